Context: an optimization exercise on an open-source flow, tuned for small area, a short achievable clock period and few clock cycles per item. The choices shown serve that exercise and are no tape-out recipe.
At most, simulation tests tie the RTL to the original design; equivalence was not proved.
The runs stand in the order in which they began. Some may have run side by side, so a run need not build on the results above it, and the first need not be the original design.
Not every run is shown, and edits may drop behaviour that the tests do not exercise.
No functional check of the RTL was part of runs 2, 4, 7 to 11, 16 to 20, 26 to 28, 33 to 36, 38, 39, 41, 42 and 47.
The clock cells of runs 20 to 49 come from the design's own scripts or RTL, not from TritonCTS.
The clock port is modelled as an ideal driver, which makes a skipped or thinned clock tree look cheaper than it is; a real chip needs a root buffer or a tree.
Power and IR drop assume default switching activity.

[design/flow/design.v]
module AEC(clk, rst, ascii_in, ready, valid, result);
input clk;
input rst;
input ready;
input [7:0] ascii_in;
output valid;
output [6:0] result;
reg valid_flag;
reg [7:0] input_Stack [0:15];
reg [6:0] output_result;
reg [7:0] output_Stack [0:15];
reg [7:0] operator_Stack [0:15];
integer i;
integer flag;
integer input_top;
integer output_top;
integer operator_top;
parameter [5:0] ADD = 6'd43;        
parameter [5:0] SUB = 6'd45;        
parameter [5:0] MUL = 6'd42;        
parameter [5:0] LPAREN = 6'd40;     
parameter [5:0] RPAREN = 6'd41;     
parameter [5:0] EQL = 6'd61;        
always @(posedge clk) begin
    if (rst || valid) begin
        flag = 0;
        input_top = -1;
        output_top = -1;
        operator_top = -1;
        valid_flag = 0;
        output_result = 7'd0;
        for (i = 0; i < 16; i = i + 1) begin
            input_Stack[i] = 8'd0;
            output_Stack[i] = 8'd0;
            operator_Stack[i] = 8'd0;
        end
    end else if(flag == 0) begin
        if(ascii_in == EQL) begin
            input_top = input_top + 1;
            input_Stack[input_top] = ascii_in;
            flag = 1;
            i = 0;
        end else begin
            input_top = input_top + 1;
            input_Stack[input_top] = ascii_in;
        end
    end else if(flag == 1) begin
        if(input_Stack[i] != EQL) begin
            if(input_Stack[i]>=48 && input_Stack[i]<=57) begin   
                output_top = output_top + 1;
                output_Stack[output_top] = input_Stack[i]-48;
                i = i + 1;
            end else if(input_Stack[i]>=97 && input_Stack[i]<=102) begin  
                output_top = output_top + 1;
                output_Stack[output_top] = input_Stack[i]-87;
                i = i + 1;
            end else if(input_Stack[i] == LPAREN) begin
                operator_top = operator_top + 1;
                operator_Stack[operator_top] = input_Stack[i];
                i = i + 1;
            end else if(input_Stack[i] == RPAREN) begin
                if(operator_Stack[operator_top] == LPAREN) begin
                    i = i + 1;
                end else begin
                    output_top = output_top + 1;
                    output_Stack[output_top] = operator_Stack[operator_top];
                end
                operator_top = operator_top - 1;
            end else begin
                if( ( operator_top!=-1 && rank(operator_Stack[operator_top]) >= rank(input_Stack[i]) ) && operator_Stack[operator_top]!=LPAREN) begin
                    output_top = output_top + 1;
                    output_Stack[output_top] = operator_Stack[operator_top];
                    operator_top = operator_top - 1;
                end else begin
                    operator_top = operator_top + 1;
                    operator_Stack[operator_top] = input_Stack[i];
                    i = i + 1;
                end
            end
        end else begin
            if(operator_top > -1) begin
                output_top = output_top + 1;
                output_Stack[output_top] = operator_Stack[operator_top];
                operator_top = operator_top - 1;
            end else begin
                flag = 2;
                i = 0;
            end
        end
    end else if(flag == 2) begin
        if(i<=output_top) begin
            if(output_Stack[i] == ADD) begin
                operator_Stack[operator_top-1] = operator_Stack[operator_top-1] + operator_Stack[operator_top];
                operator_top = operator_top - 1;
            end else if(output_Stack[i] == SUB) begin
                operator_Stack[operator_top-1] = operator_Stack[operator_top-1] - operator_Stack[operator_top];
                operator_top = operator_top - 1;
            end else if(output_Stack[i] == MUL)  begin
                operator_Stack[operator_top-1] = operator_Stack[operator_top-1] * operator_Stack[operator_top];
                operator_top = operator_top - 1;
            end else begin
                operator_top = operator_top + 1;
                operator_Stack[operator_top] = output_Stack[i];
            end
            i = i + 1;
        end else begin
            output_top = -1;
            flag = 3;
        end
    end else if(flag == 3) begin
        output_result = operator_Stack[0];
        valid_flag = 1;
    end
end
assign valid = valid_flag;
assign result = output_result;
function rank;
input [7:0] x;
    case(x)
        ADD: rank = 0;
        SUB: rank = 0;
        MUL: rank = 1;
        default: rank = 0;
    endcase
endfunction
endmodule
[design/flow/run.sh]
#!/bin/bash
# synth_recipe.tcl (not shown) runs the flow's synth.tcl, then flattens the netlist and writes it again
# the make line also repeats each setting of config.mk as NAME=value (left out here)
make -C /OpenROAD-flow-scripts/flow DESIGN_CONFIG=/design/flow/config.mk WORK_HOME=/design/flow/orfs CLKGATE_MAP_FILE= SYNTH_SCRIPT=/design/flow/synth_recipe.tcl finish
[design/flow/constraint.sdc]
create_clock -name core_clock -period 10.0 [get_ports {clk}]
set_input_delay 2.0000 -clock core_clock [delete_from_list [all_inputs] [get_ports {clk}]]
set_output_delay 2.0000 -clock core_clock [all_outputs]
set_load 0.01 [all_outputs]
[design/flow/config.mk]
export PLATFORM = sky130hd
export DESIGN_NAME = AEC
export DESIGN_NICKNAME = AEC
export VERILOG_FILES = /design/flow/design.v
export SDC_FILE = /design/flow/constraint.sdc
export NUM_CORES = 4
export LEC_CHECK = 0
export CAP_MARGIN = 20
export CORE_MARGIN = 2
export CORE_UTILIZATION = 40
export SLEW_MARGIN = 20
==> results.json, run 1 <==
{
  "status": "timing/DRC/antenna clean",
  "root_buffer": "clkbuf_16",
  "grt_pass1_vias": 24369,
  "synthMuxAreaShare_pct": 12.6,
  "finalCriticalPeriod_ns": 8.58,
  "syn_area_um2": 29500,
  "p_sw_share_pct": 44.4,
  "power.switching_uw": 3920,
  "worst_slack_ns": 1.42,
  "r2r_end": "operator_Stack[9][7]$_SDFFE_PP0P_",
  "crit_start": "operator_top[0]$_SDFFE_PP1P_",
  "p_seq_share_pct": 28.3,
  "crit_type": "flip-flop to flip-flop",
  "htreeDepth": 2,
  "cts_setup_buffers": 0,
  "clock_latency_ns": 0.64,
  "grt_pass1_wl_um": 146000,
  "syn_inst": 3532,
  "ys_ff_latch": 494,
  "nets": 3522,
  "synth_edf_count": 0,
  "wl_per_cell_um": 21.4,
  "grt-ovfl-total": 0,
  "synth.area.top_cells": "dfxtp_1 (33%), mux2i_1 (12%), nor2_1 (6.8%)",
  "fin_crit_sh_pct": 85.8,
  "viasPerCell": 6.00,
  "yosysSeqAreaShare_pct": 33.5,
  "hold_buffers": 0,
  "yosysTopAreaCell": "dfxtp_1",
  "clkPwrFrac_pct": 23.9,
  "syn2layout_area_growth_pct": 8.87,
  "finClkSkew_ns": 0.0459,
  "reg2reg_depth": 24,
  "port_buffers": 17,
  "ys.flop_type": "dfxtp_1",
  "cts_num_sinks": 494,
  "synth.distinct_cells": 119,
  "setup_viol_count_final": 0,
  "wl_um": 94300,
  "synth-async-reset-ratio_pct": 0,
  "endpoint": "operator_Stack[9][7]$_SDFFE_PP0P_",
  "cp_max_fo": 22,
  "stdcell_area_um2": 32200,
  "critical_path_arrival_ns": 9.04,
  "final_hold_viol_count": 0,
  "drt_iter0_markers": 2816,
  "synth_fp_nets": 3651,
  "fillerInstances": 7313,
  "fmax_ghz": 0.117,
  "required_ns": 10.45,
  "synthAdderAreaFrac_pct": 4.93,
  "seqCellArea_um2": 9890,
  "synthSimpleGateAreaFrac_pct": 21.3,
  "hpwl_um": 61700,
  "initial_core_util_pct": 40.4,
  "power_uw": 8840,
  "cap_violations": 0,
  "rsz0062_at_grt": "no",
  "die_area_um2": 76000,
  "drtPass1Iterations": 10,
  "die_y_um": 276,
  "fin_util_pct": 44.0,
  "place_area_um2": 30200,
  "p_leak_uw": 0.0124,
  "grt_start_max_net_pins": 161,
  "antenna_left": 0,
  "slew_headroom_pct": 25.3,
  "powerDensity_nw_per_um2": 275,
  "antenna_found_initial": 0,
  "rrSetupSlack_ns": 1.42,
  "cts_tree": "done",
  "gp_congestion": 0.922,
  "avgSynthCellArea_um2": 8.36,
  "p_comb_share_pct": 47.8,
  "multi_input_area_um2": 18000,
  "synth_xor_area_share_pct": 1.87,
  "endpoint_kind": "flip-flop",
  "drcViolationCount": 0,
  "num_vias": 26455,
  "synth_top_family_by_area": "simple AND/OR/NAND/NOR gates",
  "yosysWarnings": 4,
  "drive_above_1_share_pct": 8.24,
  "fin_setup_tns_ns": 0,
  "worst_pin_slew_ns": 1.12,
  "rr_startpoint": "operator_top[0]$_SDFFE_PP1P_",
  "post_cts_resized": 0,
  "drv_slew": 0,
  "antennaDiodeCount": 0,
  "synth-compound-area-share_pct": 20.1,
  "dp_slack_ns": 1.53,
  "numCtsBuffers": 55,
  "core_um2": 73100,
  "row_count": 99,
  "clk_pin_slew_ns": 0.06,
  "start_kind": "flip-flop",
  "ir_drop_mv": 0.260,
  "cts_buffer_depth": 3,
  "grtUsageTotal_pct": 24.2,
  "synth_top_area_share_pct": 33.5,
  "p_int_uw": 4910,
  "hold_class": "flip-flop to flip-flop",
  "ios": 19,
  "fp.dieW_um": 276
}
==> cell families (layout without fill, tap and decap cells) <==
logic type | Yosys count | count (layout)
and+or+nand+nor | 1285 | 1285
AOI/OAI and AO/OA | 827 | 827
DFF | 494 | 494
xor gates and xnor gates | 60 | 60
muxes | 367 | 367
buffers and inverters | 391 | 307
adders and majority gates | 108 | 108
==> power by group through the flow <==
stage | logic [uW] | registers (uW) | clock network (uW)
after CTS | 4160 | 2490 | 2150
final | 4220 | 2500 | 2110
after global routing | 4580 | 2540 | 2230
after floorplan | 3160 | 2460 | 0
after detailed placement | 4140 | 2530 | 0
after global placement | 4120 | 2530 | 0
==> synthesized netlist by cell type, drive strengths merged, types with 12 or more instances <==
| cell | instances |
|---|---|
| a221oi | 22 |
| o211ai | 22 |
| a21o | 46 |
| xnor2 | 45 |
| o31ai | 18 |
| or3 | 45 |
| nand2b | 22 |
| and2 | 42 |
| nand3b | 16 |
| nor3 | 85 |
| clkbuf | 145 |
| inv | 117 |
| a222oi | 34 |
| a21oi | 180 |
| mux2i | 351 |
| a31oi | 47 |
| nor2b | 13 |
| buf | 127 |
| a22oi | 85 |
| fa | 14 |
| or4 | 17 |
| and3 | 38 |
| dfxtp | 494 |
| xor2 | 13 |
| a22o | 22 |
| nand3 | 139 |
| o22ai | 22 |
| o21ai | 106 |
| a211oi | 74 |
| ha | 94 |
| o21a | 12 |
| nand4 | 34 |
| or2 | 13 |
| and4 | 15 |
| nor2 | 537 |
| mux2 | 15 |
| nand2 | 221 |
| nor4 | 24 |
==> registers in the layout, summed over array words and instances (netlist names) <==
register        flops
input_Stack       128
operator_Stack    128
output_Stack      128
i                  32
operator_top       32
output_top         32
output_result       7
input_top           4
flag                2
valid_flag          1
==> worst min-delay path by stage <==
| stage | startpoint | end | slack (ns) | depth (start not counted) |
|---|---|---|---|---|
| final | output_Stack[5][4]$_SDFFE_PP0P_ | output_Stack[5][4]$_SDFFE_PP0P_ | 0.46 | 2 |
| after floorplan | output_Stack[15][7]$_SDFFE_PP0P_ | output_Stack[15][7]$_SDFFE_PP0P_ | 0.43 | 1 |
| after global placement | output_Stack[8][4]$_SDFFE_PP0P_ | output_Stack[8][4]$_SDFFE_PP0P_ | 0.45 | 2 |
| after detailed placement | output_Stack[0][4]$_SDFFE_PP0P_ | output_Stack[0][4]$_SDFFE_PP0P_ | 0.45 | 2 |
| after CTS | output_Stack[0][4]$_SDFFE_PP0P_ | output_Stack[0][4]$_SDFFE_PP0P_ | 0.46 | 2 |
| after global routing | output_Stack[0][4]$_SDFFE_PP0P_ | output_Stack[0][4]$_SDFFE_PP0P_ | 0.48 | 2 |
==> critical path: stages, from the launching register on <==
cell,delay [ns]
dfxtp_1,0.69
ha_2,0.68
clkinv_1,0.49
o21ai_2,0.67
nand4_1,0.20
nor4_2,0.65
nor2_1,0.15
ha_1,0.25
inv_1,0.13
fa_1,0.41
inv_1,0.07
ha_1,0.23
fa_1,0.55
inv_1,0.06
fa_1,0.53
inv_1,0.04
ha_1,0.30
a21oi_1,0.17
xnor2_1,0.20
xnor2_1,0.16
xnor3_1,0.46
xnor3_1,0.40
nor3_1,0.06
o221ai_2,0.67
o21ai_0,0.18
==> final cells by class <==
type	instances	area share, %
Sequential cell	494	30.8
Clock inverter	27	0.899
Multi-Input combinational cell	2647	56.0
Tap cell	959	3.73
Inverter	119	1.39
Clock buffer	75	4.99
Timing Repair Buffer	86	2.24
==> layer usage <==
| layer | vias up | wire length (um) | GRT usage, % |
|---|---|---|---|
| li1 | 12573 | - | - |
| met1 | 12662 | 44000 | 35.6 |
| met2 | 1036 | 40200 | 36.2 |
| met3 | 184 | 7020 | 3.15 |
| met4 | 0 | 3060 | 7.95 |
| met5 | - | 0 | 0 |
==> through the flow <==
step           cells  hold WS, ns
6_report        4407        0.465
5_1_grt         4407        0.477
4_1_cts         4406        0.462
3_5_place_dp    4304        0.454
3_3_place_gp    4304        0.446
2_1_floorplan   3532        0.429
==> cells in the final DEF, fill, tap and decap left out, types with 85 or more instances in the layout <==
| cell type | count |
|---|---|
| nor2_1 | 533 |
| dfxtp_1 | 490 |
| mux2i_1 | 351 |
| nand2_1 | 218 |
| a21oi_1 | 175 |
| nand3_1 | 139 |
| inv_1 | 114 |
| o21ai_0 | 97 |
| a22oi_1 | 85 |
| ha_1 | 85 |
Testbench counts, summed over its fixed seeds: cycles 127,247, items 4,000.
==> run 2, diff against run 1 <==
==> design/flow/design.v (replaced) <==
module AEC(clk, rst, ascii_in, ready, valid, result);
input clk;
input rst;
input ready;
input [7:0] ascii_in;
output valid;
output [6:0] result;
reg c_dig, c_lp, c_rp, c_add, c_sub, c_eq;
reg [3:0] c_val;
wire a_grp = ~ascii_in[6] & ~ascii_in[4];           
wire a_num = ~ascii_in[6] &  ascii_in[4] & ~(ascii_in[3] & ascii_in[2]);
wire a_eq  = ~ascii_in[6] &  ascii_in[4] &   ascii_in[3] & ascii_in[2];
wire a_dig = ascii_in[6] | a_num;
wire [3:0] a_val = ascii_in[6] ? ascii_in[3:0] + 4'd9 : ascii_in[3:0];
always @(posedge clk) begin
    if (rst || c_eq) begin
        c_dig <= 1'b0; c_lp <= 1'b0; c_rp <= 1'b0;
        c_add <= 1'b0; c_sub <= 1'b0; c_eq <= 1'b0;
    end else begin
        c_dig <= a_dig;
        c_lp  <= a_grp & (ascii_in[2:0] == 3'b000);
        c_rp  <= a_grp & (ascii_in[2:0] == 3'b001);
        c_add <= a_grp & (ascii_in[2:0] == 3'b011);
        c_sub <= a_grp & (ascii_in[2:0] == 3'b101);
        c_eq  <= a_eq;
    end
    c_val <= a_val;
end
reg [6:0] S, M;
reg       triv;                  
reg [6:0] mark;                  
reg [6:0] DS0, DS1, DS2;         
reg [6:0] DM0, DM1, DM2;
wire [6:0] sum  = S + M;
wire [6:0] ctxS = mark[0] ? 7'd0 : DS0;
wire [6:0] ctxM = mark[0] ? 7'd1 : DM0;
wire [6:0] mul_a = c_rp ? ctxM : M;
wire [6:0] mul_b = c_rp ? sum  : {3'd0, c_val};
wire [6:0] prod = mul_a * mul_b;
wire push = c_lp & ~triv;
wire pop  = c_rp & ~mark[0];
always @(posedge clk) begin
    if (rst || c_eq) begin
        S <= 7'd0;
        M <= 7'd1;
        triv <= 1'b1;
    end else if (c_dig) begin
        M <= prod;
        triv <= 1'b0;
    end else if (c_add | c_sub) begin
        S <= sum;
        M <= c_sub ? 7'h7f : 7'd1;
    end else if (c_lp) begin
        S <= 7'd0;
        M <= 7'd1;
        triv <= 1'b1;
    end else if (c_rp) begin
        S <= ctxS;
        M <= prod;
        triv <= 1'b0;
    end
end
always @(posedge clk) begin
    if (c_lp)
        mark <= {mark[5:0], triv};
    else if (c_rp)
        mark <= {1'b0, mark[6:1]};
end
always @(posedge clk) begin
    if (push) begin
        DS0 <= S;   DM0 <= M;
        DS1 <= DS0; DM1 <= DM0;
        DS2 <= DS1; DM2 <= DM1;
    end else if (pop) begin
        DS0 <= DS1; DM0 <= DM1;
        DS1 <= DS2; DM1 <= DM2;
    end
end
assign valid = c_eq;
assign result = sum;
endmodule
==> run 2 against run 1 <==
Largest cell class is now registers. Synthesized cell count shrank 90%. Cell area fell by 86%. Core utilization grew 2.0 points. Highest routed layer unchanged. Die area shrank 86%. Area after synthesis fell by 86%. Still clean on timing, DRC and antenna. Sequential share of layout area rose by 13 points.
==> results.json, run 2 <==
{
  "start_kind": "flip-flop",
  "p_comb_share_pct": 17.7,
  "die_y_um": 105,
  "min_to": "DM2[6]$_DFFE_PP_",
  "clk_pin_slew_ns": 0.08,
  "cts_buffer_depth": 2,
  "row_count": 36,
  "power.switching_uw": 194,
  "p_sw_share_pct": 27.9,
  "layout_common_cells": "edfxtp_1 (49), mux2_2 (27), dfxtp_1 (25)",
  "synth_edf_count": 49,
  "clkPwrFrac_pct": 33.1,
  "holdPathStages": 0,
  "grt_util_met1_pct": 21.7,
  "required_ns": 10.22,
  "rrSetupSlack_ns": 4.12,
  "numCtsBuffers": 9,
  "final_common_cell": "edfxtp_1",
  "rr_startpoint": "M[0]$_SDFFE_PP1P_",
  "yosysWarnings": 1,
  "core_um2": 9820,
  "finClkSkew_ns": 0.0117,
  "fp.dieW_um": 105,
  "gp_congestion": 0.828,
  "syn_area_um2": 4050,
  "synth-async-reset-ratio_pct": 0,
  "num_vias": 2564,
  "antenna_left": 0,
  "hold_buffers": 0,
  "synthTopCellsByCount": "edfxtp_1 (49), mux2_2 (27), dfxtp_1 (25), nand2_1 (24), ha_1 (23)",
  "htreeDepth": 3,
  "status": "timing/DRC/antenna clean",
  "hold_class": "flip-flop to flip-flop",
  "dp.cells": 479,
  "fillerInstances": 978,
  "finalCriticalPeriod_ns": 5.88,
  "antenna_found_initial": 0,
  "drive_above_1_share_pct": 16.6,
  "die_area_um2": 10900,
  "grt_pass1_wl_um": 13200,
  "yosysTopAreaCell": "edfxtp_1",
  "grtUsageMet2_pct": 22.8,
  "post_cts_resized": 0,
  "drv_slew": 0,
  "clock_latency_ns": 0.35,
  "reg2reg_depth": 20,
  "fin_crit_sh_pct": 58.8,
  "drtPass1Iterations": 4,
  "ys_ff_latch": 74,
  "syn_inst": 340,
  "yosysMostFrequentCell": "edfxtp_1",
  "ys.flop_type": "edfxtp_1",
  "powerDensity_nw_per_um2": 154,
  "initial_core_util_pct": 41.2,
  "syn2layout_area_growth_pct": 11.6,
  "grt-ovfl-total": 0,
  "grt_pass1_vias": 2580,
  "top_usage_layer": "met2",
  "cp_max_fo": 5,
  "hold_ws_ns": 0.450,
  "ios": 19,
  "final_hold_viol_count": 0,
  "r2r_end": "M[6]$_SDFFE_PP0P_",
  "nets": 399,
  "cts_num_sinks": 74,
  "avgSynthCellArea_um2": 11.9,
  "hp-start": "DM1[6]$_DFFE_PP_",
  "wl_um": 7910,
  "drt_iter0_markers": 108,
  "synth.distinct_cells": 57,
  "viasPerCell": 5.18,
  "synth_top_area_share_pct": 36.3,
  "rsz0062_at_grt": "no",
  "finalNonFillerCells": 495,
  "worst_pin_slew_ns": 0.962,
  "synth.area.top_cells": "edfxtp_1 (36%), dfxtp_1 (12%), mux2_2 (7.5%)",
  "endpoint_kind": "flip-flop",
  "yosysSeqAreaShare_pct": 48.7,
  "grtUsageTotal_pct": 15.4,
  "fin_setup_tns_ns": 0,
  "drcViolationCount": 0,
  "fin_util_pct": 46.0,
  "setup_viol_count_final": 0,
  "critical_path_arrival_ns": 6.10,
  "slew_headroom_pct": 35.3,
  "cts_tree": "done",
  "hpwl_um": 5780,
  "antennaDiodeCount": 0,
  "fmax_ghz": 0.170,
  "p_leak_uw": 0.00176,
  "crit_type": "flip-flop to flip-flop",
  "grt_start_max_net_pins": 32,
  "root_buffer": "clkbuf_8",
  "ir_drop_mv": 0.0920,
  "wl_per_cell_um": 16.0,
  "use_met3_pct": 3.24,
  "p_int_uw": 503,
  "synth_fp_nets": 382,
  "power_uw": 697,
  "p_seq_share_pct": 49.3,
  "cts_setup_buffers": 0,
  "port_buffers": 15,
  "cap_violations": 0
}
[run 2: cell count changes in the layout (fill, tap and decap cells not counted), sizes merged, moves of 71 or more]
cell,previous run,this run
nor2,537,22
dfxtp,494,25
inv,118,14
nor3,85,5
o21ai,106,12
a21oi,180,17
nand2,221,24
a22oi,85,8
mux2i,351,4
nand3,139,2
ha,94,23
[run 2: per-layer routing]
layer / wire length [um] / vias to the layer above
met4: 206 / 0
met2: 3370 / 45
met5: 0 / -
met3: 339 / 15
met1: 3990 / 1228
li1: - / 1276
[run 2: critical path, stage by stage, from the launching register on]
cell and delay (ns):
dfxtp_1 0.39, ha_1 0.27, fa_1 0.41, xor2_1 0.43, mux2i_1 0.25, or2_1 0.28
fa_1 0.50, inv_1 0.04, ha_1 0.27, inv_1 0.06, fa_1 0.52, inv_1 0.05
fa_1 0.48, ha_1 0.34, a21oi_1 0.23, xor2_1 0.22, xnor2_1 0.17, xnor3_1 0.35
xor2_1 0.16, xnor2_1 0.22, o22ai_1 0.11
[run 2: per-stage QoR]
step                      setup WS (ns)  instance area (um^2)
after floorplan                    4.74                  4050
after global placement             4.20                  4330
after detailed placement           4.13                  4330
after CTS                          4.09                  4520
after global routing               3.78                  4520
final                              4.12                  4520
[run 2: power groups by stage]
stage	registers, uW	logic [uW]	clock network, uW
finish	343	123	230
global route	345	141	249
CTS	344	125	235
detailed placement	351	124	0
global placement	351	123	0
floorplan	345	90.2	0
[run 2: final cells by class]
type                            count  area [um^2]  share of cell area [%]
Clock inverter                      7         68.8                    1.52
Tap cell                          133          166                    3.68
Inverter                           13         48.8                    1.08
Sequential cell                    74         1970                    43.6
Clock buffer                        9          124                    2.74
Timing Repair Buffer               18          173                    3.82
Multi-Input combinational cell    241         1970                    43.5
[run 2: cell families after synthesis]
kind of cell    count (synthesis)  synth area share [%]
mux                            38                  10.4
flops                          74                  48.7
fa+ha+maj                      31                  11.1
buf+inv                        25                  2.78
xor+xnor                       17                  4.02
compound gates                 73                  12.6
simple gates                   82                  10.4
[run 2: worst max-delay path by stage]
| stage | from | end | cells after the start |
|---|---|---|---|
| finish | M[0]$_SDFFE_PP1P_ | M[6]$_SDFFE_PP0P_ | 20 |
| global route | M[0]$_SDFFE_PP1P_ | M[6]$_SDFFE_PP0P_ | 20 |
| CTS | M[0]$_SDFFE_PP1P_ | M[6]$_SDFFE_PP0P_ | 20 |
| detailed placement | M[0]$_SDFFE_PP1P_ | M[6]$_SDFFE_PP0P_ | 20 |
| global placement | M[0]$_SDFFE_PP1P_ | M[6]$_SDFFE_PP0P_ | 20 |
| floorplan | M[0]$_SDFFE_PP1P_ | M[6]$_SDFFE_PP0P_ | 20 |
==> run 3, diff against run 2 <==
--- a/design/flow/design.v
+++ b/design/flow/design.v
@@ -26,38 +26,50 @@
     end
     c_val <= a_val;
 end
-reg [6:0] S, M;
+reg [6:0] S, M, K;
 reg       triv;                  
 reg [6:0] mark;                  
+reg [1:0] sp;                    
 reg [6:0] DS0, DS1, DS2;         
-reg [6:0] DM0, DM1, DM2;
+reg [6:0] DK1, DK2;              
 wire [6:0] sum  = S + M;
-wire [6:0] ctxS = mark[0] ? 7'd0 : DS0;
-wire [6:0] ctxM = mark[0] ? 7'd1 : DM0;
-wire [6:0] mul_a = c_rp ? ctxM : M;
-wire [6:0] mul_b = c_rp ? sum  : {3'd0, c_val};
-wire [6:0] prod = mul_a * mul_b;
+wire [6:0] prod = M * c_val;
+wire [6:0] ctxS = (sp == 2'd1) ? DS0 : (sp == 2'd2) ? DS1 : DS2;
+wire [6:0] ctxK = (sp == 2'd1) ? 7'd1 : (sp == 2'd2) ? DK1 : DK2;
 wire push = c_lp & ~triv;
 wire pop  = c_rp & ~mark[0];
 always @(posedge clk) begin
     if (rst || c_eq) begin
         S <= 7'd0;
         M <= 7'd1;
+        K <= 7'd1;
         triv <= 1'b1;
-    end else if (c_dig) begin
-        M <= prod;
-        triv <= 1'b0;
-    end else if (c_add | c_sub) begin
-        S <= sum;
-        M <= c_sub ? 7'h7f : 7'd1;
-    end else if (c_lp) begin
-        S <= 7'd0;
-        M <= 7'd1;
-        triv <= 1'b1;
-    end else if (c_rp) begin
-        S <= ctxS;
-        M <= prod;
-        triv <= 1'b0;
+        sp <= 2'd0;
+    end else begin
+        if (c_dig) begin
+            M <= prod;
+            triv <= 1'b0;
+        end
+        if (c_add | c_sub) begin
+            S <= sum;
+            M <= c_sub ? -K : K;
+        end
+        if (push) begin
+            S <= 7'd0;
+            K <= M;
+            triv <= 1'b1;
+            sp <= sp + 2'd1;
+        end
+        if (c_rp) begin
+            S <= 7'd0;
+            M <= sum;
+            triv <= 1'b0;
+        end
+        if (pop) begin
+            S <= ctxS;
+            K <= ctxK;
+            sp <= sp - 2'd1;
+        end
     end
 end
 always @(posedge clk) begin
@@ -68,12 +80,9 @@
 end
 always @(posedge clk) begin
     if (push) begin
-        DS0 <= S;   DM0 <= M;
-        DS1 <= DS0; DM1 <= DM0;
-        DS2 <= DS1; DM2 <= DM1;
-    end else if (pop) begin
-        DS0 <= DS1; DM0 <= DM1;
-        DS1 <= DS2; DM1 <= DM2;
+        if (sp == 2'd0) DS0 <= S;
+        if (sp == 2'd1) begin DS1 <= S; DK1 <= K; end
+        if (sp == 2'd2) begin DS2 <= S; DK2 <= K; end
     end
 end
 assign valid = c_eq;
--- a/design/flow/config.mk
+++ b/design/flow/config.mk
@@ -5,6 +5,7 @@
 export SDC_FILE = /design/flow/constraint.sdc
 export NUM_CORES = 4
 export LEC_CHECK = 0
+export ABC_CLOCK_PERIOD_IN_PS = 1000
 export CAP_MARGIN = 20
 export CORE_MARGIN = 2
 export CORE_UTILIZATION = 40
==> run 3 against run 2 <==
Still clean. Sequential power rose by 2%. Critical path depth fell by 14. Area after synthesis fell by 0.34%. Via count rose by 9.8%. Worst setup slack improved by 1.1 ns. Synthesized cell count rose by 11%. Global-route usage rose by 1.3 points. Final cell count rose by 6.7%. Sequential cell count rose by 2. Cell area rose by 1.0%. Critical path type is now flip-flop to output port.
==> results.json, run 3 <==
{
  "drtPass1Iterations": 5,
  "post_cts_resized": 0,
  "power_uw": 759,
  "htreeDepth": 3,
  "viasPerCell": 5.33,
  "synth_edf_count": 42,
  "yosysSeqAreaShare_pct": 48.1,
  "die_y_um": 104,
  "grt_util_met1_pct": 23.3,
  "rrSetupSlack_ns": 6.78,
  "p_seq_share_pct": 46.0,
  "syn_inst": 379,
  "ios": 19,
  "final_hold_viol_count": 0,
  "nets": 430,
  "seqCellArea_um2": 1940,
  "antenna_left": 0,
  "fillerInstances": 927,
  "fmax_ghz": 0.208,
  "clkPwrFrac_pct": 41.0,
  "dp_slack_ns": 5.57,
  "fp.dieW_um": 104,
  "yosysMostFrequentCell": "edfxtp_1",
  "finClkSkew_ns": 0.00943,
  "grtUsageMet2_pct": 25.7,
  "cpMaxStageDelayCell": "clkdlybuf4s50_1",
  "grt_start_max_net_pins": 18,
  "ir_drop_mv": 0.0679,
  "core_um2": 9770,
  "cp_max_fo": 6,
  "syn_area_um2": 4040,
  "fin_crit_sh_pct": 48.0,
  "endpoint_kind": "output port",
  "grt_pass1_vias": 2738,
  "initial_core_util_pct": 41.3,
  "start_kind": "flip-flop",
  "setup_viol_count_final": 0,
  "antennaDiodeCount": 0,
  "power.switching_uw": 183,
  "p_leak_uw": 0.00178,
  "p_comb_share_pct": 13.0,
  "reg2reg_depth": 11,
  "root_buffer": "clkbuf_8",
  "final_common_cell": "edfxtp_1",
  "die_area_um2": 10900,
  "critical_path_arrival_ns": 2.80,
  "yosysTopAreaCell": "edfxtp_1",
  "synthTopCellsByCount": "edfxtp_1 (42), o21ai_0 (40), dfxtp_1 (34), nand2_1 (31), a21oi_1 (24)",
  "rsz0062_at_grt": "no",
  "grt_pass1_wl_um": 14200,
  "grtUsageTotal_pct": 16.7,
  "path_cells": "ha_1 > fa_1 > a211oi_1 > nor4_1 > nor3_1 > clkdlybuf4s50_1",
  "slowest_delay_ns": 0.60,
  "cts_buffer_depth": 2,
  "finalCriticalPeriod_ns": 4.80,
  "synth.distinct_cells": 47,
  "cts_setup_buffers": 0,
  "synth.area.top_cells": "edfxtp_1 (31%), dfxtp_1 (17%), ha_1 (6.5%)",
  "p_int_uw": 576,
  "powerDensity_nw_per_um2": 166,
  "numCtsBuffers": 9,
  "rr_startpoint": "M[1]$_SDFFE_PP0P_",
  "worst_pin_slew_ns": 0.931,
  "drv_slew": 0,
  "syn2layout_area_growth_pct": 13.1,
  "holdPathStages": 0,
  "worst_slack_ns": 5.20,
  "drcViolationCount": 0,
  "grt-ovfl-total": 0,
  "port_buffers": 15,
  "hold_buffers": 0,
  "antenna_found_initial": 0,
  "hpwl_um": 6170,
  "ys_ff_latch": 76,
  "wl_um": 8610,
  "row_count": 36,
  "fin_setup_tns_ns": 0,
  "slew_headroom_pct": 38.0,
  "required_ns": 8.00,
  "drive_above_1_share_pct": 7.59,
  "top_usage_layer": "met2",
  "crit_type": "flip-flop to output port",
  "clock_latency_ns": 0.35,
  "synth_fp_nets": 419,
  "cts_num_sinks": 76,
  "wl_per_cell_um": 16.3,
  "ys.flop_type": "edfxtp_1",
  "gp_congestion": 0.845,
  "hold_class": "flip-flop to flip-flop",
  "cap_violations": 0,
  "hp-start": "K[0]$_SDFFE_PP1P_",
  "status": "timing/DRC/antenna clean",
  "p_sw_share_pct": 24.1,
  "synth-async-reset-ratio_pct": 0,
  "min_to": "DK1[0]$_DFFE_PP_",
  "avgSynthCellArea_um2": 10.7,
  "yosysWarnings": 1,
  "layout_common_cells": "edfxtp_1 (42), o21ai_0 (40), dfxtp_1 (34)",
  "multi_input_area_um2": 1960,
  "synth_top_area_share_pct": 31.2,
  "r2r_end": "M[4]$_SDFFE_PP0P_",
  "num_vias": 2816,
  "drt_iter0_markers": 155,
  "use_met3_pct": 3.57,
  "cts_tree": "done",
  "clk_pin_slew_ns": 0.08
}
run 3: kinds of logic after synthesis:
group / synth area share, %
buffers and inverters: 3.41
multiplexers: 7.19
XOR/XNOR: 3.29
AO/OA/AOI/OAI: 14.3
AND/OR/NAND/NOR: 13.3
adder cells (fa/ha/maj): 10.5
flip-flops: 48.1
run 3: worst max-delay path by stage:
stage	from	endpoint	slack (ns)	depth (start not counted)
3_3_place_gp	M[1]$_SDFFE_PP0P_	result[5]	5.58	6
3_5_place_dp	M[1]$_SDFFE_PP0P_	result[5]	5.57	6
2_1_floorplan	M[0]$_SDFFE_PP1P_	result[6]	6.32	5
6_report	M[0]$_SDFFE_PP1P_	result[6]	5.20	6
4_1_cts	M[1]$_SDFFE_PP0P_	result[5]	5.17	6
5_1_grt	M[0]$_SDFFE_PP1P_	result[6]	5.05	6
run 3: worst max-delay path, delay by kind of cell, from the launching register on:
kind                       cells  cell delay, ns
and+or+nand+nor                2            0.39
AOI/OAI and AO/OA              1            0.39
DFF                            1            0.38
buffers and inverters          1            0.60
adders and majority gates      2            0.69
run 3: routing by layer:
metal / part of all wire, % / vias up / wire, um
li1: - / 1390 / -
met1: 48 / 1353 / 4130
met4: 1.3 / 0 / 111
met3: 4.5 / 9 / 383
met2: 46 / 64 / 3980
met5: 0 / - / 0
run 3: final cells by class:
class | count | share of cell area (%)
clock buffers | 9 | 2.71
well taps | 133 | 3.65
repair buffers | 15 | 3.29
flip-flops and latches | 76 | 42.6
inverters | 20 | 1.65
clock inverters | 7 | 3.21
multi-input cells | 268 | 42.9
run 3: power groups by stage:
stage / sequential, uW / combinational [uW] / clock, uW
2_1_floorplan: 349 / 69.9 / 0
3_3_place_gp: 356 / 96.1 / 0
3_5_place_dp: 356 / 97.8 / 0
4_1_cts: 349 / 98.9 / 317
5_1_grt: 351 / 111 / 329
6_report: 349 / 98.5 / 312
run 3: through the flow:
step / hold slack (ns) / utilization (%) / cell area [um^2] / cells
floorplan: 0.463 / - / 4040 / 379
global placement: 0.485 / 43.9 / 4290 / 512
detailed placement: 0.506 / 43.9 / 4290 / 512
CTS: 0.518 / 46.7 / 4560 / 528
global route: 0.547 / 46.7 / 4560 / 528
finish: 0.518 / 46.7 / 4560 / 528
Testbench counts for the RTL of run 3, summed over its fixed seeds: cycles 41,688, items 4,000.
==> run 4, diff against run 3 <==
--- a/design/flow/design.v
+++ b/design/flow/design.v
@@ -5,27 +5,15 @@
 input [7:0] ascii_in;
 output valid;
 output [6:0] result;
-reg c_dig, c_lp, c_rp, c_add, c_sub, c_eq;
-reg [3:0] c_val;
 wire a_grp = ~ascii_in[6] & ~ascii_in[4];           
 wire a_num = ~ascii_in[6] &  ascii_in[4] & ~(ascii_in[3] & ascii_in[2]);
-wire a_eq  = ~ascii_in[6] &  ascii_in[4] &   ascii_in[3] & ascii_in[2];
-wire a_dig = ascii_in[6] | a_num;
-wire [3:0] a_val = ascii_in[6] ? ascii_in[3:0] + 4'd9 : ascii_in[3:0];
-always @(posedge clk) begin
-    if (rst || c_eq) begin
-        c_dig <= 1'b0; c_lp <= 1'b0; c_rp <= 1'b0;
-        c_add <= 1'b0; c_sub <= 1'b0; c_eq <= 1'b0;
-    end else begin
-        c_dig <= a_dig;
-        c_lp  <= a_grp & (ascii_in[2:0] == 3'b000);
-        c_rp  <= a_grp & (ascii_in[2:0] == 3'b001);
-        c_add <= a_grp & (ascii_in[2:0] == 3'b011);
-        c_sub <= a_grp & (ascii_in[2:0] == 3'b101);
-        c_eq  <= a_eq;
-    end
-    c_val <= a_val;
-end
+wire c_eq  = ~ascii_in[6] &  ascii_in[4] &   ascii_in[3] & ascii_in[2];
+wire c_dig = ascii_in[6] | a_num;
+wire [3:0] c_val = ascii_in[6] ? ascii_in[3:0] + 4'd9 : ascii_in[3:0];
+wire c_lp  = a_grp & (ascii_in[2:0] == 3'b000);
+wire c_rp  = a_grp & (ascii_in[2:0] == 3'b001);
+wire c_add = a_grp & (ascii_in[2:0] == 3'b011);
+wire c_sub = a_grp & (ascii_in[2:0] == 3'b101);
 reg [6:0] S, M, K;
 reg       triv;                  
 reg [6:0] mark;                  
--- a/design/flow/config.mk
+++ b/design/flow/config.mk
@@ -5,7 +5,6 @@
 export SDC_FILE = /design/flow/constraint.sdc
 export NUM_CORES = 4
 export LEC_CHECK = 0
-export ABC_CLOCK_PERIOD_IN_PS = 1000
 export CAP_MARGIN = 20
 export CORE_MARGIN = 2
 export CORE_UTILIZATION = 40
==> run 4 against run 3 <==
Still clean on timing, DRC and antenna. Sequential cell count shrank 10. Register-to-register slack worse by 0.10 ns. Cell area is 4.7% lower. Count of clock-buffer cells in the layout grew 1. Maximum frequency fell by 20%. Global-route usage is 0.70 points higher. Total power decreased by 0.81%. Synthesized cell count grew 1.8%. Sequential share of layout area shrank 2.5 points. Largest power group unchanged. Highest routed layer unchanged.
==> results.json, run 4 <==
{
  "cts_buffer_depth": 2,
  "worst_pin_slew_ns": 0.933,
  "cts_num_sinks": 66,
  "status": "timing/DRC/antenna clean",
  "critical_path_arrival_ns": 6.26,
  "drive_above_1_share_pct": 7.23,
  "power_uw": 753,
  "gp_congestion": 0.836,
  "port_buffers": 15,
  "crit_type": "input port to flip-flop",
  "finalNonFillerCells": 534,
  "rsz0062_at_grt": "no",
  "endpoint_kind": "flip-flop",
  "setup_viol_count_final": 0,
  "rr_startpoint": "M[1]$_SDFFE_PP0P_",
  "reg2reg_depth": 12,
  "initial_core_util_pct": 40.6,
  "min_to": "sp[1]$_SDFFE_PP0P_",
  "required_ns": 10.28,
  "drtPass1Iterations": 4,
  "antenna_left": 0,
  "synthTopCellsByCount": "edfxtp_1 (42), nand2_1 (42), nor2_1 (34), o21ai_0 (25), dfxtp_1 (24)",
  "synth_fp_nets": 426,
  "ys_ff_latch": 66,
  "fin_util_pct": 45.3,
  "p_leak_uw": 0.00165,
  "syn2layout_area_growth_pct": 11.6,
  "num_vias": 2786,
  "finalCriticalPeriod_ns": 5.98,
  "powerDensity_nw_per_um2": 173,
  "start_kind": "input port",
  "synth_xor_area_share_pct": 3.95,
  "finClkSkew_ns": 0.00880,
  "avgSynthCellArea_um2": 10.1,
  "drcViolationCount": 0,
  "hp-start": "sp[1]$_SDFFE_PP0P_",
  "post_cts_resized": 0,
  "synth_top_area_share_pct": 32.3,
  "holdPathStages": 2,
  "fp.dieW_um": 103,
  "ir_drop_mv": 0.0679,
  "hold_class": "flip-flop to flip-flop",
  "cts_tree": "done",
  "viasPerCell": 5.22,
  "r2r_end": "M[6]$_SDFFE_PP0P_",
  "nets": 436,
  "final_hold_viol_count": 0,
  "ios": 19,
  "core_um2": 9590,
  "dp.cells": 518,
  "fin_setup_tns_ns": 0,
  "synth_top_family_by_area": "simple AND/OR/NAND/NOR gates",
  "layout_common_cells": "edfxtp_1 (42), nand2_1 (42), nor2_1 (34)",
  "antennaDiodeCount": 0,
  "synth.area.top_cells": "edfxtp_1 (32%), dfxtp_1 (12%), ha_1 (6.7%)",
  "cts_setup_buffers": 0,
  "grt-ovfl-total": 0,
  "yosysSeqAreaShare_pct": 44.7,
  "hold_buffers": 0,
  "fmax_ghz": 0.167,
  "fillerInstances": 926,
  "drv_slew": 0,
  "synthMuxAreaShare_pct": 5.30,
  "clock_latency_ns": 0.35,
  "cp_max_fo": 18,
  "grt_pass1_vias": 2727,
  "synth-compound-area-share_pct": 14.5,
  "antenna_found_initial": 0,
  "htreeDepth": 3,
  "grt_pass1_wl_um": 13900,
  "root_buffer": "clkbuf_8",
  "row_count": 36,
  "clk_pin_slew_ns": 0.08,
  "synth_edf_count": 42,
  "wl_um": 8230,
  "synth-async-reset-ratio_pct": 0,
  "numCtsBuffers": 9,
  "yosysTopAreaCell": "edfxtp_1",
  "synthSimpleGateAreaFrac_pct": 16.5,
  "fin_crit_sh_pct": 59.8,
  "cap_violations": 0,
  "synth.distinct_cells": 55,
  "ys.flop_type": "edfxtp_1",
  "die_y_um": 103,
  "synthAdderAreaFrac_pct": 10.8,
  "drt_iter0_markers": 143,
  "wl_per_cell_um": 15.4,
  "yosysWarnings": 1,
  "die_area_um2": 10600,
  "hpwl_um": 6070,
  "syn_area_um2": 3900,
  "syn_inst": 386,
  "rrSetupSlack_ns": 6.68,
  "grt_start_max_net_pins": 23,
  "grtUsageTotal_pct": 17.4,
  "slew_headroom_pct": 37.8
}
## run 4: changes by cell type after synthesis, sizes merged, moves of 5 or more
cell,before,now
nor2,19,35
o21ai,40,28
nand2,31,42
dfxtp,34,24
o211a,7,0
a311oi,1,7
and2,17,11
mux2i,20,15
o211ai,1,6
## run 4: layer usage
layer  GRT usage [%]  share of wire [%]  up-vias
met2            28.2                 48       51
met1            23.4                 47     1304
met5               0                  0        -
li1                -                  -     1418
met3            2.92                3.0       13
met4            6.56                2.0        0
## run 4: how the worst max path moves through the flow
stage	startpoint	endpoint	cells past startpoint
floorplan	ascii_in[2]	M[6]$_SDFFE_PP0P_	16
global placement	ascii_in[6]	M[6]$_SDFFE_PP0P_	15
detailed placement	ascii_in[6]	M[6]$_SDFFE_PP0P_	15
CTS	ascii_in[6]	M[6]$_SDFFE_PP0P_	15
global route	ascii_in[6]	M[6]$_SDFFE_PP0P_	15
finish	ascii_in[6]	M[6]$_SDFFE_PP0P_	15
## run 4: critical path, stage by stage
cell	delay [ns]
clkdlybuf4s50_1	0.93
o31ai_1	0.20
xnor2_1	0.37
nand2_1	0.15
fa_1	0.55
inv_1	0.05
fa_1	0.56
inv_1	0.06
fa_1	0.45
inv_1	0.07
a21o_1	0.12
a21oi_1	0.08
xnor2_1	0.21
xnor3_1	0.33
o21ai_1	0.13
## run 4: cell type report
type                            count  area, um^2  share of cell area, %
Tap cell                          133         166                   3.83
Clock inverter                      6        90.1                   2.07
Sequential cell                    66        1740                   40.0
Inverter                           20        75.1                   1.73
Multi-Input combinational cell    283        1990                   45.8
Clock buffer                       10         128                   2.93
Timing Repair Buffer               16         158                   3.62
## run 4: metrics by stage
stage          hold slack [ns]  setup slack, ns  instance area [um^2]
2_1_floorplan            0.448             4.69                  3900
3_5_place_dp             0.491             3.65                  4130
6_report                 0.500             4.02                  4350
3_3_place_gp             0.492             3.68                  4130
4_1_cts                  0.504             3.97                  4350
5_1_grt                  0.539             3.76                  4350
## run 4: cells by family after synthesis
| logic type | after synthesis |
|---|---|
| buf+inv | 37 |
| fa+ha+maj | 29 |
| compound gates | 90 |
| simple gates | 128 |
| xor+xnor | 16 |
| flops | 66 |
| mux | 20 |
## run 4: power by group
group	leakage (uW)	switching [uW]	internal (uW)	total, uW
Combinational	0.000939	97.0	91.6	189
Sequential	0.000599	20.2	299	319
Clock	0.000107	104	141	245
Total	0.00165	221	532	753
==> run 5, diff against run 4 <==
--- a/design/flow/design.v
+++ b/design/flow/design.v
@@ -5,15 +5,27 @@
 input [7:0] ascii_in;
 output valid;
 output [6:0] result;
+reg c_dig, c_lp, c_rp, c_add, c_sub, c_eq;
+reg [3:0] c_val;
 wire a_grp = ~ascii_in[6] & ~ascii_in[4];           
 wire a_num = ~ascii_in[6] &  ascii_in[4] & ~(ascii_in[3] & ascii_in[2]);
-wire c_eq  = ~ascii_in[6] &  ascii_in[4] &   ascii_in[3] & ascii_in[2];
-wire c_dig = ascii_in[6] | a_num;
-wire [3:0] c_val = ascii_in[6] ? ascii_in[3:0] + 4'd9 : ascii_in[3:0];
-wire c_lp  = a_grp & (ascii_in[2:0] == 3'b000);
-wire c_rp  = a_grp & (ascii_in[2:0] == 3'b001);
-wire c_add = a_grp & (ascii_in[2:0] == 3'b011);
-wire c_sub = a_grp & (ascii_in[2:0] == 3'b101);
+wire a_eq  = ~ascii_in[6] &  ascii_in[4] &   ascii_in[3] & ascii_in[2];
+wire a_dig = ascii_in[6] | a_num;
+wire [3:0] a_val = ascii_in[6] ? ascii_in[3:0] + 4'd9 : ascii_in[3:0];
+always @(posedge clk) begin
+    if (rst || c_eq) begin
+        c_dig <= 1'b0; c_lp <= 1'b0; c_rp <= 1'b0;
+        c_add <= 1'b0; c_sub <= 1'b0; c_eq <= 1'b0;
+    end else begin
+        c_dig <= a_dig;
+        c_lp  <= a_grp & (ascii_in[2:0] == 3'b000);
+        c_rp  <= a_grp & (ascii_in[2:0] == 3'b001);
+        c_add <= a_grp & (ascii_in[2:0] == 3'b011);
+        c_sub <= a_grp & (ascii_in[2:0] == 3'b101);
+        c_eq  <= a_eq;
+    end
+    c_val <= a_val;
+end
 reg [6:0] S, M, K;
 reg       triv;                  
 reg [6:0] mark;                  
==> run 5 against run 4 <==
Hold slack improved by 0.017 ns. Largest power group unchanged. Critical path depth decreased by 9. Critical path type is now flip-flop to output port. Cell area increased by 4.9%. Sequential power increased by 9.4%. Final cell count decreased by 1.1%. Sequential share of layout area increased by 2.5 points. Total power increased by 0.82%. Global-route usage decreased by 0.70 points. First-iteration DRC count increased by 8.4%. Routed wire length increased by 4.5%.
==> results.json, run 5 <==
{
  "final_hold_viol_count": 0,
  "cp_max_fo": 6,
  "post_cts_resized": 0,
  "drt_iter0_markers": 155,
  "core_um2": 9770,
  "clkPwrFrac_pct": 41.0,
  "viasPerCell": 5.33,
  "root_buffer": "clkbuf_8",
  "powerDensity_nw_per_um2": 166,
  "critical_path_arrival_ns": 2.80,
  "worst_slack_ns": 5.20,
  "die_y_um": 104,
  "cts_num_sinks": 76,
  "grt_start_max_net_pins": 18,
  "antennaDiodeCount": 0,
  "p_leak_uw": 0.00178,
  "synth_edf_count": 42,
  "yosysMostFrequentCell": "edfxtp_1",
  "finClkSkew_ns": 0.00943,
  "fin_setup_tns_ns": 0,
  "drv_slew": 0,
  "crit_type": "flip-flop to output port",
  "clk_pin_slew_ns": 0.08,
  "antenna_left": 0,
  "grt_pass1_wl_um": 14200,
  "synth_fp_nets": 419,
  "syn_area_um2": 4040,
  "start_kind": "flip-flop",
  "port_buffers": 15,
  "yosysSeqAreaShare_pct": 48.1,
  "fp.dieW_um": 104,
  "row_count": 36,
  "yosysTopAreaCell": "edfxtp_1",
  "fin_util_pct": 46.7,
  "wl_per_cell_um": 16.3,
  "cts_buffer_depth": 2,
  "die_area_um2": 10900,
  "initial_core_util_pct": 41.3,
  "stdcell_area_um2": 4560,
  "final_common_cell": "edfxtp_1",
  "drive_above_1_share_pct": 7.59,
  "synth_top_area_share_pct": 31.2,
  "synthTopCellsByCount": "edfxtp_1 (42), o21ai_0 (40), dfxtp_1 (34), nand2_1 (31), a21oi_1 (24)",
  "clock_latency_ns": 0.35,
  "drtPass1Iterations": 5,
  "synth-async-reset-ratio_pct": 0,
  "synth.distinct_cells": 47,
  "place_area_um2": 4290,
  "grt-ovfl-total": 0,
  "slew_headroom_pct": 38.0,
  "power.switching_uw": 183,
  "num_vias": 2816,
  "htreeDepth": 3,
  "layout_common_cells": "edfxtp_1 (42), o21ai_0 (40), dfxtp_1 (34)",
  "numCtsBuffers": 9,
  "hold_class": "flip-flop to flip-flop",
  "hold_buffers": 0,
  "finalCriticalPeriod_ns": 4.80,
  "rsz0062_at_grt": "no",
  "fmax_ghz": 0.208,
  "avgSynthCellArea_um2": 10.7,
  "fin_crit_sh_pct": 48.0,
  "setup_viol_count_final": 0,
  "status": "timing/DRC/antenna clean",
  "grtUsageTotal_pct": 16.7,
  "grt_pass1_vias": 2738,
  "p_comb_share_pct": 13.0,
  "nets": 430,
  "p_int_uw": 576,
  "dp_slack_ns": 5.57,
  "ios": 19,
  "endpoint_kind": "output port",
  "required_ns": 8.00,
  "p_seq_share_pct": 46.0,
  "wl_um": 8610,
  "hpwl_um": 6170,
  "crit_start": "M[0]$_SDFFE_PP1P_",
  "gp_congestion": 0.845,
  "cap_violations": 0,
  "antenna_found_initial": 0,
  "hp-start": "K[0]$_SDFFE_PP1P_",
  "cts_setup_buffers": 0,
  "yosysWarnings": 1,
  "worst_pin_slew_ns": 0.931,
  "cts_tree": "done",
  "synth.area.top_cells": "edfxtp_1 (31%), dfxtp_1 (17%), ha_1 (6.5%)",
  "drcViolationCount": 0,
  "p_sw_share_pct": 24.1,
  "ys.flop_type": "edfxtp_1",
  "syn2layout_area_growth_pct": 13.1,
  "ir_drop_mv": 0.0679,
  "rr_startpoint": "M[1]$_SDFFE_PP0P_",
  "syn_inst": 379,
  "ys_ff_latch": 76
}
-- run 5: changes by cell type after synthesis, moves of 7 or more --
| cell | before | now |
|---|---|---|
| nor2_1 | 34 | 19 |
| dfxtp_1 | 24 | 34 |
| o21ai_0 | 25 | 40 |
| nand2_1 | 42 | 31 |
| o211a_1 | 0 | 7 |
-- run 5: cell type report --
class	instances	area (um^2)
fill	927	5210
multi-input combinational	268	1960
sequential	76	1940
tap	133	166
timing repair buffer	15	150
clock inverter	7	146
clock buffer	9	124
inverter	20	75.1
-- run 5: per-stage QoR --
stage               hold WS (ns)  power [uW]  instances
finish                     0.518         759        528
global route               0.547         791        528
CTS                        0.518         765        528
detailed placement         0.506         454        512
global placement           0.485         452        512
floorplan                  0.463         419        379
-- run 5: worst paths after layout --
check	endpoint	slack (ns)	depth (start not counted)
setup / recovery	result[6]	5.20	6
hold / removal	DK1[0]$_DFFE_PP_	0.52	0
setup reg to reg	M[4]$_SDFFE_PP0P_	6.78	11
hold reg to reg	DK1[0]$_DFFE_PP_	0.52	0
-- run 5: worst max-delay path, cell delays in order, from the launching register on --
cell and delay (ns):
dfxtp_1 0.38, ha_1 0.26, fa_1 0.43, a211oi_1 0.39
nor4_1 0.12, nor3_1 0.27, clkdlybuf4s50_1 0.60
-- run 5: cells by family after synthesis --
group | after synthesis | synth area share [%]
buffers and inverters | 35 | 3.41
multiplexers | 28 | 7.19
AND/OR/NAND/NOR | 105 | 13.3
AO/OA/AOI/OAI | 94 | 14.3
XOR/XNOR | 12 | 3.29
adder cells (fa/ha/maj) | 29 | 10.5
flip-flops | 76 | 48.1
-- run 5: power by group through the flow --
stage	Clock (uW)	Sequential, uW	Combinational [uW]
CTS	317	349	98.9
floorplan	0	349	69.9
finish	312	349	98.5
global route	329	351	111
detailed placement	0	356	97.8
global placement	0	356	96.1
-- run 5: routing by layer --
layer	global-route usage (%)	vias to the layer above	part of all wire, %
met5	0	-	0
met4	5.69	0	1.3
met3	3.57	9	4.5
met2	25.7	64	46
met1	23.3	1353	48
li1	-	1390	-
Testbench counts for the RTL of run 5, summed over its fixed seeds: cycles 41,688, items 4,000.
==> run 6, diff against run 5 <==
==> design/flow/flow/run.sh (new file) <==
#!/bin/bash
# Standard ORFS layout with a tighter setup target for repair_timing and
# ports buffered with buf_4 cells. Clock period and SDC are unchanged.
set -euo pipefail
MARGIN=${MARGIN:-6.5}
bash standard.sh SETUP_SLACK_MARGIN=$MARGIN \
  "BUFFER_PORTS_ARGS=-buffer_cell sky130_fd_sc_hd__buf_4" finish > std_flow.log 2>&1
==> design/flow/standard.sh (new file) <==
#!/bin/bash
# synth_recipe.tcl (not shown) runs the flow's synth.tcl, then flattens the netlist and writes it again
# the make line also repeats each setting of config.mk as NAME=value (left out here)
make -C /OpenROAD-flow-scripts/flow DESIGN_CONFIG=/design/flow/config.mk WORK_HOME=/design/flow/orfs CLKGATE_MAP_FILE= SYNTH_SCRIPT=/design/flow/synth_recipe.tcl "${@:-finish}"
removed: design/flow/run.sh
==> run 6 against run 5 <==
Critical path depth did not move. First-iteration DRC count fell by 5.8%. Core utilization rose by 1.8 points. Synthesized cell count did not move. Combinational power rose by about 20%. Routed wire length rose by 3.5%. Count of clock-buffer cells in the layout rose by 1. Via count rose by 2.7%. Critical path type unchanged. Critical endpoint unchanged.
==> results.json, run 6 <==
{
  "wl_per_cell_um": 16.4,
  "clkPwrFrac_pct": 32.8,
  "synth.area.top_cells": "edfxtp_1 (31%), dfxtp_1 (17%), ha_1 (6.5%)",
  "root_buffer": "clkbuf_8",
  "path_cells": "ha_4 > fa_2 > a211oi_4 > o211a_1 > nor3_2 > buf_4",
  "fin_crit_sh_pct": 40.0,
  "grt_pass1_vias": 2758,
  "ios": 19,
  "power.switching_uw": 186,
  "drtPass1Iterations": 4,
  "port_buffers": 15,
  "p_comb_share_pct": 17.0,
  "cts_num_sinks": 76,
  "crit_type": "flip-flop to output port",
  "yosysMostFrequentCell": "edfxtp_1",
  "nets": 445,
  "drcViolationCount": 0,
  "drv_slew": 0,
  "antenna_left": 0,
  "antennaDiodeCount": 0,
  "final_hold_viol_count": 0,
  "grt_pass1_wl_um": 14300,
  "finalCriticalPeriod_ns": 4.00,
  "grt-ovfl-total": 0,
  "synthTopCellsByCount": "edfxtp_1 (42), o21ai_0 (40), dfxtp_1 (34), nand2_1 (31), a21oi_1 (24)",
  "yosysTopAreaCell": "edfxtp_1",
  "drt_iter0_markers": 146,
  "antenna_found_initial": 0,
  "synth_fp_nets": 419,
  "row_count": 36,
  "fin_setup_tns_ns": 0,
  "fp.dieW_um": 104,
  "status": "timing/DRC/antenna clean",
  "grtUsageTotal_pct": 16.8,
  "final_common_cell": "edfxtp_1",
  "clock_latency_ns": 0.35,
  "htreeDepth": 3,
  "die_y_um": 104,
  "drive_above_1_share_pct": 19.8,
  "num_vias": 2891,
  "p_sw_share_pct": 26.8,
  "hp-start": "S[1]$_SDFFE_PP0P_",
  "layout_common_cells": "edfxtp_1 (42), o21ai_0 (39), nand2_1 (31)",
  "crit_start": "M[0]$_SDFFE_PP1P_",
  "ys.flop_type": "edfxtp_1",
  "worst_slack_ns": 6.00,
  "initial_core_util_pct": 41.3,
  "hold_ws_ns": 0.508,
  "p_seq_share_pct": 50.2,
  "p_leak_uw": 0.00187,
  "power_uw": 696,
  "endpoint_kind": "output port",
  "numCtsBuffers": 9,
  "fmax_ghz": 0.250,
  "synth_top_area_share_pct": 31.2,
  "critical_path_arrival_ns": 2.00,
  "yosysWarnings": 1,
  "start_kind": "flip-flop",
  "core_um2": 9770,
  "powerDensity_nw_per_um2": 147,
  "ir_drop_mv": 0.0564,
  "cts_buffer_depth": 2,
  "gp_congestion": 0.804,
  "p_int_uw": 510,
  "cap_violations": 0,
  "avgSynthCellArea_um2": 10.7,
  "slowest_delay_ns": 0.38,
  "syn_area_um2": 4040,
  "finClkSkew_ns": 0.0120,
  "clk_pin_slew_ns": 0.08,
  "syn_inst": 379,
  "hold_buffers": 0,
  "setup_viol_count_final": 0,
  "synth.distinct_cells": 47,
  "rsz0062_at_grt": "yes",
  "synth-async-reset-ratio_pct": 0,
  "hold_class": "flip-flop to flip-flop",
  "worst_pin_slew_ns": 0.916,
  "yosysSeqAreaShare_pct": 48.1,
  "die_area_um2": 10900,
  "rrSetupSlack_ns": 6.89,
  "required_ns": 8.00,
  "rr_startpoint": "M[1]$_SDFFE_PP0P_",
  "slew_headroom_pct": 39.0,
  "hpwl_um": 6160,
  "cp_max_fo": 3,
  "grt_start_max_net_pins": 18,
  "wl_um": 8910,
  "cpMaxStageDelayCell": "fa_2",
  "fin_util_pct": 48.5,
  "synth_edf_count": 42,
  "ys_ff_latch": 76,
  "syn2layout_area_growth_pct": 17.5,
  "viasPerCell": 5.32,
  "cts_tree": "done",
  "dp_slack_ns": 6.16
}
==> run 6: cell counts after synthesis <==
No cell type changed its count.
==> run 6: what timing repair did <==
item | CTS | global route
resized for setup | 25 | 7
hold endpoints to repair | 0 | 0
setup buffers | 13 | 2
endpoints found under the setup margin | 6 | 6
pin swaps | 7 | 7
==> run 6: routing by layer <==
layer	GRT usage, %	part of all wire, %	vias to the layer above	routed length, um
met5	0	0	-	0
met4	6.37	1.5	0	138
met3	3.26	3.4	11	300
met2	27.4	49	46	4350
met1	22.2	46	1416	4120
li1	-	-	1418	-
==> run 6: layout make-up <==
| class | count | area [um^2] |
|---|---|---|
| Clock buffer | 10 | 128 |
| Sequential cell | 76 | 1960 |
| Timing Repair Buffer | 30 | 240 |
| Inverter | 20 | 75.1 |
| Multi-Input combinational cell | 268 | 2110 |
| Clock inverter | 6 | 65.1 |
| Tap cell | 133 | 166 |
| Fill cell | 902 | 5030 |
==> run 6: worst max-delay path: cells and delay by family, from the launching register on <==
family | cells | cell delay [ns]
AOI/OAI and AO/OA | 2 | 0.54
adders and majority gates | 2 | 0.54
buffers and inverters | 1 | 0.15
DFF | 1 | 0.36
and+or+nand+nor | 1 | 0.06
==> run 6: stage by stage <==
step / instance area, um^2 / std cells
detailed placement: 4280 / 512
CTS: 4690 / 541
finish: 4740 / 543
floorplan: 4070 / 379
global route: 4740 / 543
global placement: 4280 / 512
==> run 6: final timing paths <==
| kind | to | cells past startpoint |
|---|---|---|
| max reg2reg | M[4]$_SDFFE_PP0P_ | 12 |
| min | DS0[1]$_DFFE_PP_ | 0 |
| min reg2reg | DS0[1]$_DFFE_PP_ | 0 |
| max | result[6] | 6 |
==> run 6: cell families after synthesis <==
logic type,synth area share [%]
AO/OA/AOI/OAI,14.3
multiplexers,7.19
XOR/XNOR,3.29
adder cells (fa/ha/maj),10.5
buffers and inverters,3.41
AND/OR/NAND/NOR,13.3
flip-flops,48.1
==> run 6: power groups by stage <==
stage	clock (uW)	combinational (uW)	sequential, uW
final	228	118	350
after global routing	247	131	351
after CTS	234	115	349
after detailed placement	0	99.1	356
after global placement	0	96.6	356
after floorplan	0	73.2	349
==> run 7, diff against run 6 <==
==> design/flow/design.v (replaced) <==
module AEC(clk, rst, ascii_in, ready, valid, result);
input clk;
input rst;
input ready;
input [7:0] ascii_in;
output valid;
output [6:0] result;
localparam [3:0] OP_NOP  = 4'b0000;     
localparam [3:0] OP_EQ   = 4'b0010;
localparam [3:0] OP_LP   = 4'b0001;     
localparam [3:0] OP_LPT  = 4'b0011;     
localparam [3:0] OP_RP   = 4'b0100;
localparam [3:0] OP_MUL  = 4'b0110;
localparam [3:0] OP_ADD  = 4'b1000;
localparam [3:0] OP_SUB  = 4'b1001;
reg       c_dig;
reg [3:0] c_v;
wire is_eq  = ~c_dig & (c_v == OP_EQ);
wire is_lp  = ~c_dig & ~c_v[3] & c_v[0];
wire is_lpt = ~c_dig & ~c_v[3] & c_v[1] & c_v[0];
wire is_rp  = ~c_dig & (c_v == OP_RP);
wire is_as  = ~c_dig & c_v[3];
wire is_sub = ~c_dig & c_v[3] & c_v[0];
wire is_open = ~c_dig & ~c_v[3] & ~c_v[2] & (c_v[0] | ~c_v[1]);   
wire a_grp = ~ascii_in[6] & ~ascii_in[4];           
wire a_num = ~ascii_in[6] &  ascii_in[4] & ~(ascii_in[3] & ascii_in[2]);
wire a_eq  = ~ascii_in[6] &  ascii_in[4] &   ascii_in[3] & ascii_in[2];
wire a_dig = ascii_in[6] | a_num;
wire [3:0] a_val = ascii_in[6] ? ascii_in[3:0] + 4'd9 : ascii_in[3:0];
reg  [3:0] a_op;
always @* begin
    case (ascii_in[2:0])
        3'b000:  a_op = is_open ? OP_LPT : OP_LP;
        3'b001:  a_op = OP_RP;
        3'b010:  a_op = OP_MUL;
        3'b011:  a_op = OP_ADD;
        default: a_op = OP_SUB;
    endcase
    if (!a_grp)
        a_op = a_eq ? OP_EQ : OP_NOP;
end
always @(posedge clk) begin
    if (rst || is_eq) begin
        c_dig <= 1'b0;
        c_v   <= OP_NOP;
    end else begin
        c_dig <= a_dig;
        c_v   <= a_dig ? a_val : a_op;
    end
end
reg [6:0] S, M;
reg [6:0] mark;                  
reg [1:0] sp;                    
reg [6:0] DS0, DS1, DS2;         
reg [6:0] DK1, DK2;
reg [6:0] K;
wire [6:0] ctxK = (sp == 2'd1) ? 7'd1 : (sp == 2'd2) ? DK1 : DK2;
wire [6:0] ctxS = (sp == 2'd1) ? DS0 : (sp == 2'd2) ? DS1 : DS2;
wire [6:0] sum  = S + M;
wire [6:0] pp0 = c_v[0] ? M : 7'd0;
wire [6:0] pp1 = c_v[1] ? {M[5:0], 1'b0} : 7'd0;
wire [6:0] pp2 = c_v[2] ? {M[4:0], 2'b0} : 7'd0;
wire [6:0] pp3 = c_v[3] ? {M[3:0], 3'b0} : 7'd0;
wire [6:0] prod = (pp0 + pp1) + (pp2 + pp3);
wire push = is_lp & ~is_lpt;
wire pop  = is_rp & ~mark[0];
always @(posedge clk) begin
    if (rst || is_eq) begin
        S <= 7'd0;
        M <= 7'd1;
        K <= 7'd1;
        sp <= 2'd0;
    end else begin
        if (c_dig)
            M <= prod;
        if (is_as) begin
            S <= sum;
            M <= is_sub ? -K : K;
        end
        if (push) begin
            S <= 7'd0;
            K <= M;
            sp <= sp + 2'd1;
        end
        if (is_rp) begin
            S <= pop ? ctxS : 7'd0;
            M <= sum;
        end
        if (pop) begin
            sp <= sp - 2'd1;
            K <= ctxK;
        end
    end
end
always @(posedge clk) begin
    if (is_lp)
        mark <= {mark[5:0], is_lpt};
    else if (is_rp)
        mark <= {1'b0, mark[6:1]};
end
always @(posedge clk) begin
    if (push) begin
        if (sp == 2'd0) DS0 <= S;
        if (sp == 2'd1) begin DS1 <= S; DK1 <= K; end
        if (sp == 2'd2) begin DS2 <= S; DK2 <= K; end
    end
end
assign valid = is_eq;
assign result = sum;
endmodule
==> run 7 against run 6 <==
Still clean. Non-clock buffer count up 3. Core utilization down 0.39 points. Synthesized cell count up 2.9%. Maximum frequency down 4.5%. Sequential power up 2%. Register-to-register slack worse by 0.04 ns. Largest cell class unchanged. Highest routed layer unchanged.
==> results.json, run 7 <==
{
  "status": "timing/DRC/antenna clean",
  "synth-async-reset-ratio_pct": 0,
  "hp-start": "S[3]$_SDFFE_PP0P_",
  "p_int_uw": 603,
  "yosysMostFrequentCell": "nand2_1",
  "start_kind": "flip-flop",
  "layout_common_cells": "nand2_1 (51), edfxtp_1 (42), buf_4 (30)",
  "nets": 454,
  "num_vias": 2934,
  "drv_slew": 0,
  "min_to": "DS2[3]$_DFFE_PP_",
  "p_comb_share_pct": 25.2,
  "yosysWarnings": 1,
  "slew_headroom_pct": 44.7,
  "htreeDepth": 3,
  "fin_crit_sh_pct": 41.9,
  "holdPathStages": 0,
  "cts_buffer_depth": 2,
  "clock_latency_ns": 0.35,
  "antenna_left": 0,
  "critical_path_arrival_ns": 2.19,
  "syn2layout_area_growth_pct": 18.1,
  "dp.cells": 520,
  "ys_ff_latch": 70,
  "grt_pass1_vias": 2822,
  "row_count": 36,
  "core_um2": 9680,
  "clk_pin_slew_ns": 0.08,
  "ys.flop_type": "edfxtp_1",
  "viasPerCell": 5.32,
  "cp_max_fo": 2,
  "port_buffers": 15,
  "drcViolationCount": 0,
  "drive_above_1_share_pct": 22.4,
  "crit_type": "flip-flop to output port",
  "grt-ovfl-total": 0,
  "grt_start_max_net_pins": 25,
  "ir_drop_mv": 0.0857,
  "cap_violations": 0,
  "synth_edf_count": 42,
  "fin_setup_tns_ns": 0,
  "clkPwrFrac_pct": 32.9,
  "final_common_cell": "nand2_1",
  "cts_tree": "done",
  "p_sw_share_pct": 29.2,
  "reg2reg_depth": 11,
  "setup_viol_count_final": 0,
  "fp.dieW_um": 103,
  "drtPass1Iterations": 4,
  "syn_inst": 390,
  "fillerInstances": 893,
  "initial_core_util_pct": 40.7,
  "finalNonFillerCells": 552,
  "yosysSeqAreaShare_pct": 46.2,
  "antenna_found_initial": 0,
  "root_buffer": "clkbuf_8",
  "hold_ws_ns": 0.494,
  "synth.area.top_cells": "edfxtp_1 (32%), dfxtp_1 (14%), ha_1 (6.3%)",
  "cts_num_sinks": 70,
  "power.switching_uw": 248,
  "finClkSkew_ns": 0.00853,
  "rrSetupSlack_ns": 6.85,
  "required_ns": 8.00,
  "synth_fp_nets": 430,
  "wl_per_cell_um": 15.7,
  "hold_buffers": 0,
  "finalCriticalPeriod_ns": 4.19,
  "drt_iter0_markers": 111,
  "rsz0062_at_grt": "yes",
  "grtUsageTotal_pct": 18.1,
  "endpoint_kind": "output port",
  "ios": 19,
  "grt_pass1_wl_um": 14500,
  "synthTopCellsByCount": "nand2_1 (51), edfxtp_1 (42), dfxtp_1 (28), a21oi_1 (25)",
  "final_hold_viol_count": 0,
  "p_seq_share_pct": 41.9,
  "fmax_ghz": 0.239,
  "die_area_um2": 10700,
  "worst_pin_slew_ns": 0.830,
  "die_y_um": 103,
  "yosysTopAreaCell": "edfxtp_1",
  "numCtsBuffers": 9,
  "hpwl_um": 6080,
  "synth_top_area_share_pct": 32.0,
  "gp_congestion": 0.844,
  "syn_area_um2": 3950,
  "hold_class": "flip-flop to flip-flop",
  "r2r_end": "M[5]$_SDFFE_PP0P_",
  "p_leak_uw": 0.00175,
  "rr_startpoint": "c_v[2]$_SDFF_PP0_",
  "wl_um": 8640,
  "avgSynthCellArea_um2": 10.1,
  "antennaDiodeCount": 0,
  "synth.distinct_cells": 51,
  "powerDensity_nw_per_um2": 183
}
run 7: worst max-delay path: stages, from the launching register on:
cell and delay, ns:
dfxtp_4 0.36, ha_4 0.16, inv_2 0.05, fa_2 0.24, nor2b_4 0.05, o31a_1 0.26
or4_1 0.40, and3_4 0.19, buf_4 0.14
run 7: metrics by stage:
| stage | utilization (%) | power, uW | area [um^2] | setup WS (ns) |
|---|---|---|---|---|
| 2_1_floorplan | - | 474 | 3960 | 6.34 |
| 3_3_place_gp | 43.0 | 528 | 4160 | 6.04 |
| 3_5_place_dp | 43.0 | 531 | 4160 | 6.05 |
| 4_1_cts | 47.4 | 840 | 4590 | 5.79 |
| 5_1_grt | 48.1 | 893 | 4660 | 5.73 |
| 6_report | 48.1 | 851 | 4660 | 5.81 |
run 7: power by group through the flow:
stage	Clock [uW]	Combinational (uW)	Sequential (uW)
floorplan	0	126	348
global placement	0	166	362
detailed placement	0	168	363
CTS	284	200	356
global route	296	236	360
finish	280	214	357
run 7: cell type report:
cell class	instances	area (um^2)	share of cell area (%)
multi-input combinational	276	2050	44.1
sequential	70	1850	39.6
timing repair buffer	33	259	5.56
tap	133	166	3.57
clock buffer	9	124	2.66
clock inverter	7	120	2.58
inverter	24	90.1	1.93
run 7: timing repair:
item / CTS / global route
setup endpoints to repair: 7 / 7
pin swaps: 8 / 9
resized for setup: 22 / 8
cloned: 0 / 0
setup buffers: 13 / 3
run 7: kinds of logic (layout without fill, tap and decap cells):
| group | count (synthesis) | count (layout) | synth area share (%) |
|---|---|---|---|
| adder cells (fa/ha/maj) | 29 | 29 | 10.9 |
| buffers and inverters | 44 | 73 | 4.66 |
| flip-flops | 70 | 70 | 46.2 |
| XOR/XNOR | 17 | 17 | 3.77 |
| AND/OR/NAND/NOR | 118 | 118 | 14.7 |
| AO/OA/AOI/OAI | 93 | 93 | 14.6 |
| multiplexers | 19 | 19 | 5.20 |
run 7: worst max path at each step:
stage	end	from	slack (ns)
2_1_floorplan	result[6]	S[0]$_SDFFE_PP0P_	6.34
3_3_place_gp	result[6]	M[2]$_SDFFE_PP0P_	6.04
3_5_place_dp	result[6]	M[2]$_SDFFE_PP0P_	6.05
4_1_cts	result[6]	S[2]$_SDFFE_PP0P_	5.79
5_1_grt	result[6]	S[0]$_SDFFE_PP0P_	5.73
6_report	result[6]	S[0]$_SDFFE_PP0P_	5.81
run 7: routing by layer:
metal / global-route usage (%) / wire, um / up-vias
met5: 0 / 0 / -
met4: 6.17 / 164 / 0
met3: 3.49 / 351 / 13
met2: 28.9 / 4110 / 77
met1: 24.8 / 4010 / 1407
li1: - / - / 1437
==> run 8, diff against run 7 <==
--- a/design/flow/design.v
+++ b/design/flow/design.v
@@ -49,6 +49,7 @@
     end
 end
 reg [6:0] S, M;
+reg [6:0] R;                     
 reg [6:0] mark;                  
 reg [1:0] sp;                    
 reg [6:0] DS0, DS1, DS2;         
@@ -56,7 +57,6 @@
 reg [6:0] K;
 wire [6:0] ctxK = (sp == 2'd1) ? 7'd1 : (sp == 2'd2) ? DK1 : DK2;
 wire [6:0] ctxS = (sp == 2'd1) ? DS0 : (sp == 2'd2) ? DS1 : DS2;
-wire [6:0] sum  = S + M;
 wire [6:0] pp0 = c_v[0] ? M : 7'd0;
 wire [6:0] pp1 = c_v[1] ? {M[5:0], 1'b0} : 7'd0;
 wire [6:0] pp2 = c_v[2] ? {M[4:0], 2'b0} : 7'd0;
@@ -64,18 +64,39 @@
 wire [6:0] prod = (pp0 + pp1) + (pp2 + pp3);
 wire push = is_lp & ~is_lpt;
 wire pop  = is_rp & ~mark[0];
+wire [6:0] Kpm = is_sub ? -K : K;
+reg  [6:0] X, Y;
+always @* begin
+    X = 7'd0;
+    Y = R;
+    if (c_dig) begin
+        X = S;
+        Y = prod;
+    end else if (is_as) begin
+        X = R;
+        Y = Kpm;
+    end else if (is_lp) begin
+        Y = M;
+    end else if (pop) begin
+        X = ctxS;
+    end
+end
+wire [6:0] Rn = X + Y;
 always @(posedge clk) begin
     if (rst || is_eq) begin
         S <= 7'd0;
         M <= 7'd1;
         K <= 7'd1;
+        R <= 7'd1;
         sp <= 2'd0;
     end else begin
+        if (c_dig | is_as | push | is_rp)
+            R <= Rn;
         if (c_dig)
             M <= prod;
         if (is_as) begin
-            S <= sum;
-            M <= is_sub ? -K : K;
+            S <= R;
+            M <= Kpm;
         end
         if (push) begin
             S <= 7'd0;
@@ -84,7 +105,7 @@
         end
         if (is_rp) begin
             S <= pop ? ctxS : 7'd0;
-            M <= sum;
+            M <= R;
         end
         if (pop) begin
             sp <= sp - 2'd1;
@@ -106,5 +127,5 @@
     end
 end
 assign valid = is_eq;
-assign result = sum;
+assign result = R;
 endmodule
==> design/flow/flow/run.sh (replaced) <==
#!/bin/bash
# Standard ORFS layout with a tighter setup target for repair_timing and
# ports buffered with buf_4 cells. Clock period and SDC are unchanged.
set -euo pipefail
MARGIN=${MARGIN:-7}
bash standard.sh SETUP_SLACK_MARGIN=$MARGIN \
  "BUFFER_PORTS_ARGS=-buffer_cell sky130_fd_sc_hd__buf_4" finish > std_flow.log 2>&1
==> run 8 against run 7 <==
Still clean on timing, DRC and antenna. Core utilization fell by 1.1 points. Register-to-register slack got worse by 0.43 ns. Worst setup slack improved by 0.61 ns. Die area rose by 11%. Synthesized cell count rose by 14%. Clock skew fell by 0.0016 ns. Global-route usage rose by 0.39 points. Area after synthesis rose by 11%. Critical path depth rose by 5. Combinational power fell by 2%. Maximum frequency rose by 17%. Critical path type is now flip-flop to flip-flop.
==> results.json, run 8 <==
{
  "status": "timing/DRC/antenna clean",
  "hold_buffers": 0,
  "r2r_end": "R[6]$_SDFFE_PP0P_",
  "met2_length_um": 4860,
  "num_vias": 3314,
  "fmax_ghz": 0.280,
  "top_layer_used": "met4",
  "antennaDiodeCount": 0,
  "ir_drop_mv": 0.0663,
  "cp_max_fo": 7,
  "drt_iter0_markers": 151,
  "wl_per_cell_um": 16.5,
  "synthTopCellsByCount": "nand2_1 (54), edfxtp_1 (42), o21ai_0 (41), dfxtp_1 (35), a21oi_1 (32)",
  "nets": 508,
  "drive_above_1_share_pct": 22.4,
  "wl_um": 10100,
  "die_y_um": 109,
  "drcViolationCount": 0,
  "ios": 19,
  "cts_buffer_depth": 2,
  "dp.cells": 582,
  "grt_pass1_wl_um": 16600,
  "reg2reg_depth": 13,
  "antenna_left": 0,
  "fin_crit_sh_pct": 35.8,
  "viasPerCell": 5.41,
  "stdcell_area_um2": 5050,
  "rrSetupSlack_ns": 6.42,
  "drv_slew": 0,
  "ys.flop_type": "edfxtp_1",
  "avgSynthCellArea_um2": 9.83,
  "yosysTopAreaCell": "edfxtp_1",
  "cts_tree": "done",
  "holdPathStages": 0,
  "path_cells": "buf_4 > and2_2 > fa_1 > inv_1 > fa_1 > fa_1 > xor2_2 > a21oi_2 > ha_1 > a21oi_2 > xor2_1 > xnor2_1 > a21oi_1",
  "yosysSeqAreaShare_pct": 44.8,
  "synth.distinct_cells": 48,
  "rr_startpoint": "c_v[2]$_SDFF_PP0_",
  "critical-path-top-delay-family": "adder cells",
  "critical_path_arrival_ns": 3.79,
  "power_uw": 839,
  "p_leak_uw": 0.00195,
  "cpMaxStageDelayCell": "fa_1",
  "synth_fp_nets": 486,
  "gp_congestion": 0.800,
  "antenna_found_initial": 0,
  "met1_length_um": 4660,
  "min_to": "DS2[2]$_DFFE_PP_",
  "grt_start_max_net_pins": 33,
  "core_um2": 10700,
  "finClkSkew_ns": 0.00691,
  "place_area_um2": 4650,
  "finalCriticalPeriod_ns": 3.58,
  "hpwl_um": 6990,
  "synth.area.top_cells": "edfxtp_1 (29%), dfxtp_1 (16%), ha_1 (5.7%)",
  "numCtsBuffers": 9,
  "grtUsageTotal_pct": 18.5,
  "ys_ff_latch": 77,
  "start_kind": "flip-flop",
  "htreeDepth": 3,
  "slowest_delay_ns": 0.49,
  "crit_top_cell": "fa_1",
  "fillerInstances": 1033,
  "fp.dieW_um": 109,
  "hp-start": "S[2]$_SDFFE_PP0P_",
  "finalNonFillerCells": 613,
  "clock_latency_ns": 0.35,
  "rsz0062_at_grt": "yes",
  "fin_setup_tns_ns": 0,
  "root_buffer": "clkbuf_8",
  "crit_type": "flip-flop to flip-flop",
  "endpoint_kind": "flip-flop",
  "slew_headroom_pct": 44.7,
  "initial_core_util_pct": 40.8,
  "grt_pass1_vias": 3257,
  "yosysMostFrequentCell": "nand2_1",
  "wl_met3_um": 450,
  "cts_num_sinks": 77,
  "cap_violations": 0,
  "final_hold_viol_count": 0,
  "row_count": 38,
  "syn_area_um2": 4380,
  "die_area_um2": 11800,
  "synth_top_area_share_pct": 28.8,
  "syn2layout_area_growth_pct": 15.3,
  "setup_viol_count_final": 0,
  "final_common_cell": "nand2_1",
  "synth_edf_count": 42,
  "powerDensity_nw_per_um2": 166,
  "clk_pin_slew_ns": 0.08,
  "port_buffers": 15,
  "drtPass1Iterations": 7,
  "grt-ovfl-total": 0,
  "cp_num_buf_inv": 2,
  "syn_inst": 446,
  "yosysWarnings": 1,
  "synth-async-reset-ratio_pct": 0,
  "worst_pin_slew_ns": 0.827,
  "layout_common_cells": "nand2_1 (52), edfxtp_1 (42), o21ai_0 (38)",
  "hold_class": "flip-flop to flip-flop",
  "required_ns": 10.22
}
## run 8: cell count changes after synthesis, moves of 6 or more
| cell | previous run | this run |
|---|---|---|
| o21ai_0 | 19 | 41 |
| mux2i_1 | 7 | 15 |
| dfxtp_1 | 28 | 35 |
| nor2_1 | 22 | 28 |
| o21ai_1 | 10 | 1 |
| nor3_1 | 4 | 14 |
| mux2_2 | 12 | 18 |
| xnor2_1 | 13 | 6 |
| a21oi_1 | 25 | 32 |
| clkbuf_1 | 8 | 17 |
| a31oi_1 | 6 | 0 |
| nand3_1 | 10 | 2 |
## run 8: worst max-delay path by stage
stage / startpoint / endpoint / depth (start not counted)
after floorplan: c_v[0]$_SDFF_PP0_ / R[6]$_SDFFE_PP0P_ / 19
after global placement: c_v[0]$_SDFF_PP0_ / R[6]$_SDFFE_PP0P_ / 15
after detailed placement: c_v[0]$_SDFF_PP0_ / R[6]$_SDFFE_PP0P_ / 15
after CTS: c_v[2]$_SDFF_PP0_ / R[6]$_SDFFE_PP0P_ / 15
after global routing: c_v[2]$_SDFF_PP0_ / R[6]$_SDFFE_PP0P_ / 15
final: c_v[2]$_SDFF_PP0_ / R[6]$_SDFFE_PP0P_ / 13
## run 8: cell families (layout without fill, tap and decap cells)
kind of cell / Yosys count / after routing / share of synthesized area (%)
xor gates and xnor gates: 17 / 17 / 4.03
buffers and inverters: 49 / 76 / 4.31
DFF: 77 / 77 / 44.8
adders and majority gates: 29 / 29 / 9.82
muxes: 33 / 33 / 8.05
AOI/OAI and AO/OA: 113 / 113 / 15.7
and+or+nand+nor: 128 / 128 / 13.3
## run 8: metal layers
layer  track usage, %  up-vias
met5                0        -
met4             7.60        0
met3             2.39       11
met2             30.2       83
met1             24.9     1597
li1                 -     1623
## run 8: layout make-up
cell class / count / area, um^2 / share of cell area (%)
flip-flops and latches: 77 / 1990 / 39.3
inverters: 26 / 97.6 / 1.93
repair buffers: 34 / 270 / 5.35
multi-input cells: 320 / 2330 / 46.2
clock buffers: 9 / 124 / 2.45
well taps: 140 / 175 / 3.47
clock inverters: 7 / 66.3 / 1.31
## run 8: where the power goes
| group | leakage (uW) | switching (uW) | internal (uW) |
|---|---|---|---|
| Sequential | 0.000679 | 31.4 | 365 |
| Clock | 0.000100 | 118 | 114 |
| Combinational | 0.00117 | 117 | 93.2 |
## run 8: through the flow
stage	utilization, %	setup slack [ns]	hold slack, ns
after floorplan	-	6.43	0.459
after global placement	43.3	6.01	0.484
after detailed placement	43.3	5.99	0.500
after CTS	46.6	6.42	0.519
after global routing	47.0	6.27	0.529
final	47.0	6.42	0.522
## run 8: what timing repair did
action,CTS,global route
setup buffers,15,0
cloned,0,0
pin swaps,8,3
resized for setup,26,15
endpoints found under the setup margin,49,37
==> run 9, diff against run 8 <==
--- a/design/flow/design.v
+++ b/design/flow/design.v
@@ -69,10 +69,7 @@
 always @* begin
     X = 7'd0;
     Y = R;
-    if (c_dig) begin
-        X = S;
-        Y = prod;
-    end else if (is_as) begin
+    if (is_as) begin
         X = R;
         Y = Kpm;
     end else if (is_lp) begin
@@ -81,7 +78,7 @@
         X = ctxS;
     end
 end
-wire [6:0] Rn = X + Y;
+wire [6:0] Rn = c_dig ? ((S + pp0) + (pp1 + pp2 + pp3)) : X + Y;
 always @(posedge clk) begin
     if (rst || is_eq) begin
         S <= 7'd0;
==> run 9 against run 8 <==
Core utilization rose by 1.4 points. Cell area rose by 15%. Sequential power barely moved. Highest routed layer unchanged. Hold slack got worse by 0.045 ns. Critical endpoint unchanged.
==> results.json, run 9 <==
{
  "core_um2": 12000,
  "syn_area_um2": 4910,
  "crit_top_cell": "fa_1",
  "hold_buffers": 0,
  "cts_num_sinks": 77,
  "slew_headroom_pct": 37.0,
  "synth-async-reset-ratio_pct": 0,
  "ys_ff_latch": 77,
  "initial_core_util_pct": 40.9,
  "drcViolationCount": 0,
  "antennaDiodeCount": 0,
  "clock_latency_ns": 0.34,
  "yosysSeqAreaShare_pct": 39.9,
  "wl_um": 11600,
  "fin_setup_tns_ns": 0,
  "yosysWarnings": 1,
  "synth_fp_nets": 578,
  "grtUsageTotal_pct": 18.6,
  "synth_edf_count": 42,
  "finalCriticalPeriod_ns": 3.43,
  "cp_max_fo": 2,
  "antenna_left": 0,
  "rsz0062_at_grt": "yes",
  "die_area_um2": 13200,
  "hpwl_um": 8170,
  "clkPwrFrac_pct": 36.2,
  "worst_pin_slew_ns": 0.936,
  "p_leak_uw": 0.00235,
  "path_cells": "and2_4 > inv_2 > fa_1 > inv_1 > fa_1 > inv_2 > fa_1 > inv_1 > ha_1 > a21o_1 > a21oi_2 > xnor2_2 > xnor2_1 > a21oi_1 > and3b_1",
  "yosysTopAreaCell": "edfxtp_1",
  "slowest_delay_ns": 0.50,
  "setup_viol_count_final": 0,
  "powerDensity_nw_per_um2": 179,
  "grt_start_max_net_pins": 26,
  "cpMaxStageDelayCell": "fa_1",
  "clk_pin_slew_ns": 0.06,
  "ir_drop_mv": 0.0690,
  "numCtsBuffers": 9,
  "grt-ovfl-total": 0,
  "cp_num_buf_inv": 4,
  "layout_common_cells": "nand2_1 (64), edfxtp_1 (42), inv_1 (42)",
  "ios": 19,
  "cts_buffer_depth": 2,
  "ys.flop_type": "edfxtp_1",
  "drive_above_1_share_pct": 23.5,
  "drv_slew": 0,
  "synth.distinct_cells": 53,
  "syn2layout_area_growth_pct": 18.4,
  "hold_class": "flip-flop to flip-flop",
  "cap_violations": 0,
  "grt_pass1_vias": 3708,
  "endpoint_kind": "flip-flop",
  "row_count": 40,
  "p_int_uw": 727,
  "status": "timing/DRC/antenna clean",
  "p_comb_share_pct": 25.4,
  "antenna_found_initial": 0,
  "place_area_um2": 5150,
  "avgSynthCellArea_um2": 9.45,
  "synth_top_area_share_pct": 25.7,
  "fp.dieW_um": 115,
  "start_kind": "flip-flop",
  "p_seq_share_pct": 38.4,
  "die_y_um": 115,
  "fmax_ghz": 0.292,
  "finClkSkew_ns": 0.00600,
  "grt_pass1_wl_um": 18900,
  "power.switching_uw": 315,
  "viasPerCell": 5.39,
  "final_common_cell": "nand2_1",
  "stdcell_area_um2": 5820,
  "seqCellArea_um2": 2000,
  "synthTopCellsByCount": "nand2_1 (66), inv_1 (50), o21ai_0 (43), edfxtp_1 (42), nor2_1 (41)",
  "nets": 603,
  "root_buffer": "clkbuf_16",
  "syn_inst": 520,
  "critical-path-top-delay-family": "adder cells",
  "wl_per_cell_um": 16.6,
  "htreeDepth": 3,
  "critical_path_arrival_ns": 3.67,
  "multi_input_area_um2": 2790,
  "final_hold_viol_count": 0,
  "synth.area.top_cells": "edfxtp_1 (26%), dfxtp_1 (14%), fa_1 (8.6%)",
  "drt_iter0_markers": 286,
  "drtPass1Iterations": 4,
  "num_vias": 3755,
  "fillerInstances": 1157,
  "cts_tree": "done",
  "yosysMostFrequentCell": "nand2_1",
  "crit_type": "flip-flop to flip-flop",
  "required_ns": 10.24,
  "p_sw_share_pct": 30.2,
  "gp_congestion": 0.839,
  "fin_crit_sh_pct": 34.3,
  "port_buffers": 15
}
[run 9: cells by family after synthesis]
family | count (synthesis) | share of synthesized area (%)
AO/OA/AOI/OAI | 112 | 14.1
XOR/XNOR | 26 | 4.64
adder cells (fa/ha/maj) | 47 | 15.2
buffers and inverters | 76 | 6.04
flip-flops | 77 | 39.9
multiplexers | 23 | 5.02
AND/OR/NAND/NOR | 159 | 15.1
[run 9: final timing paths]
kind | from | end | slack (ns) | cells past startpoint
setup / recovery | M[4]$_SDFFE_PP0P_ | R[6]$_SDFFE_PP0P_ | 6.57 | 15
hold / removal | S[4]$_SDFFE_PP0P_ | DS2[4]$_DFFE_PP_ | 0.48 | 0
setup reg to reg | M[4]$_SDFFE_PP0P_ | R[6]$_SDFFE_PP0P_ | 6.57 | 15
hold reg to reg | S[4]$_SDFFE_PP0P_ | DS2[4]$_DFFE_PP_ | 0.48 | 0
[run 9: through the flow]
| step | util, % | hold slack (ns) | worst slack, ns | power (uW) | std cells |
|---|---|---|---|---|---|
| final | 48.4 | 0.477 | 6.57 | 1040 | 697 |
| after global routing | 48.4 | 0.490 | 6.42 | 1090 | 697 |
| after CTS | 47.4 | 0.473 | 6.50 | 1030 | 689 |
| after detailed placement | 42.9 | 0.509 | 6.12 | 635 | 659 |
| after global placement | 42.9 | 0.479 | 6.15 | 629 | 659 |
| after floorplan | - | 0.459 | 6.47 | 565 | 520 |
[run 9: repair_timing]
item / in CTS / in global routing
setup buffers: 14 / 8
setup endpoints to repair: 13 / 14
resized for setup: 41 / 22
pin swaps: 16 / 24
[run 9: routing by layer]
metal | routed length, um | GRT usage, %
met1 | 5320 | 25.5
met5 | 0 | 0
met2 | 5380 | 29.3
met4 | 348 | 8.35
met3 | 534 | 2.95
[run 9: worst reg2reg max path, stage by stage (launching register included)]
cell and delay (ns):
dfxtp_4 0.36, and2_4 0.14, inv_2 0.03, fa_1 0.47
inv_1 0.05, fa_1 0.49, inv_2 0.04, fa_1 0.51
inv_1 0.05, ha_1 0.26, a21o_1 0.17, a21oi_2 0.17
xnor2_2 0.09, xnor2_1 0.23, a21oi_1 0.10, and3b_1 0.17
[run 9: layout make-up]
cell class / instances / share of cell area [%]
Clock inverter: 7 / 2.06
Inverter: 50 / 3.23
Clock buffer: 9 / 3.87
Multi-Input combinational cell: 367 / 47.9
Tap cell: 147 / 3.16
Timing Repair Buffer: 40 / 5.42
Sequential cell: 77 / 34.3
[run 9: power by group through the flow]
stage / sequential [uW] / combinational (uW) / clock [uW]
6_report: 400 / 265 / 377
5_1_grt: 405 / 296 / 393
4_1_cts: 403 / 248 / 382
3_5_place_dp: 413 / 222 / 0
3_3_place_gp: 412 / 217 / 0
2_1_floorplan: 392 / 174 / 0
==> run 10, diff against run 9 <==
--- a/design/flow/design.v
+++ b/design/flow/design.v
@@ -69,7 +69,10 @@
 always @* begin
     X = 7'd0;
     Y = R;
-    if (is_as) begin
+    if (c_dig) begin
+        X = S;
+        Y = prod;
+    end else if (is_as) begin
         X = R;
         Y = Kpm;
     end else if (is_lp) begin
@@ -78,7 +81,7 @@
         X = ctxS;
     end
 end
-wire [6:0] Rn = c_dig ? ((S + pp0) + (pp1 + pp2 + pp3)) : X + Y;
+wire [6:0] Rn = X + Y;
 always @(posedge clk) begin
     if (rst || is_eq) begin
         S <= 7'd0;
==> design/flow/flow/run.sh (replaced) <==
#!/bin/bash
# Standard ORFS layout with a tighter setup target for repair_timing and
# ports buffered with buf_4 cells. Clock period and SDC are unchanged.
set -euo pipefail
MARGIN=${MARGIN:-8}
bash standard.sh SETUP_SLACK_MARGIN=$MARGIN \
  "BUFFER_PORTS_ARGS=-buffer_cell sky130_fd_sc_hd__buf_4" finish > std_flow.log 2>&1
==> run 10 against run 9 <==
Still clean on timing, DRC and antenna. Cell area up 4.4%. Total power down 1.5%. Combinational power up 13%. First-iteration DRC count down 36%. Non-clock buffer count up 34. Count of clock-buffer cells in the layout unchanged. Sequential power down 2%.
==> results.json, run 10 <==
{
  "place_area_um2": 4820,
  "initial_core_util_pct": 40.8,
  "grt_start_max_net_pins": 19,
  "cts_tree": "done",
  "final_hold_viol_count": 0,
  "grt_pass1_vias": 3569,
  "fin_setup_tns_ns": 0,
  "cts_num_sinks": 77,
  "crit_top_cell": "fa_1",
  "syn_inst": 446,
  "drive_above_1_share_pct": 42.0,
  "finalCriticalPeriod_ns": 3.61,
  "antenna_found_initial": 0,
  "num_vias": 3577,
  "cts_buffer_depth": 2,
  "final_common_cell": "nand2_1",
  "die_area_um2": 11800,
  "hold_class": "flip-flop to flip-flop",
  "rr_startpoint": "c_v[2]$_SDFF_PP0_",
  "row_count": 38,
  "reg2reg_depth": 13,
  "fillerInstances": 952,
  "yosysWarnings": 1,
  "p_leak_uw": 0.00233,
  "cpMaxStageDelayCell": "fa_1",
  "cp_max_fo": 6,
  "synth.distinct_cells": 48,
  "dp.cells": 582,
  "cap_violations": 0,
  "ios": 19,
  "fp.dieW_um": 109,
  "die_y_um": 109,
  "gp_congestion": 0.832,
  "numCtsBuffers": 9,
  "critical-path-top-delay-family": "adder cells",
  "crit_start": "c_v[2]$_SDFF_PP0_",
  "port_buffers": 15,
  "crit_type": "flip-flop to flip-flop",
  "synth_top_area_share_pct": 28.8,
  "fin_crit_sh_pct": 36.1,
  "top_layer_used": "met4",
  "r2r_end": "R[6]$_SDFFE_PP0P_",
  "synth_fp_nets": 486,
  "syn_area_um2": 4380,
  "dp_slack_ns": 5.96,
  "antennaDiodeCount": 0,
  "grt_pass1_wl_um": 18900,
  "endpoint": "R[6]$_SDFFE_PP0P_",
  "yosysSeqAreaShare_pct": 44.8,
  "hpwl_um": 7050,
  "ys_ff_latch": 77,
  "synth.area.top_cells": "edfxtp_1 (29%), dfxtp_1 (16%), ha_1 (5.7%)",
  "clock_latency_ns": 0.36,
  "critical_path_arrival_ns": 3.84,
  "worst_slack_ns": 6.39,
  "worst_pin_slew_ns": 0.749,
  "cp_num_buf_inv": 2,
  "met1_length_um": 5150,
  "root_buffer": "clkbuf_8",
  "start_kind": "flip-flop",
  "synthTopCellsByCount": "nand2_1 (54), edfxtp_1 (42), o21ai_0 (41), dfxtp_1 (35), a21oi_1 (32)",
  "met2_length_um": 6010,
  "htreeDepth": 3,
  "yosysTopAreaCell": "edfxtp_1",
  "nets": 550,
  "avgSynthCellArea_um2": 9.83,
  "slew_headroom_pct": 49.7,
  "required_ns": 10.22,
  "stdcell_area_um2": 6070,
  "grt-ovfl-total": 0,
  "status": "timing/DRC/antenna clean",
  "setup_viol_count_final": 0,
  "clk_pin_slew_ns": 0.09,
  "drt_iter0_markers": 184,
  "wl_um": 11900,
  "rrSetupSlack_ns": 6.39,
  "synth_edf_count": 42,
  "grtUsageTotal_pct": 21.4,
  "yosysMostFrequentCell": "nand2_1",
  "slowest_delay_ns": 0.55,
  "ys.flop_type": "edfxtp_1",
  "core_um2": 10700,
  "layout_common_cells": "nand2_1 (45), buf_4 (44), edfxtp_1 (42)",
  "synth-async-reset-ratio_pct": 0,
  "endpoint_kind": "flip-flop",
  "path_cells": "buf_6 > and2_4 > fa_1 > inv_2 > fa_1 > fa_1 > xor2_2 > a21oi_2 > ha_1 > a21oi_2 > xor2_1 > xnor2_1 > a21oi_1",
  "fmax_ghz": 0.277,
  "cp_num_cells": 13,
  "ir_drop_mv": 0.0694,
  "viasPerCell": 5.47,
  "finalNonFillerCells": 654,
  "antenna_left": 0,
  "drv_slew": 0,
  "hold_buffers": 0,
  "drcViolationCount": 0,
  "powerDensity_nw_per_um2": 169,
  "fin_util_pct": 56.5,
  "wl_per_cell_um": 18.2,
  "drtPass1Iterations": 5,
  "syn2layout_area_growth_pct": 38.6,
  "wl_met3_um": 360,
  "rsz0062_at_grt": "yes",
  "finClkSkew_ns": 0.0126
}
[run 10: cell count changes after synthesis, sizes merged, moves of 4 or more]
cell | before | now
mux2i | 10 | 15
xnor2 | 18 | 6
inv | 50 | 26
a21oi | 25 | 32
nor2 | 42 | 28
fa | 21 | 9
mux2 | 13 | 18
ha | 26 | 20
buf | 10 | 6
nand2 | 68 | 54
[run 10: worst min path at each step]
stage / start / to / depth (start not counted) / slack (ns)
final: K[0]$_SDFFE_PP1P_ / DK1[0]$_DFFE_PP_ / 0 / 0.53
after global routing: K[6]$_SDFFE_PP0P_ / DK1[6]$_DFFE_PP_ / 0 / 0.55
after CTS: S[6]$_SDFFE_PP0P_ / DS1[6]$_DFFE_PP_ / 0 / 0.52
after detailed placement: S[6]$_SDFFE_PP0P_ / DS1[6]$_DFFE_PP_ / 0 / 0.50
after global placement: S[6]$_SDFFE_PP0P_ / DS1[6]$_DFFE_PP_ / 0 / 0.49
after floorplan: K[0]$_SDFFE_PP1P_ / DK1[0]$_DFFE_PP_ / 0 / 0.46
[run 10: cell type report]
class / instances / area, um^2 / share of cell area [%]
multi-input combinational: 322 / 2690 / 44.3
sequential: 77 / 2010 / 33.2
timing repair buffer: 74 / 793 / 13.1
tap: 140 / 175 / 2.88
clock inverter: 6 / 159 / 2.62
clock buffer: 9 / 124 / 2.04
inverter: 26 / 115 / 1.89
[run 10: power by group]
group | switching (uW) | internal, uW | total (uW) | leakage, uW
Combinational | 155 | 144 | 299 | 0.00151
Sequential | 26.1 | 367 | 393 | 0.000683
Clock | 119 | 216 | 335 | 0.000140
Total | 300 | 727 | 1030 | 0.00233
[run 10: per-layer routing]
metal	track usage, %	vias to the layer above
met2	36.3	101
met3	2.69	28
met4	9.62	0
met5	0	-
li1	-	1718
met1	27.3	1730
[run 10: what timing repair did]
action,in CTS,in global routing
resized for setup,93,48
buffers inserted,42,11
cloned,4,0
endpoints found under the setup margin,78,64
pin swaps,35,28
hold endpoints to repair,0,0
[run 10: kinds of logic (layout without fill, tap and decap cells)]
logic type | count (synthesis) | in the layout | synth area share [%]
fa+ha+maj | 29 | 29 | 9.82
simple gates | 128 | 130 | 13.3
compound gates | 113 | 113 | 15.7
buf+inv | 49 | 115 | 4.31
mux | 33 | 33 | 8.05
xor+xnor | 17 | 17 | 4.03
flops | 77 | 77 | 44.8
[run 10: through the flow]
stage | power, uW | hold WS (ns)
after CTS | 1000 | 0.524
after global placement | 607 | 0.490
after floorplan | 550 | 0.463
final | 1030 | 0.528
after detailed placement | 611 | 0.504
after global routing | 1070 | 0.548
==> run 11, diff against run 10 <==
==> design/flow/flow/run.sh (replaced) <==
#!/bin/bash
# Standard ORFS layout with a tighter setup target for repair_timing and
# ports buffered with buf_4 cells. Clock period and SDC are unchanged.
set -euo pipefail
MARGIN=${MARGIN:-6}
bash standard.sh SETUP_SLACK_MARGIN=$MARGIN \
  "BUFFER_PORTS_ARGS=-buffer_cell sky130_fd_sc_hd__buf_4" finish > std_flow.log 2>&1
==> run 11 against run 10 <==
Synthesized cell count is the same. Core utilization shrank 11 points. Still clean. Sequential share of layout area up 6.8 points.
==> results.json, run 11 <==
{
  "status": "timing/DRC/antenna clean",
  "final_hold_viol_count": 0,
  "cts_buffer_depth": 2,
  "yosysMostFrequentCell": "nand2_1",
  "cts_num_sinks": 77,
  "critical_path_arrival_ns": 4.05,
  "finalNonFillerCells": 605,
  "htreeDepth": 3,
  "cts_tree": "done",
  "slew_headroom_pct": 31.1,
  "required_ns": 10.22,
  "ys_ff_latch": 77,
  "avgSynthCellArea_um2": 9.83,
  "wl_um": 10100,
  "nets": 500,
  "synth.distinct_cells": 48,
  "grt_start_max_net_pins": 33,
  "drt_iter0_markers": 197,
  "drive_above_1_share_pct": 16.1,
  "die_area_um2": 11800,
  "path_cells": "and2_1 > fa_1 > inv_1 > fa_1 > inv_1 > ha_1 > inv_1 > fa_1 > nand2b_1 > nand2_1 > ha_4 > o21ai_2 > o21bai_1 > a21oi_1 > xor2_1 > xnor2_1 > a21oi_1",
  "critical-path-top-delay-family": "adder cells",
  "antennaDiodeCount": 0,
  "fin_setup_tns_ns": 0,
  "yosysWarnings": 1,
  "start_kind": "flip-flop",
  "ir_drop_mv": 0.0634,
  "die_y_um": 109,
  "fmax_ghz": 0.261,
  "port_buffers": 15,
  "cp_max_fo": 4,
  "powerDensity_nw_per_um2": 177,
  "numCtsBuffers": 9,
  "dp.cells": 583,
  "grtUsageTotal_pct": 18.5,
  "syn_inst": 446,
  "antenna_left": 0,
  "final_common_cell": "nand2_1",
  "place_area_um2": 4620,
  "drcViolationCount": 0,
  "cpMaxStageDelayCell": "fa_1",
  "synth-async-reset-ratio_pct": 0,
  "yosysTopAreaCell": "edfxtp_1",
  "synthTopCellsByCount": "nand2_1 (54), edfxtp_1 (42), o21ai_0 (41), dfxtp_1 (35), a21oi_1 (32)",
  "hold_buffers": 0,
  "stdcell_area_um2": 4940,
  "grt_pass1_vias": 3184,
  "wl_per_cell_um": 16.7,
  "layout_common_cells": "nand2_1 (54), edfxtp_1 (42), o21ai_0 (40)",
  "crit_type": "flip-flop to flip-flop",
  "synth_fp_nets": 486,
  "hpwl_um": 7000,
  "endpoint_kind": "flip-flop",
  "setup_viol_count_final": 0,
  "viasPerCell": 5.45,
  "rsz0062_at_grt": "no",
  "clock_latency_ns": 0.36,
  "drv_slew": 0,
  "num_vias": 3295,
  "synth.area.top_cells": "edfxtp_1 (29%), dfxtp_1 (16%), ha_1 (5.7%)",
  "grt_pass1_wl_um": 16600,
  "cap_violations": 0,
  "synth_top_area_share_pct": 28.8,
  "p_leak_uw": 0.00191,
  "gp_congestion": 0.807,
  "syn_area_um2": 4380,
  "ios": 19,
  "ys.flop_type": "edfxtp_1",
  "row_count": 38,
  "core_um2": 10700,
  "slowest_delay_ns": 0.54,
  "power_uw": 876,
  "worst_pin_slew_ns": 1.03,
  "antenna_found_initial": 0,
  "finalCriticalPeriod_ns": 3.83,
  "clk_pin_slew_ns": 0.09,
  "initial_core_util_pct": 40.8,
  "synth_edf_count": 42,
  "syn2layout_area_growth_pct": 12.8,
  "cp_num_buf_inv": 3,
  "fp.dieW_um": 109,
  "root_buffer": "clkbuf_8",
  "hold_class": "flip-flop to flip-flop",
  "drtPass1Iterations": 5,
  "grt-ovfl-total": 0,
  "yosysSeqAreaShare_pct": 44.8,
  "finClkSkew_ns": 0.0104,
  "fin_crit_sh_pct": 38.3
}
-- run 11: cell count changes in the layout (fill, tap and decap cells not counted), sizes merged --
| cell | change |
|---|---|
| or2 | -2 |
| buf | -46 |
| inv | -1 |
| clkinvlp | +1 |
| bufinv | -2 |
| clkbuf | +1 |
| clkinv | +2 |
| bufbuf | -2 |
-- run 11: stage by stage --
step	worst slack (ns)	hold slack (ns)	utilization [%]
final	6.17	0.525	46.0
after global routing	6.01	0.537	46.0
after CTS	6.03	0.515	45.2
after detailed placement	5.85	0.506	43.0
after global placement	5.89	0.489	43.0
after floorplan	6.12	0.459	-
-- run 11: repair_timing --
action                                  CTS  global route
hold endpoints to repair                  0             0
setup buffers                             0             6
gates cloned                              0             0
endpoints found under the setup margin    1             1
resized for setup                         3            11
pin swaps                                 0             1
-- run 11: logic make-up (layout without fill, tap and decap cells) --
logic type | Yosys count | in the layout | share of synthesized area, %
AOI/OAI and AO/OA | 113 | 113 | 15.7
muxes | 33 | 33 | 8.05
xor gates and xnor gates | 17 | 17 | 4.03
adders and majority gates | 29 | 29 | 9.82
buffers and inverters | 49 | 68 | 4.31
DFF | 77 | 77 | 44.8
and+or+nand+nor | 128 | 128 | 13.3
-- run 11: where the power goes --
group,total [uW],internal (uW),switching [uW]
sequential,397,364,33.1
combinational,194,83.1,111
clock,285,166,119
total,876,613,263
-- run 11: path summary, 6_finish.rpt --
path                        to         startpoint  depth (start not counted)  slack [ns]
min reg2reg   DS0[2]$_DFFE_PP_  S[2]$_SDFFE_PP0P_                          0        0.52
max reg2reg  R[6]$_SDFFE_PP0P_  c_v[0]$_SDFF_PP0_                         17        6.17
min           DS0[2]$_DFFE_PP_  S[2]$_SDFFE_PP0P_                          0        0.52
max          R[6]$_SDFFE_PP0P_  c_v[0]$_SDFF_PP0_                         17        6.17
-- run 11: routing by layer --
metal	global-route usage [%]	up-vias	part of all wire, %
li1	-	1609	-
met1	24.9	1601	46
met2	29.9	71	48
met3	3.47	14	4.2
met4	6.87	0	2.0
met5	0	-	0
-- run 11: cell type report --
| class | count | area, um^2 |
|---|---|---|
| clock inverters | 6 | 111 |
| fillers | 1033 | 5800 |
| inverters | 26 | 97.6 |
| repair buffers | 26 | 195 |
| multi-input cells | 320 | 2260 |
| well taps | 140 | 175 |
| clock buffers | 10 | 128 |
| flip-flops and latches | 77 | 1980 |
==> run 12, diff against run 11 <==
--- a/design/flow/design.v
+++ b/design/flow/design.v
@@ -39,8 +39,10 @@
     if (!a_grp)
         a_op = a_eq ? OP_EQ : OP_NOP;
 end
+reg       out_v;
+reg [6:0] out_r;
 always @(posedge clk) begin
-    if (rst || is_eq) begin
+    if (rst || is_eq || out_v) begin
         c_dig <= 1'b0;
         c_v   <= OP_NOP;
     end else begin
@@ -49,7 +51,6 @@
     end
 end
 reg [6:0] S, M;
-reg [6:0] R;                     
 reg [6:0] mark;                  
 reg [1:0] sp;                    
 reg [6:0] DS0, DS1, DS2;         
@@ -57,6 +58,7 @@
 reg [6:0] K;
 wire [6:0] ctxK = (sp == 2'd1) ? 7'd1 : (sp == 2'd2) ? DK1 : DK2;
 wire [6:0] ctxS = (sp == 2'd1) ? DS0 : (sp == 2'd2) ? DS1 : DS2;
+wire [6:0] sum  = S + M;
 wire [6:0] pp0 = c_v[0] ? M : 7'd0;
 wire [6:0] pp1 = c_v[1] ? {M[5:0], 1'b0} : 7'd0;
 wire [6:0] pp2 = c_v[2] ? {M[4:0], 2'b0} : 7'd0;
@@ -64,39 +66,18 @@
 wire [6:0] prod = (pp0 + pp1) + (pp2 + pp3);
 wire push = is_lp & ~is_lpt;
 wire pop  = is_rp & ~mark[0];
-wire [6:0] Kpm = is_sub ? -K : K;
-reg  [6:0] X, Y;
-always @* begin
-    X = 7'd0;
-    Y = R;
-    if (c_dig) begin
-        X = S;
-        Y = prod;
-    end else if (is_as) begin
-        X = R;
-        Y = Kpm;
-    end else if (is_lp) begin
-        Y = M;
-    end else if (pop) begin
-        X = ctxS;
-    end
-end
-wire [6:0] Rn = X + Y;
 always @(posedge clk) begin
     if (rst || is_eq) begin
         S <= 7'd0;
         M <= 7'd1;
         K <= 7'd1;
-        R <= 7'd1;
         sp <= 2'd0;
     end else begin
-        if (c_dig | is_as | push | is_rp)
-            R <= Rn;
         if (c_dig)
             M <= prod;
         if (is_as) begin
-            S <= R;
-            M <= Kpm;
+            S <= sum;
+            M <= is_sub ? -K : K;
         end
         if (push) begin
             S <= 7'd0;
@@ -105,7 +86,7 @@
         end
         if (is_rp) begin
             S <= pop ? ctxS : 7'd0;
-            M <= R;
+            M <= sum;
         end
         if (pop) begin
             sp <= sp - 2'd1;
@@ -126,6 +107,10 @@
         if (sp == 2'd2) begin DS2 <= S; DK2 <= K; end
     end
 end
-assign valid = is_eq;
-assign result = R;
+always @(posedge clk) begin
+    out_v <= is_eq & ~rst;
+    out_r <= sum;
+end
+assign valid = out_v;
+assign result = out_r;
 endmodule
==> design/flow/flow/run.sh (replaced) <==
#!/bin/bash
# Standard ORFS layout with a tighter setup target for repair_timing and
# ports buffered with buf_4 cells. Clock period and SDC are unchanged.
set -euo pipefail
MARGIN=${MARGIN:-7.5}
bash standard.sh SETUP_SLACK_MARGIN=$MARGIN \
  "BUFFER_PORTS_ARGS=-buffer_cell sky130_fd_sc_hd__buf_4" finish > std_flow.log 2>&1
==> run 12 against run 11 <==
Global-route usage fell by 0.27 points. Sequential share of layout area rose by 0.16 points. Total power down 1.3%. Cell area is 1.7% higher. Maximum frequency grew 29%. First-iteration DRC count down 8.6%. Combinational power increased by 24%.
==> results.json, run 12 <==
{
  "fin_crit_sh_pct": 29.7,
  "syn2layout_area_growth_pct": 21.4,
  "grt_start_max_net_pins": 18,
  "synth_edf_count": 42,
  "start_kind": "flip-flop",
  "synth_top_area_share_pct": 30.4,
  "yosysMostFrequentCell": "nand2_1",
  "layout_common_cells": "nand2_1 (47), edfxtp_1 (42), buf_4 (26)",
  "status": "timing/DRC/antenna clean",
  "htreeDepth": 3,
  "synth-async-reset-ratio_pct": 0,
  "clock_latency_ns": 0.37,
  "fmax_ghz": 0.336,
  "die_area_um2": 11200,
  "cts_num_sinks": 78,
  "cp_num_buf_inv": 2,
  "fin_setup_tns_ns": 0,
  "synth_fp_nets": 440,
  "nets": 474,
  "syn_area_um2": 4140,
  "yosysWarnings": 1,
  "clk_pin_slew_ns": 0.09,
  "rr_startpoint": "c_v[2]$_SDFF_PP0_",
  "holdPathStages": 2,
  "top_usage_layer": "met2",
  "grt-ovfl-total": 0,
  "viasPerCell": 5.40,
  "hold_class": "flip-flop to flip-flop",
  "fp.dieW_um": 106,
  "gp_congestion": 0.860,
  "avgSynthCellArea_um2": 10.4,
  "path_cells": "and2_4 > fa_1 > inv_1 > fa_1 > inv_2 > ha_4 > a21o_1 > a21oi_2 > xnor3_1 > a222oi_1 > a21oi_1",
  "cp_max_fo": 4,
  "cpMaxStageDelayCell": "fa_1",
  "numCtsBuffers": 9,
  "grtUsageTotal_pct": 18.3,
  "place_area_um2": 4450,
  "die_y_um": 106,
  "rsz0062_at_grt": "yes",
  "syn_inst": 400,
  "worst_pin_slew_ns": 0.812,
  "core_um2": 10200,
  "cts_tree": "done",
  "drcViolationCount": 0,
  "rrSetupSlack_ns": 7.03,
  "antenna_found_initial": 0,
  "num_vias": 3106,
  "fin_util_pct": 49.4,
  "drt_iter0_markers": 180,
  "ir_drop_mv": 0.0753,
  "hpwl_um": 6660,
  "antennaDiodeCount": 0,
  "r2r_end": "M[6]$_SDFFE_PP0P_",
  "wl_um": 9900,
  "ys.flop_type": "edfxtp_1",
  "use_met3_pct": 4.08,
  "critical_path_arrival_ns": 3.23,
  "yosysTopAreaCell": "edfxtp_1",
  "critical-path-top-delay-family": "adder cells",
  "slew_headroom_pct": 45.9,
  "stdcell_area_um2": 5030,
  "grt_pass1_vias": 3085,
  "required_ns": 10.25,
  "grt_util_met1_pct": 22.8,
  "power_uw": 865,
  "final_hold_viol_count": 0,
  "antenna_left": 0,
  "crit_type": "flip-flop to flip-flop",
  "drv_slew": 0,
  "ys_ff_latch": 78,
  "crit_top_cell": "fa_1",
  "synth.area.top_cells": "edfxtp_1 (30%), dfxtp_1 (17%), ha_1 (6.0%)",
  "powerDensity_nw_per_um2": 172,
  "wl_per_cell_um": 17.2,
  "slowest_delay_ns": 0.53,
  "ios": 19,
  "finClkSkew_ns": 0.0133,
  "grt_pass1_wl_um": 15700,
  "final_common_cell": "nand2_1",
  "cts_buffer_depth": 2,
  "setup_viol_count_final": 0,
  "drtPass1Iterations": 4,
  "min_to": "sp[1]$_SDFFE_PP0P_",
  "initial_core_util_pct": 40.7,
  "grtUsageMet2_pct": 30.3,
  "root_buffer": "clkbuf_8",
  "reg2reg_depth": 11,
  "synthTopCellsByCount": "nand2_1 (48), edfxtp_1 (42), dfxtp_1 (36), inv_1 (28), o21ai_0 (26)",
  "yosysSeqAreaShare_pct": 47.8,
  "row_count": 37,
  "port_buffers": 15,
  "hp-start": "sp[1]$_SDFFE_PP0P_",
  "drive_above_1_share_pct": 27.6,
  "finalCriticalPeriod_ns": 2.97,
  "endpoint_kind": "flip-flop",
  "cap_violations": 0,
  "p_leak_uw": 0.00190,
  "synth.distinct_cells": 55
}
==> run 12: changes by cell type in the layout (fill, tap and decap cells not counted), sizes merged, moves of 8 or more <==
cell	previous run	this run
a31oi	0	9
o21ai	42	27
a21oi	32	24
mux2	18	10
nor2	28	20
buf	26	40
nor3	14	6
nand3	2	10
==> run 12: what timing repair did <==
item / CTS / global route
gates cloned: 0 / 1
hold buffers: 0 / 0
setup endpoints to repair: 16 / 27
resized for setup: 38 / 30
setup buffers: 17 / 7
pin swaps: 14 / 14
==> run 12: worst max path at each step <==
stage	from	end	depth (start not counted)
2_1_floorplan	c_v[0]$_SDFF_PP0_	M[6]$_SDFFE_PP0P_	13
3_3_place_gp	c_v[1]$_SDFF_PP0_	M[6]$_SDFFE_PP0P_	9
3_5_place_dp	c_v[1]$_SDFF_PP0_	M[6]$_SDFFE_PP0P_	9
4_1_cts	c_v[2]$_SDFF_PP0_	M[6]$_SDFFE_PP0P_	11
5_1_grt	c_v[2]$_SDFF_PP0_	M[6]$_SDFFE_PP0P_	11
6_report	c_v[2]$_SDFF_PP0_	M[6]$_SDFFE_PP0P_	11
==> run 12: metal layers <==
| layer | vias to the layer above | wire length (um) |
|---|---|---|
| met4 | 0 | 228 |
| met2 | 61 | 4910 |
| met3 | 17 | 361 |
| li1 | 1513 | - |
| met1 | 1515 | 4410 |
| met5 | - | 0 |
==> run 12: power breakdown <==
group | switching, uW | internal [uW]
clock | 123 | 92.0
combinational | 130 | 110
sequential | 31.9 | 378
==> run 12: metrics by stage <==
| step | hold WS (ns) | instances | setup slack [ns] |
|---|---|---|---|
| after CTS | 0.514 | 567 | 7.01 |
| final | 0.504 | 575 | 7.03 |
| after detailed placement | 0.496 | 534 | 6.62 |
| after global placement | 0.475 | 534 | 6.70 |
| after global routing | 0.530 | 575 | 6.92 |
| after floorplan | 0.462 | 400 | 6.98 |
==> run 12: cells by family (layout without fill, tap and decap cells) <==
family	count (synthesis)	after routing	synth area share, %
xor gates and xnor gates	15	15	3.83
adders and majority gates	29	29	10.4
AOI/OAI and AO/OA	94	95	14.3
DFF	78	78	47.8
muxes	19	19	4.89
and+or+nand+nor	119	119	14.3
buffers and inverters	46	84	4.44
==> run 12: area by class of cell <==
cell class / instances / area, um^2
Inverter: 28 / 118
Clock inverter: 6 / 43.8
Timing Repair Buffer: 40 / 374
Sequential cell: 78 / 2020
Clock buffer: 10 / 128
Fill cell: 957 / 5150
Multi-Input combinational cell: 277 / 2180
Tap cell: 136 / 170
Testbench counts for the RTL of run 12, summed over its fixed seeds: cycles 45,688, items 4,000.
==> run 13, diff against run 12 <==
==> design/flow/flow/run.sh (replaced) <==
#!/bin/bash
# Standard ORFS layout with a tighter setup target for repair_timing and
# ports buffered with buf_4 cells. Clock period and SDC are unchanged.
set -euo pipefail
MARGIN=${MARGIN:-7}
bash standard.sh SETUP_SLACK_MARGIN=$MARGIN \
  "BUFFER_PORTS_ARGS=-buffer_cell sky130_fd_sc_hd__buf_4" finish > std_flow.log 2>&1
==> run 13 against run 12 <==
Hold slack worse by 0.014 ns. Clock skew is 0.0039 ns lower. Critical path depth stayed put. Global-route usage is 0.73 points lower. Die area stayed put. First-iteration DRC count is 6.7% lower. Routed wire length is 8.2% lower. Non-clock buffer count is 15 lower. Combinational power is 15% lower. Sequential share of layout area is 2.4 points higher. Worst setup slack worse by 0.10 ns. Largest cell class unchanged. Sequential power hardly changed. Highest routed layer unchanged.
==> results.json, run 13 <==
{
  "ios": 19,
  "cts_num_sinks": 78,
  "yosysSeqAreaShare_pct": 47.8,
  "antenna_left": 0,
  "p_sw_share_pct": 31.6,
  "yosysTopAreaCell": "edfxtp_1",
  "synth.distinct_cells": 55,
  "required_ns": 10.24,
  "critical_path_arrival_ns": 3.31,
  "yosysWarnings": 1,
  "layout_common_cells": "nand2_1 (48), edfxtp_1 (42), dfxtp_1 (28), inv_1 (28), o21ai_0 (26)",
  "cp_max_fo": 7,
  "drv_slew": 0,
  "avgSynthCellArea_um2": 10.4,
  "syn_area_um2": 4140,
  "reg2reg_depth": 11,
  "r2r_end": "M[6]$_SDFFE_PP0P_",
  "die_area_um2": 11200,
  "finalCriticalPeriod_ns": 3.07,
  "fin_crit_sh_pct": 30.7,
  "cap_violations": 0,
  "rrSetupSlack_ns": 6.93,
  "drtPass1Iterations": 4,
  "ys_ff_latch": 78,
  "syn_inst": 400,
  "power.switching_uw": 270,
  "worst_pin_slew_ns": 0.836,
  "hold_class": "flip-flop to flip-flop",
  "antenna_found_initial": 0,
  "synth_fp_nets": 440,
  "nets": 458,
  "dp.cells": 534,
  "rsz0062_at_grt": "yes",
  "grt_pass1_vias": 3005,
  "synth_top_area_share_pct": 30.4,
  "fillerInstances": 1009,
  "p_int_uw": 583,
  "row_count": 37,
  "numCtsBuffers": 9,
  "num_vias": 2974,
  "p_comb_share_pct": 23.8,
  "ir_drop_mv": 0.0638,
  "viasPerCell": 5.32,
  "die_y_um": 106,
  "initial_core_util_pct": 40.7,
  "final_hold_viol_count": 0,
  "powerDensity_nw_per_um2": 181,
  "htreeDepth": 3,
  "power_uw": 853,
  "wl_um": 9090,
  "synthTopCellsByCount": "nand2_1 (48), edfxtp_1 (42), dfxtp_1 (36), inv_1 (28), o21ai_0 (26)",
  "drt_iter0_markers": 168,
  "grt-ovfl-total": 0,
  "grtUsageTotal_pct": 17.5,
  "syn2layout_area_growth_pct": 13.7,
  "synth-async-reset-ratio_pct": 0,
  "p_leak_uw": 0.00181,
  "setup_viol_count_final": 0,
  "hp-start": "out_v$_DFF_P_",
  "grt_pass1_wl_um": 15300,
  "rr_startpoint": "M[3]$_SDFFE_PP0P_",
  "status": "timing/DRC/antenna clean",
  "p_seq_share_pct": 47.7,
  "final_common_cell": "nand2_1",
  "core_um2": 10200,
  "cts_tree": "done",
  "crit_type": "flip-flop to flip-flop",
  "root_buffer": "clkbuf_8",
  "start_kind": "flip-flop",
  "cts_buffer_depth": 2,
  "antennaDiodeCount": 0,
  "clock_latency_ns": 0.35,
  "min_to": "c_v[1]$_SDFF_PP0_",
  "hold_ws_ns": 0.490,
  "hpwl_um": 6480,
  "fmax_ghz": 0.325,
  "endpoint_kind": "flip-flop",
  "synth_edf_count": 42,
  "holdPathStages": 1,
  "port_buffers": 15,
  "fin_setup_tns_ns": 0,
  "drcViolationCount": 0,
  "wl_per_cell_um": 16.3,
  "finalNonFillerCells": 559,
  "finClkSkew_ns": 0.00940,
  "clk_pin_slew_ns": 0.09,
  "yosysMostFrequentCell": "nand2_1",
  "grt_start_max_net_pins": 18,
  "synth.area.top_cells": "edfxtp_1 (30%), dfxtp_1 (17%), ha_1 (6.0%)",
  "fin_util_pct": 46.3,
  "fp.dieW_um": 106,
  "gp_congestion": 0.850,
  "drive_above_1_share_pct": 17.5,
  "ys.flop_type": "edfxtp_1",
  "clkPwrFrac_pct": 28.5,
  "slew_headroom_pct": 44.3
}
==> run 13: worst max path at each step <==
stage,depth (start not counted),from,end
final,11,M[3]$_SDFFE_PP0P_,M[6]$_SDFFE_PP0P_
after global routing,11,M[3]$_SDFFE_PP0P_,M[6]$_SDFFE_PP0P_
after CTS,11,c_v[0]$_SDFF_PP0_,M[6]$_SDFFE_PP0P_
after detailed placement,4,rst,c_v[2]$_SDFF_PP0_
after global placement,4,rst,c_v[2]$_SDFF_PP0_
after floorplan,13,c_v[0]$_SDFF_PP0_,M[6]$_SDFFE_PP0P_
==> run 13: per-layer routing <==
layer	wire length, um	global-route usage (%)	share of wire, %	vias to the layer above
met2	4310	28.3	47	52
li1	-	-	-	1466
met5	0	0	0	-
met4	227	7.14	2.5	0
met1	4250	23.2	47	1441
met3	306	3.28	3.4	15
==> run 13: logic make-up after synthesis <==
group | synth area share (%)
simple gates | 14.3
compound gates | 14.3
flops | 47.8
buf+inv | 4.44
fa+ha+maj | 10.4
mux | 4.89
xor+xnor | 3.83
==> run 13: layout make-up <==
cell class                 instances  area (um^2)  area share (%)
clock inverter                     7         82.6            1.75
sequential                        78         2000            42.5
tap                              136          170            3.61
inverter                          28          105            2.23
clock buffer                       9          124            2.63
multi-input combinational        276         2030            43.0
timing repair buffer              25          200            4.25
==> run 13: power by group through the flow <==
stage / sequential, uW / clock, uW / combinational [uW]
floorplan: 406 / 0 / 134
global placement: 416 / 0 / 184
CTS: 407 / 249 / 200
detailed placement: 418 / 0 / 187
finish: 407 / 243 / 203
global route: 411 / 262 / 229
==> run 13: critical path: stages (launching register included) <==
cell,delay (ns)
dfxtp_2,0.39
and2_1,0.17
fa_1,0.52
inv_1,0.05
fa_1,0.54
inv_1,0.06
ha_1,0.26
a21o_1,0.19
a21oi_2,0.12
xnor3_1,0.24
a222oi_1,0.29
a21oi_1,0.12
==> run 13: repair_timing <==
item / in CTS / in global routing
buffers inserted: 7 / 2
gates resized for setup: 10 / 6
hold buffers: 0 / 0
endpoints found under the setup margin: 2 / 8
pin swaps: 7 / 7
==> run 13: stage by stage <==
step | cell area, um^2 | setup slack [ns]
after floorplan | 4180 | 6.98
after global placement | 4380 | 6.68
after detailed placement | 4380 | 6.68
after CTS | 4670 | 6.92
after global routing | 4710 | 6.85
final | 4710 | 6.93
==> run 14, diff against run 13 <==
==> design/flow/flow/run.sh (replaced) <==
#!/bin/bash
# Standard ORFS layout, with:
#  - synthesis leaving adders to ABC instead of mapping them onto the
#    library's full/half-adder cells (faster logic; same registers),
#  - ports buffered with buf_4 cells,
#  - a tighter setup target for repair_timing.
# Clock period and SDC are unchanged.
set -euo pipefail
MARGIN=${MARGIN:-7.5}
bash standard.sh SETUP_SLACK_MARGIN=$MARGIN ADDER_MAP_FILE= \
  "BUFFER_PORTS_ARGS=-buffer_cell sky130_fd_sc_hd__buf_4" finish > std_flow.log 2>&1
==> run 14 against run 13 <==
Core utilization up 2.3 points. Count of clock-buffer cells in the layout up 1. Combinational power rose by 13%. Sequential power up 5%. Critical path depth decreased by 10. Largest power group unchanged. Highest routed layer unchanged.
==> results.json, run 14 <==
{
  "status": "timing/DRC/antenna clean",
  "slowest_delay_ns": 0.36,
  "rsz0062_at_grt": "yes",
  "syn2layout_area_growth_pct": 18.0,
  "wl_um": 10400,
  "antenna_found_initial": 0,
  "fin_util_pct": 48.6,
  "numCtsBuffers": 9,
  "row_count": 37,
  "dp_slack_ns": 6.57,
  "syn_inst": 451,
  "die_y_um": 107,
  "setup_viol_count_final": 0,
  "cts_tree": "done",
  "viasPerCell": 5.77,
  "synth.area.top_cells": "edfxtp_1 (30%), dfxtp_1 (17%), o21ai_0 (5.2%)",
  "ys.flop_type": "edfxtp_1",
  "cp_max_fo": 2,
  "cts_buffer_depth": 2,
  "syn_area_um2": 4250,
  "hold_buffers": 0,
  "cap_violations": 0,
  "final_common_cell": "nand2_1",
  "core_um2": 10300,
  "antenna_left": 0,
  "num_vias": 3513,
  "ir_drop_mv": 0.0628,
  "initial_core_util_pct": 41.2,
  "grt_start_max_net_pins": 34,
  "drt_iter0_markers": 295,
  "path_cells": "buf_6",
  "die_area_um2": 11500,
  "cts_num_sinks": 78,
  "crit_start": "out_v$_DFF_P_",
  "ys_ff_latch": 78,
  "yosysSeqAreaShare_pct": 46.6,
  "synth_fp_nets": 462,
  "finClkSkew_ns": 0.0128,
  "crit_type": "flip-flop to output port",
  "root_buffer": "clkbuf_8",
  "fin_setup_tns_ns": 0,
  "synth-async-reset-ratio_pct": 0,
  "nets": 479,
  "grtUsageTotal_pct": 19.0,
  "layout_common_cells": "nand2_1 (48), edfxtp_1 (42), o21ai_0 (34)",
  "synthTopCellsByCount": "nand2_1 (48), o21ai_0 (44), edfxtp_1 (42), dfxtp_1 (36), a21oi_1 (30)",
  "yosysTopAreaCell": "edfxtp_1",
  "hold_class": "flip-flop to flip-flop",
  "yosysMostFrequentCell": "nand2_1",
  "synth.distinct_cells": 54,
  "fillerInstances": 949,
  "powerDensity_nw_per_um2": 177,
  "synth_edf_count": 42,
  "drv_slew": 0,
  "antennaDiodeCount": 0,
  "htreeDepth": 3,
  "finalNonFillerCells": 609,
  "grt_pass1_wl_um": 16900,
  "final_hold_viol_count": 0,
  "hold_ws_ns": 0.513,
  "grt_pass1_vias": 3319,
  "multi_input_area_um2": 2250,
  "hpwl_um": 6650,
  "cp_num_buf_inv": 1,
  "synth_xor_area_share_pct": 9.42,
  "rr_startpoint": "c_v[0]$_SDFF_PP0_",
  "drtPass1Iterations": 7,
  "synthSimpleGateAreaFrac_pct": 15.3,
  "clk_pin_slew_ns": 0.09,
  "drive_above_1_share_pct": 22.8,
  "avgSynthCellArea_um2": 9.42,
  "endpoint_kind": "output port",
  "start_kind": "flip-flop",
  "synthMuxAreaShare_pct": 3.27,
  "ios": 19,
  "fmax_ghz": 0.352,
  "worst_slack_ns": 7.16,
  "seqCellArea_um2": 2020,
  "synth_top_family_by_area": "compound AO/OA/AOI/OAI gates",
  "critical_path_arrival_ns": 0.84,
  "worst_pin_slew_ns": 0.867,
  "hp-start": "DS2[0]$_DFFE_PP_",
  "critical-path-top-delay-family": "flip-flops",
  "dp.cells": 571,
  "slew_headroom_pct": 42.1,
  "wl_per_cell_um": 17.1,
  "synth_top_area_share_pct": 29.7,
  "clock_latency_ns": 0.37,
  "yosysWarnings": 1,
  "fin_crit_sh_pct": 28.4,
  "p_leak_uw": 0.00167,
  "grt-ovfl-total": 0,
  "gp_congestion": 0.827,
  "drcViolationCount": 0,
  "required_ns": 8.00,
  "cpMaxStageDelayCell": "dfxtp_4",
  "port_buffers": 15,
  "synthAdderAreaFrac_pct": 1.47,
  "finalCriticalPeriod_ns": 2.84,
  "fp.dieW_um": 107,
  "synth-compound-area-share_pct": 20.3
}
run 14: cell count changes in the layout (fill, tap and decap cells not counted), moves of 10 or more:
cell	previous run	this run
ha_1	19	0
xnor2_1	6	23
xor2_1	6	18
and2_1	14	4
inv_1	28	3
o21ai_1	1	13
run 14: metal layers:
metal / vias to the layer above / routed length [um] / track usage, %
li1: 1688 / - / -
met1: 1710 / 4870 / 25.6
met2: 95 / 4880 / 30.1
met3: 20 / 478 / 3.59
met4: 0 / 178 / 7.88
met5: - / 0 / 0
run 14: path summary, 6_finish.rpt:
kind,slack [ns],end,depth (start not counted)
max reg2reg,7.62,M[5]$_SDFFE_PP0P_,9
min reg2reg,0.51,S[0]$_SDFFE_PP0P_,2
min,0.51,S[0]$_SDFFE_PP0P_,2
max,7.16,valid,1
run 14: cells by family after synthesis:
kind of cell	count (synthesis)
AOI/OAI and AO/OA	139
and+or+nand+nor	134
DFF	78
xor gates and xnor gates	44
buffers and inverters	37
muxes	13
adders and majority gates	6
run 14: final cells by class:
type / count / area share, %
Sequential cell: 78 / 40.3
Inverter: 3 / 0.225
Multi-Input combinational cell: 336 / 44.9
Clock inverter: 6 / 1.25
Tap cell: 136 / 3.39
Clock buffer: 10 / 2.54
Timing Repair Buffer: 40 / 7.46
run 14: repair_timing:
item,4_1_cts,5_1_grt
resized for setup,35,23
setup endpoints to repair,46,37
setup buffers,8,14
pin swaps,2,9
run 14: report_power, final:
part	leakage, uW	internal (uW)	switching [uW]	total [uW]
clock	0.0000883	114	119	233
combinational	0.000895	107	123	230
sequential	0.000685	379	47.8	426
total	0.00167	600	290	890
run 14: stage by stage:
stage,instance area [um^2],power (uW)
after floorplan,4350,560
after global placement,4450,616
after detailed placement,4450,621
after CTS,4820,874
after global routing,5010,934
final,5010,890
==> run 15, diff against run 14 <==
--- a/design/flow/flow/run.sh
+++ b/design/flow/flow/run.sh
@@ -6,6 +6,6 @@
 #  - a tighter setup target for repair_timing.
 # Clock period and SDC are unchanged.
 set -euo pipefail
-MARGIN=${MARGIN:-7.5}
+MARGIN=${MARGIN:-7}
 bash standard.sh SETUP_SLACK_MARGIN=$MARGIN ADDER_MAP_FILE= \
   "BUFFER_PORTS_ARGS=-buffer_cell sky130_fd_sc_hd__buf_4" finish > std_flow.log 2>&1
==> run 15 against run 14 <==
Combinational power shrank 19%. Via count fell by 4.1%. Core utilization down 3.7 points. Global-route usage down 0.64 points. Maximum frequency down 0.75%. Sequential share of layout area is 2.7 points higher. Critical path type unchanged. Largest cell class unchanged. Highest routed layer unchanged.
==> results.json, run 15 <==
{
  "fin_util_pct": 44.8,
  "syn_area_um2": 4250,
  "core_um2": 10300,
  "fmax_ghz": 0.350,
  "nets": 458,
  "finalCriticalPeriod_ns": 2.86,
  "cp_max_fo": 6,
  "place_area_um2": 4430,
  "worst_pin_slew_ns": 0.832,
  "slowest_delay_ns": 0.38,
  "clk_pin_slew_ns": 0.08,
  "ios": 19,
  "final_hold_viol_count": 0,
  "crit_type": "flip-flop to output port",
  "synthTopCellsByCount": "nand2_1 (48), o21ai_0 (44), edfxtp_1 (42), dfxtp_1 (36), a21oi_1 (30)",
  "fp.dieW_um": 107,
  "drcViolationCount": 0,
  "finClkSkew_ns": 0.0122,
  "slew_headroom_pct": 44.3,
  "drv_slew": 0,
  "required_ns": 8.00,
  "yosysMostFrequentCell": "nand2_1",
  "fin_crit_sh_pct": 28.6,
  "yosysSeqAreaShare_pct": 46.6,
  "drtPass1Iterations": 4,
  "die_y_um": 107,
  "start_kind": "flip-flop",
  "hold_class": "flip-flop to flip-flop",
  "numCtsBuffers": 9,
  "cp_num_buf_inv": 1,
  "stdcell_area_um2": 4630,
  "hpwl_um": 6730,
  "fin_setup_tns_ns": 0,
  "port_buffers": 15,
  "gp_congestion": 0.823,
  "yosysWarnings": 1,
  "yosysTopAreaCell": "edfxtp_1",
  "worst_slack_ns": 7.14,
  "critical-path-top-delay-family": "flip-flops",
  "drt_iter0_markers": 238,
  "antenna_left": 0,
  "clock_latency_ns": 0.35,
  "cts_buffer_depth": 2,
  "root_buffer": "clkbuf_8",
  "rsz0062_at_grt": "yes",
  "setup_viol_count_final": 0,
  "row_count": 37,
  "synth_edf_count": 42,
  "p_leak_uw": 0.00150,
  "powerDensity_nw_per_um2": 181,
  "num_vias": 3370,
  "cts_tree": "done",
  "syn2layout_area_growth_pct": 8.92,
  "grt_pass1_wl_um": 16500,
  "path_cells": "buf_4",
  "antennaDiodeCount": 0,
  "grt_pass1_vias": 3229,
  "cts_num_sinks": 78,
  "avgSynthCellArea_um2": 9.42,
  "fillerInstances": 1025,
  "drive_above_1_share_pct": 12.6,
  "final_common_cell": "nand2_1",
  "grt_start_max_net_pins": 32,
  "dp_slack_ns": 6.50,
  "initial_core_util_pct": 41.2,
  "layout_common_cells": "nand2_1 (48), o21ai_0 (43), edfxtp_1 (42)",
  "htreeDepth": 3,
  "critical_path_arrival_ns": 0.86,
  "ys_ff_latch": 78,
  "antenna_found_initial": 0,
  "synth_fp_nets": 462,
  "die_area_um2": 11500,
  "endpoint_kind": "output port",
  "ys.flop_type": "edfxtp_1",
  "grt-ovfl-total": 0,
  "status": "timing/DRC/antenna clean",
  "synth.distinct_cells": 54,
  "wl_per_cell_um": 16.8,
  "ir_drop_mv": 0.0864,
  "grtUsageTotal_pct": 18.4,
  "wl_um": 9870,
  "cap_violations": 0,
  "cts_setup_buffers": 0,
  "synth.area.top_cells": "edfxtp_1 (30%), dfxtp_1 (17%), o21ai_0 (5.2%)",
  "cpMaxStageDelayCell": "dfxtp_2",
  "synth_top_area_share_pct": 29.7,
  "syn_inst": 451,
  "viasPerCell": 5.73,
  "synth-async-reset-ratio_pct": 0
}
## run 15: repair_timing
item	CTS	global route
hold buffers	0	0
resized for setup	5	3
setup endpoints to repair	16	11
cloned	0	0
## run 15: cells by family (layout without fill, tap and decap cells)
kind of cell	Yosys count	count (layout)	share of synthesized area [%]
compound gates	139	139	20.3
xor+xnor	44	44	9.42
fa+ha+maj	6	6	1.47
buf+inv	37	38	3.59
flops	78	78	46.6
mux	13	13	3.27
simple gates	134	134	15.3
## run 15: where the power goes
part / total [uW] / switching, uW / internal (uW)
sequential: 426 / 51.0 / 375
combinational: 186 / 104 / 81.1
clock: 226 / 112 / 114
## run 15: cell type report
class                           instances  area (um^2)  area share (%)
Sequential cell                        78         1990            42.9
Inverter                                3         11.3           0.243
Multi-Input combinational cell        336         2130            46.1
Tap cell                              136          170            3.68
Timing Repair Buffer                   19          143            3.08
Clock inverter                          5         51.3            1.11
Clock buffer                           11          131            2.84
## run 15: per-layer routing
| metal | part of all wire, % | vias up | routed length (um) | track usage [%] |
|---|---|---|---|---|
| met1 | 48 | 1626 | 4720 | 25.5 |
| met3 | 4.3 | 17 | 422 | 3.16 |
| met4 | 1.6 | 0 | 157 | 6.59 |
| li1 | - | 1646 | - | - |
| met2 | 46 | 81 | 4570 | 28.8 |
| met5 | 0 | - | 0 | 0 |
## run 15: final timing paths
| path | startpoint | to | slack (ns) | depth (start not counted) |
|---|---|---|---|---|
| max | out_v$_DFF_P_ | valid | 7.14 | 1 |
| min | out_v$_DFF_P_ | c_v[0]$_SDFF_PP0_ | 0.49 | 1 |
| max reg2reg | M[3]$_SDFFE_PP0P_ | M[6]$_SDFFE_PP0P_ | 7.20 | 9 |
| min reg2reg | out_v$_DFF_P_ | c_v[0]$_SDFF_PP0_ | 0.49 | 1 |
## run 15: metrics by stage
step / cells / hold slack (ns) / total power [uW]
after floorplan: 451 / 0.450 / 553
after global placement: 572 / 0.465 / 613
after detailed placement: 572 / 0.488 / 619
after CTS: 588 / 0.508 / 843
after global routing: 588 / 0.520 / 885
final: 588 / 0.491 / 838
==> run 16, diff against run 15 <==
--- a/design/flow/design.v
+++ b/design/flow/design.v
@@ -40,7 +40,6 @@
         a_op = a_eq ? OP_EQ : OP_NOP;
 end
 reg       out_v;
-reg [6:0] out_r;
 always @(posedge clk) begin
     if (rst || is_eq || out_v) begin
         c_dig <= 1'b0;
@@ -67,7 +66,7 @@
 wire push = is_lp & ~is_lpt;
 wire pop  = is_rp & ~mark[0];
 always @(posedge clk) begin
-    if (rst || is_eq) begin
+    if (rst || out_v) begin
         S <= 7'd0;
         M <= 7'd1;
         K <= 7'd1;
@@ -75,6 +74,8 @@
     end else begin
         if (c_dig)
             M <= prod;
+        if (is_eq)
+            S <= sum;
         if (is_as) begin
             S <= sum;
             M <= is_sub ? -K : K;
@@ -107,10 +108,8 @@
         if (sp == 2'd2) begin DS2 <= S; DK2 <= K; end
     end
 end
-always @(posedge clk) begin
+always @(posedge clk)
     out_v <= is_eq & ~rst;
-    out_r <= sum;
-end
 assign valid = out_v;
-assign result = out_r;
+assign result = S;
 endmodule
==> run 16 against run 15 <==
Still clean. Critical path depth stayed put. Non-clock buffer count is 2 lower. Routed wire length is 2.9% lower. Area after synthesis is 3.4% lower. Clock skew is 0.00061 ns lower. Die area is 3.3% lower. Clock power hardly changed. Register-to-register slack hardly changed. Global-route usage is 0.056 points lower. Worst setup slack worse by 0.080 ns.
==> results.json, run 16 <==
{
  "ios": 19,
  "status": "timing/DRC/antenna clean",
  "synth.distinct_cells": 62,
  "synth_edf_count": 42,
  "wl_per_cell_um": 17.1,
  "fin_crit_sh_pct": 29.4,
  "fp.dieW_um": 105,
  "gp_congestion": 0.840,
  "antenna_left": 0,
  "grt-ovfl-total": 0,
  "slowest_delay_ns": 0.43,
  "synth_fp_nets": 435,
  "powerDensity_nw_per_um2": 180,
  "rsz0062_at_grt": "no",
  "rr_startpoint": "c_v[2]$_SDFF_PP0_",
  "avgSynthCellArea_um2": 9.68,
  "synth-async-reset-ratio_pct": 0,
  "layout_common_cells": "nand2_1 (51), edfxtp_1 (42), nor2_1 (36)",
  "initial_core_util_pct": 41.6,
  "core_um2": 9860,
  "cp_max_fo": 9,
  "antenna_found_initial": 0,
  "yosysWarnings": 1,
  "port_buffers": 15,
  "nets": 433,
  "numCtsBuffers": 9,
  "start_kind": "flip-flop",
  "slew_headroom_pct": 43.8,
  "syn_inst": 424,
  "drcViolationCount": 0,
  "worst_slack_ns": 7.06,
  "endpoint": "result[0]",
  "rrSetupSlack_ns": 7.19,
  "clock_latency_ns": 0.35,
  "cap_violations": 0,
  "hpwl_um": 6330,
  "finalCriticalPeriod_ns": 2.94,
  "viasPerCell": 5.60,
  "dp_slack_ns": 6.30,
  "row_count": 36,
  "required_ns": 8.00,
  "crit_type": "flip-flop to output port",
  "endpoint_kind": "output port",
  "final_hold_viol_count": 0,
  "drt_iter0_markers": 208,
  "syn_area_um2": 4110,
  "ys_ff_latch": 71,
  "worst_pin_slew_ns": 0.841,
  "die_y_um": 105,
  "cts_buffer_depth": 2,
  "reg2reg_depth": 6,
  "clk_pin_slew_ns": 0.08,
  "grt_start_max_net_pins": 26,
  "syn2layout_area_growth_pct": 8.66,
  "critical-path-top-delay-family": "flip-flops",
  "htreeDepth": 3,
  "yosysTopAreaCell": "edfxtp_1",
  "setup_viol_count_final": 0,
  "root_buffer": "clkbuf_8",
  "p_leak_uw": 0.00155,
  "cts_num_sinks": 71,
  "num_vias": 3136,
  "fin_setup_tns_ns": 0,
  "fmax_ghz": 0.340,
  "ir_drop_mv": 0.0704,
  "cp_num_cells": 1,
  "drive_above_1_share_pct": 17.3,
  "finClkSkew_ns": 0.0116,
  "synth_top_area_share_pct": 30.7,
  "wl_um": 9590,
  "cts_setup_buffers": 0,
  "path_cells": "buf_4",
  "die_area_um2": 11100,
  "synth.area.top_cells": "edfxtp_1 (31%), dfxtp_1 (14%), xnor2_1 (6.0%)",
  "fillerInstances": 928,
  "grt_pass1_wl_um": 16000,
  "hold_class": "flip-flop to flip-flop",
  "cp_num_buf_inv": 1,
  "drv_slew": 0,
  "cpMaxStageDelayCell": "dfxtp_2",
  "cts_tree": "done",
  "synthTopCellsByCount": "nand2_1 (51), edfxtp_1 (42), nor2_1 (38), o21ai_0 (35), dfxtp_1 (29)",
  "yosysMostFrequentCell": "nand2_1",
  "drtPass1Iterations": 6,
  "antennaDiodeCount": 0,
  "r2r_end": "S[1]$_SDFFE_PP0P_",
  "final_common_cell": "nand2_1",
  "grt_pass1_vias": 3023,
  "crit_start": "S[0]$_SDFFE_PP0P_",
  "yosysSeqAreaShare_pct": 44.9,
  "critical_path_arrival_ns": 0.94,
  "grtUsageTotal_pct": 18.3,
  "ys.flop_type": "edfxtp_1"
}
-- run 16: cell count changes after synthesis, sizes merged, moves of 6 or more --
cell	delta
o21ai	-13
xor2	-6
dfxtp	-7
xnor2	+6
a21oi	-10
nor2	+15
-- run 16: timing repair --
action / CTS / global route
gates cloned: 0 / 0
setup endpoints to repair: 22 / 38
hold buffers: 0 / 0
hold endpoints to repair: 0 / 0
gates resized for setup: 8 / 9
-- run 16: routing by layer --
layer,up-vias,part of all wire (%),routed length [um],GRT usage (%)
met4,0,1.2,119,5.90
met2,78,46,4450,28.2
li1,1544,-,-,-
met5,-,0,0,0
met1,1503,47,4480,24.8
met3,11,5.7,542,5.26
-- run 16: cell families (layout without fill, tap and decap cells) --
family / count (synthesis) / after routing / synth area share (%)
AOI/OAI and AO/OA: 116 / 116 / 18.7
muxes: 15 / 15 / 4.21
adders and majority gates: 4 / 4 / 0.975
and+or+nand+nor: 137 / 137 / 16.6
DFF: 71 / 71 / 44.9
buffers and inverters: 37 / 40 / 4.66
xor gates and xnor gates: 44 / 44 / 10.1
-- run 16: cell type report --
type / instances / area, um^2 / area share [%]
clock buffers: 9 / 124 / 2.78
clock inverters: 7 / 63.8 / 1.43
inverters: 7 / 26.3 / 0.589
multi-input cells: 316 / 2090 / 46.9
flip-flops and latches: 71 / 1860 / 41.7
well taps: 133 / 166 / 3.73
repair buffers: 17 / 128 / 2.86
-- run 16: how the worst min path moves through the flow --
| stage | endpoint | startpoint | depth (start not counted) |
|---|---|---|---|
| 2_1_floorplan | DK1[6]$_DFFE_PP_ | K[6]$_SDFFE_PP0P_ | 0 |
| 3_3_place_gp | S[5]$_SDFFE_PP0P_ | DS2[5]$_DFFE_PP_ | 2 |
| 3_5_place_dp | S[5]$_SDFFE_PP0P_ | DS2[5]$_DFFE_PP_ | 2 |
| 4_1_cts | S[5]$_SDFFE_PP0P_ | DS2[5]$_DFFE_PP_ | 2 |
| 5_1_grt | DS1[6]$_DFFE_PP_ | S[6]$_SDFFE_PP0P_ | 0 |
| 6_report | DS1[6]$_DFFE_PP_ | S[6]$_SDFFE_PP0P_ | 0 |
-- run 16: through the flow --
stage               instances  utilization [%]  cell area (um^2)  power, uW  hold slack (ns)
floorplan                 424                -              4110        531            0.463
global placement          544             43.0              4240        574            0.491
detailed placement        544             43.0              4240        578            0.508
CTS                       560             45.0              4440        805            0.526
global route              560             45.2              4460        846            0.530
finish                    560             45.2              4460        804            0.520
-- run 16: power breakdown --
part	internal, uW	leakage [uW]	switching [uW]	total, uW
Combinational	82.3	0.000819	97.5	180
Sequential	342	0.000636	55.4	398
Clock	113	0.0000941	114	227
Total	537	0.00155	266	804
==> run 17, diff against run 16 <==
--- a/design/flow/flow/run.sh
+++ b/design/flow/flow/run.sh
@@ -7,5 +7,5 @@
 # Clock period and SDC are unchanged.
 set -euo pipefail
 MARGIN=${MARGIN:-7}
-bash standard.sh SETUP_SLACK_MARGIN=$MARGIN ADDER_MAP_FILE= \
+bash standard.sh SETUP_SLACK_MARGIN=$MARGIN ADDER_MAP_FILE= ABC_AREA=1 \
   "BUFFER_PORTS_ARGS=-buffer_cell sky130_fd_sc_hd__buf_4" finish > std_flow.log 2>&1
==> run 17 against run 16 <==
Combinational power shrank 6%. Area after synthesis fell by 5.6%. Total power up 2.7%. Critical path type unchanged. Still clean on timing, DRC and antenna.
==> results.json, run 17 <==
{
  "dp_slack_ns": 6.61,
  "finClkSkew_ns": 0.0104,
  "drive_above_1_share_pct": 12.7,
  "row_count": 35,
  "synth.distinct_cells": 44,
  "fin_setup_tns_ns": 0,
  "htreeDepth": 3,
  "drv_slew": 0,
  "endpoint_kind": "output port",
  "synthTopCellsByCount": "nand2_1 (141), inv_1 (55), edfxtp_1 (42), nand3_1 (38), o21ai_0 (36)",
  "synth_top_family_by_area": "simple AND/OR/NAND/NOR gates",
  "syn2layout_area_growth_pct": 13.0,
  "hold_ws_ns": 0.503,
  "fin_util_pct": 47.0,
  "clock_latency_ns": 0.35,
  "grt_pass1_vias": 2987,
  "p_sw_share_pct": 30.7,
  "clk_pin_slew_ns": 0.08,
  "yosysMostFrequentCell": "nand2_1",
  "setup_viol_count_final": 0,
  "p_comb_share_pct": 20.6,
  "seqCellArea_um2": 1850,
  "fmax_ghz": 0.343,
  "ios": 19,
  "num_vias": 3240,
  "ir_drop_mv": 0.0774,
  "multi_input_area_um2": 1750,
  "grt_start_max_net_pins": 21,
  "avgSynthCellArea_um2": 7.89,
  "numCtsBuffers": 9,
  "cp_num_buf_inv": 1,
  "clkPwrFrac_pct": 33.3,
  "synth-compound-area-share_pct": 13.7,
  "antenna_left": 0,
  "final_hold_viol_count": 0,
  "fp.dieW_um": 102,
  "viasPerCell": 5.05,
  "rsz0062_at_grt": "no",
  "slew_headroom_pct": 29.3,
  "hold_class": "flip-flop to flip-flop",
  "synth_top_area_share_pct": 32.5,
  "die_y_um": 102,
  "power.switching_uw": 253,
  "syn_inst": 491,
  "die_area_um2": 10500,
  "cts_buffer_depth": 2,
  "critical_path_arrival_ns": 0.92,
  "rrSetupSlack_ns": 7.31,
  "dp.cells": 624,
  "crit_type": "flip-flop to output port",
  "cts_num_sinks": 71,
  "initial_core_util_pct": 41.6,
  "yosysWarnings": 1,
  "p_seq_share_pct": 46.0,
  "hold_buffers": 0,
  "root_buffer": "clkbuf_8",
  "drt_iter0_markers": 172,
  "cpMaxStageDelayCell": "dfxtp_1",
  "antenna_found_initial": 0,
  "syn_area_um2": 3880,
  "synth.area.top_cells": "edfxtp_1 (33%), dfxtp_1 (15%), nand2_1 (14%)",
  "gp_congestion": 0.812,
  "synth_edf_count": 42,
  "drcViolationCount": 0,
  "powerDensity_nw_per_um2": 188,
  "synthAdderAreaFrac_pct": 0,
  "yosysTopAreaCell": "edfxtp_1",
  "synth_fp_nets": 502,
  "ys_ff_latch": 71,
  "drtPass1Iterations": 5,
  "cp_max_fo": 6,
  "ys.flop_type": "edfxtp_1",
  "cts_tree": "done",
  "worst_pin_slew_ns": 1.06,
  "synth-async-reset-ratio_pct": 0,
  "synthSimpleGateAreaFrac_pct": 26.4,
  "path_cells": "buf_4",
  "fillerInstances": 932,
  "synth_xor_area_share_pct": 4.52,
  "finalCriticalPeriod_ns": 2.92,
  "fin_crit_sh_pct": 29.2,
  "nets": 519,
  "slowest_delay_ns": 0.42,
  "hpwl_um": 6230,
  "layout_common_cells": "nand2_1 (141), inv_1 (54), edfxtp_1 (42)",
  "core_um2": 9330,
  "grt_pass1_wl_um": 14200,
  "yosysSeqAreaShare_pct": 47.5,
  "antennaDiodeCount": 0,
  "grt-ovfl-total": 0,
  "p_int_uw": 572,
  "finalNonFillerCells": 642,
  "required_ns": 8.00,
  "final_common_cell": "nand2_1",
  "wl_per_cell_um": 13.5,
  "synthMuxAreaShare_pct": 0,
  "critical-path-top-delay-family": "flip-flops",
  "worst_slack_ns": 7.08,
  "wl_um": 8650,
  "grtUsageTotal_pct": 17.6,
  "start_kind": "flip-flop",
  "status": "timing/DRC/antenna clean",
  "cap_violations": 0,
  "port_buffers": 15,
  "p_leak_uw": 0.00192
}
-- run 17: path summary, 6_finish.rpt --
check,start,end,depth (start not counted)
min,S[2]$_SDFFE_PP0P_,DS1[2]$_DFFE_PP_,0
max,S[1]$_SDFFE_PP0P_,result[1],1
max reg2reg,c_v[3]$_SDFF_PP0_,M[5]$_SDFFE_PP0P_,12
min reg2reg,S[2]$_SDFFE_PP0P_,DS1[2]$_DFFE_PP_,0
-- run 17: layout make-up --
type,count,share of cell area [%]
Clock buffer,11,3.00
Multi-Input combinational cell,347,39.9
Sequential cell,71,42.2
Inverter,58,5.06
Clock inverter,5,2.46
Tap cell,129,3.68
Timing Repair Buffer,21,3.68
-- run 17: repair_timing --
| item | CTS | global route |
|---|---|---|
| gates resized for setup | 3 | 6 |
| pin swaps | 0 | 0 |
| gates cloned | 0 | 0 |
| buffers inserted | 0 | 2 |
| setup endpoints to repair | 4 | 7 |
-- run 17: power groups by stage --
stage / clock [uW] / sequential [uW] / combinational, uW
final: 275 / 380 / 170
after global routing: 288 / 385 / 195
after CTS: 278 / 379 / 168
after detailed placement: 0 / 386 / 167
after global placement: 0 / 384 / 164
after floorplan: 0 / 369 / 131
-- run 17: cell families after synthesis --
group	after synthesis
AOI/OAI and AO/OA	92
DFF	71
xor gates and xnor gates	20
buffers and inverters	73
and+or+nand+nor	235
-- run 17: metal layers --
metal  GRT usage, %  routed length [um]
met5              0                   0
met3           3.49                 433
met2           28.9                3940
met4           5.95                  95
met1           23.4                4180
-- run 17: through the flow --
step	power, uW	area [um^2]
global route	868	4380
detailed placement	553	4100
global placement	548	4100
finish	826	4380
CTS	826	4340
floorplan	500	3880
==> run 18, diff against run 17 <==
==> design/flow/flow/run.sh (replaced) <==
#!/bin/bash
# Standard ORFS layout, with:
#  - synthesis leaving adders to ABC (area script) instead of mapping them
#    onto the library's full/half-adder cells; same registers,
#  - ports buffered with buf_4 cells,
#  - a tighter setup target for repair_timing.
# Clock period and SDC are unchanged.
set -euo pipefail
bash standard.sh SETUP_SLACK_MARGIN=7 ADDER_MAP_FILE= ABC_AREA=1 CTS_BUF_LIST=sky130_fd_sc_hd__clkbuf_16 CTS_CLUSTER_SIZE=100 CTS_CLUSTER_DIAMETER=500 \
  "BUFFER_PORTS_ARGS=-buffer_cell sky130_fd_sc_hd__buf_4" finish > std_flow.log 2>&1
==> run 18 against run 17 <==
Combinational power hardly changed. Core utilization increased by 1.1 points. Clock power grew 31%. Critical path type unchanged. Critical endpoint is now result[2]. Highest routed layer unchanged.
==> results.json, run 18 <==
{
  "fillerInstances": 917,
  "finalNonFillerCells": 643,
  "die_area_um2": 10500,
  "final_common_cell": "nand2_1",
  "crit_type": "flip-flop to output port",
  "required_ns": 8.00,
  "synth_top_area_share_pct": 32.5,
  "viasPerCell": 5.03,
  "grt_pass1_wl_um": 14400,
  "setup_viol_count_final": 0,
  "nets": 520,
  "endpoint_kind": "output port",
  "start_kind": "flip-flop",
  "worst_pin_slew_ns": 1.05,
  "antenna_left": 0,
  "ys_ff_latch": 71,
  "drt_iter0_markers": 180,
  "rsz0062_at_grt": "yes",
  "root_buffer": "clkbuf_16",
  "numCtsBuffers": 9,
  "ir_drop_mv": 0.115,
  "dp.cells": 624,
  "layout_common_cells": "nand2_1 (141), inv_1 (56), edfxtp_1 (42)",
  "grt-ovfl-total": 0,
  "yosysMostFrequentCell": "nand2_1",
  "synth_fp_nets": 502,
  "fmax_ghz": 0.341,
  "num_vias": 3237,
  "die_y_um": 102,
  "powerDensity_nw_per_um2": 203,
  "synth-async-reset-ratio_pct": 0,
  "synth.distinct_cells": 44,
  "p_leak_uw": 0.00197,
  "critical_path_arrival_ns": 0.94,
  "ios": 19,
  "clk_pin_slew_ns": 0.05,
  "initial_core_util_pct": 41.6,
  "cts_buffer_depth": 2,
  "finClkSkew_ns": 0.00917,
  "slew_headroom_pct": 30.1,
  "cap_violations": 0,
  "fin_setup_tns_ns": 0,
  "hold_ws_ns": 0.500,
  "dp_slack_ns": 6.61,
  "grt_start_max_net_pins": 21,
  "syn_inst": 491,
  "synth_edf_count": 42,
  "synth.area.top_cells": "edfxtp_1 (33%), dfxtp_1 (15%), nand2_1 (14%)",
  "drtPass1Iterations": 5,
  "hpwl_um": 6230,
  "grt_pass1_vias": 3023,
  "drv_slew": 0,
  "clock_latency_ns": 0.33,
  "avgSynthCellArea_um2": 7.89,
  "hold_class": "flip-flop to flip-flop",
  "slowest_delay_ns": 0.44,
  "grtUsageTotal_pct": 17.7,
  "path_cells": "buf_4",
  "final_hold_viol_count": 0,
  "yosysTopAreaCell": "edfxtp_1",
  "cpMaxStageDelayCell": "dfxtp_1",
  "yosysSeqAreaShare_pct": 47.5,
  "cts_tree": "done",
  "worst_slack_ns": 7.06,
  "core_um2": 9330,
  "antenna_found_initial": 0,
  "finalCriticalPeriod_ns": 2.94,
  "htreeDepth": 3,
  "cp_max_fo": 7,
  "ys.flop_type": "edfxtp_1",
  "status": "timing/DRC/antenna clean",
  "port_buffers": 15,
  "cp_num_buf_inv": 1,
  "gp_congestion": 0.812,
  "synthTopCellsByCount": "nand2_1 (141), inv_1 (55), edfxtp_1 (42), nand3_1 (38), o21ai_0 (36)",
  "syn_area_um2": 3880,
  "syn2layout_area_growth_pct": 15.6,
  "fp.dieW_um": 102,
  "critical-path-top-delay-family": "flip-flops",
  "drcViolationCount": 0,
  "drive_above_1_share_pct": 12.3,
  "wl_um": 8700,
  "fin_crit_sh_pct": 29.4,
  "wl_per_cell_um": 13.5,
  "cts_num_sinks": 71,
  "yosysWarnings": 1,
  "row_count": 35,
  "antennaDiodeCount": 0
}
-- run 18: cell types whose count changed in the layout (fill, tap and decap cells not counted), sizes merged --
cell | before | now
buf | 21 | 22
inv | 57 | 59
clkbuf | 11 | 9
-- run 18: metal layers --
metal  up-vias  GRT usage (%)  part of all wire (%)
met3        12           2.80                   4.2
met4         0           5.95                   1.6
met2        73           29.6                    46
met5         -              0                     0
li1       1684              -                     -
met1      1468           23.4                    48
-- run 18: cell families (layout without fill, tap and decap cells) --
family          Yosys count  in the layout  share of synthesized area (%)
compound gates           92             92                           13.7
buf+inv                  73             96                           7.81
flops                    71             71                           47.5
xor+xnor                 20             20                           4.52
simple gates            235            235                           26.4
-- run 18: area by class of cell --
cell class	instances	area, um^2	area share [%]
flip-flops and latches	71	1850	41.2
multi-input cells	347	1740	38.9
clock buffers	9	225	5.03
inverters	58	221	4.94
repair buffers	22	166	3.72
well taps	129	161	3.60
clock inverters	7	115	2.57
-- run 18: path summary, 6_finish.rpt --
kind	start	endpoint	slack, ns	cells past startpoint
min	sp[0]$_SDFFE_PP0P_	sp[0]$_SDFFE_PP0P_	0.50	1
max	S[2]$_SDFFE_PP0P_	result[2]	7.06	1
max reg2reg	c_v[3]$_SDFF_PP0_	M[5]$_SDFFE_PP0P_	7.30	12
min reg2reg	sp[0]$_SDFFE_PP0P_	sp[0]$_SDFFE_PP0P_	0.50	1
-- run 18: power breakdown --
group          total (uW)  switching, uW  internal [uW]  leakage (uW)
Combinational         170            107           63.1       0.00119
Sequential            380           37.8            342      0.000614
Clock                 361            118            243      0.000172
-- run 18: metrics by stage --
stage / power [uW] / instance area [um^2] / util (%)
after floorplan: 500 / 3880 / -
after detailed placement: 553 / 4100 / 44.0
after global placement: 548 / 4100 / 44.0
after CTS: 912 / 4440 / 47.6
after global routing: 955 / 4480 / 48.0
final: 911 / 4480 / 48.0
-- run 18: repair_timing --
item	CTS	global route
setup buffers	0	2
endpoints found under the setup margin	3	7
hold buffers	0	0
resized for setup	1	6
hold endpoints to repair	0	0
-- run 18: worst reg2reg max path, stage by stage, from the launching register on --
cell     delay (ns)
dfxtp_1        0.46
inv_1          0.07
nor2_1         0.56
inv_1          0.28
nor2_1         0.24
inv_1          0.08
o21ai_0        0.28
o21ai_0        0.13
a21oi_1        0.23
nor2_1         0.06
o21ai_1        0.07
nand2_1        0.06
a21oi_1        0.11
==> run 19, diff against run 18 <==
==> design/flow/flow/run.sh (replaced) <==
#!/bin/bash
# Standard ORFS layout, with:
#  - synthesis leaving adders to ABC (area script) instead of mapping them
#    onto the library's full/half-adder cells; same registers,
#  - ports buffered with buf_4 cells,
#  - a tighter setup target for repair_timing.
# Clock period and SDC are unchanged.
set -euo pipefail
bash standard.sh SETUP_SLACK_MARGIN=7.3 ADDER_MAP_FILE= ABC_AREA=1  \
  "BUFFER_PORTS_ARGS=-buffer_cell sky130_fd_sc_hd__buf_4" finish > std_flow.log 2>&1
==> run 19 against run 18 <==
Final cell count increased by 2.6%. Hold slack improved by 0.0051 ns. Critical endpoint unchanged. Critical path type unchanged. Area after synthesis unchanged. Highest routed layer unchanged. Largest power group unchanged. Clock power decreased by 45%.
==> results.json, run 19 <==
{
  "cp_num_cells": 1,
  "worst_pin_slew_ns": 0.995,
  "slowest_delay_ns": 0.35,
  "cts_num_sinks": 71,
  "synth_edf_count": 42,
  "synthTopCellsByCount": "nand2_1 (141), inv_1 (55), edfxtp_1 (42), nand3_1 (38), o21ai_0 (36)",
  "place_area_um2": 4100,
  "initial_core_util_pct": 41.6,
  "drt_iter0_markers": 149,
  "path_cells": "buf_6",
  "gp_congestion": 0.878,
  "grt_start_max_net_pins": 21,
  "critical-path-top-delay-family": "flip-flops",
  "grt-ovfl-total": 0,
  "final_hold_viol_count": 0,
  "dp.cells": 624,
  "syn2layout_area_growth_pct": 15.9,
  "fmax_ghz": 0.356,
  "finalNonFillerCells": 660,
  "syn_inst": 491,
  "start_kind": "flip-flop",
  "finClkSkew_ns": 0.00862,
  "root_buffer": "clkbuf_8",
  "slew_headroom_pct": 33.4,
  "fin_crit_sh_pct": 28.1,
  "ys_ff_latch": 71,
  "stdcell_area_um2": 4490,
  "p_leak_uw": 0.00198,
  "finalCriticalPeriod_ns": 2.81,
  "drv_slew": 0,
  "antenna_found_initial": 0,
  "reg2reg_depth": 12,
  "endpoint_kind": "output port",
  "antennaDiodeCount": 0,
  "grtUsageTotal_pct": 18.9,
  "viasPerCell": 5.06,
  "die_y_um": 102,
  "ios": 19,
  "yosysTopAreaCell": "edfxtp_1",
  "yosysMostFrequentCell": "nand2_1",
  "cp_num_buf_inv": 1,
  "synth-async-reset-ratio_pct": 0,
  "cpMaxStageDelayCell": "dfxtp_4",
  "ir_drop_mv": 0.0691,
  "antenna_left": 0,
  "fp.dieW_um": 102,
  "required_ns": 8.00,
  "clk_pin_slew_ns": 0.07,
  "synth_fp_nets": 502,
  "rr_startpoint": "c_v[3]$_SDFF_PP0_",
  "rrSetupSlack_ns": 7.50,
  "rsz0062_at_grt": "yes",
  "setup_viol_count_final": 0,
  "yosysWarnings": 1,
  "crit_start": "S[2]$_SDFFE_PP0P_",
  "hpwl_um": 6330,
  "cp_max_fo": 2,
  "drtPass1Iterations": 7,
  "drcViolationCount": 0,
  "synth.area.top_cells": "edfxtp_1 (33%), dfxtp_1 (15%), nand2_1 (14%)",
  "status": "timing/DRC/antenna clean",
  "clock_latency_ns": 0.35,
  "grt_pass1_vias": 3208,
  "synth.distinct_cells": 44,
  "die_area_um2": 10500,
  "wl_per_cell_um": 14.1,
  "layout_common_cells": "nand2_1 (141), inv_1 (54), edfxtp_1 (42)",
  "powerDensity_nw_per_um2": 173,
  "critical_path_arrival_ns": 0.81,
  "nets": 537,
  "port_buffers": 15,
  "final_common_cell": "nand2_1",
  "synth_top_area_share_pct": 32.5,
  "drive_above_1_share_pct": 16.4,
  "endpoint": "result[2]",
  "hold_class": "flip-flop to flip-flop",
  "yosysSeqAreaShare_pct": 47.5,
  "fin_setup_tns_ns": 0,
  "ys.flop_type": "edfxtp_1",
  "grt_pass1_wl_um": 15100,
  "numCtsBuffers": 9,
  "syn_area_um2": 3880,
  "fin_util_pct": 48.2,
  "avgSynthCellArea_um2": 7.89,
  "r2r_end": "M[5]$_SDFFE_PP0P_",
  "cts_tree": "done",
  "row_count": 35,
  "crit_type": "flip-flop to output port",
  "fillerInstances": 926,
  "cts_buffer_depth": 2,
  "htreeDepth": 3,
  "num_vias": 3341,
  "cap_violations": 0,
  "core_um2": 9330,
  "wl_um": 9300
}
run 19: per-stage QoR:
step / total power [uW] / setup slack, ns / hold WS, ns
floorplan: 500 / 7.32 / 0.444
global placement: 548 / 6.75 / 0.458
detailed placement: 554 / 6.74 / 0.485
CTS: 770 / 7.18 / 0.494
global route: 826 / 7.16 / 0.529
finish: 776 / 7.19 / 0.505
run 19: how the worst min path moves through the flow:
stage / start / endpoint / slack, ns / cells past startpoint
after floorplan: sp[0]$_SDFFE_PP0P_ / sp[0]$_SDFFE_PP0P_ / 0.44 / 1
after global placement: sp[0]$_SDFFE_PP0P_ / sp[0]$_SDFFE_PP0P_ / 0.46 / 1
after detailed placement: K[4]$_SDFFE_PP0P_ / DK2[4]$_DFFE_PP_ / 0.48 / 0
after CTS: sp[0]$_SDFFE_PP0P_ / sp[0]$_SDFFE_PP0P_ / 0.49 / 1
after global routing: K[4]$_SDFFE_PP0P_ / DK2[4]$_DFFE_PP_ / 0.53 / 0
final: sp[0]$_SDFFE_PP0P_ / sp[0]$_SDFFE_PP0P_ / 0.50 / 1
run 19: per-layer routing:
| layer | GRT usage, % | vias to the layer above | part of all wire (%) |
|---|---|---|---|
| met4 | 7.49 | 0 | 1.8 |
| li1 | - | 1709 | - |
| met3 | 4.86 | 16 | 3.9 |
| met1 | 23.5 | 1552 | 46 |
| met5 | 0 | - | 0 |
| met2 | 31.3 | 64 | 48 |
run 19: area by class of cell:
type / count / area (um^2) / share of cell area (%)
Timing Repair Buffer: 39 / 324 / 7.21
Clock buffer: 11 / 131 / 2.92
Sequential cell: 71 / 1870 / 41.6
Inverter: 58 / 221 / 4.93
Multi-Input combinational cell: 347 / 1760 / 39.2
Tap cell: 129 / 161 / 3.59
Clock inverter: 5 / 26.3 / 0.585
run 19: timing repair:
item	in CTS	in global routing
endpoints found under the hold margin	0	0
endpoints found under the setup margin	13	22
setup buffers	9	10
pin swaps	0	2
gates cloned	0	1
hold buffers	0	0
resized for setup	25	4
run 19: report_power, final:
part	leakage (uW)	switching, uW	internal (uW)
combinational	0.00129	122	82.0
sequential	0.000617	31.2	344
clock	0.0000805	109	88.1
total	0.00198	262	514
run 19: cells by family after synthesis:
family | after synthesis | synth area share, %
xor+xnor | 20 | 4.52
simple gates | 235 | 26.4
flops | 71 | 47.5
compound gates | 92 | 13.7
buf+inv | 73 | 7.81
==> run 20, diff against run 19 <==
==> design/flow/flow/run.sh (replaced) <==
#!/bin/bash
# Standard ORFS layout, with:
#  - synthesis leaving adders to ABC (area script) instead of mapping them
#    onto the library's full/half-adder cells; same registers,
#  - ports buffered with buf_4 cells,
#  - a tighter setup target for repair_timing,
#  - the clock distributed by flow/cts_hook.tcl (one level of equal
#    buffers) instead of TritonCTS's two-level tree.
# Clock period and SDC are unchanged.
set -euo pipefail
bash standard.sh SETUP_SLACK_MARGIN=${MARGIN:-7.3} ADDER_MAP_FILE= ABC_AREA=1 \
  PRE_CTS_TCL=$PWD/flow/cts_hook.tcl \
  "BUFFER_PORTS_ARGS=-buffer_cell sky130_fd_sc_hd__buf_4" finish > std_flow.log 2>&1
==> design/flow/flow/cts_hook.tcl (new file) <==
# Clock distribution in place of TritonCTS's tree, sourced by ORFS's cts.tcl
# as its PRE_CTS_TCL hook. The design has well under a hundred flip-flops,
# for which the H-tree gives two buffer levels; here the clock port drives
# CLKBUF_COUNT buffers of one size directly, each driving one group of
# flip-flops (the sinks sorted by x and cut into groups of equal size), so
# every register sees one buffer of the same kind and a similar load. The
# rest of cts.tcl (placement legalisation, repair_timing) runs as usual.
set cb_count [expr {[info exists ::env(CLKBUF_COUNT)] ? $::env(CLKBUF_COUNT) : 3}]
set cb_cell [expr {[info exists ::env(CLKBUF_CELL)] ? $::env(CLKBUF_CELL) : "sky130_fd_sc_hd__clkbuf_16"}]

set cb_db [ord::get_db]
set cb_block [ord::get_db_block]
set cb_master [$cb_db findMaster $cb_cell]
set cb_port [get_full_name [lindex [get_property [lindex [all_clocks] 0] sources] 0]]
set cb_net [[$cb_block findBTerm $cb_port] getNet]

proc cb_x { it } { return [lindex [[$it getInst] getLocation] 0] }
set cb_sinks [lsort -command {apply {{a b} {expr {[cb_x $a] - [cb_x $b]}}}} [$cb_net getITerms]]
set cb_n [llength $cb_sinks]
puts "clock distribution: $cb_n sinks, $cb_count x $cb_cell"

for {set g 0} {$g < $cb_count} {incr g} {
  set net [odb::dbNet_create $cb_block clknet_g$g]
  $net setSigType CLOCK
  set inst [odb::dbInst_create $cb_block $cb_master clkbuf_g$g]
  set lo [expr {$g * $cb_n / $cb_count}]
  set hi [expr {($g + 1) * $cb_n / $cb_count}]
  set sx 0
  set sy 0
  for {set k $lo} {$k < $hi} {incr k} {
    set it [lindex $cb_sinks $k]
    set loc [[$it getInst] getLocation]
    set sx [expr {$sx + [lindex $loc 0]}]
    set sy [expr {$sy + [lindex $loc 1]}]
    $it disconnect
    $it connect $net
  }
  set cnt [expr {$hi - $lo}]
  $inst setLocation [expr {$sx / $cnt}] [expr {$sy / $cnt}]
  $inst setPlacementStatus PLACED
  [$inst findITerm A] connect $cb_net
  [$inst findITerm X] connect $net
  puts "  clkbuf_g$g drives $cnt sinks"
}

set_propagated_clock [all_clocks]

# cts.tcl calls clock_tree_synthesis next: the clock is already distributed.
rename clock_tree_synthesis orig_clock_tree_synthesis
proc clock_tree_synthesis { args } {
  puts "clock_tree_synthesis skipped: clock distributed by cts_hook.tcl"
}
==> run 20 against run 19 <==
Sequential share of layout area grew 1.3 points. Register-to-register slack gained 0.04 ns. Critical path depth grew 7. Final cell count shrank 3.3%. Worst setup slack gained 0.0010 ns. Combinational power shrank 9%. Maximum frequency is essentially flat. Sequential cell count is the same. Clock power shrank 35%. Cell area shrank 3.0%.
==> results.json, run 20 <==
{
  "synth_top_family_by_area": "simple AND/OR/NAND/NOR gates",
  "ys.flop_type": "edfxtp_1",
  "crit_top_cell": "buf_6",
  "final_hold_viol_count": 0,
  "fillerInstances": 921,
  "syn_area_um2": 3880,
  "critical_path_arrival_ns": 2.87,
  "cp_max_fo": 4,
  "core_um2": 9330,
  "finalNonFillerCells": 638,
  "gp_congestion": 0.878,
  "wl_per_cell_um": 13.8,
  "holdPathStages": 0,
  "yosysTopAreaCell": "edfxtp_1",
  "drv_slew": 0,
  "r2r_end": "M[5]$_SDFFE_PP0P_",
  "ir_drop_mv": 0.0775,
  "initial_core_util_pct": 41.6,
  "drive_above_1_share_pct": 14.5,
  "rrSetupSlack_ns": 7.54,
  "antenna_left": 0,
  "min_to": "DS1[3]$_DFFE_PP_",
  "wl_um": 8810,
  "yosysWarnings": 1,
  "grt_start_max_net_pins": 25,
  "synthMuxAreaShare_pct": 0,
  "clock_latency_ns": 0.16,
  "status": "timing/DRC/antenna clean",
  "layout_common_cells": "nand2_1 (139), inv_1 (53), edfxtp_1 (42)",
  "fin_setup_tns_ns": 0,
  "ios": 19,
  "syn_inst": 491,
  "antenna_found_initial": 0,
  "die_area_um2": 10500,
  "dp.cells": 624,
  "reg2reg_depth": 12,
  "slowest_delay_ns": 0.15,
  "antennaDiodeCount": 0,
  "ys_ff_latch": 71,
  "synth_fp_nets": 502,
  "yosysMostFrequentCell": "nand2_1",
  "grt_pass1_wl_um": 14700,
  "fin_crit_sh_pct": 28.1,
  "grt-ovfl-total": 0,
  "synth.distinct_cells": 44,
  "fp.dieW_um": 102,
  "rsz0062_at_grt": "yes",
  "hpwl_um": 6330,
  "grt_pass1_vias": 3104,
  "cp_num_buf_inv": 5,
  "hp-start": "S[3]$_SDFFE_PP0P_",
  "clk_pin_slew_ns": 0.09,
  "synthTopCellsByCount": "nand2_1 (141), inv_1 (55), edfxtp_1 (42), nand3_1 (38), o21ai_0 (36)",
  "power_uw": 693,
  "yosysSeqAreaShare_pct": 47.5,
  "cpMaxStageDelayCell": "buf_4",
  "synth-compound-area-share_pct": 13.7,
  "synth_top_area_share_pct": 32.5,
  "port_buffers": 15,
  "synth-async-reset-ratio_pct": 0,
  "finClkSkew_ns": 0.00703,
  "row_count": 35,
  "fmax_ghz": 0.356,
  "rr_startpoint": "c_v[3]$_SDFF_PP0_",
  "worst_pin_slew_ns": 0.982,
  "synthAdderAreaFrac_pct": 0,
  "endpoint_kind": "flip-flop",
  "grtUsageTotal_pct": 17.3,
  "drt_iter0_markers": 120,
  "crit_type": "input port to flip-flop",
  "num_vias": 3212,
  "synth.area.top_cells": "edfxtp_1 (33%), dfxtp_1 (15%), nand2_1 (14%)",
  "p_leak_uw": 0.00190,
  "viasPerCell": 5.03,
  "setup_viol_count_final": 0,
  "start_kind": "input port",
  "syn2layout_area_growth_pct": 12.4,
  "crit_start": "rst",
  "critical-path-top-delay-family": "buffers and inverters",
  "hold_ws_ns": 0.472,
  "required_ns": 10.06,
  "finalCriticalPeriod_ns": 2.81,
  "avgSynthCellArea_um2": 7.89,
  "slew_headroom_pct": 34.3,
  "cap_violations": 0,
  "path_cells": "buf_8 > nor2_4 > buf_6 > clkinvlp_4 > buf_4 > buf_6 > a21oi_1 > nand2_1",
  "hold_class": "flip-flop to flip-flop",
  "powerDensity_nw_per_um2": 159,
  "drtPass1Iterations": 4,
  "die_y_um": 102,
  "synth_xor_area_share_pct": 4.52,
  "nets": 522,
  "synth_edf_count": 42,
  "drcViolationCount": 0,
  "synthSimpleGateAreaFrac_pct": 26.4,
  "final_common_cell": "nand2_1"
}
==> run 20: cell counts after synthesis <==
Identical to the previous run, type by type.
==> run 20: timing repair <==
item / in CTS / in global routing
gates cloned: 1 / 0
endpoints found under the setup margin: 16 / 21
hold buffers: 0 / 0
pin swaps: 4 / 2
endpoints found under the hold margin: 0 / 0
gates resized for setup: 22 / 14
setup buffers: 5 / 5
==> run 20: metrics by stage <==
stage               utilization (%)  worst slack, ns  cell area (um^2)
floorplan                         -             7.32              3880
CTS                            45.8             7.28              4280
finish                         46.7             7.19              4360
detailed placement             44.0             6.74              4100
global placement               44.0             6.75              4100
global route                   46.7             7.17              4360
==> run 20: layout make-up <==
type | count | area (um^2) | share of cell area, %
well taps | 129 | 161 | 3.70
plain buffers | 3 | 75.1 | 1.72
flip-flops and latches | 71 | 1870 | 42.8
repair buffers | 30 | 244 | 5.60
multi-input cells | 347 | 1790 | 41.1
inverters | 58 | 221 | 5.08
==> run 20: worst max path at each step <==
stage	end	slack, ns	cells past startpoint
after global placement	c_v[2]$_SDFF_PP0_	6.75	9
after CTS	c_v[2]$_SDFF_PP0_	7.28	9
final	M[0]$_SDFFE_PP1P_	7.19	8
after detailed placement	c_v[2]$_SDFF_PP0_	6.74	9
after global routing	c_v[3]$_SDFF_PP0_	7.17	8
after floorplan	M[6]$_SDFFE_PP0P_	7.32	5
==> run 20: where the power goes <==
part / internal, uW / leakage, uW / total (uW) / switching (uW)
Clock: 55.1 / 0.0000370 / 128 / 72.5
Sequential: 344 / 0.000617 / 379 / 35.0
Combinational: 70.9 / 0.00124 / 186 / 116
Total: 470 / 0.00190 / 693 / 223
==> run 20: kinds of logic (layout without fill, tap and decap cells) <==
kind of cell              after synthesis  in the layout
AOI/OAI and AO/OA                      92             92
xor gates and xnor gates               20             20
buffers and inverters                  73             91
DFF                                    71             71
and+or+nand+nor                       235            235
==> run 20: per-layer routing <==
metal / routed length, um / track usage, % / up-vias / share of wire [%]
met1: 4130 / 22.6 / 1487 / 47
met2: 4270 / 31.7 / 46 / 48
li1: - / - / 1673 / -
met5: 0 / 0 / - / 0
met4: 99 / 3.08 / 0 / 1.1
met3: 304 / 1.16 / 6 / 3.5
==> run 21, diff against run 20 <==
--- a/design/flow/design.v
+++ b/design/flow/design.v
@@ -40,6 +40,7 @@
         a_op = a_eq ? OP_EQ : OP_NOP;
 end
 reg       out_v;
+reg       clr;
 always @(posedge clk) begin
     if (rst || is_eq || out_v) begin
         c_dig <= 1'b0;
@@ -66,7 +67,7 @@
 wire push = is_lp & ~is_lpt;
 wire pop  = is_rp & ~mark[0];
 always @(posedge clk) begin
-    if (rst || out_v) begin
+    if (clr) begin
         S <= 7'd0;
         M <= 7'd1;
         K <= 7'd1;
@@ -108,8 +109,10 @@
         if (sp == 2'd2) begin DS2 <= S; DK2 <= K; end
     end
 end
-always @(posedge clk)
+always @(posedge clk) begin
     out_v <= is_eq & ~rst;
+    clr <= is_eq | rst;
+end
 assign valid = out_v;
 assign result = S;
 endmodule
==> run 21 against run 20 <==
Die area grew 0.18%. Critical path depth shrank 7. Sequential power grew 2%. Clock power is essentially flat. Global-route usage shrank 0.37 points. Routed wire length shrank 1.2%. Clock skew grew 0.0073 ns. Worst setup slack gained 0.13 ns. Total power shrank 2.1%. Core utilization shrank 0.78 points. Largest power group unchanged.
==> results.json, run 21 <==
{
  "status": "timing/DRC/antenna clean",
  "antennaDiodeCount": 0,
  "min_to": "DS1[0]$_DFFE_PP_",
  "fin_crit_sh_pct": 26.8,
  "synth_edf_count": 42,
  "grt-ovfl-total": 0,
  "drive_above_1_share_pct": 12.4,
  "hp-start": "S[0]$_SDFFE_PP0P_",
  "slew_headroom_pct": 54.2,
  "cp_num_buf_inv": 1,
  "yosysSeqAreaShare_pct": 47.9,
  "synth-async-reset-ratio_pct": 0,
  "ys_ff_latch": 72,
  "crit_start": "S[5]$_SDFFE_PP0P_",
  "final_common_cell": "nand2_1",
  "powerDensity_nw_per_um2": 158,
  "fin_util_pct": 45.9,
  "final_hold_viol_count": 0,
  "setup_viol_count_final": 0,
  "drtPass1Iterations": 4,
  "hpwl_um": 6400,
  "viasPerCell": 5.09,
  "cap_violations": 0,
  "drcViolationCount": 0,
  "row_count": 35,
  "nets": 513,
  "die_area_um2": 10500,
  "grt_pass1_vias": 2973,
  "fmax_ghz": 0.374,
  "r2r_end": "DK1[5]$_DFFE_PP_",
  "critical-path-top-delay-family": "flip-flops",
  "port_buffers": 15,
  "synthTopCellsByCount": "nand2_1 (140), inv_1 (58), edfxtp_1 (42), nand3_1 (39), o21ai_0 (37)",
  "syn_area_um2": 3880,
  "antenna_found_initial": 0,
  "reg2reg_depth": 5,
  "yosysMostFrequentCell": "nand2_1",
  "endpoint_kind": "output port",
  "rsz0062_at_grt": "yes",
  "hold_buffers": 0,
  "fin_setup_tns_ns": 0,
  "start_kind": "flip-flop",
  "synth_fp_nets": 505,
  "grt_start_max_net_pins": 25,
  "ios": 19,
  "synth-compound-area-share_pct": 13.9,
  "yosysTopAreaCell": "edfxtp_1",
  "ir_drop_mv": 0.112,
  "drt_iter0_markers": 167,
  "finalCriticalPeriod_ns": 2.68,
  "rr_startpoint": "c_v[0]$_SDFF_PP0_",
  "avgSynthCellArea_um2": 7.86,
  "wl_per_cell_um": 13.8,
  "slowest_delay_ns": 0.37,
  "layout_common_cells": "nand2_1 (139), inv_1 (55), edfxtp_1 (42)",
  "clk_pin_slew_ns": 0.10,
  "yosysWarnings": 1,
  "synth_xor_area_share_pct": 4.51,
  "fillerInstances": 926,
  "worst_slack_ns": 7.32,
  "wl_um": 8700,
  "synth.distinct_cells": 45,
  "worst_pin_slew_ns": 0.685,
  "cpMaxStageDelayCell": "dfxtp_4",
  "gp_congestion": 0.845,
  "grtUsageTotal_pct": 16.9,
  "required_ns": 8.00,
  "synth_top_area_share_pct": 32.5,
  "dp_slack_ns": 7.05,
  "synthMuxAreaShare_pct": 0.258,
  "grt_pass1_wl_um": 14400,
  "syn2layout_area_growth_pct": 10.3,
  "synthAdderAreaFrac_pct": 0,
  "synth.area.top_cells": "edfxtp_1 (32%), dfxtp_1 (15%), nand2_1 (14%)",
  "ys.flop_type": "edfxtp_1",
  "rrSetupSlack_ns": 7.53,
  "fp.dieW_um": 103,
  "holdPathStages": 0,
  "initial_core_util_pct": 41.6,
  "crit_type": "flip-flop to output port",
  "finClkSkew_ns": 0.0143,
  "path_cells": "buf_4",
  "drv_slew": 0,
  "die_y_um": 103,
  "core_um2": 9330,
  "cp_max_fo": 6,
  "antenna_left": 0,
  "syn_inst": 494,
  "critical_path_arrival_ns": 0.68,
  "clock_latency_ns": 0.16,
  "synth_top_family_by_area": "simple AND/OR/NAND/NOR gates",
  "power_uw": 679,
  "num_vias": 3201,
  "synthSimpleGateAreaFrac_pct": 25.5,
  "hold_class": "flip-flop to flip-flop",
  "p_leak_uw": 0.00185
}
## run 21: final cells by class
class                      count  area (um^2)  area share, %
tap                          129          161           3.77
multi-input combinational    345         1780           41.4
inverter                      61          233           5.43
sequential                    72         1890           44.0
buffer                         3         75.1           1.75
timing repair buffer          19          154           3.59
## run 21: worst max-delay path by stage
stage / depth (start not counted) / slack (ns) / end
after CTS: 1 / 7.29 / result[0]
after global routing: 7 / 7.28 / c_v[3]$_SDFF_PP0_
final: 1 / 7.32 / result[5]
after floorplan: 6 / 7.26 / c_v[3]$_SDFF_PP0_
after detailed placement: 7 / 7.05 / c_v[3]$_SDFF_PP0_
after global placement: 7 / 7.06 / c_v[3]$_SDFF_PP0_
## run 21: through the flow
step / instances / area [um^2] / hold slack, ns
after global placement: 624 / 4110 / 0.455
final: 629 / 4290 / 0.472
after global routing: 629 / 4290 / 0.488
after detailed placement: 624 / 4110 / 0.464
after CTS: 627 / 4210 / 0.498
after floorplan: 494 / 3910 / 0.444
## run 21: per-layer routing
layer  share of wire, %  global-route usage [%]
met5                  0                       0
met4               0.61                    1.13
met3                4.4                    1.36
met2                 49                    31.3
met1                 46                    22.7
## run 21: what timing repair did
action,CTS,global route
buffers inserted,0,2
pin swaps,2,5
resized for setup,11,18
endpoints found under the setup margin,17,21
cloned,0,0
## run 21: report_power, final
group          internal, uW  switching, uW  total (uW)
combinational          62.3            105         167
clock                  55.1           71.8         127
sequential              347           37.9         385
## run 21: logic make-up (layout without fill, tap and decap cells)
| family | after synthesis | in the layout |
|---|---|---|
| flip-flops | 72 | 72 |
| AO/OA/AOI/OAI | 93 | 93 |
| XOR/XNOR | 20 | 20 |
| AND/OR/NAND/NOR | 231 | 231 |
| buffers and inverters | 77 | 83 |
| multiplexers | 1 | 1 |
Testbench counts for the RTL of run 21, summed over its fixed seeds: cycles 45,688, items 4,000.
==> run 22, diff against run 21 <==
--- a/design/flow/flow/run.sh
+++ b/design/flow/flow/run.sh
@@ -8,6 +8,6 @@
 #    buffers) instead of TritonCTS's two-level tree.
 # Clock period and SDC are unchanged.
 set -euo pipefail
-bash standard.sh SETUP_SLACK_MARGIN=${MARGIN:-7.3} ADDER_MAP_FILE= ABC_AREA=1 \
+bash standard.sh SETUP_SLACK_MARGIN=${MARGIN:-7.45} ADDER_MAP_FILE= ABC_AREA=1 \
   PRE_CTS_TCL=$PWD/flow/cts_hook.tcl \
   "BUFFER_PORTS_ARGS=-buffer_cell sky130_fd_sc_hd__buf_4" finish > std_flow.log 2>&1
==> run 22 against run 21 <==
Final cell count up 2.4%. Hold slack lost 0.0084 ns. Clock skew rose by 0.00083 ns.
==> results.json, run 22 <==
{
  "crit_type": "input port to flip-flop",
  "avgSynthCellArea_um2": 7.86,
  "cap_violations": 0,
  "port_buffers": 15,
  "yosysSeqAreaShare_pct": 47.9,
  "num_vias": 3264,
  "rrSetupSlack_ns": 7.74,
  "final_hold_viol_count": 0,
  "synth.area.top_cells": "edfxtp_1 (32%), dfxtp_1 (15%), nand2_1 (14%)",
  "antenna_found_initial": 0,
  "rr_startpoint": "c_v[2]$_SDFF_PP0_",
  "initial_core_util_pct": 41.6,
  "critical_path_arrival_ns": 2.75,
  "final_common_cell": "nand2_1",
  "endpoint_kind": "flip-flop",
  "r2r_end": "K[1]$_SDFFE_PP0P_",
  "drt_iter0_markers": 231,
  "synth_top_family_by_area": "simple AND/OR/NAND/NOR gates",
  "slew_headroom_pct": 54.4,
  "synthSimpleGateAreaFrac_pct": 25.5,
  "ir_drop_mv": 0.112,
  "hpwl_um": 6400,
  "synth-async-reset-ratio_pct": 0,
  "finalCriticalPeriod_ns": 2.70,
  "core_um2": 9330,
  "finClkSkew_ns": 0.0152,
  "ios": 19,
  "grt_start_max_net_pins": 25,
  "finalNonFillerCells": 644,
  "start_kind": "input port",
  "hold_ws_ns": 0.464,
  "power_uw": 697,
  "drv_slew": 0,
  "viasPerCell": 5.07,
  "synth_edf_count": 42,
  "synth-compound-area-share_pct": 13.9,
  "synth_top_area_share_pct": 32.5,
  "row_count": 35,
  "syn2layout_area_growth_pct": 14.7,
  "antenna_left": 0,
  "grt-ovfl-total": 0,
  "synth_fp_nets": 505,
  "synthMuxAreaShare_pct": 0.258,
  "p_leak_uw": 0.00194,
  "reg2reg_depth": 10,
  "wl_per_cell_um": 13.8,
  "powerDensity_nw_per_um2": 156,
  "gp_congestion": 0.845,
  "yosysWarnings": 1,
  "hold_class": "flip-flop to flip-flop",
  "worst_pin_slew_ns": 0.682,
  "grt_pass1_wl_um": 14600,
  "wl_um": 8890,
  "endpoint": "c_v[3]$_SDFF_PP0_",
  "status": "timing/DRC/antenna clean",
  "clock_latency_ns": 0.16,
  "synth_xor_area_share_pct": 4.51,
  "layout_common_cells": "nand2_1 (139), inv_1 (54), edfxtp_1 (42)",
  "ys_ff_latch": 72,
  "syn_inst": 494,
  "synthAdderAreaFrac_pct": 0,
  "yosysMostFrequentCell": "nand2_1",
  "die_area_um2": 10500,
  "drcViolationCount": 0,
  "clk_pin_slew_ns": 0.09,
  "synth.distinct_cells": 45,
  "yosysTopAreaCell": "edfxtp_1",
  "rsz0062_at_grt": "yes",
  "die_y_um": 103,
  "stdcell_area_um2": 4450,
  "fp.dieW_um": 103,
  "drive_above_1_share_pct": 15.3,
  "place_area_um2": 4110,
  "drtPass1Iterations": 4,
  "required_ns": 10.06,
  "fmax_ghz": 0.371,
  "dp.cells": 624,
  "setup_viol_count_final": 0,
  "crit_start": "rst",
  "synthTopCellsByCount": "nand2_1 (140), inv_1 (58), edfxtp_1 (42), nand3_1 (39), o21ai_0 (37)",
  "fin_setup_tns_ns": 0,
  "antennaDiodeCount": 0,
  "nets": 528,
  "grt_pass1_vias": 3036,
  "fin_crit_sh_pct": 27.0,
  "grtUsageTotal_pct": 17.2,
  "ys.flop_type": "edfxtp_1",
  "syn_area_um2": 3880,
  "cp_max_fo": 3
}
run 22: kinds of logic after synthesis:
logic type                Yosys count
AOI/OAI and AO/OA                  93
xor gates and xnor gates           20
buffers and inverters              77
DFF                                72
muxes                               1
and+or+nand+nor                   231
run 22: layout make-up:
| class | instances | area (um^2) |
|---|---|---|
| multi-input cells | 345 | 1780 |
| inverters | 61 | 233 |
| repair buffers | 34 | 313 |
| flip-flops and latches | 72 | 1890 |
| plain buffers | 3 | 75.1 |
| fillers | 918 | 4870 |
| well taps | 129 | 161 |
run 22: report_power, final:
group	internal (uW)	switching, uW	leakage [uW]
logic	76.0	112	0.00127
clock network	55.1	72.2	0.0000370
registers	347	34.8	0.000627
run 22: what timing repair did:
item                                    4_1_cts  5_1_grt
resized for setup                            30       13
setup buffers                                 5       12
hold endpoints to repair                      0        0
hold buffers                                  0        0
pin swaps                                     8        0
endpoints found under the setup margin       28       43
run 22: layer usage:
layer	vias to the layer above	wire length, um	track usage (%)
li1	1684	-	-
met1	1516	4010	22.8
met2	60	4460	32.0
met3	4	365	1.36
met4	0	53	1.13
met5	-	0	0
run 22: worst max-delay path, cell delays in order:
cell and delay [ns]:
buf_6 0.09, or2_4 0.23, nor2_4 0.10, inv_2 0.07
nor2_4 0.10, inv_2 0.05, o32ai_1 0.10
run 22: how the worst min path moves through the flow:
stage | start | endpoint | slack [ns] | depth (start not counted)
after global routing | S[2]$_SDFFE_PP0P_ | DS2[2]$_DFFE_PP_ | 0.47 | 0
after global placement | sp[0]$_SDFFE_PP0P_ | sp[0]$_SDFFE_PP0P_ | 0.46 | 1
after detailed placement | sp[0]$_SDFFE_PP0P_ | sp[0]$_SDFFE_PP0P_ | 0.46 | 1
after floorplan | sp[0]$_SDFFE_PP0P_ | sp[0]$_SDFFE_PP0P_ | 0.44 | 1
final | S[2]$_SDFFE_PP0P_ | DS2[2]$_DFFE_PP_ | 0.46 | 0
after CTS | sp[0]$_SDFFE_PP0P_ | sp[0]$_SDFFE_PP0P_ | 0.50 | 1
run 22: per-stage QoR:
step,setup slack [ns],util [%]
6_report,7.30,47.8
5_1_grt,7.28,47.8
4_1_cts,7.31,46.2
3_5_place_dp,7.05,44.1
3_3_place_gp,7.06,44.1
2_1_floorplan,7.26,-
==> run 23, diff against run 22 <==
--- a/design/flow/flow/run.sh
+++ b/design/flow/flow/run.sh
@@ -8,6 +8,6 @@
 #    buffers) instead of TritonCTS's two-level tree.
 # Clock period and SDC are unchanged.
 set -euo pipefail
-bash standard.sh SETUP_SLACK_MARGIN=${MARGIN:-7.45} ADDER_MAP_FILE= ABC_AREA=1 \
+bash standard.sh SETUP_SLACK_MARGIN=${MARGIN:-7.1} ADDER_MAP_FILE= ABC_AREA=1 \
   PRE_CTS_TCL=$PWD/flow/cts_hook.tcl \
   "BUFFER_PORTS_ARGS=-buffer_cell sky130_fd_sc_hd__buf_4" finish > std_flow.log 2>&1
==> run 23 against run 22 <==
Area after synthesis stayed put. Highest routed layer unchanged. Maximum frequency is 4.2% lower. Final cell count is 2.5% lower. Cell area is 5.6% lower. Critical path type is now flip-flop to output port. Synthesized cell count stayed put. Worst setup slack worse by 0.12 ns.
==> results.json, run 23 <==
{
  "layout_common_cells": "nand2_1 (140), inv_1 (57), edfxtp_1 (42)",
  "status": "timing/DRC/antenna clean",
  "cp_num_buf_inv": 1,
  "port_buffers": 15,
  "grtUsageTotal_pct": 17.3,
  "p_leak_uw": 0.00183,
  "syn_inst": 494,
  "cap_violations": 0,
  "critical_path_arrival_ns": 0.81,
  "grt_util_met1_pct": 23.8,
  "cp_max_fo": 8,
  "finalCriticalPeriod_ns": 2.81,
  "synth_top_area_share_pct": 32.5,
  "rsz0062_at_grt": "no",
  "fin_util_pct": 45.1,
  "slew_headroom_pct": 24.4,
  "crit_type": "flip-flop to output port",
  "wl_um": 9090,
  "yosysSeqAreaShare_pct": 47.9,
  "nets": 512,
  "synth-async-reset-ratio_pct": 0,
  "ir_drop_mv": 0.113,
  "synthTopCellsByCount": "nand2_1 (140), inv_1 (58), edfxtp_1 (42), nand3_1 (39), o21ai_0 (37)",
  "synth_edf_count": 42,
  "synth.distinct_cells": 45,
  "antenna_found_initial": 0,
  "grt_start_max_net_pins": 25,
  "wl_per_cell_um": 14.5,
  "path_cells": "buf_4",
  "required_ns": 8.00,
  "endpoint_kind": "output port",
  "core_um2": 9330,
  "final_common_cell": "nand2_1",
  "grtUsageMet2_pct": 31.3,
  "setup_viol_count_final": 0,
  "drtPass1Iterations": 5,
  "fp.dieW_um": 103,
  "num_vias": 3228,
  "drcViolationCount": 0,
  "row_count": 35,
  "cpMaxStageDelayCell": "dfxtp_1",
  "initial_core_util_pct": 41.6,
  "syn2layout_area_growth_pct": 8.22,
  "synth_fp_nets": 505,
  "worst_pin_slew_ns": 1.13,
  "drt_iter0_markers": 214,
  "top_usage_layer": "met2",
  "final_hold_viol_count": 0,
  "yosysMostFrequentCell": "nand2_1",
  "yosysTopAreaCell": "edfxtp_1",
  "fmax_ghz": 0.355,
  "die_y_um": 103,
  "fin_crit_sh_pct": 28.1,
  "start_kind": "flip-flop",
  "grt_pass1_vias": 2938,
  "fin_setup_tns_ns": 0,
  "drive_above_1_share_pct": 9.02,
  "finClkSkew_ns": 0.0172,
  "synth.area.top_cells": "edfxtp_1 (32%), dfxtp_1 (15%), nand2_1 (14%)",
  "critical-path-top-delay-family": "flip-flops",
  "hpwl_um": 6650,
  "slowest_delay_ns": 0.49,
  "fillerInstances": 954,
  "antenna_left": 0,
  "place_area_um2": 4100,
  "antennaDiodeCount": 0,
  "syn_area_um2": 3880,
  "ys_ff_latch": 72,
  "grt_pass1_wl_um": 14500,
  "die_area_um2": 10500,
  "viasPerCell": 5.14,
  "gp_congestion": 0.864,
  "clk_pin_slew_ns": 0.09,
  "drv_slew": 0,
  "clock_latency_ns": 0.16,
  "powerDensity_nw_per_um2": 160,
  "ys.flop_type": "edfxtp_1",
  "ios": 19,
  "hold_class": "flip-flop to flip-flop",
  "grt-ovfl-total": 0,
  "yosysWarnings": 1,
  "avgSynthCellArea_um2": 7.86,
  "use_met3_pct": 1.08,
  "stdcell_area_um2": 4200
}
run 23: cell counts after synthesis:
No cell type changed its count.
run 23: path summary, 6_finish.rpt:
| kind | start | to | slack (ns) | cells after the start |
|---|---|---|---|---|
| setup / recovery | S[0]$_SDFFE_PP0P_ | result[0] | 7.19 | 1 |
| hold / removal | K[4]$_SDFFE_PP0P_ | DK1[4]$_DFFE_PP_ | 0.50 | 0 |
| setup reg to reg | c_v[0]$_SDFF_PP0_ | DS1[3]$_DFFE_PP_ | 7.37 | 5 |
| hold reg to reg | K[4]$_SDFFE_PP0P_ | DK1[4]$_DFFE_PP_ | 0.50 | 0 |
run 23: final cells by class:
type	count	area, um^2	area share (%)
timing repair buffer	18	135	3.22
tap	129	161	3.84
sequential	72	1860	44.3
inverter	61	229	5.45
multi-input combinational	345	1740	41.4
buffer	3	75.1	1.79
run 23: where the power goes:
group          switching (uW)  internal (uW)  leakage [uW]  total, uW
registers                38.8            344      0.000621        383
clock network            71.8           55.1     0.0000370        127
logic                     104           60.0       0.00117        164
run 23: kinds of logic (layout without fill, tap and decap cells):
logic type,after synthesis,after routing,share of synthesized area [%]
mux,1,1,0.258
simple gates,231,231,25.5
flops,72,72,47.9
xor+xnor,20,20,4.51
compound gates,93,93,13.9
buf+inv,77,82,7.89
run 23: timing repair:
action | 4_1_cts | 5_1_grt
resized for setup | 3 | 3
pin swaps | 1 | 2
hold buffers | 0 | 0
endpoints found under the setup margin | 3 | 3
buffers inserted | 1 | 0
run 23: routing by layer:
metal,routed length [um],up-vias
met2,4450,57
met5,0,-
met3,335,4
met1,4250,1518
met4,53,0
li1,-,1649
run 23: stage by stage:
stage | hold WS (ns) | setup slack [ns] | instances | power [uW]
floorplan | 0.444 | 7.13 | 494 | 498
global placement | 0.457 | 6.88 | 624 | 547
detailed placement | 0.470 | 6.80 | 624 | 552
CTS | 0.494 | 7.11 | 628 | 675
global route | 0.527 | 7.13 | 628 | 710
finish | 0.496 | 7.19 | 628 | 674
==> run 24, diff against run 23 <==
--- a/design/flow/flow/run.sh
+++ b/design/flow/flow/run.sh
@@ -8,6 +8,6 @@
 #    buffers) instead of TritonCTS's two-level tree.
 # Clock period and SDC are unchanged.
 set -euo pipefail
-bash standard.sh SETUP_SLACK_MARGIN=${MARGIN:-7.1} ADDER_MAP_FILE= ABC_AREA=1 \
+bash standard.sh SETUP_SLACK_MARGIN=${MARGIN:-7.3} ADDER_MAP_FILE= ABC_AREA=1 CAP_MARGIN=0 SLEW_MARGIN=0 \
   PRE_CTS_TCL=$PWD/flow/cts_hook.tcl \
   "BUFFER_PORTS_ARGS=-buffer_cell sky130_fd_sc_hd__buf_4" finish > std_flow.log 2>&1
==> run 24 against run 23 <==
Global-route usage fell by 0.35 points. Routed wire length fell by 4.3%. Highest routed layer unchanged. Sequential power barely moved.
==> results.json, run 24 <==
{
  "yosysWarnings": 1,
  "worst_pin_slew_ns": 0.685,
  "min_to": "DS1[0]$_DFFE_PP_",
  "fin_util_pct": 45.9,
  "yosysMostFrequentCell": "nand2_1",
  "die_y_um": 103,
  "final_hold_viol_count": 0,
  "antenna_left": 0,
  "clock_latency_ns": 0.16,
  "num_vias": 3201,
  "ys_ff_latch": 72,
  "die_area_um2": 10500,
  "finalCriticalPeriod_ns": 2.68,
  "ys.flop_type": "edfxtp_1",
  "finClkSkew_ns": 0.0143,
  "synth_fp_nets": 505,
  "row_count": 35,
  "crit_type": "flip-flop to output port",
  "viasPerCell": 5.09,
  "drt_iter0_markers": 167,
  "r2r_end": "DK1[5]$_DFFE_PP_",
  "nets": 513,
  "drv_slew": 0,
  "avgSynthCellArea_um2": 7.86,
  "path_cells": "buf_4",
  "hpwl_um": 6400,
  "syn_inst": 494,
  "met2_length_um": 4290,
  "p_leak_uw": 0.00185,
  "rsz0062_at_grt": "yes",
  "required_ns": 8.00,
  "grt_pass1_wl_um": 14400,
  "status": "timing/DRC/antenna clean",
  "grt_pass1_vias": 2973,
  "antenna_found_initial": 0,
  "gp_congestion": 0.845,
  "fp.dieW_um": 103,
  "drive_above_1_share_pct": 12.4,
  "ir_drop_mv": 0.112,
  "synth_top_area_share_pct": 32.5,
  "core_um2": 9330,
  "initial_core_util_pct": 41.6,
  "cap_violations": 0,
  "fmax_ghz": 0.374,
  "clk_pin_slew_ns": 0.10,
  "wl_per_cell_um": 13.8,
  "critical_path_arrival_ns": 0.68,
  "layout_common_cells": "nand2_1 (139), inv_1 (55), edfxtp_1 (42)",
  "cp_max_fo": 6,
  "fin_setup_tns_ns": 0,
  "antennaDiodeCount": 0,
  "slew_headroom_pct": 54.2,
  "port_buffers": 15,
  "reg2reg_depth": 5,
  "hp-start": "S[0]$_SDFFE_PP0P_",
  "endpoint_kind": "output port",
  "hold_ws_ns": 0.472,
  "grt-ovfl-total": 0,
  "cpMaxStageDelayCell": "dfxtp_4",
  "drtPass1Iterations": 4,
  "critical-path-top-delay-family": "flip-flops",
  "slowest_delay_ns": 0.37,
  "synth.area.top_cells": "edfxtp_1 (32%), dfxtp_1 (15%), nand2_1 (14%)",
  "wl_met3_um": 385,
  "synth.distinct_cells": 45,
  "start_kind": "flip-flop",
  "powerDensity_nw_per_um2": 158,
  "hold_class": "flip-flop to flip-flop",
  "synth-async-reset-ratio_pct": 0,
  "rr_startpoint": "c_v[0]$_SDFF_PP0_",
  "top_layer_used": "met4",
  "cp_num_buf_inv": 1,
  "setup_viol_count_final": 0,
  "yosysTopAreaCell": "edfxtp_1",
  "ios": 19,
  "syn_area_um2": 3880,
  "met1_length_um": 3980,
  "grt_start_max_net_pins": 25,
  "final_common_cell": "nand2_1",
  "rrSetupSlack_ns": 7.53,
  "syn2layout_area_growth_pct": 10.3,
  "fin_crit_sh_pct": 26.8,
  "drcViolationCount": 0,
  "holdPathStages": 0,
  "yosysSeqAreaShare_pct": 47.9,
  "grtUsageTotal_pct": 16.9,
  "wl_um": 8700,
  "synthTopCellsByCount": "nand2_1 (140), inv_1 (58), edfxtp_1 (42), nand3_1 (39), o21ai_0 (37)",
  "synth_edf_count": 42
}
run 24: layout make-up:
class / count / area (um^2)
Timing Repair Buffer: 19 / 154
Inverter: 61 / 233
Multi-Input combinational cell: 345 / 1780
Buffer: 3 / 75.1
Tap cell: 129 / 161
Fill cell: 926 / 5040
Sequential cell: 72 / 1890
run 24: report_power, final:
| part | switching, uW | leakage (uW) | internal, uW |
|---|---|---|---|
| Combinational | 105 | 0.00118 | 62.3 |
| Clock | 71.8 | 0.0000370 | 55.1 |
| Sequential | 37.9 | 0.000626 | 347 |
run 24: through the flow:
stage          setup slack (ns)  instance area [um^2]  instances  power, uW
2_1_floorplan              7.26                  3910        494        500
3_3_place_gp               7.06                  4110        624        547
3_5_place_dp               7.05                  4110        624        551
4_1_cts                    7.29                  4210        627        676
5_1_grt                    7.28                  4290        629        718
6_report                   7.32                  4290        629        679
run 24: routing by layer:
layer / up-vias / GRT usage, %
met5: - / 0
met4: 0 / 1.13
met3: 4 / 1.36
met2: 55 / 31.3
met1: 1485 / 22.7
li1: 1657 / -
run 24: cell families (layout without fill, tap and decap cells):
kind of cell           Yosys count  after routing  synth area share (%)
multiplexers                     1              1                 0.258
AND/OR/NAND/NOR                231            231                  25.5
XOR/XNOR                        20             20                  4.51
flip-flops                      72             72                  47.9
AO/OA/AOI/OAI                   93             93                  13.9
buffers and inverters           77             83                  7.89
run 24: repair_timing:
action,in CTS,in global routing
endpoints found under the setup margin,17,21
hold endpoints to repair,0,0
pin swaps,2,5
hold buffers,0,0
gates resized for setup,11,19
buffers inserted,0,2
run 24: how the worst max path moves through the flow:
stage	cells past startpoint	slack, ns	endpoint	startpoint
finish	1	7.32	result[5]	S[5]$_SDFFE_PP0P_
global placement	7	7.06	c_v[3]$_SDFF_PP0_	rst
CTS	1	7.29	result[0]	S[0]$_SDFFE_PP0P_
floorplan	6	7.26	c_v[3]$_SDFF_PP0_	rst
detailed placement	7	7.05	c_v[3]$_SDFF_PP0_	rst
global route	7	7.28	c_v[3]$_SDFF_PP0_	rst
==> run 25, diff against run 24 <==
--- a/design/flow/flow/run.sh
+++ b/design/flow/flow/run.sh
@@ -8,6 +8,6 @@
 #    buffers) instead of TritonCTS's two-level tree.
 # Clock period and SDC are unchanged.
 set -euo pipefail
-bash standard.sh SETUP_SLACK_MARGIN=${MARGIN:-7.3} ADDER_MAP_FILE= ABC_AREA=1 CAP_MARGIN=0 SLEW_MARGIN=0 \
+bash standard.sh SETUP_SLACK_MARGIN=${MARGIN:-7.3} ADDER_MAP_FILE= ABC_AREA=1 RECOVER_POWER=100 \
   PRE_CTS_TCL=$PWD/flow/cts_hook.tcl \
   "BUFFER_PORTS_ARGS=-buffer_cell sky130_fd_sc_hd__buf_4" finish > std_flow.log 2>&1
==> run 25 against run 24 <==
Clock power hardly changed. Cell area is 2.7% lower. Global-route usage unchanged. Worst setup slack lost 0.61 ns. Critical endpoint is now DK1[5]$_DFFE_PP_. Largest power group unchanged.
==> results.json, run 25 <==
{
  "syn_area_um2": 3880,
  "final_hold_viol_count": 0,
  "finalCriticalPeriod_ns": 3.29,
  "fin_crit_sh_pct": 32.9,
  "cap_violations": 0,
  "antenna_left": 0,
  "reg2reg_depth": 5,
  "power_uw": 668,
  "worst_pin_slew_ns": 1.38,
  "wl_per_cell_um": 14.0,
  "stdcell_area_um2": 4170,
  "cp_num_buf_inv": 2,
  "fmax_ghz": 0.304,
  "synth_edf_count": 42,
  "start_kind": "flip-flop",
  "die_area_um2": 10500,
  "hold_buffers": 0,
  "yosysSeqAreaShare_pct": 47.9,
  "rsz0062_at_grt": "yes",
  "antennaDiodeCount": 0,
  "wl_um": 8780,
  "nets": 513,
  "drtPass1Iterations": 4,
  "cpMaxStageDelayCell": "nor3_1",
  "slowest_delay_ns": 1.10,
  "ys_ff_latch": 72,
  "critical-path-top-delay-family": "simple AND/OR/NAND/NOR gates",
  "yosysWarnings": 1,
  "required_ns": 9.81,
  "ir_drop_mv": 0.112,
  "initial_core_util_pct": 41.6,
  "layout_common_cells": "nand2_1 (140), inv_1 (57), edfxtp_1 (42)",
  "fin_util_pct": 44.7,
  "die_y_um": 103,
  "avgSynthCellArea_um2": 7.86,
  "gp_congestion": 0.845,
  "synthTopCellsByCount": "nand2_1 (140), inv_1 (58), edfxtp_1 (42), nand3_1 (39), o21ai_0 (37)",
  "endpoint_kind": "flip-flop",
  "status": "timing/DRC/antenna clean",
  "grt_pass1_wl_um": 14400,
  "slew_headroom_pct": 7.27,
  "synth-async-reset-ratio_pct": 0,
  "drv_slew": 0,
  "cp_num_cells": 5,
  "cp_max_fo": 13,
  "syn_inst": 494,
  "drive_above_1_share_pct": 6.60,
  "synth_top_area_share_pct": 32.5,
  "grtUsageTotal_pct": 16.9,
  "critical_path_arrival_ns": 3.09,
  "powerDensity_nw_per_um2": 160,
  "port_buffers": 15,
  "holdPathStages": 1,
  "synth.distinct_cells": 45,
  "clk_pin_slew_ns": 0.10,
  "setup_viol_count_final": 0,
  "core_um2": 9330,
  "hpwl_um": 6400,
  "finClkSkew_ns": 0.0115,
  "drt_iter0_markers": 219,
  "crit_type": "flip-flop to flip-flop",
  "fin_setup_tns_ns": 0,
  "yosysMostFrequentCell": "nand2_1",
  "place_area_um2": 4110,
  "antenna_found_initial": 0,
  "grt-ovfl-total": 0,
  "grt_start_max_net_pins": 25,
  "row_count": 35,
  "yosysTopAreaCell": "edfxtp_1",
  "drcViolationCount": 0,
  "num_vias": 3196,
  "grt_pass1_vias": 2973,
  "fp.dieW_um": 103,
  "path_cells": "nand2_1 > nor2_1 > inv_1 > nor3_1 > clkbuf_1",
  "syn2layout_area_growth_pct": 7.38,
  "synth_fp_nets": 505,
  "hold_class": "flip-flop to flip-flop",
  "clock_latency_ns": 0.16,
  "p_leak_uw": 0.00179,
  "ios": 19,
  "synth.area.top_cells": "edfxtp_1 (32%), dfxtp_1 (15%), nand2_1 (14%)",
  "viasPerCell": 5.08,
  "final_common_cell": "nand2_1",
  "ys.flop_type": "edfxtp_1"
}
==> run 25: cell counts after synthesis <==
No cell type changed its count.
==> run 25: per-stage QoR <==
stage | hold slack (ns) | instances | worst slack [ns]
final | 0.497 | 629 | 6.71
after global routing | 0.525 | 629 | 6.48
after floorplan | 0.444 | 494 | 7.26
after CTS | 0.498 | 627 | 7.29
after global placement | 0.455 | 624 | 7.06
after detailed placement | 0.464 | 624 | 7.05
==> run 25: final cells by class <==
| type | count | area (um^2) |
|---|---|---|
| Timing Repair Buffer | 19 | 113 |
| Sequential cell | 72 | 1860 |
| Buffer | 3 | 75.1 |
| Fill cell | 960 | 5160 |
| Tap cell | 129 | 161 |
| Multi-Input combinational cell | 345 | 1730 |
| Inverter | 61 | 230 |
==> run 25: final timing paths <==
kind         slack [ns]               start                  to
max                6.71   c_v[0]$_SDFF_PP0_    DK1[5]$_DFFE_PP_
min reg2reg        0.50  sp[0]$_SDFFE_PP0P_  sp[0]$_SDFFE_PP0P_
max reg2reg        6.71   c_v[0]$_SDFF_PP0_    DK1[5]$_DFFE_PP_
min                0.50  sp[0]$_SDFFE_PP0P_  sp[0]$_SDFFE_PP0P_
==> run 25: logic make-up (layout without fill, tap and decap cells) <==
family	count (synthesis)	in the layout	share of synthesized area, %
AOI/OAI and AO/OA	93	93	13.9
xor gates and xnor gates	20	20	4.51
buffers and inverters	77	83	7.89
DFF	72	72	47.9
muxes	1	1	0.258
and+or+nand+nor	231	231	25.5
==> run 25: worst reg2reg max path, stage by stage, from the launching register on <==
cell and delay [ns]:
dfxtp_1 0.63, nand2_1 0.33, nor2_1 0.22, inv_1 0.21, nor3_1 1.10, clkbuf_1 0.45
==> run 25: what timing repair did <==
| action | 4_1_cts | 5_1_grt |
|---|---|---|
| buffers inserted | 0 | 2 |
| setup endpoints to repair | 17 | 21 |
| pin swaps | 2 | 5 |
| gates resized for setup | 11 | 18 |
==> run 25: report_power, final <==
group          total [uW]  internal, uW  leakage, uW  switching (uW)
Combinational         159          55.9      0.00113             104
Sequential            382           344     0.000621            37.5
Clock                 127          55.1    0.0000370            71.8
==> run 25: routing by layer <==
metal  vias to the layer above  track usage (%)  wire length (um)
met5                         -                0                 0
met4                         0             1.13                51
met3                         4             1.36               441
met2                        60             31.3              4330
met1                      1478             22.7              3960
li1                       1654                -                 -
==> run 26, diff against run 25 <==
--- a/design/flow/design.v
+++ b/design/flow/design.v
@@ -51,7 +51,7 @@
     end
 end
 reg [6:0] S, M;
-reg [6:0] mark;                  
+reg [5:0] mark;                  
 reg [1:0] sp;                    
 reg [6:0] DS0, DS1, DS2;         
 reg [6:0] DK1, DK2;
@@ -98,9 +98,9 @@
 end
 always @(posedge clk) begin
     if (is_lp)
-        mark <= {mark[5:0], is_lpt};
+        mark <= {mark[4:0], is_lpt};
     else if (is_rp)
-        mark <= {1'b0, mark[6:1]};
+        mark <= {1'b1, mark[5:1]};
 end
 always @(posedge clk) begin
     if (push) begin
--- a/design/flow/flow/run.sh
+++ b/design/flow/flow/run.sh
@@ -8,6 +8,6 @@
 #    buffers) instead of TritonCTS's two-level tree.
 # Clock period and SDC are unchanged.
 set -euo pipefail
-bash standard.sh SETUP_SLACK_MARGIN=${MARGIN:-7.3} ADDER_MAP_FILE= ABC_AREA=1 RECOVER_POWER=100 \
+bash standard.sh SETUP_SLACK_MARGIN=${MARGIN:-7.3} ADDER_MAP_FILE= ABC_AREA=1 \
   PRE_CTS_TCL=$PWD/flow/cts_hook.tcl \
   "BUFFER_PORTS_ARGS=-buffer_cell sky130_fd_sc_hd__buf_4" finish > std_flow.log 2>&1
==> run 26 against run 25 <==
Still clean on timing, DRC and antenna. Routed wire length rose by 1.2%. Sequential share of layout area fell by 2.0 points. Total power rose by 4.0%. Sequential power barely moved. Maximum frequency rose by 22%. Global-route usage rose by 0.16 points. First-iteration DRC count fell by 21%. Die area rose by 0.96%. Largest cell class unchanged. Hold slack got worse by 0.025 ns. Clock skew fell by 0.0019 ns. Core utilization rose by 0.50 points. Area after synthesis rose by 1.0%.
==> results.json, run 26 <==
{
  "ir_drop_mv": 0.0902,
  "reg2reg_depth": 5,
  "crit_start": "rst",
  "required_ns": 10.09,
  "slowest_delay_ns": 0.25,
  "fin_setup_tns_ns": 0,
  "fin_crit_sh_pct": 26.9,
  "syn_area_um2": 3920,
  "use_met3_pct": 0.746,
  "synth.distinct_cells": 46,
  "grt_pass1_wl_um": 14700,
  "grtUsageMet2_pct": 30.0,
  "num_vias": 3227,
  "status": "timing/DRC/antenna clean",
  "row_count": 36,
  "grt-ovfl-total": 0,
  "top_usage_layer": "met2",
  "worst_pin_slew_ns": 0.630,
  "hpwl_um": 6490,
  "initial_core_util_pct": 40.7,
  "grt_util_met1_pct": 24.1,
  "wl_per_cell_um": 14.0,
  "avgSynthCellArea_um2": 8.04,
  "yosysMostFrequentCell": "nand2_1",
  "critical_path_arrival_ns": 2.79,
  "setup_viol_count_final": 0,
  "ys_ff_latch": 71,
  "finalNonFillerCells": 634,
  "rr_startpoint": "c_v[0]$_SDFF_PP0_",
  "die_y_um": 103,
  "drv_slew": 0,
  "hold_ws_ns": 0.472,
  "stdcell_area_um2": 4360,
  "synth_top_area_share_pct": 31.4,
  "endpoint": "c_v[0]$_SDFF_PP0_",
  "yosysSeqAreaShare_pct": 46.7,
  "final_hold_viol_count": 0,
  "syn2layout_area_growth_pct": 11.1,
  "finalCriticalPeriod_ns": 2.69,
  "finClkSkew_ns": 0.00961,
  "cap_violations": 0,
  "core_um2": 9640,
  "drcViolationCount": 0,
  "hold_class": "flip-flop to flip-flop",
  "antenna_found_initial": 0,
  "clock_latency_ns": 0.16,
  "dp.cells": 626,
  "final_common_cell": "nand2_1",
  "synth_fp_nets": 499,
  "grtUsageTotal_pct": 17.1,
  "die_area_um2": 10600,
  "layout_common_cells": "nand2_1 (119), inv_1 (57), nand3_1 (44)",
  "fp.dieW_um": 103,
  "nets": 514,
  "cpMaxStageDelayCell": "or2_4",
  "fmax_ghz": 0.371,
  "endpoint_kind": "flip-flop",
  "synth_edf_count": 41,
  "cp_max_fo": 3,
  "start_kind": "input port",
  "yosysTopAreaCell": "edfxtp_1",
  "viasPerCell": 5.09,
  "synth.area.top_cells": "edfxtp_1 (31%), dfxtp_1 (15%), nand2_1 (11%)",
  "antenna_left": 0,
  "syn_inst": 488,
  "drt_iter0_markers": 173,
  "synthTopCellsByCount": "nand2_1 (120), inv_1 (59), nand3_1 (44), edfxtp_1 (41), o21ai_0 (36)",
  "rrSetupSlack_ns": 7.58,
  "ys.flop_type": "edfxtp_1",
  "synth-async-reset-ratio_pct": 0,
  "r2r_end": "DS1[6]$_DFFE_PP_",
  "drtPass1Iterations": 5,
  "wl_um": 8880,
  "ios": 19,
  "powerDensity_nw_per_um2": 160,
  "gp_congestion": 0.858,
  "rsz0062_at_grt": "yes",
  "drive_above_1_share_pct": 16.2,
  "slew_headroom_pct": 57.8,
  "antennaDiodeCount": 0,
  "yosysWarnings": 1,
  "clk_pin_slew_ns": 0.09,
  "grt_pass1_vias": 2960,
  "place_area_um2": 4170,
  "holdPathStages": 0,
  "path_cells": "buf_6 > or2_4 > nor2_4 > inv_2 > nor2_4 > inv_2 > o21ai_1",
  "grt_start_max_net_pins": 25,
  "p_leak_uw": 0.00188,
  "port_buffers": 15,
  "crit_type": "input port to flip-flop"
}
## run 26: cell types whose count changed after synthesis, sizes merged, moves of 2 or more
cell / before / now
inv: 60 / 62
nand3: 41 / 47
nand2: 145 / 131
a21oi: 28 / 31
buf: 10 / 6
clkbuf: 6 / 8
## run 26: cell type report
cell class / count / area (um^2)
Buffer: 3 / 75.1
Fill cell: 979 / 5280
Inverter: 62 / 233
Multi-Input combinational cell: 341 / 1830
Sequential cell: 71 / 1860
Tap cell: 133 / 166
Timing Repair Buffer: 24 / 195
## run 26: logic make-up (layout without fill, tap and decap cells)
family / Yosys count / in the layout / share of synthesized area, %
buffers and inverters: 76 / 89 / 7.94
AOI/OAI and AO/OA: 98 / 98 / 15.0
muxes: 1 / 1 / 0.255
DFF: 71 / 71 / 46.7
and+or+nand+nor: 220 / 220 / 25.2
xor gates and xnor gates: 22 / 22 / 4.91
## run 26: metrics by stage
step,power [uW],utilization [%],setup WS (ns)
after global placement,554,43.3,7.06
after detailed placement,559,43.3,7.06
final,695,45.2,7.31
after floorplan,503,-,7.26
after global routing,739,45.2,7.23
after CTS,690,44.4,7.27
## run 26: worst min-delay path by stage
stage	start	endpoint
finish	S[4]$_SDFFE_PP0P_	DS2[4]$_DFFE_PP_
global route	S[4]$_SDFFE_PP0P_	DS2[4]$_DFFE_PP_
CTS	S[2]$_SDFFE_PP0P_	DS1[2]$_DFFE_PP_
detailed placement	sp[0]$_SDFFE_PP0P_	sp[0]$_SDFFE_PP0P_
global placement	sp[0]$_SDFFE_PP0P_	sp[0]$_SDFFE_PP0P_
floorplan	clr$_DFF_P_	sp[1]$_SDFFE_PP0P_
## run 26: where the power goes
group | leakage [uW] | switching, uW | total (uW) | internal, uW
combinational | 0.00122 | 116 | 188 | 71.5
clock | 0.0000370 | 72.8 | 128 | 55.1
sequential | 0.000614 | 36.9 | 379 | 342
## run 26: per-layer routing
layer | vias to the layer above | share of wire (%)
met5 | - | 0
met4 | 0 | 1.7
met3 | 9 | 3.7
met2 | 62 | 48
met1 | 1509 | 46
li1 | 1647 | -
## run 26: timing repair
action | CTS | global route
setup buffers | 0 | 5
endpoints found under the hold margin | 0 | 0
setup endpoints to repair | 19 | 38
pin swaps | 4 | 0
resized for setup | 17 | 11
hold buffers | 0 | 0
## run 26: worst max-delay path: cells and delay by family
kind                   cells  cell delay [ns]
buffers and inverters      3             0.20
AND/OR/NAND/NOR            3             0.46
AO/OA/AOI/OAI              1             0.12
==> run 27, diff against run 26 <==
--- a/design/flow/flow/run.sh
+++ b/design/flow/flow/run.sh
@@ -8,6 +8,6 @@
 #    buffers) instead of TritonCTS's two-level tree.
 # Clock period and SDC are unchanged.
 set -euo pipefail
-bash standard.sh SETUP_SLACK_MARGIN=${MARGIN:-7.3} ADDER_MAP_FILE= ABC_AREA=1 \
+bash standard.sh SETUP_SLACK_MARGIN=${MARGIN:-7.3} ADDER_MAP_FILE= ABC_AREA=1 CORE_UTILIZATION=65 PLACE_DENSITY=0.75 \
   PRE_CTS_TCL=$PWD/flow/cts_hook.tcl \
   "BUFFER_PORTS_ARGS=-buffer_cell sky130_fd_sc_hd__buf_4" finish > std_flow.log 2>&1
==> run 27 against run 26 <==
Critical path depth decreased by 6. Still clean on timing, DRC and antenna. Via count grew 1.2%. Largest power group unchanged. Worst setup slack lost 0.0010 ns. First-iteration DRC count increased by 31%. Largest cell class unchanged. Total power shrank 0.44%. Clock skew rose by 0.00074 ns. Sequential power hardly changed. Global-route usage up 9.5 points.
==> results.json, run 27 <==
{
  "row_count": 28,
  "final_common_cell": "nand2_1",
  "path_cells": "buf_4",
  "stdcell_area_um2": 4280,
  "synth_fp_nets": 499,
  "drcViolationCount": 0,
  "grt-ovfl-total": 0,
  "ir_drop_mv": 0.195,
  "synth.area.top_cells": "edfxtp_1 (31%), dfxtp_1 (15%), nand2_1 (11%)",
  "final_hold_viol_count": 0,
  "cp_num_buf_inv": 1,
  "gp_congestion": 0.872,
  "place_area_um2": 4100,
  "synthTopCellsByCount": "nand2_1 (120), inv_1 (59), nand3_1 (44), edfxtp_1 (41), o21ai_0 (36)",
  "drive_above_1_share_pct": 16.3,
  "syn_area_um2": 3920,
  "synthAdderAreaFrac_pct": 0,
  "finClkSkew_ns": 0.0104,
  "synthSimpleGateAreaFrac_pct": 25.2,
  "synth_xor_area_share_pct": 4.91,
  "die_y_um": 81.7,
  "power_uw": 692,
  "fin_setup_tns_ns": 0,
  "ys.flop_type": "edfxtp_1",
  "start_kind": "flip-flop",
  "core_um2": 5890,
  "layout_common_cells": "nand2_1 (119), inv_1 (57), nand3_1 (44)",
  "yosysWarnings": 1,
  "ys_ff_latch": 71,
  "synth.distinct_cells": 46,
  "syn_inst": 488,
  "antenna_found_initial": 0,
  "slew_headroom_pct": 58.0,
  "slowest_delay_ns": 0.40,
  "antennaDiodeCount": 0,
  "finalCriticalPeriod_ns": 2.70,
  "drtPass1Iterations": 5,
  "critical-path-top-delay-family": "flip-flops",
  "port_buffers": 15,
  "critical_path_arrival_ns": 0.70,
  "cpMaxStageDelayCell": "dfxtp_2",
  "powerDensity_nw_per_um2": 162,
  "grt_start_max_net_pins": 25,
  "synth-compound-area-share_pct": 15.0,
  "crit_type": "flip-flop to output port",
  "initial_core_util_pct": 66.6,
  "hpwl_um": 6210,
  "required_ns": 8.00,
  "rsz0062_at_grt": "yes",
  "grt_pass1_wl_um": 14000,
  "fin_crit_sh_pct": 27.0,
  "ios": 19,
  "die_area_um2": 6670,
  "cp_max_fo": 7,
  "top_usage_layer": "met2",
  "synthMuxAreaShare_pct": 0.255,
  "grt_pass1_vias": 2877,
  "synth_top_area_share_pct": 31.4,
  "synth-async-reset-ratio_pct": 0,
  "wl_per_cell_um": 14.9,
  "yosysSeqAreaShare_pct": 46.7,
  "num_vias": 3266,
  "grtUsageTotal_pct": 26.6,
  "yosysTopAreaCell": "edfxtp_1",
  "hold_class": "flip-flop to flip-flop",
  "grt_util_met1_pct": 35.7,
  "clk_pin_slew_ns": 0.10,
  "viasPerCell": 5.66,
  "endpoint_kind": "output port",
  "avgSynthCellArea_um2": 8.04,
  "worst_pin_slew_ns": 0.629,
  "drv_slew": 0,
  "clock_latency_ns": 0.16,
  "p_leak_uw": 0.00188,
  "fmax_ghz": 0.371,
  "hold_buffers": 0,
  "use_met3_pct": 1.65,
  "nets": 515,
  "antenna_left": 0,
  "setup_viol_count_final": 0,
  "drt_iter0_markers": 227,
  "fp.dieW_um": 81.7,
  "cap_violations": 0,
  "synth_top_family_by_area": "simple AND/OR/NAND/NOR gates",
  "synth_edf_count": 41,
  "syn2layout_area_growth_pct": 9.09,
  "grtUsageMet2_pct": 47.3,
  "wl_um": 8590,
  "status": "timing/DRC/antenna clean",
  "yosysMostFrequentCell": "nand2_1"
}
-- run 27: changes by cell type in the layout (fill, tap and decap cells not counted), sizes merged --
cell	change
buf	+1
-- run 27: cell type report --
type | count | area, um^2
flip-flops and latches | 71 | 1860
multi-input cells | 341 | 1830
fillers | 467 | 1610
inverters | 62 | 233
repair buffers | 25 | 191
well taps | 75 | 93.8
plain buffers | 3 | 75.1
-- run 27: timing repair --
| item | 4_1_cts | 5_1_grt |
|---|---|---|
| gates cloned | 0 | 0 |
| pin swaps | 4 | 0 |
| setup buffers | 1 | 5 |
| setup endpoints to repair | 12 | 23 |
| gates resized for setup | 16 | 9 |
-- run 27: layer usage --
| layer | vias up | part of all wire, % |
|---|---|---|
| met2 | 99 | 50 |
| li1 | 1659 | - |
| met4 | 0 | 1.8 |
| met1 | 1497 | 43 |
| met5 | - | 0 |
| met3 | 11 | 5.4 |
-- run 27: stage by stage --
step | utilization (%) | hold WS [ns] | setup slack [ns] | cells
global placement | 69.6 | 0.468 | 7.07 | 568
CTS | 71.6 | 0.500 | 7.28 | 572
global route | 72.7 | 0.478 | 7.26 | 577
finish | 72.7 | 0.472 | 7.30 | 577
detailed placement | 69.6 | 0.466 | 7.04 | 568
floorplan | - | 0.433 | 7.26 | 488
-- run 27: worst paths after layout --
| kind | to | cells past startpoint | startpoint | slack (ns) |
|---|---|---|---|---|
| max | result[2] | 1 | S[2]$_SDFFE_PP0P_ | 7.30 |
| min | DS0[5]$_DFFE_PP_ | 0 | S[5]$_SDFFE_PP0P_ | 0.47 |
| max reg2reg | DS2[0]$_DFFE_PP_ | 5 | c_v[0]$_SDFF_PP0_ | 7.52 |
| min reg2reg | DS0[5]$_DFFE_PP_ | 0 | S[5]$_SDFFE_PP0P_ | 0.47 |
-- run 27: logic make-up (layout without fill, tap and decap cells) --
group / count (synthesis) / after routing
AND/OR/NAND/NOR: 220 / 220
AO/OA/AOI/OAI: 98 / 98
buffers and inverters: 76 / 90
flip-flops: 71 / 71
XOR/XNOR: 22 / 22
multiplexers: 1 / 1
-- run 27: where the power goes --
part	internal [uW]	switching, uW
registers	342	35.8
logic	71.1	115
clock network	55.1	72.5
==> run 28, diff against run 27 <==
--- a/design/flow/design.v
+++ b/design/flow/design.v
@@ -66,35 +66,25 @@
 wire [6:0] prod = (pp0 + pp1) + (pp2 + pp3);
 wire push = is_lp & ~is_lpt;
 wire pop  = is_rp & ~mark[0];
+wire       s_en = clr | is_as | is_eq | push | is_rp;
+wire [6:0] s_d  = (is_as | is_eq) ? sum : pop ? ctxS : 7'd0;
+wire       m_en = clr | c_dig | is_as | is_rp;
+wire [6:0] m_d  = clr ? 7'd1 : c_dig ? prod : is_as ? (is_sub ? -K : K) : sum;
+wire       k_en = clr | push | pop;
+wire [6:0] k_d  = clr ? 7'd1 : push ? M : ctxK;
 always @(posedge clk) begin
-    if (clr) begin
-        S <= 7'd0;
-        M <= 7'd1;
-        K <= 7'd1;
+    if (s_en)
+        S <= s_d;
+    if (m_en)
+        M <= m_d;
+    if (k_en)
+        K <= k_d;
+    if (clr)
         sp <= 2'd0;
-    end else begin
-        if (c_dig)
-            M <= prod;
-        if (is_eq)
-            S <= sum;
-        if (is_as) begin
-            S <= sum;
-            M <= is_sub ? -K : K;
-        end
-        if (push) begin
-            S <= 7'd0;
-            K <= M;
-            sp <= sp + 2'd1;
-        end
-        if (is_rp) begin
-            S <= pop ? ctxS : 7'd0;
-            M <= sum;
-        end
-        if (pop) begin
-            sp <= sp - 2'd1;
-            K <= ctxK;
-        end
-    end
+    else if (push)
+        sp <= sp + 2'd1;
+    else if (pop)
+        sp <= sp - 2'd1;
 end
 always @(posedge clk) begin
     if (is_lp)
--- a/design/flow/flow/run.sh
+++ b/design/flow/flow/run.sh
@@ -8,6 +8,6 @@
 #    buffers) instead of TritonCTS's two-level tree.
 # Clock period and SDC are unchanged.
 set -euo pipefail
-bash standard.sh SETUP_SLACK_MARGIN=${MARGIN:-7.3} ADDER_MAP_FILE= ABC_AREA=1 CORE_UTILIZATION=65 PLACE_DENSITY=0.75 \
+bash standard.sh SETUP_SLACK_MARGIN=${MARGIN:-7.3} ADDER_MAP_FILE= ABC_AREA=1 \
   PRE_CTS_TCL=$PWD/flow/cts_hook.tcl \
   "BUFFER_PORTS_ARGS=-buffer_cell sky130_fd_sc_hd__buf_4" finish > std_flow.log 2>&1
==> run 28 against run 27 <==
Sequential cell count did not move. Critical endpoint is now result[1]. Worst setup slack got worse by 0.045 ns. First-iteration DRC count fell by 30%. Critical path type unchanged. Sequential share of layout area rose by 2.3 points. Still clean on timing, DRC and antenna. Combinational power rose by 46%. Largest power group unchanged. Synthesized cell count fell by 5.5%.
==> results.json, run 28 <==
{
  "required_ns": 8.00,
  "yosysMostFrequentCell": "nand2_1",
  "yosysSeqAreaShare_pct": 52.0,
  "grt_pass1_vias": 2957,
  "grtUsageTotal_pct": 17.3,
  "clk_pin_slew_ns": 0.10,
  "p_seq_share_pct": 51.1,
  "core_um2": 9640,
  "antenna_found_initial": 0,
  "antenna_left": 0,
  "finalNonFillerCells": 622,
  "crit_type": "flip-flop to output port",
  "critical_path_arrival_ns": 0.74,
  "viasPerCell": 5.13,
  "initial_core_util_pct": 40.7,
  "syn_inst": 461,
  "rsz0062_at_grt": "yes",
  "grt_start_max_net_pins": 25,
  "hpwl_um": 6600,
  "syn_area_um2": 3930,
  "synth.distinct_cells": 40,
  "fin_crit_sh_pct": 27.4,
  "num_vias": 3192,
  "finalCriticalPeriod_ns": 2.74,
  "p_leak_uw": 0.00187,
  "power_uw": 819,
  "p_sw_share_pct": 34.1,
  "cp_max_fo": 2,
  "synthTopCellsByCount": "nand2_1 (145), edfxtp_1 (62), inv_1 (47), nand3_1 (38), nor2_1 (27)",
  "ys_ff_latch": 71,
  "hold_class": "flip-flop to flip-flop",
  "fin_setup_tns_ns": 0,
  "cp_num_buf_inv": 1,
  "p_int_uw": 540,
  "wl_um": 8950,
  "powerDensity_nw_per_um2": 183,
  "synth_fp_nets": 472,
  "die_area_um2": 10600,
  "final_hold_viol_count": 0,
  "ys.flop_type": "edfxtp_1",
  "wl_per_cell_um": 14.4,
  "critical-path-top-delay-family": "flip-flops",
  "drive_above_1_share_pct": 17.4,
  "cap_violations": 0,
  "fp.dieW_um": 103,
  "die_y_um": 103,
  "yosysTopAreaCell": "edfxtp_1",
  "synth-async-reset-ratio_pct": 0,
  "p_comb_share_pct": 33.1,
  "ios": 19,
  "final_common_cell": "nand2_1",
  "power.switching_uw": 280,
  "nets": 502,
  "synth_edf_count": 62,
  "slowest_delay_ns": 0.44,
  "synth.area.top_cells": "edfxtp_1 (47%), nand2_1 (14%), nand3_1 (4.8%)",
  "drcViolationCount": 0,
  "layout_common_cells": "nand2_1 (145), edfxtp_1 (62), inv_1 (45)",
  "grt_pass1_wl_um": 14600,
  "drtPass1Iterations": 5,
  "drt_iter0_markers": 158,
  "avgSynthCellArea_um2": 8.52,
  "drv_slew": 0,
  "worst_pin_slew_ns": 0.685,
  "cpMaxStageDelayCell": "edfxtp_1",
  "ir_drop_mv": 0.0751,
  "row_count": 36,
  "clkPwrFrac_pct": 15.8,
  "yosysWarnings": 1,
  "clock_latency_ns": 0.16,
  "fmax_ghz": 0.365,
  "start_kind": "flip-flop",
  "hold_buffers": 0,
  "dp.cells": 604,
  "endpoint_kind": "output port",
  "setup_viol_count_final": 0,
  "synth_top_area_share_pct": 47.4,
  "gp_congestion": 0.806,
  "path_cells": "buf_6",
  "status": "timing/DRC/antenna clean",
  "fin_util_pct": 46.4,
  "port_buffers": 15,
  "antennaDiodeCount": 0,
  "syn2layout_area_growth_pct": 13.8,
  "grt-ovfl-total": 0,
  "finClkSkew_ns": 0.00902,
  "slew_headroom_pct": 54.2
}
[run 28: cell types whose count changed in the layout (fill, tap and decap cells not counted), sizes merged, moves of 3 or more]
| cell | change |
|---|---|
| inv | -6 |
| a31oi | +9 |
| a21oi | -12 |
| nand3 | -5 |
| nand4 | +3 |
| xnor2 | +3 |
| nor2 | +3 |
| xor2 | -10 |
| edfxtp | +21 |
| o211ai | -7 |
| dfxtp | -21 |
| nand2 | +22 |
| buf | +7 |
| o21ai | -19 |
[run 28: power groups by stage]
stage | registers [uW] | logic [uW] | clock network, uW
detailed placement | 434 | 227 | 0
finish | 419 | 271 | 129
global route | 423 | 307 | 143
CTS | 419 | 257 | 132
global placement | 433 | 222 | 0
floorplan | 412 | 174 | 0
[run 28: through the flow]
| stage | worst slack (ns) | cell area, um^2 | hold WS, ns |
|---|---|---|---|
| finish | 7.26 | 4470 | 0.519 |
| global route | 7.24 | 4470 | 0.554 |
| CTS | 7.25 | 4350 | 0.496 |
| detailed placement | 7.00 | 4190 | 0.468 |
| global placement | 7.09 | 4190 | 0.453 |
| floorplan | 7.30 | 3940 | 0.444 |
[run 28: area by class of cell]
class                           instances  area (um^2)
Fill cell                             951         5170
Sequential cell                        71         2040
Multi-Input combinational cell        326         1700
Timing Repair Buffer                   32          270
Inverter                               57          216
Tap cell                              133          166
Buffer                                  3         75.1
[run 28: repair_timing]
item                       4_1_cts  5_1_grt
setup endpoints to repair       25       34
gates resized for setup         11       13
setup buffers                    7        8
pin swaps                        1        2
[run 28: cell families (layout without fill, tap and decap cells)]
kind of cell / Yosys count / in the layout / share of synthesized area (%)
XOR/XNOR: 15 / 15 / 3.35
buffers and inverters: 64 / 92 / 6.66
flip-flops: 71 / 71 / 52.0
AO/OA/AOI/OAI: 67 / 67 / 10.2
AND/OR/NAND/NOR: 244 / 244 / 27.8
[run 28: worst paths after layout]
| path | endpoint | start | slack, ns | depth (start not counted) |
|---|---|---|---|---|
| worst max-delay path | result[1] | S[1]$_DFFE_PP_ | 7.26 | 1 |
| worst max register to register | DS2[6]$_DFFE_PP_ | c_dig$_SDFF_PP0_ | 7.55 | 8 |
| worst min register to register | DK2[4]$_DFFE_PP_ | K[4]$_SDFFCE_PP0P_ | 0.52 | 0 |
| worst min-delay path | DK2[4]$_DFFE_PP_ | K[4]$_SDFFCE_PP0P_ | 0.52 | 0 |
[run 28: metal layers]
metal | track usage, % | up-vias | wire [um]
met5 | 0 | - | 0
met4 | 3.04 | 0 | 117
met3 | 1.02 | 11 | 361
met2 | 29.7 | 69 | 4300
met1 | 24.4 | 1508 | 4170
li1 | - | 1604 | -
==> run 29, diff against run 28 <==
--- a/design/flow/design.v
+++ b/design/flow/design.v
@@ -51,7 +51,7 @@
     end
 end
 reg [6:0] S, M;
-reg [5:0] mark;                  
+reg [6:0] mark;                  
 reg [1:0] sp;                    
 reg [6:0] DS0, DS1, DS2;         
 reg [6:0] DK1, DK2;
@@ -66,31 +66,41 @@
 wire [6:0] prod = (pp0 + pp1) + (pp2 + pp3);
 wire push = is_lp & ~is_lpt;
 wire pop  = is_rp & ~mark[0];
-wire       s_en = clr | is_as | is_eq | push | is_rp;
-wire [6:0] s_d  = (is_as | is_eq) ? sum : pop ? ctxS : 7'd0;
-wire       m_en = clr | c_dig | is_as | is_rp;
-wire [6:0] m_d  = clr ? 7'd1 : c_dig ? prod : is_as ? (is_sub ? -K : K) : sum;
-wire       k_en = clr | push | pop;
-wire [6:0] k_d  = clr ? 7'd1 : push ? M : ctxK;
 always @(posedge clk) begin
-    if (s_en)
-        S <= s_d;
-    if (m_en)
-        M <= m_d;
-    if (k_en)
-        K <= k_d;
-    if (clr)
+    if (clr) begin
+        S <= 7'd0;
+        M <= 7'd1;
+        K <= 7'd1;
         sp <= 2'd0;
-    else if (push)
-        sp <= sp + 2'd1;
-    else if (pop)
-        sp <= sp - 2'd1;
+    end else begin
+        if (c_dig)
+            M <= prod;
+        if (is_eq)
+            S <= sum;
+        if (is_as) begin
+            S <= sum;
+            M <= is_sub ? -K : K;
+        end
+        if (push) begin
+            S <= 7'd0;
+            K <= M;
+            sp <= sp + 2'd1;
+        end
+        if (is_rp) begin
+            S <= pop ? ctxS : 7'd0;
+            M <= sum;
+        end
+        if (pop) begin
+            sp <= sp - 2'd1;
+            K <= ctxK;
+        end
+    end
 end
 always @(posedge clk) begin
     if (is_lp)
-        mark <= {mark[4:0], is_lpt};
+        mark <= {mark[5:0], is_lpt};
     else if (is_rp)
-        mark <= {1'b1, mark[5:1]};
+        mark <= {1'b0, mark[6:1]};
 end
 always @(posedge clk) begin
     if (push) begin
--- a/design/flow/flow/run.sh
+++ b/design/flow/flow/run.sh
@@ -8,6 +8,6 @@
 #    buffers) instead of TritonCTS's two-level tree.
 # Clock period and SDC are unchanged.
 set -euo pipefail
-bash standard.sh SETUP_SLACK_MARGIN=${MARGIN:-7.3} ADDER_MAP_FILE= ABC_AREA=1 \
+bash standard.sh SETUP_SLACK_MARGIN=${MARGIN:-7.35} ADDER_MAP_FILE= ABC_AREA=1 \
   PRE_CTS_TCL=$PWD/flow/cts_hook.tcl \
   "BUFFER_PORTS_ARGS=-buffer_cell sky130_fd_sc_hd__buf_4" finish > std_flow.log 2>&1
==> run 29 against run 28 <==
Clock skew up 0.0040 ns. Total power down 15%. Core utilization up 0.92 points. Cell area down 1.3%. Still clean. Clock power about the same. Critical path depth up 6. Global-route usage down 0.31 points. Critical endpoint is now c_v[3]$_SDFF_PP0_. Sequential share of layout area down 2.9 points.
==> results.json, run 29 <==
{
  "status": "timing/DRC/antenna clean",
  "wl_per_cell_um": 13.7,
  "grt-ovfl-total": 0,
  "grt_pass1_vias": 2977,
  "syn_inst": 494,
  "nets": 525,
  "synth_top_family_by_area": "simple AND/OR/NAND/NOR gates",
  "cp_max_fo": 3,
  "synth.distinct_cells": 45,
  "die_area_um2": 10500,
  "synth_top_area_share_pct": 32.5,
  "fin_util_pct": 47.3,
  "antenna_left": 0,
  "power.switching_uw": 217,
  "die_y_um": 103,
  "p_comb_share_pct": 26.7,
  "stdcell_area_um2": 4410,
  "synth_xor_area_share_pct": 4.51,
  "clock_latency_ns": 0.16,
  "setup_viol_count_final": 0,
  "yosysWarnings": 1,
  "hold_buffers": 0,
  "power_uw": 693,
  "critical_path_arrival_ns": 2.73,
  "synth.area.top_cells": "edfxtp_1 (32%), dfxtp_1 (15%), nand2_1 (14%)",
  "fin_setup_tns_ns": 0,
  "core_um2": 9330,
  "clkPwrFrac_pct": 18.3,
  "port_buffers": 15,
  "slew_headroom_pct": 54.2,
  "yosysSeqAreaShare_pct": 47.9,
  "synthSimpleGateAreaFrac_pct": 25.5,
  "synth-async-reset-ratio_pct": 0,
  "holdPathStages": 0,
  "ios": 19,
  "place_area_um2": 4110,
  "initial_core_util_pct": 41.6,
  "rr_startpoint": "c_v[3]$_SDFF_PP0_",
  "final_common_cell": "nand2_1",
  "p_seq_share_pct": 55.0,
  "ir_drop_mv": 0.112,
  "fp.dieW_um": 103,
  "start_kind": "input port",
  "hold_class": "flip-flop to flip-flop",
  "synthMuxAreaShare_pct": 0.258,
  "grt_pass1_wl_um": 14500,
  "finalCriticalPeriod_ns": 2.67,
  "syn_area_um2": 3880,
  "synthTopCellsByCount": "nand2_1 (140), inv_1 (58), edfxtp_1 (42), nand3_1 (39), o21ai_0 (37)",
  "wl_um": 8790,
  "gp_congestion": 0.845,
  "synth_fp_nets": 505,
  "final_hold_viol_count": 0,
  "row_count": 35,
  "p_int_uw": 476,
  "crit_type": "input port to flip-flop",
  "ys.flop_type": "edfxtp_1",
  "grtUsageTotal_pct": 16.9,
  "r2r_end": "M[5]$_SDFFE_PP0P_",
  "drive_above_1_share_pct": 14.5,
  "antenna_found_initial": 0,
  "hpwl_um": 6400,
  "hp-start": "S[2]$_SDFFE_PP0P_",
  "synth_edf_count": 42,
  "avgSynthCellArea_um2": 7.86,
  "drt_iter0_markers": 237,
  "num_vias": 3257,
  "p_leak_uw": 0.00192,
  "drv_slew": 0,
  "antennaDiodeCount": 0,
  "grt_start_max_net_pins": 25,
  "powerDensity_nw_per_um2": 157,
  "cap_violations": 0,
  "layout_common_cells": "nand2_1 (139), inv_1 (54), edfxtp_1 (42)",
  "finClkSkew_ns": 0.0130,
  "p_sw_share_pct": 31.3,
  "min_to": "DS2[2]$_DFFE_PP_",
  "syn2layout_area_growth_pct": 13.5,
  "clk_pin_slew_ns": 0.09,
  "synthAdderAreaFrac_pct": 0,
  "drcViolationCount": 0,
  "yosysTopAreaCell": "edfxtp_1",
  "ys_ff_latch": 72,
  "required_ns": 10.07,
  "endpoint_kind": "flip-flop",
  "rrSetupSlack_ns": 7.65,
  "fmax_ghz": 0.375,
  "synth-compound-area-share_pct": 13.9,
  "hold_ws_ns": 0.456,
  "fin_crit_sh_pct": 26.7,
  "yosysMostFrequentCell": "nand2_1",
  "viasPerCell": 5.08,
  "rsz0062_at_grt": "yes",
  "reg2reg_depth": 12,
  "worst_pin_slew_ns": 0.685,
  "drtPass1Iterations": 4
}
-- run 29: logic make-up after synthesis --
logic type,Yosys count
compound gates,93
buf+inv,77
flops,72
xor+xnor,20
simple gates,231
mux,1
-- run 29: final cells by class --
class,instances,area (um^2)
Fill cell,918,4920
Buffer,3,75.1
Sequential cell,72,1890
Timing Repair Buffer,31,279
Tap cell,129,161
Multi-Input combinational cell,345,1770
Inverter,61,233
-- run 29: worst max path at each step --
| stage | to | depth (start not counted) | start |
|---|---|---|---|
| 2_1_floorplan | c_v[3]$_SDFF_PP0_ | 6 | rst |
| 3_3_place_gp | c_v[3]$_SDFF_PP0_ | 7 | rst |
| 3_5_place_dp | c_v[3]$_SDFF_PP0_ | 7 | rst |
| 6_report | c_v[3]$_SDFF_PP0_ | 7 | rst |
| 4_1_cts | result[4] | 1 | S[4]$_SDFFE_PP0P_ |
| 5_1_grt | c_v[3]$_SDFF_PP0_ | 7 | rst |
-- run 29: per-layer routing --
metal / part of all wire, % / GRT usage, %
met1: 45 / 22.7
met2: 49 / 31.3
met3: 4.5 / 1.36
met4: 0.67 / 1.13
met5: 0 / 0
-- run 29: critical path, stage by stage --
cell	delay, ns
buf_6	0.09
or2_4	0.23
nor2_4	0.10
inv_2	0.07
nor2_4	0.10
inv_2	0.05
o32ai_1	0.09
-- run 29: power groups by stage --
stage	Sequential [uW]	Combinational (uW)	Clock, uW
after floorplan	372	128	0
after global placement	389	158	0
after detailed placement	390	162	0
after CTS	384	167	128
after global routing	385	209	139
final	381	185	127
-- run 29: timing repair --
item / 4_1_cts / 5_1_grt
setup buffers: 1 / 13
resized for setup: 19 / 17
endpoints found under the hold margin: 0 / 0
setup endpoints to repair: 26 / 24
pin swaps: 3 / 4
-- run 29: through the flow --
| stage | setup slack [ns] | instances |
|---|---|---|
| 6_report | 7.33 | 641 |
| 5_1_grt | 7.29 | 641 |
| 4_1_cts | 7.31 | 628 |
| 3_5_place_dp | 7.05 | 624 |
| 3_3_place_gp | 7.06 | 624 |
| 2_1_floorplan | 7.26 | 494 |
Testbench counts for the RTL of run 29, summed over its fixed seeds: cycles 45,688, items 4,000.
==> run 30, diff against run 29 <==
--- a/design/flow/flow/run.sh
+++ b/design/flow/flow/run.sh
@@ -8,6 +8,6 @@
 #    buffers) instead of TritonCTS's two-level tree.
 # Clock period and SDC are unchanged.
 set -euo pipefail
-bash standard.sh SETUP_SLACK_MARGIN=${MARGIN:-7.35} ADDER_MAP_FILE= ABC_AREA=1 \
+bash standard.sh SETUP_SLACK_MARGIN=${MARGIN:-7.3} ADDER_MAP_FILE= ABC_AREA=1 \
   PRE_CTS_TCL=$PWD/flow/cts_hook.tcl \
   "BUFFER_PORTS_ARGS=-buffer_cell sky130_fd_sc_hd__buf_4" finish > std_flow.log 2>&1
--- a/design/flow/flow/cts_hook.tcl
+++ b/design/flow/flow/cts_hook.tcl
@@ -5,7 +5,7 @@
 # flip-flops (the sinks sorted by x and cut into groups of equal size), so
 # every register sees one buffer of the same kind and a similar load. The
 # rest of cts.tcl (placement legalisation, repair_timing) runs as usual.
-set cb_count [expr {[info exists ::env(CLKBUF_COUNT)] ? $::env(CLKBUF_COUNT) : 3}]
+set cb_count [expr {[info exists ::env(CLKBUF_COUNT)] ? $::env(CLKBUF_COUNT) : 4}]
 set cb_cell [expr {[info exists ::env(CLKBUF_CELL)] ? $::env(CLKBUF_CELL) : "sky130_fd_sc_hd__clkbuf_16"}]
 
 set cb_db [ord::get_db]
==> run 30 against run 29 <==
Die area is the same. Total power about the same. Sequential power rose by 1%. Via count shrank 1.8%. Sequential cell count is the same. Clock power is 13% higher. Routed wire length fell by 0.72%.
==> results.json, run 30 <==
{
  "status": "timing/DRC/antenna clean",
  "synthTopCellsByCount": "nand2_1 (140), inv_1 (58), edfxtp_1 (42), nand3_1 (39), o21ai_0 (37)",
  "hp-start": "S[5]$_SDFFE_PP0P_",
  "clock_latency_ns": 0.14,
  "p_leak_uw": 0.00185,
  "synth_edf_count": 42,
  "ir_drop_mv": 0.0767,
  "worst_pin_slew_ns": 0.683,
  "ios": 19,
  "initial_core_util_pct": 41.6,
  "cap_violations": 0,
  "synth.area.top_cells": "edfxtp_1 (32%), dfxtp_1 (15%), nand2_1 (14%)",
  "crit_type": "input port to flip-flop",
  "start_kind": "input port",
  "hold_class": "flip-flop to flip-flop",
  "grt_pass1_wl_um": 14500,
  "r2r_end": "DK1[5]$_DFFE_PP_",
  "required_ns": 10.05,
  "hpwl_um": 6400,
  "rrSetupSlack_ns": 7.54,
  "synth_top_area_share_pct": 32.5,
  "cpMaxStageDelayCell": "or2_4",
  "die_area_um2": 10500,
  "nets": 513,
  "row_count": 35,
  "die_y_um": 103,
  "drt_iter0_markers": 177,
  "setup_viol_count_final": 0,
  "critical-path-top-delay-family": "simple AND/OR/NAND/NOR gates",
  "synth-async-reset-ratio_pct": 0,
  "slew_headroom_pct": 54.3,
  "grt_start_max_net_pins": 20,
  "rsz0062_at_grt": "yes",
  "hold_ws_ns": 0.494,
  "drv_slew": 0,
  "antenna_found_initial": 0,
  "yosysSeqAreaShare_pct": 47.9,
  "num_vias": 3197,
  "final_common_cell": "nand2_1",
  "yosysWarnings": 1,
  "powerDensity_nw_per_um2": 161,
  "fmax_ghz": 0.371,
  "cp_max_fo": 3,
  "finClkSkew_ns": 0.00824,
  "final_hold_viol_count": 0,
  "fin_setup_tns_ns": 0,
  "holdPathStages": 0,
  "antenna_left": 0,
  "critical_path_arrival_ns": 2.74,
  "syn_inst": 494,
  "core_um2": 9330,
  "fp.dieW_um": 103,
  "antennaDiodeCount": 0,
  "syn_area_um2": 3880,
  "drive_above_1_share_pct": 12.2,
  "grt-ovfl-total": 0,
  "synth_fp_nets": 505,
  "fillerInstances": 927,
  "min_to": "DS0[5]$_DFFE_PP_",
  "grt_pass1_vias": 3007,
  "grtUsageTotal_pct": 17.0,
  "path_cells": "buf_6 > or2_4 > nor2_4 > inv_2 > nor2_4 > inv_2 > o32ai_1",
  "wl_um": 8720,
  "gp_congestion": 0.845,
  "worst_slack_ns": 7.31,
  "cp_num_cells": 7,
  "cp_num_buf_inv": 3,
  "ys_ff_latch": 72,
  "syn2layout_area_growth_pct": 10.7,
  "endpoint_kind": "flip-flop",
  "yosysTopAreaCell": "edfxtp_1",
  "port_buffers": 15,
  "fin_util_pct": 46.1,
  "reg2reg_depth": 5,
  "fin_crit_sh_pct": 26.9,
  "ys.flop_type": "edfxtp_1",
  "avgSynthCellArea_um2": 7.86,
  "wl_per_cell_um": 13.9,
  "layout_common_cells": "nand2_1 (139), inv_1 (55), edfxtp_1 (42)",
  "rr_startpoint": "c_v[0]$_SDFF_PP0_",
  "viasPerCell": 5.08,
  "drcViolationCount": 0,
  "slowest_delay_ns": 0.23,
  "clk_pin_slew_ns": 0.08,
  "synth.distinct_cells": 45,
  "yosysMostFrequentCell": "nand2_1",
  "drtPass1Iterations": 4,
  "dp_slack_ns": 7.05,
  "finalCriticalPeriod_ns": 2.69
}
[run 30: per-stage QoR]
step                instances  cell area (um^2)  total power (uW)
finish                    629              4300               694
global route              629              4300               735
CTS                       628              4230               693
detailed placement        624              4110               551
global placement          624              4110               547
floorplan                 494              3910               500
[run 30: area by class of cell]
class | instances | area [um^2] | area share (%)
Sequential cell | 72 | 1880 | 43.7
Multi-Input combinational cell | 345 | 1780 | 41.3
Inverter | 61 | 233 | 5.41
Tap cell | 129 | 161 | 3.75
Timing Repair Buffer | 18 | 150 | 3.49
Buffer | 4 | 100 | 2.33
[run 30: worst max path at each step]
stage                     start                 to  slack, ns
after floorplan             rst  c_v[3]$_SDFF_PP0_       7.26
after global placement      rst  c_v[3]$_SDFF_PP0_       7.06
after detailed placement    rst  c_v[3]$_SDFF_PP0_       7.05
after CTS                   rst  c_v[3]$_SDFF_PP0_       7.28
after global routing        rst  c_v[3]$_SDFF_PP0_       7.26
final                       rst  c_v[3]$_SDFF_PP0_       7.31
[run 30: worst register-to-register path: stages (launching register included)]
cell     delay (ns)
dfxtp_1        0.63
nand2_1        0.33
nor2_1         0.22
inv_1          0.25
nor3_4         0.47
buf_4          0.27
[run 30: layer usage]
layer / up-vias / global-route usage, % / share of wire, %
li1: 1653 / - / -
met4: 0 / 1.85 / 1.2
met2: 62 / 31.3 / 50
met5: - / 0 / 0
met3: 9 / 1.36 / 4.3
met1: 1473 / 22.5 / 45
[run 30: where the power goes]
group          internal, uW  switching, uW
Sequential              347           38.5
Combinational          61.4            104
Clock                  72.3           71.0
Total                   480            213
[run 30: repair_timing]
action                                  4_1_cts  5_1_grt
endpoints found under the setup margin       11       25
setup buffers                                 0        1
pin swaps                                     2        5
hold buffers                                  0        0
resized for setup                            11       16
[run 30: logic make-up (layout without fill, tap and decap cells)]
logic type / Yosys count / count (layout) / synth area share [%]
compound gates: 93 / 93 / 13.9
mux: 1 / 1 / 0.258
simple gates: 231 / 231 / 25.5
buf+inv: 77 / 83 / 7.89
xor+xnor: 20 / 20 / 4.51
flops: 72 / 72 / 47.9
==> run 31, diff against run 30 <==
--- a/design/flow/flow/run.sh
+++ b/design/flow/flow/run.sh
@@ -8,6 +8,6 @@
 #    buffers) instead of TritonCTS's two-level tree.
 # Clock period and SDC are unchanged.
 set -euo pipefail
-bash standard.sh SETUP_SLACK_MARGIN=${MARGIN:-7.3} ADDER_MAP_FILE= ABC_AREA=1 \
+bash standard.sh SETUP_SLACK_MARGIN=${MARGIN:-7.25} ADDER_MAP_FILE= ABC_AREA=1 \
   PRE_CTS_TCL=$PWD/flow/cts_hook.tcl \
   "BUFFER_PORTS_ARGS=-buffer_cell sky130_fd_sc_hd__buf_4" finish > std_flow.log 2>&1
--- a/design/flow/flow/cts_hook.tcl
+++ b/design/flow/flow/cts_hook.tcl
@@ -5,7 +5,7 @@
 # flip-flops (the sinks sorted by x and cut into groups of equal size), so
 # every register sees one buffer of the same kind and a similar load. The
 # rest of cts.tcl (placement legalisation, repair_timing) runs as usual.
-set cb_count [expr {[info exists ::env(CLKBUF_COUNT)] ? $::env(CLKBUF_COUNT) : 4}]
+set cb_count [expr {[info exists ::env(CLKBUF_COUNT)] ? $::env(CLKBUF_COUNT) : 3}]
 set cb_cell [expr {[info exists ::env(CLKBUF_CELL)] ? $::env(CLKBUF_CELL) : "sky130_fd_sc_hd__clkbuf_16"}]
 
 set cb_db [ord::get_db]
==> run 31 against run 30 <==
Worst setup slack lost 0.017 ns. Core utilization shrank 0.59 points. Final cell count down 0.16%. Via count up 0.84%. Total power shrank 2.7%. First-iteration DRC count up 8.5%. Synthesized cell count unchanged. Die area unchanged. Clock power shrank 13%. Sequential share of layout area is 0.33 points higher. Critical path type is now flip-flop to output port. Largest cell class unchanged.
==> results.json, run 31 <==
{
  "yosysSeqAreaShare_pct": 47.9,
  "syn_inst": 494,
  "critical-path-top-delay-family": "flip-flops",
  "grt-ovfl-total": 0,
  "fin_util_pct": 45.5,
  "synth.area.top_cells": "edfxtp_1 (32%), dfxtp_1 (15%), nand2_1 (14%)",
  "path_cells": "buf_4",
  "synth_top_area_share_pct": 32.5,
  "slowest_delay_ns": 0.41,
  "grt_start_max_net_pins": 25,
  "fin_setup_tns_ns": 0,
  "crit_type": "flip-flop to output port",
  "rr_startpoint": "c_v[0]$_SDFF_PP0_",
  "antenna_left": 0,
  "fp.dieW_um": 103,
  "syn2layout_area_growth_pct": 9.31,
  "p_int_uw": 462,
  "drcViolationCount": 0,
  "antenna_found_initial": 0,
  "worst_pin_slew_ns": 0.687,
  "row_count": 35,
  "clock_latency_ns": 0.17,
  "die_y_um": 103,
  "final_common_cell": "nand2_1",
  "port_buffers": 15,
  "die_area_um2": 10500,
  "slew_headroom_pct": 54.0,
  "required_ns": 8.00,
  "cpMaxStageDelayCell": "dfxtp_2",
  "clk_pin_slew_ns": 0.10,
  "cap_violations": 0,
  "powerDensity_nw_per_um2": 159,
  "initial_core_util_pct": 41.6,
  "drv_slew": 0,
  "gp_congestion": 0.850,
  "finalNonFillerCells": 628,
  "viasPerCell": 5.13,
  "synth.distinct_cells": 45,
  "wl_met3_um": 417,
  "start_kind": "flip-flop",
  "avgSynthCellArea_um2": 7.86,
  "final_hold_viol_count": 0,
  "yosysWarnings": 1,
  "core_um2": 9330,
  "ios": 19,
  "p_sw_share_pct": 31.6,
  "ys_ff_latch": 72,
  "top_layer_used": "met4",
  "finClkSkew_ns": 0.0207,
  "syn_area_um2": 3880,
  "cp_num_buf_inv": 1,
  "antennaDiodeCount": 0,
  "yosysMostFrequentCell": "nand2_1",
  "yosysTopAreaCell": "edfxtp_1",
  "cp_max_fo": 8,
  "p_seq_share_pct": 57.0,
  "grtUsageTotal_pct": 17.4,
  "hold_class": "flip-flop to flip-flop",
  "endpoint_kind": "output port",
  "layout_common_cells": "nand2_1 (139), inv_1 (56), edfxtp_1 (42)",
  "critical_path_arrival_ns": 0.71,
  "rsz0062_at_grt": "yes",
  "wl_per_cell_um": 14.1,
  "power.switching_uw": 213,
  "fin_crit_sh_pct": 27.1,
  "grt_pass1_wl_um": 14800,
  "dp.cells": 624,
  "crit_start": "S[0]$_SDFFE_PP0P_",
  "num_vias": 3224,
  "synth-async-reset-ratio_pct": 0,
  "drive_above_1_share_pct": 11.6,
  "drt_iter0_markers": 192,
  "hold_buffers": 0,
  "clkPwrFrac_pct": 18.5,
  "hp-start": "K[4]$_SDFFE_PP0P_",
  "setup_viol_count_final": 0,
  "synth_fp_nets": 505,
  "hpwl_um": 6480,
  "ys.flop_type": "edfxtp_1",
  "finalCriticalPeriod_ns": 2.71,
  "power_uw": 675,
  "nets": 512,
  "met1_length_um": 4060,
  "grt_pass1_vias": 3032,
  "ir_drop_mv": 0.118,
  "synthTopCellsByCount": "nand2_1 (140), inv_1 (58), edfxtp_1 (42), nand3_1 (39), o21ai_0 (37)",
  "drtPass1Iterations": 4,
  "p_comb_share_pct": 24.5,
  "met2_length_um": 4250,
  "synth_edf_count": 42,
  "wl_um": 8840,
  "p_leak_uw": 0.00184,
  "fmax_ghz": 0.369,
  "status": "timing/DRC/antenna clean"
}
==> run 31: cell counts after synthesis <==
No cell type changed its count.
==> run 31: worst paths after layout <==
kind                            slack (ns)  cells after the start               end
worst max-delay path                  7.29                      1         result[0]
worst min register to register        0.48                      0  DK2[4]$_DFFE_PP_
worst min-delay path                  0.48                      0  DK2[4]$_DFFE_PP_
worst max register to register        7.56                      5  DK1[5]$_DFFE_PP_
==> run 31: kinds of logic (layout without fill, tap and decap cells) <==
logic type | after synthesis | after routing | share of synthesized area [%]
multiplexers | 1 | 1 | 0.258
AND/OR/NAND/NOR | 231 | 231 | 25.5
buffers and inverters | 77 | 82 | 7.89
XOR/XNOR | 20 | 20 | 4.51
flip-flops | 72 | 72 | 47.9
AO/OA/AOI/OAI | 93 | 93 | 13.9
==> run 31: power by group through the flow <==
stage	Combinational, uW	Sequential (uW)	Clock, uW
5_1_grt	190	390	140
6_report	166	385	125
3_5_place_dp	162	390	0
3_3_place_gp	158	389	0
2_1_floorplan	128	372	0
4_1_cts	163	385	129
==> run 31: cell type report <==
type	instances	area, um^2
buffer	3	75.1
multi-input combinational	345	1770
inverter	61	229
fill	921	5080
timing repair buffer	18	139
sequential	72	1870
tap	129	161
==> run 31: metal layers <==
layer | vias up | global-route usage, %
met2 | 69 | 31.1
met1 | 1494 | 23.7
met3 | 9 | 1.36
li1 | 1652 | -
met5 | - | 0
met4 | 0 | 2.05
==> run 31: repair_timing <==
item                                    CTS  global route
endpoints found under the setup margin    8            14
pin swaps                                 1             3
gates cloned                              0             0
resized for setup                         7            10
buffers inserted                          0             1
==> run 31: through the flow <==
stage / instance area [um^2] / worst slack, ns / hold slack (ns)
6_report: 4250 / 7.29 / 0.480
5_1_grt: 4250 / 7.24 / 0.515
4_1_cts: 4200 / 7.23 / 0.490
3_5_place_dp: 4110 / 7.06 / 0.468
3_3_place_gp: 4110 / 7.06 / 0.456
2_1_floorplan: 3900 / 7.26 / 0.444
==> run 32, diff against run 31 <==
--- a/design/flow/flow/run.sh
+++ b/design/flow/flow/run.sh
@@ -8,6 +8,6 @@
 #    buffers) instead of TritonCTS's two-level tree.
 # Clock period and SDC are unchanged.
 set -euo pipefail
-bash standard.sh SETUP_SLACK_MARGIN=${MARGIN:-7.25} ADDER_MAP_FILE= ABC_AREA=1 \
+bash standard.sh SETUP_SLACK_MARGIN=${MARGIN:-7.2} ADDER_MAP_FILE= ABC_AREA=1 \
   PRE_CTS_TCL=$PWD/flow/cts_hook.tcl \
   "BUFFER_PORTS_ARGS=-buffer_cell sky130_fd_sc_hd__buf_4" finish > std_flow.log 2>&1
==> run 32 against run 31 <==
Combinational power is essentially flat. Sequential share of layout area grew 0.097 points. Critical path type unchanged. Still clean. Critical endpoint is now result[5]. Die area is the same.
==> results.json, run 32 <==
{
  "finalCriticalPeriod_ns": 2.76,
  "required_ns": 8.00,
  "syn_inst": 494,
  "grt_pass1_wl_um": 14500,
  "clk_pin_slew_ns": 0.10,
  "cp_max_fo": 6,
  "finClkSkew_ns": 0.0129,
  "rsz0062_at_grt": "yes",
  "synth.area.top_cells": "edfxtp_1 (32%), dfxtp_1 (15%), nand2_1 (14%)",
  "core_um2": 9330,
  "grtUsageTotal_pct": 17.1,
  "rr_startpoint": "sp[0]$_SDFFE_PP0P_",
  "dp.cells": 624,
  "crit_start": "S[5]$_SDFFE_PP0P_",
  "syn_area_um2": 3880,
  "hold_class": "flip-flop to flip-flop",
  "drcViolationCount": 0,
  "drive_above_1_share_pct": 10.4,
  "antennaDiodeCount": 0,
  "grt-ovfl-total": 0,
  "die_area_um2": 10500,
  "wl_um": 8760,
  "final_hold_viol_count": 0,
  "syn2layout_area_growth_pct": 8.92,
  "layout_common_cells": "nand2_1 (140), inv_1 (57), edfxtp_1 (42)",
  "cpMaxStageDelayCell": "dfxtp_1",
  "fp.dieW_um": 103,
  "port_buffers": 15,
  "initial_core_util_pct": 41.6,
  "powerDensity_nw_per_um2": 159,
  "avgSynthCellArea_um2": 7.86,
  "synth-async-reset-ratio_pct": 0,
  "gp_congestion": 0.870,
  "grt_pass1_vias": 3013,
  "synth_top_area_share_pct": 32.5,
  "yosysTopAreaCell": "edfxtp_1",
  "ios": 19,
  "yosysSeqAreaShare_pct": 47.9,
  "hp-start": "K[4]$_SDFFE_PP0P_",
  "nets": 512,
  "ys_ff_latch": 72,
  "fmax_ghz": 0.363,
  "synth_edf_count": 42,
  "yosysWarnings": 1,
  "row_count": 35,
  "synthMuxAreaShare_pct": 0.258,
  "synth.distinct_cells": 45,
  "crit_type": "flip-flop to output port",
  "antenna_found_initial": 0,
  "critical_path_arrival_ns": 0.76,
  "synth_fp_nets": 505,
  "endpoint_kind": "output port",
  "wl_per_cell_um": 13.9,
  "ir_drop_mv": 0.126,
  "cp_num_buf_inv": 1,
  "yosysMostFrequentCell": "nand2_1",
  "drv_slew": 0,
  "finalNonFillerCells": 628,
  "hold_buffers": 0,
  "num_vias": 3207,
  "fillerInstances": 951,
  "final_common_cell": "nand2_1",
  "fin_crit_sh_pct": 27.6,
  "hpwl_um": 6440,
  "grt_start_max_net_pins": 25,
  "drtPass1Iterations": 4,
  "clock_latency_ns": 0.16,
  "path_cells": "buf_4",
  "viasPerCell": 5.11,
  "synth_xor_area_share_pct": 4.51,
  "synthSimpleGateAreaFrac_pct": 25.5,
  "start_kind": "flip-flop",
  "antenna_left": 0,
  "p_leak_uw": 0.00183,
  "slew_headroom_pct": 26.4,
  "die_y_um": 103,
  "drt_iter0_markers": 261,
  "synthTopCellsByCount": "nand2_1 (140), inv_1 (58), edfxtp_1 (42), nand3_1 (39), o21ai_0 (37)",
  "cap_violations": 0,
  "synth-compound-area-share_pct": 13.9,
  "status": "timing/DRC/antenna clean",
  "fin_setup_tns_ns": 0,
  "synth_top_family_by_area": "simple AND/OR/NAND/NOR gates",
  "critical-path-top-delay-family": "flip-flops",
  "slowest_delay_ns": 0.44,
  "ys.flop_type": "edfxtp_1",
  "synthAdderAreaFrac_pct": 0,
  "setup_viol_count_final": 0,
  "worst_pin_slew_ns": 1.10
}
[run 32: area by class of cell]
cell class                      count  area, um^2  share of cell area (%)
Buffer                              3        75.1                    1.77
Tap cell                          129         161                    3.82
Sequential cell                    72        1870                    44.2
Timing Repair Buffer               18         135                    3.19
Inverter                           61         229                    5.41
Multi-Input combinational cell    345        1760                    41.6
[run 32: logic make-up after synthesis]
| family | Yosys count |
|---|---|
| AND/OR/NAND/NOR | 231 |
| AO/OA/AOI/OAI | 93 |
| buffers and inverters | 77 |
| flip-flops | 72 |
| XOR/XNOR | 20 |
| multiplexers | 1 |
[run 32: timing repair]
action | in CTS | in global routing
resized for setup | 2 | 9
buffers inserted | 0 | 1
pin swaps | 0 | 1
endpoints found under the setup margin | 3 | 16
[run 32: worst reg2reg max path, cell delays in order (launching register included)]
cell      delay, ns
dfxtp_1        0.39
inv_1          0.11
nand2_1        0.11
inv_1          0.26
nor2_1         0.92
nand2_1        0.11
nand3_1        0.11
a21oi_1        0.07
a221oi_1       0.26
[run 32: worst paths after layout]
check	slack, ns	depth (start not counted)	endpoint
setup / recovery	7.24	1	result[5]
hold reg to reg	0.50	0	DK1[4]$_DFFE_PP_
hold / removal	0.50	0	DK1[4]$_DFFE_PP_
setup reg to reg	7.56	8	S[5]$_SDFFE_PP0P_
[run 32: metal layers]
| metal | vias to the layer above | global-route usage [%] | wire [um] |
|---|---|---|---|
| li1 | 1648 | - | - |
| met2 | 71 | 31.5 | 4340 |
| met3 | 6 | 1.02 | 409 |
| met4 | 0 | 1.54 | 79 |
| met5 | - | 0 | 0 |
| met1 | 1482 | 22.9 | 3920 |
[run 32: per-stage QoR]
| stage | util (%) | total power [uW] | hold WS (ns) | area (um^2) | setup WS, ns |
|---|---|---|---|---|---|
| 6_report | 45.4 | 674 | 0.495 | 4230 | 7.24 |
| 5_1_grt | 45.4 | 715 | 0.503 | 4230 | 7.19 |
| 4_1_cts | 45.0 | 677 | 0.491 | 4190 | 7.19 |
| 3_5_place_dp | 44.1 | 552 | 0.466 | 4110 | 7.00 |
| 3_3_place_gp | 44.1 | 548 | 0.456 | 4110 | 7.03 |
| 2_1_floorplan | - | 499 | 0.444 | 3900 | 7.24 |
[run 32: where the power goes]
group	leakage, uW	switching [uW]	internal, uW
Clock	0.0000370	71.5	55.1
Combinational	0.00117	103	60.5
Sequential	0.000623	38.6	345
Total	0.00183	213	461
==> run 33, diff against run 32 <==
--- a/design/flow/design.v
+++ b/design/flow/design.v
@@ -51,7 +51,7 @@
     end
 end
 reg [6:0] S, M;
-reg [6:0] mark;                  
+reg [5:0] mark;                  
 reg [1:0] sp;                    
 reg [6:0] DS0, DS1, DS2;         
 reg [6:0] DK1, DK2;
@@ -98,9 +98,9 @@
 end
 always @(posedge clk) begin
     if (is_lp)
-        mark <= {mark[5:0], is_lpt};
+        mark <= {mark[4:0], is_lpt};
     else if (is_rp)
-        mark <= {1'b0, mark[6:1]};
+        mark <= {1'b1, mark[5:1]};
 end
 always @(posedge clk) begin
     if (push) begin
--- a/design/flow/flow/run.sh
+++ b/design/flow/flow/run.sh
@@ -8,6 +8,6 @@
 #    buffers) instead of TritonCTS's two-level tree.
 # Clock period and SDC are unchanged.
 set -euo pipefail
-bash standard.sh SETUP_SLACK_MARGIN=${MARGIN:-7.2} ADDER_MAP_FILE= ABC_AREA=1 \
+bash standard.sh SETUP_SLACK_MARGIN=${MARGIN:-7.25} ADDER_MAP_FILE= ABC_AREA=1 \
   PRE_CTS_TCL=$PWD/flow/cts_hook.tcl \
   "BUFFER_PORTS_ARGS=-buffer_cell sky130_fd_sc_hd__buf_4" finish > std_flow.log 2>&1
==> run 33 against run 32 <==
Sequential power decreased by 1%. Routed wire length increased by 0.77%. Combinational power increased by 9%. Cell area increased by 1.9%. Critical path type is now input port to flip-flop. Largest power group unchanged.
==> results.json, run 33 <==
{
  "ios": 19,
  "cp_max_fo": 6,
  "synth_top_area_share_pct": 31.4,
  "cap_violations": 0,
  "avgSynthCellArea_um2": 8.04,
  "antennaDiodeCount": 0,
  "grt_pass1_vias": 2952,
  "drtPass1Iterations": 4,
  "antenna_left": 0,
  "ir_drop_mv": 0.0886,
  "powerDensity_nw_per_um2": 159,
  "synth.distinct_cells": 46,
  "gp_congestion": 0.858,
  "fin_crit_sh_pct": 27.5,
  "fp.dieW_um": 103,
  "antenna_found_initial": 0,
  "ys_ff_latch": 71,
  "hold_class": "flip-flop to flip-flop",
  "crit_type": "input port to flip-flop",
  "port_buffers": 15,
  "final_common_cell": "nand2_1",
  "ys.flop_type": "edfxtp_1",
  "endpoint_kind": "flip-flop",
  "grt_start_max_net_pins": 25,
  "yosysMostFrequentCell": "nand2_1",
  "required_ns": 10.04,
  "synth_edf_count": 41,
  "drv_slew": 0,
  "multi_input_area_um2": 1840,
  "num_vias": 3200,
  "start_kind": "input port",
  "drcViolationCount": 0,
  "fin_setup_tns_ns": 0,
  "core_um2": 9640,
  "synth.area.top_cells": "edfxtp_1 (31%), dfxtp_1 (15%), nand2_1 (11%)",
  "clock_latency_ns": 0.16,
  "rsz0062_at_grt": "yes",
  "hpwl_um": 6490,
  "slew_headroom_pct": 57.1,
  "final_hold_viol_count": 0,
  "synth_fp_nets": 499,
  "p_leak_uw": 0.00185,
  "seqCellArea_um2": 1850,
  "drive_above_1_share_pct": 15.5,
  "syn2layout_area_growth_pct": 9.92,
  "grtUsageTotal_pct": 17.1,
  "grt-ovfl-total": 0,
  "wl_um": 8820,
  "wl_per_cell_um": 14.0,
  "initial_core_util_pct": 40.7,
  "critical_path_arrival_ns": 2.79,
  "clk_pin_slew_ns": 0.09,
  "viasPerCell": 5.08,
  "die_y_um": 103,
  "finalCriticalPeriod_ns": 2.75,
  "status": "timing/DRC/antenna clean",
  "power_uw": 686,
  "setup_viol_count_final": 0,
  "fillerInstances": 987,
  "yosysWarnings": 1,
  "yosysSeqAreaShare_pct": 46.7,
  "finClkSkew_ns": 0.0106,
  "syn_area_um2": 3920,
  "drt_iter0_markers": 185,
  "worst_pin_slew_ns": 0.643,
  "yosysTopAreaCell": "edfxtp_1",
  "row_count": 36,
  "layout_common_cells": "nand2_1 (120), inv_1 (57), nand3_1 (44)",
  "synthTopCellsByCount": "nand2_1 (120), inv_1 (59), nand3_1 (44), edfxtp_1 (41), o21ai_0 (36)",
  "grt_pass1_wl_um": 14700,
  "fmax_ghz": 0.364,
  "syn_inst": 488,
  "synth-async-reset-ratio_pct": 0,
  "die_area_um2": 10600,
  "nets": 510
}
[run 33: cell types whose count changed after synthesis, sizes merged, moves of 2 or more]
cell    before  now
nand2      145  131
inv         60   62
a21oi       28   31
buf         10    6
clkbuf       6    8
nand3       41   47
[run 33: routing by layer]
layer  GRT usage (%)  up-vias  wire length, um
li1                -     1644                -
met2            30.0       56             4280
met1            24.0     1493             4090
met5               0        -                0
met3           0.746        7              329
met4            2.33        0              120
[run 33: worst max-delay path, cell delays in order]
cell and delay (ns):
buf_4 0.08, inv_1 0.08, o21ai_0 0.29, xor2_1 0.23
o32ai_2 0.11
[run 33: cells by family after synthesis]
kind of cell    after synthesis  synth area share, %
xor+xnor                     22                 4.91
flops                        71                 46.7
mux                           1                0.255
compound gates               98                 15.0
buf+inv                      76                 7.94
simple gates                220                 25.2
[run 33: path summary, 6_finish.rpt]
path / start / endpoint / slack [ns] / depth (start not counted)
worst min-delay path: S[0]$_SDFFE_PP0P_ / DS1[0]$_DFFE_PP_ / 0.51 / 0
worst max-delay path: ascii_in[2] / c_v[3]$_SDFF_PP0_ / 7.25 / 5
worst min register to register: S[0]$_SDFFE_PP0P_ / DS1[0]$_DFFE_PP_ / 0.51 / 0
worst max register to register: c_v[0]$_SDFF_PP0_ / DS1[4]$_DFFE_PP_ / 7.59 / 5
[run 33: final cells by class]
type                            instances  share of cell area [%]
Buffer                                  3                    1.74
Inverter                               62                    5.40
Multi-Input combinational cell        341                    42.6
Sequential cell                        71                    42.8
Tap cell                              133                    3.86
Timing Repair Buffer                   20                    3.57
[run 33: timing repair]
action,in CTS,in global routing
buffers inserted,0,1
pin swaps,1,3
gates resized for setup,8,11
setup endpoints to repair,9,27
hold buffers,0,0
[run 33: stage by stage]
stage               hold slack, ns  cells  worst slack (ns)  instance area, um^2  utilization (%)
floorplan                    0.433    488              7.26                 3940                -
global placement             0.469    626              7.06                 4170             43.3
detailed placement           0.490    626              7.06                 4170             43.3
CTS                          0.505    629              7.25                 4260             44.2
global route                 0.524    630              7.23                 4310             44.7
finish                       0.512    630              7.25                 4310             44.7
[run 33: power by group]
part	internal, uW	switching [uW]	leakage, uW
combinational	66.2	113	0.00120
sequential	342	38.4	0.000612
clock	55.1	71.6	0.0000370
total	463	223	0.00185
==> run 34, diff against run 33 <==
--- a/design/flow/flow/run.sh
+++ b/design/flow/flow/run.sh
@@ -8,6 +8,6 @@
 #    buffers) instead of TritonCTS's two-level tree.
 # Clock period and SDC are unchanged.
 set -euo pipefail
-bash standard.sh SETUP_SLACK_MARGIN=${MARGIN:-7.25} ADDER_MAP_FILE= ABC_AREA=1 \
+bash standard.sh SETUP_SLACK_MARGIN=${MARGIN:-7.2} ADDER_MAP_FILE= ABC_AREA=1 \
   PRE_CTS_TCL=$PWD/flow/cts_hook.tcl \
   "BUFFER_PORTS_ARGS=-buffer_cell sky130_fd_sc_hd__buf_4" finish > std_flow.log 2>&1
==> run 34 against run 33 <==
Largest cell class unchanged. Still clean. Clock skew is 0.00068 ns higher. Critical endpoint is now c_v[0]$_SDFF_PP0_. Total power hardly changed. Critical path type unchanged. Hold slack hardly changed.
==> results.json, run 34 <==
{
  "fin_setup_tns_ns": 0,
  "ys_ff_latch": 71,
  "place_area_um2": 4170,
  "synth.area.top_cells": "edfxtp_1 (31%), dfxtp_1 (15%), nand2_1 (11%)",
  "nets": 509,
  "synth.distinct_cells": 46,
  "grt_start_max_net_pins": 25,
  "row_count": 36,
  "critical_path_arrival_ns": 2.87,
  "final_common_cell": "nand2_1",
  "min_to": "sp[1]$_SDFFE_PP0P_",
  "fmax_ghz": 0.360,
  "required_ns": 10.09,
  "hold_buffers": 0,
  "wl_um": 8950,
  "avgSynthCellArea_um2": 8.04,
  "syn2layout_area_growth_pct": 8.90,
  "rr_startpoint": "c_v[0]$_SDFF_PP0_",
  "grtUsageTotal_pct": 17.7,
  "fin_crit_sh_pct": 27.8,
  "path_cells": "buf_4 > or2_4 > nor2_4 > inv_2 > nor2_2 > inv_1 > o21ai_0",
  "yosysSeqAreaShare_pct": 46.7,
  "synth_top_area_share_pct": 31.4,
  "rrSetupSlack_ns": 7.33,
  "hpwl_um": 6580,
  "finClkSkew_ns": 0.0113,
  "slowest_delay_ns": 0.25,
  "stdcell_area_um2": 4270,
  "cap_violations": 0,
  "die_y_um": 103,
  "hold_class": "flip-flop to flip-flop",
  "antennaDiodeCount": 0,
  "grt_pass1_wl_um": 15200,
  "yosysTopAreaCell": "edfxtp_1",
  "fp.dieW_um": 103,
  "drtPass1Iterations": 5,
  "finalCriticalPeriod_ns": 2.78,
  "grt-ovfl-total": 0,
  "worst_pin_slew_ns": 0.915,
  "wl_per_cell_um": 14.2,
  "reg2reg_depth": 5,
  "port_buffers": 15,
  "fin_util_pct": 44.3,
  "p_leak_uw": 0.00184,
  "rsz0062_at_grt": "yes",
  "antenna_found_initial": 0,
  "setup_viol_count_final": 0,
  "num_vias": 3190,
  "yosysMostFrequentCell": "nand2_1",
  "ir_drop_mv": 0.0752,
  "synth_fp_nets": 499,
  "drive_above_1_share_pct": 13.9,
  "ios": 19,
  "hp-start": "clr$_DFF_P_",
  "powerDensity_nw_per_um2": 160,
  "start_kind": "input port",
  "grt_pass1_vias": 3027,
  "slew_headroom_pct": 38.8,
  "syn_area_um2": 3920,
  "synthTopCellsByCount": "nand2_1 (120), inv_1 (59), nand3_1 (44), edfxtp_1 (41), o21ai_0 (36)",
  "crit_type": "input port to flip-flop",
  "drv_slew": 0,
  "drt_iter0_markers": 132,
  "gp_congestion": 0.822,
  "power_uw": 685,
  "fillerInstances": 988,
  "layout_common_cells": "nand2_1 (120), inv_1 (58), nand3_1 (44)",
  "core_um2": 9640,
  "r2r_end": "DS2[4]$_DFFE_PP_",
  "initial_core_util_pct": 40.7,
  "clk_pin_slew_ns": 0.10,
  "clock_latency_ns": 0.16,
  "synth_edf_count": 41,
  "cp_max_fo": 3,
  "drcViolationCount": 0,
  "synth-async-reset-ratio_pct": 0,
  "syn_inst": 488,
  "final_hold_viol_count": 0,
  "die_area_um2": 10600,
  "antenna_left": 0,
  "yosysWarnings": 1,
  "cpMaxStageDelayCell": "or2_4",
  "viasPerCell": 5.07,
  "endpoint_kind": "flip-flop",
  "status": "timing/DRC/antenna clean",
  "ys.flop_type": "edfxtp_1",
  "holdPathStages": 1
}
[run 34: cell counts after synthesis]
Identical to the previous run, type by type.
[run 34: cells by family after synthesis]
logic type / count (synthesis) / share of synthesized area [%]
xor+xnor: 22 / 4.91
mux: 1 / 0.255
simple gates: 220 / 25.2
buf+inv: 76 / 7.94
compound gates: 98 / 15.0
flops: 71 / 46.7
[run 34: metrics by stage]
step / worst slack, ns / hold slack [ns] / std cells
6_report: 7.22 / 0.511 / 629
5_1_grt: 7.16 / 0.537 / 629
4_1_cts: 7.21 / 0.520 / 629
3_5_place_dp: 7.04 / 0.508 / 626
3_3_place_gp: 7.03 / 0.471 / 626
2_1_floorplan: 7.24 / 0.433 / 488
[run 34: worst max-delay path: cells and delay by family]
kind / cells / cell delay [ns]
AO/OA/AOI/OAI: 1 / 0.12
buffers and inverters: 3 / 0.23
AND/OR/NAND/NOR: 3 / 0.52
[run 34: how the worst max path moves through the flow]
stage / end / startpoint / slack, ns
global placement: c_v[0]$_SDFF_PP0_ / rst / 7.03
finish: c_v[0]$_SDFF_PP0_ / rst / 7.22
floorplan: c_v[0]$_SDFF_PP0_ / rst / 7.24
global route: c_v[0]$_SDFF_PP0_ / rst / 7.16
detailed placement: c_v[0]$_SDFF_PP0_ / rst / 7.04
CTS: result[0] / S[0]$_SDFFE_PP0P_ / 7.21
[run 34: layout make-up]
type | count | area [um^2] | share of cell area [%]
multi-input cells | 341 | 1820 | 42.5
inverters | 62 | 233 | 5.45
well taps | 133 | 166 | 3.90
repair buffers | 19 | 143 | 3.34
flip-flops and latches | 71 | 1840 | 43.0
plain buffers | 3 | 75.1 | 1.76
[run 34: timing repair]
action | in CTS | in global routing
cloned | 0 | 0
endpoints found under the setup margin | 5 | 19
setup buffers | 0 | 0
gates resized for setup | 3 | 6
hold endpoints to repair | 0 | 0
[run 34: routing by layer]
layer / GRT usage [%] / vias to the layer above / wire length, um
met4: 1.32 / 0 / 76
li1: - / 1647 / -
met1: 24.9 / 1479 / 4240
met3: 0.746 / 5 / 262
met2: 31.7 / 59 / 4370
met5: 0 / - / 0
[run 34: power breakdown]
part | switching [uW] | leakage [uW] | total, uW | internal [uW]
Combinational | 113 | 0.00119 | 178 | 64.9
Sequential | 38.8 | 0.000611 | 380 | 341
Clock | 72.4 | 0.0000370 | 128 | 55.1
Total | 224 | 0.00184 | 685 | 461
==> run 35, diff against run 34 <==
--- a/design/flow/design.v
+++ b/design/flow/design.v
@@ -42,23 +42,25 @@
 reg       out_v;
 reg       clr;
 always @(posedge clk) begin
-    if (rst || is_eq || out_v) begin
+    if (rst || is_eq) begin
         c_dig <= 1'b0;
         c_v   <= OP_NOP;
+        out_v <= 1'b0;
     end else begin
         c_dig <= a_dig;
         c_v   <= a_dig ? a_val : a_op;
+        out_v <= a_eq;
     end
 end
 reg [6:0] S, M;
-reg [5:0] mark;                  
+reg [6:0] R;                     
+reg [6:0] mark;                  
 reg [1:0] sp;                    
 reg [6:0] DS0, DS1, DS2;         
 reg [6:0] DK1, DK2;
 reg [6:0] K;
 wire [6:0] ctxK = (sp == 2'd1) ? 7'd1 : (sp == 2'd2) ? DK1 : DK2;
 wire [6:0] ctxS = (sp == 2'd1) ? DS0 : (sp == 2'd2) ? DS1 : DS2;
-wire [6:0] sum  = S + M;
 wire [6:0] pp0 = c_v[0] ? M : 7'd0;
 wire [6:0] pp1 = c_v[1] ? {M[5:0], 1'b0} : 7'd0;
 wire [6:0] pp2 = c_v[2] ? {M[4:0], 2'b0} : 7'd0;
@@ -66,20 +68,25 @@
 wire [6:0] prod = (pp0 + pp1) + (pp2 + pp3);
 wire push = is_lp & ~is_lpt;
 wire pop  = is_rp & ~mark[0];
+wire [6:0] Kpm = is_sub ? -K : K;
+wire [6:0] X = c_dig ? S : is_as ? R : pop ? ctxS : 7'd0;
+wire [6:0] Y = c_dig ? prod : is_as ? Kpm : is_rp ? R : M;
+wire [6:0] Rn = X + Y;
 always @(posedge clk) begin
     if (clr) begin
         S <= 7'd0;
         M <= 7'd1;
         K <= 7'd1;
+        R <= 7'd1;
         sp <= 2'd0;
     end else begin
+        if (c_dig | is_as | push | is_rp)
+            R <= Rn;
         if (c_dig)
             M <= prod;
-        if (is_eq)
-            S <= sum;
         if (is_as) begin
-            S <= sum;
-            M <= is_sub ? -K : K;
+            S <= R;
+            M <= Kpm;
         end
         if (push) begin
             S <= 7'd0;
@@ -88,7 +95,7 @@
         end
         if (is_rp) begin
             S <= pop ? ctxS : 7'd0;
-            M <= sum;
+            M <= R;
         end
         if (pop) begin
             sp <= sp - 2'd1;
@@ -98,9 +105,9 @@
 end
 always @(posedge clk) begin
     if (is_lp)
-        mark <= {mark[4:0], is_lpt};
+        mark <= {mark[5:0], is_lpt};
     else if (is_rp)
-        mark <= {1'b1, mark[5:1]};
+        mark <= {1'b0, mark[6:1]};
 end
 always @(posedge clk) begin
     if (push) begin
@@ -109,10 +116,8 @@
         if (sp == 2'd2) begin DS2 <= S; DK2 <= K; end
     end
 end
-always @(posedge clk) begin
-    out_v <= is_eq & ~rst;
+always @(posedge clk)
     clr <= is_eq | rst;
-end
 assign valid = out_v;
-assign result = S;
+assign result = R;
 endmodule
--- a/design/flow/flow/run.sh
+++ b/design/flow/flow/run.sh
@@ -8,6 +8,6 @@
 #    buffers) instead of TritonCTS's two-level tree.
 # Clock period and SDC are unchanged.
 set -euo pipefail
-bash standard.sh SETUP_SLACK_MARGIN=${MARGIN:-7.2} ADDER_MAP_FILE= ABC_AREA=1 \
+bash standard.sh SETUP_SLACK_MARGIN=${MARGIN:-7.3} ADDER_MAP_FILE= ABC_AREA=1 \
   PRE_CTS_TCL=$PWD/flow/cts_hook.tcl \
   "BUFFER_PORTS_ARGS=-buffer_cell sky130_fd_sc_hd__buf_4" finish > std_flow.log 2>&1
==> run 35 against run 34 <==
Total power increased by 2.0%. Sequential power up 4%. Critical endpoint is now result[2]. First-iteration DRC count is 120% higher. Sequential share of layout area decreased by 1.9 points. Hold slack improved by 0.0086 ns. Critical path type is now flip-flop to output port. Core utilization rose by 1.4 points. Combinational power is 6% lower. Largest cell class is now multi-input combinational cells. Maximum frequency rose by 4.0%. Clock skew down 0.0034 ns. Global-route usage increased by 0.97 points. Die area rose by 13%. Critical path depth down 6. Largest power group unchanged.
==> results.json, run 35 <==
{
  "ys_ff_latch": 79,
  "yosysTopAreaCell": "edfxtp_1",
  "yosysWarnings": 1,
  "synth_top_area_share_pct": 28.3,
  "ir_drop_mv": 0.154,
  "fmax_ghz": 0.374,
  "row_count": 38,
  "grt_start_max_net_pins": 28,
  "grtUsageTotal_pct": 18.7,
  "ys.flop_type": "edfxtp_1",
  "hpwl_um": 7910,
  "final_common_cell": "nand2_1",
  "cp_max_fo": 4,
  "synth_edf_count": 42,
  "cap_violations": 0,
  "syn2layout_area_growth_pct": 11.3,
  "ios": 19,
  "gp_congestion": 0.809,
  "yosysMostFrequentCell": "nand2_1",
  "power.switching_uw": 214,
  "synth_fp_nets": 603,
  "grt_pass1_vias": 3735,
  "p_leak_uw": 0.00226,
  "grt-ovfl-total": 0,
  "finClkSkew_ns": 0.00782,
  "synth-async-reset-ratio_pct": 0,
  "antenna_found_initial": 0,
  "finalNonFillerCells": 753,
  "cp_num_buf_inv": 1,
  "antenna_left": 0,
  "hold_buffers": 0,
  "drtPass1Iterations": 5,
  "rsz0062_at_grt": "yes",
  "viasPerCell": 5.18,
  "fin_crit_sh_pct": 26.8,
  "initial_core_util_pct": 41.1,
  "port_buffers": 15,
  "yosysSeqAreaShare_pct": 44.9,
  "fin_setup_tns_ns": 0,
  "drt_iter0_markers": 292,
  "p_comb_share_pct": 24.0,
  "num_vias": 3898,
  "synth.distinct_cells": 40,
  "final_hold_viol_count": 0,
  "grt_pass1_wl_um": 17900,
  "worst_pin_slew_ns": 0.647,
  "setup_viol_count_final": 0,
  "fillerInstances": 1072,
  "antennaDiodeCount": 0,
  "wl_um": 10800,
  "cpMaxStageDelayCell": "dfxtp_4",
  "slew_headroom_pct": 56.8,
  "clkPwrFrac_pct": 19.2,
  "drv_slew": 0,
  "drcViolationCount": 0,
  "drive_above_1_share_pct": 18.3,
  "dp.cells": 736,
  "fin_util_pct": 45.8,
  "avgSynthCellArea_um2": 7.53,
  "die_y_um": 110,
  "status": "timing/DRC/antenna clean",
  "synthTopCellsByCount": "nand2_1 (168), inv_1 (74), nand3_1 (53), nor2_1 (47), edfxtp_1 (42)",
  "slowest_delay_ns": 0.37,
  "powerDensity_nw_per_um2": 141,
  "synth.area.top_cells": "edfxtp_1 (28%), dfxtp_1 (17%), nand2_1 (14%)",
  "clk_pin_slew_ns": 0.10,
  "critical-path-top-delay-family": "flip-flops",
  "core_um2": 10800,
  "layout_common_cells": "nand2_1 (165), inv_1 (73), nand3_1 (52)",
  "p_seq_share_pct": 56.8,
  "required_ns": 8.00,
  "wl_per_cell_um": 14.3,
  "fp.dieW_um": 110,
  "syn_area_um2": 4460,
  "nets": 626,
  "finalCriticalPeriod_ns": 2.68,
  "p_int_uw": 484,
  "p_sw_share_pct": 30.6,
  "endpoint_kind": "output port",
  "critical_path_arrival_ns": 0.68,
  "hold_class": "flip-flop to flip-flop",
  "crit_type": "flip-flop to output port",
  "clock_latency_ns": 0.16,
  "start_kind": "flip-flop",
  "syn_inst": 592,
  "die_area_um2": 12000,
  "path_cells": "buf_4"
}
-- run 35: area by class of cell --
| type | instances | area, um^2 | area share [%] |
|---|---|---|---|
| tap | 140 | 175 | 3.53 |
| timing repair buffer | 31 | 233 | 4.69 |
| inverter | 81 | 307 | 6.18 |
| sequential | 79 | 2040 | 41.1 |
| multi-input combinational | 419 | 2130 | 42.9 |
| buffer | 3 | 75.1 | 1.51 |
-- run 35: final timing paths --
kind,startpoint,end,slack (ns),cells past startpoint
worst max-delay path,R[2]$_SDFFE_PP0P_,result[2],7.32,1
worst max register to register,c_v[0]$_SDFF_PP0_,R[5]$_SDFFE_PP0P_,7.50,19
worst min-delay path,S[2]$_SDFFE_PP0P_,DS0[2]$_DFFE_PP_,0.52,0
worst min register to register,S[2]$_SDFFE_PP0P_,DS0[2]$_DFFE_PP_,0.52,0
-- run 35: cells by family (layout without fill, tap and decap cells) --
kind of cell / after synthesis / after routing / share of synthesized area, %
buffers and inverters: 94 / 115 / 8.87
AO/OA/AOI/OAI: 95 / 95 / 12.8
AND/OR/NAND/NOR: 312 / 312 / 31.0
XOR/XNOR: 12 / 12 / 2.36
flip-flops: 79 / 79 / 44.9
-- run 35: metrics by stage --
stage,instance area (um^2),hold slack [ns],setup WS [ns],total power (uW)
finish,4960,0.520,7.32,698
global route,4960,0.538,7.28,737
CTS,4800,0.524,7.30,691
detailed placement,4670,0.503,6.51,555
global placement,4670,0.491,6.54,550
floorplan,4460,0.458,7.33,508
-- run 35: what timing repair did --
action	in CTS	in global routing
buffers inserted	2	12
endpoints found under the setup margin	54	33
gates cloned	0	0
resized for setup	17	28
hold endpoints to repair	0	0
pin swaps	1	1
-- run 35: power by group through the flow --
stage / clock network, uW / logic (uW) / registers, uW
2_1_floorplan: 0 / 118 / 389
3_3_place_gp: 0 / 147 / 403
3_5_place_dp: 0 / 152 / 404
4_1_cts: 139 / 154 / 398
5_1_grt: 147 / 189 / 401
6_report: 134 / 167 / 397
-- run 35: routing by layer --
| metal | part of all wire (%) | GRT usage [%] | vias to the layer above |
|---|---|---|---|
| met1 | 47 | 26.4 | 1816 |
| li1 | - | - | 1988 |
| met3 | 3.6 | 1.07 | 10 |
| met2 | 47 | 31.8 | 84 |
| met4 | 1.6 | 3.71 | 0 |
| met5 | 0 | 0 | - |
==> run 36, diff against run 35 <==
--- a/design/flow/design.v
+++ b/design/flow/design.v
@@ -69,39 +69,46 @@
 wire push = is_lp & ~is_lpt;
 wire pop  = is_rp & ~mark[0];
 wire [6:0] Kpm = is_sub ? -K : K;
-wire [6:0] X = c_dig ? S : is_as ? R : pop ? ctxS : 7'd0;
-wire [6:0] Y = c_dig ? prod : is_as ? Kpm : is_rp ? R : M;
-wire [6:0] Rn = X + Y;
-always @(posedge clk) begin
+reg  [6:0] S_n, M_n, K_n;
+reg  [1:0] sp_n;
+always @* begin
+    S_n = S;
+    M_n = M;
+    K_n = K;
+    sp_n = sp;
     if (clr) begin
-        S <= 7'd0;
-        M <= 7'd1;
-        K <= 7'd1;
-        R <= 7'd1;
-        sp <= 2'd0;
+        S_n = 7'd0;
+        M_n = 7'd1;
+        K_n = 7'd1;
+        sp_n = 2'd0;
     end else begin
-        if (c_dig | is_as | push | is_rp)
-            R <= Rn;
         if (c_dig)
-            M <= prod;
+            M_n = prod;
         if (is_as) begin
-            S <= R;
-            M <= Kpm;
+            S_n = R;
+            M_n = Kpm;
         end
         if (push) begin
-            S <= 7'd0;
-            K <= M;
-            sp <= sp + 2'd1;
+            S_n = 7'd0;
+            K_n = M;
+            sp_n = sp + 2'd1;
         end
         if (is_rp) begin
-            S <= pop ? ctxS : 7'd0;
-            M <= R;
+            S_n = pop ? ctxS : 7'd0;
+            M_n = R;
         end
         if (pop) begin
-            sp <= sp - 2'd1;
-            K <= ctxK;
+            sp_n = sp - 2'd1;
+            K_n = ctxK;
         end
     end
+end
+always @(posedge clk) begin
+    S <= S_n;
+    M <= M_n;
+    K <= K_n;
+    sp <= sp_n;
+    R <= S_n + M_n;
 end
 always @(posedge clk) begin
     if (is_lp)
==> run 36 against run 35 <==
Combinational power decreased by 5%. Clock power about the same. Hold slack worse by 0.043 ns. Critical endpoint unchanged.
==> results.json, run 36 <==
{
  "endpoint_kind": "output port",
  "yosysTopAreaCell": "edfxtp_1",
  "nets": 597,
  "path_cells": "buf_4",
  "fp.dieW_um": 108,
  "finClkSkew_ns": 0.0109,
  "yosysMostFrequentCell": "nand2_1",
  "worst_slack_ns": 7.33,
  "drtPass1Iterations": 5,
  "avgSynthCellArea_um2": 7.61,
  "synthTopCellsByCount": "nand2_1 (176), inv_1 (68), nor2_1 (45), nand3_1 (43), edfxtp_1 (42)",
  "yosysWarnings": 1,
  "fin_crit_sh_pct": 26.7,
  "viasPerCell": 5.10,
  "crit_type": "flip-flop to output port",
  "num_vias": 3691,
  "ys.flop_type": "edfxtp_1",
  "hold_class": "flip-flop to flip-flop",
  "status": "timing/DRC/antenna clean",
  "synthSimpleGateAreaFrac_pct": 32.9,
  "finalCriticalPeriod_ns": 2.67,
  "dp.cells": 716,
  "initial_core_util_pct": 40.5,
  "synthAdderAreaFrac_pct": 0,
  "clk_pin_slew_ns": 0.10,
  "antennaDiodeCount": 0,
  "syn_inst": 571,
  "power_uw": 693,
  "ir_drop_mv": 0.115,
  "synth-compound-area-share_pct": 10.5,
  "fin_setup_tns_ns": 0,
  "grt_pass1_vias": 3389,
  "powerDensity_nw_per_um2": 146,
  "die_area_um2": 11700,
  "stdcell_area_um2": 4750,
  "synth.area.top_cells": "edfxtp_1 (29%), dfxtp_1 (17%), nand2_1 (15%)",
  "grt_start_max_net_pins": 28,
  "clock_latency_ns": 0.16,
  "synth_fp_nets": 582,
  "cp_max_fo": 3,
  "start_kind": "flip-flop",
  "hpwl_um": 7180,
  "setup_viol_count_final": 0,
  "synth_xor_area_share_pct": 2.01,
  "synthMuxAreaShare_pct": 0,
  "ios": 19,
  "rsz0062_at_grt": "yes",
  "critical_path_arrival_ns": 0.67,
  "final_hold_viol_count": 0,
  "wl_per_cell_um": 14.0,
  "drive_above_1_share_pct": 16.4,
  "cap_violations": 0,
  "drv_slew": 0,
  "fmax_ghz": 0.374,
  "place_area_um2": 4590,
  "die_y_um": 108,
  "dp_slack_ns": 7.08,
  "synth.distinct_cells": 42,
  "required_ns": 8.00,
  "slowest_delay_ns": 0.38,
  "critical-path-top-delay-family": "flip-flops",
  "wl_um": 10100,
  "antenna_left": 0,
  "grt-ovfl-total": 0,
  "drcViolationCount": 0,
  "ys_ff_latch": 79,
  "row_count": 38,
  "grtUsageTotal_pct": 16.8,
  "yosysSeqAreaShare_pct": 46.0,
  "worst_pin_slew_ns": 0.765,
  "antenna_found_initial": 0,
  "finalNonFillerCells": 724,
  "final_common_cell": "nand2_1",
  "p_leak_uw": 0.00221,
  "core_um2": 10700,
  "slew_headroom_pct": 48.7,
  "syn_area_um2": 4350,
  "cp_num_buf_inv": 1,
  "gp_congestion": 0.811,
  "layout_common_cells": "nand2_1 (176), inv_1 (67), nor2_1 (45)",
  "synth_top_area_share_pct": 29.0,
  "synth_top_family_by_area": "simple AND/OR/NAND/NOR gates",
  "port_buffers": 15,
  "synth-async-reset-ratio_pct": 0,
  "grt_pass1_wl_um": 15900,
  "synth_edf_count": 42,
  "drt_iter0_markers": 156,
  "syn2layout_area_growth_pct": 9.27,
  "cpMaxStageDelayCell": "dfxtp_1"
}
[run 36: logic make-up after synthesis]
logic type	Yosys count
buf+inv	92
simple gates	316
compound gates	74
flops	79
xor+xnor	10
[run 36: layer usage]
layer  wire (um)  GRT usage [%]  vias up
met1        4570           22.9     1703
met2        4960           30.4      100
met5           0              0        -
li1            -              -     1879
met3         440          0.663        9
met4         152           2.38        0
[run 36: what timing repair did]
action | in CTS | in global routing
hold buffers | 0 | 0
buffers inserted | 2 | 2
pin swaps | 1 | 1
gates resized for setup | 3 | 14
setup endpoints to repair | 4 | 8
cloned | 0 | 1
endpoints found under the hold margin | 0 | 0
[run 36: final cells by class]
type / instances / area, um^2
Fill cell: 1104 / 5990
Inverter: 80 / 307
Timing Repair Buffer: 21 / 158
Multi-Input combinational cell: 401 / 2020
Tap cell: 140 / 175
Sequential cell: 79 / 2020
Buffer: 3 / 75.1
[run 36: path summary, 6_finish.rpt]
path / start / endpoint / slack [ns] / cells past startpoint
setup / recovery: R[2]$_DFF_P_ / result[2] / 7.33 / 1
hold / removal: S[3]$_DFF_P_ / DS2[3]$_DFFE_PP_ / 0.48 / 0
setup reg to reg: M[2]$_DFF_P_ / R[6]$_DFF_P_ / 7.53 / 23
hold reg to reg: S[3]$_DFF_P_ / DS2[3]$_DFFE_PP_ / 0.48 / 0
[run 36: stage by stage]
step,utilization (%),hold WS (ns)
after floorplan,-,0.443
after CTS,43.7,0.488
after global placement,42.7,0.457
after detailed placement,42.7,0.468
final,44.2,0.476
after global routing,44.2,0.515
[run 36: where the power goes]
part           leakage, uW  total, uW  internal (uW)  switching (uW)
Sequential        0.000691        400            369            30.4
Clock            0.0000370        134           55.4            78.9
Combinational      0.00148        159           56.9             102
Total              0.00221        693            482             211
==> run 37, diff against run 36 <==
==> design/flow/design.v: back to that of run 21 <==
--- a/design/flow/flow/run.sh
+++ b/design/flow/flow/run.sh
@@ -6,7 +6,8 @@
 #  - a tighter setup target for repair_timing,
 #  - the clock distributed by flow/cts_hook.tcl (one level of equal
 #    buffers) instead of TritonCTS's two-level tree.
-# Clock period and SDC are unchanged.
+# Clock period and SDC are unchanged. make's output goes to std_flow.log
+# here; each ORFS step writes its own log under orfs/logs/.
 set -euo pipefail
 bash standard.sh SETUP_SLACK_MARGIN=${MARGIN:-7.3} ADDER_MAP_FILE= ABC_AREA=1 \
   PRE_CTS_TCL=$PWD/flow/cts_hook.tcl \
==> run 37 against run 36 <==
Still clean on timing, DRC and antenna. Synthesized cell count shrank 13%. Clock skew increased by 0.0035 ns. Sequential cell count is 7 lower. Routed wire length is 14% lower. Maximum frequency fell by 0.19%. Final cell count shrank 13%. Total power decreased by 2.0%. Via count down 13%. Die area fell by 10%.
==> results.json, run 37 <==
{
  "status": "timing/DRC/antenna clean",
  "fin_setup_tns_ns": 0,
  "clk_pin_slew_ns": 0.10,
  "synthTopCellsByCount": "nand2_1 (140), inv_1 (58), edfxtp_1 (42), nand3_1 (39), o21ai_0 (37)",
  "powerDensity_nw_per_um2": 158,
  "clock_latency_ns": 0.16,
  "grt_pass1_vias": 2973,
  "cp_max_fo": 6,
  "fp.dieW_um": 103,
  "nets": 513,
  "p_leak_uw": 0.00185,
  "holdPathStages": 0,
  "yosysTopAreaCell": "edfxtp_1",
  "stdcell_area_um2": 4290,
  "drv_slew": 0,
  "synth_edf_count": 42,
  "path_cells": "buf_4",
  "grt-ovfl-total": 0,
  "start_kind": "flip-flop",
  "fmax_ghz": 0.374,
  "fin_crit_sh_pct": 26.8,
  "fin_util_pct": 45.9,
  "synth_fp_nets": 505,
  "hpwl_um": 6400,
  "syn2layout_area_growth_pct": 10.3,
  "ys.flop_type": "edfxtp_1",
  "r2r_end": "DK1[5]$_DFFE_PP_",
  "ios": 19,
  "place_area_um2": 4110,
  "core_um2": 9330,
  "antenna_found_initial": 0,
  "viasPerCell": 5.09,
  "rr_startpoint": "c_v[0]$_SDFF_PP0_",
  "num_vias": 3201,
  "finalCriticalPeriod_ns": 2.68,
  "rsz0062_at_grt": "yes",
  "drcViolationCount": 0,
  "yosysSeqAreaShare_pct": 47.9,
  "avgSynthCellArea_um2": 7.86,
  "reg2reg_depth": 5,
  "syn_area_um2": 3880,
  "worst_pin_slew_ns": 0.685,
  "hp-start": "S[0]$_SDFFE_PP0P_",
  "layout_common_cells": "nand2_1 (139), inv_1 (55), edfxtp_1 (42)",
  "finClkSkew_ns": 0.0143,
  "synth-async-reset-ratio_pct": 0,
  "antenna_left": 0,
  "grt_pass1_wl_um": 14400,
  "drtPass1Iterations": 4,
  "critical_path_arrival_ns": 0.68,
  "hold_class": "flip-flop to flip-flop",
  "synth.area.top_cells": "edfxtp_1 (32%), dfxtp_1 (15%), nand2_1 (14%)",
  "slew_headroom_pct": 54.2,
  "ys_ff_latch": 72,
  "initial_core_util_pct": 41.6,
  "critical-path-top-delay-family": "flip-flops",
  "final_hold_viol_count": 0,
  "required_ns": 8.00,
  "drt_iter0_markers": 167,
  "gp_congestion": 0.845,
  "drive_above_1_share_pct": 12.4,
  "antennaDiodeCount": 0,
  "rrSetupSlack_ns": 7.53,
  "cpMaxStageDelayCell": "dfxtp_4",
  "wl_per_cell_um": 13.8,
  "grtUsageTotal_pct": 16.9,
  "yosysMostFrequentCell": "nand2_1",
  "cp_num_buf_inv": 1,
  "syn_inst": 494,
  "slowest_delay_ns": 0.37,
  "ir_drop_mv": 0.112,
  "grt_start_max_net_pins": 25,
  "yosysWarnings": 1,
  "die_y_um": 103,
  "power_uw": 679,
  "synth_top_area_share_pct": 32.5,
  "crit_type": "flip-flop to output port",
  "final_common_cell": "nand2_1",
  "cap_violations": 0,
  "setup_viol_count_final": 0,
  "wl_um": 8700,
  "row_count": 35,
  "endpoint_kind": "output port",
  "synth.distinct_cells": 45,
  "die_area_um2": 10500,
  "min_to": "DS1[0]$_DFFE_PP_",
  "port_buffers": 15
}
==> run 37: cell types whose count changed in the layout (fill, tap and decap cells not counted), moves of 10 or more <==
cell,change
inv_1,-12
nand2_1,-37
nand2_2,-13
nor2_1,-21
o21ai_0,+14
xor2_1,+10
==> run 37: per-layer routing <==
layer  up-vias  global-route usage (%)  routed length, um
li1       1657                       -                  -
met2        55                    31.3               4290
met4         0                    1.13                 53
met5         -                       0                  0
met1      1485                    22.7               3980
met3         4                    1.36                385
==> run 37: worst max-delay path by stage <==
stage | start | end | cells after the start
after global routing | rst | c_v[3]$_SDFF_PP0_ | 7
after floorplan | rst | c_v[3]$_SDFF_PP0_ | 6
after detailed placement | rst | c_v[3]$_SDFF_PP0_ | 7
final | S[5]$_SDFFE_PP0P_ | result[5] | 1
after global placement | rst | c_v[3]$_SDFF_PP0_ | 7
after CTS | S[0]$_SDFFE_PP0P_ | result[0] | 1
==> run 37: stage by stage <==
stage          std cells  hold slack [ns]  setup WS, ns
2_1_floorplan        494            0.444          7.26
3_3_place_gp         624            0.455          7.06
3_5_place_dp         624            0.464          7.05
4_1_cts              627            0.498          7.29
5_1_grt              629            0.488          7.28
6_report             629            0.472          7.32
==> run 37: logic make-up after synthesis <==
logic type | synth area share, %
AOI/OAI and AO/OA | 13.9
xor gates and xnor gates | 4.51
buffers and inverters | 7.89
DFF | 47.9
muxes | 0.258
and+or+nand+nor | 25.5
==> run 37: layout make-up <==
type / instances / area [um^2]
sequential: 72 / 1890
fill: 926 / 5040
buffer: 3 / 75.1
multi-input combinational: 345 / 1780
tap: 129 / 161
timing repair buffer: 19 / 154
inverter: 61 / 233
==> run 37: what timing repair did <==
item                       in CTS  in global routing
hold endpoints to repair        0                  0
pin swaps                       2                  5
gates resized for setup        11                 18
setup endpoints to repair      17                 21
hold buffers                    0                  0
setup buffers                   0                  2
==> run 37: power breakdown <==
part / switching, uW / internal (uW) / leakage, uW
Sequential: 37.9 / 347 / 0.000626
Combinational: 105 / 62.3 / 0.00118
Clock: 71.8 / 55.1 / 0.0000370
Total: 214 / 464 / 0.00185
Testbench counts for the RTL of run 37, summed over its fixed seeds: cycles 45,688, items 4,000.
==> run 38, diff against run 37 <==
--- a/design/flow/design.v
+++ b/design/flow/design.v
@@ -42,15 +42,18 @@
 reg       out_v;
 reg       clr;
 always @(posedge clk) begin
-    if (rst || is_eq || out_v) begin
+    if (rst || is_eq) begin
         c_dig <= 1'b0;
         c_v   <= OP_NOP;
+        out_v <= 1'b0;
     end else begin
         c_dig <= a_dig;
         c_v   <= a_dig ? a_val : a_op;
+        out_v <= a_eq;
     end
 end
 reg [6:0] S, M;
+reg [6:0] R;                     
 reg [6:0] mark;                  
 reg [1:0] sp;                    
 reg [6:0] DS0, DS1, DS2;         
@@ -58,7 +61,6 @@
 reg [6:0] K;
 wire [6:0] ctxK = (sp == 2'd1) ? 7'd1 : (sp == 2'd2) ? DK1 : DK2;
 wire [6:0] ctxS = (sp == 2'd1) ? DS0 : (sp == 2'd2) ? DS1 : DS2;
-wire [6:0] sum  = S + M;
 wire [6:0] pp0 = c_v[0] ? M : 7'd0;
 wire [6:0] pp1 = c_v[1] ? {M[5:0], 1'b0} : 7'd0;
 wire [6:0] pp2 = c_v[2] ? {M[4:0], 2'b0} : 7'd0;
@@ -66,35 +68,47 @@
 wire [6:0] prod = (pp0 + pp1) + (pp2 + pp3);
 wire push = is_lp & ~is_lpt;
 wire pop  = is_rp & ~mark[0];
-always @(posedge clk) begin
+wire [6:0] Kpm = is_sub ? -K : K;
+reg  [6:0] S_n, M_n, K_n;
+reg  [1:0] sp_n;
+always @* begin
+    S_n = S;
+    M_n = M;
+    K_n = K;
+    sp_n = sp;
     if (clr) begin
-        S <= 7'd0;
-        M <= 7'd1;
-        K <= 7'd1;
-        sp <= 2'd0;
+        S_n = 7'd0;
+        M_n = 7'd1;
+        K_n = 7'd1;
+        sp_n = 2'd0;
     end else begin
         if (c_dig)
-            M <= prod;
-        if (is_eq)
-            S <= sum;
+            M_n = prod;
         if (is_as) begin
-            S <= sum;
-            M <= is_sub ? -K : K;
+            S_n = R;
+            M_n = Kpm;
         end
         if (push) begin
-            S <= 7'd0;
-            K <= M;
-            sp <= sp + 2'd1;
+            S_n = 7'd0;
+            K_n = M;
+            sp_n = sp + 2'd1;
         end
         if (is_rp) begin
-            S <= pop ? ctxS : 7'd0;
-            M <= sum;
+            S_n = pop ? ctxS : 7'd0;
+            M_n = R;
         end
         if (pop) begin
-            sp <= sp - 2'd1;
-            K <= ctxK;
+            sp_n = sp - 2'd1;
+            K_n = ctxK;
         end
     end
+end
+always @(posedge clk) begin
+    S <= S_n;
+    M <= M_n;
+    K <= K_n;
+    sp <= sp_n;
+    R <= add7(S_n, M_n);
 end
 always @(posedge clk) begin
     if (is_lp)
@@ -109,10 +123,20 @@
         if (sp == 2'd2) begin DS2 <= S; DK2 <= K; end
     end
 end
-always @(posedge clk) begin
-    out_v <= is_eq & ~rst;
+always @(posedge clk)
     clr <= is_eq | rst;
-end
 assign valid = out_v;
-assign result = S;
+assign result = R;
+function [6:0] add7;
+    input [6:0] x, y;
+    integer i;
+    reg c;
+    begin
+        c = 1'b0;
+        for (i = 0; i < 7; i = i + 1) begin
+            add7[i] = x[i] ^ y[i] ^ c;
+            c = (x[i] & y[i]) | (c & (x[i] ^ y[i]));
+        end
+    end
+endfunction
 endmodule
--- a/design/flow/flow/run.sh
+++ b/design/flow/flow/run.sh
@@ -6,8 +6,7 @@
 #  - a tighter setup target for repair_timing,
 #  - the clock distributed by flow/cts_hook.tcl (one level of equal
 #    buffers) instead of TritonCTS's two-level tree.
-# Clock period and SDC are unchanged. make's output goes to std_flow.log
-# here; each ORFS step writes its own log under orfs/logs/.
+# Clock period and SDC are unchanged.
 set -euo pipefail
 bash standard.sh SETUP_SLACK_MARGIN=${MARGIN:-7.3} ADDER_MAP_FILE= ABC_AREA=1 \
   PRE_CTS_TCL=$PWD/flow/cts_hook.tcl \
==> run 38 against run 37 <==
Still clean on timing, DRC and antenna. Worst setup slack got worse by 0.0099 ns. Clock power increased by 9%. Global-route usage increased by 1.4 points. Clock skew up 0.0035 ns. Sequential cell count is 7 higher. Largest cell class unchanged. Largest power group unchanged.
==> results.json, run 38 <==
{
  "status": "timing/DRC/antenna clean",
  "num_vias": 3613,
  "grt_pass1_vias": 3541,
  "p_comb_share_pct": 24.4,
  "r2r_end": "R[6]$_DFF_P_",
  "synthAdderAreaFrac_pct": 0,
  "reg2reg_depth": 19,
  "ios": 19,
  "drcViolationCount": 0,
  "p_int_uw": 496,
  "gp_congestion": 0.808,
  "avgSynthCellArea_um2": 7.84,
  "worst_slack_ns": 7.31,
  "hp-start": "S[2]$_DFF_P_",
  "antenna_left": 0,
  "fmax_ghz": 0.372,
  "power.switching_uw": 222,
  "holdPathStages": 0,
  "rr_startpoint": "sp[0]$_SDFFE_PP0P_",
  "synth_xor_area_share_pct": 2.08,
  "grt_pass1_wl_um": 17000,
  "initial_core_util_pct": 40.9,
  "drtPass1Iterations": 4,
  "hold_class": "flip-flop to flip-flop",
  "clk_pin_slew_ns": 0.11,
  "powerDensity_nw_per_um2": 152,
  "fp.dieW_um": 107,
  "min_to": "DS2[2]$_DFFE_PP_",
  "core_um2": 10300,
  "cpMaxStageDelayCell": "dfxtp_1",
  "synthMuxAreaShare_pct": 0.803,
  "fin_crit_sh_pct": 26.9,
  "synth.area.top_cells": "edfxtp_1 (30%), dfxtp_1 (18%), nand2_1 (14%)",
  "slew_headroom_pct": 53.9,
  "yosysTopAreaCell": "edfxtp_1",
  "synthSimpleGateAreaFrac_pct": 29.9,
  "nets": 574,
  "viasPerCell": 5.18,
  "p_sw_share_pct": 30.9,
  "syn2layout_area_growth_pct": 12.2,
  "start_kind": "flip-flop",
  "yosysWarnings": 1,
  "p_seq_share_pct": 56.4,
  "synth-async-reset-ratio_pct": 0,
  "synth.distinct_cells": 43,
  "syn_area_um2": 4210,
  "yosysMostFrequentCell": "nand2_1",
  "die_y_um": 107,
  "cp_num_buf_inv": 1,
  "endpoint_kind": "output port",
  "fin_util_pct": 45.9,
  "syn_inst": 537,
  "wl_um": 10200,
  "yosysSeqAreaShare_pct": 47.6,
  "synthTopCellsByCount": "nand2_1 (153), inv_1 (65), nor2_1 (53), edfxtp_1 (42), nand3_1 (39)",
  "row_count": 37,
  "worst_pin_slew_ns": 0.689,
  "final_common_cell": "nand2_1",
  "setup_viol_count_final": 0,
  "hpwl_um": 7070,
  "finalCriticalPeriod_ns": 2.69,
  "cap_violations": 0,
  "critical_path_arrival_ns": 0.69,
  "dp_slack_ns": 7.05,
  "ir_drop_mv": 0.167,
  "grt-ovfl-total": 0,
  "grt_start_max_net_pins": 28,
  "antennaDiodeCount": 0,
  "synth_fp_nets": 548,
  "port_buffers": 15,
  "drive_above_1_share_pct": 18.0,
  "final_hold_viol_count": 0,
  "wl_per_cell_um": 14.6,
  "drv_slew": 0,
  "grtUsageTotal_pct": 18.3,
  "ys_ff_latch": 79,
  "crit_type": "flip-flop to output port",
  "synth_top_family_by_area": "simple AND/OR/NAND/NOR gates",
  "die_area_um2": 11400,
  "drt_iter0_markers": 237,
  "synth_edf_count": 42,
  "p_leak_uw": 0.00211,
  "critical-path-top-delay-family": "flip-flops",
  "clock_latency_ns": 0.17,
  "slowest_delay_ns": 0.38,
  "cp_max_fo": 3,
  "rsz0062_at_grt": "yes",
  "antenna_found_initial": 0,
  "rrSetupSlack_ns": 7.49,
  "synth-compound-area-share_pct": 11.8,
  "synth_top_area_share_pct": 30.0,
  "layout_common_cells": "nand2_1 (151), inv_1 (62), nor2_1 (50)",
  "path_cells": "buf_4",
  "fin_setup_tns_ns": 0,
  "finClkSkew_ns": 0.0178,
  "clkPwrFrac_pct": 19.2,
  "ys.flop_type": "edfxtp_1",
  "required_ns": 8.00
}
==> run 38: cell count changes in the layout (fill, tap and decap cells not counted), sizes merged, moves of 3 or more <==
cell	previous run	this run
inv	60	69
dfxtp	30	37
mux2	0	3
o41ai	0	4
nand3	41	47
nand2	145	165
o22ai	2	5
o211ai	6	3
a21oi	28	20
o21ai	40	32
nor2	32	58
buf	19	31
a31oi	3	10
xor2	16	5
==> run 38: worst max-delay path by stage <==
stage	start	endpoint	depth (start not counted)	slack, ns
after floorplan	ascii_in[6]	c_v[3]$_SDFF_PP0_	7	7.30
after global placement	c_dig$_SDFF_PP0_	R[6]$_DFF_P_	18	7.06
after detailed placement	c_dig$_SDFF_PP0_	R[6]$_DFF_P_	18	7.05
after CTS	c_dig$_SDFF_PP0_	R[6]$_DFF_P_	14	7.30
after global routing	M[2]$_DFF_P_	R[6]$_DFF_P_	20	7.27
final	R[6]$_DFF_P_	result[6]	1	7.31
==> run 38: cell type report <==
class / count / area [um^2]
inverter: 72 / 283
buffer: 3 / 75.1
tap: 136 / 170
timing repair buffer: 31 / 233
fill: 1029 / 5560
sequential: 79 / 2020
multi-input combinational: 376 / 1940
==> run 38: power groups by stage <==
stage                     Combinational (uW)  Clock, uW  Sequential, uW
after global placement                   162          0             410
final                                    175        138             405
after detailed placement                 166          0             410
after floorplan                          121          0             401
after global routing                     197        150             409
after CTS                                171        140             403
==> run 38: what timing repair did <==
item / 4_1_cts / 5_1_grt
setup endpoints to repair: 7 / 11
setup buffers: 11 / 2
hold buffers: 0 / 0
pin swaps: 3 / 3
resized for setup: 4 / 25
==> run 38: logic make-up after synthesis <==
logic type | Yosys count
compound gates | 82
xor+xnor | 10
buf+inv | 82
flops | 79
mux | 3
simple gates | 281
==> run 38: per-stage QoR <==
| step | area (um^2) | total power, uW | std cells | hold WS [ns] |
|---|---|---|---|---|
| global route | 4720 | 757 | 697 | 0.509 |
| floorplan | 4230 | 522 | 537 | 0.435 |
| finish | 4720 | 718 | 697 | 0.477 |
| CTS | 4640 | 713 | 695 | 0.483 |
| detailed placement | 4470 | 576 | 681 | 0.459 |
| global placement | 4470 | 571 | 681 | 0.457 |
==> run 38: metal layers <==
layer	part of all wire (%)	global-route usage (%)	up-vias
li1	-	-	1821
met5	0	0	-
met4	2.2	3.34	0
met2	48	32.2	102
met3	5.8	0.858	21
met1	44	25.3	1669
==> run 39, diff against run 38 <==
--- a/design/flow/design.v
+++ b/design/flow/design.v
@@ -65,7 +65,7 @@
 wire [6:0] pp1 = c_v[1] ? {M[5:0], 1'b0} : 7'd0;
 wire [6:0] pp2 = c_v[2] ? {M[4:0], 2'b0} : 7'd0;
 wire [6:0] pp3 = c_v[3] ? {M[3:0], 3'b0} : 7'd0;
-wire [6:0] prod = (pp0 + pp1) + (pp2 + pp3);
+wire [6:0] prod = add7(add7(pp0, pp1), add7(pp2, pp3));
 wire push = is_lp & ~is_lpt;
 wire pop  = is_rp & ~mark[0];
 wire [6:0] Kpm = is_sub ? -K : K;
==> run 39 against run 38 <==
Still clean on timing, DRC and antenna. Core utilization down 0.46 points. Hold slack better by 0.0065 ns. Worst setup slack gained 0.013 ns. Area after synthesis decreased by 0.48%. Critical path depth stayed put. Global-route usage shrank 1.4 points. First-iteration DRC count down 35%. Via count is 2.5% lower. Final cell count decreased by 1.3%. Combinational power fell by 7%. Register-to-register slack about the same. Sequential power about the same. Critical path type unchanged.
==> results.json, run 39 <==
{
  "status": "timing/DRC/antenna clean",
  "layout_common_cells": "nand2_1 (161), inv_1 (61), nor2_1 (47)",
  "nets": 565,
  "syn_inst": 536,
  "crit_type": "flip-flop to output port",
  "multi_input_area_um2": 1890,
  "setup_viol_count_final": 0,
  "dp_slack_ns": 7.06,
  "cp_max_fo": 3,
  "critical_path_arrival_ns": 0.67,
  "synth_top_area_share_pct": 30.1,
  "grt_pass1_wl_um": 15700,
  "cap_violations": 0,
  "syn2layout_area_growth_pct": 11.1,
  "rsz0062_at_grt": "yes",
  "fmax_ghz": 0.374,
  "port_buffers": 15,
  "row_count": 37,
  "fp.dieW_um": 106,
  "hold_buffers": 0,
  "antennaDiodeCount": 0,
  "synth-async-reset-ratio_pct": 0,
  "yosysTopAreaCell": "edfxtp_1",
  "wl_per_cell_um": 14.2,
  "required_ns": 8.00,
  "drtPass1Iterations": 4,
  "grtUsageTotal_pct": 16.9,
  "cpMaxStageDelayCell": "dfxtp_2",
  "synth.area.top_cells": "edfxtp_1 (30%), dfxtp_1 (18%), nand2_1 (14%)",
  "wl_um": 9770,
  "worst_pin_slew_ns": 0.675,
  "clock_latency_ns": 0.16,
  "finClkSkew_ns": 0.00670,
  "finalCriticalPeriod_ns": 2.67,
  "start_kind": "flip-flop",
  "yosysWarnings": 1,
  "hold_class": "flip-flop to flip-flop",
  "fin_crit_sh_pct": 26.7,
  "viasPerCell": 5.12,
  "synthTopCellsByCount": "nand2_1 (161), inv_1 (64), nor2_1 (51), edfxtp_1 (42), dfxtp_1 (37)",
  "seqCellArea_um2": 2020,
  "syn_area_um2": 4190,
  "fin_setup_tns_ns": 0,
  "hpwl_um": 7080,
  "grt-ovfl-total": 0,
  "num_vias": 3523,
  "initial_core_util_pct": 40.9,
  "ir_drop_mv": 0.0947,
  "antenna_found_initial": 0,
  "p_leak_uw": 0.00212,
  "synth_edf_count": 42,
  "worst_slack_ns": 7.33,
  "synth.distinct_cells": 45,
  "antenna_left": 0,
  "slew_headroom_pct": 54.7,
  "final_common_cell": "nand2_1",
  "grt_start_max_net_pins": 28,
  "yosysSeqAreaShare_pct": 47.8,
  "drt_iter0_markers": 153,
  "slowest_delay_ns": 0.38,
  "clk_pin_slew_ns": 0.10,
  "final_hold_viol_count": 0,
  "core_um2": 10200,
  "yosysMostFrequentCell": "nand2_1",
  "drive_above_1_share_pct": 16.7,
  "die_area_um2": 11300,
  "path_cells": "buf_4",
  "endpoint_kind": "output port",
  "ys.flop_type": "edfxtp_1",
  "avgSynthCellArea_um2": 7.81,
  "ys_ff_latch": 79,
  "critical-path-top-delay-family": "flip-flops",
  "grt_pass1_vias": 3271,
  "cp_num_buf_inv": 1,
  "powerDensity_nw_per_um2": 152,
  "die_y_um": 106,
  "gp_congestion": 0.804,
  "ios": 19,
  "drv_slew": 0,
  "drcViolationCount": 0,
  "synth_fp_nets": 547,
  "fillerInstances": 1026
}
[run 39: worst paths after layout]
| kind | startpoint | end | slack [ns] | depth (start not counted) |
|---|---|---|---|---|
| min | S[4]$_DFF_P_ | DS2[4]$_DFFE_PP_ | 0.48 | 0 |
| min reg2reg | S[4]$_DFF_P_ | DS2[4]$_DFFE_PP_ | 0.48 | 0 |
| max reg2reg | c_v[2]$_SDFF_PP0_ | R[6]$_DFF_P_ | 7.50 | 15 |
| max | R[2]$_DFF_P_ | result[2] | 7.33 | 1 |
[run 39: layout make-up]
cell class / instances / share of cell area (%)
flip-flops and latches: 79 / 43.4
repair buffers: 24 / 4.46
inverters: 73 / 6.19
well taps: 136 / 3.66
plain buffers: 3 / 1.61
multi-input cells: 373 / 40.6
[run 39: layer usage]
layer  share of wire, %  GRT usage [%]
met1                 46           23.4
met2                 49           29.8
met3                3.9          0.736
met4                1.2           3.01
met5                  0              0
[run 39: cell families after synthesis]
family	after synthesis	synth area share, %
AND/OR/NAND/NOR	272	28.6
AO/OA/AOI/OAI	89	13.0
buffers and inverters	84	7.89
flip-flops	79	47.8
XOR/XNOR	9	1.88
multiplexers	3	0.807
[run 39: power by group]
group / internal [uW] / total, uW / switching [uW]
combinational: 61.5 / 163 / 101
sequential: 374 / 407 / 33.1
clock: 55.4 / 135 / 79.6
[run 39: per-stage QoR]
step	area (um^2)	utilization, %	power, uW	std cells	hold WS, ns
detailed placement	4450	43.5	569	678	0.461
finish	4650	45.5	705	688	0.483
global placement	4450	43.5	564	678	0.458
floorplan	4220	-	516	536	0.435
CTS	4540	44.4	700	682	0.485
global route	4650	45.5	744	688	0.502
[run 39: repair_timing]
item                                    CTS  global route
endpoints found under the setup margin    7            10
hold endpoints to repair                  0             0
gates resized for setup                   7            22
setup buffers                             1             6
pin swaps                                 1             5
==> run 40, diff against run 39 <==
--- a/design/flow/design.v
+++ b/design/flow/design.v
@@ -40,7 +40,7 @@
         a_op = a_eq ? OP_EQ : OP_NOP;
 end
 reg       out_v;
-reg       clr;
+wire      clr = ~c_dig & (c_v == OP_NOP);
 always @(posedge clk) begin
     if (rst || is_eq) begin
         c_dig <= 1'b0;
@@ -54,7 +54,7 @@
 end
 reg [6:0] S, M;
 reg [6:0] R;                     
-reg [6:0] mark;                  
+reg [5:0] mark;                  
 reg [1:0] sp;                    
 reg [6:0] DS0, DS1, DS2;         
 reg [6:0] DK1, DK2;
@@ -65,7 +65,7 @@
 wire [6:0] pp1 = c_v[1] ? {M[5:0], 1'b0} : 7'd0;
 wire [6:0] pp2 = c_v[2] ? {M[4:0], 2'b0} : 7'd0;
 wire [6:0] pp3 = c_v[3] ? {M[3:0], 3'b0} : 7'd0;
-wire [6:0] prod = add7(add7(pp0, pp1), add7(pp2, pp3));
+wire [6:0] prod = (pp0 + pp1) + (pp2 + pp3);
 wire push = is_lp & ~is_lpt;
 wire pop  = is_rp & ~mark[0];
 wire [6:0] Kpm = is_sub ? -K : K;
@@ -112,9 +112,9 @@
 end
 always @(posedge clk) begin
     if (is_lp)
-        mark <= {mark[5:0], is_lpt};
+        mark <= {mark[4:0], is_lpt};
     else if (is_rp)
-        mark <= {1'b0, mark[6:1]};
+        mark <= {1'b1, mark[5:1]};
 end
 always @(posedge clk) begin
     if (push) begin
@@ -123,8 +123,6 @@
         if (sp == 2'd2) begin DS2 <= S; DK2 <= K; end
     end
 end
-always @(posedge clk)
-    clr <= is_eq | rst;
 assign valid = out_v;
 assign result = R;
 function [6:0] add7;
==> run 40 against run 39 <==
Total power grew 26%. Global-route usage rose by 0.47 points. Routed wire length is 2.0% lower. Clock skew rose by 0.0044 ns. Synthesized cell count increased by 1.5%. First-iteration DRC count rose by 35%. Register-to-register slack is essentially flat. Critical path depth stayed put. Largest cell class unchanged.
==> results.json, run 40 <==
{
  "ys_ff_latch": 77,
  "p_sw_share_pct": 36.5,
  "grt_start_max_net_pins": 27,
  "final_common_cell": "nand2_1",
  "grt_pass1_wl_um": 16200,
  "p_int_uw": 564,
  "wl_per_cell_um": 13.7,
  "wl_um": 9580,
  "clkPwrFrac_pct": 14.6,
  "finalCriticalPeriod_ns": 2.64,
  "port_buffers": 15,
  "endpoint_kind": "output port",
  "cap_violations": 0,
  "met2_length_um": 4690,
  "core_um2": 10200,
  "worst_pin_slew_ns": 0.562,
  "syn2layout_area_growth_pct": 10.8,
  "slowest_delay_ns": 0.36,
  "wl_met3_um": 373,
  "synth_top_area_share_pct": 29.6,
  "final_hold_viol_count": 0,
  "die_area_um2": 11200,
  "p_leak_uw": 0.00211,
  "drcViolationCount": 0,
  "layout_common_cells": "nand2_1 (177), inv_1 (70), edfxtp_1 (41), nand3_1 (41), dfxtp_1 (29)",
  "drtPass1Iterations": 5,
  "fin_setup_tns_ns": 0,
  "grtUsageTotal_pct": 17.4,
  "fp.dieW_um": 106,
  "antennaDiodeCount": 0,
  "worst_slack_ns": 7.36,
  "ir_drop_mv": 0.167,
  "finClkSkew_ns": 0.0111,
  "path_cells": "buf_4",
  "ys.flop_type": "edfxtp_1",
  "critical_path_arrival_ns": 0.64,
  "syn_inst": 544,
  "power.switching_uw": 324,
  "syn_area_um2": 4160,
  "synth_edf_count": 41,
  "row_count": 37,
  "grt-ovfl-total": 0,
  "antenna_found_initial": 0,
  "viasPerCell": 5.10,
  "slew_headroom_pct": 62.4,
  "cp_max_fo": 2,
  "start_kind": "flip-flop",
  "hold_ws_ns": 0.494,
  "synth-async-reset-ratio_pct": 0,
  "yosysSeqAreaShare_pct": 46.9,
  "p_seq_share_pct": 50.7,
  "yosysTopAreaCell": "edfxtp_1",
  "clk_pin_slew_ns": 0.09,
  "synthTopCellsByCount": "nand2_1 (177), inv_1 (71), edfxtp_1 (41), nand3_1 (41), dfxtp_1 (36)",
  "synth_fp_nets": 555,
  "p_comb_share_pct": 34.7,
  "nets": 575,
  "fin_crit_sh_pct": 26.4,
  "cp_num_buf_inv": 1,
  "avgSynthCellArea_um2": 7.65,
  "crit_type": "flip-flop to output port",
  "met1_length_um": 4450,
  "synth.area.top_cells": "edfxtp_1 (30%), dfxtp_1 (17%), nand2_1 (16%)",
  "cpMaxStageDelayCell": "dfxtp_1",
  "num_vias": 3562,
  "status": "timing/DRC/antenna clean",
  "die_y_um": 106,
  "rsz0062_at_grt": "yes",
  "drt_iter0_markers": 207,
  "critical-path-top-delay-family": "flip-flops",
  "initial_core_util_pct": 40.7,
  "yosysMostFrequentCell": "nand2_1",
  "dp_slack_ns": 7.11,
  "required_ns": 8.00,
  "fmax_ghz": 0.379,
  "grt_pass1_vias": 3383,
  "top_layer_used": "met4",
  "hold_class": "flip-flop to flip-flop",
  "setup_viol_count_final": 0,
  "hpwl_um": 6950,
  "yosysWarnings": 1,
  "ios": 19,
  "powerDensity_nw_per_um2": 193,
  "gp_congestion": 0.809,
  "drv_slew": 0,
  "synth.distinct_cells": 37,
  "drive_above_1_share_pct": 13.7,
  "clock_latency_ns": 0.16,
  "antenna_left": 0
}
## run 40: cell type report
class	count	area [um^2]
inverter	75	289
timing repair buffer	25	188
buffer	3	75.1
tap	136	170
fill	1043	5620
multi-input combinational	382	1920
sequential	77	1970
## run 40: worst register-to-register path, delay by kind of cell, from the launching register on
family                 cells  cell delay (ns)
and+or+nand+nor            9             1.02
buffers and inverters      2             0.27
DFF                        1             0.43
AOI/OAI and AO/OA          4             0.71
## run 40: kinds of logic after synthesis
| logic type | Yosys count | share of synthesized area, % |
|---|---|---|
| flip-flops | 77 | 46.9 |
| AO/OA/AOI/OAI | 86 | 12.1 |
| XOR/XNOR | 9 | 1.89 |
| AND/OR/NAND/NOR | 287 | 30.6 |
| buffers and inverters | 85 | 8.45 |
## run 40: layer usage
metal | up-vias | GRT usage (%)
met5 | - | 0
met4 | 0 | 1.32
met3 | 6 | 0.613
met2 | 63 | 31.8
met1 | 1682 | 23.9
li1 | 1811 | -
## run 40: worst paths after layout
kind,startpoint,end,slack (ns),depth (start not counted)
worst max-delay path,R[3]$_DFF_P_,result[3],7.36,1
worst min-delay path,S[3]$_DFF_P_,DS0[3]$_DFFE_PP_,0.49,0
worst max register to register,c_v[0]$_SDFF_PP0_,R[6]$_DFF_P_,7.49,15
worst min register to register,S[3]$_DFF_P_,DS0[3]$_DFFE_PP_,0.49,0
## run 40: what timing repair did
| action | in CTS | in global routing |
|---|---|---|
| setup endpoints to repair | 18 | 20 |
| pin swaps | 1 | 2 |
| hold buffers | 0 | 0 |
| resized for setup | 4 | 18 |
| setup buffers | 3 | 3 |
## run 40: through the flow
step | cells | area (um^2) | util (%) | power, uW
2_1_floorplan | 544 | 4170 | - | 658
3_3_place_gp | 689 | 4420 | 43.2 | 744
3_5_place_dp | 689 | 4420 | 43.2 | 752
4_1_cts | 695 | 4530 | 44.3 | 881
5_1_grt | 698 | 4610 | 45.1 | 953
6_report | 698 | 4610 | 45.1 | 888
## run 40: power by group through the flow
stage / combinational (uW) / sequential, uW / clock (uW)
4_1_cts: 301 / 449 / 131
6_report: 308 / 450 / 130
2_1_floorplan: 217 / 441 / 0
5_1_grt: 350 / 459 / 144
3_5_place_dp: 297 / 455 / 0
3_3_place_gp: 291 / 453 / 0
Testbench counts for the RTL of run 40, summed over its fixed seeds: cycles 41,688, items 4,000.
==> run 41, diff against run 40 <==
--- a/design/flow/design.v
+++ b/design/flow/design.v
@@ -65,7 +65,7 @@
 wire [6:0] pp1 = c_v[1] ? {M[5:0], 1'b0} : 7'd0;
 wire [6:0] pp2 = c_v[2] ? {M[4:0], 2'b0} : 7'd0;
 wire [6:0] pp3 = c_v[3] ? {M[3:0], 3'b0} : 7'd0;
-wire [6:0] prod = (pp0 + pp1) + (pp2 + pp3);
+wire [6:0] prod = add7(add7(pp0, pp1), add7(pp2, pp3));
 wire push = is_lp & ~is_lpt;
 wire pop  = is_rp & ~mark[0];
 wire [6:0] Kpm = is_sub ? -K : K;
==> run 41 against run 40 <==
Hold slack better by 0.0022 ns. Maximum frequency down 0.73%. Core utilization about the same. Still clean. Via count down 0.90%. Final cell count up 0.57%. Critical endpoint is now result[5]. Cell area down 0.43%. Die area down 0.73%. Global-route usage down 0.54 points. Worst setup slack worse by 0.019 ns. Clock skew up 0.0025 ns. Combinational power down 8.1%.
==> results.json, run 41 <==
{
  "start_kind": "flip-flop",
  "final_common_cell": "nand2_1",
  "antennaDiodeCount": 0,
  "rsz0062_at_grt": "yes",
  "drv_slew": 0,
  "p_int_uw": 553,
  "nets": 579,
  "cpMaxStageDelayCell": "dfxtp_1",
  "hpwl_um": 7020,
  "p_leak_uw": 0.00214,
  "antenna_left": 0,
  "critical_path_arrival_ns": 0.66,
  "die_area_um2": 11200,
  "layout_common_cells": "nand2_1 (187), inv_1 (68), edfxtp_1 (41)",
  "hold_class": "flip-flop to flip-flop",
  "stdcell_area_um2": 4590,
  "clock_latency_ns": 0.17,
  "cap_violations": 0,
  "seqCellArea_um2": 1960,
  "hold_buffers": 0,
  "gp_congestion": 0.859,
  "wl_per_cell_um": 13.7,
  "slew_headroom_pct": 51.0,
  "finalCriticalPeriod_ns": 2.66,
  "place_area_um2": 4390,
  "grt_pass1_vias": 3331,
  "final_hold_viol_count": 0,
  "p_seq_share_pct": 52.1,
  "num_vias": 3530,
  "drcViolationCount": 0,
  "fin_setup_tns_ns": 0,
  "ys.flop_type": "edfxtp_1",
  "drtPass1Iterations": 5,
  "ios": 19,
  "grtUsageTotal_pct": 16.9,
  "drt_iter0_markers": 165,
  "grt-ovfl-total": 0,
  "synth_edf_count": 41,
  "worst_pin_slew_ns": 0.733,
  "powerDensity_nw_per_um2": 190,
  "grt_pass1_wl_um": 15800,
  "synth_fp_nets": 555,
  "port_buffers": 15,
  "cp_max_fo": 2,
  "synthTopCellsByCount": "nand2_1 (187), inv_1 (68), edfxtp_1 (41), dfxtp_1 (36), nor2_1 (34)",
  "avgSynthCellArea_um2": 7.59,
  "clkPwrFrac_pct": 15.4,
  "dp.cells": 689,
  "antenna_found_initial": 0,
  "syn_inst": 544,
  "required_ns": 8.00,
  "synth.distinct_cells": 41,
  "slowest_delay_ns": 0.37,
  "endpoint_kind": "output port",
  "syn_area_um2": 4130,
  "fillerInstances": 1037,
  "multi_input_area_um2": 1880,
  "finalNonFillerCells": 702,
  "status": "timing/DRC/antenna clean",
  "fp.dieW_um": 106,
  "setup_viol_count_final": 0,
  "synth_top_area_share_pct": 29.8,
  "yosysWarnings": 1,
  "row_count": 37,
  "yosysMostFrequentCell": "nand2_1",
  "crit_type": "flip-flop to output port",
  "synth.area.top_cells": "edfxtp_1 (30%), dfxtp_1 (17%), nand2_1 (17%)",
  "yosysTopAreaCell": "edfxtp_1",
  "fin_crit_sh_pct": 26.6,
  "ys_ff_latch": 77,
  "worst_slack_ns": 7.34,
  "core_um2": 10200,
  "path_cells": "buf_4",
  "p_comb_share_pct": 32.5,
  "power.switching_uw": 319,
  "grt_start_max_net_pins": 27,
  "clk_pin_slew_ns": 0.10,
  "initial_core_util_pct": 40.6,
  "ir_drop_mv": 0.190,
  "dp_slack_ns": 7.07,
  "wl_um": 9620,
  "power_uw": 872,
  "viasPerCell": 5.03,
  "critical-path-top-delay-family": "flip-flops",
  "yosysSeqAreaShare_pct": 47.3,
  "synth-async-reset-ratio_pct": 0,
  "die_y_um": 106,
  "fmax_ghz": 0.376,
  "cp_num_buf_inv": 1,
  "p_sw_share_pct": 36.6,
  "syn2layout_area_growth_pct": 11.1,
  "drive_above_1_share_pct": 13.8,
  "finClkSkew_ns": 0.0136
}
[run 41: cells by family after synthesis]
| family | share of synthesized area [%] |
|---|---|
| and+or+nand+nor | 30.2 |
| AOI/OAI and AO/OA | 12.6 |
| buffers and inverters | 8.30 |
| DFF | 47.3 |
| xor gates and xnor gates | 1.70 |
[run 41: power groups by stage]
stage          Combinational (uW)  Clock (uW)  Sequential (uW)
2_1_floorplan                 200           0              439
3_3_place_gp                  271           0              456
4_1_cts                       279         136              452
6_report                      283         135              454
5_1_grt                       321         148              462
3_5_place_dp                  277           0              458
[run 41: what timing repair did]
item / CTS / global route
hold endpoints to repair: 0 / 0
cloned: 0 / 1
buffers inserted: 0 / 9
resized for setup: 5 / 14
pin swaps: 0 / 2
endpoints found under the setup margin: 4 / 9
[run 41: metrics by stage]
step,hold WS [ns],util (%)
after floorplan,0.443,-
after global placement,0.465,43.1
after detailed placement,0.470,43.1
after CTS,0.499,44.0
after global routing,0.510,45.1
final,0.496,45.1
[run 41: layer usage]
layer / part of all wire [%] / track usage (%) / vias up
li1: - / - / 1813
met4: 0.65 / 1.41 / 0
met3: 1.8 / 0.618 / 6
met5: 0 / 0 / -
met2: 50 / 30.2 / 49
met1: 48 / 23.6 / 1662
[run 41: path summary, 6_finish.rpt]
kind | startpoint | to | slack [ns] | depth (start not counted)
max | R[5]$_DFF_P_ | result[5] | 7.34 | 1
min | S[2]$_DFF_P_ | DS0[2]$_DFFE_PP_ | 0.50 | 0
max reg2reg | c_dig$_SDFF_PP0_ | R[6]$_DFF_P_ | 7.51 | 16
min reg2reg | S[2]$_DFF_P_ | DS0[2]$_DFFE_PP_ | 0.50 | 0
[run 41: final cells by class]
type                       count  area share [%]
buffer                         3            1.64
inverter                      78            6.43
multi-input combinational    381            41.0
sequential                    77            42.8
tap                          136            3.71
timing repair buffer          27            4.42
==> run 42, diff against run 41 <==
--- a/design/flow/design.v
+++ b/design/flow/design.v
@@ -42,18 +42,15 @@
 reg       out_v;
 wire      clr = ~c_dig & (c_v == OP_NOP);
 always @(posedge clk) begin
-    if (rst || is_eq) begin
+    if (rst || is_eq || out_v) begin
         c_dig <= 1'b0;
         c_v   <= OP_NOP;
-        out_v <= 1'b0;
     end else begin
         c_dig <= a_dig;
         c_v   <= a_dig ? a_val : a_op;
-        out_v <= a_eq;
     end
 end
 reg [6:0] S, M;
-reg [6:0] R;                     
 reg [5:0] mark;                  
 reg [1:0] sp;                    
 reg [6:0] DS0, DS1, DS2;         
@@ -61,54 +58,43 @@
 reg [6:0] K;
 wire [6:0] ctxK = (sp == 2'd1) ? 7'd1 : (sp == 2'd2) ? DK1 : DK2;
 wire [6:0] ctxS = (sp == 2'd1) ? DS0 : (sp == 2'd2) ? DS1 : DS2;
+wire [6:0] sum  = S + M;
 wire [6:0] pp0 = c_v[0] ? M : 7'd0;
 wire [6:0] pp1 = c_v[1] ? {M[5:0], 1'b0} : 7'd0;
 wire [6:0] pp2 = c_v[2] ? {M[4:0], 2'b0} : 7'd0;
 wire [6:0] pp3 = c_v[3] ? {M[3:0], 3'b0} : 7'd0;
-wire [6:0] prod = add7(add7(pp0, pp1), add7(pp2, pp3));
+wire [6:0] prod = (pp0 + pp1) + (pp2 + pp3);
 wire push = is_lp & ~is_lpt;
 wire pop  = is_rp & ~mark[0];
-wire [6:0] Kpm = is_sub ? -K : K;
-reg  [6:0] S_n, M_n, K_n;
-reg  [1:0] sp_n;
-always @* begin
-    S_n = S;
-    M_n = M;
-    K_n = K;
-    sp_n = sp;
+always @(posedge clk) begin
     if (clr) begin
-        S_n = 7'd0;
-        M_n = 7'd1;
-        K_n = 7'd1;
-        sp_n = 2'd0;
+        S <= 7'd0;
+        M <= 7'd1;
+        K <= 7'd1;
+        sp <= 2'd0;
     end else begin
         if (c_dig)
-            M_n = prod;
+            M <= prod;
+        if (is_eq)
+            S <= sum;
         if (is_as) begin
-            S_n = R;
-            M_n = Kpm;
+            S <= sum;
+            M <= is_sub ? -K : K;
         end
         if (push) begin
-            S_n = 7'd0;
-            K_n = M;
-            sp_n = sp + 2'd1;
+            S <= 7'd0;
+            K <= M;
+            sp <= sp + 2'd1;
         end
         if (is_rp) begin
-            S_n = pop ? ctxS : 7'd0;
-            M_n = R;
+            S <= pop ? ctxS : 7'd0;
+            M <= sum;
         end
         if (pop) begin
-            sp_n = sp - 2'd1;
-            K_n = ctxK;
+            sp <= sp - 2'd1;
+            K <= ctxK;
         end
     end
-end
-always @(posedge clk) begin
-    S <= S_n;
-    M <= M_n;
-    K <= K_n;
-    sp <= sp_n;
-    R <= add7(S_n, M_n);
 end
 always @(posedge clk) begin
     if (is_lp)
@@ -123,18 +109,9 @@
         if (sp == 2'd2) begin DS2 <= S; DK2 <= K; end
     end
 end
+always @(posedge clk) begin
+    out_v <= is_eq & ~rst;
+end
 assign valid = out_v;
-assign result = R;
-function [6:0] add7;
-    input [6:0] x, y;
-    integer i;
-    reg c;
-    begin
-        c = 1'b0;
-        for (i = 0; i < 7; i = i + 1) begin
-            add7[i] = x[i] ^ y[i] ^ c;
-            c = (x[i] & y[i]) | (c & (x[i] ^ y[i]));
-        end
-    end
-endfunction
+assign result = S;
 endmodule
==> run 42 against run 41 <==
Largest cell class unchanged. Register-to-register slack hardly changed. Final cell count decreased by 12%. Hold slack lost 0.034 ns. Critical path depth stayed put. Sequential share of layout area grew 0.41 points. Sequential power shrank 0.9%. Die area down 7.5%. Sequential cell count is 7 lower. Synthesized cell count is 13% lower.
==> results.json, run 42 <==
{
  "cpMaxStageDelayCell": "dfxtp_1",
  "finalCriticalPeriod_ns": 2.70,
  "wl_per_cell_um": 14.5,
  "drtPass1Iterations": 4,
  "synth-async-reset-ratio_pct": 0,
  "ir_drop_mv": 0.0936,
  "wl_um": 8930,
  "hold_class": "flip-flop to flip-flop",
  "dp_slack_ns": 6.95,
  "num_vias": 3213,
  "final_common_cell": "nand2_1",
  "rsz0062_at_grt": "yes",
  "powerDensity_nw_per_um2": 217,
  "drv_slew": 0,
  "fmax_ghz": 0.370,
  "synth_top_area_share_pct": 32.3,
  "fin_setup_tns_ns": 0,
  "ios": 19,
  "power_uw": 924,
  "clock_latency_ns": 0.16,
  "rrSetupSlack_ns": 7.51,
  "cp_max_fo": 2,
  "endpoint_kind": "output port",
  "multi_input_area_um2": 1810,
  "path_cells": "buf_4",
  "avgSynthCellArea_um2": 8.08,
  "grt_util_met1_pct": 23.9,
  "grtUsageTotal_pct": 18.1,
  "min_to": "DS2[0]$_DFFE_PP_",
  "core_um2": 9240,
  "top_usage_layer": "met2",
  "use_met3_pct": 1.45,
  "fin_crit_sh_pct": 27.0,
  "setup_viol_count_final": 0,
  "holdPathStages": 0,
  "yosysSeqAreaShare_pct": 47.6,
  "worst_pin_slew_ns": 0.639,
  "yosysTopAreaCell": "edfxtp_1",
  "antenna_found_initial": 0,
  "synth.distinct_cells": 39,
  "grtUsageMet2_pct": 32.2,
  "finalNonFillerCells": 617,
  "critical_path_arrival_ns": 0.70,
  "syn2layout_area_growth_pct": 11.9,
  "dp.cells": 608,
  "cap_violations": 0,
  "grt_pass1_vias": 3180,
  "p_leak_uw": 0.00177,
  "die_area_um2": 10300,
  "seqCellArea_um2": 1840,
  "row_count": 35,
  "syn_inst": 471,
  "layout_common_cells": "nand2_1 (125), inv_1 (45), edfxtp_1 (41)",
  "finClkSkew_ns": 0.00488,
  "drcViolationCount": 0,
  "hpwl_um": 6570,
  "rr_startpoint": "c_v[0]$_SDFF_PP0_",
  "hp-start": "S[0]$_SDFFE_PP0P_",
  "grt-ovfl-total": 0,
  "synth.area.top_cells": "edfxtp_1 (32%), dfxtp_1 (15%), nand2_1 (12%)",
  "worst_slack_ns": 7.30,
  "nets": 501,
  "port_buffers": 15,
  "grt_start_max_net_pins": 25,
  "fillerInstances": 908,
  "slowest_delay_ns": 0.40,
  "viasPerCell": 5.21,
  "reg2reg_depth": 7,
  "crit_type": "flip-flop to output port",
  "slew_headroom_pct": 57.4,
  "ys_ff_latch": 70,
  "grt_pass1_wl_um": 15200,
  "clk_pin_slew_ns": 0.09,
  "fp.dieW_um": 102,
  "required_ns": 8.00,
  "die_y_um": 102,
  "drive_above_1_share_pct": 14.8,
  "cp_num_buf_inv": 1,
  "syn_area_um2": 3810,
  "r2r_end": "DS2[2]$_DFFE_PP_",
  "antenna_left": 0,
  "synth_edf_count": 41,
  "synth_fp_nets": 482,
  "yosysWarnings": 1,
  "yosysMostFrequentCell": "nand2_1",
  "status": "timing/DRC/antenna clean",
  "ys.flop_type": "edfxtp_1",
  "start_kind": "flip-flop",
  "fin_util_pct": 46.1,
  "gp_congestion": 0.831,
  "initial_core_util_pct": 41.2,
  "critical-path-top-delay-family": "flip-flops",
  "hold_buffers": 0,
  "antennaDiodeCount": 0,
  "final_hold_viol_count": 0,
  "synthTopCellsByCount": "nand2_1 (125), inv_1 (45), edfxtp_1 (41), o21ai_0 (41), a21oi_1 (33)",
  "drt_iter0_markers": 138
}
[run 42: changes by cell type after synthesis, sizes merged, moves of 4 or more]
cell and change:
xor2 +7, a21oi +11, inv -26, or2 +4, o21ai +9, dfxtp -7, xnor2 +5, nand3 -6
nor2 -6, nand2 -64
[run 42: cell families (layout without fill, tap and decap cells)]
| group | after synthesis | count (layout) | share of synthesized area [%] |
|---|---|---|---|
| xor gates and xnor gates | 20 | 20 | 4.60 |
| AOI/OAI and AO/OA | 110 | 110 | 16.7 |
| and+or+nand+nor | 210 | 210 | 24.8 |
| buffers and inverters | 61 | 78 | 6.31 |
| DFF | 70 | 70 | 47.6 |
[run 42: cell type report]
| cell class | instances | share of cell area, % |
|---|---|---|
| inverters | 51 | 4.49 |
| well taps | 129 | 3.79 |
| repair buffers | 24 | 4.23 |
| multi-input cells | 340 | 42.5 |
| plain buffers | 3 | 1.76 |
| flip-flops and latches | 70 | 43.2 |
[run 42: stage by stage]
stage | hold slack, ns | instance area, um^2
4_1_cts | 0.507 | 4180
2_1_floorplan | 0.464 | 3840
3_5_place_dp | 0.497 | 4070
3_3_place_gp | 0.486 | 4070
5_1_grt | 0.471 | 4260
6_report | 0.462 | 4260
[run 42: how the worst max path moves through the flow]
| stage | slack (ns) | end | start | cells after the start |
|---|---|---|---|---|
| 2_1_floorplan | 7.27 | c_v[2]$_SDFF_PP0_ | ascii_in[6] | 6 |
| 3_3_place_gp | 6.85 | DS0[0]$_DFFE_PP_ | c_v[0]$_SDFF_PP0_ | 6 |
| 3_5_place_dp | 6.95 | DS2[2]$_DFFE_PP_ | c_v[0]$_SDFF_PP0_ | 7 |
| 4_1_cts | 7.30 | result[6] | S[6]$_SDFFE_PP0P_ | 1 |
| 5_1_grt | 7.28 | valid | out_v$_DFF_P_ | 1 |
| 6_report | 7.30 | valid | out_v$_DFF_P_ | 1 |
[run 42: report_power, final]
part           switching [uW]  leakage (uW)  internal, uW
Combinational             208       0.00111           139
Clock                    72.2     0.0000370          55.1
Sequential               74.5      0.000620           376
[run 42: repair_timing]
action | CTS | global route
resized for setup | 15 | 9
pin swaps | 0 | 2
setup buffers | 0 | 6
cloned | 0 | 0
endpoints found under the setup margin | 43 | 30
[run 42: routing by layer]
metal  vias up  wire (um)
met4         0        239
li1       1639          -
met1      1486       4080
met2        70       4260
met5         -          0
met3        18        349
==> run 43, diff against run 42 <==
==> design/flow/design.v: back to that of run 40 <==
--- a/design/flow/flow/run.sh
+++ b/design/flow/flow/run.sh
@@ -8,6 +8,6 @@
 #    buffers) instead of TritonCTS's two-level tree.
 # Clock period and SDC are unchanged.
 set -euo pipefail
-bash standard.sh SETUP_SLACK_MARGIN=${MARGIN:-7.3} ADDER_MAP_FILE= ABC_AREA=1 \
+bash standard.sh SETUP_SLACK_MARGIN=${MARGIN:-7.2} ADDER_MAP_FILE= ABC_AREA=1 \
   PRE_CTS_TCL=$PWD/flow/cts_hook.tcl \
   "BUFFER_PORTS_ARGS=-buffer_cell sky130_fd_sc_hd__buf_4" finish > std_flow.log 2>&1
==> run 43 against run 42 <==
Sequential share of layout area down 0.22 points. Worst setup slack worse by 0.0074 ns. Combinational power down 13%. First-iteration DRC count up 28%.
==> results.json, run 43 <==
{
  "syn_inst": 544,
  "required_ns": 10.09,
  "drv_slew": 0,
  "path_cells": "buf_4 > inv_1 > nor3_2 > nor2_1 > o211ai_1 > a21oi_1",
  "wl_met3_um": 408,
  "die_area_um2": 11200,
  "clkPwrFrac_pct": 14.8,
  "cpMaxStageDelayCell": "nor2_1",
  "fin_crit_sh_pct": 27.1,
  "synth_top_area_share_pct": 29.6,
  "setup_viol_count_final": 0,
  "finClkSkew_ns": 0.00845,
  "viasPerCell": 4.97,
  "worst_pin_slew_ns": 0.714,
  "synth.distinct_cells": 37,
  "grtUsageTotal_pct": 17.0,
  "p_sw_share_pct": 36.2,
  "drive_above_1_share_pct": 11.7,
  "p_int_uw": 561,
  "final_common_cell": "nand2_1",
  "grt_pass1_wl_um": 15700,
  "worst_slack_ns": 7.29,
  "powerDensity_nw_per_um2": 193,
  "grt_pass1_vias": 3371,
  "gp_congestion": 0.865,
  "reg2reg_depth": 6,
  "initial_core_util_pct": 40.7,
  "antennaDiodeCount": 0,
  "ios": 19,
  "cp_num_cells": 6,
  "start_kind": "input port",
  "fp.dieW_um": 106,
  "cp_num_buf_inv": 2,
  "slew_headroom_pct": 52.1,
  "top_layer_used": "met4",
  "die_y_um": 106,
  "p_leak_uw": 0.00210,
  "status": "timing/DRC/antenna clean",
  "syn_area_um2": 4160,
  "synth_edf_count": 41,
  "yosysMostFrequentCell": "nand2_1",
  "dp_slack_ns": 7.12,
  "synth-async-reset-ratio_pct": 0,
  "fmax_ghz": 0.369,
  "antenna_found_initial": 0,
  "grt-ovfl-total": 0,
  "fin_setup_tns_ns": 0,
  "synth_fp_nets": 555,
  "hold_ws_ns": 0.486,
  "yosysSeqAreaShare_pct": 46.9,
  "wl_um": 9410,
  "slowest_delay_ns": 0.23,
  "power.switching_uw": 318,
  "yosysWarnings": 1,
  "syn2layout_area_growth_pct": 9.38,
  "port_buffers": 15,
  "grt_start_max_net_pins": 27,
  "clk_pin_slew_ns": 0.10,
  "row_count": 37,
  "wl_per_cell_um": 13.5,
  "hold_class": "flip-flop to flip-flop",
  "clock_latency_ns": 0.16,
  "finalCriticalPeriod_ns": 2.71,
  "ys_ff_latch": 77,
  "crit_type": "input port to flip-flop",
  "core_um2": 10200,
  "synthTopCellsByCount": "nand2_1 (177), inv_1 (71), edfxtp_1 (41), nand3_1 (41), dfxtp_1 (36)",
  "met1_length_um": 4210,
  "synth.area.top_cells": "edfxtp_1 (30%), dfxtp_1 (17%), nand2_1 (16%)",
  "yosysTopAreaCell": "edfxtp_1",
  "ys.flop_type": "edfxtp_1",
  "critical-path-top-delay-family": "simple AND/OR/NAND/NOR gates",
  "drcViolationCount": 0,
  "endpoint_kind": "flip-flop",
  "hpwl_um": 6940,
  "rsz0062_at_grt": "yes",
  "met2_length_um": 4710,
  "num_vias": 3466,
  "antenna_left": 0,
  "drtPass1Iterations": 4,
  "nets": 575,
  "holdPathStages": 0,
  "p_seq_share_pct": 50.9,
  "cp_max_fo": 5,
  "critical_path_arrival_ns": 2.80,
  "avgSynthCellArea_um2": 7.65,
  "fillerInstances": 1026,
  "layout_common_cells": "nand2_1 (177), inv_1 (70), edfxtp_1 (41), nand3_1 (41), dfxtp_1 (33)",
  "fin_util_pct": 44.5,
  "drt_iter0_markers": 176,
  "cap_violations": 0,
  "ir_drop_mv": 0.178,
  "p_comb_share_pct": 34.3,
  "final_hold_viol_count": 0
}
==> run 43: cell families after synthesis <==
| kind of cell | share of synthesized area [%] |
|---|---|
| compound gates | 12.1 |
| flops | 46.9 |
| simple gates | 30.6 |
| buf+inv | 8.45 |
| xor+xnor | 1.89 |
==> run 43: path summary, 6_finish.rpt <==
kind | start | end | slack (ns)
worst max-delay path | ascii_in[2] | c_v[2]$_SDFF_PP0_ | 7.29
worst min-delay path | S[5]$_DFF_P_ | DS2[5]$_DFFE_PP_ | 0.49
worst min register to register | S[5]$_DFF_P_ | DS2[5]$_DFFE_PP_ | 0.49
worst max register to register | c_dig$_SDFF_PP0_ | DS1[2]$_DFFE_PP_ | 7.37
==> run 43: area by class of cell <==
class                           instances  area (um^2)  share of cell area, %
Timing Repair Buffer                   25          188                   4.12
Tap cell                              136          170                   3.74
Multi-Input combinational cell        382         1880                   41.2
Inverter                               75          288                   6.32
Buffer                                  3         75.1                   1.65
Sequential cell                        77         1960                   43.0
==> run 43: power groups by stage <==
stage               combinational [uW]  sequential, uW  clock, uW
finish                             302             448        130
CTS                                300             448        133
global placement                   291             453          0
global route                       343             458        143
detailed placement                 297             454          0
floorplan                          217             441          0
==> run 43: layer usage <==
metal / vias up / GRT usage, %
li1: 1814 / -
met1: 1574 / 22.1
met2: 70 / 31.8
met3: 8 / 1.04
met4: 0 / 2.82
met5: - / 0
==> run 43: repair_timing <==
item / 4_1_cts / 5_1_grt
buffers inserted: 3 / 3
hold buffers: 0 / 0
hold endpoints to repair: 0 / 0
endpoints found under the setup margin: 1 / 18
gates resized for setup: 1 / 6
pin swaps: 1 / 1
==> run 43: per-stage QoR <==
step                std cells  total power [uW]  area [um^2]
floorplan                 544               658         4170
global placement          689               745         4410
detailed placement        689               751         4410
CTS                       695               880         4510
global route              698               944         4550
finish                    698               880         4550
Testbench counts for the RTL of run 43, summed over its fixed seeds: cycles 41,688, items 4,000.
==> run 44, diff against run 43 <==
--- a/design/flow/flow/run.sh
+++ b/design/flow/flow/run.sh
@@ -6,8 +6,9 @@
 #  - a tighter setup target for repair_timing,
 #  - the clock distributed by flow/cts_hook.tcl (one level of equal
 #    buffers) instead of TritonCTS's two-level tree.
-# Clock period and SDC are unchanged.
+# Clock period and SDC are unchanged. make's output goes to std_flow.log
+# here; each ORFS step writes its own log under orfs/logs/.
 set -euo pipefail
-bash standard.sh SETUP_SLACK_MARGIN=${MARGIN:-7.2} ADDER_MAP_FILE= ABC_AREA=1 \
+bash standard.sh SETUP_SLACK_MARGIN=${MARGIN:-7.3} ADDER_MAP_FILE= ABC_AREA=1 \
   PRE_CTS_TCL=$PWD/flow/cts_hook.tcl \
   "BUFFER_PORTS_ARGS=-buffer_cell sky130_fd_sc_hd__buf_4" finish > std_flow.log 2>&1
==> run 44 against run 43 <==
Register-to-register slack improved by 0.12 ns. Global-route usage grew 0.35 points. Total power rose by 0.98%. Largest cell class unchanged. Cell area is 1.3% higher. Area after synthesis stayed put. Final cell count unchanged. Core utilization is 0.56 points higher. Hold slack better by 0.0082 ns. Die area unchanged. Clock power is essentially flat.
==> results.json, run 44 <==
{
  "setup_viol_count_final": 0,
  "drtPass1Iterations": 5,
  "seqCellArea_um2": 1970,
  "wl_um": 9580,
  "drive_above_1_share_pct": 13.7,
  "ir_drop_mv": 0.167,
  "ios": 19,
  "avgSynthCellArea_um2": 7.65,
  "drcViolationCount": 0,
  "hp-start": "S[3]$_DFF_P_",
  "holdPathStages": 0,
  "critical_path_arrival_ns": 0.64,
  "synthTopCellsByCount": "nand2_1 (177), inv_1 (71), edfxtp_1 (41), nand3_1 (41), dfxtp_1 (36)",
  "syn2layout_area_growth_pct": 10.8,
  "dp.cells": 689,
  "fp.dieW_um": 106,
  "finClkSkew_ns": 0.0111,
  "hold_buffers": 0,
  "ys.flop_type": "edfxtp_1",
  "p_comb_share_pct": 34.7,
  "min_to": "DS0[3]$_DFFE_PP_",
  "syn_area_um2": 4160,
  "port_buffers": 15,
  "dp_slack_ns": 7.11,
  "worst_pin_slew_ns": 0.562,
  "grtUsageTotal_pct": 17.4,
  "yosysSeqAreaShare_pct": 46.9,
  "finalCriticalPeriod_ns": 2.64,
  "antennaDiodeCount": 0,
  "num_vias": 3562,
  "slowest_delay_ns": 0.36,
  "clk_pin_slew_ns": 0.09,
  "initial_core_util_pct": 40.7,
  "powerDensity_nw_per_um2": 193,
  "viasPerCell": 5.10,
  "grt_pass1_wl_um": 16200,
  "critical-path-top-delay-family": "flip-flops",
  "gp_congestion": 0.809,
  "final_hold_viol_count": 0,
  "slew_headroom_pct": 62.4,
  "crit_type": "flip-flop to output port",
  "syn_inst": 544,
  "hold_ws_ns": 0.494,
  "synth_top_area_share_pct": 29.6,
  "required_ns": 8.00,
  "hpwl_um": 6950,
  "path_cells": "buf_4",
  "endpoint_kind": "output port",
  "power_uw": 888,
  "grt_pass1_vias": 3383,
  "antenna_found_initial": 0,
  "reg2reg_depth": 15,
  "yosysTopAreaCell": "edfxtp_1",
  "rr_startpoint": "c_v[0]$_SDFF_PP0_",
  "synth-async-reset-ratio_pct": 0,
  "core_um2": 10200,
  "grt_start_max_net_pins": 27,
  "rsz0062_at_grt": "yes",
  "die_area_um2": 11200,
  "status": "timing/DRC/antenna clean",
  "fin_setup_tns_ns": 0,
  "cp_num_buf_inv": 1,
  "drt_iter0_markers": 207,
  "drv_slew": 0,
  "clkPwrFrac_pct": 14.6,
  "layout_common_cells": "nand2_1 (177), inv_1 (70), edfxtp_1 (41), nand3_1 (41), dfxtp_1 (29)",
  "antenna_left": 0,
  "synth_fp_nets": 555,
  "p_leak_uw": 0.00211,
  "ys_ff_latch": 77,
  "multi_input_area_um2": 1920,
  "cap_violations": 0,
  "synth.distinct_cells": 37,
  "nets": 575,
  "yosysWarnings": 1,
  "power.switching_uw": 324,
  "fmax_ghz": 0.379,
  "grt-ovfl-total": 0,
  "cp_max_fo": 2,
  "p_sw_share_pct": 36.5,
  "synth_edf_count": 41,
  "rrSetupSlack_ns": 7.49,
  "clock_latency_ns": 0.16,
  "p_seq_share_pct": 50.7,
  "final_common_cell": "nand2_1",
  "r2r_end": "R[6]$_DFF_P_",
  "die_y_um": 106,
  "wl_per_cell_um": 13.7,
  "worst_slack_ns": 7.36,
  "hold_class": "flip-flop to flip-flop",
  "p_int_uw": 564,
  "fin_crit_sh_pct": 26.4,
  "fillerInstances": 1043,
  "row_count": 37,
  "synth.area.top_cells": "edfxtp_1 (30%), dfxtp_1 (17%), nand2_1 (16%)",
  "cpMaxStageDelayCell": "dfxtp_1",
  "finalNonFillerCells": 698,
  "yosysMostFrequentCell": "nand2_1",
  "start_kind": "flip-flop"
}
==> run 44: repair_timing <==
action / 4_1_cts / 5_1_grt
endpoints found under the setup margin: 18 / 20
cloned: 0 / 0
pin swaps: 1 / 2
setup buffers: 3 / 3
resized for setup: 4 / 18
==> run 44: layout make-up <==
| class | instances | area share [%] |
|---|---|---|
| Sequential cell | 77 | 42.6 |
| Multi-Input combinational cell | 382 | 41.7 |
| Inverter | 75 | 6.27 |
| Timing Repair Buffer | 25 | 4.07 |
| Tap cell | 136 | 3.69 |
| Buffer | 3 | 1.63 |
==> run 44: stage by stage <==
stage	instance area (um^2)	utilization, %
after floorplan	4170	-
after global placement	4420	43.2
after detailed placement	4420	43.2
after CTS	4530	44.3
after global routing	4610	45.1
final	4610	45.1
==> run 44: how the worst max path moves through the flow <==
stage / startpoint / endpoint / slack, ns / cells after the start
after floorplan: ascii_in[6] / c_v[2]$_SDFF_PP0_ / 7.31 / 5
after global placement: sp[1]$_SDFFE_PP0P_ / R[6]$_DFF_P_ / 7.14 / 20
after detailed placement: ascii_in[2] / c_v[2]$_SDFF_PP0_ / 7.11 / 6
after CTS: c_v[0]$_SDFF_PP0_ / R[6]$_DFF_P_ / 7.22 / 17
after global routing: c_v[2]$_SDFF_PP0_ / R[6]$_DFF_P_ / 7.28 / 19
final: R[3]$_DFF_P_ / result[3] / 7.36 / 1
==> run 44: kinds of logic after synthesis <==
family	synth area share, %
AOI/OAI and AO/OA	12.1
buffers and inverters	8.45
DFF	46.9
and+or+nand+nor	30.6
xor gates and xnor gates	1.89
==> run 44: power by group through the flow <==
stage               registers [uW]  logic (uW)  clock network (uW)
floorplan                      441         217                   0
global placement               453         291                   0
global route                   459         350                 144
detailed placement             455         297                   0
finish                         450         308                 130
CTS                            449         301                 131
==> run 44: worst register-to-register path: cells and delay by family (launching register included) <==
kind / cells / cell delay (ns)
flip-flops: 1 / 0.43
AO/OA/AOI/OAI: 4 / 0.71
AND/OR/NAND/NOR: 9 / 1.02
buffers and inverters: 2 / 0.27
==> run 44: layer usage <==
metal,up-vias,share of wire [%],track usage (%)
li1,1811,-,-
met1,1682,46,23.9
met2,63,49,31.8
met3,6,3.9,0.613
met4,0,0.72,1.32
met5,-,0,0
==> run 45, diff against run 44 <==
--- a/design/flow/flow/cts_hook.tcl
+++ b/design/flow/flow/cts_hook.tcl
@@ -5,7 +5,7 @@
 # flip-flops (the sinks sorted by x and cut into groups of equal size), so
 # every register sees one buffer of the same kind and a similar load. The
 # rest of cts.tcl (placement legalisation, repair_timing) runs as usual.
-set cb_count [expr {[info exists ::env(CLKBUF_COUNT)] ? $::env(CLKBUF_COUNT) : 3}]
+set cb_count [expr {[info exists ::env(CLKBUF_COUNT)] ? $::env(CLKBUF_COUNT) : 4}]
 set cb_cell [expr {[info exists ::env(CLKBUF_CELL)] ? $::env(CLKBUF_CELL) : "sky130_fd_sc_hd__clkbuf_16"}]
 
 set cb_db [ord::get_db]
==> run 45 against run 44 <==
Still clean. Clock power rose by 15%. Routed wire length increased by 0.79%. Critical endpoint is now c_v[2]$_SDFF_PP0_. Sequential cell count unchanged. Total power rose by 2.5%. Worst setup slack got worse by 0.021 ns. First-iteration DRC count decreased by 2.9%. Sequential share of layout area is 0.64 points lower. Sequential power hardly changed. Register-to-register slack better by 0.02 ns.
==> results.json, run 45 <==
{
  "viasPerCell": 5.11,
  "cp_max_fo": 8,
  "endpoint_kind": "flip-flop",
  "path_cells": "buf_4 > nor3_4 > nor2_4 > o211ai_1 > a21oi_1",
  "final_common_cell": "nand2_1",
  "drcViolationCount": 0,
  "ys_ff_latch": 77,
  "grt_pass1_vias": 3390,
  "finalCriticalPeriod_ns": 2.66,
  "fin_setup_tns_ns": 0,
  "wl_per_cell_um": 13.7,
  "met2_length_um": 4740,
  "top_layer_used": "met4",
  "synthTopCellsByCount": "nand2_1 (177), inv_1 (71), edfxtp_1 (41), nand3_1 (41), dfxtp_1 (36)",
  "reg2reg_depth": 16,
  "fmax_ghz": 0.376,
  "synth_fp_nets": 555,
  "synth.distinct_cells": 37,
  "grtUsageTotal_pct": 17.3,
  "fin_util_pct": 45.7,
  "row_count": 37,
  "synth.area.top_cells": "edfxtp_1 (30%), dfxtp_1 (17%), nand2_1 (16%)",
  "dp_slack_ns": 7.11,
  "die_area_um2": 11200,
  "ios": 19,
  "worst_slack_ns": 7.34,
  "drv_slew": 0,
  "syn_area_um2": 4160,
  "rsz0062_at_grt": "yes",
  "initial_core_util_pct": 40.7,
  "critical_path_arrival_ns": 2.67,
  "grt_pass1_wl_um": 16200,
  "met1_length_um": 4560,
  "antennaDiodeCount": 0,
  "cap_violations": 0,
  "yosysSeqAreaShare_pct": 46.9,
  "drive_above_1_share_pct": 14.8,
  "clock_latency_ns": 0.15,
  "setup_viol_count_final": 0,
  "required_ns": 10.01,
  "syn2layout_area_growth_pct": 12.4,
  "antenna_left": 0,
  "finalNonFillerCells": 704,
  "num_vias": 3597,
  "yosysTopAreaCell": "edfxtp_1",
  "grt-ovfl-total": 0,
  "grt_start_max_net_pins": 21,
  "wl_met3_um": 288,
  "gp_congestion": 0.809,
  "synth_top_area_share_pct": 29.6,
  "yosysWarnings": 1,
  "yosysMostFrequentCell": "nand2_1",
  "crit_type": "input port to flip-flop",
  "status": "timing/DRC/antenna clean",
  "ir_drop_mv": 0.153,
  "ys.flop_type": "edfxtp_1",
  "power_uw": 910,
  "hpwl_um": 6950,
  "drt_iter0_markers": 201,
  "powerDensity_nw_per_um2": 195,
  "holdPathStages": 0,
  "start_kind": "input port",
  "fp.dieW_um": 106,
  "antenna_found_initial": 0,
  "synth-async-reset-ratio_pct": 0,
  "die_y_um": 106,
  "nets": 581,
  "core_um2": 10200,
  "slowest_delay_ns": 0.28,
  "final_hold_viol_count": 0,
  "syn_inst": 544,
  "layout_common_cells": "nand2_1 (177), inv_1 (70), edfxtp_1 (41), nand3_1 (41), buf_4 (30)",
  "wl_um": 9650,
  "port_buffers": 15,
  "fin_crit_sh_pct": 26.6,
  "hold_class": "flip-flop to flip-flop",
  "synth_edf_count": 41,
  "dp.cells": 689,
  "avgSynthCellArea_um2": 7.65,
  "drtPass1Iterations": 4,
  "clk_pin_slew_ns": 0.08,
  "slew_headroom_pct": 63.0,
  "worst_pin_slew_ns": 0.553,
  "p_leak_uw": 0.00214,
  "finClkSkew_ns": 0.00839,
  "cpMaxStageDelayCell": "nor3_4"
}
-- run 45: cell counts after synthesis --
No cell type changed its count.
-- run 45: final timing paths --
check              startpoint                 to  slack (ns)
max               ascii_in[6]  c_v[2]$_SDFF_PP0_        7.34
min              S[2]$_DFF_P_   DS2[2]$_DFFE_PP_        0.48
max reg2reg  c_dig$_SDFF_PP0_       R[6]$_DFF_P_        7.51
min reg2reg      S[2]$_DFF_P_   DS2[2]$_DFFE_PP_        0.48
-- run 45: final cells by class --
class	count	area, um^2
multi-input combinational	382	1930
tap	136	170
sequential	77	1970
fill	1033	5550
buffer	4	100
timing repair buffer	30	225
inverter	75	292
-- run 45: cells by family (layout without fill, tap and decap cells) --
kind of cell,after synthesis,after routing,share of synthesized area [%]
flops,77,77,46.9
compound gates,86,86,12.1
simple gates,287,287,30.6
buf+inv,85,109,8.45
xor+xnor,9,9,1.89
-- run 45: timing repair --
action                                  4_1_cts  5_1_grt
cloned                                        0        0
pin swaps                                     1        4
endpoints found under the setup margin       18       20
resized for setup                             4       21
hold buffers                                  0        0
setup buffers                                 3        8
-- run 45: power by group --
group	switching (uW)	internal [uW]
Clock	77.0	72.6
Combinational	195	116
Sequential	53.3	396
-- run 45: critical path, delay by kind of cell --
kind	cells	cell delay, ns
buffers and inverters	1	0.15
and+or+nand+nor	2	0.35
AOI/OAI and AO/OA	2	0.16
-- run 45: per-stage QoR --
step	area (um^2)	hold WS (ns)
finish	4680	0.483
global placement	4420	0.461
CTS	4560	0.483
floorplan	4170	0.443
detailed placement	4420	0.461
global route	4680	0.517
-- run 45: layer usage --
| metal | up-vias | global-route usage (%) |
|---|---|---|
| li1 | 1830 | - |
| met1 | 1698 | 23.7 |
| met2 | 62 | 32.0 |
| met3 | 7 | 0.613 |
| met4 | 0 | 1.32 |
| met5 | - | 0 |
==> run 46, diff against run 45 <==
--- a/design/flow/flow/run.sh
+++ b/design/flow/flow/run.sh
@@ -9,6 +9,6 @@
 # Clock period and SDC are unchanged. make's output goes to std_flow.log
 # here; each ORFS step writes its own log under orfs/logs/.
 set -euo pipefail
-bash standard.sh SETUP_SLACK_MARGIN=${MARGIN:-7.3} ADDER_MAP_FILE= ABC_AREA=1 \
+bash standard.sh SETUP_SLACK_MARGIN=${MARGIN:-7.35} ADDER_MAP_FILE= ABC_AREA=1 \
   PRE_CTS_TCL=$PWD/flow/cts_hook.tcl \
   "BUFFER_PORTS_ARGS=-buffer_cell sky130_fd_sc_hd__buf_4" finish > std_flow.log 2>&1
--- a/design/flow/flow/cts_hook.tcl
+++ b/design/flow/flow/cts_hook.tcl
@@ -5,7 +5,7 @@
 # flip-flops (the sinks sorted by x and cut into groups of equal size), so
 # every register sees one buffer of the same kind and a similar load. The
 # rest of cts.tcl (placement legalisation, repair_timing) runs as usual.
-set cb_count [expr {[info exists ::env(CLKBUF_COUNT)] ? $::env(CLKBUF_COUNT) : 4}]
+set cb_count [expr {[info exists ::env(CLKBUF_COUNT)] ? $::env(CLKBUF_COUNT) : 3}]
 set cb_cell [expr {[info exists ::env(CLKBUF_CELL)] ? $::env(CLKBUF_CELL) : "sky130_fd_sc_hd__clkbuf_16"}]
 
 set cb_db [ord::get_db]
==> run 46 against run 45 <==
Largest power group unchanged. Core utilization grew 1.1 points. Worst setup slack gained 0.029 ns. Sequential cell count stayed put. Die area unchanged.
==> results.json, run 46 <==
{
  "status": "timing/DRC/antenna clean",
  "setup_viol_count_final": 0,
  "finClkSkew_ns": 0.0102,
  "rr_startpoint": "c_v[3]$_SDFF_PP0_",
  "fp.dieW_um": 106,
  "start_kind": "flip-flop",
  "hpwl_um": 7050,
  "cp_max_fo": 2,
  "synthTopCellsByCount": "nand2_1 (177), inv_1 (71), edfxtp_1 (41), nand3_1 (41), dfxtp_1 (36)",
  "hold_class": "flip-flop to flip-flop",
  "stdcell_area_um2": 4790,
  "die_y_um": 106,
  "reg2reg_depth": 19,
  "endpoint_kind": "output port",
  "fillerInstances": 995,
  "required_ns": 8.00,
  "slew_headroom_pct": 61.4,
  "p_int_uw": 579,
  "slowest_delay_ns": 0.34,
  "p_sw_share_pct": 36.4,
  "powerDensity_nw_per_um2": 190,
  "die_area_um2": 11200,
  "fmax_ghz": 0.380,
  "cap_violations": 0,
  "hp-start": "S[2]$_DFF_P_",
  "antenna_left": 0,
  "syn_inst": 544,
  "p_leak_uw": 0.00218,
  "yosysTopAreaCell": "edfxtp_1",
  "drive_above_1_share_pct": 19.7,
  "synth_top_area_share_pct": 29.6,
  "synth.area.top_cells": "edfxtp_1 (30%), dfxtp_1 (17%), nand2_1 (16%)",
  "wl_per_cell_um": 13.6,
  "ys_ff_latch": 77,
  "drcViolationCount": 0,
  "grt_pass1_wl_um": 16700,
  "wl_um": 9660,
  "nets": 586,
  "synth_fp_nets": 555,
  "clk_pin_slew_ns": 0.10,
  "multi_input_area_um2": 1990,
  "synth_edf_count": 41,
  "port_buffers": 15,
  "core_um2": 10200,
  "rrSetupSlack_ns": 7.54,
  "crit_type": "flip-flop to output port",
  "ir_drop_mv": 0.175,
  "r2r_end": "R[6]$_DFF_P_",
  "grt-ovfl-total": 0,
  "finalNonFillerCells": 709,
  "clkPwrFrac_pct": 14.5,
  "avgSynthCellArea_um2": 7.65,
  "place_area_um2": 4430,
  "cpMaxStageDelayCell": "dfxtp_2",
  "fin_util_pct": 46.9,
  "yosysSeqAreaShare_pct": 46.9,
  "rsz0062_at_grt": "yes",
  "clock_latency_ns": 0.16,
  "final_common_cell": "nand2_1",
  "final_hold_viol_count": 0,
  "viasPerCell": 4.99,
  "syn2layout_area_growth_pct": 15.2,
  "critical-path-top-delay-family": "flip-flops",
  "initial_core_util_pct": 40.7,
  "antenna_found_initial": 0,
  "cp_num_buf_inv": 1,
  "holdPathStages": 0,
  "layout_common_cells": "nand2_1 (172), inv_1 (66), edfxtp_1 (41)",
  "dp.cells": 689,
  "row_count": 37,
  "fin_crit_sh_pct": 26.3,
  "finalCriticalPeriod_ns": 2.63,
  "syn_area_um2": 4160,
  "synth.distinct_cells": 37,
  "critical_path_arrival_ns": 0.63,
  "yosysMostFrequentCell": "nand2_1",
  "p_seq_share_pct": 49.6,
  "yosysWarnings": 1,
  "gp_congestion": 0.777,
  "ios": 19,
  "drt_iter0_markers": 202,
  "num_vias": 3541,
  "antennaDiodeCount": 0,
  "fin_setup_tns_ns": 0,
  "power.switching_uw": 331,
  "synth-async-reset-ratio_pct": 0,
  "worst_pin_slew_ns": 0.575,
  "grt_start_max_net_pins": 27,
  "min_to": "DS1[2]$_DFFE_PP_",
  "p_comb_share_pct": 35.8,
  "grtUsageTotal_pct": 17.8,
  "ys.flop_type": "edfxtp_1",
  "hold_buffers": 0,
  "drtPass1Iterations": 5,
  "grt_pass1_vias": 3510,
  "path_cells": "buf_4",
  "cp_num_cells": 1,
  "hold_ws_ns": 0.484,
  "drv_slew": 0,
  "seqCellArea_um2": 1980
}
run 46: cell counts after synthesis:
No cell type changed its count.
run 46: cells by family (layout without fill, tap and decap cells):
logic type / after synthesis / count (layout) / synth area share (%)
compound gates: 86 / 86 / 12.1
xor+xnor: 9 / 9 / 1.89
flops: 77 / 77 / 46.9
simple gates: 287 / 287 / 30.6
buf+inv: 85 / 114 / 8.45
run 46: area by class of cell:
cell class / instances / area share [%]
multi-input combinational: 382 / 41.6
buffer: 3 / 1.57
tap: 136 / 3.55
inverter: 75 / 6.13
sequential: 77 / 41.3
timing repair buffer: 36 / 5.90
run 46: power groups by stage:
| stage | clock, uW | sequential (uW) | combinational, uW |
|---|---|---|---|
| 2_1_floorplan | 0 | 441 | 218 |
| 3_3_place_gp | 0 | 453 | 291 |
| 3_5_place_dp | 0 | 455 | 298 |
| 4_1_cts | 135 | 447 | 301 |
| 5_1_grt | 145 | 460 | 374 |
| 6_report | 132 | 451 | 326 |
run 46: how the worst max path moves through the flow:
stage,from,end,slack (ns)
finish,R[3]$_DFF_P_,result[3],7.37
global placement,ascii_in[2],c_v[1]$_SDFF_PP0_,7.18
global route,ascii_in[2],c_v[2]$_SDFF_PP0_,7.34
CTS,c_v[3]$_SDFF_PP0_,R[6]$_DFF_P_,7.27
detailed placement,ascii_in[2],c_v[1]$_SDFF_PP0_,7.15
floorplan,ascii_in[6],c_v[2]$_SDFF_PP0_,7.37
run 46: metal layers:
metal	up-vias	track usage, %	part of all wire, %
li1	1844	-	-
met1	1634	25.0	47
met2	53	31.6	49
met3	10	0.736	2.0
met4	0	2.07	1.3
met5	-	0	0
run 46: timing repair:
| action | 4_1_cts | 5_1_grt |
|---|---|---|
| setup endpoints to repair | 11 | 28 |
| cloned | 0 | 0 |
| hold endpoints to repair | 0 | 0 |
| pin swaps | 2 | 9 |
| setup buffers | 3 | 14 |
| gates resized for setup | 3 | 54 |
run 46: per-stage QoR:
step	setup WS, ns	power [uW]
finish	7.37	909
global route	7.34	978
CTS	7.27	883
detailed placement	7.15	752
global placement	7.18	744
floorplan	7.37	659
==> run 47, diff against run 46 <==
--- a/design/flow/design.v
+++ b/design/flow/design.v
@@ -54,7 +54,7 @@
 end
 reg [6:0] S, M;
 reg [6:0] R;                     
-reg [5:0] mark;                  
+reg [4:0] mark;                  
 reg [1:0] sp;                    
 reg [6:0] DS0, DS1, DS2;         
 reg [6:0] DK1, DK2;
@@ -67,7 +67,7 @@
 wire [6:0] pp3 = c_v[3] ? {M[3:0], 3'b0} : 7'd0;
 wire [6:0] prod = (pp0 + pp1) + (pp2 + pp3);
 wire push = is_lp & ~is_lpt;
-wire pop  = is_rp & ~mark[0];
+wire pop  = is_rp & ~mark[0] & (sp != 2'd0);
 wire [6:0] Kpm = is_sub ? -K : K;
 reg  [6:0] S_n, M_n, K_n;
 reg  [1:0] sp_n;
@@ -112,9 +112,9 @@
 end
 always @(posedge clk) begin
     if (is_lp)
-        mark <= {mark[4:0], is_lpt};
+        mark <= {mark[3:0], is_lpt};
     else if (is_rp)
-        mark <= {1'b1, mark[5:1]};
+        mark <= {1'b0, mark[4:1]};
 end
 always @(posedge clk) begin
     if (push) begin
--- a/design/flow/flow/run.sh
+++ b/design/flow/flow/run.sh
@@ -9,6 +9,6 @@
 # Clock period and SDC are unchanged. make's output goes to std_flow.log
 # here; each ORFS step writes its own log under orfs/logs/.
 set -euo pipefail
-bash standard.sh SETUP_SLACK_MARGIN=${MARGIN:-7.35} ADDER_MAP_FILE= ABC_AREA=1 \
+bash standard.sh SETUP_SLACK_MARGIN=${MARGIN:-7.3} ADDER_MAP_FILE= ABC_AREA=1 \
   PRE_CTS_TCL=$PWD/flow/cts_hook.tcl \
   "BUFFER_PORTS_ARGS=-buffer_cell sky130_fd_sc_hd__buf_4" finish > std_flow.log 2>&1
==> run 47 against run 46 <==
Still clean on timing, DRC and antenna. First-iteration DRC count rose by 18%. Maximum frequency fell by 1.6%. Synthesized cell count is 0.37% higher. Cell area shrank 1.2%. Sequential share of layout area decreased by 0.51 points. Final cell count unchanged. Largest cell class unchanged. Largest power group unchanged. Highest routed layer unchanged.
==> results.json, run 47 <==
{
  "status": "timing/DRC/antenna clean",
  "syn_area_um2": 4220,
  "gp_congestion": 0.843,
  "port_buffers": 15,
  "cap_violations": 0,
  "rsz0062_at_grt": "yes",
  "clock_latency_ns": 0.16,
  "ys_ff_latch": 76,
  "viasPerCell": 4.99,
  "clkPwrFrac_pct": 14.3,
  "power.switching_uw": 347,
  "required_ns": 10.09,
  "layout_common_cells": "nand2_1 (169), inv_1 (66), edfxtp_1 (40)",
  "crit_type": "input port to flip-flop",
  "nets": 586,
  "die_y_um": 107,
  "synth-async-reset-ratio_pct": 0,
  "antennaDiodeCount": 0,
  "antenna_found_initial": 0,
  "yosysTopAreaCell": "edfxtp_1",
  "clk_pin_slew_ns": 0.10,
  "p_int_uw": 577,
  "ios": 19,
  "finClkSkew_ns": 0.0114,
  "synth_edf_count": 40,
  "syn_inst": 546,
  "hpwl_um": 6990,
  "powerDensity_nw_per_um2": 195,
  "synth_top_area_share_pct": 28.5,
  "num_vias": 3537,
  "fp.dieW_um": 107,
  "synth.distinct_cells": 46,
  "drt_iter0_markers": 238,
  "synth.area.top_cells": "edfxtp_1 (28%), dfxtp_1 (17%), nand2_1 (15%)",
  "avgSynthCellArea_um2": 7.72,
  "worst_pin_slew_ns": 0.621,
  "ir_drop_mv": 0.208,
  "p_seq_share_pct": 48.8,
  "cp_max_fo": 4,
  "rrSetupSlack_ns": 7.50,
  "syn2layout_area_growth_pct": 12.4,
  "drcViolationCount": 0,
  "top_usage_layer": "met2",
  "core_um2": 10300,
  "row_count": 37,
  "wl_um": 10000,
  "yosysSeqAreaShare_pct": 45.6,
  "p_comb_share_pct": 36.9,
  "synth_fp_nets": 557,
  "final_common_cell": "nand2_1",
  "final_hold_viol_count": 0,
  "fin_setup_tns_ns": 0,
  "grt_pass1_wl_um": 16100,
  "fin_crit_sh_pct": 26.8,
  "grt-ovfl-total": 0,
  "grt_start_max_net_pins": 27,
  "setup_viol_count_final": 0,
  "fin_util_pct": 46.1,
  "p_sw_share_pct": 37.6,
  "grt_pass1_vias": 3331,
  "yosysMostFrequentCell": "nand2_1",
  "p_leak_uw": 0.00216,
  "antenna_left": 0,
  "wl_per_cell_um": 14.2,
  "grtUsageMet2_pct": 31.0,
  "fmax_ghz": 0.374,
  "drive_above_1_share_pct": 18.7,
  "endpoint_kind": "flip-flop",
  "drv_slew": 0,
  "initial_core_util_pct": 41.0,
  "slew_headroom_pct": 58.4,
  "ys.flop_type": "edfxtp_1",
  "die_area_um2": 11400,
  "synthTopCellsByCount": "nand2_1 (170), inv_1 (69), edfxtp_1 (40), nor2_1 (40), dfxtp_1 (36)",
  "hold_class": "flip-flop to flip-flop",
  "yosysWarnings": 1,
  "grt_util_met1_pct": 23.9,
  "drtPass1Iterations": 5,
  "use_met3_pct": 0.669,
  "critical_path_arrival_ns": 2.76,
  "start_kind": "input port",
  "finalCriticalPeriod_ns": 2.68,
  "grtUsageTotal_pct": 17.2
}
[run 47: cell types whose count changed after synthesis, sizes merged, moves of 4 or more]
cell / change
o211ai: -5
nor3: -4
o2bb2ai: +7
a21oi: +5
nand3: -13
[run 47: metrics by stage]
step	setup slack (ns)	hold WS [ns]	power (uW)	instances	area, um^2
floorplan	7.23	0.426	684	546	4240
global placement	6.54	0.437	776	689	4460
detailed placement	6.51	0.450	782	689	4460
CTS	7.29	0.475	915	696	4600
global route	7.23	0.490	990	709	4740
finish	7.32	0.476	924	709	4740
[run 47: path summary, 6_finish.rpt]
kind | start | endpoint | cells past startpoint
max | rst | c_v[3]$_SDFF_PP0_ | 6
min | K[6]$_SDFFE_PP0P_ | DK1[6]$_DFFE_PP_ | 0
max reg2reg | c_v[3]$_SDFF_PP0_ | R[6]$_DFF_P_ | 15
min reg2reg | K[6]$_SDFFE_PP0P_ | DK1[6]$_DFFE_PP_ | 0
[run 47: area by class of cell]
class                           instances  area (um^2)
Buffer                                  3         75.1
Fill cell                            1042         5540
Inverter                               80          313
Multi-Input combinational cell        381         1990
Sequential cell                        76         1930
Tap cell                              136          170
Timing Repair Buffer                   33          255
[run 47: logic make-up after synthesis]
group,count (synthesis),share of synthesized area (%)
AO/OA/AOI/OAI,91,13.7
AND/OR/NAND/NOR,276,29.2
buffers and inverters,90,8.84
XOR/XNOR,13,2.70
flip-flops,76,45.6
[run 47: power by group through the flow]
stage / logic (uW) / registers, uW / clock network [uW]
CTS: 330 / 450 / 135
global route: 386 / 460 / 143
detailed placement: 325 / 456 / 0
floorplan: 243 / 441 / 0
global placement: 320 / 456 / 0
finish: 341 / 451 / 132
[run 47: metal layers]
metal  share of wire (%)  routed length, um
met5                   0                  0
met4                0.32                 32
met3                 4.1                414
met1                  46               4590
met2                  50               5010
[run 47: what timing repair did]
action | 4_1_cts | 5_1_grt
setup buffers | 4 | 12
pin swaps | 1 | 2
hold buffers | 0 | 0
cloned | 0 | 1
setup endpoints to repair | 15 | 7
resized for setup | 7 | 15
[run 47: worst max-delay path, stage by stage]
cell and delay [ns]:
buf_4 0.11, a31oi_1 0.20, inv_1 0.14, nor2_2 0.17, nand2_1 0.06, o21ai_0 0.08
==> run 48, diff against run 47 <==
--- a/design/flow/design.v
+++ b/design/flow/design.v
@@ -54,7 +54,7 @@
 end
 reg [6:0] S, M;
 reg [6:0] R;                     
-reg [4:0] mark;                  
+reg [5:0] mark;                  
 reg [1:0] sp;                    
 reg [6:0] DS0, DS1, DS2;         
 reg [6:0] DK1, DK2;
@@ -67,7 +67,7 @@
 wire [6:0] pp3 = c_v[3] ? {M[3:0], 3'b0} : 7'd0;
 wire [6:0] prod = (pp0 + pp1) + (pp2 + pp3);
 wire push = is_lp & ~is_lpt;
-wire pop  = is_rp & ~mark[0] & (sp != 2'd0);
+wire pop  = is_rp & ~mark[0];
 wire [6:0] Kpm = is_sub ? -K : K;
 reg  [6:0] S_n, M_n, K_n;
 reg  [1:0] sp_n;
@@ -112,9 +112,9 @@
 end
 always @(posedge clk) begin
     if (is_lp)
-        mark <= {mark[3:0], is_lpt};
+        mark <= {mark[4:0], is_lpt};
     else if (is_rp)
-        mark <= {1'b0, mark[4:1]};
+        mark <= {1'b1, mark[5:1]};
 end
 always @(posedge clk) begin
     if (push) begin
--- a/design/flow/flow/run.sh
+++ b/design/flow/flow/run.sh
@@ -9,6 +9,6 @@
 # Clock period and SDC are unchanged. make's output goes to std_flow.log
 # here; each ORFS step writes its own log under orfs/logs/.
 set -euo pipefail
-bash standard.sh SETUP_SLACK_MARGIN=${MARGIN:-7.3} ADDER_MAP_FILE= ABC_AREA=1 \
+bash standard.sh SETUP_SLACK_MARGIN=${MARGIN:-7.3} \
   PRE_CTS_TCL=$PWD/flow/cts_hook.tcl \
   "BUFFER_PORTS_ARGS=-buffer_cell sky130_fd_sc_hd__buf_4" finish > std_flow.log 2>&1
==> run 48 against run 47 <==
Still clean. Routed wire length down 15%. Hold slack better by 0.029 ns. First-iteration DRC count fell by 31%. Sequential power down 0.9%. Clock skew grew 0.0029 ns. Global-route usage down 1.3 points. Critical endpoint is now R[6]$_DFF_P_. Highest routed layer unchanged.
==> results.json, run 48 <==
{
  "initial_core_util_pct": 41.1,
  "rr_startpoint": "M[1]$_DFF_P_",
  "gp_congestion": 0.818,
  "yosysTopAreaCell": "edfxtp_1",
  "grtUsageTotal_pct": 15.8,
  "critical-path-top-delay-family": "adder cells",
  "fin_setup_tns_ns": 0,
  "finClkSkew_ns": 0.0143,
  "ys_ff_latch": 77,
  "yosysMostFrequentCell": "edfxtp_1",
  "crit_start": "M[1]$_DFF_P_",
  "final_hold_viol_count": 0,
  "grt_start_max_net_pins": 27,
  "num_vias": 2746,
  "endpoint_kind": "flip-flop",
  "antenna_left": 0,
  "synth_top_area_share_pct": 30.6,
  "clock_latency_ns": 0.16,
  "fp.dieW_um": 104,
  "status": "timing/DRC/antenna clean",
  "syn_area_um2": 4020,
  "power.switching_uw": 283,
  "start_kind": "flip-flop",
  "fin_crit_sh_pct": 34.7,
  "die_area_um2": 10900,
  "viasPerCell": 5.22,
  "final_common_cell": "edfxtp_1",
  "clkPwrFrac_pct": 15.1,
  "crit_type": "flip-flop to flip-flop",
  "powerDensity_nw_per_um2": 180,
  "synthTopCellsByCount": "edfxtp_1 (41), nand2_1 (38), nor2_1 (37), dfxtp_1 (36), a21oi_1 (21)",
  "critical_path_arrival_ns": 3.53,
  "wl_um": 8550,
  "drv_slew": 0,
  "synth.area.top_cells": "edfxtp_1 (31%), dfxtp_1 (18%), fa_1 (6.5%)",
  "cp_num_buf_inv": 2,
  "finalNonFillerCells": 526,
  "port_buffers": 15,
  "fillerInstances": 889,
  "drtPass1Iterations": 4,
  "endpoint": "R[6]$_DFF_P_",
  "hold_buffers": 0,
  "synth_fp_nets": 407,
  "reg2reg_depth": 12,
  "slowest_delay_ns": 0.53,
  "drive_above_1_share_pct": 32.6,
  "core_um2": 9770,
  "rrSetupSlack_ns": 6.53,
  "yosysSeqAreaShare_pct": 48.5,
  "syn2layout_area_growth_pct": 20.2,
  "yosysWarnings": 1,
  "fmax_ghz": 0.288,
  "drcViolationCount": 0,
  "cp_max_fo": 6,
  "ios": 19,
  "grt_pass1_wl_um": 14200,
  "required_ns": 10.06,
  "synth-async-reset-ratio_pct": 0,
  "finalCriticalPeriod_ns": 3.47,
  "synth.distinct_cells": 47,
  "grt_pass1_vias": 2740,
  "path_cells": "and2_4 > fa_1 > inv_1 > fa_1 > inv_2 > ha_4 > fa_2 > a21oi_2 > a211oi_2 > fa_2 > fa_2 > xnor2_1",
  "crit_top_cell": "fa_2",
  "antennaDiodeCount": 0,
  "cap_violations": 0,
  "dp.cells": 502,
  "grt-ovfl-total": 0,
  "synth_edf_count": 41,
  "p_sw_share_pct": 32.6,
  "p_comb_share_pct": 33.4,
  "drt_iter0_markers": 164,
  "hpwl_um": 5920,
  "hold_class": "flip-flop to flip-flop",
  "wl_per_cell_um": 16.3,
  "nets": 434,
  "antenna_found_initial": 0,
  "worst_pin_slew_ns": 0.713,
  "r2r_end": "R[6]$_DFF_P_",
  "clk_pin_slew_ns": 0.10,
  "p_leak_uw": 0.00182,
  "row_count": 36,
  "p_int_uw": 586,
  "layout_common_cells": "edfxtp_1 (41), nand2_1 (37), nor2_1 (36)",
  "cp_num_cells": 12,
  "syn_inst": 368,
  "ys.flop_type": "edfxtp_1",
  "die_y_um": 104,
  "rsz0062_at_grt": "yes",
  "ir_drop_mv": 0.111,
  "p_seq_share_pct": 51.5,
  "cpMaxStageDelayCell": "fa_1",
  "avgSynthCellArea_um2": 10.9,
  "setup_viol_count_final": 0,
  "slew_headroom_pct": 52.5
}
run 48: cell types whose count changed in the layout (fill, tap and decap cells not counted), sizes merged, moves of 6 or more:
cell	delta
nor3	-6
o21ai	-18
nor2	-7
fa	+13
mux2	+11
a21oi	-12
ha	+15
nand3	-25
inv	-55
and2	+15
nand2	-150
mux2i	+17
a211oi	+10
o2bb2ai	-7
run 48: cells by family after synthesis:
kind of cell | after synthesis | share of synthesized area (%)
compound gates | 68 | 11.2
xor+xnor | 14 | 3.73
fa+ha+maj | 28 | 11.1
buf+inv | 38 | 3.73
flops | 77 | 48.5
mux | 28 | 7.31
simple gates | 115 | 14.3
run 48: cell type report:
cell class	instances	area (um^2)	area share [%]
Buffer	3	75.1	1.55
Inverter	20	77.6	1.60
Multi-Input combinational cell	253	2120	43.8
Sequential cell	77	1990	41.1
Tap cell	133	166	3.44
Timing Repair Buffer	40	408	8.44
run 48: power groups by stage:
stage / registers (uW) / logic (uW) / clock network, uW
finish: 447 / 290 / 132
global route: 453 / 326 / 145
global placement: 448 / 249 / 0
detailed placement: 449 / 254 / 0
floorplan: 429 / 195 / 0
CTS: 445 / 284 / 134
run 48: worst min path at each step:
| stage | start | end | depth (start not counted) |
|---|---|---|---|
| global route | K[0]$_SDFFE_PP1P_ | DK1[0]$_DFFE_PP_ | 0 |
| global placement | S[1]$_DFF_P_ | DS0[1]$_DFFE_PP_ | 0 |
| finish | K[0]$_SDFFE_PP1P_ | DK1[0]$_DFFE_PP_ | 0 |
| CTS | S[1]$_DFF_P_ | DS0[1]$_DFFE_PP_ | 0 |
| detailed placement | S[1]$_DFF_P_ | DS2[1]$_DFFE_PP_ | 0 |
| floorplan | S[0]$_DFF_P_ | DS0[0]$_DFFE_PP_ | 0 |
run 48: per-stage QoR:
| stage | cell area, um^2 | total power, uW | util, % | setup slack (ns) | hold WS [ns] |
|---|---|---|---|---|---|
| final | 4830 | 868 | 49.4 | 6.53 | 0.506 |
| after global routing | 4830 | 924 | 49.4 | 6.41 | 0.523 |
| after CTS | 4760 | 863 | 48.7 | 6.51 | 0.505 |
| after detailed placement | 4380 | 703 | 44.8 | 5.79 | 0.477 |
| after global placement | 4380 | 697 | 44.8 | 5.76 | 0.457 |
| after floorplan | 4210 | 624 | - | 6.48 | 0.442 |
run 48: routing by layer:
metal | wire length [um] | GRT usage, %
met1 | 4080 | 22.6
met2 | 4180 | 27.9
met3 | 230 | 0.752
met4 | 62 | 0.965
met5 | 0 | 0
run 48: timing repair:
item	4_1_cts	5_1_grt
buffers inserted	15	4
pin swaps	7	5
gates resized for setup	39	16
gates cloned	2	0
setup endpoints to repair	41	17
Testbench counts for the RTL of run 48, summed over its fixed seeds: cycles 41,688, items 4,000.
==> run 49, diff against run 48 <==
--- a/design/flow/flow/run.sh
+++ b/design/flow/flow/run.sh
@@ -9,6 +9,6 @@
 # Clock period and SDC are unchanged. make's output goes to std_flow.log
 # here; each ORFS step writes its own log under orfs/logs/.
 set -euo pipefail
-bash standard.sh SETUP_SLACK_MARGIN=${MARGIN:-7.3} \
+bash standard.sh SETUP_SLACK_MARGIN=${MARGIN:-7.3} ABC_AREA=1 \
   PRE_CTS_TCL=$PWD/flow/cts_hook.tcl \
   "BUFFER_PORTS_ARGS=-buffer_cell sky130_fd_sc_hd__buf_4" finish > std_flow.log 2>&1
==> run 49 against run 48 <==
Die area rose by 0.45%. Final cell count rose by 18%. Clock skew fell by 0.011 ns. Sequential share of layout area grew 0.084 points. Combinational power barely moved. Critical endpoint unchanged. Total power hardly changed. Worst setup slack got worse by 0.077 ns. Register-to-register slack got worse by 0.08 ns. Sequential cell count is the same. Synthesized cell count up 22%. Routed wire length is 10% higher. Area after synthesis is 0.47% higher.
==> results.json, run 49 <==
{
  "synth.area.top_cells": "edfxtp_1 (30%), dfxtp_1 (18%), nand2_1 (11%)",
  "place_area_um2": 4350,
  "layout_common_cells": "nand2_1 (122), inv_1 (47), buf_4 (46)",
  "ios": 19,
  "synth.distinct_cells": 39,
  "yosysSeqAreaShare_pct": 48.3,
  "yosysTopAreaCell": "edfxtp_1",
  "worst_pin_slew_ns": 0.771,
  "drive_above_1_share_pct": 25.4,
  "wl_per_cell_um": 15.1,
  "required_ns": 10.11,
  "initial_core_util_pct": 41.3,
  "die_area_um2": 10900,
  "drt_iter0_markers": 117,
  "grtUsageTotal_pct": 17.1,
  "synth_edf_count": 41,
  "grt_pass1_wl_um": 15400,
  "cp_max_fo": 3,
  "row_count": 36,
  "clk_pin_slew_ns": 0.10,
  "drv_slew": 0,
  "synthTopCellsByCount": "nand2_1 (123), inv_1 (54), edfxtp_1 (41), dfxtp_1 (36), nor2_1 (25)",
  "die_y_um": 105,
  "port_buffers": 15,
  "synth_fp_nets": 487,
  "stdcell_area_um2": 4830,
  "fmax_ghz": 0.282,
  "drtPass1Iterations": 4,
  "grt-ovfl-total": 0,
  "start_kind": "flip-flop",
  "slew_headroom_pct": 48.4,
  "avgSynthCellArea_um2": 9.02,
  "syn_inst": 448,
  "nets": 530,
  "synth-async-reset-ratio_pct": 0,
  "gp_congestion": 0.932,
  "synth_top_area_share_pct": 30.5,
  "num_vias": 3089,
  "yosysWarnings": 1,
  "antenna_found_initial": 0,
  "wl_um": 9420,
  "syn2layout_area_growth_pct": 19.5,
  "fin_setup_tns_ns": 0,
  "antenna_left": 0,
  "antennaDiodeCount": 0,
  "core_um2": 9770,
  "fp.dieW_um": 105,
  "status": "timing/DRC/antenna clean",
  "powerDensity_nw_per_um2": 180,
  "yosysMostFrequentCell": "nand2_1",
  "finClkSkew_ns": 0.00303,
  "finalCriticalPeriod_ns": 3.55,
  "critical_path_arrival_ns": 3.66,
  "p_leak_uw": 0.00205,
  "hpwl_um": 6630,
  "grt_start_max_net_pins": 27,
  "crit_type": "flip-flop to flip-flop",
  "ys_ff_latch": 77,
  "final_hold_viol_count": 0,
  "endpoint_kind": "flip-flop",
  "viasPerCell": 4.97,
  "clock_latency_ns": 0.16,
  "ir_drop_mv": 0.101,
  "grt_pass1_vias": 3010,
  "ys.flop_type": "edfxtp_1",
  "syn_area_um2": 4040,
  "drcViolationCount": 0,
  "fin_crit_sh_pct": 35.5,
  "cap_violations": 0,
  "hold_class": "flip-flop to flip-flop",
  "rsz0062_at_grt": "yes",
  "setup_viol_count_final": 0,
  "final_common_cell": "nand2_1"
}
run 49: metrics by stage:
stage	power, uW	setup slack, ns	utilization [%]	cells	hold WS (ns)
3_3_place_gp	683	5.64	44.5	588	0.461
2_1_floorplan	604	6.46	-	448	0.442
4_1_cts	862	6.43	48.3	614	0.496
6_report	868	6.45	49.4	622	0.484
5_1_grt	926	6.28	49.4	622	0.514
3_5_place_dp	694	5.56	44.5	588	0.472
run 49: final timing paths:
check	cells after the start	from	endpoint	slack, ns
max	16	M[1]$_DFF_P_	R[6]$_DFF_P_	6.45
min	0	K[1]$_SDFFE_PP0P_	DK2[1]$_DFFE_PP_	0.48
max reg2reg	16	M[1]$_DFF_P_	R[6]$_DFF_P_	6.45
min reg2reg	0	K[1]$_SDFFE_PP0P_	DK2[1]$_DFFE_PP_	0.48
run 49: cell families (layout without fill, tap and decap cells):
family | count (synthesis) | in the layout | share of synthesized area (%)
and+or+nand+nor | 188 | 188 | 21.0
AOI/OAI and AO/OA | 79 | 79 | 11.8
DFF | 77 | 77 | 48.3
buffers and inverters | 72 | 113 | 7.00
adders and majority gates | 28 | 28 | 11.1
xor gates and xnor gates | 4 | 4 | 0.867
run 49: what timing repair did:
item                                    in CTS  in global routing
hold buffers                                 0                  0
buffers inserted                            23                  8
pin swaps                                   14                  7
resized for setup                           42                 18
endpoints found under the setup margin      12                 13
run 49: per-layer routing:
metal  up-vias  share of wire, %  global-route usage (%)
li1       1568                 -                       -
met1      1459                45                    22.4
met2        49                50                    31.5
met3        13               2.9                   0.689
met4         0               2.4                    3.38
met5         -                 0                       0
run 49: power by group:
part | leakage, uW | switching [uW] | internal, uW | total (uW)
Combinational | 0.00133 | 170 | 122 | 292
Sequential | 0.000682 | 50.4 | 393 | 443
Clock | 0.0000370 | 76.8 | 55.3 | 132
run 49: critical path: stages (launching register included):
cell and delay (ns):
dfxtp_4 0.36, nand2_2 0.06, inv_2 0.04, fa_1 0.52
inv_1 0.05, fa_1 0.49, inv_2 0.05, ha_4 0.15
fa_2 0.40, o22a_1 0.21, o211ai_1 0.11, a21oi_2 0.10
fa_2 0.38, fa_2 0.36, inv_1 0.07, nand3_1 0.07
nand2_1 0.06
run 49: area by class of cell:
type	instances	area (um^2)
plain buffers	3	75.1
fillers	922	4940
inverters	62	255
multi-input cells	299	1960
flip-flops and latches	77	1990
well taps	133	166
repair buffers	48	380

-- re-timing with driven ports --
In the flow no input, the clock included, has a driving cell. The finished layouts below were timed again as built, in two steps.
Step 1 assumes that a clkbuf_16 drives the clock port and a buf_2 every other input.
Step 2 also shifts input and output timing later by t, the mid clock arrival at the registers, as if the neighbouring blocks saw the same clock.
Slacks: no drivers / after step 1 / after step 2; pairs: no drivers / after step 1.
run	shift t [ns]	slack for setup (ns)	worst setup path after step 2	clock arrival spread, ns
run 1	0.673	1.416 / 1.416 / 1.416	register to register	0.046 / 0.046
run 2	0.371	4.119 / 4.119 / 4.119	register to register	0.013 / 0.012
run 3	0.379	5.200 / 5.167 / 5.546	register to output	0.010 / 0.010
run 4	0.372	4.022 / 4.031 / 3.659	input to register	0.010 / 0.010
run 5	0.379	5.200 / 5.167 / 5.546	register to output	0.010 / 0.010
run 6	0.372	6.002 / 5.971 / 6.343	register to output	0.012 / 0.012
run 7	0.373	5.813 / 5.782 / 6.155	register to output	0.009 / 0.008
run 8	0.375	6.425 / 6.425 / 6.425	register to register	0.007 / 0.006
run 9	0.374	6.570 / 6.570 / 6.570	register to register	0.008 / 0.008
run 10	0.384	6.388 / 6.388 / 6.388	register to register	0.013 / 0.013
run 11	0.387	6.169 / 6.169 / 6.169	register to register	0.010 / 0.011
run 12	0.393	7.027 / 7.027 / 6.877	input to register	0.014 / 0.013
run 13	0.381	6.927 / 6.927 / 6.779	input to register	0.010 / 0.010
run 14	0.391	7.161 / 7.129 / 7.006	input to register	0.013 / 0.012
run 15	0.374	7.139 / 7.105 / 6.841	input to register	0.013 / 0.012
run 16	0.381	7.059 / 7.027 / 6.952	input to register	0.012 / 0.012
run 17	0.378	7.081 / 7.051 / 6.790	input to register	0.011 / 0.011
run 18	0.358	7.065 / 7.030 / 6.793	input to register	0.009 / 0.009
run 19	0.377	7.190 / 7.156 / 6.934	input to register	0.010 / 0.009
run 20	0.219	7.191 / 7.218 / 6.999	input to register	0.008 / 0.008
run 21	0.214	7.324 / 7.265 / 7.137	input to register	0.015 / 0.015
run 22	0.215	7.305 / 7.300 / 7.116	input to register	0.016 / 0.015
run 23	0.219	7.187 / 7.123 / 7.018	input to register	0.018 / 0.018
run 24	0.214	7.324 / 7.265 / 7.137	input to register	0.015 / 0.015
run 25	0.216	6.714 / 6.714 / 6.714	register to register	0.012 / 0.012
run 26	0.220	7.305 / 7.260 / 7.119	input to register	0.011 / 0.011
run 27	0.218	7.304 / 7.241 / 7.139	input to register	0.010 / 0.011
run 28	0.215	7.259 / 7.200 / 7.161	input to register	0.010 / 0.010
run 29	0.215	7.331 / 7.300 / 7.144	input to register	0.013 / 0.013
run 30	0.216	7.306 / 7.252 / 7.134	input to register	0.008 / 0.008
run 31	0.220	7.290 / 7.225 / 7.108	input to register	0.020 / 0.021
run 32	0.219	7.244 / 7.180 / 7.094	input to register	0.013 / 0.014
run 33	0.217	7.252 / 7.233 / 7.072	input to register	0.011 / 0.011
run 34	0.221	7.218 / 7.180 / 7.039	input to register	0.011 / 0.011
run 35	0.218	7.325 / 7.265 / 7.191	input to register	0.008 / 0.008
run 36	0.218	7.329 / 7.269 / 7.238	input to register	0.012 / 0.012
run 37	0.214	7.324 / 7.265 / 7.137	input to register	0.015 / 0.015
run 38	0.231	7.314 / 7.248 / 7.168	input to register	0.018 / 0.018
run 39	0.225	7.327 / 7.262 / 7.140	input to register	0.006 / 0.007
run 40	0.218	7.360 / 7.297 / 7.187	input to register	0.012 / 0.012
run 41	0.218	7.340 / 7.280 / 7.207	input to register	0.013 / 0.013
run 42	0.216	7.296 / 7.234 / 7.166	input to register	0.006 / 0.005
run 43	0.216	7.289 / 7.293 / 7.114	input to register	0.009 / 0.009
run 44	0.218	7.360 / 7.297 / 7.187	input to register	0.012 / 0.012
run 45	0.213	7.339 / 7.309 / 7.172	input to register	0.009 / 0.009
run 46	0.217	7.368 / 7.307 / 7.205	input to register	0.010 / 0.010
run 47	0.216	7.324 / 7.279 / 7.119	input to register	0.012 / 0.012
run 48	0.217	6.528 / 6.528 / 6.528	register to register	0.014 / 0.014
run 49	0.221	6.451 / 6.451 / 6.451	register to register	0.004 / 0.004
After both steps every run listed still meets setup and hold. The setup slack of run 4, which loses most, moves by +0.009 ns with the drivers and by -0.363 ns with both steps.
